This is an optimization exercise on Yosys and OpenROAD, whose aim is a short achievable clock period and few clock cycles, not a production implementation.
Only simulation tests tie the RTL to the original design; equivalence was not proved.
Runs are listed by start time; runs that overlapped did not see each other's results, and the first one shown may already differ from the original design.
The series may have gaps, and a smaller design here may also do less where the tests do not look.
Power is estimated from default activity; no workload was simulated.

$ cat config.mk
export PLATFORM = sky130hd
export DESIGN_NAME = cpu
export DESIGN_NICKNAME = cpu
export VERILOG_FILES = /design/flow/design.v
export SDC_FILE = /design/flow/constraint.sdc
export NUM_CORES = 4
export LEC_CHECK = 0
export CAP_MARGIN = 20
export CORE_MARGIN = 2
export CORE_UTILIZATION = 40
export PLACE_DENSITY = 0.6
export SETUP_SLACK_MARGIN = 2.5
export SLEW_MARGIN = 20
$ cat constraint.sdc
create_clock -name core_clock -period 5.5 [get_ports {clk}]
set_input_delay 1.1000 -clock core_clock [delete_from_list [all_inputs] [get_ports {clk}]]
set_output_delay 1.1000 -clock core_clock [all_outputs]
set_load 0.01 [all_outputs]
$ cat design.v
module alu
(
  input                i_op_sel,
  input  [15:0]        i_op_a,
  input  [15:0]        i_op_b,
  output logic [15:0]  o_alu_out,
  output  o_n,
  output  o_z
);
  assign o_n = o_alu_out[15];
  assign o_z = ~|o_alu_out;
  always_comb begin
    case (i_op_sel)
      0: o_alu_out = i_op_a + i_op_b;
      1: o_alu_out = i_op_a - i_op_b;
      default: o_alu_out = 16'd0;
    endcase
  end
endmodule
module regfile 
(
  input clk,
  input reset,
  input i_write,
  input [2:0] i_addrw,
  input [2:0] i_addrx,
  input [2:0] i_addry,
  input [15:0] i_data_in,
  output logic [15:0] o_datax,
  output logic [15:0] o_datay,
  output logic [7:0][15:0] tb_regs
);
  logic [7:0][15:0] regs;
  assign o_datax = regs[i_addrx];
  assign o_datay = regs[i_addry];
  always_ff @ (posedge clk, posedge reset) begin
    if (reset) regs <= '0;
    else if (i_write) regs[i_addrw] <= i_data_in;
  end
  assign tb_regs = regs;
endmodule
module cpu_fetch
(
input [15:0] instr_x,
input [15:0] instr_w,
input n,
input z,
output logic pc_ld,
output logic decode_pc_ld,
output logic decode_ir_ld,
output logic pc_rd,
output logic [1:0] pc_addr_sel,
output logic flush_f,
output logic fwd_pc
);
logic rx_write;
logic branch;
logic cond_b_n;
logic cond_b_z;
assign branch = ((!instr_x[0] && instr_x[3] && !instr_x[1]) || (instr_x[3:2] == 2'b11));
assign cond_b_z = (instr_x[3] && instr_x[0] && z);
assign cond_b_n = (instr_x[3] && instr_x[1] && n);
logic [2:0] w_dest;
assign rx_write = (instr_w[3:0] == 4'd0 || instr_w[3:0] == 4'd1 || instr_w[3:0] == 4'd2 ||
                   instr_w[3:0] == 4'd4 || instr_w[3:0] == 4'd6 || instr_w[3:0] == 4'd12);
assign w_dest = (instr_w[3:0] == 4'd12) ? 3'd7 : instr_w[7:5];
assign fwd_pc = (rx_write) && (instr_x[7:5] == w_dest);
always_comb begin
	pc_ld = 1'b0;
	decode_pc_ld = 1'b1;
	decode_ir_ld = 1'b1;
	pc_rd = 1'b1;
	flush_f = 1'b0;
	if(instr_x[3] == 1'b1)begin
		if(branch || cond_b_z || cond_b_n) begin
			case(instr_x[4])
				1'b0: pc_addr_sel = 2'd1;
				1'b1: pc_addr_sel = 2'd2;
			endcase
			pc_ld = 1'b1;
			flush_f = 1'b1;
		end
		else begin
			pc_addr_sel = 2'd0;
			pc_ld = 1'b1;
		end
	end
	else begin
		pc_addr_sel = 2'd0;
		pc_ld = 1'b1;
	end
end
endmodule
module cpu_decode(
input [15:0] instr_d,
input [15:0] instr_x,
input [15:0] instr_w,
output logic execute_pc_ld,
output logic execute_ir_ld,
output logic rf_rx_rd,
output logic rf_ry_rd,
output logic ry_sel,
output logic rx_sel
);
logic [2:0] rx_d,ry_d;
logic [2:0] rx_x,ry_x;
logic [2:0] rx_w,ry_w;
assign rx_d = instr_d [7:5];
assign ry_d = instr_d [10:8];
assign rx_x = instr_x [7:5];
assign ry_x = instr_x [10:8];
assign rx_w = instr_w [7:5];
assign ry_w = instr_w [10:8];
logic w_wr;
logic [2:0] w_dest;
assign w_wr = (instr_w[3:0] == 4'd0 || instr_w[3:0] == 4'd1 || instr_w[3:0] == 4'd2 ||
               instr_w[3:0] == 4'd4 || instr_w[3:0] == 4'd6 || instr_w[3:0] == 4'd12);
assign w_dest = (instr_w[3:0] == 4'd12) ? 3'd7 : rx_w;
always_comb begin
	execute_pc_ld = 1'b1;
	execute_ir_ld = 1'b1;
	rf_rx_rd = 1'b1;
	rf_ry_rd = 1'b1;
	ry_sel = 1'b0;
	rx_sel = 1'b0;
	if(w_wr && rx_d == w_dest)begin
		rx_sel = 1'b1;
	end
	if(w_wr && ry_d == w_dest)begin
		ry_sel = 1'b1;
	end
end
endmodule
module cpu_execute
(
input [15:0] instr_x,
input [15:0] instr_rfw,
input n,
input z,
output logic rfwrite_pc_ld,
output logic rfwrite_ir_ld,
output logic alu_a_sel,
output logic [1:0]alu_b_sel, 
output logic alu_ld_n,
output logic alu_ld_z,
output logic alu_op,
output logic alu_A_ld,
output logic rfx_wr_ld,
output logic rfy_wr_ld,
output logic rfx_wr_sel,
output logic rfy_wr_sel,
output logic ldst_rd,
output logic ldst_wr,
output logic ldst_addr_sel,
output logic ldst_wrdata_sel
);
logic [2:0] rx_w,ry_w;
logic [2:0] rx_x,ry_x;
assign rx_w = instr_rfw [7:5];
assign ry_w = instr_rfw [10:8];
assign rx_x = instr_x [7:5];
assign ry_x = instr_x [10:8];
logic w_wr;
logic [2:0] w_dest;
logic fwd_rx, fwd_ry;
assign w_wr = (instr_rfw[3:0] == 4'd0 || instr_rfw[3:0] == 4'd1 || instr_rfw[3:0] == 4'd2 ||
               instr_rfw[3:0] == 4'd4 || instr_rfw[3:0] == 4'd6 || instr_rfw[3:0] == 4'd12);
assign w_dest = (instr_rfw[3:0] == 4'd12) ? 3'd7 : rx_w;
assign fwd_rx = w_wr && (w_dest == rx_x);
assign fwd_ry = w_wr && (w_dest == ry_x);
always_comb begin
	rfwrite_pc_ld = 1'b1;
	rfwrite_ir_ld = 1'b1;
	alu_op = 1'b0;
	alu_a_sel = 1'b0;
	alu_b_sel = 2'd0;
	alu_ld_n = 1'b0;
	alu_ld_z = 1'b0;
	alu_A_ld = 1'b0;
	rfx_wr_ld = 1'b1;
	rfy_wr_ld = 1'b1;
	rfx_wr_sel = 1'b0;
	rfy_wr_sel = 1'b0;
	ldst_rd = 1'b0;
	ldst_wr = 1'b0;
	ldst_wrdata_sel = 1'b0;
	ldst_addr_sel = 1'b0;
	if(instr_x[3:0] == 4'd0 || instr_x[3:0] == 4'd6)begin
		if(fwd_rx)begin
			rfx_wr_sel = 1'b1;
		end
		if(fwd_ry)begin
			rfy_wr_sel = 1'b1;
		end
	end
	else if(instr_x[3:0] >= 4'd1 && instr_x[3:0] <= 4'd3)begin
		alu_ld_n = 1'b1;
		alu_ld_z = 1'b1;
		alu_A_ld = 1'b1;
		alu_op = instr_x[1];
		if(fwd_rx) begin
			alu_a_sel = 1'b1;
		end
		if(fwd_ry && !instr_x[4]) begin
			alu_b_sel = 2'd2;
		end
			else alu_b_sel = instr_x[4] ? 2'd1 : 2'd0;  
		end
	else if(instr_x[3:1] == 3'd2)begin
		ldst_rd = !instr_x[0];
		ldst_wr = instr_x[0];
		if(fwd_ry)begin
			ldst_addr_sel = 1'd1;
			rfy_wr_sel = 1'b1;
		end
		if(fwd_rx)begin
			rfx_wr_sel = 1'b1;
			ldst_wrdata_sel = 1'd1;
		end
	end
end
endmodule
module cpu_rfwrite(
input [15:0] instr,
input n,
input z,
output logic rf_wr,
output logic rf_seven,
output logic [2:0] rf_sel,
output logic flush_w
);
always_comb begin
rf_wr = 1'b0;
rf_seven = 1'b0;
rf_sel = 3'd0;
flush_w = 1'b0;
	case(instr[3:0])
		4'd0:begin
			rf_wr = 1'b1;
			rf_sel = (instr[4] == 1'b1) ? 3'd5:3'd0;  
		end
		4'd1:begin
			rf_wr = 1'b1;
			rf_sel = 3'd2;  
		end
		4'd2:begin
			rf_wr = 1'b1;
			rf_sel = 3'd2;  
		end
		4'd4:begin
			rf_wr = 1'b1;
			rf_sel = 3'd4;  
		end
		4'd6:begin
			rf_wr = 1'b1;
			rf_sel = 3'd1;  
		end
		4'd12:begin
			rf_wr = 1'b1;
			rf_seven = 1'b1;
			rf_sel = 3'd3;  
		end
	endcase
end
endmodule
module cpu_control
(
input clk,
input reset,
output logic o_decode_pc_ld,
output logic o_decode_ir_ld,
output logic o_pc_ld,
output logic o_pc_rd,
output logic [1:0]o_pc_addr_sel,
output logic o_flush_f,
output logic o_fwd_pc,
input [15:0] i_ir_decode,
output logic o_execute_pc_ld,
output logic o_execute_ir_ld,
output logic o_rf_rx_rd,
output logic o_rf_ry_rd,
output logic o_rx_d_sel,
output logic o_ry_d_sel,
input [15:0] i_ir_execute,
input [15:0] i_ir_rf_write,
input i_n,
input i_z,
output logic o_rfwrite_pc_ld,
output logic o_rfwrite_ir_ld,
output logic o_alu_a_sel,
output logic [1:0]o_alu_b_sel, 
output logic o_alu_ld_n,
output logic o_alu_ld_z,
output logic o_alu_op,
output logic o_alu_A_ld,
output logic o_rfx_wr_ld,
output logic o_rfy_wr_ld,
output logic o_rfx_wr_sel,
output logic o_rfy_wr_sel,
output o_ldst_rd,
output o_ldst_wr,
output logic o_ldst_addr_sel,
output logic o_ldst_wrdata_sel,
output logic o_rf_wr,
output logic o_rf_seven,
output logic [2:0] o_rf_sel,
output logic o_flush_w
);
cpu_fetch cpu_fetch0
(
	.instr_x(i_ir_execute),
	.instr_w(i_ir_rf_write),
	.n(i_n),
	.z(i_z),
	.pc_ld(o_pc_ld),
	.decode_pc_ld(o_decode_pc_ld),
	.decode_ir_ld(o_decode_ir_ld),
	.pc_rd(o_pc_rd),
	.pc_addr_sel(o_pc_addr_sel),
	.flush_f(o_flush_f),
	.fwd_pc(o_fwd_pc)
);
cpu_decode cpu_decode0
(
	.instr_d(i_ir_decode),
	.instr_x(i_ir_execute),
	.instr_w(i_ir_rf_write),
	.execute_pc_ld(o_execute_pc_ld),
	.execute_ir_ld(o_execute_ir_ld),
	.rf_rx_rd(o_rf_rx_rd),
	.rf_ry_rd(o_rf_ry_rd),
	.rx_sel(o_rx_d_sel),
	.ry_sel(o_ry_d_sel)
);
cpu_execute cpu_execute0
(
	.instr_x(i_ir_execute),
	.instr_rfw(i_ir_rf_write),
	.n(i_n),
	.z(i_z),
	.rfwrite_pc_ld(o_rfwrite_pc_ld),
	.rfwrite_ir_ld(o_rfwrite_ir_ld),
	.alu_a_sel(o_alu_a_sel),
	.alu_b_sel(o_alu_b_sel),
	.alu_ld_n(o_alu_ld_n),
	.alu_ld_z(o_alu_ld_z),
	.alu_op(o_alu_op),
	.alu_A_ld(o_alu_A_ld),
	.rfx_wr_ld(o_rfx_wr_ld),
	.rfy_wr_ld(o_rfy_wr_ld),
	.rfx_wr_sel(o_rfx_wr_sel),
	.rfy_wr_sel(o_rfy_wr_sel),
	.ldst_rd(o_ldst_rd),
	.ldst_wr(o_ldst_wr),
	.ldst_addr_sel(o_ldst_addr_sel),
	.ldst_wrdata_sel(o_ldst_wrdata_sel)
);
cpu_rfwrite cpu_rfwrite0
(
	.instr(i_ir_rf_write),
	.n(i_n),
	.z(i_z),
	.rf_wr(o_rf_wr),
	.rf_seven(o_rf_seven),
	.rf_sel(o_rf_sel),
	.flush_w(o_flush_w)
);
endmodule
module cpu_datapath
(
input clk,
input reset,
input [15:0] i_pc_rddata,
output logic [15:0] o_pc_addr,
input [15:0] i_ldst_rddata,
output logic [15:0] o_ldst_wrdata,
output logic [15:0] o_ldst_addr,
input i_pc_ld,
input i_decode_pc_ld,
input i_decode_ir_ld,
input [1:0]i_pc_addr_sel,
input i_flush_w,
input i_flush_f,
input i_fwd_pc,
output [15:0] o_ir_decode,
input i_execute_pc_ld,
input i_execute_ir_ld,
input i_rf_rx_rd,
input i_rf_ry_rd,
input i_rx_d_sel,
input i_ry_d_sel,
output [15:0] o_ir_execute,
output [15:0] o_ir_rf_write,
output logic o_n,
output logic o_z,
input i_rfwrite_pc_ld,
input i_rfwrite_ir_ld,
input i_alu_a_sel,
input [1:0]i_alu_b_sel, 
input i_alu_ld_n,
input i_alu_ld_z,
input i_alu_op,
input i_alu_A_ld,
input i_rfx_wr_ld,
input i_rfy_wr_ld,
input i_rfx_wr_sel,
input i_rfy_wr_sel,
input i_ldst_addr_sel,
input i_ldst_wrdata_sel,
input i_rf_wr,
input i_rf_seven,
input [2:0] i_rf_sel,
output logic [7:0][15:0] o_tb_regs
);
logic [15:0] pc, pc_in, pc_register;
logic [15:0] pc_next;
logic [15:0] pc_jmp;
logic [15:0] pc_decode;
logic [15:0] pc_execute;
logic [15:0] pc_writeback;
logic [15:0] ir;
logic [15:0] ir_decode;
logic [15:0] ir_execute;
logic [15:0] ir_writeback;
logic [15:0] rx_execute, ry_execute;
logic [15:0] rx_writeback, ry_writeback;
logic [15:0] rX,rY,rXin,rYin,rx_writebackIn,ry_writebackIn;
logic [15:0] rf_data_in;
logic [2:0] rf_addr;  
logic [2:0] rX_Addr;
logic [2:0] rY_Addr;
logic [15:0] decode_imm8, execute_imm8, writeback_imm8;
logic [15:0] decode_imm11, execute_imm11, writeback_imm11;
logic [15:0] alu_op_a;
logic [15:0] alu_op_b;
logic [15:0] alu_out;
logic [15:0] alu_A;
logic alu_n;
logic alu_z;
alu a0(
	.i_op_sel(i_alu_op),
	.i_op_a(alu_op_a),
	.i_op_b(alu_op_b),
	.o_alu_out(alu_out),
	.o_n(alu_n),
	.o_z(alu_z)
);
regfile r0(
	 .clk(clk),
    .reset(reset),
    .i_write(i_rf_wr),
    .i_addrw(rf_addr),
    .i_addrx(rX_Addr),
    .i_addry(rY_Addr),
    .i_data_in(rf_data_in),
    .o_datax(rX),
    .o_datay(rY),
	 .tb_regs(o_tb_regs)
);
assign o_ir_decode = ir_decode;
assign o_ir_execute = ir_execute;
assign o_ir_rf_write = ir_writeback;
assign pc_next = pc + 2;
assign pc_jmp = pc_execute + (execute_imm11 << 1);
assign pc_register = (i_fwd_pc) ? rf_data_in : rx_execute;
always_comb begin
	case(i_pc_addr_sel)
		2'd0: begin
			pc_in = pc_next;
			o_pc_addr = pc;
		end
		2'd1: begin
			pc_in = pc_register + 2; 
			o_pc_addr = pc_register;
		end
		2'd2: begin
			pc_in = pc_jmp + 2;
			o_pc_addr = pc_jmp;
		end
		default: begin
			pc_in = 16'd0;
			o_pc_addr = 16'd0;
		end
	endcase
end
assign ir_decode = (i_flush_f || i_flush_w) ? 16'h0007 : i_pc_rddata;
assign ir = (i_flush_f || i_flush_w) ? 16'h0007 : i_pc_rddata;
assign rX_Addr = ir_decode[7:5];
assign rY_Addr = ir_decode[10:8];
assign decode_imm11 = {{5{ir_decode[15]}},{ir_decode[15:5]}};
assign rXin = (i_rx_d_sel) ? rf_data_in : rX;
assign rYin = (i_ry_d_sel) ? rf_data_in : rY;
assign execute_imm8 = {{8{ir_execute[15]}},{ir_execute[15:8]}};
assign execute_imm11 = {{5{ir_execute[15]}},{ir_execute[15:5]}};
assign alu_op_a = (i_alu_a_sel) ? rf_data_in : rx_execute;
always_comb begin
	case(i_alu_b_sel)
		2'd0: alu_op_b = ry_execute;
		2'd1: alu_op_b = execute_imm8;
		2'd2: alu_op_b = rf_data_in;
		default: alu_op_b = 16'd0;
	endcase
end
assign o_ldst_wrdata = (i_ldst_wrdata_sel) ? rf_data_in : rx_writebackIn;
assign o_ldst_addr = (i_ldst_addr_sel) ? rf_data_in : ry_writebackIn;
assign writeback_imm8 = {{8{ir_writeback[15]}},{ir_writeback[15:8]}};
assign writeback_imm11 = {{5{ir_writeback[15]}},{ir_writeback[15:5]}};
assign rx_writebackIn = (i_rfx_wr_sel) ? rf_data_in : rx_execute;
assign ry_writebackIn = (i_rfy_wr_sel) ? rf_data_in : ry_execute;
always_comb begin
	rf_addr = (i_rf_seven) ? 3'd7 : ir_writeback[7:5];
	case (i_rf_sel)
		3'd0:rf_data_in = ry_writeback;  
		3'd1:rf_data_in = {writeback_imm8[7:0],rx_writeback[7:0]};  
		3'd2:rf_data_in = alu_A;  
		3'd3:rf_data_in = pc_writeback;  
		3'd4:rf_data_in = i_ldst_rddata;  
		3'd5:rf_data_in = writeback_imm8;  
		default: rf_data_in = 16'd0;
    endcase
end
always_ff @ (posedge clk) begin
	if(i_alu_A_ld) alu_A <= alu_out;
end
always_ff @ (posedge clk, posedge reset) begin
	if (reset) begin
		pc <= 0;
		pc_decode <= 0;
		pc_execute <= 0;
		pc_writeback <= 0;
		ir_execute <= 0;
		ir_writeback <= 0;
		o_n <= 0;
		o_z <= 0;
		rx_execute <= 0;
		ry_execute <= 0;
		rx_writeback <= 0;
		ry_writeback <= 0;
	end
	else if(i_flush_f)begin
		if(i_pc_ld) pc <= pc_in;
		if(i_decode_pc_ld) pc_decode <= pc_in;
		ry_execute <= 0;
		rx_execute <= 0;
		pc_execute <= 16'h0007;  
		ir_execute <= 16'h0007;  
		if(i_rfwrite_pc_ld) pc_writeback <= pc_execute;
		if(i_rfwrite_ir_ld) ir_writeback <= ir_execute;
		if(i_rfx_wr_ld) rx_writeback <= rx_writebackIn;
		if(i_rfy_wr_ld) ry_writeback <= ry_writebackIn;
	end
	else begin
		if(i_pc_ld) pc <= pc_in;
		if(i_decode_pc_ld) pc_decode <= pc_in;
		if(i_rf_rx_rd) rx_execute <= rXin;
		if(i_rf_ry_rd) ry_execute <= rYin;
		if(i_execute_pc_ld)pc_execute <= pc_decode;
		if(i_execute_ir_ld)ir_execute <= ir_decode;
		if(i_alu_ld_n) o_n <= alu_n;
		if(i_alu_ld_z) o_z <= alu_z;
		if(i_rfwrite_pc_ld) pc_writeback <= pc_execute;
		if(i_rfwrite_ir_ld) ir_writeback <= ir_execute;
		if(i_rfx_wr_ld) rx_writeback <= rx_writebackIn;
		if(i_rfy_wr_ld) ry_writeback <= ry_writebackIn;
	end
end
endmodule
module cpu
(
input clk,
input reset,
output [15:0] o_pc_addr,
output o_pc_rd,
input [15:0] i_pc_rddata,
input [15:0] i_ldst_rddata,
output [15:0] o_ldst_wrdata,
output [15:0] o_ldst_addr,
output o_ldst_rd,
output o_ldst_wr,
output [127:0] o_tb_regs
);
logic decode_pc_ld;
logic decode_ir_ld;
logic pc_ld;
logic [1:0] pc_addr_sel;
logic flush_w;
logic flush_f;
logic fwd_pc;
logic [15:0] ir_decode;
logic execute_pc_ld;
logic execute_ir_ld;
logic rf_rx_rd;
logic rf_ry_rd;
logic ry_d_sel;
logic rx_d_sel;
logic [15:0] ir_execute;
logic [15:0] ir_rf_write;
logic n;
logic z;
logic rfwrite_pc_ld;
logic rfwrite_ir_ld;
logic alu_a_sel;
logic [1:0] alu_b_sel; 
logic alu_ld_n;
logic alu_ld_z;
logic alu_op;
logic alu_A_ld;
logic rfx_wr_ld;
logic rfy_wr_ld;
logic rfx_wr_sel;
logic rfy_wr_sel;
logic ldst_addr_sel;
logic ldst_wrdata_sel;
logic rf_wr;
logic rf_seven;
logic [2:0] rf_sel;
cpu_control cpu_control0
(
	.clk(clk),
	.reset(reset),
	.o_decode_pc_ld(decode_pc_ld),
	.o_decode_ir_ld(decode_ir_ld),
	.o_pc_ld(pc_ld),
	.o_pc_rd(o_pc_rd),
	.o_pc_addr_sel(pc_addr_sel),
	.o_flush_f(flush_f),
	.o_fwd_pc(fwd_pc),
	.i_ir_decode(ir_decode),
	.o_execute_pc_ld(execute_pc_ld),
	.o_execute_ir_ld(execute_ir_ld),
	.o_rf_rx_rd(rf_rx_rd),
	.o_rf_ry_rd(rf_ry_rd),
	.o_rx_d_sel(rx_d_sel),
	.o_ry_d_sel(ry_d_sel),
	.i_ir_execute(ir_execute),
	.i_ir_rf_write(ir_rf_write),
	.i_n(n),
	.i_z(z),
	.o_rfwrite_pc_ld(rfwrite_pc_ld),
	.o_rfwrite_ir_ld(rfwrite_ir_ld),
	.o_alu_a_sel(alu_a_sel),
	.o_alu_b_sel(alu_b_sel), 
	.o_alu_ld_n(alu_ld_n),
	.o_alu_ld_z(alu_ld_z),
	.o_alu_op(alu_op),
	.o_alu_A_ld(alu_A_ld),
	.o_rfx_wr_ld(rfx_wr_ld),
	.o_rfy_wr_ld(rfy_wr_ld),
	.o_rfx_wr_sel(rfx_wr_sel),
	.o_rfy_wr_sel(rfy_wr_sel),
	.o_ldst_rd(o_ldst_rd),
	.o_ldst_wr(o_ldst_wr),
	.o_ldst_addr_sel(ldst_addr_sel),
	.o_ldst_wrdata_sel(ldst_wrdata_sel),
	.o_rf_wr(rf_wr),
	.o_rf_seven(rf_seven),
	.o_rf_sel(rf_sel),
	.o_flush_w(flush_w)
);
cpu_datapath cpu_datapath0
(
	.clk(clk),
	.reset(reset),
	.i_pc_rddata(i_pc_rddata),
	.o_pc_addr(o_pc_addr),
	.i_ldst_rddata(i_ldst_rddata),
	.o_ldst_wrdata(o_ldst_wrdata),
	.o_ldst_addr(o_ldst_addr),
	.i_pc_ld(pc_ld),
	.i_decode_pc_ld(decode_pc_ld),
	.i_decode_ir_ld(decode_ir_ld),
	.i_pc_addr_sel(pc_addr_sel),
	.i_flush_f(flush_f),
	.i_flush_w(flush_w),
	.i_fwd_pc(fwd_pc),
	.o_ir_decode(ir_decode),
	.i_execute_pc_ld(execute_pc_ld),
	.i_execute_ir_ld(execute_ir_ld),
	.i_rf_rx_rd(rf_rx_rd),
	.i_rf_ry_rd(rf_ry_rd),
	.i_rx_d_sel(rx_d_sel),
	.i_ry_d_sel(ry_d_sel),
	.o_ir_execute(ir_execute),
	.o_ir_rf_write(ir_rf_write),
	.o_n(n),
	.o_z(z),
	.i_rfwrite_pc_ld(rfwrite_pc_ld),
	.i_rfwrite_ir_ld(rfwrite_ir_ld),
	.i_alu_a_sel(alu_a_sel),
	.i_alu_b_sel(alu_b_sel), 
	.i_alu_ld_n(alu_ld_n),
	.i_alu_ld_z(alu_ld_z),
	.i_alu_op(alu_op),
	.i_alu_A_ld(alu_A_ld),
	.i_rfx_wr_ld(rfx_wr_ld),
	.i_rfy_wr_ld(rfy_wr_ld),
	.i_rfx_wr_sel(rfx_wr_sel),
	.i_rfy_wr_sel(rfy_wr_sel),
	.i_ldst_addr_sel(ldst_addr_sel),
	.i_ldst_wrdata_sel(ldst_wrdata_sel),
	.i_rf_wr(rf_wr),
	.i_rf_seven(rf_seven),
	.i_rf_sel(rf_sel),
	.o_tb_regs(o_tb_regs)
);
endmodule
$ cat run.sh
#!/bin/bash
# synth_recipe.tcl (not shown) runs the flow's synth.tcl, then flattens the netlist and writes it again
# the make line also repeats each setting of config.mk as NAME=value (left out here)
make -C /OpenROAD-flow-scripts/flow DESIGN_CONFIG=/design/flow/config.mk WORK_HOME=/design/flow/orfs CLKGATE_MAP_FILE= SYNTH_SCRIPT=/design/flow/synth_recipe.tcl finish
==> results of run 1 <==
==> cells in the final DEF (no fill, tap or decap), drive strengths merged, types with 15 or more instances in the layout <==
master / synthesis / final
mux2i: 98 / 98
and2: 29 / 29
nor3: 19 / 19
inv: 43 / 43
o21ai: 61 / 61
a22oi: 24 / 24
buf: 36 / 359
o22ai: 29 / 29
a21oi: 68 / 68
nand2b: 18 / 18
xnor2: 31 / 31
dfrtp: 266 / 266
xor2: 24 / 24
a22o: 125 / 125
edfxtp: 16 / 16
nand3b: 15 / 15
a31oi: 39 / 39
nor2: 97 / 97
ha: 43 / 43
nand2: 96 / 104
clkdlybuf4s50: 0 / 152
a221o: 25 / 25
clkbuf: 103 / 47
mux2: 80 / 80
a211oi: 38 / 38
==> critical path, delay by kind of cell (launching register included) <==
kind	cells	cell delay [ns]
adder cells (fa/ha/maj)	1	0.32
AND/OR/NAND/NOR	7	1.71
XOR/XNOR	2	0.26
flip-flops	1	0.57
AO/OA/AOI/OAI	8	1.16
buffers and inverters	5	0.77
==> cells by family (layout without fill, tap and decap cells) <==
family | after synthesis | after routing | share of synthesized area (%)
DFF | 282 | 282 | 41.99
muxes | 188 | 188 | 12.40
AOI/OAI and AO/OA | 512 | 512 | 22.50
other | 1 | 1 | 0.02206
and+or+nand+nor | 392 | 406 | 12.42
adders and majority gates | 46 | 46 | 3.460
xor gates and xnor gates | 55 | 55 | 2.834
buffers and inverters | 182 | 624 | 4.373
==> flip-flops by register name (all words and copies together) (netlist names) <==
signal,flops
cpu_datapath0.ir_execute,16
cpu_datapath0.ry_writeback,16
cpu_datapath0.pc_execute,16
cpu_datapath0.pc_writeback,16
cpu_datapath0.ir_writeback,16
cpu_datapath0.rx_writeback,8
cpu_datapath0.pc,16
cpu_datapath0.ry_execute,16
cpu_datapath0.rx_execute,16
cpu_datapath0.o_z,1
cpu_datapath0.alu_A,16
cpu_datapath0.o_n,1
cpu_datapath0.r0.regs,128
==> power breakdown <==
group	internal [mW]	switching (mW)	total, mW	leakage, nW
clock network	1.33	0.976	2.30	0.557
registers	2.91	1.02	3.93	3.54
logic	4.10	4.08	8.19	7.21
total	8.34	6.08	14.4	11.3
==> cell type report <==
type	instances	area, um^2	area share [%]
multi-input cells	1208	11480	44.27
inverters	43	185.2	0.7141
clock buffers	44	991.0	3.821
repair buffers	523	5318	20.51
well taps	539	674.4	2.601
clock inverters	14	127.6	0.4922
flip-flops and latches	282	7157	27.60
==> worst max path at each step <==
stage                                                to  slack (ns)
final                     cpu_datapath0.o_z$_DFFE_PP0P_        0.60
after global routing      cpu_datapath0.o_z$_DFFE_PP0P_        0.44
after CTS                 cpu_datapath0.o_z$_DFFE_PP0P_        0.62
after detailed placement  cpu_datapath0.o_z$_DFFE_PP0P_       -0.21
after global placement    cpu_datapath0.o_z$_DFFE_PP0P_       -0.18
after floorplan           cpu_datapath0.o_z$_DFFE_PP0P_        0.54
==> per-layer routing <==
layer  global-route usage (%)  part of all wire, %
met4                    15.14                  5.5
met5                        0                    0
met1                    47.32                   39
met2                    52.99                   45
met3                    6.615                   11
==> per-stage QoR <==
step                utilization [%]  area, um^2  instances
floorplan                         -       18000       1658
global placement              49.26       20660       2367
detailed placement            49.26       20660       2367
CTS                           58.54       24560       2603
global route                  61.82       25930       2653
finish                        61.82       25930       2653
==> what timing repair did <==
action,in CTS,in global routing
gates cloned,17,6
setup endpoints to repair,258,247
pin swaps,113,104
resized for setup,530,236
setup buffers,161,44
==> impl_metrics.py, run 1 <==
metrics = {
    "outcome": {
        "status": "no timing/DRC/antenna violations",
    },
    "die": {
        "core_mm2": 0.04195,
        "die_area_mm2": 0.04415,
        "ioPinCount": 213,
        "fp.dieW_um": 210.1,
        "die_h_um": 210.1,
        "fp-row-count": 75,
        "start_util_pct": 40.52,
    },
    "sta": {
        "fin_hold_ws_ns": 0.3883,
        "setup_ws_ns": 0.6020,
        "worstMarginPinSlew_ns": 1.327,
        "rsz0062_at_grt": "yes",
        "drv_slew": 0,
        "setup_violations": 0,
        "hold_violations": 0,
        "period_share_pct": 89.05,
        "min_period_ns": 4.898,
        "fmax_ghz": 0.2042,
        "worst_clock_skew_ns": 0.03009,
        "tns_ns": 0,
        "max_slew_margin_pct": 11.18,
    },
    "route": {
        "post_drt_wl_per_cell_um": 30.01,
        "drc_errors": 0,
        "drt-total-wl_mm": 79.61,
        "antenna_left": 0,
        "drt_iter0_drc": 2305,
        "vias": 17307,
        "via_per_inst": 6.524,
        "first_pass_iters": 6,
    },
    "logic_synthesis": {
        "synth_edf_count": 16,
        "synth_warnings": 7,
        "synth_top_area_share_pct": 39.16,
        "ys_seq_elements": 282,
        "avgSynthCellArea_um2": 10.25,
        "synthArstFlopShare_pct": 94.33,
        "synth_area_mm2": 0.01700,
        "synth-seq-area-share_pct": 41.99,
        "synth.area.top_cells": "dfrtp_1 (39%), a22o_1 (6.4%), mux2i_1 (5.8%)",
        "yosysMostFrequentCell": "dfrtp_1",
        "synth_largest_area_cell": "dfrtp_1",
        "ys.flop_type": "dfrtp_1",
        "netlist_top_cells_count": "dfrtp_1 (266), a22o_1 (125), clkbuf_1 (103)",
        "synth_cell_types": 96,
        "syn_inst": 1658,
    },
    "critical_path": {
        "critPathSlowestCell": "dfrtp_4",
        "critPathRequiredTime_ns": 5.96,
        "startpoint_type": "flop",
        "r2r-end": "cpu_datapath0.o_z$_DFFE_PP0P_",
        "crit_top_cell": "a21oi_2",
        "critPathArrivalTime_ns": 5.36,
        "worstSetupPathType": "flop to flop",
        "cp_slowest_stage_delay_ns": 0.57,
        "r2r-start": "cpu_datapath0.ir_writeback[1]$_DFF_PP0_",
        "cp_max_fo": 8,
        "startpoint": "cpu_datapath0.ir_writeback[1]$_DFF_PP0_",
        "critPathCaptureType": "flop",
        "path_cells": "nor4bb_4, buf_6, and3_4, a211o_4, buf_12, a21oi_2, nor3b_4, nand4_1, nor3b_4, nor2b_4, a21oi_2, xor2_1, ha_2, buf_4, a41oi_4, a21oi_2, buf_4, buf_4, a21o_1, a21oi_2, xnor2_1, or3_1, o31ai_1",
        "r2r.worst_path.cells": 23,
        "rrSetupSlack_ns": 0.60,
    },
    "global_routing": {
        "antenna_found_initial": 1,
        "grt_overflow": 0,
        "grt_max_degree": 94,
        "grtUsageTotal_pct": 34.42,
        "grt_pass1_wl_mm": 112.2,
        "first_global_vias": 16560,
    },
    "cts": {
        "cts_buffer_depth": 3,
        "cts_hold_buf": 0,
        "cts.sinks": 282,
        "numCtsBuffers": 34,
        "path_clk_slew_ns": 0.06,
        "cts.root.buffer_cell": "clkbuf_16",
        "clk_latency_ns": 0.57,
        "htreeDepth": 2,
        "cts_tree": "built",
    },
    "power_and_ir_drop": {
        "p_total_mw": 14.42,
        "p_leak_nw": 11.31,
        "ir_drop_mv": 0.3489,
        "powerDensity_mw_per_mm2": 556.0,
    },
    "cells_and_area": {
        "n_fill_cell": 3296,
        "final_layout_size_suffix_gt1_share_pct": 38.98,
        "area_growth_syn_to_layout_pct": 52.57,
        "nNetsFinal": 2171,
        "diodes": 0,
    },
    "worst_hold_path": {
        "hold_depth": 0,
        "hold_path_end": "cpu_datapath0.pc_writeback[10]$_DFF_PP0_",
        "hold_class": "flop to flop",
        "worstHoldStart": "cpu_datapath0.pc_execute[10]$_DFF_PP0_",
    },
    "place": {
        "portBuffers": 211,
        "place_ws_ns": -0.2103,
        "hpwlAfterDp_mm": 50.06,
        "place.gp.congestion": 0.9660,
    },
    "flow_run": {
        "drv_cap": 0,
    },
}
Testbench counts, summed over its fixed seeds: cycles 116,508.
==> inputs of run 2 (changes only) <==
==> design.v (replaced) <==
module alu
(
  input                i_op_sel,
  input  [15:0]        i_op_a,
  input  [15:0]        i_op_b,
  output logic [15:0]  o_alu_out
);
  assign o_alu_out = i_op_a + (i_op_sel ? ~i_op_b : i_op_b) + {15'd0, i_op_sel};
endmodule
module regfile
(
  input clk,
  input reset,
  input i_write,
  input [2:0] i_addrw,
  input [15:0] i_data_in,
  output logic [7:0][15:0] o_regs
);
  always_ff @ (posedge clk, posedge reset) begin
    if (reset) o_regs <= '0;
    else if (i_write) o_regs[i_addrw] <= i_data_in;
  end
endmodule
module cpu
(
input clk,
input reset,
output [15:0] o_pc_addr,
output o_pc_rd,
input [15:0] i_pc_rddata,
input [15:0] i_ldst_rddata,
output [15:0] o_ldst_wrdata,
output [15:0] o_ldst_addr,
output o_ldst_rd,
output o_ldst_wr,
output [127:0] o_tb_regs
);
logic [7:0][15:0] rf;
logic [15:0] pc_f;        
logic [15:0] pc_d;        
logic        d_valid;
logic        x_valid;
logic        x_wait;      
logic        x_wa, x_wb;  
logic [15:0] x_a, x_b;    
logic [15:0] x_tgt;       
logic [7:0]  x_hi;        
logic        x_alu, x_sub, x_flags, x_mvhi, x_ld, x_st;
logic        x_br, x_breg, x_jz, x_jn, x_jmp;
logic        x_wr;
logic [2:0]  x_rd;
logic        w_wr, w_ld;
logic [2:0]  w_rd;
logic [15:0] w_res;
logic        f_n, f_z;
logic [15:0] x_sum, x_res;
logic        x_go, x_take;
logic [15:0] x_target;
alu alu0 (.i_op_sel(x_sub), .i_op_a(x_a), .i_op_b(x_b), .o_alu_out(x_sum));
assign x_res  = x_alu ? x_sum : (x_mvhi ? {x_hi, x_a[7:0]} : x_b);
assign x_go   = x_valid && !x_wait;
assign x_take = x_go && x_br && (x_jmp || (x_jz && f_z) || (x_jn && f_n));
assign x_target = x_breg ? x_a : x_tgt;
assign o_ldst_addr   = x_b;
assign o_ldst_wrdata = x_a;
assign o_ldst_rd     = x_valid && x_ld;
assign o_ldst_wr     = x_go && x_st;
logic [15:0] fetch;
assign fetch     = x_wait ? pc_d : (x_take ? x_target : pc_f);
assign o_pc_addr = fetch;
assign o_pc_rd   = 1'b1;
logic [15:0] w_val;
assign w_val = w_ld ? i_ldst_rddata : w_res;
regfile rf0 (.clk(clk), .reset(reset), .i_write(w_wr), .i_addrw(w_rd),
             .i_data_in(w_val), .o_regs(rf));
assign o_tb_regs = rf;
logic [15:0] ir;
logic [3:0]  op;
logic        im;
logic [2:0]  rx, ry;
logic [15:0] imm8, tgt_imm;
logic [15:0] va, vb;
logic        use_a, use_b;
logic        d_wr;
logic        xfw;       
logic        d_ok;
assign ir = i_pc_rddata;
assign op = ir[3:0];
assign im = ir[4];
assign rx = ir[7:5];
assign ry = ir[10:8];
assign imm8 = {{8{ir[15]}}, ir[15:8]};
assign tgt_imm = pc_f + {{4{ir[15]}}, ir[15:5], 1'b0};
assign xfw = x_valid && x_wr && !x_ld;
always_comb begin
  if (xfw && x_rd == rx) va = x_res;
  else if (w_wr && w_rd == rx) va = w_val;
  else va = rf[rx];
  if (xfw && x_rd == ry) vb = x_res;
  else if (w_wr && w_rd == ry) vb = w_val;
  else vb = rf[ry];
end
assign use_a = (op == 4'd1) || (op == 4'd2) || (op == 4'd3) || (op == 4'd5) || (op == 4'd6) ||
               (op[3] && !im);
assign use_b = (!im && (op == 4'd0 || op == 4'd1 || op == 4'd2 || op == 4'd3)) ||
               (op == 4'd4) || (op == 4'd5);
assign d_wr  = (op == 4'd0) || (op == 4'd1) || (op == 4'd2) || (op == 4'd4) ||
               (op == 4'd6) || (op == 4'd12);
logic ld_a, ld_b;    
assign ld_a = x_valid && x_ld && use_a && (x_rd == rx);
assign ld_b = x_valid && x_ld && use_b && (x_rd == ry);
assign d_ok = d_valid && !x_take;
always_ff @ (posedge clk, posedge reset) begin
  if (reset) begin
    pc_f <= 16'd2;    
    pc_d <= 16'd0;
    d_valid <= 1'b0;
    x_valid <= 1'b0;
    x_wait <= 1'b0;
    x_wa <= 1'b0; x_wb <= 1'b0;
    x_a <= 16'd0; x_b <= 16'd0; x_tgt <= 16'd0; x_hi <= 8'd0;
    x_alu <= 1'b0; x_sub <= 1'b0; x_flags <= 1'b0; x_mvhi <= 1'b0;
    x_ld <= 1'b0; x_st <= 1'b0;
    x_br <= 1'b0; x_breg <= 1'b0; x_jz <= 1'b0; x_jn <= 1'b0; x_jmp <= 1'b0;
    x_wr <= 1'b0; x_rd <= 3'd0;
    w_wr <= 1'b0; w_ld <= 1'b0; w_rd <= 3'd0; w_res <= 16'd0;
    f_n <= 1'b0; f_z <= 1'b0;
  end else begin
    d_valid <= 1'b1;
    pc_d <= fetch;
    if (!x_wait) pc_f <= fetch + 16'd2;
    if (x_go && x_flags) begin
      f_n <= x_sum[15];
      f_z <= (x_sum == 16'd0);
    end
    w_wr  <= x_go && x_wr;
    w_ld  <= x_ld;
    w_rd  <= x_rd;
    w_res <= x_res;
    if (x_wait) begin
      x_wait <= 1'b0;
      if (x_wa) x_a <= i_ldst_rddata;
      if (x_wb) x_b <= i_ldst_rddata;
    end else begin
      x_valid <= d_ok;
      x_wait  <= d_ok && (ld_a || ld_b);
      x_wa    <= ld_a;
      x_wb    <= ld_b;
      x_a     <= va;
      x_b     <= (op == 4'd12) ? pc_f : (im ? imm8 : vb);
      x_tgt   <= tgt_imm;
      x_hi    <= ir[15:8];
      x_alu   <= (op == 4'd1) || (op == 4'd2) || (op == 4'd3);
      x_sub   <= (op == 4'd2) || (op == 4'd3);
      x_flags <= (op == 4'd1) || (op == 4'd2) || (op == 4'd3);
      x_mvhi  <= (op == 4'd6);
      x_ld    <= (op == 4'd4);
      x_st    <= (op == 4'd5);
      x_br    <= op[3];
      x_breg  <= !im;
      x_jz    <= (op == 4'd9);
      x_jn    <= (op == 4'd10);
      x_jmp   <= (op == 4'd8) || (op == 4'd12);
      x_wr    <= d_wr;
      x_rd    <= (op == 4'd12) ? 3'd7 : rx;
    end
  end
end
endmodule
==> impl_metrics.py, run 2 <==
metrics = {
    "route": {
        "post_drt_wl_per_cell_um": 24.74,
        "drt-total-wl_mm": 56.91,
        "drc_errors": 0,
        "first_pass_iters": 5,
        "via_per_inst": 5.998,
        "antenna_left": 0,
        "drt_iter0_drc": 1400,
        "vias": 13795,
    },
    "place": {
        "dp.cells": 2153,
        "portBuffers": 211,
        "hpwlAfterDp_mm": 38.58,
        "place_ws_ns": 1.430,
        "place.gp.congestion": 0.9478,
    },
    "sta": {
        "setup_ws_ns": 2.132,
        "period_share_pct": 61.25,
        "worst_clock_skew_ns": 0.03161,
        "max_slew_margin_pct": 25.98,
        "min_period_ns": 3.369,
        "fmax_ghz": 0.2969,
        "fin_hold_ws_ns": 0.4668,
        "tns_ns": 0,
        "rsz0062_at_grt": "yes",
        "setup_violations": 0,
        "worstMarginPinSlew_ns": 1.110,
        "drv_slew": 0,
        "hold_violations": 0,
    },
    "critical_path": {
        "cp_max_fo": 7,
        "cp_slowest_stage_delay_ns": 0.51,
        "worstSetupPathType": "flop to output port",
        "path_cells": "a221o_2, nand2_8, buf_4, o21ai_2, mux2_2, buf_6",
        "startpoint_type": "flop",
        "critPathRequiredTime_ns": 4.40,
        "path_delay_family": "compound AO/OA/AOI/OAI gates",
        "critPathArrivalTime_ns": 2.27,
        "critPathSlowestCell": "a221o_2",
        "critPathCaptureType": "output port",
        "cp_num_buf_inv": 2,
    },
    "logic_synthesis": {
        "synth_area_mm2": 0.01547,
        "avgSynthCellArea_um2": 10.25,
        "synth_warnings": 2,
        "synth_top_area_share_pct": 41.58,
        "netlist_top_cells_count": "dfrtp_1 (257), nand2_1 (187), o21ai_0 (141)",
        "synthArstFlopShare_pct": 100.0,
        "synth_edf_count": 0,
        "ys_seq_elements": 258,
        "synth-seq-area-share_pct": 41.75,
        "ys.flop_type": "dfrtp_1",
        "synth_largest_area_cell": "dfrtp_1",
        "syn_inst": 1509,
        "yosysMostFrequentCell": "dfrtp_1",
        "synth_cell_types": 80,
        "synth.area.top_cells": "dfrtp_1 (42%), mux4_2 (9.3%), mux2i_1 (4.6%)",
    },
    "power_and_ir_drop": {
        "sequentialPowerShare_pct": 33.0,
        "p_clk_share_pct": 19.9,
        "powerDensity_mw_per_mm2": 504.5,
        "switching_share_pct": 38.44,
        "ir_drop_mv": 0.2816,
        "p_leak_nw": 8.495,
        "p_switching_mw": 3.966,
        "pwr-share-comb_pct": 47.1,
        "internal_power_mw": 6.352,
    },
    "global_routing": {
        "first_global_vias": 13644,
        "grtUsageTotal_pct": 27.47,
        "grt_pass1_wl_mm": 85.26,
        "antenna_found_initial": 0,
        "grt_max_degree": 138,
        "grt_overflow": 0,
    },
    "die": {
        "fp.dieW_um": 200.6,
        "ioPinCount": 213,
        "die_area_mm2": 0.04026,
        "core_mm2": 0.03838,
        "start_util_pct": 40.30,
        "die_h_um": 200.6,
        "fp-row-count": 72,
    },
    "cells_and_area": {
        "final_layout_size_suffix_gt1_share_pct": 24.04,
        "final_common_cell": "dfrtp_1",
        "largest_register_ffs": 128,
        "final_cells": 2300,
        "nNetsFinal": 1827,
        "top_register": "rf0.o_regs",
        "area_growth_syn_to_layout_pct": 32.24,
        "final_cell_mix": "dfrtp_1 (249), clkdlybuf4s50_1 (188), nand2_1 (181), o21ai_0 (124), nor2_1 (92)",
    },
    "cts": {
        "clk_latency_ns": 0.59,
        "numCtsBuffers": 30,
        "htreeDepth": 1,
        "cts.root.buffer_cell": "clkbuf_16",
        "cts_buffer_depth": 3,
        "cts.sinks": 258,
        "cts_tree": "built",
        "path_clk_slew_ns": 0.06,
    },
    "worst_hold_path": {
        "hold_class": "flop to flop",
    },
    "outcome": {
        "status": "no timing/DRC/antenna violations",
    },
    "flow_run": {
        "drv_cap": 0,
    },
}
[run 2: cell types whose count changed after synthesis, moves of 21 or more]
cell      before  now
a22o_1       125   65
a31oi_1       37    4
and2_1        28    7
clkbuf_1     103   75
mux2i_1       98   71
mux4_2        10   64
nand2_1       96  187
o21ai_0       58  141
o22ai_1       28    1
[run 2: timing repair]
action,CTS,global route
buffers inserted,62,24
hold buffers,0,0
endpoints found under the setup margin,115,84
pin swaps,39,44
endpoints found under the hold margin,0,0
resized for setup,174,95
cloned,3,1
[run 2: final timing paths]
| kind | from | cells past startpoint | slack (ns) | endpoint |
|---|---|---|---|---|
| worst max-delay path | x_jz$_DFFE_PP0N_ | 6 | 2.13 | o_pc_addr[0] |
| worst min-delay path | pc_d[15]$_DFF_PP0_ | 2 | 0.47 | pc_d[15]$_DFF_PP0_ |
| worst max register to register | x_sub$_DFFE_PP0N_ | 10 | 2.36 | f_z$_DFFE_PP0P_ |
| worst min register to register | pc_d[15]$_DFF_PP0_ | 2 | 0.47 | pc_d[15]$_DFF_PP0_ |
| max in group asynchronous | reset | 3 | 3.61 | x_breg$_DFFE_PP0N_ |
| min in group asynchronous | reset | 2 | 0.77 | rf0.o_regs[30]$_DFFE_PP0P_ |
[run 2: metal layers]
layer	global-route usage, %	vias up	part of all wire (%)
met5	0	-	0
met4	10.00	0	3.2
met2	42.93	585	47
met3	6.234	124	8.2
met1	37.55	7011	42
li1	-	6075	-
[run 2: tightest hold or removal path, delay by kind of cell, from the launching register on]
kind,cells,cell delay [ns]
and+or+nand+nor,1,0.06
AOI/OAI and AO/OA,1,0.06
DFF,1,0.32
[run 2: layout make-up]
class	count	area [um^2]
flip-flops and latches	258	6472
multi-input cells	1124	9180
diodes	2	5.005
clock buffers	45	867.1
clock inverters	10	136.4
fillers	3421	17920
well taps	518	648.1
inverters	27	108.9
repair buffers	316	3035
[run 2: stage by stage]
| step | power [mW] | utilization [%] | area, um^2 |
|---|---|---|---|
| finish | 10.32 | 53.30 | 20450 |
| CTS | 10.03 | 51.85 | 19900 |
| global route | 10.87 | 53.28 | 20450 |
| detailed placement | 7.610 | 46.81 | 17960 |
| floorplan | 5.672 | - | 15530 |
| global placement | 7.543 | 46.81 | 17960 |
[run 2: kinds of logic (layout without fill, tap and decap cells)]
logic type               count (synthesis)  count (layout)  synth area share, %
AO/OA/AOI/OAI                          405             405                17.38
adder cells (fa/ha/maj)                 36              36                3.009
multiplexers                           194             194                18.21
AND/OR/NAND/NOR                        425             427                12.72
flip-flops                             258             258                41.75
XOR/XNOR                                60              60                3.486
other                                    1               4              0.02424
buffers and inverters                  130             398                3.422
[run 2: power groups by stage]
stage | sequential [mW] | combinational, mW | clock, mW
2_1_floorplan | 3.25 | 2.42 | 0
3_3_place_gp | 3.37 | 4.17 | 0
5_1_grt | 3.48 | 5.25 | 2.15
3_5_place_dp | 3.38 | 4.22 | 0
6_report | 3.40 | 4.86 | 2.05
4_1_cts | 3.38 | 4.58 | 2.08
Testbench counts for the RTL of run 2, summed over its fixed seeds: cycles 116,982.
==> inputs of run 3 (changes only) <==
--- a/config.mk
+++ b/config.mk
@@ -11,3 +11,3 @@
 export PLACE_DENSITY = 0.6
-export SETUP_SLACK_MARGIN = 2.5
+export SETUP_SLACK_MARGIN = 4
 export SLEW_MARGIN = 20
==> impl_metrics.py, run 3 <==
metrics = {
    "die": {
        "core_mm2": 0.03838,
        "fp-row-count": 72,
        "fp.dieW_um": 200.6,
        "die_area_mm2": 0.04026,
        "start_util_pct": 40.30,
        "die_h_um": 200.6,
        "ioPinCount": 213,
    },
    "sta": {
        "period_share_pct": 62.32,
        "rsz0062_at_grt": "yes",
        "tns_ns": 0,
        "min_period_ns": 3.427,
        "drv_slew": 0,
        "worstMarginPinSlew_ns": 1.141,
        "setup_violations": 0,
        "max_slew_margin_pct": 23.94,
        "worst_clock_skew_ns": 0.02023,
        "hold_violations": 0,
        "fmax_ghz": 0.2918,
    },
    "route": {
        "drt_iter0_drc": 1914,
        "first_pass_iters": 7,
        "vias": 16779,
        "post_drt_wl_per_cell_um": 28.02,
        "drt-total-wl_mm": 74.64,
        "antenna_left": 0,
        "drc_errors": 0,
        "via_per_inst": 6.298,
    },
    "cts": {
        "path_clk_slew_ns": 0.06,
        "numCtsBuffers": 29,
        "cts.sinks": 258,
        "clk_latency_ns": 0.59,
        "cts_buffer_depth": 3,
        "cts.root.buffer_cell": "clkbuf_16",
        "cts_hold_buf": 0,
        "htreeDepth": 1,
        "cts_tree": "built",
    },
    "critical_path": {
        "crit_top_cell": "buf_12",
        "critPathRequiredTime_ns": 4.40,
        "critPathCaptureType": "output port",
        "rrSetupSlack_ns": 2.25,
        "r2r-end": "f_z$_DFFE_PP0P_",
        "critPathSlowestCell": "dfrtp_4",
        "path_cells": "and3b_4, buf_12, nand2_8, buf_12, nand2_4, o21ai_4, mux2_4, buf_6",
        "r2r-start": "x_sub$_DFFE_PP0N_",
        "r2r.worst_path.cells": 11,
        "cp_slowest_stage_delay_ns": 0.51,
        "startpoint_type": "flop",
        "critPathArrivalTime_ns": 2.33,
        "worstSetupPathType": "flop to output port",
        "cp_max_fo": 5,
    },
    "outcome": {
        "status": "no timing/DRC/antenna violations",
    },
    "place": {
        "post_dp_cell_area_mm2": 0.01857,
        "place.gp.congestion": 0.8745,
        "portBuffers": 211,
        "hpwlAfterDp_mm": 38.92,
    },
    "logic_synthesis": {
        "synth_area_mm2": 0.01547,
        "yosysMostFrequentCell": "dfrtp_1",
        "syn_inst": 1509,
        "synth_top_area_share_pct": 41.58,
        "synth_edf_count": 0,
        "netlist_top_cells_count": "dfrtp_1 (257), nand2_1 (187), o21ai_0 (141)",
        "ys.flop_type": "dfrtp_1",
        "synth_cell_types": 80,
        "avgSynthCellArea_um2": 10.25,
        "ys_seq_elements": 258,
        "synth.area.top_cells": "dfrtp_1 (42%), mux4_2 (9.3%), mux2i_1 (4.6%)",
        "synth_warnings": 2,
        "synth-seq-area-share_pct": 41.75,
        "synth_largest_area_cell": "dfrtp_1",
        "synthArstFlopShare_pct": 100.0,
    },
    "cells_and_area": {
        "final_common_cell": "buf_4",
        "final_layout_size_suffix_gt1_share_pct": 57.62,
        "nNetsFinal": 2194,
        "area_growth_syn_to_layout_pct": 67.62,
        "finalInstanceArea_mm2": 0.02593,
        "final_cell_mix": "buf_4 (298), dfrtp_1 (215), buf_6 (153), nand2_1 (141), buf_2 (122)",
        "largest_register_ffs": 128,
        "top_register": "rf0.o_regs",
    },
    "global_routing": {
        "antenna_found_initial": 1,
        "grt_max_degree": 46,
        "grt_overflow": 0,
        "grtUsageTotal_pct": 34.42,
        "first_global_vias": 16278,
        "grt_pass1_wl_mm": 104.9,
    },
    "worst_hold_path": {
        "hold_depth": 2,
        "worstHoldStart": "pc_d[15]$_DFF_PP0_",
        "hold_path_end": "pc_d[15]$_DFF_PP0_",
        "hold_class": "flop to flop",
    },
    "power_and_ir_drop": {
        "ir_drop_mv": 0.3158,
        "p_leak_nw": 11.32,
        "p_total_mw": 12.41,
        "powerDensity_mw_per_mm2": 478.5,
    },
    "flow_run": {
        "drv_cap": 0,
    },
}
-- run 3: cell type report --
cell class / instances / area [um^2]
Timing Repair inverter: 1 / 7.507
Clock inverter: 6 / 72.57
Antenna cell: 1 / 2.502
Fill cell: 2711 / 12450
Timing Repair Buffer: 675 / 6554
Tap cell: 518 / 648.1
Sequential cell: 258 / 6518
Clock buffer: 46 / 869.6
Inverter: 27 / 128.9
Multi-Input combinational cell: 1132 / 11130
-- run 3: stage by stage --
| stage | hold slack (ns) | util, % | setup slack [ns] | std cells |
|---|---|---|---|---|
| finish | 0.4754 | 67.56 | 2.073 | 2664 |
| floorplan | 0.4242 | - | 1.001 | 1510 |
| CTS | 0.4727 | 63.05 | 2.082 | 2569 |
| global placement | 0.4562 | 48.38 | 1.636 | 2157 |
| global route | 0.5048 | 67.56 | 2.031 | 2664 |
| detailed placement | 0.4601 | 48.38 | 1.532 | 2157 |
-- run 3: where the power goes --
part	internal, mW	switching [mW]	total, mW
sequential	2.58	0.696	3.27
clock	1.13	0.866	1.99
combinational	3.73	3.41	7.14
total	7.43	4.97	12.4
-- run 3: worst max path at each step --
stage                                    to  cells past startpoint  slack [ns]        startpoint
final                          o_pc_addr[0]                      8        2.07  x_wait$_DFF_PP0_
after global routing          o_pc_addr[14]                      8        2.03   f_z$_DFFE_PP0P_
after CTS                     o_pc_addr[14]                      8        2.08  x_jz$_DFFE_PP0N_
after detailed placement      o_pc_addr[12]                      5        1.53  x_wait$_DFF_PP0_
after global placement        o_pc_addr[12]                      5        1.64  x_wait$_DFF_PP0_
after floorplan           d_valid$_DFF_PP0_                      1        1.00             reset
-- run 3: cell families (layout without fill, tap and decap cells) --
logic type / count (synthesis) / count (layout) / synth area share (%)
AO/OA/AOI/OAI: 405 / 405 / 17.38
XOR/XNOR: 60 / 60 / 3.486
adder cells (fa/ha/maj): 36 / 36 / 3.009
buffers and inverters: 130 / 755 / 3.422
flip-flops: 258 / 258 / 41.75
multiplexers: 194 / 194 / 18.21
other: 1 / 3 / 0.02424
AND/OR/NAND/NOR: 425 / 435 / 12.72
-- run 3: critical path: cells and delay by family (launching register included) --
kind	cells	cell delay [ns]
buffers and inverters	3	0.37
AOI/OAI and AO/OA	1	0.05
muxes	1	0.29
and+or+nand+nor	3	0.51
DFF	1	0.51
-- run 3: timing repair --
action,CTS,global route
cloned,32,5
buffers inserted,328,89
pin swaps,124,125
endpoints found under the setup margin,686,502
gates resized for setup,1283,246
-- run 3: layer usage --
| layer | track usage [%] | vias to the layer above | wire length (um) |
|---|---|---|---|
| met3 | 7.045 | 354 | 8062 |
| met4 | 16.64 | 0 | 4962 |
| met2 | 53.73 | 1264 | 33810 |
| li1 | - | 6873 | - |
| met1 | 45.98 | 8288 | 27810 |
| met5 | 0 | - | 0 |
==> inputs of run 4 (changes only) <==
==> design.v (replaced) <==
module alu
(
  input                i_cin,
  input  [15:0]        i_op_a,
  input  [15:0]        i_op_b,
  output logic [15:0]  o_sum,
  output logic         o_z
);
  logic [16:0] s;
  assign s = {i_op_a, 1'b1} + {i_op_b, i_cin};
  assign o_sum = s[16:1];
  assign o_z = ((i_op_a ^ i_op_b) == {i_op_a[14:0] | i_op_b[14:0], i_cin});
endmodule
module regfile
(
  input clk,
  input reset,
  input i_write,
  input [2:0] i_addrw,
  input [15:0] i_data_in,
  output logic [7:0][15:0] o_regs
);
  always_ff @ (posedge clk, posedge reset) begin
    if (reset) o_regs <= '0;
    else if (i_write) o_regs[i_addrw] <= i_data_in;
  end
endmodule
module cpu
(
input clk,
input reset,
output [15:0] o_pc_addr,
output o_pc_rd,
input [15:0] i_pc_rddata,
input [15:0] i_ldst_rddata,
output [15:0] o_ldst_wrdata,
output [15:0] o_ldst_addr,
output o_ldst_rd,
output o_ldst_wr,
output [127:0] o_tb_regs
);
localparam int NB = 8;    
logic [7:0][15:0] rf;
logic [14:0] fa;          
logic        d_valid;
logic [14:0] d_pc, d_pc2;    
logic        d_pt;           
logic [14:0] d_ptgt;         
logic        x_valid;
logic        x_wait;      
logic        x_wa, x_wb;  
logic [15:0] x_a, x_b;    
logic        x_cin;
logic [14:0] x_tgt;       
logic [14:0] x_pc, x_pc2;
logic        x_pt;
logic [14:0] x_ptgt;
logic [7:0]  x_hi;        
logic        x_mvhi, x_flags, x_ld, x_st, x_ldrd, x_stw;
logic        x_br, x_breg, x_jz, x_jn, x_jmp, x_call;
logic        x_wr;
logic [2:0]  x_rd;
logic        w_wr, w_ld;
logic [2:0]  w_rd;
logic [15:0] w_res;
logic        f_n, f_z;
logic [NB-1:0]       b_v;
logic [NB-1:0][14:0] b_tag, b_tgt;
logic [2:0]          b_ptr;     
logic [NB-1:0]       b_hitx;    
logic [15:0] x_sum;
logic        x_z;
logic        x_go, x_take, x_mis;
logic [14:0] x_target, x_redir;
alu alu0 (.i_cin(x_cin), .i_op_a(x_a), .i_op_b(x_b), .o_sum(x_sum), .o_z(x_z));
assign x_go     = x_valid && !x_wait;
assign x_take   = x_br && (x_jmp || (x_jz && f_z) || (x_jn && f_n));
assign x_target = x_breg ? x_a[15:1] : x_tgt;
assign x_mis    = x_go && (x_take ? (!x_pt || (x_breg && x_a[15:1] != x_ptgt)) : x_pt);
assign x_redir  = x_take ? x_target : x_pc2;
assign o_ldst_addr   = x_b;
assign o_ldst_wrdata = x_a;
assign o_ldst_rd     = x_ldrd;
assign o_ldst_wr     = x_stw;
logic [15:0] w_val;
assign w_val = w_ld ? i_ldst_rddata : w_res;
regfile rf0 (.clk(clk), .reset(reset), .i_write(w_wr), .i_addrw(w_rd),
             .i_data_in(w_val), .o_regs(rf));
assign o_tb_regs = rf;
assign o_pc_addr = {fa, 1'b0};
assign o_pc_rd   = 1'b1;
logic          b_hit;
logic [14:0]   b_pred;
always_comb begin
  b_hit = 1'b0;
  b_pred = 15'd0;
  for (int k = 0; k < NB; k++) begin
    if (b_v[k] && b_tag[k] == fa) begin
      b_hit = 1'b1;
      b_pred = b_pred | b_tgt[k];
    end
  end
end
always_comb begin
  for (int k = 0; k < NB; k++) b_hitx[k] = b_v[k] && (b_tag[k] == x_pc);
end
logic [15:0] ir;
logic [3:0]  op;
logic        im;
logic [2:0]  rx, ry, rb;
logic [15:0] imm8;
logic [14:0] tgt_imm;
logic [15:0] va, vb, b_sel;
logic        use_a, use_b;
logic        d_wr, d_sub, d_zero_a, d_mvhi;
logic        ld_a, ld_b, d_live, d_stall, d_redir;
assign ir = i_pc_rddata;
assign op = ir[3:0];
assign im = ir[4];
assign rx = ir[7:5];
assign ry = ir[10:8];
assign d_mvhi = (op == 4'd6);
assign rb = d_mvhi ? rx : ry;          
assign imm8 = {{8{ir[15]}}, ir[15:8]};
assign tgt_imm = d_pc2 + {{4{ir[15]}}, ir[15:5]};
logic        xf_alu, xf_call;
assign xf_alu  = x_valid && x_wr && !x_ld && !x_call;
assign xf_call = x_valid && x_call;
always_comb begin
  if (xf_alu && x_rd == rx) va = x_sum;
  else if (xf_call && rx == 3'd7) va = {x_pc2, 1'b0};
  else if (w_wr && w_rd == rx) va = w_val;
  else va = rf[rx];
  if (xf_alu && x_rd == rb) vb = x_sum;
  else if (xf_call && rb == 3'd7) vb = {x_pc2, 1'b0};
  else if (w_wr && w_rd == rb) vb = w_val;
  else vb = rf[rb];
end
assign d_sub    = (op == 4'd2) || (op == 4'd3);
assign d_zero_a = (op == 4'd0) || d_mvhi;
assign b_sel    = d_mvhi ? {ir[15:8], vb[7:0]} : (im ? imm8 : vb);
assign use_a = (op == 4'd1) || (op == 4'd2) || (op == 4'd3) || (op == 4'd5) ||
               (op[3] && !im);
assign use_b = (!im && (op == 4'd0 || op == 4'd1 || op == 4'd2 || op == 4'd3)) ||
               (op == 4'd4) || (op == 4'd5) || d_mvhi;
assign d_wr  = (op == 4'd0) || (op == 4'd1) || (op == 4'd2) || (op == 4'd4) ||
               d_mvhi || (op == 4'd12);
assign ld_a = x_valid && x_ld && use_a && (x_rd == rx);
assign ld_b = x_valid && x_ld && use_b && (x_rd == rb);
assign d_live  = d_valid && !x_mis;
assign d_stall = d_live && (ld_a || ld_b);
assign d_redir = d_live && !d_pt && im &&
                 ((op == 4'd8) || (op == 4'd12) || (((op == 4'd9) || (op == 4'd10)) && ir[15]));
logic [14:0] fa_next;
always_comb begin
  if (x_mis) fa_next = x_redir;
  else if (d_stall) fa_next = fa;
  else if (d_redir) fa_next = tgt_imm;
  else if (b_hit) fa_next = b_pred;
  else fa_next = fa + 15'd1;
end
always_ff @ (posedge clk, posedge reset) begin
  if (reset) begin
    fa <= 15'd1;      
    d_valid <= 1'b0;
    d_pc <= 15'd0; d_pc2 <= 15'd0; d_pt <= 1'b0; d_ptgt <= 15'd0;
    x_valid <= 1'b0;
    x_wait <= 1'b0;
    x_wa <= 1'b0; x_wb <= 1'b0;
    x_a <= 16'd0; x_b <= 16'd0; x_cin <= 1'b0;
    x_tgt <= 15'd0; x_pc <= 15'd0; x_pc2 <= 15'd0; x_pt <= 1'b0; x_ptgt <= 15'd0;
    x_hi <= 8'd0;
    x_mvhi <= 1'b0; x_flags <= 1'b0; x_ld <= 1'b0; x_st <= 1'b0; x_ldrd <= 1'b0; x_stw <= 1'b0;
    x_br <= 1'b0; x_breg <= 1'b0; x_jz <= 1'b0; x_jn <= 1'b0; x_jmp <= 1'b0; x_call <= 1'b0;
    x_wr <= 1'b0; x_rd <= 3'd0;
    w_wr <= 1'b0; w_ld <= 1'b0; w_rd <= 3'd0; w_res <= 16'd0;
    f_n <= 1'b0; f_z <= 1'b0;
    b_v <= '0; b_ptr <= '0;
  end else begin
    fa      <= fa_next;
    d_valid <= !(x_mis || d_stall || d_redir);
    d_pc    <= fa;
    d_pc2   <= fa + 15'd1;
    d_pt    <= b_hit;
    d_ptgt  <= b_pred;
    if (x_go && x_flags) begin
      f_n <= x_sum[15];
      f_z <= x_z;
    end
    if (x_go && x_take && !(|b_hitx)) begin
      b_v[b_ptr] <= 1'b1;
      b_ptr <= b_ptr + 1'b1;
    end
    w_wr  <= x_go && x_wr;
    w_ld  <= x_ld;
    w_rd  <= x_rd;
    w_res <= x_call ? {x_pc2, 1'b0} : x_sum;
    if (x_wait) begin
      x_wait <= 1'b0;
      x_stw  <= x_st;
      if (x_wa) x_a <= i_ldst_rddata;
      if (x_wb) x_b <= {x_mvhi ? x_hi : i_ldst_rddata[15:8], i_ldst_rddata[7:0]} ^ {16{x_cin}};
    end else begin
      x_valid <= d_live;
      x_wait  <= d_stall;
      x_wa    <= ld_a;
      x_wb    <= ld_b;
      x_a     <= d_zero_a ? 16'd0 : va;
      x_b     <= ((op == 4'd12) ? {d_pc2, 1'b0} : b_sel) ^ {16{d_sub}};
      x_cin   <= d_sub;
      x_tgt   <= tgt_imm;
      x_pc    <= d_pc;
      x_pc2   <= d_pc2;
      x_pt    <= d_pt || d_redir;
      x_ptgt  <= d_pt ? d_ptgt : tgt_imm;
      x_hi    <= ir[15:8];
      x_mvhi  <= d_mvhi;
      x_flags <= (op == 4'd1) || d_sub;
      x_ld    <= (op == 4'd4);
      x_st    <= (op == 4'd5);
      x_ldrd  <= d_live && (op == 4'd4);
      x_stw   <= d_live && (op == 4'd5) && !d_stall;
      x_br    <= op[3];
      x_breg  <= !im;
      x_jz    <= (op == 4'd9);
      x_jn    <= (op == 4'd10);
      x_jmp   <= (op == 4'd8) || (op == 4'd12);
      x_call  <= (op == 4'd12);
      x_wr    <= d_wr;
      x_rd    <= (op == 4'd12) ? 3'd7 : rx;
    end
  end
end
always_ff @ (posedge clk) begin
  if (x_go && x_take) begin
    for (int k = 0; k < NB; k++) begin
      if (b_hitx[k] || (!(|b_hitx) && b_ptr == k)) begin
        b_tag[k] <= x_pc;
        b_tgt[k] <= x_target;
      end
    end
  end
end
endmodule
==> impl_metrics.py, run 4 <==
metrics = {
    "outcome": {
        "status": "no timing/DRC/antenna violations",
    },
    "global_routing": {
        "grt_pass1_wl_mm": 202.9,
        "grt_max_degree": 75,
        "first_global_vias": 29174,
        "grtUsageTotal_pct": 35.68,
        "antenna_found_initial": 6,
        "grt_overflow": 0,
    },
    "sta": {
        "min_period_ns": 3.170,
        "rsz0062_at_grt": "yes",
        "fmax_ghz": 0.3155,
        "worstMarginPinSlew_ns": 1.110,
        "setup_violations": 0,
        "drv_slew": 0,
        "max_slew_margin_pct": 25.74,
        "hold_violations": 0,
        "worst_clock_skew_ns": 0.03071,
        "period_share_pct": 57.63,
        "fin_hold_ws_ns": 0.4737,
    },
    "die": {
        "core_mm2": 0.07582,
        "die_area_mm2": 0.07872,
        "die_h_um": 280.6,
        "start_util_pct": 40.35,
        "fp.dieW_um": 280.6,
        "fp-row-count": 101,
        "ioPinCount": 213,
    },
    "cts": {
        "htreeDepth": 3,
        "path_clk_slew_ns": 0.06,
        "cts.sinks": 586,
        "cts_tree": "built",
        "clk_latency_ns": 0.64,
        "cts.root.buffer_cell": "clkbuf_16",
        "cts_hold_buf": 0,
        "cts_buffer_depth": 3,
        "numCtsBuffers": 67,
    },
    "cells_and_area": {
        "final_layout_size_suffix_gt1_share_pct": 52.08,
        "top_register": "rf0.o_regs",
        "final_cell_mix": "buf_4 (403), buf_6 (305), nand2_1 (263), xnor2_1 (250), edfxtp_1 (240)",
        "area_growth_syn_to_layout_pct": 56.95,
        "ff_latch_area_mm2": 0.01609,
        "reg_top3": "rf0.o_regs: 128 flops, b_tag: 120 flops, b_tgt: 120 flops",
        "final_common_cell": "buf_4",
        "nNetsFinal": 3672,
        "finalInstanceArea_mm2": 0.04802,
        "largest_register_ffs": 128,
        "multi_input_area_mm2": 0.01808,
        "n_fill_cell": 5396,
    },
    "logic_synthesis": {
        "synth-seq-area-share_pct": 51.86,
        "netlist_top_cells_count": "dfrtp_1 (345), nand2_1 (318), xnor2_1 (291)",
        "avgSynthCellArea_um2": 11.30,
        "synthArstFlopShare_pct": 59.04,
        "ys.flop_type": "dfrtp_1",
        "syn_inst": 2708,
        "synth_warnings": 2,
        "synth_cell_types": 77,
        "synth_largest_area_cell": "dfrtp_1",
        "ys_seq_elements": 586,
        "synth_area_mm2": 0.03060,
        "synth_edf_count": 240,
        "synth.area.top_cells": "dfrtp_1 (28%), edfxtp_1 (24%), xnor2_1 (8.3%)",
        "yosysMostFrequentCell": "dfrtp_1",
        "synth_top_area_share_pct": 28.22,
    },
    "flow_run": {
        "drv_cap": 0,
    },
    "power_and_ir_drop": {
        "p_total_mw": 26.55,
        "powerDensity_mw_per_mm2": 552.8,
        "ir_drop_mv": 0.3377,
        "p_leak_nw": 19.46,
    },
    "critical_path": {
        "critPathSlowestCell": "mux2i_4",
        "cp_slowest_stage_delay_ns": 0.42,
        "r2r-end": "b_tgt[70]$_DFFE_PP_",
        "crit_cells": 11,
        "rrSetupSlack_ns": 2.42,
        "r2r.worst_path.cells": 11,
        "path_delay_family": "compound AO/OA/AOI/OAI gates",
        "cp_max_fo": 9,
        "critPathArrivalTime_ns": 3.68,
        "setup.worst_path.end": "x_b[14]$_DFFE_PP0P_",
        "worstSetupPathType": "input pin to flop",
        "r2r-start": "x_pc[14]$_DFFE_PP0N_",
        "critPathRequiredTime_ns": 6.01,
        "startpoint_type": "input pin",
        "critPathCaptureType": "flop",
        "startpoint": "i_pc_rddata[0]",
        "cp_num_buf_inv": 3,
        "path_cells": "buf_8, and4bb_4, buf_6, mux2i_4, xnor2_2, nand4_1, buf_6, o211ai_1, o21ai_1, a221o_1, a311oi_1",
        "crit_top_cell": "buf_6",
    },
    "route": {
        "first_pass_iters": 8,
        "vias": 29597,
        "antenna_left": 0,
        "post_drt_wl_per_cell_um": 32.60,
        "drt_iter0_drc": 4014,
        "drt-total-wl_mm": 150.3,
        "via_per_inst": 6.419,
        "drc_errors": 0,
    },
    "place": {
        "portBuffers": 210,
        "post_dp_cell_area_mm2": 0.03401,
        "hpwlAfterDp_mm": 80.66,
        "place.gp.congestion": 0.9899,
    },
    "worst_hold_path": {
        "hold_class": "flop to flop",
    },
}
[run 4: cell types whose count changed after synthesis, moves of 42 or more]
cell      change
buf_2        +42
edfxtp_1    +240
nand2_1     +131
dfrtp_1      +88
o21ai_0      +73
xnor2_1     +267
nand4_1      +68
[run 4: cell type report]
| cell class | count | share of cell area [%] |
|---|---|---|
| Antenna cell | 4 | 0.02084 |
| Clock buffer | 91 | 3.992 |
| Clock inverter | 29 | 0.9171 |
| Inverter | 57 | 0.4898 |
| Multi-Input combinational cell | 1919 | 37.65 |
| Sequential cell | 586 | 33.50 |
| Tap cell | 978 | 2.548 |
| Timing Repair Buffer | 947 | 20.88 |
[run 4: report_power, final]
part | switching (mW) | leakage (nW) | internal (mW)
combinational | 7.61 | 12.1 | 6.70
sequential | 1.43 | 6.19 | 6.00
clock | 2.02 | 1.15 | 2.78
[run 4: logic make-up after synthesis]
kind of cell    Yosys count  synth area share [%]
flops                   586                 51.86
simple gates            662                 10.06
buf+inv                 227                 3.276
mux                     219                 9.254
xor+xnor                341                 9.761
compound gates          611                 13.27
fa+ha+maj                60                 2.503
other cells               2               0.02455
[run 4: repair_timing]
item | CTS | global route
buffers inserted | 500 | 114
cloned | 44 | 13
pin swaps | 264 | 223
endpoints found under the setup margin | 1177 | 866
gates resized for setup | 1875 | 430
[run 4: worst min path at each step]
stage	slack, ns	cells after the start	to	start
finish	0.47	1	x_pc[13]$_DFFE_PP0N_	d_pc[13]$_DFF_PP0_
global route	0.49	1	x_pc[6]$_DFFE_PP0N_	d_pc[6]$_DFF_PP0_
CTS	0.48	1	x_pc[6]$_DFFE_PP0N_	d_pc[6]$_DFF_PP0_
detailed placement	0.44	0	w_ld$_DFF_PP0_	x_ld$_DFFE_PP0N_
global placement	0.42	0	w_ld$_DFF_PP0_	x_ld$_DFFE_PP0N_
floorplan	0.40	0	w_ld$_DFF_PP0_	x_ld$_DFFE_PP0N_
[run 4: metal layers]
metal,part of all wire (%),track usage [%]
met2,45,57.06
met3,11,8.044
met1,34,41.89
met5,0.014,0
met4,9.9,27.15
[run 4: stage by stage]
step                setup TNS, ns  instances  utilization (%)  setup WS [ns]
floorplan                  -79.23       2708                -        -0.2296
global placement                0       3816            44.85         0.6032
detailed placement              0       3816            44.85         0.4965
CTS                             0       4480            59.60          2.469
global route                    0       4608            63.32          2.298
finish                          0       4611            63.33          2.330
Testbench counts for the RTL of run 4, summed over its fixed seeds: cycles 119,392.
==> inputs of run 5 (changes only) <==
--- a/design.v
+++ b/design.v
@@ -2,3 +2,3 @@
 (
-  input                i_cin,
+  input                i_sub,
   input  [15:0]        i_op_a,
@@ -8,6 +8,8 @@
 );
+  logic [15:0] b;
   logic [16:0] s;
-  assign s = {i_op_a, 1'b1} + {i_op_b, i_cin};
+  assign b = i_op_b ^ {16{i_sub}};
+  assign s = {i_op_a, 1'b1} + {b, i_sub};
   assign o_sum = s[16:1];
-  assign o_z = ((i_op_a ^ i_op_b) == {i_op_a[14:0] | i_op_b[14:0], i_cin});
+  assign o_z = ((i_op_a ^ b) == {i_op_a[14:0] | b[14:0], i_sub});
 endmodule
@@ -44,2 +46,3 @@
 logic [14:0] fa;          
+logic [14:0] ras;         
 logic        d_valid;
@@ -52,3 +55,3 @@
 logic [15:0] x_a, x_b;    
-logic        x_cin;
+logic        x_sub;
 logic [14:0] x_tgt;       
@@ -57,5 +60,4 @@
 logic [14:0] x_ptgt;
-logic [7:0]  x_hi;        
 logic        x_mvhi, x_flags, x_ld, x_st, x_ldrd, x_stw;
-logic        x_br, x_breg, x_jz, x_jn, x_jmp, x_call;
+logic        x_br, x_breg, x_jz, x_jn, x_jmp, x_call, x_ret;
 logic        x_wr;
@@ -66,6 +68,7 @@
 logic        f_n, f_z;
-logic [NB-1:0]       b_v;
+logic [NB-1:0]       b_v, b_ret;
 logic [NB-1:0][14:0] b_tag, b_tgt;
 logic [2:0]          b_ptr;     
-logic [NB-1:0]       b_hitx;    
+logic        u_v, u_ret;
+logic [14:0] u_pc, u_tgt;
 logic [15:0] x_sum;
@@ -74,3 +77,3 @@
 logic [14:0] x_target, x_redir;
-alu alu0 (.i_cin(x_cin), .i_op_a(x_a), .i_op_b(x_b), .o_sum(x_sum), .o_z(x_z));
+alu alu0 (.i_sub(x_sub), .i_op_a(x_a), .i_op_b(x_b), .o_sum(x_sum), .o_z(x_z));
 assign x_go     = x_valid && !x_wait;
@@ -99,8 +102,5 @@
       b_hit = 1'b1;
-      b_pred = b_pred | b_tgt[k];
-    end
-  end
-end
-always_comb begin
-  for (int k = 0; k < NB; k++) b_hitx[k] = b_v[k] && (b_tag[k] == x_pc);
+      b_pred = b_pred | (b_ret[k] ? ras : b_tgt[k]);
+    end
+  end
 end
@@ -109,8 +109,6 @@
 logic        im;
-logic [2:0]  rx, ry, rb;
-logic [15:0] imm8;
+logic [2:0]  rx, ry;
 logic [14:0] tgt_imm;
-logic [15:0] va, vb, b_sel;
 logic        use_a, use_b;
-logic        d_wr, d_sub, d_zero_a, d_mvhi;
+logic        d_wr, d_sub, d_mvhi, d_call;
 logic        ld_a, ld_b, d_live, d_stall, d_redir;
@@ -122,29 +120,44 @@
 assign d_mvhi = (op == 4'd6);
-assign rb = d_mvhi ? rx : ry;          
-assign imm8 = {{8{ir[15]}}, ir[15:8]};
+assign d_call = (op == 4'd12);
+assign d_sub  = (op == 4'd2) || (op == 4'd3);
 assign tgt_imm = d_pc2 + {{4{ir[15]}}, ir[15:5]};
 logic        xf_alu, xf_call;
+logic        hxa, hxb, hca, hcb, hwa, hwb;
+logic [15:0] ra, rb;           
+logic [15:0] ma, sa;           
+logic [15:0] cb;               
+logic        kb;               
+logic [15:0] na, nb;           
 assign xf_alu  = x_valid && x_wr && !x_ld && !x_call;
 assign xf_call = x_valid && x_call;
-always_comb begin
-  if (xf_alu && x_rd == rx) va = x_sum;
-  else if (xf_call && rx == 3'd7) va = {x_pc2, 1'b0};
-  else if (w_wr && w_rd == rx) va = w_val;
-  else va = rf[rx];
-  if (xf_alu && x_rd == rb) vb = x_sum;
-  else if (xf_call && rb == 3'd7) vb = {x_pc2, 1'b0};
-  else if (w_wr && w_rd == rb) vb = w_val;
-  else vb = rf[rb];
-end
-assign d_sub    = (op == 4'd2) || (op == 4'd3);
-assign d_zero_a = (op == 4'd0) || d_mvhi;
-assign b_sel    = d_mvhi ? {ir[15:8], vb[7:0]} : (im ? imm8 : vb);
-assign use_a = (op == 4'd1) || (op == 4'd2) || (op == 4'd3) || (op == 4'd5) ||
+assign hxa = xf_alu && (x_rd == rx);
+assign hxb = xf_alu && (x_rd == ry);
+assign hca = xf_call && (rx == 3'd7);
+assign hcb = xf_call && (ry == 3'd7);
+assign hwa = w_wr && (w_rd == rx);
+assign hwb = w_wr && (w_rd == ry);
+always_comb begin
+  ra = 16'd0;
+  rb = 16'd0;
+  for (int k = 0; k < 8; k++) begin
+    ra = ra | (rf[k] & {16{rx == k && !hca && !hwa}});
+    rb = rb | (rf[k] & {16{ry == k && !hcb && !hwb}});
+  end
+  ra = ra | ({x_pc2, 1'b0} & {16{hca}}) | (w_val & {16{hwa && !hca}});
+  rb = rb | ({x_pc2, 1'b0} & {16{hcb}}) | (w_val & {16{hwb && !hcb}});
+end
+assign ma = (op == 4'd0) ? 16'h0000 : (d_mvhi ? 16'h00ff : 16'hffff);
+assign sa = ma & {16{hxa}};
+assign na = (x_sum & sa) | (ra & ma & ~{16{hxa}});
+assign kb = im || d_call;
+assign cb = d_call ? {d_pc2, 1'b0} : (d_mvhi ? {ir[15:8], 8'h00} : {{8{ir[15]}}, ir[15:8]});
+assign nb = (x_sum & {16{hxb && !kb}}) | (rb & {16{!hxb && !kb}}) | (cb & {16{kb}});
+assign use_a = (op == 4'd1) || (op == 4'd2) || (op == 4'd3) || (op == 4'd5) || d_mvhi ||
                (op[3] && !im);
 assign use_b = (!im && (op == 4'd0 || op == 4'd1 || op == 4'd2 || op == 4'd3)) ||
-               (op == 4'd4) || (op == 4'd5) || d_mvhi;
+               (op == 4'd4) || (op == 4'd5);
 assign d_wr  = (op == 4'd0) || (op == 4'd1) || (op == 4'd2) || (op == 4'd4) ||
-               d_mvhi || (op == 4'd12);
+               d_mvhi || d_call;
 assign ld_a = x_valid && x_ld && use_a && (x_rd == rx);
-assign ld_b = x_valid && x_ld && use_b && (x_rd == rb);
+assign ld_b = x_valid && x_ld && use_b && (x_rd == ry);
 assign d_live  = d_valid && !x_mis;
@@ -152,3 +165,3 @@
 assign d_redir = d_live && !d_pt && im &&
-                 ((op == 4'd8) || (op == 4'd12) || (((op == 4'd9) || (op == 4'd10)) && ir[15]));
+                 ((op == 4'd8) || d_call || (((op == 4'd9) || (op == 4'd10)) && ir[15]));
 logic [14:0] fa_next;
@@ -161,2 +174,6 @@
 end
+logic [NB-1:0] u_hit;    
+always_comb begin
+  for (int k = 0; k < NB; k++) u_hit[k] = b_v[k] && (b_tag[k] == u_pc);
+end
 always_ff @ (posedge clk, posedge reset) begin
@@ -164,2 +181,3 @@
     fa <= 15'd1;      
+    ras <= 15'd0;
     d_valid <= 1'b0;
@@ -169,7 +187,7 @@
     x_wa <= 1'b0; x_wb <= 1'b0;
-    x_a <= 16'd0; x_b <= 16'd0; x_cin <= 1'b0;
+    x_a <= 16'd0; x_b <= 16'd0; x_sub <= 1'b0;
     x_tgt <= 15'd0; x_pc <= 15'd0; x_pc2 <= 15'd0; x_pt <= 1'b0; x_ptgt <= 15'd0;
-    x_hi <= 8'd0;
     x_mvhi <= 1'b0; x_flags <= 1'b0; x_ld <= 1'b0; x_st <= 1'b0; x_ldrd <= 1'b0; x_stw <= 1'b0;
     x_br <= 1'b0; x_breg <= 1'b0; x_jz <= 1'b0; x_jn <= 1'b0; x_jmp <= 1'b0; x_call <= 1'b0;
+    x_ret <= 1'b0;
     x_wr <= 1'b0; x_rd <= 3'd0;
@@ -177,3 +195,4 @@
     f_n <= 1'b0; f_z <= 1'b0;
-    b_v <= '0; b_ptr <= '0;
+    b_v <= '0; b_ptr <= 3'd0;
+    u_v <= 1'b0; u_ret <= 1'b0; u_pc <= 15'd0; u_tgt <= 15'd0;
   end else begin
@@ -185,2 +204,3 @@
     d_ptgt  <= b_pred;
+    if (d_live && d_call) ras <= d_pc2;
     if (x_go && x_flags) begin
@@ -189,3 +209,7 @@
     end
-    if (x_go && x_take && !(|b_hitx)) begin
+    u_v   <= x_go && x_take;
+    u_ret <= x_ret;
+    u_pc  <= x_pc;
+    u_tgt <= x_target;
+    if (u_v && !(|u_hit)) begin
       b_v[b_ptr] <= 1'b1;
@@ -200,4 +224,4 @@
       x_stw  <= x_st;
-      if (x_wa) x_a <= i_ldst_rddata;
-      if (x_wb) x_b <= {x_mvhi ? x_hi : i_ldst_rddata[15:8], i_ldst_rddata[7:0]} ^ {16{x_cin}};
+      if (x_wa) x_a <= x_mvhi ? {8'h00, i_ldst_rddata[7:0]} : i_ldst_rddata;
+      if (x_wb) x_b <= i_ldst_rddata;
     end else begin
@@ -207,5 +231,5 @@
       x_wb    <= ld_b;
-      x_a     <= d_zero_a ? 16'd0 : va;
-      x_b     <= ((op == 4'd12) ? {d_pc2, 1'b0} : b_sel) ^ {16{d_sub}};
-      x_cin   <= d_sub;
+      x_a     <= na;
+      x_b     <= nb;
+      x_sub   <= d_sub;
       x_tgt   <= tgt_imm;
@@ -215,3 +239,2 @@
       x_ptgt  <= d_pt ? d_ptgt : tgt_imm;
-      x_hi    <= ir[15:8];
       x_mvhi  <= d_mvhi;
@@ -226,6 +249,7 @@
       x_jn    <= (op == 4'd10);
-      x_jmp   <= (op == 4'd8) || (op == 4'd12);
-      x_call  <= (op == 4'd12);
+      x_jmp   <= (op == 4'd8) || d_call;
+      x_call  <= d_call;
+      x_ret   <= (op == 4'd8) && !im && (rx == 3'd7);
       x_wr    <= d_wr;
-      x_rd    <= (op == 4'd12) ? 3'd7 : rx;
+      x_rd    <= d_call ? 3'd7 : rx;
     end
@@ -234,7 +258,8 @@
 always_ff @ (posedge clk) begin
-  if (x_go && x_take) begin
+  if (u_v) begin
     for (int k = 0; k < NB; k++) begin
-      if (b_hitx[k] || (!(|b_hitx) && b_ptr == k)) begin
-        b_tag[k] <= x_pc;
-        b_tgt[k] <= x_target;
+      if (u_hit[k] || (!(|u_hit) && b_ptr == k)) begin
+        b_tag[k] <= u_pc;
+        b_tgt[k] <= u_tgt;
+        b_ret[k] <= u_ret;
       end
--- a/config.mk
+++ b/config.mk
@@ -11,3 +11,3 @@
 export PLACE_DENSITY = 0.6
-export SETUP_SLACK_MARGIN = 4
+export SETUP_SLACK_MARGIN = 2.5
 export SLEW_MARGIN = 20
==> impl_metrics.py, run 5 <==
metrics = {
    "sta": {
        "drv_slew": 0,
        "tns_ns": 0,
        "min_period_ns": 3.043,
        "setup_ws_ns": 2.457,
        "fmax_ghz": 0.3286,
        "hold_violations": 0,
        "rsz0062_at_grt": "yes",
        "period_share_pct": 55.33,
        "worstMarginPinSlew_ns": 1.201,
        "fin_hold_ws_ns": 0.3680,
        "max_slew_margin_pct": 19.97,
        "worst_clock_skew_ns": 0.02696,
        "setup_violations": 0,
    },
    "flow_run": {
        "drv_cap": 0,
    },
    "cells_and_area": {
        "final_common_cell": "dfrtp_1",
        "nNetsFinal": 3244,
        "final_cell_mix": "dfrtp_1 (346), xnor2_1 (286), edfxtp_1 (248), nand2_1 (235), clkdlybuf4s50_1 (193)",
        "top_register": "rf0.o_regs",
        "multi_input_area_mm2": 0.01526,
        "largest_register_ffs": 128,
        "reg_top3": "rf0.o_regs: 128 flops, b_tag: 120 flops, b_tgt: 120 flops",
        "finalInstanceArea_mm2": 0.04038,
        "area_growth_syn_to_layout_pct": 24.54,
        "n_fill_cell": 7101,
        "ff_latch_area_mm2": 0.01721,
        "final_cells": 4276,
        "utilization_pct": 50.21,
        "final_layout_size_suffix_gt1_share_pct": 18.70,
    },
    "cts": {
        "clk_latency_ns": 0.63,
        "cts_tree": "built",
        "cts.root.buffer_cell": "clkbuf_16",
        "htreeDepth": 3,
        "cts_buffer_depth": 3,
        "cts_hold_buf": 0,
        "path_clk_slew_ns": 0.06,
        "numCtsBuffers": 71,
        "cts.sinks": 634,
    },
    "global_routing": {
        "grt_use_met1_pct": 43.10,
        "use_met2_pct": 44.66,
        "grt_overflow": 0,
        "grtUsageTotal_pct": 29.73,
        "first_global_vias": 25667,
        "grt_util_met3_pct": 5.829,
        "grt_pass1_wl_mm": 180.9,
        "grt-busiest-layer": "met2",
        "antenna_found_initial": 17,
        "grt_max_degree": 114,
    },
    "logic_synthesis": {
        "synth_edf_count": 248,
        "synth_warnings": 2,
        "synth_cell_types": 80,
        "yosysMostFrequentCell": "dfrtp_1",
        "synth_area_mm2": 0.03242,
        "synth.area.top_cells": "dfrtp_1 (30%), edfxtp_1 (23%), xnor2_1 (7.9%)",
        "syn_inst": 2885,
        "synth-seq-area-share_pct": 52.77,
        "netlist_top_cells_count": "dfrtp_1 (385), xnor2_1 (292), edfxtp_1 (248), nand2_1 (248), o21ai_0 (205)",
        "avgSynthCellArea_um2": 11.24,
        "ys_seq_elements": 634,
        "synthArstFlopShare_pct": 60.88,
        "synth_top_area_share_pct": 29.72,
        "synth_largest_area_cell": "dfrtp_1",
        "ys.flop_type": "dfrtp_1",
    },
    "critical_path": {
        "rrSetupSlack_ns": 2.46,
        "startpoint_type": "flop",
        "worstSetupPathType": "flop to flop",
        "r2r-start": "x_sub$_DFFE_PP0N_",
        "r2r.worst_path.cells": 14,
        "r2r-end": "x_b[5]$_DFFE_PP0P_",
        "critPathCaptureType": "flop",
        "critPathRequiredTime_ns": 5.96,
        "critPathArrivalTime_ns": 3.51,
        "cp_max_fo": 5,
    },
    "die": {
        "die_h_um": 288.7,
        "fp-row-count": 104,
        "die_area_mm2": 0.08334,
        "core_mm2": 0.08042,
        "start_util_pct": 40.32,
        "ioPinCount": 213,
        "fp.dieW_um": 288.7,
    },
    "power_and_ir_drop": {
        "ir_drop_mv": 0.3847,
        "powerDensity_mw_per_mm2": 548.8,
        "p_leak_nw": 15.59,
        "p_total_mw": 22.16,
    },
    "worst_hold_path": {
        "hold_path_end": "u_pc[1]$_DFF_PP0_",
        "hold_class": "flop to flop",
        "hold_depth": 0,
        "worstHoldStart": "x_pc[1]$_DFFE_PP0N_",
    },
    "route": {
        "antenna_left": 0,
        "drc_errors": 0,
        "first_pass_iters": 6,
        "vias": 26544,
        "drt-total-wl_mm": 126.5,
        "post_drt_wl_per_cell_um": 29.59,
        "via_per_inst": 6.208,
        "drt_iter0_drc": 3046,
    },
    "outcome": {
        "status": "no timing/DRC/antenna violations",
    },
    "place": {
        "dp.cells": 4028,
        "portBuffers": 210,
        "place.gp.congestion": 0.9634,
        "hpwlAfterDp_mm": 87.73,
        "place_ws_ns": 1.087,
        "post_dp_cell_area_mm2": 0.03564,
    },
}
[run 5: report_power, final]
part	switching [mW]	internal (mW)	leakage, nW	total [mW]
Sequential	2.48	6.42	6.84	8.90
Clock	2.03	2.97	1.20	4.99
Combinational	4.26	4.00	7.54	8.26
[run 5: cells by family after synthesis]
logic type | after synthesis | synth area share, %
xor gates and xnor gates | 336 | 9.123
AOI/OAI and AO/OA | 653 | 13.16
buffers and inverters | 270 | 3.767
DFF | 634 | 52.77
adders and majority gates | 60 | 2.339
other | 2 | 0.02316
and+or+nand+nor | 661 | 10.22
muxes | 269 | 8.602
[run 5: final cells by class]
class | count | area share (%)
repair buffers | 395 | 9.544
multi-input cells | 1983 | 37.79
flip-flops and latches | 634 | 42.62
well taps | 1060 | 3.285
clock buffers | 103 | 5.129
clock inverters | 28 | 0.9513
diodes | 8 | 0.04958
inverters | 65 | 0.6260
[run 5: critical path, stage by stage (launching register included)]
cell	delay (ns)
dfrtp_2	0.45
buf_12	0.16
buf_8	0.14
xor2_4	0.18
inv_2	0.08
ha_4	0.20
a21oi_2	0.13
nor2b_2	0.07
a31oi_4	0.20
buf_4	0.18
nand2b_1	0.06
a21oi_1	0.17
xor2_1	0.45
o21ai_0	0.25
a2bb2oi_1	0.17
[run 5: how the worst max path moves through the flow]
stage,slack (ns),startpoint,end,cells after the start
floorplan,-0.79,reset,b_ptr[0]$_DFFE_PP0P_,1
global placement,1.07,i_pc_rddata[5],fa[14]$_DFFE_PP0P_,12
detailed placement,1.09,i_pc_rddata[5],fa[14]$_DFFE_PP0P_,12
CTS,2.44,w_rd[0]$_DFF_PP0_,rf0.o_regs[16]$_DFFE_PP0P_,12
global route,2.37,x_sub$_DFFE_PP0N_,f_n$_DFFE_PP0P_,16
finish,2.46,x_sub$_DFFE_PP0N_,x_b[5]$_DFFE_PP0P_,14
[run 5: routing by layer]
layer  routed length [um]  vias to the layer above
met5                   25                        -
met4                 4566                        4
met3                12650                      270
met2                55360                     1526
met1                53910                    13562
li1                     -                    11182
[run 5: timing repair]
| action | in CTS | in global routing |
|---|---|---|
| setup endpoints to repair | 514 | 421 |
| pin swaps | 32 | 51 |
| cloned | 2 | 2 |
| buffers inserted | 61 | 42 |
| gates resized for setup | 221 | 128 |
Testbench counts for the RTL of run 5, summed over its fixed seeds: cycles 118,050.
==> inputs of run 6 (changes only) <==
--- a/design.v
+++ b/design.v
@@ -2,3 +2,3 @@
 (
-  input                i_sub,
+  input                i_cin,
   input  [15:0]        i_op_a,
@@ -8,8 +8,6 @@
 );
-  logic [15:0] b;
   logic [16:0] s;
-  assign b = i_op_b ^ {16{i_sub}};
-  assign s = {i_op_a, 1'b1} + {b, i_sub};
+  assign s = {i_op_a, 1'b1} + {i_op_b, i_cin};
   assign o_sum = s[16:1];
-  assign o_z = ((i_op_a ^ b) == {i_op_a[14:0] | b[14:0], i_sub});
+  assign o_z = ((i_op_a ^ i_op_b) == {i_op_a[14:0] | i_op_b[14:0], i_cin});
 endmodule
@@ -77,3 +75,3 @@
 logic [14:0] x_target, x_redir;
-alu alu0 (.i_sub(x_sub), .i_op_a(x_a), .i_op_b(x_b), .o_sum(x_sum), .o_z(x_z));
+alu alu0 (.i_cin(x_sub), .i_op_a(x_a), .i_op_b(x_b), .o_sum(x_sum), .o_z(x_z));
 assign x_go     = x_valid && !x_wait;
@@ -122,3 +120,9 @@
 assign d_sub  = (op == 4'd2) || (op == 4'd3);
-assign tgt_imm = d_pc2 + {{4{ir[15]}}, ir[15:5]};
+logic [11:0] tgt_lo;
+logic [3:0]  pc_hi_p, pc_hi_m;
+assign tgt_lo  = {1'b0, d_pc2[10:0]} + {1'b0, ir[15:5]};
+assign pc_hi_p = d_pc2[14:11] + 4'd1;
+assign pc_hi_m = d_pc2[14:11] - 4'd1;
+assign tgt_imm = {(tgt_lo[11] == ir[15]) ? d_pc2[14:11] : (tgt_lo[11] ? pc_hi_p : pc_hi_m),
+                  tgt_lo[10:0]};
 logic        xf_alu, xf_call;
@@ -153,3 +157,3 @@
 assign cb = d_call ? {d_pc2, 1'b0} : (d_mvhi ? {ir[15:8], 8'h00} : {{8{ir[15]}}, ir[15:8]});
-assign nb = (x_sum & {16{hxb && !kb}}) | (rb & {16{!hxb && !kb}}) | (cb & {16{kb}});
+assign nb = ((x_sum & {16{hxb && !kb}}) | (rb & {16{!hxb && !kb}}) | (cb & {16{kb}})) ^ {16{d_sub}};
 assign use_a = (op == 4'd1) || (op == 4'd2) || (op == 4'd3) || (op == 4'd5) || d_mvhi ||
@@ -225,3 +229,3 @@
       if (x_wa) x_a <= x_mvhi ? {8'h00, i_ldst_rddata[7:0]} : i_ldst_rddata;
-      if (x_wb) x_b <= i_ldst_rddata;
+      if (x_wb) x_b <= i_ldst_rddata ^ {16{x_sub}};
     end else begin
==> impl_metrics.py, run 6 <==
metrics = {
    "logic_synthesis": {
        "synth_warnings": 2,
        "synth.area.top_cells": "dfrtp_1 (30%), edfxtp_1 (23%), xnor2_1 (8.2%)",
        "synth_edf_count": 248,
        "synthArstFlopShare_pct": 60.88,
        "synth_area_mm2": 0.03262,
        "synth_cell_types": 92,
        "synth-seq-area-share_pct": 52.44,
        "synth_top_area_share_pct": 29.53,
        "ys.flop_type": "dfrtp_1",
        "avgSynthCellArea_um2": 11.35,
        "syn_inst": 2873,
        "netlist_top_cells_count": "dfrtp_1 (385), xnor2_1 (307), nand2_1 (270)",
        "ys_seq_elements": 634,
        "synth_largest_area_cell": "dfrtp_1",
        "yosysMostFrequentCell": "dfrtp_1",
    },
    "die": {
        "die_h_um": 289.6,
        "die_area_mm2": 0.08386,
        "start_util_pct": 40.44,
        "core_mm2": 0.08068,
        "ioPinCount": 213,
        "fp.dieW_um": 289.6,
        "fp-row-count": 104,
    },
    "global_routing": {
        "grt_overflow": 0,
        "antenna_found_initial": 4,
        "grt_pass1_wl_mm": 186.3,
        "first_global_vias": 25717,
        "grtUsageTotal_pct": 30.82,
        "grt_max_degree": 125,
    },
    "cts": {
        "clk_latency_ns": 0.64,
        "cts.sinks": 634,
        "path_clk_slew_ns": 0.06,
        "cts_tree": "built",
        "cts_buffer_depth": 3,
        "cts.root.buffer_cell": "clkbuf_16",
        "numCtsBuffers": 71,
        "htreeDepth": 3,
    },
    "critical_path": {
        "r2r-end": "x_ptgt[14]$_DFFE_PP0N_",
        "path_cells": "ha_4, o21ai_2, o21a_1, o31ai_4, o41ai_4, ha_1, a21o_1, a21oi_2, nand2_1, mux2i_1, xnor2_1, o21ai_1, mux2_4",
        "cp_slowest_stage_delay_ns": 0.57,
        "critPathArrivalTime_ns": 3.78,
        "critPathCaptureType": "flop",
        "cp_max_fo": 4,
        "r2r-start": "d_pc2[2]$_DFF_PP0_",
        "r2r.worst_path.cells": 13,
        "worstSetupPathType": "flop to flop",
        "startpoint_type": "flop",
        "critPathRequiredTime_ns": 6.01,
        "rrSetupSlack_ns": 2.24,
        "critPathSlowestCell": "dfrtp_1",
    },
    "cells_and_area": {
        "finalInstanceArea_mm2": 0.04034,
        "final_common_cell": "dfrtp_1",
        "nNetsFinal": 3267,
        "area_growth_syn_to_layout_pct": 23.66,
        "n_fill_cell": 7089,
        "final_layout_size_suffix_gt1_share_pct": 19.82,
        "largest_register_ffs": 128,
        "reg_top3": "rf0.o_regs: 128 flops, b_tag: 120 flops, b_tgt: 120 flops",
        "top_register": "rf0.o_regs",
        "final_cell_mix": "dfrtp_1 (345), xnor2_1 (298), nand2_1 (262), edfxtp_1 (248), clkdlybuf4s50_1 (192)",
    },
    "route": {
        "highest_layer": "met5",
        "antenna_left": 0,
        "first_pass_iters": 8,
        "post_drt_wl_per_cell_um": 30.67,
        "wl_met2_mm": 55.62,
        "drc_errors": 0,
        "vias": 26636,
        "drt-total-wl_mm": 131.4,
        "route.met3.wl_mm": 14.44,
        "met1_length_mm": 55.06,
        "via_per_inst": 6.216,
        "drt_iter0_drc": 3594,
    },
    "flow_run": {
        "drv_cap": 0,
    },
    "sta": {
        "worst_clock_skew_ns": 0.02814,
        "period_share_pct": 59.33,
        "min_period_ns": 3.263,
        "setup_ws_ns": 2.237,
        "rsz0062_at_grt": "yes",
        "max_slew_margin_pct": 23.31,
        "worstMarginPinSlew_ns": 1.150,
        "setup_violations": 0,
        "hold_violations": 0,
        "fmax_ghz": 0.3065,
        "drv_slew": 0,
    },
    "worst_hold_path": {
        "worstHoldStart": "x_pc[2]$_DFFE_PP0N_",
        "hold_class": "flop to flop",
        "hold_path_end": "u_pc[2]$_DFF_PP0_",
        "hold_depth": 0,
    },
    "place": {
        "post_dp_cell_area_mm2": 0.03599,
        "place_ws_ns": 0.7406,
        "place.gp.congestion": 1.049,
        "hpwlAfterDp_mm": 90.70,
        "portBuffers": 210,
    },
    "power_and_ir_drop": {
        "internal_power_mw": 12.98,
        "ir_drop_mv": 0.3282,
        "p_clk_share_pct": 21.1,
        "powerDensity_mw_per_mm2": 543.7,
        "p_total_mw": 21.94,
        "switching_share_pct": 40.81,
        "p_switching_mw": 8.952,
        "pwr-share-comb_pct": 38.2,
        "p_leak_nw": 15.67,
        "sequentialPowerShare_pct": 40.7,
    },
    "outcome": {
        "status": "no timing/DRC/antenna violations",
    },
}
run 6: kinds of logic after synthesis:
group,Yosys count,synth area share (%)
compound gates,631,13.28
other cells,2,0.02302
fa+ha+maj,64,2.516
xor+xnor,340,9.243
simple gates,678,10.24
flops,634,52.44
mux,262,8.549
buf+inv,262,3.705
run 6: how the worst max path moves through the flow:
stage / startpoint / end / cells after the start
global route: i_pc_rddata[6] / x_ptgt[14]$_DFFE_PP0N_ / 14
detailed placement: i_pc_rddata[9] / x_ptgt[14]$_DFFE_PP0N_ / 14
finish: d_pc2[2]$_DFF_PP0_ / x_ptgt[14]$_DFFE_PP0N_ / 13
CTS: i_pc_rddata[8] / x_ptgt[14]$_DFFE_PP0N_ / 14
global placement: i_pc_rddata[4] / fa[3]$_DFFE_PP0P_ / 9
floorplan: reset / b_ptr[0]$_DFFE_PP0P_ / 1
run 6: what timing repair did:
| action | CTS | global route |
|---|---|---|
| gates resized for setup | 234 | 95 |
| setup buffers | 87 | 29 |
| endpoints found under the setup margin | 449 | 390 |
| gates cloned | 5 | 4 |
| pin swaps | 41 | 29 |
| hold buffers | 0 | 0 |
run 6: cell type report:
cell class	instances	area [um^2]	share of cell area, %
antenna	1	2.502	0.006203
clock buffer	102	1994	4.944
clock inverter	25	249.0	0.6172
inverter	62	254.0	0.6296
multi-input combinational	1985	15270	37.86
sequential	634	17210	42.67
tap	1060	1326	3.288
timing repair buffer	416	4028	9.984
run 6: metrics by stage:
step | std cells | util (%) | hold slack [ns] | TNS (ns)
6_report | 4285 | 50.00 | 0.3685 | 0
5_1_grt | 4284 | 50.00 | 0.3836 | 0
4_1_cts | 4251 | 49.07 | 0.3708 | 0
3_5_place_dp | 4032 | 44.61 | 0.3569 | 0
3_3_place_gp | 4032 | 44.61 | 0.3526 | 0
2_1_floorplan | 2873 | - | 0.3486 | -303.82
run 6: per-layer routing:
metal / GRT usage (%) / vias up
met2: 44.73 / 1660
li1: - / 11176
met4: 12.56 / 2
met5: 0 / -
met3: 7.645 / 361
met1: 44.07 / 13437
run 6: power by group through the flow:
| stage | sequential (mW) | clock [mW] | combinational, mW |
|---|---|---|---|
| floorplan | 7.57 | 0 | 4.49 |
| finish | 8.92 | 4.64 | 8.38 |
| global placement | 9.04 | 0 | 7.04 |
| detailed placement | 9.07 | 0 | 7.15 |
| CTS | 8.80 | 4.69 | 8.01 |
| global route | 8.93 | 4.89 | 8.89 |
run 6: critical path, delay by kind of cell (launching register included):
kind / cells / cell delay (ns)
AO/OA/AOI/OAI: 7 / 1.27
XOR/XNOR: 1 / 0.20
adder cells (fa/ha/maj): 2 / 0.58
flip-flops: 1 / 0.57
multiplexers: 2 / 0.47
AND/OR/NAND/NOR: 1 / 0.07
Testbench counts for the RTL of run 6, summed over its fixed seeds: cycles 118,050.
==> inputs of run 7 (changes only) <==
--- a/design.v
+++ b/design.v
@@ -58,2 +58,3 @@
 logic [14:0] x_ptgt;
+logic        x_mov;       
 logic        x_mvhi, x_flags, x_ld, x_st, x_ldrd, x_stw;
@@ -111,3 +112,4 @@
 logic        d_wr, d_sub, d_mvhi, d_call;
-logic        ld_a, ld_b, d_live, d_stall, d_redir;
+logic        ld_a, ld_b, d_live, d_stall, d_redir, d_rj;
+logic [15:0] va_fast;
 assign ir = i_pc_rddata;
@@ -166,2 +168,3 @@
 assign ld_b = x_valid && x_ld && use_b && (x_rd == ry);
+assign va_fast = (xf_alu && x_mov && x_rd == rx) ? (x_a | x_b) : ra;
 assign d_live  = d_valid && !x_mis;
@@ -170,2 +173,4 @@
                  ((op == 4'd8) || d_call || (((op == 4'd9) || (op == 4'd10)) && ir[15]));
+assign d_rj    = d_live && !d_pt && !im && ((op == 4'd8) || d_call) && !ld_a &&
+                 !(xf_alu && !x_mov && x_rd == rx);
 logic [14:0] fa_next;
@@ -175,2 +180,3 @@
   else if (d_redir) fa_next = tgt_imm;
+  else if (d_rj) fa_next = va_fast[15:1];
   else if (b_hit) fa_next = b_pred;
@@ -193,3 +199,3 @@
     x_tgt <= 15'd0; x_pc <= 15'd0; x_pc2 <= 15'd0; x_pt <= 1'b0; x_ptgt <= 15'd0;
-    x_mvhi <= 1'b0; x_flags <= 1'b0; x_ld <= 1'b0; x_st <= 1'b0; x_ldrd <= 1'b0; x_stw <= 1'b0;
+    x_mov <= 1'b0; x_mvhi <= 1'b0; x_flags <= 1'b0; x_ld <= 1'b0; x_st <= 1'b0; x_ldrd <= 1'b0; x_stw <= 1'b0;
     x_br <= 1'b0; x_breg <= 1'b0; x_jz <= 1'b0; x_jn <= 1'b0; x_jmp <= 1'b0; x_call <= 1'b0;
@@ -203,3 +209,3 @@
     fa      <= fa_next;
-    d_valid <= !(x_mis || d_stall || d_redir);
+    d_valid <= !(x_mis || d_stall || d_redir || d_rj);
     d_pc    <= fa;
@@ -241,5 +247,6 @@
       x_pc2   <= d_pc2;
-      x_pt    <= d_pt || d_redir;
-      x_ptgt  <= d_pt ? d_ptgt : tgt_imm;
+      x_pt    <= d_pt || d_redir || d_rj;
+      x_ptgt  <= d_pt ? d_ptgt : (d_rj ? va_fast[15:1] : tgt_imm);
       x_mvhi  <= d_mvhi;
+      x_mov   <= (op == 4'd0) || d_mvhi;
       x_flags <= (op == 4'd1) || d_sub;
==> impl_metrics.py, run 7 <==
metrics = {
    "outcome": {
        "status": "no timing/DRC/antenna violations",
    },
    "logic_synthesis": {
        "synth-seq-area-share_pct": 52.26,
        "synth_cell_types": 89,
        "avgSynthCellArea_um2": 11.07,
        "synth_largest_area_cell": "dfrtp_1",
        "synthArstFlopShare_pct": 60.94,
        "ys_seq_elements": 635,
        "yosysMostFrequentCell": "dfrtp_1",
        "ys.flop_type": "dfrtp_1",
        "syn_inst": 2961,
        "synth.area.top_cells": "dfrtp_1 (29%), edfxtp_1 (23%), xnor2_1 (8.3%)",
        "synth_area_mm2": 0.03279,
        "synth_top_area_share_pct": 29.46,
        "synth_edf_count": 248,
        "synth_warnings": 2,
        "netlist_top_cells_count": "dfrtp_1 (386), xnor2_1 (312), nand2_1 (266)",
    },
    "global_routing": {
        "grt_pass1_wl_mm": 189.0,
        "first_global_vias": 27054,
        "antenna_found_initial": 0,
        "grt_overflow": 0,
        "grtUsageTotal_pct": 30.14,
        "grt_max_degree": 143,
    },
    "critical_path": {
        "critPathCaptureType": "flop",
        "critPathArrivalTime_ns": 3.74,
        "r2r-end": "fa[14]$_DFFE_PP0P_",
        "path_cells": "buf_6, buf_6, ha_4, a211oi_2, o21a_1, o31ai_4, nor4_2, nor3_2, inv_1, ha_1, a21o_1, a21oi_2, or2_4, mux2i_1, xnor2_1, nand2b_4, a41oi_2",
        "cp_max_fo": 3,
        "startpoint_type": "input pin",
        "r2r-start": "d_pc2[8]$_DFF_PP0_",
        "cp_slowest_stage_delay_ns": 0.27,
        "r2r.worst_path.cells": 14,
        "critPathRequiredTime_ns": 5.97,
        "crit_top_cell": "buf_6",
        "critPathSlowestCell": "xnor2_1",
        "rrSetupSlack_ns": 2.24,
        "worstSetupPathType": "input pin to flop",
    },
    "cells_and_area": {
        "final_common_cell": "dfrtp_1",
        "utilization_pct": 52.13,
        "top_register": "rf0.o_regs",
        "nNetsFinal": 3444,
        "reg_top3": "rf0.o_regs: 128 flops, b_tag: 120 flops, b_tgt: 120 flops",
        "largest_register_ffs": 128,
        "diodes": 0,
        "final_layout_size_suffix_gt1_share_pct": 23.55,
        "area_growth_syn_to_layout_pct": 28.49,
        "final_cell_mix": "dfrtp_1 (331), xnor2_1 (303), buf_4 (253), nand2_1 (252), edfxtp_1 (248)",
    },
    "sta": {
        "drv_slew": 0,
        "setup_ws_ns": 2.230,
        "setup_violations": 0,
        "worst_clock_skew_ns": 0.03216,
        "tns_ns": 0,
        "rsz0062_at_grt": "yes",
        "fmax_ghz": 0.3058,
        "worstMarginPinSlew_ns": 1.128,
        "max_slew_margin_pct": 24.81,
        "hold_violations": 0,
        "min_period_ns": 3.270,
        "period_share_pct": 59.46,
    },
    "cts": {
        "numCtsBuffers": 70,
        "cts_hold_buf": 0,
        "clk_latency_ns": 0.64,
        "cts_buffer_depth": 3,
        "path_clk_slew_ns": 0.06,
        "htreeDepth": 3,
        "cts_tree": "built",
        "cts.root.buffer_cell": "clkbuf_16",
        "cts.sinks": 635,
    },
    "power_and_ir_drop": {
        "ir_drop_mv": 0.3209,
        "internal_power_mw": 13.78,
        "pwr-share-comb_pct": 39.2,
        "p_switching_mw": 9.021,
        "sequentialPowerShare_pct": 38.6,
        "powerDensity_mw_per_mm2": 541.4,
        "switching_share_pct": 39.56,
        "p_leak_nw": 16.72,
        "p_clk_share_pct": 22.2,
    },
    "die": {
        "die_h_um": 290.3,
        "fp.dieW_um": 290.3,
        "ioPinCount": 213,
        "core_mm2": 0.08081,
        "die_area_mm2": 0.08427,
        "start_util_pct": 40.57,
        "fp-row-count": 104,
    },
    "route": {
        "via_per_inst": 6.189,
        "drc_errors": 0,
        "post_drt_wl_per_cell_um": 29.64,
        "antenna_left": 0,
        "drt-total-wl_mm": 132.4,
        "vias": 27632,
        "first_pass_iters": 7,
        "drt_iter0_drc": 3246,
    },
    "worst_hold_path": {
        "hold_path_end": "u_pc[4]$_DFF_PP0_",
        "worstHoldStart": "x_pc[4]$_DFFE_PP0N_",
        "hold_depth": 0,
        "hold_class": "flop to flop",
    },
    "flow_run": {
        "drv_cap": 0,
    },
    "place": {
        "portBuffers": 210,
        "place_ws_ns": 0.6890,
        "hpwlAfterDp_mm": 91.09,
        "place.gp.congestion": 0.9712,
    },
}
run 7: cell count changes in the layout (fill, tap and decap cells not counted), moves of 16 or more:
cell      previous run  this run
buf_4              163       253
nor2_1             107       148
o211ai_1            22         6
mux2_2             106        87
a21oi_1             62        82
dfrtp_2             19        37
run 7: repair_timing:
action                                 4_1_cts  5_1_grt
gates resized for setup                    223      165
pin swaps                                   59      100
setup buffers                              122       78
gates cloned                                 3        6
setup endpoints to repair                  426      366
endpoints found under the hold margin        0        0
run 7: layout make-up:
cell class,instances,area [um^2]
clock buffer,96,2002
clock inverter,33,464.2
inverter,64,251.5
sequential,635,17250
multi-input combinational,2059,15960
fill,6877,38680
tap,1060,1326
timing repair buffer,518,4872
run 7: worst max-delay path by stage:
stage,depth (start not counted),end,from
2_1_floorplan,1,b_ptr[0]$_DFFE_PP0P_,reset
3_3_place_gp,11,fa[12]$_DFFE_PP0P_,i_pc_rddata[7]
3_5_place_dp,11,fa[12]$_DFFE_PP0P_,i_pc_rddata[7]
4_1_cts,16,fa[14]$_DFFE_PP0P_,i_pc_rddata[6]
5_1_grt,17,x_ptgt[14]$_DFFE_PP0N_,i_pc_rddata[5]
6_report,17,fa[14]$_DFFE_PP0P_,i_pc_rddata[5]
run 7: through the flow:
stage	power [mW]	instance area (um^2)	hold WS [ns]	std cells
detailed placement	16.15	36450	0.3583	4127
CTS	21.97	40670	0.3666	4381
finish	22.81	42130	0.3660	4465
global route	23.58	42130	0.3789	4465
floorplan	12.14	33180	0.3486	2961
global placement	16.01	36440	0.3517	4127
run 7: critical path: cells and delay by family:
family / cells / cell delay, ns
compound gates: 6 / 0.98
buf+inv: 3 / 0.30
fa+ha+maj: 2 / 0.38
mux: 1 / 0.07
xor+xnor: 1 / 0.27
simple gates: 4 / 0.65
run 7: kinds of logic after synthesis:
kind of cell               share of synthesized area (%)
other                                            0.02291
buffers and inverters                              3.488
muxes                                              8.182
adders and majority gates                          2.465
xor gates and xnor gates                           9.083
AOI/OAI and AO/OA                                  13.79
and+or+nand+nor                                    10.71
DFF                                                52.26
run 7: power by group through the flow:
stage          clock [mW]  combinational [mW]  sequential (mW)
3_3_place_gp            0                7.13             8.88
4_1_cts              5.10                8.11             8.77
5_1_grt              5.29                9.44             8.86
6_report             5.06                8.94             8.81
3_5_place_dp            0                7.24             8.91
2_1_floorplan           0                4.55             7.59
run 7: per-layer routing:
metal | global-route usage [%] | routed length, um | part of all wire [%] | up-vias
li1 | - | - | - | 11638
met1 | 38.43 | 50990 | 39 | 13926
met2 | 49.35 | 62130 | 47 | 1673
met3 | 5.109 | 11700 | 8.8 | 395
met4 | 15.65 | 7538 | 5.7 | 0
met5 | 0 | 0 | 0 | -
Testbench counts for the RTL of run 7, summed over its fixed seeds: cycles 115,878.
==> inputs of run 8 (changes only) <==
--- a/design.v
+++ b/design.v
@@ -51,3 +51,3 @@
 logic        x_wait;      
-logic        x_wa, x_wb;  
+logic        x_la, x_lb;  
 logic [15:0] x_a, x_b;    
@@ -59,3 +59,4 @@
 logic        x_mov;       
-logic        x_mvhi, x_flags, x_ld, x_st, x_ldrd, x_stw;
+logic        x_add;       
+logic        x_mvhi, x_flags, x_ld, x_st;
 logic        x_br, x_breg, x_jz, x_jn, x_jmp, x_call, x_ret;
@@ -63,5 +64,8 @@
 logic [2:0]  x_rd;
-logic        w_wr, w_ld;
+logic        w_wr, w_ld, w_call;
 logic [2:0]  w_rd;
 logic [15:0] w_res;
+logic [14:0] w_pc2;
+logic        p_rd, p_wr;
+logic [15:0] p_addr, p_data;
 logic        f_n, f_z;
@@ -82,8 +86,8 @@
 assign x_redir  = x_take ? x_target : x_pc2;
-assign o_ldst_addr   = x_b;
-assign o_ldst_wrdata = x_a;
-assign o_ldst_rd     = x_ldrd;
-assign o_ldst_wr     = x_stw;
+assign o_ldst_addr   = p_addr;
+assign o_ldst_wrdata = p_data;
+assign o_ldst_rd     = p_rd;
+assign o_ldst_wr     = p_wr;
 logic [15:0] w_val;
-assign w_val = w_ld ? i_ldst_rddata : w_res;
+assign w_val = w_ld ? i_ldst_rddata : (w_call ? {w_pc2, 1'b0} : w_res);
 regfile rf0 (.clk(clk), .reset(reset), .i_write(w_wr), .i_addrw(w_rd),
@@ -111,5 +115,4 @@
 logic        use_a, use_b;
-logic        d_wr, d_sub, d_mvhi, d_call;
-logic        ld_a, ld_b, d_live, d_stall, d_redir, d_rj;
-logic [15:0] va_fast;
+logic        d_wr, d_sub, d_mvhi, d_call, d_ld, d_st;
+logic        d_live, d_wait, d_redir, d_rj;
 assign ir = i_pc_rddata;
@@ -121,14 +124,10 @@
 assign d_call = (op == 4'd12);
+assign d_ld   = (op == 4'd4);
+assign d_st   = (op == 4'd5);
 assign d_sub  = (op == 4'd2) || (op == 4'd3);
-logic [11:0] tgt_lo;
-logic [3:0]  pc_hi_p, pc_hi_m;
-assign tgt_lo  = {1'b0, d_pc2[10:0]} + {1'b0, ir[15:5]};
-assign pc_hi_p = d_pc2[14:11] + 4'd1;
-assign pc_hi_m = d_pc2[14:11] - 4'd1;
-assign tgt_imm = {(tgt_lo[11] == ir[15]) ? d_pc2[14:11] : (tgt_lo[11] ? pc_hi_p : pc_hi_m),
-                  tgt_lo[10:0]};
-logic        xf_alu, xf_call;
-logic        hxa, hxb, hca, hcb, hwa, hwb;
-logic [15:0] ra, rb;           
-logic [15:0] ma, sa;           
+assign tgt_imm = d_pc2 + {{4{ir[15]}}, ir[15:5]};
+logic        xm, xl;
+logic        hma, hmb, hca, hcb, hwa, hwb, la, lb;
+logic [15:0] va, vb;
+logic [15:0] ma;               
 logic [15:0] cb;               
@@ -136,8 +135,10 @@
 logic [15:0] na, nb;           
-assign xf_alu  = x_valid && x_wr && !x_ld && !x_call;
-assign xf_call = x_valid && x_call;
-assign hxa = xf_alu && (x_rd == rx);
-assign hxb = xf_alu && (x_rd == ry);
-assign hca = xf_call && (rx == 3'd7);
-assign hcb = xf_call && (ry == 3'd7);
+assign xm  = x_valid && x_wr && x_mov;
+assign xl  = x_valid && x_wr && (x_ld || x_add);
+assign hma = xm && (x_rd == rx);
+assign hmb = xm && (x_rd == ry);
+assign hca = x_valid && x_call && (rx == 3'd7);
+assign hcb = x_valid && x_call && (ry == 3'd7);
+assign la  = xl && (x_rd == rx);
+assign lb  = xl && (x_rd == ry);
 assign hwa = w_wr && (w_rd == rx);
@@ -145,40 +146,40 @@
 always_comb begin
-  ra = 16'd0;
-  rb = 16'd0;
+  va = 16'd0;
+  vb = 16'd0;
   for (int k = 0; k < 8; k++) begin
-    ra = ra | (rf[k] & {16{rx == k && !hca && !hwa}});
-    rb = rb | (rf[k] & {16{ry == k && !hcb && !hwb}});
-  end
-  ra = ra | ({x_pc2, 1'b0} & {16{hca}}) | (w_val & {16{hwa && !hca}});
-  rb = rb | ({x_pc2, 1'b0} & {16{hcb}}) | (w_val & {16{hwb && !hcb}});
+    va = va | (rf[k] & {16{rx == k && !hma && !hca && !hwa}});
+    vb = vb | (rf[k] & {16{ry == k && !hmb && !hcb && !hwb}});
+  end
+  va = va | ((x_a | x_b) & {16{hma}}) | ({x_pc2, 1'b0} & {16{hca}}) |
+       (w_val & {16{hwa && !hma && !hca}});
+  vb = vb | ((x_a | x_b) & {16{hmb}}) | ({x_pc2, 1'b0} & {16{hcb}}) |
+       (w_val & {16{hwb && !hmb && !hcb}});
 end
 assign ma = (op == 4'd0) ? 16'h0000 : (d_mvhi ? 16'h00ff : 16'hffff);
-assign sa = ma & {16{hxa}};
-assign na = (x_sum & sa) | (ra & ma & ~{16{hxa}});
+assign na = va & ma;
 assign kb = im || d_call;
 assign cb = d_call ? {d_pc2, 1'b0} : (d_mvhi ? {ir[15:8], 8'h00} : {{8{ir[15]}}, ir[15:8]});
-assign nb = ((x_sum & {16{hxb && !kb}}) | (rb & {16{!hxb && !kb}}) | (cb & {16{kb}})) ^ {16{d_sub}};
-assign use_a = (op == 4'd1) || (op == 4'd2) || (op == 4'd3) || (op == 4'd5) || d_mvhi ||
+assign nb = (kb ? cb : vb) ^ {16{d_sub}};
+assign use_a = (op == 4'd1) || (op == 4'd2) || (op == 4'd3) || d_st || d_mvhi ||
                (op[3] && !im);
 assign use_b = (!im && (op == 4'd0 || op == 4'd1 || op == 4'd2 || op == 4'd3)) ||
-               (op == 4'd4) || (op == 4'd5);
-assign d_wr  = (op == 4'd0) || (op == 4'd1) || (op == 4'd2) || (op == 4'd4) ||
+               d_ld || d_st;
+assign d_wr  = (op == 4'd0) || (op == 4'd1) || (op == 4'd2) || d_ld ||
                d_mvhi || d_call;
-assign ld_a = x_valid && x_ld && use_a && (x_rd == rx);
-assign ld_b = x_valid && x_ld && use_b && (x_rd == ry);
-assign va_fast = (xf_alu && x_mov && x_rd == rx) ? (x_a | x_b) : ra;
+logic st_now;
+assign st_now = x_go && x_st;
 assign d_live  = d_valid && !x_mis;
-assign d_stall = d_live && (ld_a || ld_b);
+assign d_wait  = d_live && ((!d_st && ((use_a && la) || (use_b && lb))) || (d_ld && st_now));
 assign d_redir = d_live && !d_pt && im &&
                  ((op == 4'd8) || d_call || (((op == 4'd9) || (op == 4'd10)) && ir[15]));
-assign d_rj    = d_live && !d_pt && !im && ((op == 4'd8) || d_call) && !ld_a &&
-                 !(xf_alu && !x_mov && x_rd == rx);
-logic [14:0] fa_next;
+assign d_rj    = d_live && !d_pt && !im && ((op == 4'd8) || d_call) && !la;
+logic [14:0] fa_early, fa_next;
 always_comb begin
-  if (x_mis) fa_next = x_redir;
-  else if (d_stall) fa_next = fa;
-  else if (d_redir) fa_next = tgt_imm;
-  else if (d_rj) fa_next = va_fast[15:1];
-  else if (b_hit) fa_next = b_pred;
-  else fa_next = fa + 15'd1;
+  if (x_mis) fa_early = x_redir;
+  else if (d_wait) fa_early = fa;
+  else if (b_hit) fa_early = b_pred;
+  else fa_early = fa + 15'd1;
+  if (d_redir) fa_next = tgt_imm;
+  else if (d_rj) fa_next = va[15:1];
+  else fa_next = fa_early;
 end
@@ -188,2 +189,5 @@
 end
+logic [15:0] wa, wb;
+assign wa = x_la ? (x_mvhi ? {8'h00, w_val[7:0]} : w_val) : x_a;
+assign wb = x_lb ? (w_val ^ {16{x_sub}}) : x_b;
 always_ff @ (posedge clk, posedge reset) begin
@@ -196,6 +200,6 @@
     x_wait <= 1'b0;
-    x_wa <= 1'b0; x_wb <= 1'b0;
+    x_la <= 1'b0; x_lb <= 1'b0;
     x_a <= 16'd0; x_b <= 16'd0; x_sub <= 1'b0;
     x_tgt <= 15'd0; x_pc <= 15'd0; x_pc2 <= 15'd0; x_pt <= 1'b0; x_ptgt <= 15'd0;
-    x_mov <= 1'b0; x_mvhi <= 1'b0; x_flags <= 1'b0; x_ld <= 1'b0; x_st <= 1'b0; x_ldrd <= 1'b0; x_stw <= 1'b0;
+    x_mov <= 1'b0; x_add <= 1'b0; x_mvhi <= 1'b0; x_flags <= 1'b0; x_ld <= 1'b0; x_st <= 1'b0;
     x_br <= 1'b0; x_breg <= 1'b0; x_jz <= 1'b0; x_jn <= 1'b0; x_jmp <= 1'b0; x_call <= 1'b0;
@@ -203,3 +207,4 @@
     x_wr <= 1'b0; x_rd <= 3'd0;
-    w_wr <= 1'b0; w_ld <= 1'b0; w_rd <= 3'd0; w_res <= 16'd0;
+    w_wr <= 1'b0; w_ld <= 1'b0; w_call <= 1'b0; w_rd <= 3'd0; w_res <= 16'd0; w_pc2 <= 15'd0;
+    p_rd <= 1'b0; p_wr <= 1'b0; p_addr <= 16'd0; p_data <= 16'd0;
     f_n <= 1'b0; f_z <= 1'b0;
@@ -209,3 +214,3 @@
     fa      <= fa_next;
-    d_valid <= !(x_mis || d_stall || d_redir || d_rj);
+    d_valid <= !(x_mis || d_wait || d_redir || d_rj);
     d_pc    <= fa;
@@ -227,16 +232,33 @@
     end
-    w_wr  <= x_go && x_wr;
-    w_ld  <= x_ld;
-    w_rd  <= x_rd;
-    w_res <= x_call ? {x_pc2, 1'b0} : x_sum;
+    w_wr   <= x_go && x_wr;
+    w_ld   <= x_ld;
+    w_call <= x_call;
+    w_rd   <= x_rd;
+    w_res  <= x_sum;
+    w_pc2  <= x_pc2;
+    if (st_now) begin
+      p_wr   <= 1'b1;
+      p_rd   <= 1'b0;
+      p_addr <= x_lb ? w_val : x_b;
+      p_data <= x_la ? w_val : x_a;
+    end else if (x_wait) begin
+      p_wr   <= 1'b0;
+      p_rd   <= x_ld;
+      p_addr <= wb;
+    end else begin
+      p_wr   <= 1'b0;
+      p_rd   <= d_live && d_ld && !d_wait;
+      p_addr <= nb;
+    end
     if (x_wait) begin
       x_wait <= 1'b0;
-      x_stw  <= x_st;
-      if (x_wa) x_a <= x_mvhi ? {8'h00, i_ldst_rddata[7:0]} : i_ldst_rddata;
-      if (x_wb) x_b <= i_ldst_rddata ^ {16{x_sub}};
+      x_a    <= wa;
+      x_b    <= wb;
+      x_la   <= 1'b0;
+      x_lb   <= 1'b0;
     end else begin
       x_valid <= d_live;
-      x_wait  <= d_stall;
-      x_wa    <= ld_a;
-      x_wb    <= ld_b;
+      x_wait  <= d_wait;
+      x_la    <= la && use_a;
+      x_lb    <= lb && use_b;
       x_a     <= na;
@@ -248,10 +270,9 @@
       x_pt    <= d_pt || d_redir || d_rj;
-      x_ptgt  <= d_pt ? d_ptgt : (d_rj ? va_fast[15:1] : tgt_imm);
+      x_ptgt  <= d_pt ? d_ptgt : (d_rj ? va[15:1] : tgt_imm);
+      x_mov   <= (op == 4'd0) || d_mvhi;
+      x_add   <= (op == 4'd1) || (op == 4'd2);
       x_mvhi  <= d_mvhi;
-      x_mov   <= (op == 4'd0) || d_mvhi;
       x_flags <= (op == 4'd1) || d_sub;
-      x_ld    <= (op == 4'd4);
-      x_st    <= (op == 4'd5);
-      x_ldrd  <= d_live && (op == 4'd4);
-      x_stw   <= d_live && (op == 4'd5) && !d_stall;
+      x_ld    <= d_ld;
+      x_st    <= d_st;
       x_br    <= op[3];
==> impl_metrics.py, run 8 <==
metrics = {
    "die": {
        "die_h_um": 301.1,
        "start_util_pct": 40.51,
        "fp.dieW_um": 301.1,
        "die_area_mm2": 0.09066,
        "fp-row-count": 108,
        "core_mm2": 0.08716,
        "ioPinCount": 213,
    },
    "logic_synthesis": {
        "synthArstFlopShare_pct": 63.74,
        "netlist_top_cells_count": "dfrtp_1 (435), nand2_1 (347), xnor2_1 (304)",
        "yosysMostFrequentCell": "dfrtp_1",
        "synth_area_mm2": 0.03531,
        "synth_top_area_share_pct": 30.83,
        "syn_inst": 3201,
        "synth-seq-area-share_pct": 52.00,
        "avgSynthCellArea_um2": 11.03,
        "ys_seq_elements": 684,
        "synth.area.top_cells": "dfrtp_1 (31%), edfxtp_1 (21%), xnor2_1 (7.5%)",
        "synth_warnings": 2,
        "ys.flop_type": "dfrtp_1",
        "synth_edf_count": 248,
        "synth_largest_area_cell": "dfrtp_1",
        "synth_cell_types": 93,
    },
    "cells_and_area": {
        "ff_latch_area_mm2": 0.01845,
        "top_register": "rf0.o_regs",
        "reg_top3": "rf0.o_regs: 128 flops, b_tag: 120 flops, b_tgt: 120 flops",
        "final_cell_mix": "dfrtp_1 (397), nand2_1 (337), xnor2_1 (297), edfxtp_1 (248), buf_4 (212)",
        "final_common_cell": "dfrtp_1",
        "final_layout_size_suffix_gt1_share_pct": 21.58,
        "finalInstanceArea_mm2": 0.04442,
        "utilization_pct": 50.96,
        "largest_register_ffs": 128,
        "multi_input_area_mm2": 0.01693,
        "n_fill_cell": 7743,
        "nNetsFinal": 3637,
        "area_growth_syn_to_layout_pct": 25.81,
    },
    "cts": {
        "numCtsBuffers": 78,
        "cts.sinks": 684,
        "clk_latency_ns": 0.66,
        "cts_tree": "built",
        "cts.root.buffer_cell": "clkbuf_16",
        "path_clk_slew_ns": 0.06,
        "cts_buffer_depth": 3,
        "htreeDepth": 3,
    },
    "route": {
        "first_pass_iters": 8,
        "drc_errors": 0,
        "drt_iter0_drc": 4138,
        "vias": 29470,
        "post_drt_wl_per_cell_um": 30.73,
        "drt-total-wl_mm": 146.4,
        "antenna_left": 0,
        "via_per_inst": 6.186,
    },
    "sta": {
        "drv_slew": 0,
        "worst_clock_skew_ns": 0.03287,
        "max_slew_margin_pct": 23.70,
        "setup_ws_ns": 2.457,
        "setup_violations": 0,
        "worstMarginPinSlew_ns": 1.145,
        "rsz0062_at_grt": "yes",
        "fmax_ghz": 0.3286,
        "period_share_pct": 55.32,
        "hold_violations": 0,
        "min_period_ns": 3.043,
    },
    "place": {
        "portBuffers": 210,
        "place_ws_ns": 0.9054,
        "post_dp_cell_area_mm2": 0.03901,
        "hpwlAfterDp_mm": 100.9,
        "place.gp.congestion": 1.025,
    },
    "critical_path": {
        "startpoint_type": "flop",
        "critPathArrivalTime_ns": 3.55,
        "cp_max_fo": 5,
        "critPathCaptureType": "flop",
        "r2r-start": "fa[0]$_DFFE_PP1P_",
        "path_cells": "buf_12, buf_12, xnor2_2, nand4_1, nor4_4, buf_6, buf_6, or4b_4, buf_6, or3_1, a31oi_2, o211ai_1",
        "r2r.worst_path.cells": 12,
        "cp_num_buf_inv": 5,
        "critPathRequiredTime_ns": 6.01,
        "crit_top_cell": "buf_6",
        "path_delay_family": "simple AND/OR/NAND/NOR gates",
        "r2r-end": "fa[3]$_DFFE_PP0P_",
        "critPathSlowestCell": "dfstp_4",
        "cp_slowest_stage_delay_ns": 0.71,
        "worstSetupPathType": "flop to flop",
        "rrSetupSlack_ns": 2.46,
    },
    "global_routing": {
        "first_global_vias": 27909,
        "grt_pass1_wl_mm": 204.5,
        "antenna_found_initial": 9,
        "grtUsageTotal_pct": 31.23,
        "grt_max_degree": 133,
        "grt_overflow": 0,
    },
    "power_and_ir_drop": {
        "powerDensity_mw_per_mm2": 543.3,
        "p_leak_nw": 17.63,
        "ir_drop_mv": 0.3205,
    },
    "worst_hold_path": {
        "hold_class": "flop to flop",
        "hold_depth": 0,
        "worstHoldStart": "x_pc[8]$_DFFE_PP0N_",
        "hold_path_end": "u_pc[8]$_DFF_PP0_",
    },
    "flow_run": {
        "drv_cap": 0,
    },
    "outcome": {
        "status": "no timing/DRC/antenna violations",
    },
}
==> run 8: how the worst max path moves through the flow <==
stage	startpoint	endpoint	depth (start not counted)
6_report	fa[0]$_DFFE_PP1P_	fa[3]$_DFFE_PP0P_	12
5_1_grt	fa[0]$_DFFE_PP1P_	fa[12]$_DFFE_PP0P_	10
4_1_cts	fa[7]$_DFFE_PP0P_	fa[8]$_DFFE_PP0P_	10
3_5_place_dp	i_pc_rddata[9]	x_b[5]$_DFF_PP0_	9
3_3_place_gp	i_pc_rddata[9]	p_addr[1]$_DFF_PP0_	10
2_1_floorplan	reset	b_ptr[0]$_DFFE_PP0P_	1
==> run 8: metrics by stage <==
stage	TNS, ns	power, mW	hold WS [ns]	cells
final	0	24.13	0.3662	4764
after global routing	0	24.93	0.3727	4762
after CTS	0	23.47	0.3580	4675
after global placement	0	17.47	0.3526	4456
after floorplan	-647.49	13.02	0.3486	3201
after detailed placement	0	17.54	0.3575	4456
==> run 8: layout make-up <==
class	instances	share of cell area, %
inverters	68	0.6395
repair buffers	484	10.54
clock buffers	111	5.037
well taps	1155	3.254
diodes	3	0.01690
clock inverters	33	0.8648
multi-input cells	2226	38.11
flip-flops and latches	684	41.54
==> run 8: metal layers <==
metal  wire length (um)  GRT usage, %  share of wire (%)  vias up
li1                   -             -                  -    12448
met1              56970         41.15                 39    14769
met2              64880         47.71                 44     1773
met3              14360         6.304                9.8      472
met4              10130         18.54                6.9        8
met5                 77             0              0.053        -
==> run 8: cell families (layout without fill, tap and decap cells) <==
group                    Yosys count  after routing  share of synthesized area [%]
adder cells (fa/ha/maj)           61             61                          2.204
buffers and inverters            301            696                          3.835
other                              2              5                        0.02127
AND/OR/NAND/NOR                  837            842                          11.57
multiplexers                     269            269                          8.080
AO/OA/AOI/OAI                    693            698                          13.37
flip-flops                       684            684                          52.00
XOR/XNOR                         354            354                          8.920
==> run 8: power by group <==
| group | switching, mW | leakage [nW] | total (mW) | internal [mW] |
|---|---|---|---|---|
| registers | 2.61 | 7.34 | 9.56 | 6.95 |
| logic | 4.94 | 9.01 | 9.20 | 4.26 |
| clock network | 2.23 | 1.29 | 5.37 | 3.13 |
| total | 9.79 | 17.6 | 24.1 | 14.3 |
==> run 8: timing repair <==
item,in CTS,in global routing
resized for setup,231,123
buffers inserted,68,78
endpoints found under the setup margin,443,381
pin swaps,37,67
gates cloned,7,8
hold buffers,0,0
Testbench counts for the RTL of run 8, summed over its fixed seeds: cycles 117,831.
==> inputs of run 9 (changes only) <==
--- a/design.v
+++ b/design.v
@@ -51,3 +51,3 @@
 logic        x_wait;      
-logic        x_la, x_lb;  
+logic        x_wa, x_wb;  
 logic [15:0] x_a, x_b;    
@@ -59,4 +59,3 @@
 logic        x_mov;       
-logic        x_add;       
-logic        x_mvhi, x_flags, x_ld, x_st;
+logic        x_mvhi, x_flags, x_ld, x_st, x_ldrd, x_stw;
 logic        x_br, x_breg, x_jz, x_jn, x_jmp, x_call, x_ret;
@@ -64,8 +63,5 @@
 logic [2:0]  x_rd;
-logic        w_wr, w_ld, w_call;
+logic        w_wr, w_ld;
 logic [2:0]  w_rd;
 logic [15:0] w_res;
-logic [14:0] w_pc2;
-logic        p_rd, p_wr;
-logic [15:0] p_addr, p_data;
 logic        f_n, f_z;
@@ -86,8 +82,8 @@
 assign x_redir  = x_take ? x_target : x_pc2;
-assign o_ldst_addr   = p_addr;
-assign o_ldst_wrdata = p_data;
-assign o_ldst_rd     = p_rd;
-assign o_ldst_wr     = p_wr;
+assign o_ldst_addr   = x_b;
+assign o_ldst_wrdata = x_a;
+assign o_ldst_rd     = x_ldrd;
+assign o_ldst_wr     = x_stw;
 logic [15:0] w_val;
-assign w_val = w_ld ? i_ldst_rddata : (w_call ? {w_pc2, 1'b0} : w_res);
+assign w_val = w_ld ? i_ldst_rddata : w_res;
 regfile rf0 (.clk(clk), .reset(reset), .i_write(w_wr), .i_addrw(w_rd),
@@ -115,4 +111,5 @@
 logic        use_a, use_b;
-logic        d_wr, d_sub, d_mvhi, d_call, d_ld, d_st;
-logic        d_live, d_wait, d_redir, d_rj;
+logic        d_wr, d_sub, d_mvhi, d_call;
+logic        ld_a, ld_b, d_live, d_stall, d_redir, d_rj;
+logic [15:0] va_fast;
 assign ir = i_pc_rddata;
@@ -124,10 +121,8 @@
 assign d_call = (op == 4'd12);
-assign d_ld   = (op == 4'd4);
-assign d_st   = (op == 4'd5);
 assign d_sub  = (op == 4'd2) || (op == 4'd3);
 assign tgt_imm = d_pc2 + {{4{ir[15]}}, ir[15:5]};
-logic        xm, xl;
-logic        hma, hmb, hca, hcb, hwa, hwb, la, lb;
-logic [15:0] va, vb;
-logic [15:0] ma;               
+logic        xf_alu, xf_call;
+logic        hxa, hxb, hca, hcb, hwa, hwb;
+logic [15:0] ra, rb;           
+logic [15:0] ma, sa;           
 logic [15:0] cb;               
@@ -135,10 +130,8 @@
 logic [15:0] na, nb;           
-assign xm  = x_valid && x_wr && x_mov;
-assign xl  = x_valid && x_wr && (x_ld || x_add);
-assign hma = xm && (x_rd == rx);
-assign hmb = xm && (x_rd == ry);
-assign hca = x_valid && x_call && (rx == 3'd7);
-assign hcb = x_valid && x_call && (ry == 3'd7);
-assign la  = xl && (x_rd == rx);
-assign lb  = xl && (x_rd == ry);
+assign xf_alu  = x_valid && x_wr && !x_ld && !x_call;
+assign xf_call = x_valid && x_call;
+assign hxa = xf_alu && (x_rd == rx);
+assign hxb = xf_alu && (x_rd == ry);
+assign hca = xf_call && (rx == 3'd7);
+assign hcb = xf_call && (ry == 3'd7);
 assign hwa = w_wr && (w_rd == rx);
@@ -146,35 +139,37 @@
 always_comb begin
-  va = 16'd0;
-  vb = 16'd0;
+  ra = 16'd0;
+  rb = 16'd0;
   for (int k = 0; k < 8; k++) begin
-    va = va | (rf[k] & {16{rx == k && !hma && !hca && !hwa}});
-    vb = vb | (rf[k] & {16{ry == k && !hmb && !hcb && !hwb}});
-  end
-  va = va | ((x_a | x_b) & {16{hma}}) | ({x_pc2, 1'b0} & {16{hca}}) |
-       (w_val & {16{hwa && !hma && !hca}});
-  vb = vb | ((x_a | x_b) & {16{hmb}}) | ({x_pc2, 1'b0} & {16{hcb}}) |
-       (w_val & {16{hwb && !hmb && !hcb}});
+    ra = ra | (rf[k] & {16{rx == k && !hca && !hwa}});
+    rb = rb | (rf[k] & {16{ry == k && !hcb && !hwb}});
+  end
+  ra = ra | ({x_pc2, 1'b0} & {16{hca}}) | (w_val & {16{hwa && !hca}});
+  rb = rb | ({x_pc2, 1'b0} & {16{hcb}}) | (w_val & {16{hwb && !hcb}});
 end
 assign ma = (op == 4'd0) ? 16'h0000 : (d_mvhi ? 16'h00ff : 16'hffff);
-assign na = va & ma;
+assign sa = ma & {16{hxa}};
+assign na = (x_sum & sa) | (ra & ma & ~{16{hxa}});
 assign kb = im || d_call;
 assign cb = d_call ? {d_pc2, 1'b0} : (d_mvhi ? {ir[15:8], 8'h00} : {{8{ir[15]}}, ir[15:8]});
-assign nb = (kb ? cb : vb) ^ {16{d_sub}};
-assign use_a = (op == 4'd1) || (op == 4'd2) || (op == 4'd3) || d_st || d_mvhi ||
+assign nb = ((x_sum & {16{hxb && !kb}}) | (rb & {16{!hxb && !kb}}) | (cb & {16{kb}})) ^ {16{d_sub}};
+assign use_a = (op == 4'd1) || (op == 4'd2) || (op == 4'd3) || (op == 4'd5) || d_mvhi ||
                (op[3] && !im);
 assign use_b = (!im && (op == 4'd0 || op == 4'd1 || op == 4'd2 || op == 4'd3)) ||
-               d_ld || d_st;
-assign d_wr  = (op == 4'd0) || (op == 4'd1) || (op == 4'd2) || d_ld ||
+               (op == 4'd4) || (op == 4'd5);
+assign d_wr  = (op == 4'd0) || (op == 4'd1) || (op == 4'd2) || (op == 4'd4) ||
                d_mvhi || d_call;
-logic st_now;
-assign st_now = x_go && x_st;
+assign ld_a = x_valid && x_ld && use_a && (x_rd == rx);
+assign ld_b = x_valid && x_ld && use_b && (x_rd == ry);
+assign va_fast = (xf_alu && x_mov && x_rd == rx) ? (x_a | x_b) : ra;
 assign d_live  = d_valid && !x_mis;
-assign d_wait  = d_live && ((!d_st && ((use_a && la) || (use_b && lb))) || (d_ld && st_now));
+assign d_stall = d_live && (ld_a || ld_b);
 assign d_redir = d_live && !d_pt && im &&
                  ((op == 4'd8) || d_call || (((op == 4'd9) || (op == 4'd10)) && ir[15]));
-assign d_rj    = d_live && !d_pt && !im && ((op == 4'd8) || d_call) && !la;
-logic [14:0] fa_early, fa_next;
+assign d_rj    = d_live && !d_pt && !im && ((op == 4'd8) || d_call) && !ld_a &&
+                 !(xf_alu && !x_mov && x_rd == rx);
+logic [14:0] fa_next;
+logic [14:0] fa_early;
 always_comb begin
   if (x_mis) fa_early = x_redir;
-  else if (d_wait) fa_early = fa;
+  else if (d_stall) fa_early = fa;
   else if (b_hit) fa_early = b_pred;
@@ -182,3 +177,3 @@
   if (d_redir) fa_next = tgt_imm;
-  else if (d_rj) fa_next = va[15:1];
+  else if (d_rj) fa_next = va_fast[15:1];
   else fa_next = fa_early;
@@ -189,5 +184,2 @@
 end
-logic [15:0] wa, wb;
-assign wa = x_la ? (x_mvhi ? {8'h00, w_val[7:0]} : w_val) : x_a;
-assign wb = x_lb ? (w_val ^ {16{x_sub}}) : x_b;
 always_ff @ (posedge clk, posedge reset) begin
@@ -200,6 +192,6 @@
     x_wait <= 1'b0;
-    x_la <= 1'b0; x_lb <= 1'b0;
+    x_wa <= 1'b0; x_wb <= 1'b0;
     x_a <= 16'd0; x_b <= 16'd0; x_sub <= 1'b0;
     x_tgt <= 15'd0; x_pc <= 15'd0; x_pc2 <= 15'd0; x_pt <= 1'b0; x_ptgt <= 15'd0;
-    x_mov <= 1'b0; x_add <= 1'b0; x_mvhi <= 1'b0; x_flags <= 1'b0; x_ld <= 1'b0; x_st <= 1'b0;
+    x_mov <= 1'b0; x_mvhi <= 1'b0; x_flags <= 1'b0; x_ld <= 1'b0; x_st <= 1'b0; x_ldrd <= 1'b0; x_stw <= 1'b0;
     x_br <= 1'b0; x_breg <= 1'b0; x_jz <= 1'b0; x_jn <= 1'b0; x_jmp <= 1'b0; x_call <= 1'b0;
@@ -207,4 +199,3 @@
     x_wr <= 1'b0; x_rd <= 3'd0;
-    w_wr <= 1'b0; w_ld <= 1'b0; w_call <= 1'b0; w_rd <= 3'd0; w_res <= 16'd0; w_pc2 <= 15'd0;
-    p_rd <= 1'b0; p_wr <= 1'b0; p_addr <= 16'd0; p_data <= 16'd0;
+    w_wr <= 1'b0; w_ld <= 1'b0; w_rd <= 3'd0; w_res <= 16'd0;
     f_n <= 1'b0; f_z <= 1'b0;
@@ -214,3 +205,3 @@
     fa      <= fa_next;
-    d_valid <= !(x_mis || d_wait || d_redir || d_rj);
+    d_valid <= !(x_mis || d_stall || d_redir || d_rj);
     d_pc    <= fa;
@@ -232,33 +223,16 @@
     end
-    w_wr   <= x_go && x_wr;
-    w_ld   <= x_ld;
-    w_call <= x_call;
-    w_rd   <= x_rd;
-    w_res  <= x_sum;
-    w_pc2  <= x_pc2;
-    if (st_now) begin
-      p_wr   <= 1'b1;
-      p_rd   <= 1'b0;
-      p_addr <= x_lb ? w_val : x_b;
-      p_data <= x_la ? w_val : x_a;
-    end else if (x_wait) begin
-      p_wr   <= 1'b0;
-      p_rd   <= x_ld;
-      p_addr <= wb;
-    end else begin
-      p_wr   <= 1'b0;
-      p_rd   <= d_live && d_ld && !d_wait;
-      p_addr <= nb;
-    end
+    w_wr  <= x_go && x_wr;
+    w_ld  <= x_ld;
+    w_rd  <= x_rd;
+    w_res <= x_call ? {x_pc2, 1'b0} : x_sum;
     if (x_wait) begin
       x_wait <= 1'b0;
-      x_a    <= wa;
-      x_b    <= wb;
-      x_la   <= 1'b0;
-      x_lb   <= 1'b0;
+      x_stw  <= x_st;
+      if (x_wa) x_a <= x_mvhi ? {8'h00, i_ldst_rddata[7:0]} : i_ldst_rddata;
+      if (x_wb) x_b <= i_ldst_rddata ^ {16{x_sub}};
     end else begin
       x_valid <= d_live;
-      x_wait  <= d_wait;
-      x_la    <= la && use_a;
-      x_lb    <= lb && use_b;
+      x_wait  <= d_stall;
+      x_wa    <= ld_a;
+      x_wb    <= ld_b;
       x_a     <= na;
@@ -270,9 +244,10 @@
       x_pt    <= d_pt || d_redir || d_rj;
-      x_ptgt  <= d_pt ? d_ptgt : (d_rj ? va[15:1] : tgt_imm);
+      x_ptgt  <= d_pt ? d_ptgt : (d_rj ? va_fast[15:1] : tgt_imm);
+      x_mvhi  <= d_mvhi;
       x_mov   <= (op == 4'd0) || d_mvhi;
-      x_add   <= (op == 4'd1) || (op == 4'd2);
-      x_mvhi  <= d_mvhi;
       x_flags <= (op == 4'd1) || d_sub;
-      x_ld    <= d_ld;
-      x_st    <= d_st;
+      x_ld    <= (op == 4'd4);
+      x_st    <= (op == 4'd5);
+      x_ldrd  <= d_live && (op == 4'd4);
+      x_stw   <= d_live && (op == 4'd5) && !d_stall;
       x_br    <= op[3];
==> impl_metrics.py, run 9 <==
metrics = {
    "outcome": {
        "status": "no timing/DRC/antenna violations",
    },
    "logic_synthesis": {
        "synth_area_mm2": 0.03333,
        "synth-seq-area-share_pct": 51.40,
        "synthSimpleGateAreaFrac_pct": 10.16,
        "avgSynthCellArea_um2": 11.16,
        "synth_compound_area_share_pct": 14.27,
        "synth_xor_area_share_pct": 8.960,
        "synth.area.top_cells": "dfrtp_1 (29%), edfxtp_1 (22%), xnor2_1 (8.1%)",
        "netlist_top_cells_count": "dfrtp_1 (386), xnor2_1 (310), nand2_1 (254)",
        "synth_largest_area_cell": "dfrtp_1",
        "synth_warnings": 2,
        "synthMuxAreaShare_pct": 9.245,
        "synth_cell_types": 86,
        "ys.flop_type": "dfrtp_1",
        "yosys.area_share.adder_pct": 2.335,
        "syn_inst": 2986,
        "synth_top_family_by_area": "compound AO/OA/AOI/OAI gates",
        "yosysMostFrequentCell": "dfrtp_1",
        "ys_seq_elements": 635,
        "synthArstFlopShare_pct": 60.94,
        "synth_top_area_share_pct": 28.98,
        "synth_edf_count": 248,
    },
    "die": {
        "die_h_um": 292.7,
        "fp.dieW_um": 292.7,
        "fp-row-count": 105,
        "start_util_pct": 40.53,
        "core_mm2": 0.08224,
        "ioPinCount": 213,
        "die_area_mm2": 0.08566,
    },
    "place": {
        "place_ws_ns": 0.7325,
        "hpwlAfterDp_mm": 96.93,
        "post_dp_cell_area_mm2": 0.03698,
        "dp.cells": 4143,
        "portBuffers": 210,
        "place.gp.congestion": 0.9685,
    },
    "route": {
        "antenna_left": 0,
        "met1_length_mm": 58.01,
        "first_pass_iters": 6,
        "drt-total-wl_mm": 141.7,
        "route.met3.wl_mm": 13.91,
        "post_drt_wl_per_cell_um": 31.84,
        "drc_errors": 0,
        "wl_met2_mm": 62.56,
        "highest_layer": "met5",
        "vias": 28344,
        "via_per_inst": 6.371,
        "drt_iter0_drc": 3768,
    },
    "critical_path": {
        "critPathCaptureType": "flop",
        "critPathArrivalTime_ns": 3.62,
        "cp_slowest_stage_delay_ns": 0.60,
        "path_delay_family": "compound AO/OA/AOI/OAI gates",
        "critPathRequiredTime_ns": 6.00,
        "cp_num_buf_inv": 2,
        "path_cells": "buf_12, xor2_4, or4_4, buf_6, and3_4, a32o_2, a2111o_1, o211ai_2, o311a_1, o221ai_2",
        "startpoint_type": "input pin",
        "cp_max_fo": 5,
        "worstSetupPathType": "input pin to flop",
        "critPathSlowestCell": "or4_4",
    },
    "cells_and_area": {
        "nNetsFinal": 3412,
        "n_fill_cell": 7187,
        "finalInstanceArea_mm2": 0.04247,
        "final_layout_size_suffix_gt1_share_pct": 22.18,
        "utilization_pct": 51.64,
        "multi_input_area_mm2": 0.01645,
        "final_cells": 4449,
        "largest_register_ffs": 128,
        "final_cell_mix": "dfrtp_1 (341), xnor2_1 (301), edfxtp_1 (248), nand2_1 (246), mux2i_1 (197)",
        "area_growth_syn_to_layout_pct": 27.40,
        "top_register": "rf0.o_regs",
        "reg_top3": "rf0.o_regs: 128 flops, b_tag: 120 flops, b_tgt: 120 flops",
        "ff_latch_area_mm2": 0.01725,
        "final_common_cell": "dfrtp_1",
    },
    "global_routing": {
        "first_global_vias": 27339,
        "grt_overflow": 0,
        "grtUsageTotal_pct": 32.17,
        "grt_pass1_wl_mm": 200.8,
        "grt_max_degree": 148,
        "antenna_found_initial": 7,
    },
    "cts": {
        "cts.root.buffer_cell": "clkbuf_16",
        "cts_hold_buf": 0,
        "cts_buffer_depth": 3,
        "numCtsBuffers": 72,
        "cts.sinks": 635,
        "clk_latency_ns": 0.65,
        "cts_tree": "built",
        "htreeDepth": 3,
        "path_clk_slew_ns": 0.06,
    },
    "power_and_ir_drop": {
        "p_total_mw": 23.24,
        "ir_drop_mv": 0.2988,
        "p_leak_nw": 16.78,
        "powerDensity_mw_per_mm2": 547.2,
    },
    "worst_hold_path": {
        "hold_class": "flop to flop",
    },
    "sta": {
        "max_slew_margin_pct": 26.08,
        "rsz0062_at_grt": "yes",
        "setup_violations": 0,
        "worstMarginPinSlew_ns": 1.109,
        "fmax_ghz": 0.3210,
        "period_share_pct": 56.64,
        "setup_ws_ns": 2.385,
        "drv_slew": 0,
        "min_period_ns": 3.115,
        "hold_violations": 0,
        "worst_clock_skew_ns": 0.03578,
    },
    "flow_run": {
        "drv_cap": 0,
    },
}
==> run 9: worst paths after layout <==
check                                             end  depth (start not counted)  slack [ns]                 from
max in group asynchronous          u_pc[13]$_DFF_PP0_                          3        3.14                reset
setup / recovery                   fa[13]$_DFFE_PP0P_                         10        2.38       i_pc_rddata[7]
setup reg to reg                   fa[13]$_DFFE_PP0P_                         10        2.39       w_wr$_DFF_PP0_
hold reg to reg                     u_pc[5]$_DFF_PP0_                          0        0.36  x_pc[5]$_DFFE_PP0N_
hold / removal                      u_pc[5]$_DFF_PP0_                          0        0.36  x_pc[5]$_DFFE_PP0N_
min in group asynchronous  rf0.o_regs[61]$_DFFE_PP0P_                          2        0.96                reset
==> run 9: what timing repair did <==
action,CTS,global route
endpoints found under the setup margin,413,309
gates resized for setup,234,141
gates cloned,6,3
buffers inserted,80,80
pin swaps,46,72
==> run 9: worst reg2reg max path, cell delays in order (launching register included) <==
cell and delay (ns):
dfrtp_1 0.38, buf_6 0.22, inv_2 0.18, or4_4 0.57, buf_6 0.15, and3_4 0.20, a32o_2 0.26, a2111o_1 0.44
o211ai_2 0.27, o311a_1 0.24, o221ai_2 0.09
==> run 9: power breakdown <==
group          switching, mW  total, mW  internal [mW]  leakage, nW
clock                   2.13       5.13           3.00         1.22
sequential              2.52       8.95           6.42         6.87
combinational           4.88       9.16           4.28         8.69
==> run 9: layout make-up <==
class | instances | area share (%)
Inverter | 68 | 0.6334
Tap cell | 1070 | 3.152
Timing Repair Buffer | 468 | 10.94
Sequential cell | 635 | 40.61
Clock buffer | 92 | 4.634
Multi-Input combinational cell | 2072 | 38.74
Antenna cell | 2 | 0.01178
Clock inverter | 42 | 1.287
==> run 9: metal layers <==
layer | GRT usage, % | vias up
met5 | 0 | -
met4 | 14.02 | 4
met3 | 5.569 | 390
met2 | 48.69 | 1880
met1 | 45.36 | 14348
li1 | - | 11722
==> run 9: kinds of logic after synthesis <==
| group | Yosys count |
|---|---|
| buffers and inverters | 285 |
| xor gates and xnor gates | 338 |
| and+or+nand+nor | 694 |
| other | 2 |
| muxes | 296 |
| adders and majority gates | 61 |
| AOI/OAI and AO/OA | 675 |
| DFF | 635 |
==> run 9: through the flow <==
step / hold WS (ns) / setup TNS, ns
3_3_place_gp: 0.3527 / 0
4_1_cts: 0.3619 / 0
3_5_place_dp: 0.3567 / 0
2_1_floorplan: 0.3486 / -310.00
5_1_grt: 0.3754 / 0
6_report: 0.3640 / 0
Testbench counts for the RTL of run 9, summed over its fixed seeds: cycles 115,878.
==> inputs of run 10 (changes only) <==
==> design.v (replaced) <==
module alu
(
  input                i_cin,
  input  [15:0]        i_op_a,
  input  [15:0]        i_op_b,
  output logic [15:0]  o_sum,
  output logic         o_z
);
  logic [16:0] s;
  assign s = {i_op_a, 1'b1} + {i_op_b, i_cin};
  assign o_sum = s[16:1];
  assign o_z = ((i_op_a ^ i_op_b) == {i_op_a[14:0] | i_op_b[14:0], i_cin});
endmodule
module regfile
(
  input clk,
  input reset,
  input i_write,
  input [2:0] i_addrw,
  input [15:0] i_data_in,
  output logic [7:0][15:0] o_regs
);
  always_ff @ (posedge clk, posedge reset) begin
    if (reset) o_regs <= '0;
    else if (i_write) o_regs[i_addrw] <= i_data_in;
  end
endmodule
module cpu
(
input clk,
input reset,
output [15:0] o_pc_addr,
output o_pc_rd,
input [15:0] i_pc_rddata,
input [15:0] i_ldst_rddata,
output [15:0] o_ldst_wrdata,
output [15:0] o_ldst_addr,
output o_ldst_rd,
output o_ldst_wr,
output [127:0] o_tb_regs
);
localparam int NB = 8;    
logic [7:0][15:0] rf;
logic [14:0] fa;          
logic [14:0] fa_b;        
logic [14:0] ras;         
logic        d_valid;
logic [14:0] d_pc, d_pc2;    
logic        d_pt;           
logic [14:0] d_ptgt;         
logic        x_valid;
logic        x_wait;      
logic        x_la, x_lb;  
logic [15:0] x_a, x_b;    
logic        x_sub;
logic [14:0] x_tgt;       
logic [14:0] x_pc, x_pc2;
logic        x_pt;
logic [14:0] x_ptgt;
logic        x_mov;       
logic        x_add;       
logic        x_mvhi, x_flags, x_ld, x_st;
logic        x_br, x_breg, x_jz, x_jn, x_jmp, x_call, x_ret;
logic        x_wr;
logic [2:0]  x_rd;
logic        w_wr, w_ld, w_call;
logic [2:0]  w_rd;
logic [15:0] w_res;
logic [14:0] w_pc2;
logic        p_rd, p_wr;
logic [15:0] p_addr, p_data;
logic        f_n, f_z;
logic [NB-1:0]       b_v, b_ret;
logic [NB-1:0][14:0] b_tag, b_tgt;
logic [2:0]          b_ptr;     
logic        u_v, u_ret;
logic [14:0] u_pc, u_tgt;
logic [NB-1:0] u2_we;
logic        u2_ret;
logic [14:0] u2_pc, u2_tgt;
logic [15:0] x_sum;
logic        x_z;
logic        x_go, x_take, x_mis;
logic [14:0] x_target, x_redir;
alu alu0 (.i_cin(x_sub), .i_op_a(x_a), .i_op_b(x_b), .o_sum(x_sum), .o_z(x_z));
assign x_go     = x_valid && !x_wait;
assign x_take   = x_br && (x_jmp || (x_jz && f_z) || (x_jn && f_n));
assign x_target = x_breg ? x_a[15:1] : x_tgt;
assign x_mis    = x_go && (x_take ? (!x_pt || x_target != x_ptgt) : x_pt);
assign x_redir  = x_take ? x_target : x_pc2;
assign o_ldst_addr   = p_addr;
assign o_ldst_wrdata = p_data;
assign o_ldst_rd     = p_rd;
assign o_ldst_wr     = p_wr;
logic [15:0] w_val;
assign w_val = w_ld ? i_ldst_rddata : (w_call ? {w_pc2, 1'b0} : w_res);
regfile rf0 (.clk(clk), .reset(reset), .i_write(w_wr), .i_addrw(w_rd),
             .i_data_in(w_val), .o_regs(rf));
assign o_tb_regs = rf;
assign o_pc_addr = {fa, 1'b0};
assign o_pc_rd   = 1'b1;
logic          b_hit;
logic [14:0]   b_pred;
always_comb begin
  b_hit = 1'b0;
  b_pred = 15'd0;
  for (int k = 0; k < NB; k++) begin
    if (b_v[k] && b_tag[k] == fa_b) begin
      b_hit = 1'b1;
      b_pred = b_pred | (b_ret[k] ? ras : b_tgt[k]);
    end
  end
end
logic [15:0] ir;
logic [3:0]  op;
logic        im;
logic [2:0]  rx, ry;
logic [14:0] tgt_imm;
logic        use_a, use_b;
logic        d_wr, d_sub, d_mvhi, d_call, d_ld, d_st;
logic        d_live, d_wait, d_redir, d_rj;
assign ir = i_pc_rddata;
assign op = ir[3:0];
assign im = ir[4];
assign rx = ir[7:5];
assign ry = ir[10:8];
assign d_mvhi = (op == 4'd6);
assign d_call = (op == 4'd12);
assign d_ld   = (op == 4'd4);
assign d_st   = (op == 4'd5);
assign d_sub  = (op == 4'd2) || (op == 4'd3);
assign tgt_imm = d_pc2 + {{4{ir[15]}}, ir[15:5]};
logic        xm, xl;
logic        hma, hmb, hca, hcb, hwa, hwb, la, lb;
logic [15:0] va, vb;
logic [15:0] ma;               
logic [15:0] cb;               
logic        kb;               
logic [15:0] na, nb;           
assign xm  = x_valid && x_wr && x_mov;
assign xl  = x_valid && x_wr && (x_ld || x_add);
assign hma = xm && (x_rd == rx);
assign hmb = xm && (x_rd == ry);
assign hca = x_valid && x_call && (rx == 3'd7);
assign hcb = x_valid && x_call && (ry == 3'd7);
assign la  = xl && (x_rd == rx);
assign lb  = xl && (x_rd == ry);
assign hwa = w_wr && (w_rd == rx);
assign hwb = w_wr && (w_rd == ry);
logic [15:0] rfa, rfb;
assign rfa = rf[rx];
assign rfb = rf[ry];
always_comb begin
  if (hma) va = x_a | x_b;
  else if (hca) va = {x_pc2, 1'b0};
  else if (hwa) va = w_val;
  else va = rfa;
  if (hmb) vb = x_a | x_b;
  else if (hcb) vb = {x_pc2, 1'b0};
  else if (hwb) vb = w_val;
  else vb = rfb;
end
assign ma = (op == 4'd0) ? 16'h0000 : (d_mvhi ? 16'h00ff : 16'hffff);
assign na = va & ma;
assign kb = im || d_call;
assign cb = d_call ? {d_pc2, 1'b0} : (d_mvhi ? {ir[15:8], 8'h00} : {{8{ir[15]}}, ir[15:8]});
assign nb = (kb ? cb : vb) ^ {16{d_sub}};
assign use_a = (op == 4'd1) || (op == 4'd2) || (op == 4'd3) || d_st || d_mvhi ||
               (op[3] && !im);
assign use_b = (!im && (op == 4'd0 || op == 4'd1 || op == 4'd2 || op == 4'd3)) ||
               d_ld || d_st;
assign d_wr  = (op == 4'd0) || (op == 4'd1) || (op == 4'd2) || d_ld ||
               d_mvhi || d_call;
logic st_now;
assign st_now = x_go && x_st;
assign d_live  = d_valid && !x_mis;
assign d_wait  = d_live && ((!d_st && ((use_a && la) || (use_b && lb))) || (d_ld && st_now));
assign d_redir = d_live && !d_pt && im &&
                 ((op == 4'd8) || d_call || (((op == 4'd9) || (op == 4'd10)) && ir[15]));
assign d_rj    = d_live && !d_pt && !im && ((op == 4'd8) || d_call) && !la;
logic        ovr;
logic [14:0] ovr_pc, fa_next;
always_comb begin
  ovr = x_mis || d_wait || d_redir || d_rj;
  if (x_mis) ovr_pc = x_redir;
  else if (d_wait) ovr_pc = fa;
  else if (d_redir) ovr_pc = tgt_imm;
  else ovr_pc = va[15:1];
  if (ovr) fa_next = ovr_pc;
  else if (b_hit) fa_next = b_pred;
  else fa_next = fa + 15'd1;
end
logic [NB-1:0] u_hit;    
always_comb begin
  for (int k = 0; k < NB; k++) u_hit[k] = b_v[k] && (b_tag[k] == u_pc);
end
logic [15:0] wa, wb;
assign wa = x_la ? (x_mvhi ? {8'h00, w_val[7:0]} : w_val) : x_a;
assign wb = x_lb ? (w_val ^ {16{x_sub}}) : x_b;
always_ff @ (posedge clk, posedge reset) begin
  if (reset) begin
    fa <= 15'd1;      
    fa_b <= 15'd0;
    ras <= 15'd0;
    d_valid <= 1'b0;
    d_pc <= 15'd0; d_pc2 <= 15'd0; d_pt <= 1'b0; d_ptgt <= 15'd0;
    x_valid <= 1'b0;
    x_wait <= 1'b0;
    x_la <= 1'b0; x_lb <= 1'b0;
    x_a <= 16'd0; x_b <= 16'd0; x_sub <= 1'b0;
    x_tgt <= 15'd0; x_pc <= 15'd0; x_pc2 <= 15'd0; x_pt <= 1'b0; x_ptgt <= 15'd0;
    x_mov <= 1'b0; x_add <= 1'b0; x_mvhi <= 1'b0; x_flags <= 1'b0; x_ld <= 1'b0; x_st <= 1'b0;
    x_br <= 1'b0; x_breg <= 1'b0; x_jz <= 1'b0; x_jn <= 1'b0; x_jmp <= 1'b0; x_call <= 1'b0;
    x_ret <= 1'b0;
    x_wr <= 1'b0; x_rd <= 3'd0;
    w_wr <= 1'b0; w_ld <= 1'b0; w_call <= 1'b0; w_rd <= 3'd0; w_res <= 16'd0; w_pc2 <= 15'd0;
    p_rd <= 1'b0; p_wr <= 1'b0; p_addr <= 16'd0; p_data <= 16'd0;
    f_n <= 1'b0; f_z <= 1'b0;
    b_v <= '0; b_ptr <= 3'd0;
    u_v <= 1'b0; u_ret <= 1'b0; u_pc <= 15'd0; u_tgt <= 15'd0;
    u2_we <= '0; u2_ret <= 1'b0; u2_pc <= 15'd0; u2_tgt <= 15'd0;
  end else begin
    fa      <= fa_next;
    fa_b    <= fa_next;
    d_valid <= !(x_mis || d_wait || d_redir || d_rj);
    d_pc    <= fa;
    d_pc2   <= fa + 15'd1;
    d_pt    <= b_hit;
    d_ptgt  <= b_pred;
    if (d_live && d_call) ras <= d_pc2;
    if (x_go && x_flags) begin
      f_n <= x_sum[15];
      f_z <= x_z;
    end
    u_v   <= x_go && x_take;
    u_ret <= x_ret;
    u_pc  <= x_pc;
    u_tgt <= x_target;
    for (int k = 0; k < NB; k++) u2_we[k] <= u_v && (u_hit[k] || (!(|u_hit) && b_ptr == k));
    u2_ret <= u_ret;
    u2_pc  <= u_pc;
    u2_tgt <= u_tgt;
    if (u_v && !(|u_hit)) b_ptr <= b_ptr + 1'b1;
    b_v <= b_v | u2_we;
    w_wr   <= x_go && x_wr;
    w_ld   <= x_ld;
    w_call <= x_call;
    w_rd   <= x_rd;
    w_res  <= x_sum;
    w_pc2  <= x_pc2;
    if (st_now) begin
      p_wr   <= 1'b1;
      p_rd   <= 1'b0;
      p_addr <= x_lb ? w_val : x_b;
      p_data <= x_la ? w_val : x_a;
    end else if (x_wait) begin
      p_wr   <= 1'b0;
      p_rd   <= x_ld;
      p_addr <= wb;
    end else begin
      p_wr   <= 1'b0;
      p_rd   <= d_live && d_ld && !d_wait;
      p_addr <= vb;
    end
    if (x_wait) begin
      x_wait <= 1'b0;
      x_a    <= wa;
      x_b    <= wb;
      x_la   <= 1'b0;
      x_lb   <= 1'b0;
    end else begin
      x_valid <= d_live;
      x_wait  <= d_wait;
      x_la    <= la && use_a;
      x_lb    <= lb && use_b;
      x_a     <= na;
      x_b     <= nb;
      x_sub   <= d_sub;
      x_tgt   <= tgt_imm;
      x_pc    <= d_pc;
      x_pc2   <= d_pc2;
      x_pt    <= d_pt || d_redir || d_rj;
      x_ptgt  <= d_pt ? d_ptgt : (d_rj ? va[15:1] : tgt_imm);
      x_mov   <= (op == 4'd0) || d_mvhi;
      x_add   <= (op == 4'd1) || (op == 4'd2);
      x_mvhi  <= d_mvhi;
      x_flags <= (op == 4'd1) || d_sub;
      x_ld    <= d_ld;
      x_st    <= d_st;
      x_br    <= op[3];
      x_breg  <= !im;
      x_jz    <= (op == 4'd9);
      x_jn    <= (op == 4'd10);
      x_jmp   <= (op == 4'd8) || d_call;
      x_call  <= d_call;
      x_ret   <= (op == 4'd8) && !im && (rx == 3'd7);
      x_wr    <= d_wr;
      x_rd    <= d_call ? 3'd7 : rx;
    end
  end
end
always_ff @ (posedge clk) begin
  for (int k = 0; k < NB; k++) begin
    if (u2_we[k]) begin
      b_tag[k] <= u2_pc;
      b_tgt[k] <= u2_tgt;
      b_ret[k] <= u2_ret;
    end
  end
end
endmodule
==> impl_metrics.py, run 10 <==
metrics = {
    "sta": {
        "worst_clock_skew_ns": 0.03301,
        "fmax_ghz": 0.3230,
        "min_period_ns": 3.096,
        "tns_ns": 0,
        "worstMarginPinSlew_ns": 1.260,
        "setup_violations": 0,
        "period_share_pct": 56.29,
        "drv_slew": 0,
        "hold_violations": 0,
        "max_slew_margin_pct": 15.22,
        "rsz0062_at_grt": "yes",
    },
    "global_routing": {
        "grt_overflow": 0,
        "grtUsageTotal_pct": 26.92,
        "grt_pass1_wl_mm": 184.8,
        "grt_max_degree": 103,
        "first_global_vias": 26179,
        "antenna_found_initial": 5,
    },
    "die": {
        "core_mm2": 0.08987,
        "die_h_um": 304.8,
        "ioPinCount": 213,
        "die_area_mm2": 0.09291,
        "fp.dieW_um": 304.8,
        "start_util_pct": 40.27,
        "fp-row-count": 110,
    },
    "route": {
        "drt_iter0_drc": 2938,
        "drc_errors": 0,
        "vias": 26843,
        "first_pass_iters": 5,
        "via_per_inst": 5.924,
        "drt-total-wl_mm": 128.3,
        "antenna_left": 0,
        "post_drt_wl_per_cell_um": 28.31,
    },
    "logic_synthesis": {
        "avgSynthCellArea_um2": 11.81,
        "synth.area.top_cells": "dfrtp_1 (33%), edfxtp_1 (21%), xnor2_1 (7.3%)",
        "synth_top_family_by_area": "multiplexers",
        "synth_xor_area_share_pct": 8.179,
        "ys.flop_type": "dfrtp_1",
        "netlist_top_cells_count": "dfrtp_1 (475), xnor2_1 (302), edfxtp_1 (248)",
        "synth_cell_types": 71,
        "yosysMostFrequentCell": "dfrtp_1",
        "synthSimpleGateAreaFrac_pct": 8.639,
        "synthArstFlopShare_pct": 65.75,
        "synth_area_mm2": 0.03619,
        "ys_seq_elements": 724,
        "synth_compound_area_share_pct": 11.65,
        "synth_edf_count": 248,
        "yosys.area_share.adder_pct": 2.074,
        "syn_inst": 3065,
        "synth_top_area_share_pct": 32.84,
        "synth-seq-area-share_pct": 53.49,
        "synth_warnings": 2,
        "synth_largest_area_cell": "dfrtp_1",
        "synthMuxAreaShare_pct": 12.46,
    },
    "outcome": {
        "status": "no timing/DRC/antenna violations",
    },
    "cells_and_area": {
        "final_common_cell": "dfrtp_1",
        "nNetsFinal": 3378,
        "reg_top3": "rf0.o_regs: 128 flops, b_tag: 120 flops, b_tgt: 120 flops",
        "top_register": "rf0.o_regs",
        "final_layout_size_suffix_gt1_share_pct": 18.83,
        "area_growth_syn_to_layout_pct": 20.71,
        "final_cell_mix": "dfrtp_1 (455), xnor2_1 (299), edfxtp_1 (248), nand2_1 (228), clkdlybuf4s50_1 (195)",
        "final_cells": 4531,
        "largest_register_ffs": 128,
    },
    "critical_path": {
        "cp_max_fo": 7,
        "r2r.worst_path.cells": 12,
        "critPathRequiredTime_ns": 4.40,
        "cp_slowest_stage_delay_ns": 0.56,
        "worstSetupPathType": "flop to output port",
        "rrSetupSlack_ns": 2.50,
        "critPathSlowestCell": "dfrtp_4",
        "r2r-start": "x_breg$_DFFE_PP0N_",
        "startpoint_type": "flop",
        "path_cells": "buf_4, buf_12, clkdlybuf4s50_1",
        "critPathCaptureType": "output port",
        "r2r-end": "fa_b[8]$_DFFE_PP0P_",
        "critPathArrivalTime_ns": 2.00,
    },
    "cts": {
        "cts_buffer_depth": 3,
        "numCtsBuffers": 78,
        "cts.sinks": 724,
        "htreeDepth": 3,
        "clk_latency_ns": 0.66,
        "cts.root.buffer_cell": "clkbuf_16",
        "cts_tree": "built",
        "cts_hold_buf": 0,
        "path_clk_slew_ns": 0.06,
    },
    "place": {
        "place.gp.congestion": 0.9493,
        "portBuffers": 210,
        "hpwlAfterDp_mm": 86.91,
        "dp.cells": 4300,
    },
    "worst_hold_path": {
        "worstHoldStart": "u_tgt[3]$_DFF_PP0_",
        "hold_depth": 0,
        "hold_class": "flop to flop",
        "hold_path_end": "u2_tgt[3]$_DFF_PP0_",
    },
    "power_and_ir_drop": {
        "ir_drop_mv": 0.3577,
        "p_leak_nw": 17.11,
        "powerDensity_mw_per_mm2": 545.4,
    },
    "flow_run": {
        "drv_cap": 0,
    },
}
==> run 10: changes by cell type after synthesis, sizes merged, moves of 17 or more <==
cell    previous run  this run
mux2              95       138
mux2i            201       150
o21a               2        24
a211oi            24        42
o21ai            176       193
a21oi             66        91
o22ai             82        38
dfrtp            386       475
mux4               0        64
nand2            254       235
a22oi             45        14
buf               83       103
o211ai            20        40
nand3             30        53
==> run 10: area by class of cell <==
| type | instances | area (um^2) |
|---|---|---|
| diodes | 4 | 10.01 |
| clock buffers | 105 | 2223 |
| clock inverters | 40 | 534.3 |
| fillers | 8008 | 46190 |
| inverters | 60 | 229.0 |
| multi-input cells | 2046 | 16110 |
| flip-flops and latches | 724 | 19420 |
| well taps | 1176 | 1471 |
| repair buffers | 376 | 3696 |
==> run 10: worst max-delay path, delay by kind of cell, from the launching register on <==
family	cells	cell delay, ns
buffers and inverters	3	0.78
DFF	1	0.56
==> run 10: where the power goes <==
| group | total, mW | leakage [nW] | internal, mW | switching (mW) |
|---|---|---|---|---|
| clock | 5.62 | 1.35 | 3.26 | 2.36 |
| sequential | 9.63 | 8.04 | 7.33 | 2.30 |
| combinational | 8.57 | 7.72 | 4.23 | 4.35 |
==> run 10: worst max-delay path by stage <==
stage                                     from                     end
after floorplan                          reset    b_ptr[0]$_DFFE_PP0P_
after global placement          i_pc_rddata[7]  x_ptgt[12]$_DFFE_PP0N_
after detailed placement        i_pc_rddata[7]  x_ptgt[12]$_DFFE_PP0N_
after CTS                       i_pc_rddata[0]       x_b[10]$_DFF_PP0_
after global routing      fa_b[12]$_DFFE_PP0P_           o_pc_addr[13]
final                     fa_b[12]$_DFFE_PP0P_           o_pc_addr[13]
==> run 10: kinds of logic (layout without fill, tap and decap cells) <==
kind of cell / count (synthesis) / in the layout
compound gates: 637 / 637
xor+xnor: 338 / 338
fa+ha+maj: 59 / 59
buf+inv: 295 / 581
flops: 724 / 724
mux: 352 / 352
other cells: 2 / 6
simple gates: 658 / 658
==> run 10: per-stage QoR <==
step	power (mW)	hold WS, ns	cell area [um^2]	util, %	setup slack (ns)
after CTS	23.35	0.3482	42810	47.63	2.474
after global routing	24.80	0.3565	43680	48.60	2.392
after global placement	17.36	0.3327	39490	43.94	1.268
after detailed placement	17.43	0.3347	39500	43.95	1.237
after floorplan	13.61	0.3312	36260	-	-2.048
final	23.83	0.3490	43690	48.61	2.404
==> run 10: metal layers <==
| metal | vias to the layer above | global-route usage, % | part of all wire [%] |
|---|---|---|---|
| li1 | 11618 | - | - |
| met1 | 13637 | 36.88 | 41 |
| met2 | 1362 | 43.10 | 47 |
| met3 | 220 | 4.916 | 8.8 |
| met4 | 6 | 9.199 | 3.7 |
| met5 | - | 0 | 0.025 |
==> run 10: timing repair <==
item / 4_1_cts / 5_1_grt
pin swaps: 9 / 30
buffers inserted: 32 / 49
gates resized for setup: 90 / 113
cloned: 0 / 0
endpoints found under the setup margin: 166 / 170
Testbench counts for the RTL of run 10, summed over its fixed seeds: cycles 117,923.
==> inputs of run 11 (changes only) <==
--- a/config.mk
+++ b/config.mk
@@ -11,3 +11,3 @@
 export PLACE_DENSITY = 0.6
-export SETUP_SLACK_MARGIN = 2.5
+export SETUP_SLACK_MARGIN = 3.5
 export SLEW_MARGIN = 20
==> impl_metrics.py, run 11 <==
metrics = {
    "cells_and_area": {
        "ff_latch_area_mm2": 0.01953,
        "utilization_pct": 56.80,
        "final_common_cell": "dfrtp_1",
        "multi_input_area_mm2": 0.01891,
        "nNetsFinal": 3821,
        "n_fill_cell": 7057,
        "reg_top3": "rf0.o_regs: 128 flops, b_tag: 120 flops, b_tgt: 120 flops",
        "largest_register_ffs": 128,
        "final_cells": 4972,
        "final_cell_mix": "dfrtp_1 (401), buf_4 (387), xnor2_1 (250), edfxtp_1 (248), nand2_1 (210)",
        "top_register": "rf0.o_regs",
        "finalInstanceArea_mm2": 0.05105,
        "final_layout_size_suffix_gt1_share_pct": 43.87,
        "area_growth_syn_to_layout_pct": 41.05,
    },
    "cts": {
        "cts_buffer_depth": 3,
        "cts_tree": "built",
        "clk_latency_ns": 0.65,
        "numCtsBuffers": 79,
        "htreeDepth": 3,
        "cts.sinks": 724,
        "cts.root.buffer_cell": "clkbuf_16",
        "path_clk_slew_ns": 0.06,
    },
    "critical_path": {
        "startpoint_type": "flop",
        "cp_num_buf_inv": 3,
        "path_cells": "buf_6, mux2_2, xor2_1, nor4_2, nand3_1, o21ba_4, nor3_4, buf_6, buf_16, mux2_4, o211ai_1",
        "cp_slowest_stage_delay_ns": 0.52,
        "critPathCaptureType": "flop",
        "crit_top_cell": "buf_6",
        "startpoint": "x_breg$_DFFE_PP0N_",
        "r2r-start": "x_breg$_DFFE_PP0N_",
        "path_delay_family": "simple AND/OR/NAND/NOR gates",
        "worstSetupPathType": "flop to flop",
        "cp_max_fo": 4,
        "critPathArrivalTime_ns": 3.59,
        "critPathRequiredTime_ns": 6.05,
        "critPathSlowestCell": "dfrtp_4",
    },
    "route": {
        "post_drt_wl_per_cell_um": 29.65,
        "drt_iter0_drc": 2800,
        "first_pass_iters": 5,
        "drt-total-wl_mm": 147.4,
        "drc_errors": 0,
        "via_per_inst": 6.092,
        "antenna_left": 0,
        "vias": 30288,
    },
    "sta": {
        "setup_ws_ns": 2.466,
        "worst_clock_skew_ns": 0.02519,
        "tns_ns": 0,
        "rsz0062_at_grt": "yes",
        "setup_violations": 0,
        "max_slew_margin_pct": 26.70,
        "period_share_pct": 55.16,
        "fmax_ghz": 0.3296,
        "fin_hold_ws_ns": 0.3479,
        "worstMarginPinSlew_ns": 1.100,
        "hold_violations": 0,
        "drv_slew": 0,
        "min_period_ns": 3.034,
    },
    "logic_synthesis": {
        "synthArstFlopShare_pct": 65.75,
        "syn_inst": 3065,
        "synth_warnings": 2,
        "synth_edf_count": 248,
        "synth.area.top_cells": "dfrtp_1 (33%), edfxtp_1 (21%), xnor2_1 (7.3%)",
        "synth_area_mm2": 0.03619,
        "synth_top_area_share_pct": 32.84,
        "netlist_top_cells_count": "dfrtp_1 (475), xnor2_1 (302), edfxtp_1 (248)",
        "ys.flop_type": "dfrtp_1",
        "yosysMostFrequentCell": "dfrtp_1",
        "ys_seq_elements": 724,
        "synth_cell_types": 71,
        "synth_largest_area_cell": "dfrtp_1",
        "avgSynthCellArea_um2": 11.81,
        "synth-seq-area-share_pct": 53.49,
    },
    "place": {
        "place.gp.congestion": 0.9171,
        "post_dp_cell_area_mm2": 0.03987,
        "dp.cells": 4290,
        "place_ws_ns": 1.331,
        "hpwlAfterDp_mm": 87.97,
        "portBuffers": 210,
    },
    "die": {
        "ioPinCount": 213,
        "die_h_um": 304.8,
        "fp-row-count": 110,
        "core_mm2": 0.08987,
        "die_area_mm2": 0.09291,
        "start_util_pct": 40.27,
        "fp.dieW_um": 304.8,
    },
    "power_and_ir_drop": {
        "p_total_mw": 27.21,
        "p_leak_nw": 20.74,
        "ir_drop_mv": 0.3071,
        "powerDensity_mw_per_mm2": 533.0,
    },
    "global_routing": {
        "grt_overflow": 0,
        "grt_pass1_wl_mm": 208.7,
        "antenna_found_initial": 6,
        "grtUsageTotal_pct": 30.43,
        "first_global_vias": 30418,
        "grt_max_degree": 73,
    },
    "outcome": {
        "status": "no timing/DRC/antenna violations",
    },
    "flow_run": {
        "drv_cap": 0,
    },
    "worst_hold_path": {
        "worstHoldStart": "u_tgt[3]$_DFF_PP0_",
        "hold_class": "flop to flop",
    },
}
[run 11: cell counts after synthesis]
Identical to the previous run, type by type.
[run 11: logic make-up (layout without fill, tap and decap cells)]
group           Yosys count  after routing  synth area share (%)
fa+ha+maj                59             59                 2.074
xor+xnor                338            338                 8.179
other cells               2              3               0.02075
mux                     352            352                 12.46
buf+inv                 295           1022                 3.488
compound gates          637            637                 11.65
simple gates            658            661                 8.639
flops                   724            724                 53.49
[run 11: power breakdown]
| group | switching, mW | internal, mW |
|---|---|---|
| logic | 6.07 | 6.13 |
| registers | 2.14 | 7.40 |
| clock network | 2.34 | 3.14 |
[run 11: path summary, 6_finish.rpt]
path,to,slack (ns),cells past startpoint
min in group asynchronous,x_ptgt[14]$_DFFE_PP0N_,1.08,2
max in group asynchronous,u_pc[11]$_DFF_PP0_,3.64,5
setup / recovery,fa_b[2]$_DFFE_PP0P_,2.47,11
setup reg to reg,fa_b[2]$_DFFE_PP0P_,2.47,11
hold / removal,u2_tgt[3]$_DFF_PP0_,0.35,0
hold reg to reg,u2_tgt[3]$_DFF_PP0_,0.35,0
[run 11: layout make-up]
| cell class | count | area share [%] |
|---|---|---|
| clock inverters | 36 | 0.6863 |
| well taps | 1176 | 2.882 |
| diodes | 1 | 0.004902 |
| flip-flops and latches | 724 | 38.26 |
| clock buffers | 111 | 4.507 |
| repair inverters | 1 | 0.009804 |
| inverters | 60 | 0.4730 |
| repair buffers | 814 | 16.13 |
| multi-input cells | 2049 | 37.05 |
[run 11: routing by layer]
layer	global-route usage, %	vias to the layer above	wire (um)
li1	-	12532	-
met1	37.51	15263	54430
met2	50.16	1921	69530
met3	5.897	564	13260
met4	17.29	8	10120
met5	0	-	57
[run 11: worst register-to-register path: cells and delay by family (launching register included)]
kind | cells | cell delay (ns)
buf+inv | 3 | 0.44
mux | 2 | 0.59
simple gates | 3 | 0.78
compound gates | 2 | 0.44
flops | 1 | 0.52
xor+xnor | 1 | 0.19
[run 11: repair_timing]
| item | CTS | global route |
|---|---|---|
| pin swaps | 180 | 129 |
| endpoints found under the setup margin | 804 | 511 |
| resized for setup | 1503 | 283 |
| setup buffers | 406 | 105 |
| hold buffers | 0 | 0 |
| cloned | 20 | 3 |
==> inputs of run 12 (changes only) <==
--- a/design.v
+++ b/design.v
@@ -53,2 +53,3 @@
 logic        x_la, x_lb;  
+logic        x_ia, x_ib;  
 logic [15:0] x_a, x_b;    
@@ -59,2 +60,3 @@
 logic [14:0] x_ptgt;
+logic        x_tok;       
 logic        x_mov;       
@@ -84,3 +86,9 @@
 logic [14:0] x_target, x_redir;
-alu alu0 (.i_cin(x_sub), .i_op_a(x_a), .i_op_b(x_b), .o_sum(x_sum), .o_z(x_z));
+logic [15:0] x_aa, x_bb;
+assign x_aa = x_ia ? (x_mvhi ? {8'h00, i_ldst_rddata[7:0]} : i_ldst_rddata) : x_a;
+assign x_bb = x_ib ? (i_ldst_rddata ^ {16{x_sub}}) : x_b;
+alu alu0 (.i_cin(x_sub), .i_op_a(x_aa), .i_op_b(x_bb), .o_sum(x_sum), .o_z(x_z));
+logic [15:0] x_fsum;
+logic        x_fz;
+alu alu1 (.i_cin(x_sub), .i_op_a(x_a), .i_op_b(x_b), .o_sum(x_fsum), .o_z(x_fz));
 assign x_go     = x_valid && !x_wait;
@@ -88,3 +96,3 @@
 assign x_target = x_breg ? x_a[15:1] : x_tgt;
-assign x_mis    = x_go && (x_take ? (!x_pt || x_target != x_ptgt) : x_pt);
+assign x_mis    = x_go && (x_take ? (!x_pt || (x_breg && !x_tok)) : x_pt);
 assign x_redir  = x_take ? x_target : x_pc2;
@@ -147,2 +155,6 @@
 assign lb  = xl && (x_rd == ry);
+logic d_alu, ia, ib;
+assign d_alu = (op == 4'd0) || (op == 4'd1) || (op == 4'd2) || (op == 4'd3) || d_mvhi;
+assign ia  = d_alu && x_valid && x_wr && x_ld && (x_rd == rx);
+assign ib  = d_alu && x_valid && x_wr && x_ld && (x_rd == ry);
 assign hwa = w_wr && (w_rd == rx);
@@ -153,3 +165,3 @@
 always_comb begin
-  if (hma) va = x_a | x_b;
+  if (hma) va = x_aa | x_bb;
   else if (hca) va = {x_pc2, 1'b0};
@@ -157,3 +169,3 @@
   else va = rfa;
-  if (hmb) vb = x_a | x_b;
+  if (hmb) vb = x_aa | x_bb;
   else if (hcb) vb = {x_pc2, 1'b0};
@@ -176,5 +188,12 @@
 assign d_live  = d_valid && !x_mis;
-assign d_wait  = d_live && ((!d_st && ((use_a && la) || (use_b && lb))) || (d_ld && st_now));
-assign d_redir = d_live && !d_pt && im &&
-                 ((op == 4'd8) || d_call || (((op == 4'd9) || (op == 4'd10)) && ir[15]));
+assign d_wait  = d_live && ((!d_st && ((use_a && la && !ia) || (use_b && lb && !ib))) || (d_ld && st_now));
+assign d_redir = d_live && !d_pt && im && ((op == 4'd8) || d_call);
+logic n_eff, z_eff, d_cond, d_ctake, d_cr;
+assign n_eff   = (x_go && x_flags) ? x_fsum[15] : f_n;
+assign z_eff   = (x_go && x_flags) ? x_fz : f_z;
+assign d_cond  = im && ((op == 4'd9) || (op == 4'd10));
+assign d_ctake = (op == 4'd9) ? z_eff : n_eff;
+logic d_cok;    
+assign d_cok   = !(x_go && x_flags && (x_ia || x_ib));
+assign d_cr    = d_live && d_cond && d_cok && (d_ctake != d_pt);
 assign d_rj    = d_live && !d_pt && !im && ((op == 4'd8) || d_call) && !la;
@@ -183,6 +202,7 @@
 always_comb begin
-  ovr = x_mis || d_wait || d_redir || d_rj;
+  ovr = x_mis || d_wait || d_redir || d_rj || d_cr;
   if (x_mis) ovr_pc = x_redir;
   else if (d_wait) ovr_pc = fa;
-  else if (d_redir) ovr_pc = tgt_imm;
+  else if (d_redir || (d_cond && !d_pt)) ovr_pc = tgt_imm;
+  else if (d_cond) ovr_pc = d_pc2;
   else ovr_pc = va[15:1];
@@ -208,5 +228,5 @@
     x_wait <= 1'b0;
-    x_la <= 1'b0; x_lb <= 1'b0;
+    x_la <= 1'b0; x_lb <= 1'b0; x_ia <= 1'b0; x_ib <= 1'b0;
     x_a <= 16'd0; x_b <= 16'd0; x_sub <= 1'b0;
-    x_tgt <= 15'd0; x_pc <= 15'd0; x_pc2 <= 15'd0; x_pt <= 1'b0; x_ptgt <= 15'd0;
+    x_tgt <= 15'd0; x_pc <= 15'd0; x_pc2 <= 15'd0; x_pt <= 1'b0; x_ptgt <= 15'd0; x_tok <= 1'b0;
     x_mov <= 1'b0; x_add <= 1'b0; x_mvhi <= 1'b0; x_flags <= 1'b0; x_ld <= 1'b0; x_st <= 1'b0;
@@ -224,3 +244,3 @@
     fa_b    <= fa_next;
-    d_valid <= !(x_mis || d_wait || d_redir || d_rj);
+    d_valid <= !(x_mis || d_wait || d_redir || d_rj || d_cr);
     d_pc    <= fa;
@@ -229,3 +249,3 @@
     d_ptgt  <= b_pred;
-    if (d_live && d_call) ras <= d_pc2;
+    if (d_valid && d_call) ras <= d_pc2;
     if (x_go && x_flags) begin
@@ -268,2 +288,3 @@
       x_b    <= wb;
+      x_tok  <= (wa[15:1] == x_ptgt);
       x_la   <= 1'b0;
@@ -273,4 +294,6 @@
       x_wait  <= d_wait;
-      x_la    <= la && use_a;
-      x_lb    <= lb && use_b;
+      x_la    <= la && use_a && !ia;
+      x_lb    <= lb && use_b && !ib;
+      x_ia    <= ia && use_a;
+      x_ib    <= ib && use_b;
       x_a     <= na;
@@ -281,4 +304,5 @@
       x_pc2   <= d_pc2;
-      x_pt    <= d_pt || d_redir || d_rj;
-      x_ptgt  <= d_pt ? d_ptgt : (d_rj ? va[15:1] : tgt_imm);
+      x_pt    <= (d_cond && d_cok) ? d_ctake : (d_pt || d_redir || d_rj);
+      x_ptgt  <= d_ptgt;
+      x_tok   <= !d_pt || (va[15:1] == d_ptgt);
       x_mov   <= (op == 4'd0) || d_mvhi;
==> impl_metrics.py, run 12 <==
metrics = {
    "logic_synthesis": {
        "yosys.area_share.adder_pct": 2.978,
        "netlist_top_cells_count": "dfrtp_1 (478), nand2_1 (369), xnor2_1 (348)",
        "synth_top_area_share_pct": 31.70,
        "synth-seq-area-share_pct": 51.51,
        "synth_compound_area_share_pct": 11.06,
        "ys.flop_type": "dfrtp_1",
        "synth.area.top_cells": "dfrtp_1 (32%), edfxtp_1 (20%), xnor2_1 (8.1%)",
        "synth_area_mm2": 0.03773,
        "synthMuxAreaShare_pct": 12.51,
        "avgSynthCellArea_um2": 11.29,
        "synth_largest_area_cell": "dfrtp_1",
        "synth_xor_area_share_pct": 9.007,
        "ys_seq_elements": 727,
        "synth_cell_types": 81,
        "synth_top_family_by_area": "multiplexers",
        "yosysMostFrequentCell": "dfrtp_1",
        "synth_warnings": 2,
        "synthSimpleGateAreaFrac_pct": 9.342,
        "synthArstFlopShare_pct": 65.89,
        "synth_edf_count": 248,
        "syn_inst": 3341,
    },
    "flow_run": {
        "drv_cap": 0,
    },
    "critical_path": {
        "worstSetupPathType": "flop to flop",
        "critPathCaptureType": "flop",
        "startpoint_type": "flop",
        "r2r-start": "x_a[15]$_DFF_PP0_",
        "critPathRequiredTime_ns": 6.03,
        "critPathArrivalTime_ns": 3.69,
        "rrSetupSlack_ns": 2.34,
        "startpoint": "x_a[15]$_DFF_PP0_",
        "cp_max_fo": 8,
        "r2r-end": "fa_b[12]$_DFFE_PP0P_",
        "r2r.worst_path.cells": 9,
        "setup.worst_path.end": "fa_b[12]$_DFFE_PP0P_",
    },
    "cells_and_area": {
        "top_register": "rf0.o_regs",
        "final_cell_mix": "buf_4 (444), dfrtp_1 (403), nand2_1 (322), xnor2_1 (300), edfxtp_1 (248)",
        "area_growth_syn_to_layout_pct": 40.19,
        "utilization_pct": 56.59,
        "final_cells": 5347,
        "final_layout_size_suffix_gt1_share_pct": 43.06,
        "reg_top3": "rf0.o_regs: 128 flops, b_tag: 120 flops, b_tgt: 120 flops",
        "n_fill_cell": 7628,
        "nNetsFinal": 4149,
        "final_common_cell": "buf_4",
        "largest_register_ffs": 128,
    },
    "sta": {
        "rsz0062_at_grt": "yes",
        "hold_violations": 0,
        "min_period_ns": 3.156,
        "worstMarginPinSlew_ns": 1.055,
        "fmax_ghz": 0.3168,
        "tns_ns": 0,
        "setup_violations": 0,
        "max_slew_margin_pct": 29.67,
        "drv_slew": 0,
        "worst_clock_skew_ns": 0.04495,
        "period_share_pct": 57.38,
        "setup_ws_ns": 2.344,
    },
    "power_and_ir_drop": {
        "p_total_mw": 28.88,
        "pwr-share-comb_pct": 46.8,
        "sequentialPowerShare_pct": 33.9,
        "internal_power_mw": 17.09,
        "switching_share_pct": 40.85,
        "p_switching_mw": 11.80,
        "powerDensity_mw_per_mm2": 546.1,
        "p_leak_nw": 21.50,
        "p_clk_share_pct": 19.4,
        "ir_drop_mv": 0.3592,
    },
    "worst_hold_path": {
        "hold_depth": 0,
        "hold_class": "flop to flop",
    },
    "place": {
        "place_ws_ns": 1.081,
        "dp.cells": 4663,
        "hpwlAfterDp_mm": 100.0,
        "place.gp.congestion": 0.9647,
        "portBuffers": 210,
    },
    "global_routing": {
        "antenna_found_initial": 4,
        "grt_overflow": 0,
        "grt_pass1_wl_mm": 224.9,
        "grtUsageTotal_pct": 31.85,
        "grt_max_degree": 110,
        "first_global_vias": 31584,
    },
    "route": {
        "first_pass_iters": 5,
        "vias": 32037,
        "antenna_left": 0,
        "drc_errors": 0,
        "via_per_inst": 5.992,
        "post_drt_wl_per_cell_um": 30.03,
        "drt-total-wl_mm": 160.6,
        "drt_iter0_drc": 3713,
    },
    "die": {
        "die_h_um": 311.1,
        "start_util_pct": 40.37,
        "core_mm2": 0.09347,
        "die_area_mm2": 0.09680,
        "fp-row-count": 112,
        "ioPinCount": 213,
        "fp.dieW_um": 311.1,
    },
    "cts": {
        "cts_hold_buf": 0,
        "htreeDepth": 3,
        "cts.sinks": 727,
        "cts.root.buffer_cell": "clkbuf_16",
        "cts_buffer_depth": 3,
        "numCtsBuffers": 80,
        "path_clk_slew_ns": 0.06,
        "clk_latency_ns": 0.68,
        "cts_tree": "built",
    },
    "outcome": {
        "status": "no timing/DRC/antenna violations",
    },
}
## run 12: cell types whose count changed in the layout (fill, tap and decap cells not counted), sizes merged, moves of 16 or more
| cell | previous run | this run |
|---|---|---|
| a21oi | 91 | 124 |
| a22o | 77 | 18 |
| buf | 785 | 809 |
| clkdlybuf4s50 | 17 | 1 |
| ha | 56 | 85 |
| inv | 63 | 86 |
| nand2 | 236 | 371 |
| nor2 | 144 | 119 |
| nor2b | 23 | 7 |
| o21ai | 193 | 253 |
| xnor2 | 302 | 348 |
## run 12: repair_timing
item                       in CTS  in global routing
cloned                         11                  7
gates resized for setup      1500                307
setup buffers                 395                123
pin swaps                     157                140
setup endpoints to repair     481                619
## run 12: worst max-delay path: stages (launching register included)
cell      delay [ns]
dfrtp_1         0.59
xnor2_2         0.52
xnor2_1         0.18
nand4_1         0.29
o21ai_2         0.26
o41ai_4         0.12
o211ai_1        0.16
or4b_4          0.57
buf_12          0.19
mux2i_1         0.12
## run 12: per-layer routing
metal / up-vias / part of all wire [%] / track usage [%]
met2: 2027 / 45 / 49.21
met3: 576 / 9.7 / 7.558
met4: 4 / 7.7 / 20.02
met5: - / 0.013 / 0
met1: 16033 / 38 / 40.33
li1: 13397 / - / -
## run 12: cell type report
cell class	instances	area (um^2)	area share (%)
tap	1254	1569	2.966
inverter	87	342.8	0.6481
clock inverter	34	400.4	0.7569
timing repair buffer	835	7878	14.89
timing repair inverter	1	5.005	0.009462
clock buffer	113	2310	4.367
antenna	1	2.502	0.004731
sequential	727	19600	37.06
multi-input combinational	2295	20780	39.30
## run 12: worst min path at each step
| stage | slack, ns | endpoint | startpoint |
|---|---|---|---|
| 2_1_floorplan | 0.33 | u2_ret$_DFF_PP0_ | u_ret$_DFF_PP0_ |
| 3_3_place_gp | 0.33 | u2_tgt[0]$_DFF_PP0_ | u_tgt[0]$_DFF_PP0_ |
| 3_5_place_dp | 0.33 | u2_tgt[11]$_DFF_PP0_ | u_tgt[11]$_DFF_PP0_ |
| 4_1_cts | 0.35 | u2_tgt[6]$_DFF_PP0_ | u_tgt[6]$_DFF_PP0_ |
| 5_1_grt | 0.35 | u2_tgt[12]$_DFF_PP0_ | u_tgt[12]$_DFF_PP0_ |
| 6_report | 0.35 | u2_tgt[12]$_DFF_PP0_ | u_tgt[12]$_DFF_PP0_ |
## run 12: power by group through the flow
stage          clock network [mW]  registers [mW]  logic (mW)
2_1_floorplan                   0            8.64        6.10
3_3_place_gp                    0            10.2        9.26
3_5_place_dp                    0            10.2        9.30
4_1_cts                      5.62            9.65        12.1
5_1_grt                      5.85            9.83        14.1
6_report                     5.59            9.78        13.5
## run 12: cells by family (layout without fill, tap and decap cells)
group | after synthesis | count (layout)
xor+xnor | 388 | 388
simple gates | 771 | 775
buf+inv | 324 | 1070
flops | 727 | 727
mux | 373 | 373
compound gates | 668 | 669
other cells | 2 | 3
fa+ha+maj | 88 | 88
## run 12: stage by stage
| stage | hold WS (ns) | cell area, um^2 |
|---|---|---|
| 3_3_place_gp | 0.3322 | 41970 |
| 4_1_cts | 0.3478 | 50400 |
| 5_1_grt | 0.3490 | 52890 |
| 6_report | 0.3455 | 52890 |
| 2_1_floorplan | 0.3312 | 38840 |
| 3_5_place_dp | 0.3347 | 41980 |
Testbench counts for the RTL of run 12, summed over its fixed seeds: cycles 114,623.
==> inputs of run 13 (changes only) <==
--- a/design.v
+++ b/design.v
@@ -53,3 +53,2 @@
 logic        x_la, x_lb;  
-logic        x_ia, x_ib;  
 logic [15:0] x_a, x_b;    
@@ -86,9 +85,3 @@
 logic [14:0] x_target, x_redir;
-logic [15:0] x_aa, x_bb;
-assign x_aa = x_ia ? (x_mvhi ? {8'h00, i_ldst_rddata[7:0]} : i_ldst_rddata) : x_a;
-assign x_bb = x_ib ? (i_ldst_rddata ^ {16{x_sub}}) : x_b;
-alu alu0 (.i_cin(x_sub), .i_op_a(x_aa), .i_op_b(x_bb), .o_sum(x_sum), .o_z(x_z));
-logic [15:0] x_fsum;
-logic        x_fz;
-alu alu1 (.i_cin(x_sub), .i_op_a(x_a), .i_op_b(x_b), .o_sum(x_fsum), .o_z(x_fz));
+alu alu0 (.i_cin(x_sub), .i_op_a(x_a), .i_op_b(x_b), .o_sum(x_sum), .o_z(x_z));
 assign x_go     = x_valid && !x_wait;
@@ -155,6 +148,2 @@
 assign lb  = xl && (x_rd == ry);
-logic d_alu, ia, ib;
-assign d_alu = (op == 4'd0) || (op == 4'd1) || (op == 4'd2) || (op == 4'd3) || d_mvhi;
-assign ia  = d_alu && x_valid && x_wr && x_ld && (x_rd == rx);
-assign ib  = d_alu && x_valid && x_wr && x_ld && (x_rd == ry);
 assign hwa = w_wr && (w_rd == rx);
@@ -165,3 +154,3 @@
 always_comb begin
-  if (hma) va = x_aa | x_bb;
+  if (hma) va = x_a | x_b;
   else if (hca) va = {x_pc2, 1'b0};
@@ -169,3 +158,3 @@
   else va = rfa;
-  if (hmb) vb = x_aa | x_bb;
+  if (hmb) vb = x_a | x_b;
   else if (hcb) vb = {x_pc2, 1'b0};
@@ -188,12 +177,10 @@
 assign d_live  = d_valid && !x_mis;
-assign d_wait  = d_live && ((!d_st && ((use_a && la && !ia) || (use_b && lb && !ib))) || (d_ld && st_now));
+assign d_wait  = d_live && ((!d_st && ((use_a && la) || (use_b && lb))) || (d_ld && st_now));
 assign d_redir = d_live && !d_pt && im && ((op == 4'd8) || d_call);
 logic n_eff, z_eff, d_cond, d_ctake, d_cr;
-assign n_eff   = (x_go && x_flags) ? x_fsum[15] : f_n;
-assign z_eff   = (x_go && x_flags) ? x_fz : f_z;
+assign n_eff   = (x_go && x_flags) ? x_sum[15] : f_n;
+assign z_eff   = (x_go && x_flags) ? x_z : f_z;
 assign d_cond  = im && ((op == 4'd9) || (op == 4'd10));
 assign d_ctake = (op == 4'd9) ? z_eff : n_eff;
-logic d_cok;    
-assign d_cok   = !(x_go && x_flags && (x_ia || x_ib));
-assign d_cr    = d_live && d_cond && d_cok && (d_ctake != d_pt);
+assign d_cr    = d_live && d_cond && (d_ctake != d_pt);
 assign d_rj    = d_live && !d_pt && !im && ((op == 4'd8) || d_call) && !la;
@@ -228,3 +215,3 @@
     x_wait <= 1'b0;
-    x_la <= 1'b0; x_lb <= 1'b0; x_ia <= 1'b0; x_ib <= 1'b0;
+    x_la <= 1'b0; x_lb <= 1'b0;
     x_a <= 16'd0; x_b <= 16'd0; x_sub <= 1'b0;
@@ -294,6 +281,4 @@
       x_wait  <= d_wait;
-      x_la    <= la && use_a && !ia;
-      x_lb    <= lb && use_b && !ib;
-      x_ia    <= ia && use_a;
-      x_ib    <= ib && use_b;
+      x_la    <= la && use_a;
+      x_lb    <= lb && use_b;
       x_a     <= na;
@@ -304,3 +289,3 @@
       x_pc2   <= d_pc2;
-      x_pt    <= (d_cond && d_cok) ? d_ctake : (d_pt || d_redir || d_rj);
+      x_pt    <= d_cond ? d_ctake : (d_pt || d_redir || d_rj);
       x_ptgt  <= d_ptgt;
==> impl_metrics.py, run 13 <==
metrics = {
    "cells_and_area": {
        "reg_top3": "rf0.o_regs: 128 flops, b_tag: 120 flops, b_tgt: 120 flops",
        "final_common_cell": "buf_4",
        "top_register": "rf0.o_regs",
        "final_layout_size_suffix_gt1_share_pct": 46.46,
        "finalInstanceArea_mm2": 0.05183,
        "final_cell_mix": "buf_4 (401), dfrtp_1 (377), xnor2_1 (276), edfxtp_1 (248), nand2_1 (218)",
        "area_growth_syn_to_layout_pct": 42.38,
        "n_fill_cell": 6961,
        "largest_register_ffs": 128,
        "nNetsFinal": 3846,
    },
    "place": {
        "portBuffers": 210,
        "place.gp.congestion": 0.9560,
        "post_dp_cell_area_mm2": 0.04002,
        "hpwlAfterDp_mm": 90.80,
    },
    "power_and_ir_drop": {
        "p_leak_nw": 20.77,
        "ir_drop_mv": 0.4113,
        "powerDensity_mw_per_mm2": 542.8,
    },
    "critical_path": {
        "startpoint": "x_a[1]$_DFF_PP0_",
        "cp_max_fo": 5,
        "critPathCaptureType": "flop",
        "r2r-start": "x_a[1]$_DFF_PP0_",
        "worstSetupPathType": "flop to flop",
        "startpoint_type": "flop",
        "critPathArrivalTime_ns": 3.63,
        "critPathRequiredTime_ns": 6.05,
    },
    "logic_synthesis": {
        "synth_largest_area_cell": "dfrtp_1",
        "synth_cell_types": 84,
        "synth-seq-area-share_pct": 53.26,
        "syn_inst": 3077,
        "netlist_top_cells_count": "dfrtp_1 (476), xnor2_1 (334), nand2_1 (250)",
        "yosysMostFrequentCell": "dfrtp_1",
        "synth.area.top_cells": "dfrtp_1 (33%), edfxtp_1 (20%), xnor2_1 (8.0%)",
        "synth_top_area_share_pct": 32.72,
        "ys.flop_type": "dfrtp_1",
        "ys_seq_elements": 725,
        "synth_edf_count": 248,
        "synth_area_mm2": 0.03640,
        "synthArstFlopShare_pct": 65.79,
        "synth_warnings": 2,
        "avgSynthCellArea_um2": 11.83,
    },
    "die": {
        "start_util_pct": 40.38,
        "fp-row-count": 110,
        "ioPinCount": 213,
        "fp.dieW_um": 305.7,
        "core_mm2": 0.09015,
        "die_h_um": 305.7,
        "die_area_mm2": 0.09343,
    },
    "cts": {
        "cts_buffer_depth": 3,
        "path_clk_slew_ns": 0.06,
        "cts_tree": "built",
        "numCtsBuffers": 80,
        "cts.root.buffer_cell": "clkbuf_16",
        "cts.sinks": 725,
        "clk_latency_ns": 0.66,
        "cts_hold_buf": 0,
        "htreeDepth": 3,
    },
    "sta": {
        "rsz0062_at_grt": "yes",
        "max_slew_margin_pct": 25.08,
        "fin_hold_ws_ns": 0.3469,
        "drv_slew": 0,
        "worst_clock_skew_ns": 0.02190,
        "fmax_ghz": 0.3242,
        "worstMarginPinSlew_ns": 1.124,
        "setup_violations": 0,
        "hold_violations": 0,
        "period_share_pct": 56.08,
        "min_period_ns": 3.084,
    },
    "outcome": {
        "status": "no timing/DRC/antenna violations",
    },
    "worst_hold_path": {
        "hold_class": "flop to flop",
        "worstHoldStart": "u_tgt[10]$_DFF_PP0_",
    },
    "route": {
        "post_drt_wl_per_cell_um": 30.32,
        "via_per_inst": 6.160,
        "drt_iter0_drc": 4256,
        "first_pass_iters": 8,
        "vias": 30759,
        "drc_errors": 0,
        "antenna_left": 0,
        "drt-total-wl_mm": 151.4,
    },
    "global_routing": {
        "grt_pass1_wl_mm": 212.3,
        "grt_overflow": 0,
        "first_global_vias": 29401,
        "grtUsageTotal_pct": 31.25,
        "grt_max_degree": 106,
        "antenna_found_initial": 5,
    },
    "flow_run": {
        "drv_cap": 0,
    },
}
[run 13: cell types whose count changed after synthesis, moves of 29 or more]
cell      before  now
buf_2         25   59
ha_1          85   56
clkbuf_1     155  113
nand2_1      369  250
a22o_1        18   56
inv_1         84   55
o21ai_0      245  203
[run 13: area by class of cell]
type | instances | area (um^2) | area share (%)
antenna | 1 | 2.502 | 0.004828
multi-input combinational | 2070 | 19550 | 37.73
clock inverter | 31 | 309.0 | 0.5963
clock buffer | 113 | 2322 | 4.481
sequential | 725 | 19560 | 37.74
timing repair buffer | 819 | 8368 | 16.15
tap | 1176 | 1471 | 2.839
inverter | 57 | 234.0 | 0.4515
timing repair inverter | 1 | 5.005 | 0.009657
[run 13: metal layers]
layer,vias up,global-route usage [%],part of all wire [%]
met5,-,0,0
met4,0,15.19,5.8
met3,506,8.354,11
met2,2057,46.39,44
met1,15576,42.42,39
li1,12620,-,-
[run 13: worst max-delay path, cell delays in order, from the launching register on]
cell      delay (ns)
dfrtp_2         0.46
inv_2           0.09
ha_4            0.20
nor2b_4         0.13
o31a_1          0.29
o41ai_4         0.47
and3_4          0.32
or4_4           0.16
a31oi_4         0.14
buf_4           0.19
nand3b_4        0.21
a211oi_2        0.24
a21oi_1         0.06
[run 13: path summary, 6_finish.rpt]
check                                  endpoint  slack (ns)  cells past startpoint
min                        u2_tgt[10]$_DFF_PP0_        0.35                      0
min in group asynchronous     x_sub$_DFFE_PP0N_        0.95                      3
max in group asynchronous     u_pc[0]$_DFF_PP0_        3.69                      4
max                         fa_b[8]$_DFFE_PP0P_        2.42                     12
max reg2reg                 fa_b[8]$_DFFE_PP0P_        2.42                     12
min reg2reg                u2_tgt[10]$_DFF_PP0_        0.35                      0
[run 13: cells by family (layout without fill, tap and decap cells)]
group	after synthesis	after routing	synth area share [%]
mux	360	360	12.62
xor+xnor	368	368	8.855
flops	725	725	53.26
other cells	2	3	0.02063
fa+ha+maj	58	58	2.035
buf+inv	290	1021	3.578
simple gates	630	638	8.288
compound gates	644	644	11.35
[run 13: through the flow]
step	TNS [ns]	utilization, %	worst slack (ns)	total power, mW	instances
floorplan	-981.75	-	-2.062	14.00	3077
global placement	0	44.39	1.319	18.12	4311
detailed placement	0	44.39	1.264	18.17	4311
CTS	0	55.09	2.566	26.45	4884
global route	0	57.49	2.429	28.93	4992
finish	0	57.49	2.416	28.13	4993
[run 13: power by group]
part	total [mW]	internal, mW	switching, mW	leakage (nW)
clock network	5.47	3.14	2.32	1.28
logic	13.0	6.47	6.50	11.7
registers	9.69	7.41	2.29	7.83
total	28.1	17.0	11.1	20.8
[run 13: timing repair]
action / CTS / global route
buffers inserted: 399 / 105
pin swaps: 198 / 161
gates resized for setup: 1633 / 313
cloned: 30 / 2
setup endpoints to repair: 785 / 669
hold endpoints to repair: 0 / 0
Testbench counts for the RTL of run 13, summed over its fixed seeds: cycles 115,281.
==> inputs of run 14 (changes only) <==
--- a/design.v
+++ b/design.v
@@ -53,2 +53,3 @@
 logic        x_la, x_lb;  
+logic        x_ia, x_ib;  
 logic [15:0] x_a, x_b;    
@@ -85,3 +86,8 @@
 logic [14:0] x_target, x_redir;
-alu alu0 (.i_cin(x_sub), .i_op_a(x_a), .i_op_b(x_b), .o_sum(x_sum), .o_z(x_z));
+logic [15:0] x_aa, x_bb;
+assign x_aa = x_ia ? (x_mvhi ? {8'h00, i_ldst_rddata[7:0]} : i_ldst_rddata) : x_a;
+assign x_bb = x_ib ? (i_ldst_rddata ^ {16{x_sub}}) : x_b;
+alu alu0 (.i_cin(x_sub), .i_op_a(x_aa), .i_op_b(x_bb), .o_sum(x_sum), .o_z(x_z));
+logic        x_fz;
+assign x_fz = ((x_a ^ x_b) == {x_a[14:0] | x_b[14:0], x_sub});
 assign x_go     = x_valid && !x_wait;
@@ -148,2 +154,6 @@
 assign lb  = xl && (x_rd == ry);
+logic d_alu, ia, ib;
+assign d_alu = (op == 4'd0) || (op == 4'd1) || (op == 4'd2) || (op == 4'd3) || d_mvhi;
+assign ia  = d_alu && x_valid && x_wr && x_ld && (x_rd == rx);
+assign ib  = d_alu && x_valid && x_wr && x_ld && (x_rd == ry);
 assign hwa = w_wr && (w_rd == rx);
@@ -154,3 +164,3 @@
 always_comb begin
-  if (hma) va = x_a | x_b;
+  if (hma) va = x_aa | x_bb;
   else if (hca) va = {x_pc2, 1'b0};
@@ -158,3 +168,3 @@
   else va = rfa;
-  if (hmb) vb = x_a | x_b;
+  if (hmb) vb = x_aa | x_bb;
   else if (hcb) vb = {x_pc2, 1'b0};
@@ -177,10 +187,14 @@
 assign d_live  = d_valid && !x_mis;
-assign d_wait  = d_live && ((!d_st && ((use_a && la) || (use_b && lb))) || (d_ld && st_now));
+assign d_wait  = d_live && ((!d_st && ((use_a && la && !ia) || (use_b && lb && !ib))) || (d_ld && st_now));
 assign d_redir = d_live && !d_pt && im && ((op == 4'd8) || d_call);
 logic n_eff, z_eff, d_cond, d_ctake, d_cr;
-assign n_eff   = (x_go && x_flags) ? x_sum[15] : f_n;
-assign z_eff   = (x_go && x_flags) ? x_z : f_z;
+assign n_eff   = f_n;
+assign z_eff   = (x_go && x_flags) ? x_fz : f_z;
 assign d_cond  = im && ((op == 4'd9) || (op == 4'd10));
 assign d_ctake = (op == 4'd9) ? z_eff : n_eff;
-assign d_cr    = d_live && d_cond && (d_ctake != d_pt);
+logic d_cok;    
+assign d_cok   = !(x_go && x_flags && (x_ia || x_ib || (op == 4'd10)));
+logic d_sp;     
+assign d_sp    = ir[15];
+assign d_cr    = d_live && d_cond && (d_cok ? (d_ctake != d_pt) : (!d_pt && d_sp));
 assign d_rj    = d_live && !d_pt && !im && ((op == 4'd8) || d_call) && !la;
@@ -192,3 +206,3 @@
   else if (d_wait) ovr_pc = fa;
-  else if (d_redir || (d_cond && !d_pt)) ovr_pc = tgt_imm;
+  else if (d_redir || (d_cond && !d_pt)) ovr_pc = tgt_imm;   
   else if (d_cond) ovr_pc = d_pc2;
@@ -215,3 +229,3 @@
     x_wait <= 1'b0;
-    x_la <= 1'b0; x_lb <= 1'b0;
+    x_la <= 1'b0; x_lb <= 1'b0; x_ia <= 1'b0; x_ib <= 1'b0;
     x_a <= 16'd0; x_b <= 16'd0; x_sub <= 1'b0;
@@ -281,4 +295,6 @@
       x_wait  <= d_wait;
-      x_la    <= la && use_a;
-      x_lb    <= lb && use_b;
+      x_la    <= la && use_a && !ia;
+      x_lb    <= lb && use_b && !ib;
+      x_ia    <= ia && use_a;
+      x_ib    <= ib && use_b;
       x_a     <= na;
@@ -289,3 +305,3 @@
       x_pc2   <= d_pc2;
-      x_pt    <= d_cond ? d_ctake : (d_pt || d_redir || d_rj);
+      x_pt    <= d_cond ? (d_cok ? d_ctake : (d_pt || d_sp)) : (d_pt || d_redir || d_rj);
       x_ptgt  <= d_ptgt;
==> impl_metrics.py, run 14 <==
metrics = {
    "logic_synthesis": {
        "synth_largest_area_cell": "dfrtp_1",
        "syn_inst": 3242,
        "synth_cell_types": 94,
        "yosysMostFrequentCell": "dfrtp_1",
        "synthArstFlopShare_pct": 65.89,
        "synth_edf_count": 248,
        "synth.area.top_cells": "dfrtp_1 (32%), edfxtp_1 (20%), xnor2_1 (8.1%)",
        "avgSynthCellArea_um2": 11.66,
        "ys.flop_type": "dfrtp_1",
        "synth_area_mm2": 0.03780,
        "synth_warnings": 2,
        "synth_top_area_share_pct": 31.64,
        "netlist_top_cells_count": "dfrtp_1 (478), xnor2_1 (348), nand2_1 (282)",
        "ys_seq_elements": 727,
        "synth-seq-area-share_pct": 51.41,
    },
    "critical_path": {
        "r2r-end": "f_n$_DFFE_PP0P_",
        "critPathRequiredTime_ns": 6.03,
        "rrSetupSlack_ns": 2.47,
        "worstSetupPathType": "flop to flop",
        "cp_max_fo": 7,
        "r2r.worst_path.cells": 12,
        "critPathArrivalTime_ns": 3.55,
        "critPathCaptureType": "flop",
        "r2r-start": "x_ia$_DFFE_PP0N_",
        "startpoint_type": "flop",
    },
    "route": {
        "via_per_inst": 6.018,
        "drc_errors": 0,
        "drt-total-wl_mm": 157.9,
        "drt_iter0_drc": 3693,
        "first_pass_iters": 6,
        "post_drt_wl_per_cell_um": 29.51,
        "antenna_left": 0,
        "vias": 32204,
    },
    "cts": {
        "cts_buffer_depth": 3,
        "numCtsBuffers": 79,
        "path_clk_slew_ns": 0.06,
        "cts.sinks": 727,
        "htreeDepth": 3,
        "cts.root.buffer_cell": "clkbuf_16",
        "clk_latency_ns": 0.66,
        "cts_tree": "built",
    },
    "power_and_ir_drop": {
        "pwr-share-comb_pct": 47.5,
        "p_switching_mw": 11.68,
        "p_leak_nw": 22.56,
        "sequentialPowerShare_pct": 32.7,
        "internal_power_mw": 17.75,
        "switching_share_pct": 39.68,
        "powerDensity_mw_per_mm2": 537.9,
        "p_clk_share_pct": 19.8,
        "ir_drop_mv": 0.3875,
    },
    "cells_and_area": {
        "finalInstanceArea_mm2": 0.05470,
        "reg_top3": "rf0.o_regs: 128 flops, b_tag: 120 flops, b_tgt: 120 flops",
        "final_layout_size_suffix_gt1_share_pct": 47.47,
        "n_fill_cell": 7251,
        "area_growth_syn_to_layout_pct": 44.70,
        "final_cell_mix": "buf_4 (495), dfrtp_1 (394), xnor2_1 (265), edfxtp_1 (248), nand2_1 (243)",
        "largest_register_ffs": 128,
        "top_register": "rf0.o_regs",
        "multi_input_area_mm2": 0.02129,
        "final_common_cell": "buf_4",
        "final_cells": 5351,
        "nNetsFinal": 4135,
        "ff_latch_area_mm2": 0.01961,
    },
    "sta": {
        "rsz0062_at_grt": "yes",
        "setup_violations": 0,
        "hold_violations": 0,
        "fmax_ghz": 0.3304,
        "worst_clock_skew_ns": 0.02929,
        "min_period_ns": 3.027,
        "max_slew_margin_pct": 25.33,
        "drv_slew": 0,
        "period_share_pct": 55.04,
        "worstMarginPinSlew_ns": 1.120,
    },
    "place": {
        "dp.cells": 4559,
        "hpwlAfterDp_mm": 96.36,
        "portBuffers": 210,
        "post_dp_cell_area_mm2": 0.04199,
        "place.gp.congestion": 0.9553,
    },
    "die": {
        "start_util_pct": 40.44,
        "die_area_mm2": 0.09699,
        "die_h_um": 311.4,
        "core_mm2": 0.09347,
        "ioPinCount": 213,
        "fp.dieW_um": 311.4,
        "fp-row-count": 112,
    },
    "worst_hold_path": {
        "hold_path_end": "u2_tgt[5]$_DFF_PP0_",
        "hold_depth": 0,
        "hold_class": "flop to flop",
        "worstHoldStart": "u_tgt[5]$_DFF_PP0_",
    },
    "flow_run": {
        "drv_cap": 0,
    },
    "global_routing": {
        "grt_max_degree": 110,
        "grtUsageTotal_pct": 30.58,
        "antenna_found_initial": 6,
        "grt_pass1_wl_mm": 217.4,
        "grt_overflow": 0,
        "first_global_vias": 30790,
    },
    "outcome": {
        "status": "no timing/DRC/antenna violations",
    },
}
-- run 14: cell types whose count changed in the layout (fill, tap and decap cells not counted), sizes merged, moves of 16 or more --
cell,delta
o211ai,+21
buf,+124
mux2i,+28
nand2,+31
a22oi,+22
a22o,+16
a211oi,-40
inv,+44
o21ai,-31
a21oi,-17
-- run 14: layout make-up --
type / count / share of cell area (%)
sequential: 727 / 35.84
inverter: 103 / 0.7731
timing repair inverter: 2 / 0.03888
multi-input combinational: 2179 / 38.91
antenna: 2 / 0.009149
clock buffer: 120 / 4.401
clock inverter: 28 / 0.8372
tap: 1254 / 2.868
timing repair buffer: 936 / 16.32
-- run 14: kinds of logic after synthesis --
kind of cell | synth area share (%)
other | 0.01987
xor gates and xnor gates | 9.198
DFF | 51.41
muxes | 13.32
AOI/OAI and AO/OA | 11.11
buffers and inverters | 3.945
and+or+nand+nor | 8.542
adders and majority gates | 2.456
-- run 14: what timing repair did --
action,CTS,global route
endpoints found under the hold margin,0,0
gates resized for setup,1563,356
setup buffers,444,176
hold buffers,0,0
endpoints found under the setup margin,656,469
pin swaps,212,194
cloned,18,4
-- run 14: metrics by stage --
stage,util [%],worst slack (ns),power [mW],setup TNS (ns),hold WS [ns]
final,58.52,2.473,29.42,0,0.3463
after global routing,58.52,2.396,30.32,0,0.3558
after CTS,55.12,2.510,27.46,0,0.3447
after detailed placement,44.92,0.9756,18.92,0,0.3347
after global placement,44.92,1.001,18.86,0,0.3330
after floorplan,-,-2.090,14.46,-999.27,0.3312
-- run 14: power by group through the flow --
stage / Sequential [mW] / Clock, mW / Combinational (mW)
after global routing: 9.66 / 6.08 / 14.6
after detailed placement: 9.94 / 0 / 8.98
final: 9.62 / 5.82 / 14.0
after CTS: 9.52 / 5.85 / 12.1
after global placement: 9.93 / 0 / 8.93
after floorplan: 8.53 / 0 / 5.93
-- run 14: worst max-delay path by stage --
| stage | to | cells after the start | slack [ns] | start |
|---|---|---|---|---|
| finish | f_n$_DFFE_PP0P_ | 12 | 2.47 | x_ia$_DFFE_PP0N_ |
| global placement | fa_b[0]$_DFF_PP0_ | 10 | 1.00 | i_pc_rddata[2] |
| floorplan | b_ptr[0]$_DFFE_PP0P_ | 1 | -2.09 | reset |
| detailed placement | fa_b[0]$_DFF_PP0_ | 10 | 0.98 | i_pc_rddata[1] |
| global route | f_n$_DFFE_PP0P_ | 13 | 2.40 | x_ia$_DFFE_PP0N_ |
| CTS | f_n$_DFFE_PP0P_ | 12 | 2.51 | x_ia$_DFFE_PP0N_ |
-- run 14: critical path, stage by stage (launching register included) --
cell	delay, ns
dfrtp_1	0.40
clkinvlp_4	0.28
buf_6	0.23
a21boi_2	0.15
inv_1	0.08
ha_4	0.18
a2111oi_4	0.34
inv_1	0.09
o21ba_4	0.22
a31o_4	0.25
a311oi_4	0.35
mux2i_1	0.22
nand3_1	0.09
-- run 14: routing by layer --
layer  track usage (%)  up-vias  wire length, um
met2             47.22     2079            71160
li1                  -    13369                -
met5                 0        -               33
met1             39.75    16188            59020
met3             7.114      562            17190
met4             16.93        6            10510
Testbench counts for the RTL of run 14, summed over its fixed seeds: cycles 116,963.
==> inputs of run 15 (changes only) <==
--- a/design.v
+++ b/design.v
@@ -53,3 +53,2 @@
 logic        x_la, x_lb;  
-logic        x_ia, x_ib;  
 logic [15:0] x_a, x_b;    
@@ -86,8 +85,3 @@
 logic [14:0] x_target, x_redir;
-logic [15:0] x_aa, x_bb;
-assign x_aa = x_ia ? (x_mvhi ? {8'h00, i_ldst_rddata[7:0]} : i_ldst_rddata) : x_a;
-assign x_bb = x_ib ? (i_ldst_rddata ^ {16{x_sub}}) : x_b;
-alu alu0 (.i_cin(x_sub), .i_op_a(x_aa), .i_op_b(x_bb), .o_sum(x_sum), .o_z(x_z));
-logic        x_fz;
-assign x_fz = ((x_a ^ x_b) == {x_a[14:0] | x_b[14:0], x_sub});
+alu alu0 (.i_cin(x_sub), .i_op_a(x_a), .i_op_b(x_b), .o_sum(x_sum), .o_z(x_z));
 assign x_go     = x_valid && !x_wait;
@@ -154,6 +148,2 @@
 assign lb  = xl && (x_rd == ry);
-logic d_alu, ia, ib;
-assign d_alu = (op == 4'd0) || (op == 4'd1) || (op == 4'd2) || (op == 4'd3) || d_mvhi;
-assign ia  = d_alu && x_valid && x_wr && x_ld && (x_rd == rx);
-assign ib  = d_alu && x_valid && x_wr && x_ld && (x_rd == ry);
 assign hwa = w_wr && (w_rd == rx);
@@ -164,3 +154,3 @@
 always_comb begin
-  if (hma) va = x_aa | x_bb;
+  if (hma) va = x_a | x_b;
   else if (hca) va = {x_pc2, 1'b0};
@@ -168,3 +158,3 @@
   else va = rfa;
-  if (hmb) vb = x_aa | x_bb;
+  if (hmb) vb = x_a | x_b;
   else if (hcb) vb = {x_pc2, 1'b0};
@@ -187,3 +177,3 @@
 assign d_live  = d_valid && !x_mis;
-assign d_wait  = d_live && ((!d_st && ((use_a && la && !ia) || (use_b && lb && !ib))) || (d_ld && st_now));
+assign d_wait  = d_live && ((!d_st && ((use_a && la) || (use_b && lb))) || (d_ld && st_now));
 assign d_redir = d_live && !d_pt && im && ((op == 4'd8) || d_call);
@@ -191,8 +181,7 @@
 assign n_eff   = f_n;
-assign z_eff   = (x_go && x_flags) ? x_fz : f_z;
+assign z_eff   = (x_go && x_flags) ? x_z : f_z;
 assign d_cond  = im && ((op == 4'd9) || (op == 4'd10));
 assign d_ctake = (op == 4'd9) ? z_eff : n_eff;
-logic d_cok;    
-assign d_cok   = !(x_go && x_flags && (x_ia || x_ib || (op == 4'd10)));
-logic d_sp;     
+logic d_cok, d_sp;
+assign d_cok   = !(x_go && x_flags && (op == 4'd10));
 assign d_sp    = ir[15];
@@ -206,3 +195,3 @@
   else if (d_wait) ovr_pc = fa;
-  else if (d_redir || (d_cond && !d_pt)) ovr_pc = tgt_imm;   
+  else if (d_redir || (d_cond && !d_pt)) ovr_pc = tgt_imm;
   else if (d_cond) ovr_pc = d_pc2;
@@ -229,3 +218,3 @@
     x_wait <= 1'b0;
-    x_la <= 1'b0; x_lb <= 1'b0; x_ia <= 1'b0; x_ib <= 1'b0;
+    x_la <= 1'b0; x_lb <= 1'b0;
     x_a <= 16'd0; x_b <= 16'd0; x_sub <= 1'b0;
@@ -295,6 +284,4 @@
       x_wait  <= d_wait;
-      x_la    <= la && use_a && !ia;
-      x_lb    <= lb && use_b && !ib;
-      x_ia    <= ia && use_a;
-      x_ib    <= ib && use_b;
+      x_la    <= la && use_a;
+      x_lb    <= lb && use_b;
       x_a     <= na;
==> impl_metrics.py, run 15 <==
metrics = {
    "power_and_ir_drop": {
        "p_leak_nw": 21.29,
        "ir_drop_mv": 0.3221,
        "p_total_mw": 27.97,
        "powerDensity_mw_per_mm2": 539.7,
    },
    "die": {
        "die_area_mm2": 0.09362,
        "fp-row-count": 110,
        "ioPinCount": 213,
        "die_h_um": 306.0,
        "fp.dieW_um": 306.0,
        "core_mm2": 0.09015,
        "start_util_pct": 40.46,
    },
    "cells_and_area": {
        "top_register": "rf0.o_regs",
        "final_common_cell": "dfrtp_1",
        "largest_register_ffs": 128,
        "multi_input_area_mm2": 0.01975,
        "nNetsFinal": 3863,
        "utilization_pct": 57.49,
        "area_growth_syn_to_layout_pct": 42.08,
        "final_layout_size_suffix_gt1_share_pct": 44.92,
        "final_cell_mix": "dfrtp_1 (405), buf_4 (390), edfxtp_1 (248), xnor2_1 (246), nand2_1 (244)",
        "reg_top3": "rf0.o_regs: 128 flops, b_tag: 120 flops, b_tgt: 120 flops",
        "n_fill_cell": 7046,
        "ff_latch_area_mm2": 0.01953,
    },
    "global_routing": {
        "first_global_vias": 29390,
        "grt_overflow": 0,
        "grt_pass1_wl_mm": 204.4,
        "grt_max_degree": 112,
        "grtUsageTotal_pct": 29.69,
        "antenna_found_initial": 5,
    },
    "critical_path": {
        "critPathCaptureType": "flop",
        "startpoint": "fa[14]$_DFFE_PP0P_",
        "cp_max_fo": 5,
        "critPathRequiredTime_ns": 6.04,
        "worstSetupPathType": "flop to flop",
        "critPathArrivalTime_ns": 3.37,
        "startpoint_type": "flop",
        "r2r-start": "fa[14]$_DFFE_PP0P_",
    },
    "sta": {
        "rsz0062_at_grt": "yes",
        "period_share_pct": 51.34,
        "fmax_ghz": 0.3542,
        "setup_ws_ns": 2.677,
        "worstMarginPinSlew_ns": 1.071,
        "setup_violations": 0,
        "min_period_ns": 2.823,
        "max_slew_margin_pct": 28.60,
        "hold_violations": 0,
        "drv_slew": 0,
        "worst_clock_skew_ns": 0.04386,
    },
    "place": {
        "place.gp.congestion": 0.9238,
        "portBuffers": 210,
        "place_ws_ns": 1.171,
        "hpwlAfterDp_mm": 88.84,
    },
    "route": {
        "antenna_left": 0,
        "drt_iter0_drc": 3034,
        "vias": 29958,
        "drc_errors": 0,
        "post_drt_wl_per_cell_um": 29.06,
        "via_per_inst": 5.970,
        "drt-total-wl_mm": 145.8,
        "first_pass_iters": 5,
    },
    "cts": {
        "cts.sinks": 725,
        "cts_buffer_depth": 3,
        "cts_hold_buf": 0,
        "htreeDepth": 3,
        "path_clk_slew_ns": 0.06,
        "cts.root.buffer_cell": "clkbuf_16",
        "numCtsBuffers": 82,
        "clk_latency_ns": 0.69,
        "cts_tree": "built",
    },
    "logic_synthesis": {
        "avgSynthCellArea_um2": 11.75,
        "netlist_top_cells_count": "dfrtp_1 (476), xnor2_1 (313), nand2_1 (274)",
        "synth.area.top_cells": "dfrtp_1 (33%), edfxtp_1 (20%), xnor2_1 (7.5%)",
        "ys_seq_elements": 725,
        "synth_edf_count": 248,
        "ys.flop_type": "dfrtp_1",
        "synth_warnings": 2,
        "synth-seq-area-share_pct": 53.15,
        "yosysMostFrequentCell": "dfrtp_1",
        "syn_inst": 3105,
        "synth_cell_types": 80,
        "synth_top_area_share_pct": 32.66,
        "synthArstFlopShare_pct": 65.79,
        "synth_area_mm2": 0.03647,
        "synth_largest_area_cell": "dfrtp_1",
    },
    "outcome": {
        "status": "no timing/DRC/antenna violations",
    },
    "flow_run": {
        "drv_cap": 0,
    },
    "worst_hold_path": {
        "hold_class": "flop to flop",
        "worstHoldStart": "u_tgt[14]$_DFF_PP0_",
    },
}
-- run 15: changes by cell type in the layout (fill, tap and decap cells not counted), moves of 14 or more --
cell,before,now
buf_4,495,390
o21ai_1,55,75
mux2_2,151,123
mux2i_1,121,140
xnor2_1,265,246
inv_1,83,34
clkdlybuf4s50_1,1,17
mux2i_4,39,23
xnor2_2,70,56
-- run 15: path summary, 6_finish.rpt --
kind	end	slack (ns)	cells past startpoint
max	fa_b[5]$_DFFE_PP0P_	2.68	9
max in group asynchronous	x_rd[0]$_DFFE_PP0N_	3.59	4
min in group asynchronous	w_res[13]$_DFF_PP0_	1.04	2
min	u2_tgt[14]$_DFF_PP0_	0.35	0
max reg2reg	fa_b[5]$_DFFE_PP0P_	2.68	9
min reg2reg	u2_tgt[14]$_DFF_PP0_	0.35	0
-- run 15: stage by stage --
stage                     instance area [um^2]  instances  hold WS, ns  TNS [ns]
final                                    51820       5018       0.3494         0
after global routing                     51820       5016       0.3523         0
after CTS                                49520       4898       0.3487         0
after detailed placement                 40230       4333       0.3355         0
after global placement                   40230       4333       0.3333         0
after floorplan                          37420       3105       0.3312   -981.75
-- run 15: layout make-up --
class                   instances  share of cell area (%)
clock inverters                34                  0.9392
repair inverters                1                0.009657
clock buffers                 119                   4.541
repair buffers                809                   15.32
multi-input cells            2093                   38.11
flip-flops and latches        725                   37.69
diodes                          2                0.009657
inverters                      59                  0.5312
well taps                    1176                   2.839
-- run 15: timing repair --
item                                    4_1_cts  5_1_grt
endpoints found under the setup margin      656      466
cloned                                       17       10
gates resized for setup                    1544      295
pin swaps                                   177      147
setup buffers                               395      108
endpoints found under the hold margin         0        0
-- run 15: cell families after synthesis --
family / synth area share (%)
other: 0.02059
adder cells (fa/ha/maj): 2.031
AND/OR/NAND/NOR: 8.857
XOR/XNOR: 8.905
multiplexers: 12.95
AO/OA/AOI/OAI: 10.62
buffers and inverters: 3.471
flip-flops: 53.15
-- run 15: critical path, stage by stage, from the launching register on --
cell and delay (ns):
dfrtp_4 0.57, buf_12 0.19, xnor2_2 0.12, nand4_1 0.19, or4_4 0.61, and4_4 0.27, nand2_8 0.11, and4b_2 0.28
nor4_2 0.06, a221o_1 0.26
-- run 15: power by group --
part           internal, mW  leakage, nW  switching (mW)  total, mW
clock                  3.43         1.38            2.38       5.81
combinational          6.41         11.9            6.22       12.6
sequential             7.36         8.01            2.17       9.52
total                  17.2         21.3            10.8       28.0
-- run 15: metal layers --
metal	track usage, %	share of wire, %	wire (um)
met1	39.00	39	56330
met2	47.33	46	66880
met3	5.205	8.7	12660
met4	15.24	6.8	9894
met5	0	0.027	40
Testbench counts for the RTL of run 15, summed over its fixed seeds: cycles 117,626.
==> inputs of run 16 (changes only) <==
--- a/config.mk
+++ b/config.mk
@@ -9,4 +9,4 @@
 export CORE_MARGIN = 2
-export CORE_UTILIZATION = 40
-export PLACE_DENSITY = 0.6
+export CORE_UTILIZATION = 50
+export PLACE_DENSITY = 0.65
 export SETUP_SLACK_MARGIN = 3.5
==> impl_metrics.py, run 16 <==
metrics = {
    "outcome": {
        "status": "no timing/DRC/antenna violations",
    },
    "sta": {
        "max_slew_margin_pct": 22.66,
        "fmax_ghz": 0.3500,
        "worst_clock_skew_ns": 0.03028,
        "setup_violations": 0,
        "min_period_ns": 2.857,
        "rsz0062_at_grt": "yes",
        "tns_ns": 0,
        "worstMarginPinSlew_ns": 1.160,
        "drv_slew": 0,
        "hold_violations": 0,
        "period_share_pct": 51.94,
        "setup_ws_ns": 2.643,
    },
    "critical_path": {
        "critPathRequiredTime_ns": 6.02,
        "startpoint_type": "flop",
        "cp_max_fo": 7,
        "worstSetupPathType": "flop to flop",
        "r2r-start": "fa_b[6]$_DFFE_PP0P_",
        "critPathArrivalTime_ns": 3.38,
        "rrSetupSlack_ns": 2.64,
        "startpoint": "fa_b[6]$_DFFE_PP0P_",
        "critPathCaptureType": "flop",
    },
    "global_routing": {
        "antenna_found_initial": 2,
        "first_global_vias": 30634,
        "grtUsageTotal_pct": 39.30,
        "grt_max_degree": 109,
        "grt_pass1_wl_mm": 213.2,
        "grt_overflow": 0,
    },
    "place": {
        "place.gp.congestion": 0.9768,
        "dp.cells": 4116,
        "hpwlAfterDp_mm": 90.92,
        "portBuffers": 210,
        "place_ws_ns": 1.074,
    },
    "cts": {
        "cts.root.buffer_cell": "clkbuf_16",
        "cts_tree": "built",
        "numCtsBuffers": 78,
        "path_clk_slew_ns": 0.06,
        "cts_hold_buf": 0,
        "clk_latency_ns": 0.66,
        "cts_buffer_depth": 3,
        "htreeDepth": 3,
        "cts.sinks": 725,
    },
    "logic_synthesis": {
        "ys_seq_elements": 725,
        "synth_warnings": 2,
        "synth_top_area_share_pct": 32.66,
        "syn_inst": 3105,
        "synth_cell_types": 80,
        "synth.area.top_cells": "dfrtp_1 (33%), edfxtp_1 (20%), xnor2_1 (7.5%)",
        "yosysMostFrequentCell": "dfrtp_1",
        "netlist_top_cells_count": "dfrtp_1 (476), xnor2_1 (313), nand2_1 (274)",
        "synthArstFlopShare_pct": 65.79,
        "synth_edf_count": 248,
        "synth_largest_area_cell": "dfrtp_1",
        "ys.flop_type": "dfrtp_1",
        "synth_area_mm2": 0.03647,
        "synth-seq-area-share_pct": 53.15,
        "avgSynthCellArea_um2": 11.75,
    },
    "route": {
        "vias": 31613,
        "drc_errors": 0,
        "first_pass_iters": 9,
        "antenna_left": 0,
        "via_per_inst": 6.581,
        "post_drt_wl_per_cell_um": 32.06,
        "drt-total-wl_mm": 154.0,
        "drt_iter0_drc": 4129,
    },
    "cells_and_area": {
        "top_register": "rf0.o_regs",
        "final_layout_size_suffix_gt1_share_pct": 47.38,
        "utilization_pct": 71.82,
        "largest_register_ffs": 128,
        "area_growth_syn_to_layout_pct": 42.93,
        "final_common_cell": "buf_4",
        "final_cell_mix": "buf_4 (399), dfrtp_1 (379), edfxtp_1 (248), xnor2_1 (247), nand2_1 (242)",
        "nNetsFinal": 3870,
        "reg_top3": "rf0.o_regs: 128 flops, b_tag: 120 flops, b_tgt: 120 flops",
        "final_cells": 4804,
    },
    "worst_hold_path": {
        "worstHoldStart": "u_tgt[11]$_DFF_PP0_",
        "hold_class": "flop to flop",
    },
    "die": {
        "ioPinCount": 213,
        "die_area_mm2": 0.07513,
        "die_h_um": 274.1,
        "core_mm2": 0.07259,
        "fp.dieW_um": 274.1,
        "fp-row-count": 99,
        "start_util_pct": 50.25,
    },
    "power_and_ir_drop": {
        "ir_drop_mv": 0.3337,
        "p_leak_nw": 21.40,
        "powerDensity_mw_per_mm2": 547.4,
    },
    "flow_run": {
        "drv_cap": 0,
    },
}
[run 16: cell count changes in the layout (fill, tap and decap cells not counted), sizes merged]
cell           previous run  this run
nand2                   280       277
clkbuf                  125       110
bufinv                   10         7
clkdlybuf4s15             2         3
bufbuf                    3         7
clkinv                   16        25
o211ai                   27        26
buf                     780       789
nor2                    128       129
clkinvlp                  6         7
[run 16: layer usage]
layer	track usage (%)	routed length [um]
met5	0	50
met4	21.85	11250
met3	8.722	16750
met2	60.45	69750
met1	51.88	56230
[run 16: logic make-up after synthesis]
group           Yosys count  share of synthesized area [%]
other cells               2                        0.02059
compound gates          602                          10.62
flops                   725                          53.15
simple gates            677                          8.857
xor+xnor                370                          8.905
mux                     376                          12.95
fa+ha+maj                58                          2.031
buf+inv                 295                          3.471
[run 16: final timing paths]
| path | endpoint | cells past startpoint |
|---|---|---|
| setup reg to reg | fa_b[6]$_DFFE_PP0P_ | 11 |
| hold reg to reg | u2_tgt[11]$_DFF_PP0_ | 0 |
| min in group asynchronous | x_b[13]$_DFF_PP0_ | 2 |
| hold / removal | u2_tgt[11]$_DFF_PP0_ | 0 |
| setup / recovery | fa_b[6]$_DFFE_PP0P_ | 11 |
| max in group asynchronous | rf0.o_regs[100]$_DFFE_PP0P_ | 3 |
[run 16: metrics by stage]
stage | power, mW | hold slack (ns) | instance area (um^2)
floorplan | 13.93 | 0.3312 | 37420
global placement | 17.91 | 0.3347 | 39950
detailed placement | 18.07 | 0.3362 | 39950
CTS | 26.63 | 0.3485 | 49550
global route | 29.27 | 0.3567 | 52130
finish | 28.54 | 0.3444 | 52130
[run 16: report_power, final]
group | total [mW] | internal (mW) | switching [mW]
Sequential | 9.45 | 7.37 | 2.09
Combinational | 13.6 | 6.68 | 6.95
Clock | 5.46 | 3.12 | 2.34
Total | 28.5 | 17.2 | 11.4
[run 16: what timing repair did]
item                                    4_1_cts  5_1_grt
resized for setup                          1605      400
pin swaps                                   195      183
buffers inserted                            421       97
gates cloned                                 19        4
endpoints found under the setup margin      734      446
[run 16: layout make-up]
| type | count | area (um^2) |
|---|---|---|
| well taps | 959 | 1200 |
| inverters | 59 | 276.5 |
| flip-flops and latches | 725 | 19560 |
| clock inverters | 41 | 445.4 |
| clock buffers | 104 | 2161 |
| multi-input cells | 2090 | 20250 |
| repair inverters | 1 | 5.005 |
| fillers | 4728 | 20450 |
| diodes | 2 | 5.005 |
| repair buffers | 823 | 8225 |
[run 16: critical path, cell delays in order (launching register included)]
cell      delay [ns]
dfrtp_4         0.53
buf_12          0.17
buf_12          0.13
xnor2_2         0.11
nand4_1         0.10
or4_4           0.56
buf_12          0.16
and4bb_4        0.24
nand2_8         0.10
and4b_1         0.28
nor4_4          0.06
a221o_1         0.27
==> inputs of run 17 (changes only) <==
--- a/config.mk
+++ b/config.mk
@@ -9,5 +9,6 @@
 export CORE_MARGIN = 2
-export CORE_UTILIZATION = 50
-export PLACE_DENSITY = 0.65
-export SETUP_SLACK_MARGIN = 3.5
+export CORE_UTILIZATION = 40
+export PLACE_DENSITY = 0.6
+export SETUP_SLACK_MARGIN = 5
 export SLEW_MARGIN = 20
+export TNS_END_PERCENT = 100
==> impl_metrics.py, run 17 <==
metrics = {
    "outcome": {
        "status": "no timing/DRC/antenna violations",
    },
    "die": {
        "core_mm2": 0.09015,
        "fp.dieW_um": 306.0,
        "die_area_mm2": 0.09362,
        "start_util_pct": 40.46,
        "fp-row-count": 110,
        "ioPinCount": 213,
        "die_h_um": 306.0,
    },
    "place": {
        "portBuffers": 210,
        "post_dp_cell_area_mm2": 0.04028,
        "hpwlAfterDp_mm": 89.38,
        "dp.cells": 4340,
        "place.gp.congestion": 0.9524,
    },
    "critical_path": {
        "r2r-start": "fa_b[11]$_DFFE_PP0P_",
        "critPathArrivalTime_ns": 3.74,
        "cp_max_fo": 6,
        "critPathCaptureType": "flop",
        "worstSetupPathType": "flop to flop",
        "critPathRequiredTime_ns": 6.13,
        "startpoint_type": "flop",
        "startpoint": "fa_b[11]$_DFFE_PP0P_",
        "rrSetupSlack_ns": 2.39,
    },
    "route": {
        "vias": 35566,
        "first_pass_iters": 8,
        "drt-total-wl_mm": 191.2,
        "drt_iter0_drc": 4539,
        "post_drt_wl_per_cell_um": 35.06,
        "via_per_inst": 6.523,
        "drc_errors": 0,
        "antenna_left": 0,
    },
    "logic_synthesis": {
        "syn_inst": 3105,
        "synth_edf_count": 248,
        "avgSynthCellArea_um2": 11.75,
        "synth_largest_area_cell": "dfrtp_1",
        "ys.flop_type": "dfrtp_1",
        "netlist_top_cells_count": "dfrtp_1 (476), xnor2_1 (313), nand2_1 (274)",
        "synth-seq-area-share_pct": 53.15,
        "synth.area.top_cells": "dfrtp_1 (33%), edfxtp_1 (20%), xnor2_1 (7.5%)",
        "synthArstFlopShare_pct": 65.79,
        "synth_top_area_share_pct": 32.66,
        "synth_area_mm2": 0.03647,
        "synth_warnings": 2,
        "synth_cell_types": 80,
        "ys_seq_elements": 725,
        "yosysMostFrequentCell": "dfrtp_1",
    },
    "cts": {
        "cts_hold_buf": 0,
        "cts.sinks": 725,
        "cts_tree": "built",
        "path_clk_slew_ns": 0.06,
        "numCtsBuffers": 82,
        "cts.root.buffer_cell": "clkbuf_16",
        "cts_buffer_depth": 3,
        "htreeDepth": 3,
        "clk_latency_ns": 0.70,
    },
    "cells_and_area": {
        "final_cell_mix": "buf_4 (444), dfrtp_1 (348), buf_6 (334), edfxtp_1 (248), xnor2_1 (235)",
        "final_layout_size_suffix_gt1_share_pct": 55.09,
        "finalInstanceArea_mm2": 0.06022,
        "utilization_pct": 66.81,
        "area_growth_syn_to_layout_pct": 65.11,
        "largest_register_ffs": 128,
        "top_register": "rf0.o_regs",
        "reg_top3": "rf0.o_regs: 128 flops, b_tag: 120 flops, b_tgt: 120 flops",
        "nNetsFinal": 4288,
        "final_cells": 5452,
        "final_common_cell": "buf_4",
    },
    "global_routing": {
        "grt_pass1_wl_mm": 240.1,
        "grt_max_degree": 52,
        "antenna_found_initial": 17,
        "grt_overflow": 0,
        "grtUsageTotal_pct": 35.47,
        "first_global_vias": 33473,
    },
    "sta": {
        "worst_clock_skew_ns": 0.05266,
        "fmax_ghz": 0.3214,
        "tns_ns": 0,
        "worstMarginPinSlew_ns": 1.110,
        "min_period_ns": 3.112,
        "period_share_pct": 56.57,
        "rsz0062_at_grt": "yes",
        "drv_slew": 0,
        "setup_violations": 0,
        "hold_violations": 0,
        "max_slew_margin_pct": 25.98,
    },
    "power_and_ir_drop": {
        "powerDensity_mw_per_mm2": 510.9,
        "ir_drop_mv": 0.4022,
        "p_leak_nw": 25.24,
    },
    "worst_hold_path": {
        "worstHoldStart": "u_tgt[10]$_DFF_PP0_",
        "hold_class": "flop to flop",
    },
    "flow_run": {
        "drv_cap": 0,
    },
}
==> run 17: cell counts after synthesis <==
No cell type changed its count.
==> run 17: final timing paths <==
path	depth (start not counted)	endpoint
worst max-delay path	10	fa_b[5]$_DFFE_PP0P_
worst min-delay path	0	u2_tgt[10]$_DFF_PP0_
worst max register to register	10	fa_b[5]$_DFFE_PP0P_
worst min register to register	0	u2_tgt[10]$_DFF_PP0_
max in group asynchronous	9	x_ptgt[5]$_DFFE_PP0N_
min in group asynchronous	5	rf0.o_regs[124]$_DFFE_PP0P_
==> run 17: final cells by class <==
type | instances | area [um^2]
Fill cell | 5649 | 29930
Multi-Input combinational cell | 2097 | 20890
Sequential cell | 725 | 19610
Timing Repair Buffer | 1228 | 15040
Clock buffer | 110 | 2311
Tap cell | 1176 | 1471
Clock inverter | 44 | 544.3
Inverter | 59 | 286.5
Timing Repair inverter | 3 | 40.04
Antenna cell | 10 | 25.02
==> run 17: cells by family (layout without fill, tap and decap cells) <==
family,after synthesis,after routing,synth area share (%)
DFF,725,725,53.15
and+or+nand+nor,677,689,8.857
AOI/OAI and AO/OA,602,602,10.62
muxes,376,376,12.95
xor gates and xnor gates,370,370,8.905
buffers and inverters,295,1444,3.471
adders and majority gates,58,58,2.031
other,2,12,0.02059
==> run 17: what timing repair did <==
item | CTS | global route
gates cloned | 112 | 25
endpoints found under the setup margin | 1597 | 1611
resized for setup | 2103 | 520
setup buffers | 595 | 216
pin swaps | 261 | 230
==> run 17: where the power goes <==
group / internal [mW] / switching [mW]
logic: 7.61 / 7.59
clock network: 3.34 / 2.61
registers: 7.39 / 2.23
==> run 17: critical path, stage by stage (launching register included) <==
cell      delay (ns)
dfrtp_4         0.54
buf_6           0.20
xnor2_1         0.23
nand4_1         0.27
or4_4           0.69
buf_8           0.20
o22ai_4         0.16
a211oi_2        0.09
and4b_1         0.26
nor4_2          0.26
a221o_1         0.16
==> run 17: metrics by stage <==
step	total power, mW	setup slack (ns)	hold slack (ns)
after floorplan	13.94	-2.062	0.3312
after global placement	17.85	1.155	0.3332
after detailed placement	17.89	1.088	0.3347
after CTS	27.47	2.700	0.3478
after global routing	31.41	2.333	0.3535
final	30.77	2.388	0.3466
==> run 17: per-layer routing <==
metal / vias up / GRT usage [%] / share of wire, %
met1: 17393 / 43.15 / 33
li1: 13547 / - / -
met4: 16 / 24.99 / 11
met2: 3331 / 55.52 / 43
met3: 1279 / 8.661 / 13
met5: - / 0 / 0.069
==> inputs of run 18 (changes only) <==
--- a/design.v
+++ b/design.v
@@ -63,2 +63,3 @@
 logic        x_mvhi, x_flags, x_ld, x_st;
+logic        x_stx;       
 logic        x_br, x_breg, x_jz, x_jn, x_jmp, x_call, x_ret;
@@ -175,5 +176,7 @@
 logic st_now;
-assign st_now = x_go && x_st;
+assign st_now = x_go && x_st && !x_stx;
 assign d_live  = d_valid && !x_mis;
 assign d_wait  = d_live && ((!d_st && ((use_a && la) || (use_b && lb))) || (d_ld && st_now));
+logic d_stx;
+assign d_stx   = d_live && d_st && !la && !lb && !st_now;
 assign d_redir = d_live && !d_pt && im && ((op == 4'd8) || d_call);
@@ -221,3 +224,3 @@
     x_tgt <= 15'd0; x_pc <= 15'd0; x_pc2 <= 15'd0; x_pt <= 1'b0; x_ptgt <= 15'd0; x_tok <= 1'b0;
-    x_mov <= 1'b0; x_add <= 1'b0; x_mvhi <= 1'b0; x_flags <= 1'b0; x_ld <= 1'b0; x_st <= 1'b0;
+    x_mov <= 1'b0; x_add <= 1'b0; x_mvhi <= 1'b0; x_flags <= 1'b0; x_ld <= 1'b0; x_st <= 1'b0; x_stx <= 1'b0;
     x_br <= 1'b0; x_breg <= 1'b0; x_jz <= 1'b0; x_jn <= 1'b0; x_jmp <= 1'b0; x_call <= 1'b0;
@@ -269,2 +272,7 @@
       p_addr <= wb;
+    end else if (d_stx) begin
+      p_wr   <= 1'b1;
+      p_rd   <= 1'b0;
+      p_addr <= vb;
+      p_data <= va;
     end else begin
@@ -301,2 +309,3 @@
       x_st    <= d_st;
+      x_stx   <= d_stx;
       x_br    <= op[3];
--- a/config.mk
+++ b/config.mk
@@ -11,4 +11,3 @@
 export PLACE_DENSITY = 0.6
-export SETUP_SLACK_MARGIN = 5
+export SETUP_SLACK_MARGIN = 3.5
 export SLEW_MARGIN = 20
-export TNS_END_PERCENT = 100
==> impl_metrics.py, run 18 <==
metrics = {
    "outcome": {
        "status": "no timing/DRC/antenna violations",
    },
    "worst_hold_path": {
        "hold_path_end": "u_pc[5]$_DFF_PP0_",
        "worstHoldStart": "x_pc[5]$_DFFE_PP0N_",
        "hold_depth": 0,
        "hold_class": "flop to flop",
    },
    "logic_synthesis": {
        "netlist_top_cells_count": "dfrtp_1 (477), xnor2_1 (324), nand2_1 (274)",
        "synth_area_mm2": 0.03664,
        "synth_cell_types": 80,
        "synth_largest_area_cell": "dfrtp_1",
        "syn_inst": 3102,
        "synthArstFlopShare_pct": 65.84,
        "avgSynthCellArea_um2": 11.81,
        "ys.flop_type": "dfrtp_1",
        "synth_warnings": 2,
        "yosysMostFrequentCell": "dfrtp_1",
        "synth-seq-area-share_pct": 52.98,
        "synth_edf_count": 248,
        "synth_top_area_share_pct": 32.58,
        "ys_seq_elements": 726,
        "synth.area.top_cells": "dfrtp_1 (33%), edfxtp_1 (20%), xnor2_1 (7.7%)",
    },
    "critical_path": {
        "critPathCaptureType": "flop",
        "cp_slowest_stage_delay_ns": 0.58,
        "rrSetupSlack_ns": 2.35,
        "r2r-start": "fa_b[7]$_DFFE_PP0P_",
        "path_delay_family": "simple AND/OR/NAND/NOR gates",
        "worstSetupPathType": "flop to flop",
        "critPathRequiredTime_ns": 6.01,
        "critPathArrivalTime_ns": 3.65,
        "r2r.worst_path.cells": 10,
        "startpoint_type": "flop",
        "path_cells": "buf_6, xnor2_1, nand4_1, nor4_2, buf_6, and4b_2, nand4b_4, nand4_1, a21oi_2, o21ai_1",
        "cp_max_fo": 16,
        "cp_num_buf_inv": 2,
        "r2r-end": "fa_b[2]$_DFFE_PP0P_",
        "critPathSlowestCell": "dfrtp_4",
    },
    "die": {
        "die_area_mm2": 0.09403,
        "ioPinCount": 213,
        "fp.dieW_um": 306.6,
        "core_mm2": 0.09042,
        "die_h_um": 306.6,
        "start_util_pct": 40.51,
        "fp-row-count": 110,
    },
    "sta": {
        "drv_slew": 0,
        "min_period_ns": 3.146,
        "worstMarginPinSlew_ns": 1.099,
        "setup_ws_ns": 2.354,
        "worst_clock_skew_ns": 0.05840,
        "hold_violations": 0,
        "max_slew_margin_pct": 26.73,
        "tns_ns": 0,
        "fmax_ghz": 0.3178,
        "period_share_pct": 57.21,
        "rsz0062_at_grt": "yes",
        "setup_violations": 0,
    },
    "power_and_ir_drop": {
        "p_leak_nw": 20.82,
        "ir_drop_mv": 0.3363,
        "powerDensity_mw_per_mm2": 552.7,
        "p_total_mw": 28.34,
    },
    "cells_and_area": {
        "final_cell_mix": "buf_4 (402), dfrtp_1 (389), xnor2_1 (288), edfxtp_1 (248), nand2_1 (239)",
        "final_cells": 4982,
        "final_layout_size_suffix_gt1_share_pct": 45.13,
        "area_growth_syn_to_layout_pct": 39.99,
        "nNetsFinal": 3827,
        "final_common_cell": "buf_4",
        "reg_top3": "rf0.o_regs: 128 flops, b_tag: 120 flops, b_tgt: 120 flops",
        "largest_register_ffs": 128,
        "top_register": "rf0.o_regs",
        "n_fill_cell": 7163,
    },
    "global_routing": {
        "first_global_vias": 29594,
        "grtUsageTotal_pct": 31.20,
        "grt_max_degree": 105,
        "grt_overflow": 0,
        "grt_pass1_wl_mm": 211.9,
        "antenna_found_initial": 6,
    },
    "place": {
        "place.gp.congestion": 0.9531,
        "hpwlAfterDp_mm": 93.04,
        "dp.cells": 4333,
        "place_ws_ns": 1.239,
        "portBuffers": 210,
    },
    "cts": {
        "cts_tree": "built",
        "clk_latency_ns": 0.68,
        "cts.sinks": 726,
        "numCtsBuffers": 81,
        "htreeDepth": 3,
        "cts_buffer_depth": 3,
        "path_clk_slew_ns": 0.06,
        "cts_hold_buf": 0,
        "cts.root.buffer_cell": "clkbuf_16",
    },
    "route": {
        "post_drt_wl_per_cell_um": 30.24,
        "drc_errors": 0,
        "drt-total-wl_mm": 150.7,
        "drt_iter0_drc": 3522,
        "via_per_inst": 6.104,
        "antenna_left": 0,
        "vias": 30408,
        "first_pass_iters": 8,
    },
    "flow_run": {
        "drv_cap": 0,
    },
}
==> run 18: final cells by class <==
type | instances | area [um^2] | share of cell area, %
clock inverters | 37 | 591.8 | 1.154
repair inverters | 2 | 16.27 | 0.03172
inverters | 52 | 222.7 | 0.4343
multi-input cells | 2086 | 19390 | 37.80
well taps | 1176 | 1471 | 2.869
diodes | 4 | 10.01 | 0.01952
repair buffers | 786 | 7712 | 15.04
flip-flops and latches | 726 | 19600 | 38.21
clock buffers | 113 | 2278 | 4.443
==> run 18: stage by stage <==
step / instance area, um^2 / utilization (%) / hold WS (ns)
2_1_floorplan: 37660 / - / 0.3312
3_3_place_gp: 40480 / 44.77 / 0.3329
3_5_place_dp: 40520 / 44.81 / 0.3355
4_1_cts: 49400 / 54.63 / 0.3393
5_1_grt: 51280 / 56.71 / 0.3550
6_report: 51290 / 56.72 / 0.3350
==> run 18: what timing repair did <==
action,CTS,global route
resized for setup,1492,261
endpoints found under the hold margin,0,0
pin swaps,169,207
buffers inserted,376,94
gates cloned,23,2
endpoints found under the setup margin,746,487
==> run 18: worst max-delay path by stage <==
stage | start | end | slack (ns) | cells after the start
floorplan | reset | b_ptr[0]$_DFFE_PP0P_ | -2.08 | 1
global placement | i_pc_rddata[5] | fa_b[0]$_DFF_PP0_ | 1.13 | 9
detailed placement | i_pc_rddata[2] | fa_b[2]$_DFFE_PP0P_ | 1.24 | 10
CTS | x_b[11]$_DFF_PP0_ | fa_b[13]$_DFFE_PP0P_ | 2.40 | 12
global route | fa_b[11]$_DFFE_PP0P_ | fa_b[2]$_DFFE_PP0P_ | 2.31 | 10
finish | fa_b[7]$_DFFE_PP0P_ | fa_b[2]$_DFFE_PP0P_ | 2.35 | 10
==> run 18: kinds of logic after synthesis <==
kind of cell / Yosys count / share of synthesized area, %
compound gates: 594 / 10.58
buf+inv: 295 / 3.518
other cells: 2 / 0.02050
mux: 385 / 13.26
simple gates: 672 / 8.767
fa+ha+maj: 58 / 2.022
xor+xnor: 370 / 8.846
flops: 726 / 52.98
==> run 18: worst register-to-register path, delay by kind of cell, from the launching register on <==
kind | cells | cell delay, ns
DFF | 1 | 0.58
buffers and inverters | 2 | 0.47
xor gates and xnor gates | 1 | 0.16
and+or+nand+nor | 5 | 1.38
AOI/OAI and AO/OA | 2 | 0.43
==> run 18: report_power, final <==
group	total [mW]	switching, mW	internal [mW]
registers	9.67	2.27	7.41
logic	12.8	6.37	6.42
clock network	5.89	2.43	3.45
==> run 18: metal layers <==
metal	vias to the layer above	global-route usage [%]	wire length, um
met5	-	0	70
met4	8	18.14	10840
met3	588	5.865	14570
met2	1999	48.37	67590
met1	15245	41.04	57580
li1	12568	-	-
Testbench counts for the RTL of run 18, summed over its fixed seeds: cycles 117,120.
==> inputs of run 19 (changes only) <==
--- a/design.v
+++ b/design.v
@@ -44,3 +44,3 @@
 logic [14:0] fa;          
-logic [14:0] fa_b;        
+logic [14:0] fa_o;        
 logic [14:0] ras;         
@@ -101,3 +101,3 @@
 assign o_tb_regs = rf;
-assign o_pc_addr = {fa, 1'b0};
+assign o_pc_addr = {fa_o, 1'b0};
 assign o_pc_rd   = 1'b1;
@@ -109,3 +109,3 @@
   for (int k = 0; k < NB; k++) begin
-    if (b_v[k] && b_tag[k] == fa_b) begin
+    if (b_v[k] && b_tag[k] == fa) begin
       b_hit = 1'b1;
@@ -215,3 +215,3 @@
     fa <= 15'd1;      
-    fa_b <= 15'd0;
+    fa_o <= 15'd1;
     ras <= 15'd0;
@@ -235,4 +235,4 @@
   end else begin
-    fa      <= fa_next;
-    fa_b    <= fa_next;
+    fa_o    <= fa_next;
+    if (!d_wait) fa <= fa_next;    
     d_valid <= !(x_mis || d_wait || d_redir || d_rj || d_cr);
==> impl_metrics.py, run 19 <==
metrics = {
    "logic_synthesis": {
        "synthArstFlopShare_pct": 66.49,
        "netlist_top_cells_count": "dfrtp_1 (490), xnor2_1 (327), nand2_1 (268)",
        "synth-seq-area-share_pct": 53.17,
        "synth_cell_types": 83,
        "ys_seq_elements": 740,
        "avgSynthCellArea_um2": 11.90,
        "ys.flop_type": "dfrtp_1",
        "synth_area_mm2": 0.03717,
        "yosysMostFrequentCell": "dfrtp_1",
        "synth_warnings": 2,
        "synth_top_area_share_pct": 32.99,
        "syn_inst": 3123,
        "synth_edf_count": 248,
        "synth_largest_area_cell": "dfrtp_1",
        "synth.area.top_cells": "dfrtp_1 (33%), edfxtp_1 (20%), xnor2_1 (7.7%)",
    },
    "route": {
        "drt_iter0_drc": 3554,
        "drt-total-wl_mm": 149.3,
        "drc_errors": 0,
        "via_per_inst": 6.009,
        "vias": 30520,
        "post_drt_wl_per_cell_um": 29.39,
        "first_pass_iters": 5,
        "antenna_left": 0,
    },
    "cts": {
        "path_clk_slew_ns": 0.07,
        "htreeDepth": 3,
        "cts.root.buffer_cell": "clkbuf_16",
        "clk_latency_ns": 0.67,
        "cts.sinks": 740,
        "cts_tree": "built",
        "cts_hold_buf": 0,
        "numCtsBuffers": 81,
        "cts_buffer_depth": 3,
    },
    "cells_and_area": {
        "area_growth_syn_to_layout_pct": 39.85,
        "reg_top3": "rf0.o_regs: 128 flops, b_tag: 120 flops, b_tgt: 120 flops",
        "ff_latch_area_mm2": 0.01991,
        "multi_input_area_mm2": 0.01993,
        "top_register": "rf0.o_regs",
        "final_layout_size_suffix_gt1_share_pct": 45.03,
        "final_common_cell": "dfrtp_1",
        "n_fill_cell": 7466,
        "nNetsFinal": 3858,
        "largest_register_ffs": 128,
        "utilization_pct": 56.54,
        "finalInstanceArea_mm2": 0.05198,
        "final_cell_mix": "dfrtp_1 (416), buf_4 (398), xnor2_1 (283), edfxtp_1 (248), nand2_1 (226)",
    },
    "critical_path": {
        "r2r-start": "fa[0]$_DFFE_PP1N_",
        "rrSetupSlack_ns": 2.59,
        "worstSetupPathType": "flop to flop",
        "cp_max_fo": 6,
        "startpoint_type": "flop",
        "r2r.worst_path.cells": 10,
        "critPathArrivalTime_ns": 3.46,
        "critPathRequiredTime_ns": 6.06,
        "critPathCaptureType": "flop",
        "r2r-end": "fa[7]$_DFFE_PP0N_",
    },
    "power_and_ir_drop": {
        "p_leak_nw": 21.24,
        "ir_drop_mv": 0.3131,
        "powerDensity_mw_per_mm2": 539.5,
    },
    "worst_hold_path": {
        "hold_path_end": "u2_ret$_DFF_PP0_",
        "hold_class": "flop to flop",
        "hold_depth": 0,
        "worstHoldStart": "u_ret$_DFF_PP0_",
    },
    "sta": {
        "worstMarginPinSlew_ns": 1.141,
        "worst_clock_skew_ns": 0.03828,
        "period_share_pct": 52.87,
        "fmax_ghz": 0.3439,
        "setup_ws_ns": 2.592,
        "max_slew_margin_pct": 23.96,
        "min_period_ns": 2.908,
        "setup_violations": 0,
        "tns_ns": 0,
        "fin_hold_ws_ns": 0.3465,
        "rsz0062_at_grt": "yes",
        "hold_violations": 0,
        "drv_slew": 0,
    },
    "global_routing": {
        "antenna_found_initial": 5,
        "grt_pass1_wl_mm": 208.1,
        "grtUsageTotal_pct": 30.08,
        "grt_overflow": 0,
        "first_global_vias": 29253,
        "grt_max_degree": 102,
    },
    "die": {
        "die_h_um": 308.8,
        "fp-row-count": 111,
        "fp.dieW_um": 308.8,
        "core_mm2": 0.09194,
        "ioPinCount": 213,
        "start_util_pct": 40.43,
        "die_area_mm2": 0.09538,
    },
    "place": {
        "portBuffers": 210,
        "place_ws_ns": 0.9509,
        "post_dp_cell_area_mm2": 0.04101,
        "place.gp.congestion": 0.9563,
        "hpwlAfterDp_mm": 90.95,
    },
    "outcome": {
        "status": "no timing/DRC/antenna violations",
    },
    "flow_run": {
        "drv_cap": 0,
    },
}
==> run 19: cells by family after synthesis <==
logic type / after synthesis / share of synthesized area, %
multiplexers: 426 / 14.22
AND/OR/NAND/NOR: 654 / 8.284
XOR/XNOR: 369 / 8.715
AO/OA/AOI/OAI: 580 / 9.934
buffers and inverters: 294 / 3.666
other: 2 / 0.02020
flip-flops: 740 / 53.17
adder cells (fa/ha/maj): 58 / 1.993
==> run 19: layout make-up <==
class	instances	area share (%)
multi-input combinational	2100	38.34
sequential	740	38.29
timing repair buffer	777	14.23
clock buffer	111	4.431
tap	1243	2.992
clock inverter	41	1.177
inverter	66	0.5416
antenna	1	0.004814
==> run 19: worst max-delay path: stages (launching register included) <==
cell and delay [ns]:
dfstp_4 0.65, buf_12 0.14, xnor2_2 0.10, nand4_1 0.19
or4_4 0.60, buf_12 0.16, nand4_4 0.07, or4_4 0.22
inv_4 0.06, mux2_4 0.31, mux2_4 0.26
==> run 19: how the worst max path moves through the flow <==
stage / depth (start not counted) / slack [ns] / start / end
global route: 12 / 2.60 / x_b[11]$_DFF_PP0_ / fa[10]$_DFFE_PP0N_
detailed placement: 11 / 0.95 / i_pc_rddata[6] / fa[14]$_DFFE_PP0N_
finish: 10 / 2.59 / fa[0]$_DFFE_PP1N_ / fa[7]$_DFFE_PP0N_
CTS: 11 / 2.70 / fa[3]$_DFFE_PP0N_ / fa[7]$_DFFE_PP0N_
floorplan: 1 / -2.27 / reset / b_ptr[0]$_DFFE_PP0P_
global placement: 11 / 1.0 / i_pc_rddata[6] / fa_o[14]$_DFF_PP0_
==> run 19: what timing repair did <==
action                                  4_1_cts  5_1_grt
cloned                                       22        5
pin swaps                                   166      150
gates resized for setup                    1415      411
endpoints found under the setup margin      644      506
setup buffers                               348      124
==> run 19: stage by stage <==
stage | total power, mW | cells
after detailed placement | 18.25 | 4427
after CTS | 26.37 | 4949
after floorplan | 14.14 | 3123
final | 28.05 | 5079
after global routing | 28.92 | 5079
after global placement | 18.21 | 4427
==> run 19: report_power, final <==
group | internal (mW) | total, mW | leakage [nW] | switching, mW
Clock | 3.54 | 5.95 | 1.43 | 2.41
Sequential | 7.53 | 9.88 | 8.18 | 2.35
Combinational | 6.10 | 12.2 | 11.6 | 6.11
Total | 17.2 | 28.0 | 21.2 | 10.9
==> run 19: routing by layer <==
| layer | part of all wire [%] | wire length [um] | track usage [%] |
|---|---|---|---|
| met5 | 0.029 | 43 | 0 |
| met2 | 44 | 66090 | 45.73 |
| met1 | 40 | 59830 | 41.79 |
| met3 | 10 | 15610 | 6.673 |
| met4 | 5.1 | 7683 | 12.21 |
Testbench counts for the RTL of run 19, summed over its fixed seeds: cycles 117,120.
==> inputs of run 20 (changes only) <==
--- a/design.v
+++ b/design.v
@@ -41,3 +41,3 @@
 );
-localparam int NB = 8;    
+localparam int NB = 4;    
 logic [7:0][15:0] rf;
@@ -76,3 +76,3 @@
 logic [NB-1:0][14:0] b_tag, b_tgt;
-logic [2:0]          b_ptr;     
+logic [1:0]          b_ptr;     
 logic        u_v, u_ret;
@@ -231,3 +231,3 @@
     f_n <= 1'b0; f_z <= 1'b0;
-    b_v <= '0; b_ptr <= 3'd0;
+    b_v <= '0; b_ptr <= 2'd0;
     u_v <= 1'b0; u_ret <= 1'b0; u_pc <= 15'd0; u_tgt <= 15'd0;
==> impl_metrics.py, run 20 <==
metrics = {
    "outcome": {
        "status": "no timing/DRC/antenna violations",
    },
    "route": {
        "met1_length_mm": 49.09,
        "drt-total-wl_mm": 131.6,
        "via_per_inst": 6.070,
        "post_drt_wl_per_cell_um": 30.08,
        "vias": 26557,
        "first_pass_iters": 5,
        "drt_iter0_drc": 2769,
        "wl_met2_mm": 60.21,
        "highest_layer": "met5",
        "drc_errors": 0,
        "route.met3.wl_mm": 10.69,
        "antenna_left": 0,
    },
    "logic_synthesis": {
        "yosysMostFrequentCell": "dfrtp_1",
        "ys_seq_elements": 607,
        "synth_edf_count": 124,
        "synth_top_area_share_pct": 39.19,
        "syn_inst": 2641,
        "synth_warnings": 2,
        "ys.flop_type": "dfrtp_1",
        "synthArstFlopShare_pct": 79.57,
        "synth_largest_area_cell": "dfrtp_1",
        "synth_area_mm2": 0.03071,
        "avgSynthCellArea_um2": 11.63,
        "synth.area.top_cells": "dfrtp_1 (39%), edfxtp_1 (12%), xnor2_1 (5.5%)",
        "netlist_top_cells_count": "dfrtp_1 (481), nand2_1 (243), xnor2_1 (193)",
        "synth-seq-area-share_pct": 51.48,
        "synth_cell_types": 92,
    },
    "sta": {
        "drv_slew": 0,
        "setup_violations": 0,
        "min_period_ns": 2.912,
        "worstMarginPinSlew_ns": 1.052,
        "max_slew_margin_pct": 29.86,
        "rsz0062_at_grt": "yes",
        "worst_clock_skew_ns": 0.05337,
        "period_share_pct": 52.94,
        "fin_hold_ws_ns": 0.3500,
        "fmax_ghz": 0.3434,
        "setup_ws_ns": 2.588,
        "hold_violations": 0,
    },
    "global_routing": {
        "grt_max_degree": 106,
        "grt_overflow": 0,
        "grtUsageTotal_pct": 32.41,
        "antenna_found_initial": 2,
        "first_global_vias": 26212,
        "grt_pass1_wl_mm": 184.7,
    },
    "power_and_ir_drop": {
        "switching_share_pct": 39.44,
        "p_total_mw": 23.95,
        "p_switching_mw": 9.445,
        "internal_power_mw": 14.50,
        "p_leak_nw": 18.65,
        "pwr-share-comb_pct": 45.9,
        "sequentialPowerShare_pct": 34.1,
        "powerDensity_mw_per_mm2": 540.4,
        "p_clk_share_pct": 20.0,
        "ir_drop_mv": 0.2924,
    },
    "critical_path": {
        "critPathRequiredTime_ns": 6.03,
        "startpoint_type": "flop",
        "critPathCaptureType": "flop",
        "worstSetupPathType": "flop to flop",
        "cp_max_fo": 6,
        "critPathArrivalTime_ns": 3.44,
    },
    "flow_run": {
        "drv_cap": 0,
    },
    "cells_and_area": {
        "area_growth_syn_to_layout_pct": 44.29,
        "utilization_pct": 58.35,
        "nNetsFinal": 3379,
        "largest_register_ffs": 128,
        "n_fill_cell": 5972,
        "final_common_cell": "dfrtp_1",
        "final_cells": 4375,
        "final_cell_mix": "dfrtp_1 (416), buf_4 (367), nand2_1 (214), xnor2_1 (160), buf_6 (143)",
        "final_layout_size_suffix_gt1_share_pct": 48.44,
        "reg_top3": "rf0.o_regs: 128 flops, b_tag: 60 flops, b_tgt: 60 flops",
        "top_register": "rf0.o_regs",
    },
    "place": {
        "hpwlAfterDp_mm": 80.47,
        "portBuffers": 210,
        "place.gp.congestion": 0.9477,
        "place_ws_ns": 0.8419,
        "dp.cells": 3739,
    },
    "die": {
        "fp.dieW_um": 281.1,
        "fp-row-count": 101,
        "ioPinCount": 213,
        "die_area_mm2": 0.07901,
        "core_mm2": 0.07595,
        "start_util_pct": 40.44,
        "die_h_um": 281.1,
    },
    "cts": {
        "cts_tree": "built",
        "numCtsBuffers": 68,
        "path_clk_slew_ns": 0.07,
        "cts.sinks": 607,
        "htreeDepth": 3,
        "clk_latency_ns": 0.65,
        "cts_hold_buf": 0,
        "cts_buffer_depth": 3,
        "cts.root.buffer_cell": "clkbuf_16",
    },
    "worst_hold_path": {
        "hold_class": "flop to flop",
    },
}
run 20: logic make-up after synthesis:
kind of cell / after synthesis / share of synthesized area (%)
flip-flops: 607 / 51.48
buffers and inverters: 252 / 3.544
AND/OR/NAND/NOR: 571 / 8.938
AO/OA/AOI/OAI: 560 / 12.12
other: 2 / 0.02445
adder cells (fa/ha/maj): 56 / 2.330
XOR/XNOR: 248 / 7.170
multiplexers: 345 / 14.39
run 20: path summary, 6_finish.rpt:
kind / endpoint / cells past startpoint / from / slack [ns]
worst min-delay path: u2_tgt[0]$_DFF_PP0_ / 0 / u_tgt[0]$_DFF_PP0_ / 0.35
worst max register to register: fa_o[0]$_DFF_PP1_ / 13 / x_b[13]$_DFF_PP0_ / 2.59
worst max-delay path: fa_o[0]$_DFF_PP1_ / 13 / x_b[13]$_DFF_PP0_ / 2.59
min in group asynchronous: x_a[1]$_DFF_PP0_ / 2 / reset / 0.88
max in group asynchronous: w_rd[0]$_DFF_PP0_ / 4 / reset / 3.65
worst min register to register: u2_tgt[0]$_DFF_PP0_ / 0 / u_tgt[0]$_DFF_PP0_ / 0.35
run 20: area by class of cell:
type	count	area [um^2]	share of cell area, %
diodes	1	2.502	0.005647
clock buffers	97	1941	4.379
clock inverters	28	389.1	0.8781
inverters	60	276.5	0.6240
multi-input cells	1795	17410	39.28
flip-flops and latches	607	15910	35.89
well taps	1030	1289	2.908
repair buffers	756	7102	16.03
repair inverters	1	5.005	0.01129
run 20: metal layers:
metal  track usage [%]  vias up
li1                  -    10952
met1             40.75    13423
met5                 0        -
met2             51.16     1654
met4             22.83        2
met3             5.196      526
run 20: critical path, stage by stage (launching register included):
cell	delay, ns
dfrtp_1	0.43
inv_2	0.07
ha_4	0.33
xor2_4	0.17
nand4_1	0.15
nor4_2	0.32
buf_4	0.24
a21oi_4	0.08
xor2_2	0.16
o21ai_4	0.26
buf_6	0.19
buf_6	0.11
a211oi_4	0.04
a21oi_2	0.23
run 20: timing repair:
| action | in CTS | in global routing |
|---|---|---|
| setup buffers | 352 | 130 |
| cloned | 24 | 4 |
| setup endpoints to repair | 664 | 481 |
| pin swaps | 172 | 145 |
| gates resized for setup | 1386 | 333 |
run 20: per-stage QoR:
| stage | setup TNS, ns | cell area [um^2] |
|---|---|---|
| CTS | 0 | 41890 |
| floorplan | -1032.42 | 31620 |
| detailed placement | 0 | 34250 |
| finish | 0 | 44320 |
| global placement | 0 | 34220 |
| global route | 0 | 44310 |
run 20: power by group through the flow:
| stage | logic, mW | registers, mW | clock network, mW |
|---|---|---|---|
| finish | 11.0 | 8.17 | 4.79 |
| floorplan | 4.63 | 7.39 | 0 |
| detailed placement | 7.46 | 8.31 | 0 |
| global placement | 7.40 | 8.23 | 0 |
| global route | 11.5 | 8.27 | 5.02 |
| CTS | 9.50 | 8.07 | 4.82 |
Testbench counts for the RTL of run 20, summed over its fixed seeds: cycles 117,431.
==> inputs of run 21 (changes only) <==
--- a/design.v
+++ b/design.v
@@ -44,2 +44,5 @@
 logic [14:0] fa;          
+logic [14:1] fa_hi;       
+logic        fa0n;
+assign fa = {fa_hi, ~fa0n};
 logic [14:0] fa_o;        
@@ -184,3 +187,3 @@
 assign n_eff   = f_n;
-assign z_eff   = (x_go && x_flags) ? x_z : f_z;
+assign z_eff   = f_z;
 assign d_cond  = im && ((op == 4'd9) || (op == 4'd10));
@@ -188,3 +191,3 @@
 logic d_cok, d_sp;
-assign d_cok   = !(x_go && x_flags && (op == 4'd10));
+assign d_cok   = !(x_go && x_flags);
 assign d_sp    = ir[15];
@@ -214,3 +217,4 @@
   if (reset) begin
-    fa <= 15'd1;      
+    fa_hi <= 14'd0;   
+    fa0n <= 1'b0;
     fa_o <= 15'd1;
@@ -236,3 +240,6 @@
     fa_o    <= fa_next;
-    if (!d_wait) fa <= fa_next;    
+    if (!d_wait) begin
+      fa_hi <= fa_next[14:1];
+      fa0n  <= ~fa_next[0];
+    end    
     d_valid <= !(x_mis || d_wait || d_redir || d_rj || d_cr);
==> impl_metrics.py, run 21 <==
metrics = {
    "power_and_ir_drop": {
        "sequentialPowerShare_pct": 34.3,
        "p_switching_mw": 9.468,
        "switching_share_pct": 39.80,
        "internal_power_mw": 14.32,
        "ir_drop_mv": 0.3286,
        "p_total_mw": 23.79,
        "p_clk_share_pct": 20.7,
        "p_leak_nw": 18.56,
        "powerDensity_mw_per_mm2": 547.3,
        "pwr-share-comb_pct": 45.0,
    },
    "critical_path": {
        "r2r.worst_path.cells": 11,
        "rrSetupSlack_ns": 2.75,
        "r2r-start": "d_pc2[0]$_DFF_PP0_",
        "setup.worst_path.end": "fa_o[10]$_DFF_PP0_",
        "startpoint_type": "input pin",
        "cp_max_fo": 7,
        "r2r-end": "fa_o[14]$_DFF_PP0_",
        "critPathRequiredTime_ns": 6.05,
        "startpoint": "i_pc_rddata[5]",
        "worstSetupPathType": "input pin to flop",
        "critPathArrivalTime_ns": 3.36,
        "critPathCaptureType": "flop",
    },
    "global_routing": {
        "grtUsageTotal_pct": 32.55,
        "antenna_found_initial": 7,
        "grt_overflow": 0,
        "grt_max_degree": 130,
        "first_global_vias": 25394,
        "grt_pass1_wl_mm": 183.8,
    },
    "cells_and_area": {
        "multi_input_area_mm2": 0.01677,
        "area_growth_syn_to_layout_pct": 42.46,
        "final_layout_size_suffix_gt1_share_pct": 45.49,
        "n_fill_cell": 6021,
        "top_register": "rf0.o_regs",
        "final_common_cell": "dfrtp_1",
        "reg_top3": "rf0.o_regs: 128 flops, b_tag: 60 flops, b_tgt: 60 flops",
        "nNetsFinal": 3313,
        "ff_latch_area_mm2": 0.01591,
        "final_cell_mix": "dfrtp_1 (415), buf_4 (336), nand2_1 (224), xnor2_1 (150), buf_6 (145)",
        "diodes": 0,
        "largest_register_ffs": 128,
    },
    "route": {
        "first_pass_iters": 7,
        "vias": 25807,
        "antenna_left": 0,
        "via_per_inst": 6.061,
        "post_drt_wl_per_cell_um": 31.16,
        "drt-total-wl_mm": 132.7,
        "drt_iter0_drc": 2630,
        "drc_errors": 0,
    },
    "logic_synthesis": {
        "synth_xor_area_share_pct": 6.853,
        "yosysMostFrequentCell": "dfrtp_1",
        "synth.area.top_cells": "dfrtp_1 (40%), edfxtp_1 (12%), xnor2_1 (5.5%)",
        "synthMuxAreaShare_pct": 14.69,
        "netlist_top_cells_count": "dfrtp_1 (482), nand2_1 (252), xnor2_1 (192)",
        "synth_warnings": 2,
        "synth_compound_area_share_pct": 12.01,
        "yosys.area_share.adder_pct": 2.346,
        "synth_area_mm2": 0.03051,
        "ys.flop_type": "dfrtp_1",
        "synth_edf_count": 124,
        "synth-seq-area-share_pct": 51.83,
        "synth_cell_types": 82,
        "syn_inst": 2631,
        "synth_largest_area_cell": "dfrtp_1",
        "synth_top_family_by_area": "multiplexers",
        "avgSynthCellArea_um2": 11.60,
        "ys_seq_elements": 607,
        "synthSimpleGateAreaFrac_pct": 8.703,
        "synth_top_area_share_pct": 39.54,
        "synthArstFlopShare_pct": 79.57,
    },
    "cts": {
        "htreeDepth": 3,
        "numCtsBuffers": 69,
        "cts_buffer_depth": 3,
        "cts.sinks": 607,
        "cts_tree": "built",
        "clk_latency_ns": 0.65,
        "cts.root.buffer_cell": "clkbuf_16",
        "path_clk_slew_ns": 0.06,
    },
    "sta": {
        "drv_slew": 0,
        "tns_ns": 0,
        "worstMarginPinSlew_ns": 1.086,
        "rsz0062_at_grt": "yes",
        "min_period_ns": 2.811,
        "setup_ws_ns": 2.689,
        "max_slew_margin_pct": 27.57,
        "period_share_pct": 51.11,
        "worst_clock_skew_ns": 0.05744,
        "setup_violations": 0,
        "hold_violations": 0,
        "fmax_ghz": 0.3557,
    },
    "die": {
        "fp-row-count": 101,
        "core_mm2": 0.07570,
        "die_area_mm2": 0.07849,
        "ioPinCount": 213,
        "fp.dieW_um": 280.2,
        "die_h_um": 280.2,
        "start_util_pct": 40.30,
    },
    "place": {
        "place.gp.congestion": 0.9478,
        "hpwlAfterDp_mm": 84.67,
        "place_ws_ns": 1.203,
        "portBuffers": 210,
    },
    "outcome": {
        "status": "no timing/DRC/antenna violations",
    },
    "worst_hold_path": {
        "hold_class": "flop to flop",
    },
    "flow_run": {
        "drv_cap": 0,
    },
}
run 21: cell types whose count changed in the layout (fill, tap and decap cells not counted), moves of 14 or more:
cell     previous run  this run
nor2_1             55        86
ha_1               21        35
buf_4             367       336
a21oi_2            45        25
buf_2             133       119
a21oi_4            22         8
a21oi_1            65        84
run 21: what timing repair did:
action,CTS,global route
endpoints found under the hold margin,0,0
pin swaps,167,164
buffers inserted,312,107
resized for setup,1349,275
gates cloned,19,9
endpoints found under the setup margin,703,611
hold buffers,0,0
run 21: layout make-up:
cell class / instances / share of cell area [%]
well taps: 978 / 2.816
multi-input cells: 1782 / 38.58
inverters: 56 / 0.5240
clock buffers: 93 / 4.390
flip-flops and latches: 607 / 36.61
clock inverters: 35 / 1.160
repair buffers: 707 / 15.92
run 21: cells by family after synthesis:
kind of cell,count (synthesis)
buffers and inverters,249
muxes,352
other,2
AOI/OAI and AO/OA,548
adders and majority gates,56
and+or+nand+nor,580
DFF,607
xor gates and xnor gates,237
run 21: worst min-delay path by stage:
stage                          endpoint  cells after the start               start  slack, ns
finish              u2_tgt[1]$_DFF_PP0_                      0  u_tgt[1]$_DFF_PP0_       0.34
floorplan              u2_ret$_DFF_PP0_                      0     u_ret$_DFF_PP0_       0.33
global route        u2_tgt[9]$_DFF_PP0_                      0  u_tgt[9]$_DFF_PP0_       0.35
global placement    u2_tgt[7]$_DFF_PP0_                      0  u_tgt[7]$_DFF_PP0_       0.33
detailed placement  u2_tgt[5]$_DFF_PP0_                      0  u_tgt[5]$_DFF_PP0_       0.33
CTS                 u2_tgt[9]$_DFF_PP0_                      0  u_tgt[9]$_DFF_PP0_       0.35
run 21: power by group through the flow:
stage | Sequential, mW | Combinational, mW | Clock (mW)
finish | 8.16 | 10.7 | 4.92
global route | 8.23 | 11.2 | 5.15
CTS | 8.04 | 9.61 | 4.94
detailed placement | 8.31 | 7.62 | 0
global placement | 8.26 | 7.57 | 0
floorplan | 7.34 | 4.65 | 0
run 21: through the flow:
stage          hold slack [ns]  cells  cell area [um^2]  util [%]
6_report                0.3414   4258             43460     57.41
5_1_grt                 0.3453   4258             43460     57.41
4_1_cts                 0.3451   4142             41390     54.68
3_5_place_dp            0.3347   3683             34050     44.98
3_3_place_gp            0.3321   3681             34030     44.95
2_1_floorplan           0.3312   2631             31410         -
run 21: metal layers:
| metal | routed length (um) | GRT usage, % |
|---|---|---|
| met5 | 0 | 0 |
| met4 | 8767 | 15.86 |
| met3 | 9853 | 4.488 |
| met2 | 62600 | 53.47 |
| met1 | 51460 | 42.47 |
run 21: worst max-delay path, stage by stage:
cell      delay (ns)
buf_16          0.13
ha_4            0.14
inv_2           0.04
fa_2            0.38
nor2b_4         0.13
o31a_1          0.24
o21ai_2         0.11
o21ai_2         0.19
a21oi_2         0.10
xnor2_2         0.33
o21ai_2         0.16
a221oi_2        0.30
Testbench counts for the RTL of run 21, summed over its fixed seeds: cycles 117,485.
==> inputs of run 22 (changes only) <==
--- a/design.v
+++ b/design.v
@@ -41,3 +41,3 @@
 );
-localparam int NB = 4;    
+localparam int NB = 8;    
 logic [7:0][15:0] rf;
@@ -79,3 +79,3 @@
 logic [NB-1:0][14:0] b_tag, b_tgt;
-logic [1:0]          b_ptr;     
+logic [2:0]          b_ptr;     
 logic        u_v, u_ret;
@@ -235,3 +235,3 @@
     f_n <= 1'b0; f_z <= 1'b0;
-    b_v <= '0; b_ptr <= 2'd0;
+    b_v <= '0; b_ptr <= 3'd0;
     u_v <= 1'b0; u_ret <= 1'b0; u_pc <= 15'd0; u_tgt <= 15'd0;
==> impl_metrics.py, run 22 <==
metrics = {
    "global_routing": {
        "grtUsageTotal_pct": 31.90,
        "antenna_found_initial": 3,
        "grt_overflow": 0,
        "grt_max_degree": 106,
        "grt_pass1_wl_mm": 218.3,
        "first_global_vias": 30753,
    },
    "logic_synthesis": {
        "synthArstFlopShare_pct": 66.49,
        "synth_warnings": 2,
        "ys.flop_type": "dfrtp_1",
        "synth_largest_area_cell": "dfrtp_1",
        "avgSynthCellArea_um2": 11.65,
        "synth_edf_count": 248,
        "netlist_top_cells_count": "dfrtp_1 (491), nand2_1 (370), xnor2_1 (307)",
        "synth.area.top_cells": "dfrtp_1 (33%), edfxtp_1 (20%), xnor2_1 (7.3%)",
        "synth-seq-area-share_pct": 53.43,
        "synth_top_area_share_pct": 33.22,
        "yosysMostFrequentCell": "dfrtp_1",
        "synth_cell_types": 85,
        "syn_inst": 3174,
        "synth_area_mm2": 0.03698,
        "ys_seq_elements": 740,
    },
    "sta": {
        "tns_ns": 0,
        "worst_clock_skew_ns": 0.06008,
        "setup_violations": 0,
        "rsz0062_at_grt": "yes",
        "worstMarginPinSlew_ns": 1.006,
        "period_share_pct": 53.04,
        "hold_violations": 0,
        "max_slew_margin_pct": 32.96,
        "fmax_ghz": 0.3428,
        "min_period_ns": 2.917,
        "drv_slew": 0,
    },
    "cells_and_area": {
        "final_cell_mix": "buf_4 (427), dfrtp_1 (421), nand2_1 (326), edfxtp_1 (248), xnor2_1 (237)",
        "final_cells": 5188,
        "ff_latch_area_mm2": 0.01991,
        "top_register": "rf0.o_regs",
        "final_common_cell": "buf_4",
        "nNetsFinal": 4022,
        "final_layout_size_suffix_gt1_share_pct": 47.90,
        "multi_input_area_mm2": 0.02027,
        "reg_top3": "rf0.o_regs: 128 flops, b_tag: 120 flops, b_tgt: 120 flops",
        "largest_register_ffs": 128,
        "area_growth_syn_to_layout_pct": 44.86,
        "n_fill_cell": 7118,
        "utilization_pct": 58.45,
    },
    "critical_path": {
        "startpoint_type": "input pin",
        "critPathRequiredTime_ns": 6.07,
        "cp_max_fo": 8,
        "critPathArrivalTime_ns": 3.48,
        "r2r-start": "x_rd[1]$_DFFE_PP0N_",
        "cp_slowest_stage_delay_ns": 0.61,
        "r2r.worst_path.cells": 8,
        "r2r-end": "x_tok$_DFF_PP0_",
        "path_cells": "buf_8, xor2_4, or4_4, and2_4, a31oi_4, xnor2_2, nor4_4, nand4_1, o31ai_2",
        "critPathCaptureType": "flop",
        "worstSetupPathType": "input pin to flop",
        "critPathSlowestCell": "or4_4",
        "rrSetupSlack_ns": 2.63,
    },
    "route": {
        "antenna_left": 0,
        "via_per_inst": 6.114,
        "drc_errors": 0,
        "vias": 31717,
        "drt-total-wl_mm": 158.3,
        "drt_iter0_drc": 3640,
        "post_drt_wl_per_cell_um": 30.52,
        "first_pass_iters": 5,
    },
    "power_and_ir_drop": {
        "powerDensity_mw_per_mm2": 521.8,
        "ir_drop_mv": 0.3181,
        "p_leak_nw": 21.86,
        "p_total_mw": 27.95,
    },
    "cts": {
        "clk_latency_ns": 0.68,
        "cts_buffer_depth": 3,
        "cts.root.buffer_cell": "clkbuf_16",
        "path_clk_slew_ns": 0.06,
        "numCtsBuffers": 83,
        "cts_tree": "built",
        "htreeDepth": 3,
        "cts.sinks": 740,
    },
    "worst_hold_path": {
        "hold_path_end": "u2_tgt[4]$_DFF_PP0_",
        "hold_depth": 0,
        "worstHoldStart": "u_tgt[4]$_DFF_PP0_",
        "hold_class": "flop to flop",
    },
    "die": {
        "start_util_pct": 40.35,
        "ioPinCount": 213,
        "die_area_mm2": 0.09490,
        "fp.dieW_um": 308.1,
        "die_h_um": 308.1,
        "core_mm2": 0.09166,
        "fp-row-count": 111,
    },
    "flow_run": {
        "drv_cap": 0,
    },
    "place": {
        "portBuffers": 210,
        "place.gp.congestion": 0.9541,
        "dp.cells": 4434,
        "hpwlAfterDp_mm": 92.40,
    },
    "outcome": {
        "status": "no timing/DRC/antenna violations",
    },
}
[run 22: worst max-delay path by stage]
stage	startpoint	endpoint	depth (start not counted)
2_1_floorplan	reset	b_ptr[0]$_DFFE_PP0P_	1
3_3_place_gp	i_pc_rddata[3]	fa_hi[13]$_DFFE_PP0N_	10
3_5_place_dp	i_pc_rddata[3]	fa_o[13]$_DFF_PP0_	10
4_1_cts	i_pc_rddata[6]	x_tok$_DFF_PP0_	9
5_1_grt	i_pc_rddata[7]	x_tok$_DFF_PP0_	10
6_report	i_pc_rddata[7]	x_tok$_DFF_PP0_	9
[run 22: metal layers]
| metal | wire length [um] | up-vias | GRT usage, % |
|---|---|---|---|
| met5 | 13 | - | 0 |
| met4 | 12800 | 2 | 19.63 |
| met3 | 14910 | 601 | 6.219 |
| met2 | 72120 | 2038 | 50.34 |
| met1 | 58480 | 16026 | 40.54 |
| li1 | - | 13050 | - |
[run 22: power breakdown]
group | internal [mW] | switching [mW] | total (mW)
Combinational | 6.07 | 6.22 | 12.3
Clock | 3.39 | 2.50 | 5.90
Sequential | 7.51 | 2.25 | 9.76
Total | 17.0 | 11.0 | 28.0
[run 22: cells by family after synthesis]
family / after synthesis / synth area share [%]
and+or+nand+nor: 753 / 9.345
other: 2 / 0.02031
DFF: 740 / 53.43
muxes: 397 / 13.54
adders and majority gates: 58 / 2.003
AOI/OAI and AO/OA: 584 / 9.977
xor gates and xnor gates: 355 / 8.428
buffers and inverters: 285 / 3.255
[run 22: critical path, delay by kind of cell]
family                    cells  cell delay, ns
AOI/OAI and AO/OA             2            0.53
xor gates and xnor gates      2            0.28
buffers and inverters         1            0.14
and+or+nand+nor               4            1.40
[run 22: cell type report]
type / count / area share [%]
Clock buffer: 109 / 4.400
Tap cell: 1186 / 2.770
Antenna cell: 2 / 0.009342
Multi-Input combinational cell: 2159 / 37.83
Sequential cell: 740 / 37.17
Inverter: 67 / 0.5745
Timing Repair inverter: 1 / 0.009342
Clock inverter: 46 / 0.9996
Timing Repair Buffer: 878 / 16.24
[run 22: through the flow]
step / hold WS [ns] / instance area, um^2 / setup slack, ns
5_1_grt: 0.3477 / 53570 / 2.568
3_5_place_dp: 0.3347 / 40910 / 0.8809
3_3_place_gp: 0.3325 / 40900 / 0.8965
2_1_floorplan: 0.3312 / 37890 / -2.272
6_report: 0.3440 / 53570 / 2.583
4_1_cts: 0.3479 / 50350 / 2.630
[run 22: what timing repair did]
| item | 4_1_cts | 5_1_grt |
|---|---|---|
| setup buffers | 432 | 129 |
| endpoints found under the setup margin | 842 | 583 |
| hold buffers | 0 | 0 |
| gates cloned | 27 | 9 |
| pin swaps | 204 | 230 |
| resized for setup | 1532 | 478 |
Testbench counts for the RTL of run 22, summed over its fixed seeds: cycles 117,173.
==> inputs of run 23 (changes only) <==
--- a/design.v
+++ b/design.v
@@ -41,3 +41,3 @@
 );
-localparam int NB = 8;    
+localparam int NB = 4;    
 logic [7:0][15:0] rf;
@@ -79,3 +79,3 @@
 logic [NB-1:0][14:0] b_tag, b_tgt;
-logic [2:0]          b_ptr;     
+logic [1:0]          b_ptr;     
 logic        u_v, u_ret;
@@ -235,3 +235,3 @@
     f_n <= 1'b0; f_z <= 1'b0;
-    b_v <= '0; b_ptr <= 3'd0;
+    b_v <= '0; b_ptr <= 2'd0;
     u_v <= 1'b0; u_ret <= 1'b0; u_pc <= 15'd0; u_tgt <= 15'd0;
--- a/config.mk
+++ b/config.mk
@@ -11,3 +11,3 @@
 export PLACE_DENSITY = 0.6
-export SETUP_SLACK_MARGIN = 3.5
+export SETUP_SLACK_MARGIN = 3
 export SLEW_MARGIN = 20
==> impl_metrics.py, run 23 <==
metrics = {
    "die": {
        "fp.dieW_um": 280.2,
        "start_util_pct": 40.30,
        "die_area_mm2": 0.07849,
        "core_mm2": 0.07570,
        "fp-row-count": 101,
        "die_h_um": 280.2,
        "ioPinCount": 213,
    },
    "global_routing": {
        "antenna_found_initial": 2,
        "grt_max_degree": 145,
        "first_global_vias": 24478,
        "grt_pass1_wl_mm": 175.0,
        "grt_overflow": 0,
        "grtUsageTotal_pct": 30.82,
    },
    "power_and_ir_drop": {
        "powerDensity_mw_per_mm2": 547.9,
        "p_leak_nw": 17.32,
        "sequentialPowerShare_pct": 36.7,
        "p_switching_mw": 8.863,
        "ir_drop_mv": 0.3055,
        "internal_power_mw": 13.50,
        "p_total_mw": 22.37,
        "pwr-share-comb_pct": 41.4,
        "p_clk_share_pct": 21.9,
        "switching_share_pct": 39.63,
    },
    "critical_path": {
        "path_cells": "buf_12, xnor2_2, nand4_1, or4_4, buf_12, o22a_1, o221ai_2, a21oi_1, a221oi_2",
        "r2r.worst_path.cells": 9,
        "cp_slowest_stage_delay_ns": 0.59,
        "critPathArrivalTime_ns": 3.35,
        "critPathSlowestCell": "or4_4",
        "path_delay_family": "compound AO/OA/AOI/OAI gates",
        "r2r-end": "fa_o[3]$_DFF_PP0_",
        "critPathCaptureType": "flop",
        "rrSetupSlack_ns": 2.67,
        "cp_max_fo": 15,
        "cp_num_buf_inv": 2,
        "crit_top_cell": "buf_12",
        "r2r-start": "fa_hi[5]$_DFFE_PP0N_",
        "startpoint_type": "flop",
        "critPathRequiredTime_ns": 6.02,
        "worstSetupPathType": "flop to flop",
        "crit_cells": 9,
    },
    "logic_synthesis": {
        "synth_area_mm2": 0.03051,
        "syn_inst": 2631,
        "ys.flop_type": "dfrtp_1",
        "ys_seq_elements": 607,
        "synth-seq-area-share_pct": 51.83,
        "netlist_top_cells_count": "dfrtp_1 (482), nand2_1 (252), xnor2_1 (192)",
        "synth_edf_count": 124,
        "synth.area.top_cells": "dfrtp_1 (40%), edfxtp_1 (12%), xnor2_1 (5.5%)",
        "yosysMostFrequentCell": "dfrtp_1",
        "synth_warnings": 2,
        "synth_largest_area_cell": "dfrtp_1",
        "synth_cell_types": 82,
        "avgSynthCellArea_um2": 11.60,
        "synthArstFlopShare_pct": 79.57,
        "synth_top_area_share_pct": 39.54,
    },
    "cells_and_area": {
        "n_fill_cell": 6303,
        "final_common_cell": "dfrtp_1",
        "final_layout_size_suffix_gt1_share_pct": 32.59,
        "reg_top3": "rf0.o_regs: 128 flops, b_tag: 60 flops, b_tgt: 60 flops",
        "final_cells": 4054,
        "largest_register_ffs": 128,
        "area_growth_syn_to_layout_pct": 33.80,
        "ff_latch_area_mm2": 0.01590,
        "nNetsFinal": 3110,
        "final_cell_mix": "dfrtp_1 (425), nand2_1 (227), buf_4 (210), dlygate4sd2_1 (172), xnor2_1 (166)",
        "multi_input_area_mm2": 0.01594,
        "top_register": "rf0.o_regs",
        "finalInstanceArea_mm2": 0.04082,
    },
    "place": {
        "place.gp.congestion": 0.9700,
        "dp.cells": 3684,
        "portBuffers": 210,
        "hpwlAfterDp_mm": 83.51,
        "post_dp_cell_area_mm2": 0.03390,
    },
    "outcome": {
        "status": "no timing/DRC/antenna violations",
    },
    "cts": {
        "htreeDepth": 3,
        "clk_latency_ns": 0.64,
        "cts.sinks": 607,
        "numCtsBuffers": 68,
        "cts_buffer_depth": 3,
        "path_clk_slew_ns": 0.06,
        "cts_tree": "built",
        "cts_hold_buf": 0,
        "cts.root.buffer_cell": "clkbuf_16",
    },
    "route": {
        "vias": 24733,
        "first_pass_iters": 6,
        "antenna_left": 0,
        "met1_length_mm": 48.28,
        "drc_errors": 0,
        "wl_met2_mm": 57.95,
        "route.met3.wl_mm": 9.276,
        "via_per_inst": 6.101,
        "post_drt_wl_per_cell_um": 30.40,
        "highest_layer": "met4",
        "drt_iter0_drc": 2282,
        "drt-total-wl_mm": 123.2,
    },
    "sta": {
        "fmax_ghz": 0.3534,
        "max_slew_margin_pct": 29.91,
        "worst_clock_skew_ns": 0.04212,
        "fin_hold_ws_ns": 0.3470,
        "drv_slew": 0,
        "setup_violations": 0,
        "period_share_pct": 51.45,
        "worstMarginPinSlew_ns": 1.051,
        "min_period_ns": 2.830,
        "rsz0062_at_grt": "yes",
        "hold_violations": 0,
    },
    "flow_run": {
        "drv_cap": 0,
    },
    "worst_hold_path": {
        "hold_depth": 0,
        "hold_path_end": "u2_tgt[8]$_DFF_PP0_",
        "hold_class": "flop to flop",
        "worstHoldStart": "u_tgt[8]$_DFF_PP0_",
    },
}
[run 23: changes by cell type after synthesis, moves of 14 or more]
cell / previous run / this run
nand2_1: 370 / 252
o221ai_1: 2 / 16
mux2_2: 174 / 111
buf_1: 30 / 15
nand4_1: 80 / 48
a22o_1: 11 / 75
xnor2_1: 307 / 192
o21ai_0: 210 / 149
clkbuf_1: 139 / 117
edfxtp_1: 248 / 124
o22ai_1: 41 / 13
[run 23: layer usage]
metal,vias up,GRT usage [%]
met3,339,4.555
met5,-,0
met2,1347,49.79
met4,0,16.44
met1,12726,40.15
li1,10321,-
[run 23: cells by family (layout without fill, tap and decap cells)]
group,after synthesis,in the layout,share of synthesized area (%)
adders and majority gates,56,56,2.346
muxes,352,352,14.69
AOI/OAI and AO/OA,548,548,12.01
xor gates and xnor gates,237,237,6.853
and+or+nand+nor,580,585,8.703
buffers and inverters,249,688,3.544
other,2,3,0.02462
DFF,607,607,51.83
[run 23: area by class of cell]
class                   instances  share of cell area, %
diodes                          1               0.006130
clock buffers                  89                  4.586
clock inverters                36                  1.294
inverters                      56                 0.5824
multi-input cells            1780                  39.06
flip-flops and latches        607                  38.94
well taps                     978                  2.998
repair buffers                507                  12.53
[run 23: how the worst max path moves through the flow]
stage / slack [ns] / startpoint / end
2_1_floorplan: -2.15 / reset / b_ptr[0]$_DFFE_PP0P_
3_3_place_gp: 1.04 / i_pc_rddata[5] / x_tok$_DFF_PP0_
3_5_place_dp: 1.07 / i_pc_rddata[3] / fa_o[0]$_DFF_PP1_
4_1_cts: 2.76 / d_pc2[1]$_DFF_PP0_ / fa_hi[14]$_DFFE_PP0N_
5_1_grt: 2.67 / x_wait$_DFF_PP0_ / fa_o[3]$_DFF_PP0_
6_report: 2.67 / fa_hi[5]$_DFFE_PP0N_ / fa_o[3]$_DFF_PP0_
[run 23: metrics by stage]
stage	setup TNS (ns)	util, %	worst slack, ns
6_report	0	53.92	2.670
5_1_grt	0	53.92	2.665
4_1_cts	0	52.16	2.765
3_5_place_dp	0	44.78	1.068
3_3_place_gp	0	44.76	1.042
2_1_floorplan	-1034.64	-	-2.146
[run 23: power by group through the flow]
stage | clock network (mW) | logic, mW | registers [mW]
2_1_floorplan | 0 | 4.61 | 7.34
3_3_place_gp | 0 | 7.49 | 8.20
3_5_place_dp | 0 | 7.56 | 8.26
4_1_cts | 4.93 | 8.56 | 8.13
5_1_grt | 5.12 | 9.70 | 8.31
6_report | 4.89 | 9.26 | 8.21
[run 23: what timing repair did]
action,CTS,global route
setup buffers,159,66
setup endpoints to repair,477,224
gates cloned,14,5
pin swaps,91,86
gates resized for setup,608,147
Testbench counts for the RTL of run 23, summed over its fixed seeds: cycles 117,485.
==> inputs of run 24 (changes only) <==
--- a/config.mk
+++ b/config.mk
@@ -9,5 +9,5 @@
 export CORE_MARGIN = 2
-export CORE_UTILIZATION = 40
-export PLACE_DENSITY = 0.6
-export SETUP_SLACK_MARGIN = 3
+export CORE_UTILIZATION = 35
+export PLACE_DENSITY = 0.55
+export SETUP_SLACK_MARGIN = 3.2
 export SLEW_MARGIN = 20
==> impl_metrics.py, run 24 <==
metrics = {
    "outcome": {
        "status": "no timing/DRC/antenna violations",
    },
    "logic_synthesis": {
        "synth_largest_area_cell": "dfrtp_1",
        "synth_cell_types": 82,
        "synth_top_area_share_pct": 39.54,
        "syn_inst": 2631,
        "synth_warnings": 2,
        "synth-seq-area-share_pct": 51.83,
        "avgSynthCellArea_um2": 11.60,
        "synthArstFlopShare_pct": 79.57,
        "synth_edf_count": 124,
        "netlist_top_cells_count": "dfrtp_1 (482), nand2_1 (252), xnor2_1 (192)",
        "synth.area.top_cells": "dfrtp_1 (40%), edfxtp_1 (12%), xnor2_1 (5.5%)",
        "ys_seq_elements": 607,
        "yosysMostFrequentCell": "dfrtp_1",
        "ys.flop_type": "dfrtp_1",
        "synth_area_mm2": 0.03051,
    },
    "critical_path": {
        "cp_max_fo": 7,
        "startpoint": "i_pc_rddata[7]",
        "startpoint_type": "input pin",
        "critPathSlowestCell": "o31a_1",
        "critPathArrivalTime_ns": 3.25,
        "cp_num_buf_inv": 2,
        "worstSetupPathType": "input pin to flop",
        "r2r-start": "fa_hi[9]$_DFFE_PP0N_",
        "critPathCaptureType": "flop",
        "path_cells": "buf_4, ha_4, nor2b_2, o31a_1, buf_4, o21ai_4, o21ai_4, a21oi_2, xnor2_2, o21ai_2, a221oi_2",
        "cp_slowest_stage_delay_ns": 0.33,
        "path_delay_family": "compound AO/OA/AOI/OAI gates",
        "critPathRequiredTime_ns": 6.00,
    },
    "global_routing": {
        "grt_pass1_wl_mm": 182.2,
        "grtUsageTotal_pct": 27.88,
        "antenna_found_initial": 2,
        "grt_max_degree": 133,
        "first_global_vias": 25620,
        "grt_overflow": 0,
    },
    "sta": {
        "min_period_ns": 2.754,
        "rsz0062_at_grt": "yes",
        "setup_violations": 0,
        "fin_hold_ws_ns": 0.3461,
        "worstMarginPinSlew_ns": 1.126,
        "drv_slew": 0,
        "fmax_ghz": 0.3631,
        "hold_violations": 0,
        "max_slew_margin_pct": 24.95,
        "period_share_pct": 50.08,
        "setup_ws_ns": 2.746,
        "worst_clock_skew_ns": 0.04727,
    },
    "cells_and_area": {
        "largest_register_ffs": 128,
        "ff_latch_area_mm2": 0.01590,
        "finalInstanceArea_mm2": 0.04195,
        "nNetsFinal": 3227,
        "final_common_cell": "dfrtp_1",
        "area_growth_syn_to_layout_pct": 37.52,
        "reg_top3": "rf0.o_regs: 128 flops, b_tag: 60 flops, b_tgt: 60 flops",
        "final_layout_size_suffix_gt1_share_pct": 41.34,
        "final_cell_mix": "dfrtp_1 (424), buf_4 (292), nand2_1 (231), xnor2_1 (161), mux2i_1 (147)",
        "top_register": "rf0.o_regs",
        "multi_input_area_mm2": 0.01614,
        "n_fill_cell": 7666,
    },
    "power_and_ir_drop": {
        "powerDensity_mw_per_mm2": 548.9,
        "ir_drop_mv": 0.2998,
        "p_leak_nw": 17.87,
    },
    "route": {
        "drt-total-wl_mm": 127.1,
        "antenna_left": 0,
        "vias": 25010,
        "first_pass_iters": 5,
        "via_per_inst": 5.749,
        "drc_errors": 0,
        "post_drt_wl_per_cell_um": 29.22,
        "drt_iter0_drc": 2222,
    },
    "die": {
        "die_h_um": 299.2,
        "fp.dieW_um": 299.2,
        "core_mm2": 0.08662,
        "fp-row-count": 108,
        "die_area_mm2": 0.08954,
        "ioPinCount": 213,
        "start_util_pct": 35.22,
    },
    "cts": {
        "cts_tree": "built",
        "cts.root.buffer_cell": "clkbuf_16",
        "path_clk_slew_ns": 0.06,
        "cts_hold_buf": 0,
        "cts_buffer_depth": 3,
        "clk_latency_ns": 0.63,
        "htreeDepth": 3,
        "cts.sinks": 607,
        "numCtsBuffers": 70,
    },
    "place": {
        "hpwlAfterDp_mm": 83.68,
        "place.gp.congestion": 0.9559,
        "post_dp_cell_area_mm2": 0.03425,
        "portBuffers": 210,
        "place_ws_ns": 1.184,
    },
    "worst_hold_path": {
        "worstHoldStart": "u_tgt[2]$_DFF_PP0_",
        "hold_class": "flop to flop",
    },
    "flow_run": {
        "drv_cap": 0,
    },
}
==> run 24: cell counts after synthesis <==
No cell type changed its count.
==> run 24: final cells by class <==
cell class / count / area share, %
clock inverter: 30 / 0.8619
timing repair buffer: 624 / 14.04
clock buffer: 96 / 4.680
antenna: 4 / 0.02386
sequential: 607 / 37.90
inverter: 56 / 0.5697
multi-input combinational: 1778 / 38.48
tap: 1155 / 3.445
==> run 24: routing by layer <==
layer | global-route usage, % | share of wire (%) | up-vias
li1 | - | - | 10580
met2 | 45.92 | 48 | 1308
met3 | 4.791 | 6.9 | 338
met5 | 0 | 0 | -
met1 | 35.34 | 39 | 12784
met4 | 14.30 | 6.1 | 0
==> run 24: stage by stage <==
| stage | power (mW) | std cells | util, % | setup TNS [ns] |
|---|---|---|---|---|
| finish | 23.03 | 4350 | 48.43 | 0 |
| global route | 23.94 | 4347 | 48.42 | 0 |
| CTS | 22.36 | 4298 | 47.20 | 0 |
| detailed placement | 15.82 | 3860 | 39.54 | 0 |
| global placement | 15.71 | 3859 | 39.53 | 0 |
| floorplan | 11.98 | 2631 | - | -1034.64 |
==> run 24: what timing repair did <==
action / 4_1_cts / 5_1_grt
setup endpoints to repair: 482 / 277
pin swaps: 122 / 88
cloned: 20 / 3
setup buffers: 292 / 45
resized for setup: 1264 / 132
==> run 24: power by group <==
group / internal, mW / switching (mW) / leakage (nW)
registers: 6.21 / 1.83 / 6.84
clock network: 2.77 / 2.01 / 1.13
logic: 5.04 / 5.16 / 9.91
==> run 24: final timing paths <==
path / end / slack [ns] / cells past startpoint
max: fa_o[10]$_DFF_PP0_ / 2.75 / 11
min in group asynchronous: w_pc2[0]$_DFF_PP0_ / 0.85 / 2
min reg2reg: u2_tgt[2]$_DFF_PP0_ / 0.35 / 0
max reg2reg: fa_o[10]$_DFF_PP0_ / 2.81 / 8
max in group asynchronous: u2_we[1]$_DFF_PP0_ / 3.46 / 3
min: u2_tgt[2]$_DFF_PP0_ / 0.35 / 0
==> run 24: logic make-up after synthesis <==
kind of cell               share of synthesized area, %
DFF                                               51.83
and+or+nand+nor                                   8.703
AOI/OAI and AO/OA                                 12.01
muxes                                             14.69
buffers and inverters                             3.544
xor gates and xnor gates                          6.853
adders and majority gates                         2.346
other                                           0.02462
==> inputs of run 25 (changes only) <==
--- a/config.mk
+++ b/config.mk
@@ -9,4 +9,4 @@
 export CORE_MARGIN = 2
-export CORE_UTILIZATION = 35
-export PLACE_DENSITY = 0.55
+export CORE_UTILIZATION = 45
+export PLACE_DENSITY = 0.7
 export SETUP_SLACK_MARGIN = 3.2
==> impl_metrics.py, run 25 <==
metrics = {
    "global_routing": {
        "grtUsageTotal_pct": 35.13,
        "grt_max_degree": 123,
        "grt_pass1_wl_mm": 179.4,
        "first_global_vias": 25970,
        "antenna_found_initial": 4,
        "grt_overflow": 0,
    },
    "route": {
        "via_per_inst": 6.347,
        "antenna_left": 0,
        "post_drt_wl_per_cell_um": 30.91,
        "drt-total-wl_mm": 127.2,
        "vias": 26123,
        "first_pass_iters": 6,
        "drc_errors": 0,
        "drt_iter0_drc": 3187,
    },
    "logic_synthesis": {
        "yosysMostFrequentCell": "dfrtp_1",
        "synth_largest_area_cell": "dfrtp_1",
        "synth_area_mm2": 0.03051,
        "synth_top_area_share_pct": 39.54,
        "ys.flop_type": "dfrtp_1",
        "syn_inst": 2631,
        "ys_seq_elements": 607,
        "avgSynthCellArea_um2": 11.60,
        "netlist_top_cells_count": "dfrtp_1 (482), nand2_1 (252), xnor2_1 (192)",
        "synth-seq-area-share_pct": 51.83,
        "synth_cell_types": 82,
        "synth.area.top_cells": "dfrtp_1 (40%), edfxtp_1 (12%), xnor2_1 (5.5%)",
        "synth_edf_count": 124,
        "synth_warnings": 2,
        "synthArstFlopShare_pct": 79.57,
    },
    "critical_path": {
        "worstSetupPathType": "input pin to flop",
        "critPathArrivalTime_ns": 3.32,
        "r2r-start": "d_pc2[10]$_DFF_PP0_",
        "startpoint_type": "input pin",
        "critPathCaptureType": "flop",
        "startpoint": "i_pc_rddata[5]",
        "critPathRequiredTime_ns": 6.02,
        "cp_max_fo": 5,
    },
    "cts": {
        "cts_buffer_depth": 3,
        "cts_hold_buf": 0,
        "cts_tree": "built",
        "numCtsBuffers": 67,
        "cts.sinks": 607,
        "htreeDepth": 3,
        "cts.root.buffer_cell": "clkbuf_16",
        "clk_latency_ns": 0.65,
        "path_clk_slew_ns": 0.06,
    },
    "outcome": {
        "status": "no timing/DRC/antenna violations",
    },
    "place": {
        "portBuffers": 210,
        "post_dp_cell_area_mm2": 0.03382,
        "place.gp.congestion": 1.021,
        "hpwlAfterDp_mm": 80.63,
        "place_ws_ns": 1.008,
    },
    "power_and_ir_drop": {
        "ir_drop_mv": 0.3686,
        "powerDensity_mw_per_mm2": 547.4,
        "p_leak_nw": 18.06,
    },
    "die": {
        "fp-row-count": 95,
        "start_util_pct": 45.43,
        "ioPinCount": 213,
        "die_h_um": 264.4,
        "die_area_mm2": 0.06989,
        "fp.dieW_um": 264.4,
        "core_mm2": 0.06716,
    },
    "worst_hold_path": {
        "hold_class": "flop to flop",
        "worstHoldStart": "u_tgt[4]$_DFF_PP0_",
    },
    "sta": {
        "period_share_pct": 50.91,
        "worst_clock_skew_ns": 0.04978,
        "min_period_ns": 2.800,
        "drv_slew": 0,
        "setup_ws_ns": 2.700,
        "worstMarginPinSlew_ns": 1.089,
        "hold_violations": 0,
        "setup_violations": 0,
        "max_slew_margin_pct": 27.42,
        "rsz0062_at_grt": "yes",
        "fmax_ghz": 0.3571,
    },
    "cells_and_area": {
        "finalInstanceArea_mm2": 0.04199,
        "final_common_cell": "dfrtp_1",
        "nNetsFinal": 3275,
        "final_cell_mix": "dfrtp_1 (427), buf_4 (330), nand2_1 (229), xnor2_1 (161), buf_2 (147)",
        "largest_register_ffs": 128,
        "top_register": "rf0.o_regs",
        "area_growth_syn_to_layout_pct": 37.64,
        "n_fill_cell": 4906,
        "final_layout_size_suffix_gt1_share_pct": 42.27,
        "reg_top3": "rf0.o_regs: 128 flops, b_tag: 60 flops, b_tgt: 60 flops",
    },
    "flow_run": {
        "drv_cap": 0,
    },
}
-- run 25: cell count changes in the layout (fill, tap and decap cells not counted), moves of 7 or more --
cell	before	now
a21oi_4	8	15
buf_12	39	46
buf_2	128	147
buf_4	292	330
buf_6	112	91
clkbuf_1	18	10
nor2_4	19	10
o221ai_4	5	13
-- run 25: power breakdown --
| part | switching (mW) | total [mW] | internal [mW] |
|---|---|---|---|
| sequential | 1.91 | 8.11 | 6.20 |
| combinational | 5.28 | 10.2 | 4.92 |
| clock | 2.05 | 4.67 | 2.63 |
-- run 25: cell type report --
class | instances | area, um^2 | share of cell area (%)
inverters | 56 | 226.5 | 0.5393
flip-flops and latches | 607 | 15890 | 37.84
multi-input cells | 1782 | 16250 | 38.71
clock inverters | 34 | 400.4 | 0.9535
repair buffers | 670 | 6221 | 14.82
well taps | 873 | 1092 | 2.601
repair inverters | 1 | 5.005 | 0.01192
diodes | 4 | 10.01 | 0.02384
clock buffers | 89 | 1891 | 4.502
-- run 25: final timing paths --
check | to | slack (ns) | cells past startpoint
max reg2reg | fa_hi[14]$_DFFE_PP0N_ | 2.73 | 10
max | fa_hi[6]$_DFFE_PP0N_ | 2.70 | 11
min reg2reg | u2_tgt[4]$_DFF_PP0_ | 0.35 | 0
min | u2_tgt[4]$_DFF_PP0_ | 0.35 | 0
max in group asynchronous | x_wait$_DFF_PP0_ | 3.53 | 4
min in group asynchronous | ras[1]$_DFFE_PP0P_ | 1.04 | 3
-- run 25: cell families after synthesis --
kind of cell | count (synthesis) | synth area share [%]
compound gates | 548 | 12.01
flops | 607 | 51.83
fa+ha+maj | 56 | 2.346
buf+inv | 249 | 3.544
other cells | 2 | 0.02462
simple gates | 580 | 8.703
mux | 352 | 14.69
xor+xnor | 237 | 6.853
-- run 25: through the flow --
step | utilization (%) | power, mW | hold slack [ns] | TNS, ns | std cells
after detailed placement | 50.36 | 15.76 | 0.3364 | 0 | 3575
after global placement | 50.36 | 15.57 | 0.3351 | 0 | 3575
final | 62.52 | 22.99 | 0.3452 | 0 | 4116
after global routing | 62.51 | 23.68 | 0.3468 | 0 | 4113
after CTS | 59.69 | 21.81 | 0.3493 | 0 | 4010
after floorplan | - | 11.98 | 0.3312 | -1034.64 | 2631
-- run 25: metal layers --
layer | vias to the layer above | part of all wire (%) | track usage (%)
met5 | - | 0.0079 | 0
li1 | 10694 | - | -
met3 | 547 | 9.3 | 7.199
met4 | 2 | 8.2 | 22.44
met1 | 13037 | 37 | 43.98
met2 | 1843 | 46 | 55.83
-- run 25: repair_timing --
action	4_1_cts	5_1_grt
pin swaps	104	109
resized for setup	1192	195
endpoints found under the setup margin	486	394
cloned	24	7
setup buffers	288	95
-- run 25: critical path, stage by stage --
cell and delay [ns]:
buf_16 0.12, buf_16 0.13, mux4_2 0.54, mux2i_4 0.17, mux2i_4 0.13, o21ai_4 0.30, buf_4 0.18, o211ai_1 0.07
o211ai_1 0.16, o211ai_1 0.15, a22o_1 0.25
==> inputs of run 26 (changes only) <==
--- a/config.mk
+++ b/config.mk
@@ -9,4 +9,4 @@
 export CORE_MARGIN = 2
-export CORE_UTILIZATION = 45
-export PLACE_DENSITY = 0.7
+export CORE_UTILIZATION = 30
+export PLACE_DENSITY = 0.5
 export SETUP_SLACK_MARGIN = 3.2
==> impl_metrics.py, run 26 <==
metrics = {
    "outcome": {
        "status": "no timing/DRC/antenna violations",
    },
    "die": {
        "fp-row-count": 116,
        "start_util_pct": 30.37,
        "ioPinCount": 213,
        "die_area_mm2": 0.1043,
        "core_mm2": 0.1004,
        "die_h_um": 322.9,
        "fp.dieW_um": 322.9,
    },
    "cells_and_area": {
        "utilization_pct": 42.08,
        "top_register": "rf0.o_regs",
        "final_common_cell": "dfrtp_1",
        "final_cells": 4548,
        "final_layout_size_suffix_gt1_share_pct": 40.75,
        "reg_top3": "rf0.o_regs: 128 flops, b_tag: 60 flops, b_tgt: 60 flops",
        "area_growth_syn_to_layout_pct": 38.54,
        "nNetsFinal": 3221,
        "final_cell_mix": "dfrtp_1 (403), buf_4 (297), nand2_1 (238), xnor2_1 (164), mux2i_1 (151)",
        "largest_register_ffs": 128,
        "finalInstanceArea_mm2": 0.04227,
    },
    "cts": {
        "cts_tree": "built",
        "cts_buffer_depth": 3,
        "numCtsBuffers": 73,
        "cts.root.buffer_cell": "clkbuf_16",
        "htreeDepth": 3,
        "cts.sinks": 607,
        "cts_hold_buf": 0,
        "clk_latency_ns": 0.67,
        "path_clk_slew_ns": 0.06,
    },
    "global_routing": {
        "grtUsageTotal_pct": 24.24,
        "antenna_found_initial": 7,
        "grt_overflow": 0,
        "first_global_vias": 25257,
        "grt_pass1_wl_mm": 183.7,
        "grt_max_degree": 134,
    },
    "place": {
        "portBuffers": 210,
        "dp.cells": 4070,
        "place.gp.congestion": 0.9364,
        "post_dp_cell_area_mm2": 0.03451,
        "hpwlAfterDp_mm": 85.99,
    },
    "logic_synthesis": {
        "synth_compound_area_share_pct": 12.01,
        "synth.area.top_cells": "dfrtp_1 (40%), edfxtp_1 (12%), xnor2_1 (5.5%)",
        "yosys.area_share.adder_pct": 2.346,
        "synth_largest_area_cell": "dfrtp_1",
        "synth_xor_area_share_pct": 6.853,
        "synth_top_area_share_pct": 39.54,
        "avgSynthCellArea_um2": 11.60,
        "synth_warnings": 2,
        "synthArstFlopShare_pct": 79.57,
        "ys.flop_type": "dfrtp_1",
        "synth_edf_count": 124,
        "netlist_top_cells_count": "dfrtp_1 (482), nand2_1 (252), xnor2_1 (192)",
        "yosysMostFrequentCell": "dfrtp_1",
        "ys_seq_elements": 607,
        "synthMuxAreaShare_pct": 14.69,
        "synthSimpleGateAreaFrac_pct": 8.703,
        "synth-seq-area-share_pct": 51.83,
        "synth_cell_types": 82,
        "synth_top_family_by_area": "multiplexers",
        "synth_area_mm2": 0.03051,
        "syn_inst": 2631,
    },
    "power_and_ir_drop": {
        "pwr-share-comb_pct": 44.0,
        "p_clk_share_pct": 21.2,
        "internal_power_mw": 14.05,
        "powerDensity_mw_per_mm2": 546.4,
        "p_switching_mw": 9.048,
        "p_leak_nw": 17.81,
        "switching_share_pct": 39.18,
        "ir_drop_mv": 0.3196,
        "sequentialPowerShare_pct": 34.8,
    },
    "sta": {
        "worstMarginPinSlew_ns": 1.120,
        "worst_clock_skew_ns": 0.04192,
        "setup_violations": 0,
        "period_share_pct": 49.30,
        "min_period_ns": 2.712,
        "hold_violations": 0,
        "fin_hold_ws_ns": 0.3476,
        "rsz0062_at_grt": "yes",
        "drv_slew": 0,
        "fmax_ghz": 0.3688,
        "tns_ns": 0,
        "max_slew_margin_pct": 25.34,
    },
    "critical_path": {
        "r2r.worst_path.cells": 10,
        "startpoint": "i_pc_rddata[5]",
        "critPathCaptureType": "flop",
        "critPathSlowestCell": "xor2_1",
        "startpoint_type": "input pin",
        "path_delay_family": "buffers and inverters",
        "cp_max_fo": 12,
        "r2r-end": "x_tok$_DFF_PP0_",
        "crit_top_cell": "nand4_1",
        "critPathRequiredTime_ns": 6.04,
        "cp_slowest_stage_delay_ns": 0.34,
        "worstSetupPathType": "input pin to flop",
        "r2r-start": "x_valid$_DFFE_PP0N_",
        "path_cells": "buf_16, buf_12, xnor2_4, nand4_1, buf_6, buf_4, clkbuf_16, nor2_1, o21ai_2, xor2_1, nand4_1, o31ai_1",
        "rrSetupSlack_ns": 2.86,
        "cp_num_buf_inv": 5,
        "critPathArrivalTime_ns": 3.25,
    },
    "route": {
        "drt-total-wl_mm": 128.8,
        "drt_iter0_drc": 2292,
        "antenna_left": 0,
        "drc_errors": 0,
        "first_pass_iters": 7,
        "post_drt_wl_per_cell_um": 28.33,
        "via_per_inst": 5.423,
        "vias": 24662,
    },
    "worst_hold_path": {
        "hold_class": "flop to flop",
        "hold_depth": 0,
        "worstHoldStart": "u_tgt[6]$_DFF_PP0_",
        "hold_path_end": "u2_tgt[6]$_DFF_PP0_",
    },
    "flow_run": {
        "drv_cap": 0,
    },
}
-- run 26: cell counts after synthesis --
Identical to the previous run, type by type.
-- run 26: stage by stage --
step | power [mW] | setup slack [ns]
5_1_grt | 24.09 | 2.741
6_report | 23.09 | 2.788
2_1_floorplan | 11.98 | -2.146
3_5_place_dp | 15.84 | 1.166
3_3_place_gp | 15.76 | 1.195
4_1_cts | 22.34 | 2.871
-- run 26: per-layer routing --
metal	share of wire (%)	global-route usage (%)	vias up
met2	47	40.03	1096
met3	6.0	3.944	311
met1	41	30.85	12679
li1	-	-	10572
met5	0.023	0	-
met4	6.2	11.98	4
-- run 26: cell families after synthesis --
kind of cell / after synthesis
xor gates and xnor gates: 237
and+or+nand+nor: 580
muxes: 352
other: 2
DFF: 607
buffers and inverters: 249
AOI/OAI and AO/OA: 548
adders and majority gates: 56
-- run 26: worst max-delay path by stage --
stage	endpoint	slack (ns)	cells past startpoint
final	x_tok$_DFF_PP0_	2.79	12
after global routing	fa_o[14]$_DFF_PP0_	2.74	13
after CTS	fa_o[11]$_DFF_PP0_	2.87	8
after detailed placement	fa_o[0]$_DFF_PP1_	1.17	9
after global placement	fa_o[0]$_DFF_PP1_	1.20	9
after floorplan	b_ptr[0]$_DFFE_PP0P_	-2.15	1
-- run 26: worst register-to-register path, stage by stage (launching register included) --
cell,delay (ns)
dfrtp_2,0.52
and3_4,0.33
nand4_1,0.13
buf_6,0.17
buf_4,0.17
clkbuf_16,0.18
o221a_4,0.31
xnor2_1,0.14
nor3_1,0.21
nand4_1,0.13
o31ai_1,0.22
-- run 26: what timing repair did --
item	in CTS	in global routing
cloned	14	6
endpoints found under the setup margin	545	452
resized for setup	1259	149
buffers inserted	251	72
pin swaps	91	81
-- run 26: power by group through the flow --
stage	Combinational [mW]	Sequential, mW	Clock, mW
3_5_place_dp	7.59	8.25	0
3_3_place_gp	7.55	8.21	0
6_report	10.2	8.03	4.90
4_1_cts	9.36	8.01	4.97
2_1_floorplan	4.64	7.34	0
5_1_grt	10.7	8.16	5.19
-- run 26: area by class of cell --
cell class              instances  area [um^2]
diodes                          1        2.502
clock buffers                  97         1988
clock inverters                37        426.7
fillers                      9513        58170
inverters                      56        236.5
multi-input cells            1780        15960
flip-flops and latches        607        15920
well taps                    1357         1698
repair buffers                612         6035
repair inverters                1        5.005
==> inputs of run 27 (changes only) <==
--- a/config.mk
+++ b/config.mk
@@ -9,5 +9,5 @@
 export CORE_MARGIN = 2
-export CORE_UTILIZATION = 30
-export PLACE_DENSITY = 0.5
-export SETUP_SLACK_MARGIN = 3.2
+export CORE_UTILIZATION = 35
+export PLACE_DENSITY = 0.55
+export SETUP_SLACK_MARGIN = 3.6
 export SLEW_MARGIN = 20
==> impl_metrics.py, run 27 <==
metrics = {
    "die": {
        "core_mm2": 0.08662,
        "fp-row-count": 108,
        "ioPinCount": 213,
        "die_h_um": 299.2,
        "die_area_mm2": 0.08954,
        "fp.dieW_um": 299.2,
        "start_util_pct": 35.22,
    },
    "logic_synthesis": {
        "synth_edf_count": 124,
        "synth.area.top_cells": "dfrtp_1 (40%), edfxtp_1 (12%), xnor2_1 (5.5%)",
        "synth_cell_types": 82,
        "synth_warnings": 2,
        "synthArstFlopShare_pct": 79.57,
        "yosysMostFrequentCell": "dfrtp_1",
        "synth_largest_area_cell": "dfrtp_1",
        "ys.flop_type": "dfrtp_1",
        "synth-seq-area-share_pct": 51.83,
        "synth_area_mm2": 0.03051,
        "synth_top_area_share_pct": 39.54,
        "netlist_top_cells_count": "dfrtp_1 (482), nand2_1 (252), xnor2_1 (192)",
        "syn_inst": 2631,
        "avgSynthCellArea_um2": 11.60,
        "ys_seq_elements": 607,
    },
    "cts": {
        "cts_buffer_depth": 3,
        "clk_latency_ns": 0.66,
        "htreeDepth": 3,
        "numCtsBuffers": 72,
        "cts_tree": "built",
        "cts.sinks": 607,
        "path_clk_slew_ns": 0.06,
        "cts.root.buffer_cell": "clkbuf_16",
    },
    "worst_hold_path": {
        "worstHoldStart": "u_tgt[4]$_DFF_PP0_",
        "hold_depth": 0,
        "hold_class": "flop to flop",
        "hold_path_end": "u2_tgt[4]$_DFF_PP0_",
    },
    "cells_and_area": {
        "final_common_cell": "dfrtp_1",
        "final_cells": 4454,
        "area_growth_syn_to_layout_pct": 45.03,
        "final_cell_mix": "dfrtp_1 (413), buf_4 (333), nand2_1 (215), buf_6 (158), mux2i_1 (150)",
        "diodes": 0,
        "final_layout_size_suffix_gt1_share_pct": 46.95,
        "top_register": "rf0.o_regs",
        "reg_top3": "rf0.o_regs: 128 flops, b_tag: 60 flops, b_tgt: 60 flops",
        "finalInstanceArea_mm2": 0.04424,
        "nNetsFinal": 3330,
        "utilization_pct": 51.08,
        "largest_register_ffs": 128,
        "n_fill_cell": 7353,
    },
    "critical_path": {
        "startpoint_type": "input pin",
        "startpoint": "i_pc_rddata[5]",
        "rrSetupSlack_ns": 2.67,
        "critPathCaptureType": "flop",
        "r2r-end": "x_tok$_DFF_PP0_",
        "critPathRequiredTime_ns": 6.01,
        "critPathArrivalTime_ns": 3.40,
        "worstSetupPathType": "input pin to flop",
        "r2r.worst_path.cells": 9,
        "r2r-start": "w_call$_DFF_PP0_",
        "cp_max_fo": 7,
    },
    "route": {
        "first_pass_iters": 6,
        "antenna_left": 0,
        "drc_errors": 0,
        "post_drt_wl_per_cell_um": 30.40,
        "drt-total-wl_mm": 135.4,
        "via_per_inst": 5.847,
        "drt_iter0_drc": 2821,
        "vias": 26043,
    },
    "global_routing": {
        "grt_max_degree": 92,
        "grt_pass1_wl_mm": 188.2,
        "first_global_vias": 25923,
        "grtUsageTotal_pct": 29.02,
        "use_met2_pct": 47.67,
        "grt_util_met3_pct": 4.479,
        "grt_use_met1_pct": 36.80,
        "antenna_found_initial": 1,
        "grt-busiest-layer": "met2",
        "grt_overflow": 0,
    },
    "sta": {
        "max_slew_margin_pct": 28.23,
        "hold_violations": 0,
        "period_share_pct": 52.59,
        "min_period_ns": 2.892,
        "fin_hold_ws_ns": 0.3451,
        "worst_clock_skew_ns": 0.03026,
        "drv_slew": 0,
        "setup_violations": 0,
        "worstMarginPinSlew_ns": 1.076,
        "rsz0062_at_grt": "yes",
        "fmax_ghz": 0.3457,
    },
    "place": {
        "place.gp.congestion": 0.9673,
        "dp.cells": 3862,
        "portBuffers": 210,
        "post_dp_cell_area_mm2": 0.03430,
        "hpwlAfterDp_mm": 85.23,
    },
    "power_and_ir_drop": {
        "ir_drop_mv": 0.3267,
        "powerDensity_mw_per_mm2": 544.1,
        "p_total_mw": 24.07,
        "p_leak_nw": 18.85,
    },
    "flow_run": {
        "drv_cap": 0,
    },
    "outcome": {
        "status": "no timing/DRC/antenna violations",
    },
}
## run 27: cell counts after synthesis
No cell type changed its count.
## run 27: kinds of logic (layout without fill, tap and decap cells)
kind of cell             after synthesis  in the layout  share of synthesized area (%)
multiplexers                         352            352                          14.69
AO/OA/AOI/OAI                        548            548                          12.01
other                                  2              2                        0.02462
flip-flops                           607            607                          51.83
adder cells (fa/ha/maj)               56             56                          2.346
buffers and inverters                249            909                          3.544
AND/OR/NAND/NOR                      580            588                          8.703
XOR/XNOR                             237            237                          6.853
## run 27: area by class of cell
class,instances,area (um^2),area share (%)
timing repair inverter,1,5.005,0.01131
timing repair buffer,719,7197,16.27
multi-input combinational,1783,17020,38.47
clock buffer,97,1986,4.488
tap,1155,1445,3.266
sequential,607,15910,35.95
inverter,56,231.5,0.5232
clock inverter,36,452.9,1.024
## run 27: per-layer routing
metal,vias to the layer above,wire length (um)
li1,10823,-
met3,401,10270
met4,2,9478
met1,13344,51820
met2,1473,63810
met5,-,12
## run 27: worst max-delay path by stage
stage | to | slack, ns | cells after the start
after global placement | fa_o[0]$_DFF_PP1_ | 1.36 | 9
after global routing | fa_hi[6]$_DFFE_PP0N_ | 2.58 | 11
after CTS | fa_hi[14]$_DFFE_PP0N_ | 2.71 | 13
after detailed placement | fa_o[0]$_DFF_PP1_ | 1.21 | 9
final | fa_hi[13]$_DFFE_PP0N_ | 2.61 | 12
after floorplan | b_ptr[0]$_DFFE_PP0P_ | -2.15 | 1
## run 27: repair_timing
action	4_1_cts	5_1_grt
endpoints found under the setup margin	973	545
setup buffers	324	101
hold buffers	0	0
resized for setup	1394	299
pin swaps	196	168
cloned	28	6
## run 27: per-stage QoR
stage	TNS [ns]	worst slack, ns
floorplan	-1034.64	-2.146
global placement	0	1.364
detailed placement	0	1.209
CTS	0	2.710
global route	0	2.583
finish	0	2.608
## run 27: worst max-delay path, cell delays in order
cell and delay (ns):
buf_12 0.11, buf_12 0.14, ha_4 0.16, buf_4 0.14
a211oi_4 0.28, o21ai_2 0.10, nor3b_4 0.17, o21ai_2 0.18
or4b_4 0.49, o2111a_1 0.14, o211ai_1 0.26, a22oi_1 0.14
## run 27: where the power goes
part,internal (mW),switching (mW)
registers,6.22,1.91
logic,5.38,5.60
clock network,2.87,2.09
==> inputs of run 28 (changes only) <==
--- a/config.mk
+++ b/config.mk
@@ -9,5 +9,5 @@
 export CORE_MARGIN = 2
-export CORE_UTILIZATION = 35
-export PLACE_DENSITY = 0.55
-export SETUP_SLACK_MARGIN = 3.6
+export CORE_UTILIZATION = 30
+export PLACE_DENSITY = 0.5
+export SETUP_SLACK_MARGIN = 3.0
 export SLEW_MARGIN = 20
==> impl_metrics.py, run 28 <==
metrics = {
    "route": {
        "drt_iter0_drc": 2354,
        "antenna_left": 0,
        "drc_errors": 0,
        "post_drt_wl_per_cell_um": 28.45,
        "drt-total-wl_mm": 128.6,
        "vias": 24437,
        "via_per_inst": 5.408,
        "first_pass_iters": 5,
    },
    "worst_hold_path": {
        "hold_class": "flop to flop",
    },
    "cts": {
        "htreeDepth": 3,
        "numCtsBuffers": 73,
        "path_clk_slew_ns": 0.07,
        "cts.sinks": 607,
        "clk_latency_ns": 0.68,
        "cts_tree": "built",
        "cts.root.buffer_cell": "clkbuf_16",
        "cts_buffer_depth": 3,
    },
    "die": {
        "fp.dieW_um": 322.9,
        "die_h_um": 322.9,
        "fp-row-count": 116,
        "ioPinCount": 213,
        "core_mm2": 0.1004,
        "start_util_pct": 30.37,
        "die_area_mm2": 0.1043,
    },
    "critical_path": {
        "path_cells": "buf_16, ha_4, inv_2, fa_2, nor2b_4, o31a_1, buf_6, o211ai_1, a31oi_1, xor2_1, nand3_1, a31oi_4, a211oi_2",
        "critPathArrivalTime_ns": 3.28,
        "rrSetupSlack_ns": 2.79,
        "critPathRequiredTime_ns": 6.04,
        "startpoint_type": "input pin",
        "cp_slowest_stage_delay_ns": 0.42,
        "worstSetupPathType": "input pin to flop",
        "critPathSlowestCell": "fa_2",
        "critPathCaptureType": "flop",
        "cp_max_fo": 6,
    },
    "sta": {
        "fmax_ghz": 0.3644,
        "hold_violations": 0,
        "max_slew_margin_pct": 26.31,
        "drv_slew": 0,
        "worst_clock_skew_ns": 0.03486,
        "fin_hold_ws_ns": 0.3469,
        "min_period_ns": 2.744,
        "tns_ns": 0,
        "setup_ws_ns": 2.756,
        "worstMarginPinSlew_ns": 1.105,
        "rsz0062_at_grt": "yes",
        "period_share_pct": 49.89,
        "setup_violations": 0,
    },
    "logic_synthesis": {
        "avgSynthCellArea_um2": 11.60,
        "synth_largest_area_cell": "dfrtp_1",
        "synth_top_area_share_pct": 39.54,
        "yosysMostFrequentCell": "dfrtp_1",
        "synthArstFlopShare_pct": 79.57,
        "synth.area.top_cells": "dfrtp_1 (40%), edfxtp_1 (12%), xnor2_1 (5.5%)",
        "ys_seq_elements": 607,
        "ys.flop_type": "dfrtp_1",
        "synth_edf_count": 124,
        "synth-seq-area-share_pct": 51.83,
        "synth_area_mm2": 0.03051,
        "synth_warnings": 2,
        "synth_cell_types": 82,
        "netlist_top_cells_count": "dfrtp_1 (482), nand2_1 (252), xnor2_1 (192)",
        "syn_inst": 2631,
    },
    "place": {
        "dp.cells": 4069,
        "place.gp.congestion": 0.9387,
        "portBuffers": 210,
        "hpwlAfterDp_mm": 84.65,
        "place_ws_ns": 1.134,
    },
    "global_routing": {
        "antenna_found_initial": 4,
        "grt_overflow": 0,
        "grt_pass1_wl_mm": 180.1,
        "grtUsageTotal_pct": 23.98,
        "grt_max_degree": 167,
        "first_global_vias": 24920,
    },
    "cells_and_area": {
        "reg_top3": "rf0.o_regs: 128 flops, b_tag: 60 flops, b_tgt: 60 flops",
        "final_common_cell": "dfrtp_1",
        "final_cell_mix": "dfrtp_1 (409), buf_4 (279), nand2_1 (238), xnor2_1 (169), mux2i_1 (153)",
        "final_cells": 4519,
        "nNetsFinal": 3193,
        "top_register": "rf0.o_regs",
        "largest_register_ffs": 128,
        "area_growth_syn_to_layout_pct": 37.07,
        "multi_input_area_mm2": 0.01556,
        "n_fill_cell": 9463,
        "final_layout_size_suffix_gt1_share_pct": 34.23,
        "ff_latch_area_mm2": 0.01592,
    },
    "power_and_ir_drop": {
        "ir_drop_mv": 0.3365,
        "p_total_mw": 22.77,
        "p_leak_nw": 17.69,
        "powerDensity_mw_per_mm2": 544.6,
    },
    "outcome": {
        "status": "no timing/DRC/antenna violations",
    },
    "flow_run": {
        "drv_cap": 0,
    },
}
run 28: cell counts after synthesis:
Identical to the previous run, type by type.
run 28: per-stage QoR:
step / utilization (%) / area (um^2)
finish: 41.63 / 41820
global route: 41.63 / 41810
CTS: 40.10 / 40270
detailed placement: 34.28 / 34430
global placement: 34.27 / 34420
floorplan: - / 31140
run 28: logic make-up after synthesis:
| family | count (synthesis) | share of synthesized area, % |
|---|---|---|
| other | 2 | 0.02462 |
| XOR/XNOR | 237 | 6.853 |
| buffers and inverters | 249 | 3.544 |
| AO/OA/AOI/OAI | 548 | 12.01 |
| adder cells (fa/ha/maj) | 56 | 2.346 |
| AND/OR/NAND/NOR | 580 | 8.703 |
| multiplexers | 352 | 14.69 |
| flip-flops | 607 | 51.83 |
run 28: worst paths after layout:
path,from,endpoint,cells past startpoint
max,i_pc_rddata[5],fa_hi[14]$_DFFE_PP0N_,13
min,u_tgt[1]$_DFF_PP0_,u2_tgt[1]$_DFF_PP0_,0
max reg2reg,fa_hi[4]$_DFFE_PP0N_,fa_o[13]$_DFF_PP0_,9
min reg2reg,u_tgt[1]$_DFF_PP0_,u2_tgt[1]$_DFF_PP0_,0
max in group asynchronous,reset,rf0.o_regs[7]$_DFFE_PP0P_,3
min in group asynchronous,reset,ras[4]$_DFFE_PP0P_,2
run 28: power by group:
group          total [mW]  switching, mW  internal, mW
registers            8.03           1.80          6.23
clock network        5.20           2.12          3.08
logic                9.55           4.90          4.65
run 28: cell type report:
class / count / share of cell area (%)
antenna: 1 / 0.005984
clock buffer: 101 / 4.979
clock inverter: 32 / 1.266
inverter: 56 / 0.5685
multi-input combinational: 1779 / 37.22
sequential: 607 / 38.07
tap: 1357 / 4.060
timing repair buffer: 586 / 13.83
run 28: routing by layer:
layer  track usage [%]  wire (um)  share of wire, %
met4             10.15       6649               5.2
met2             39.68      61040                47
met5                 0         54             0.042
met3             4.245       8339               6.5
met1             30.90      52470                41
run 28: timing repair:
item	in CTS	in global routing
hold buffers	0	0
endpoints found under the setup margin	480	239
pin swaps	72	87
gates resized for setup	646	193
cloned	11	7
setup buffers	215	82
run 28: critical path: cells and delay by family:
family / cells / cell delay [ns]
simple gates: 2 / 0.30
buf+inv: 3 / 0.28
compound gates: 5 / 0.77
fa+ha+maj: 2 / 0.58
xor+xnor: 1 / 0.25
==> inputs of run 29 (changes only) <==
--- a/config.mk
+++ b/config.mk
@@ -9,5 +9,5 @@
 export CORE_MARGIN = 2
-export CORE_UTILIZATION = 30
-export PLACE_DENSITY = 0.5
-export SETUP_SLACK_MARGIN = 3.0
+export CORE_UTILIZATION = 25
+export PLACE_DENSITY = 0.45
+export SETUP_SLACK_MARGIN = 3.2
 export SLEW_MARGIN = 20
==> impl_metrics.py, run 29 <==
metrics = {
    "place": {
        "hpwlAfterDp_mm": 87.61,
        "portBuffers": 210,
        "place.gp.congestion": 0.8951,
    },
    "die": {
        "die_h_um": 353.3,
        "die_area_mm2": 0.1248,
        "start_util_pct": 25.13,
        "core_mm2": 0.1214,
        "fp-row-count": 128,
        "fp.dieW_um": 353.3,
        "ioPinCount": 213,
    },
    "logic_synthesis": {
        "synth.area.top_cells": "dfrtp_1 (40%), edfxtp_1 (12%), xnor2_1 (5.5%)",
        "synth_cell_types": 82,
        "avgSynthCellArea_um2": 11.60,
        "synth_edf_count": 124,
        "yosysMostFrequentCell": "dfrtp_1",
        "synth_largest_area_cell": "dfrtp_1",
        "synthArstFlopShare_pct": 79.57,
        "synth_area_mm2": 0.03051,
        "netlist_top_cells_count": "dfrtp_1 (482), nand2_1 (252), xnor2_1 (192)",
        "synth-seq-area-share_pct": 51.83,
        "synth_warnings": 2,
        "synth_top_area_share_pct": 39.54,
        "ys.flop_type": "dfrtp_1",
        "syn_inst": 2631,
        "ys_seq_elements": 607,
    },
    "critical_path": {
        "startpoint_type": "input pin",
        "critPathRequiredTime_ns": 6.06,
        "critPathCaptureType": "flop",
        "worstSetupPathType": "input pin to flop",
        "critPathArrivalTime_ns": 3.40,
        "cp_max_fo": 6,
    },
    "cells_and_area": {
        "nNetsFinal": 3240,
        "final_cell_mix": "dfrtp_1 (407), buf_4 (315), nand2_1 (229), xnor2_1 (171), mux2i_1 (150)",
        "utilization_pct": 35.18,
        "area_growth_syn_to_layout_pct": 40.00,
        "final_common_cell": "dfrtp_1",
        "final_layout_size_suffix_gt1_share_pct": 41.57,
        "top_register": "rf0.o_regs",
        "reg_top3": "rf0.o_regs: 128 flops, b_tag: 60 flops, b_tgt: 60 flops",
        "largest_register_ffs": 128,
    },
    "global_routing": {
        "grt-busiest-layer": "met2",
        "grt_util_met3_pct": 3.008,
        "antenna_found_initial": 3,
        "grt_pass1_wl_mm": 183.7,
        "grt_use_met1_pct": 26.81,
        "use_met2_pct": 33.82,
        "grt_overflow": 0,
        "grt_max_degree": 97,
        "first_global_vias": 24411,
        "grtUsageTotal_pct": 20.18,
    },
    "cts": {
        "htreeDepth": 3,
        "numCtsBuffers": 72,
        "cts_tree": "built",
        "clk_latency_ns": 0.65,
        "path_clk_slew_ns": 0.06,
        "cts.root.buffer_cell": "clkbuf_16",
        "cts_hold_buf": 0,
        "cts_buffer_depth": 3,
        "cts.sinks": 607,
    },
    "sta": {
        "setup_violations": 0,
        "period_share_pct": 51.66,
        "hold_violations": 0,
        "drv_slew": 0,
        "rsz0062_at_grt": "yes",
        "worstMarginPinSlew_ns": 1.097,
        "worst_clock_skew_ns": 0.04107,
        "fmax_ghz": 0.3520,
        "min_period_ns": 2.841,
        "tns_ns": 0,
        "max_slew_margin_pct": 26.86,
        "fin_hold_ws_ns": 0.3423,
    },
    "power_and_ir_drop": {
        "ir_drop_mv": 0.2542,
        "powerDensity_mw_per_mm2": 544.1,
        "p_total_mw": 23.24,
        "p_leak_nw": 17.94,
    },
    "worst_hold_path": {
        "hold_class": "flop to flop",
    },
    "route": {
        "via_per_inst": 4.987,
        "drc_errors": 0,
        "drt_iter0_drc": 1747,
        "drt-total-wl_mm": 129.5,
        "first_pass_iters": 6,
        "post_drt_wl_per_cell_um": 26.79,
        "vias": 24109,
        "antenna_left": 0,
    },
    "outcome": {
        "status": "no timing/DRC/antenna violations",
    },
    "flow_run": {
        "drv_cap": 0,
    },
}
==> run 29: cell counts after synthesis <==
No cell type changed its count.
==> run 29: worst paths after layout <==
kind | start | end | slack, ns | depth (start not counted)
worst max-delay path | i_pc_rddata[5] | x_tok$_DFF_PP0_ | 2.66 | 13
worst min-delay path | u_tgt[10]$_DFF_PP0_ | u2_tgt[10]$_DFF_PP0_ | 0.34 | 0
worst max register to register | d_pc2[0]$_DFF_PP0_ | fa_o[10]$_DFF_PP0_ | 2.77 | 14
worst min register to register | u_tgt[10]$_DFF_PP0_ | u2_tgt[10]$_DFF_PP0_ | 0.34 | 0
max in group asynchronous | reset | rf0.o_regs[61]$_DFFE_PP0P_ | 3.36 | 3
min in group asynchronous | reset | w_res[3]$_DFF_PP0_ | 1.00 | 2
==> run 29: area by class of cell <==
| class | count | area (um^2) |
|---|---|---|
| tap | 1625 | 2033 |
| multi-input combinational | 1777 | 15970 |
| fill | 12050 | 78690 |
| sequential | 607 | 15920 |
| inverter | 56 | 229.0 |
| clock inverter | 30 | 379.1 |
| clock buffer | 101 | 2095 |
| antenna | 2 | 5.005 |
| timing repair buffer | 636 | 6077 |
==> run 29: stage by stage <==
step           area, um^2  setup slack (ns)  std cells
6_report            42710             2.659       4834
3_3_place_gp        34910             1.069       4345
5_1_grt             42700             2.591       4832
2_1_floorplan       31280            -2.146       2631
4_1_cts             41220             2.793       4760
3_5_place_dp        34910             1.037       4345
==> run 29: where the power goes <==
group	switching (mW)	leakage, nW	internal [mW]	total [mW]
Clock	2.10	1.21	2.93	5.03
Sequential	1.88	6.82	6.23	8.11
Combinational	5.05	9.90	5.05	10.1
Total	9.03	17.9	14.2	23.2
==> run 29: metal layers <==
layer,vias up,routed length (um)
met5,-,29
met4,4,4238
met3,198,6327
met2,748,62760
met1,12552,56150
li1,10607,-
==> run 29: kinds of logic (layout without fill, tap and decap cells) <==
family                   Yosys count  in the layout  share of synthesized area (%)
AND/OR/NAND/NOR                  580            581                          8.703
buffers and inverters            249            823                          3.544
adder cells (fa/ha/maj)           56             56                          2.346
multiplexers                     352            352                          14.69
flip-flops                       607            607                          51.83
other                              2              4                        0.02462
AO/OA/AOI/OAI                    548            549                          12.01
XOR/XNOR                         237            237                          6.853
==> run 29: what timing repair did <==
| action | in CTS | in global routing |
|---|---|---|
| resized for setup | 1253 | 175 |
| pin swaps | 104 | 111 |
| endpoints found under the setup margin | 479 | 374 |
| buffers inserted | 273 | 65 |
| gates cloned | 11 | 5 |
==> run 29: worst max-delay path, cell delays in order <==
cell and delay (ns):
buf_16 0.12, buf_4 0.14, buf_12 0.13, buf_12 0.12, buf_16 0.14, buf_12 0.12
mux4_2 0.42, nand2_1 0.12, nand3_2 0.10, a31oi_4 0.32, xor2_1 0.18, nand4_1 0.13
o31ai_2 0.25

==> static timing again, ports no longer ideal <==
In the flow no input, the clock included, has a driving cell. The finished layouts below were timed again as built, in two steps. Step 1 (the two cells are an assumption about what drives the block):
set clk [get_ports {clk}]
set_driving_cell -lib_cell sky130_fd_sc_hd__clkbuf_16 $clk
set_driving_cell -lib_cell sky130_fd_sc_hd__buf_2 [delete_from_list [all_inputs] $clk]
Step 2 moves the port delays by t, midway between the first and last clock arrival at a register: inputs arrive t later, outputs are due t later. That takes back most of the time a late clock gives input paths. Three values: no drivers, after step 1, after step 2; two values: the first two.
run | shift t [ns] | slack for setup (ns) | latest minus earliest clock arrival (ns)
run 1 | 0.612 | 0.602 / 0.602 / 0.065 | 0.030 / 0.030
run 2 | 0.628 | 2.131 / 2.077 / 1.949 | 0.032 / 0.032
run 3 | 0.640 | 2.073 / 2.015 / 2.155 | 0.024 / 0.024
run 4 | 0.685 | 2.330 / 2.289 / 1.603 | 0.033 / 0.033
run 5 | 0.686 | 2.457 / 2.406 / 1.773 | 0.029 / 0.028
run 6 | 0.686 | 2.237 / 2.192 / 1.506 | 0.028 / 0.028
run 7 | 0.688 | 2.230 / 2.240 / 1.572 | 0.032 / 0.033
run 8 | 0.712 | 2.457 / 2.442 / 1.789 | 0.033 / 0.033
run 9 | 0.704 | 2.385 / 2.388 / 1.700 | 0.036 / 0.036
run 10 | 0.709 | 2.404 / 2.337 / 1.819 | 0.034 / 0.034
run 11 | 0.709 | 2.466 / 2.466 / 1.788 | 0.025 / 0.026
run 12 | 0.729 | 2.344 / 2.344 / 1.728 | 0.048 / 0.048
run 13 | 0.723 | 2.416 / 2.416 / 1.884 | 0.030 / 0.030
run 14 | 0.718 | 2.473 / 2.473 / 1.845 | 0.030 / 0.030
run 15 | 0.730 | 2.677 / 2.677 / 1.953 | 0.044 / 0.044
run 16 | 0.720 | 2.643 / 2.606 / 1.886 | 0.034 / 0.034
run 17 | 0.746 | 2.388 / 2.388 / 1.819 | 0.057 / 0.057
run 18 | 0.718 | 2.354 / 2.354 / 1.699 | 0.061 / 0.061
run 19 | 0.728 | 2.592 / 2.592 / 2.024 | 0.040 / 0.039
run 20 | 0.688 | 2.588 / 2.588 / 1.910 | 0.054 / 0.055
run 21 | 0.692 | 2.689 / 2.673 / 1.981 | 0.057 / 0.058
run 22 | 0.732 | 2.583 / 2.612 / 1.879 | 0.066 / 0.065
run 23 | 0.689 | 2.670 / 2.670 / 1.994 | 0.046 / 0.046
run 24 | 0.680 | 2.746 / 2.739 / 2.059 | 0.050 / 0.050
run 25 | 0.696 | 2.700 / 2.591 / 1.895 | 0.051 / 0.051
run 26 | 0.717 | 2.788 / 2.792 / 2.075 | 0.043 / 0.042
run 27 | 0.711 | 2.608 / 2.625 / 1.914 | 0.032 / 0.032
run 28 | 0.728 | 2.756 / 2.741 / 2.013 | 0.041 / 0.041
run 29 | 0.702 | 2.659 / 2.633 / 1.931 | 0.046 / 0.046
After both steps setup and hold are still met in every run listed. The setup slack of run 25, which loses most, moves by -0.109 ns with the drivers and by -0.805 ns with both steps.
